Source: an optimization exercise on an open RTL-to-GDS flow (aim: small area and a short achievable clock period). Production flows keep margins and buffers that such runs may drop. At most, simulation tests tie the RTL to the original design; equivalence was not proved. Order is by start time. A run may have started before the one above it ended, and the first run may already hold edits. The series may have gaps, and a smaller design here may also do less where the tests do not look. For runs 17, 27 and 41, only the layout was checked, not whether the RTL still works. Power figures rest on the tool's default switching activity, not on a simulated workload.

$ cat design.v
`timescale 1ns / 1ps
module CompareAndShift32Bit (
    input [7:0] exp_a,
    input [7:0] exp_b,
    input [23:0] man_a,
    input [23:0] man_b,
    output reg [23:0] al_man_a,
    output reg [23:0] al_man_b,
    output reg [7:0] shift
);
    always @(*) begin
        if (exp_a > exp_b) begin
            shift = exp_a - exp_b;
            al_man_a = man_a;
            al_man_b = man_b >> shift;
        end else begin
            shift = exp_b - exp_a;
            al_man_a = man_a >> shift;
            al_man_b = man_b;
        end
    end
endmodule
`timescale 1ns / 1ps
module Addition32Bit (
    input sign_a,
    input sign_b,
    input [23:0] a,b,
    output reg [24:0] res,
    output reg sign_res
    );
    always @(*) begin
        if (sign_a == sign_b) begin
            sign_res = sign_a;   
            res = a+b;
        end
        else if (a >= b) begin
            res = a - b;
            sign_res = sign_a;
        end
        else begin
            res = b - a;
            sign_res = sign_b;
        end
    end
endmodule	
`timescale 1ns / 1ps
module Normalization32Bit (
    input [24:0] res,
    input [7:0] exp_base,
    output reg [23:0] man_res,
    output reg [7:0] exp_res,
    output reg overflow
);
    reg [24:0] normalized_result;
    integer i;
    always @(*) begin
        normalized_result = res;
        exp_res = exp_base;
        if (normalized_result[24]) begin
            normalized_result = normalized_result >> 1;
            exp_res = exp_base + 1;
        end else begin
            for (i = 0; i < 24; i = i + 1) begin
                if (normalized_result[23] == 0 && exp_res > 0) begin
                    normalized_result = normalized_result << 1;
                    exp_res = exp_res - 1;
                end
            end
            if (normalized_result == 25'b0)
                exp_res = 8'b0;
        end
        man_res = normalized_result[23:0];
        overflow = (exp_res >= 8'b11111111);
    end
endmodule
`timescale 1ns / 1ps
module adder_32bit(
    input clk,
    input rst,
    input [31:0] i_a,
    input [31:0] i_b,
    input i_vld,
    output reg [31:0] o_res,
    output reg o_res_vld,
    output reg overflow
);
wire [7:0] shift;
wire [23:0] al_man_a, al_man_b;
wire sign_a, sign_b, sign_res;
wire [7:0] exp_a, exp_b, exp_res;
wire [23:0] man_a, man_b, man_res;
wire [24:0] res;
wire operation_overflow;
assign sign_a = i_a[31];
assign sign_b = i_b[31];
assign exp_a = i_a[30:23];
assign exp_b = i_b[30:23];
assign man_a = (exp_a == 8'b0) ? {1'b0, i_a[22:0]} : {1'b1, i_a[22:0]};  
assign man_b = (exp_b == 8'b0) ? {1'b0, i_b[22:0]} : {1'b1, i_b[22:0]};
wire is_nan_a = ((exp_a == 8'b11111111) && (man_a[22:0] != 0));  
wire is_nan_b = ((exp_b == 8'b11111111) && (man_b[22:0] != 0));
wire is_inf_a = ((exp_a == 8'b11111111) && (man_a[22:0] == 0));
wire is_inf_b = ((exp_b == 8'b11111111) && (man_b[22:0] == 0));
wire is_zero_a = ((i_a[30:0] == 0));  
wire is_zero_b = ((i_b[30:0] == 0));
CompareAndShift32Bit u_CompareAndShift32Bit (
    .exp_a(exp_a),           
    .exp_b(exp_b),           
    .man_a(man_a),           
    .man_b(man_b),           
    .al_man_a(al_man_a),     
    .al_man_b(al_man_b),     
    .shift(shift)            
);
Addition32Bit u_Addition32Bit (
    .sign_a(sign_a),         
    .sign_b(sign_b),         
    .a(al_man_a),            
    .b(al_man_b),            
    .res(res),               
    .sign_res(sign_res)      
);
Normalization32Bit u_Normalization32Bit (
    .res(res),                                   
    .exp_base((exp_a > exp_b) ? exp_a : exp_b),  
    .man_res(man_res),                           
    .exp_res(exp_res),                           
    .overflow(operation_overflow)                
);
always @(posedge clk or posedge rst) begin
    if (rst) begin
        o_res <= 32'b0;
        o_res_vld <= 1'b0;
        overflow <= 1'b0;
    end else if (i_vld) begin
        if (is_nan_a || is_nan_b || (is_inf_a && is_inf_b && (sign_a != sign_b))) begin
            o_res <= 32'h7FC00000;  
            overflow <= 1'b1;
        end 
        else if (is_inf_a || is_inf_b) begin
            o_res <= is_inf_a ? i_a : i_b;  
            overflow <= 1'b1;
        end 
        else if (is_zero_a && is_zero_b) begin
            o_res <= 32'b0;  
            overflow <= 1'b0;
        end 
        else begin
        o_res <= {sign_res, exp_res, man_res[22:0]};
        o_res_vld <= 1'b1;
        overflow <= operation_overflow;
        end
        o_res_vld <= 1'b1;
    end else begin
        o_res_vld <= 1'b0;
    end
end
endmodule
$ cat run.sh
#!/bin/bash
# synth_recipe.tcl (not shown) runs the flow's synth.tcl, then flattens the netlist and writes it again
# the make line also repeats each setting of config.mk as NAME=value (left out here)
make -C /OpenROAD-flow-scripts/flow DESIGN_CONFIG=/design/flow/config.mk WORK_HOME=/design/flow/orfs CLKGATE_MAP_FILE= SYNTH_SCRIPT=/design/flow/synth_recipe.tcl finish
$ cat config.mk
export PLATFORM = sky130hd
export DESIGN_NAME = adder_32bit
export DESIGN_NICKNAME = adder_32bit
export VERILOG_FILES = /design/flow/design.v
export SDC_FILE = /design/flow/constraint.sdc
export NUM_CORES = 4
export LEC_CHECK = 0
export CAP_MARGIN = 20
export CORE_MARGIN = 2
export CORE_UTILIZATION = 40
export SLEW_MARGIN = 20
$ cat constraint.sdc
create_clock -name core_clock -period 40.0 [get_ports {clk}]
set_input_delay 8.0000 -clock core_clock [delete_from_list [all_inputs] [get_ports {clk}]]
set_output_delay 8.0000 -clock core_clock [all_outputs]
set_load 0.01 [all_outputs]
==> results of run 1 <==
## logic make-up after synthesis
| group | synth area share |
|---|---|
| XOR/XNOR | 0.04350 |
| AND/OR/NAND/NOR | 0.2762 |
| buffers and inverters | 0.06295 |
| AO/OA/AOI/OAI | 0.3084 |
| adder cells (fa/ha/maj) | 0.06229 |
| multiplexers | 0.2120 |
| flip-flops | 0.03472 |
## per-layer routing
layer	vias to the layer above	share of wire	global-route usage	wire (um)
li1	13830	-	-	-
met1	13420	0.50	0.4355	46110
met2	1101	0.41	0.4128	38090
met3	119	0.072	0.02878	6750
met4	2	0.023	0.05816	2162
met5	-	0.00017	0	16
## power groups by stage
stage	registers, mW	logic, mW	clock network (mW)
finish	0.0672	2.56	0.0382
global placement	0.0664	2.42	0
CTS	0.0658	2.43	0.0388
floorplan	0.0652	1.79	0
detailed placement	0.0653	2.41	0
global route	0.0680	2.82	0.0403
## worst max-delay path by stage
stage	start	endpoint	slack (ps)	cells past startpoint
2_1_floorplan	i_a[23]	overflow$_DFFE_PP0P_	-4010	219
3_3_place_gp	i_b[23]	o_res[25]$_DFFE_PP0P_	160	164
3_5_place_dp	i_b[23]	o_res[25]$_DFFE_PP0P_	-480	164
4_1_cts	i_b[23]	o_res[25]$_DFFE_PP0P_	110	166
5_1_grt	i_a[25]	o_res[28]$_DFFE_PP0P_	-100	166
6_report	i_a[25]	o_res[22]$_DFFE_PP0P_	1660	160
## area by class of cell
| class | count | area share |
|---|---|---|
| multi-input combinational | 3206 | 0.8018 |
| timing repair buffer | 373 | 0.1076 |
| tap | 782 | 0.03352 |
| sequential | 34 | 0.02914 |
| inverter | 177 | 0.02302 |
| clock buffer | 6 | 0.004415 |
| clock inverter | 2 | 0.0004715 |
## cells in the mapped netlist (all sizes together) (15+ instances only)
cell / count
o22ai: 47
o21bai: 24
nand3: 108
nor3b: 16
o31ai: 38
xnor2: 92
o211ai: 33
mux2: 118
o21ai: 239
nand2: 423
a2111oi: 17
a31oi: 43
dfrtp: 34
nor4: 52
a21oi: 318
nor2b: 35
a22o: 36
mux2i: 361
o211a: 17
inv: 176
ha: 114
nand4: 48
o21a: 22
or2: 15
and2: 33
xor2: 25
nand2b: 31
buf: 72
or3: 27
nor2: 391
and3: 35
nor3: 98
clkbuf: 135
a211oi: 50
a21o: 41
## registers in the layout, indices dropped and copies added, names as in the netlist
register / flops
o_res: 32
overflow: 1
o_res_vld: 1
## critical path: cells and delay by family
family | cells | cell delay [ps]
AOI/OAI and AO/OA | 39 | 7950
buffers and inverters | 18 | 2240
and+or+nand+nor | 59 | 11320
muxes | 10 | 2780
adders and majority gates | 23 | 4250
xor gates and xnor gates | 11 | 1900
## what timing repair did
action / CTS / global route
setup endpoints to repair: 10 / 32
pin swaps: 1 / 41
hold buffers: 0 / 0
buffers inserted: 1 / 38
cloned: 0 / 2
resized for setup: 11 / 118
==> results.json, run 1 <==
{
  "dpl.hpwl_um": 75930,
  "finalSetupViolCount": 0,
  "hold_ws_ps": 519.6,
  "port_buffers": 100,
  "synth_nets": 3809,
  "status": "finished clean",
  "placed_area_um2": 28200,
  "synthArstFlopShare": 1.000,
  "core-area_um2": 60470,
  "path_common_cell": "ha_2",
  "start_util": 0.4053,
  "intPower_mw": 1.110,
  "cts_buffer_depth": 2,
  "post-place-cells": 4531,
  "grt_max_degree": 56,
  "fp.dieW_um": 251.5,
  "synth_top_area_frac": 0.1466,
  "cts-root-buf": "clkbuf_16",
  "totalPowerFinal_mw": 2.661,
  "irDropWorstVdd_mv": 0.05539,
  "holdPathStages": 1,
  "totalWireLength_um": 93130,
  "drive_gt1_frac": 0.1896,
  "grt_use_total": 0.2812,
  "fin_crit_sh": 0.9585,
  "p_per_area_nw_per_um2": 91.14,
  "drt_iter0_drc": 2812,
  "gp_congestion": 1.003,
  "first_global_vias": 26270,
  "p_sw_mw": 1.551,
  "reg2reg_depth": 2,
  "syn_inst": 3623,
  "drv_cap": 0,
  "syn_area_um2": 24510,
  "antenna_left": 0,
  "place_ws_ps": -478.6,
  "slew_headroom": 0.1504,
  "finClkSkew_ps": 0,
  "avgSynthCellArea_um2": 6.764,
  "worst_pin_slew_ps": 1274,
  "diodes": 0,
  "wl_per_cell_um": 20.33,
  "fin_area_um2": 29190,
  "clk_pin_slew_ps": 60,
  "swShare": 0.5830,
  "ys_seq_elements": 34,
  "criticalPathCategory": "input pin to register",
  "min_to": "o_res[28]$_DFFE_PP0P_",
  "pwr-share-seq": 0.025,
  "critPathMaxStageDelay_ps": 580,
  "nFillCells": 6179,
  "synthTopCellsByArea": "mux2i_1 (15%), nand2_1 (6.5%), a21oi_1 (6.3%), nor2_1 (5.9%), ha_1 (5.8%)",
  "synth_cell_type_count": 138,
  "via_per_inst": 6.216,
  "maxSlewViolCount": 0,
  "htreeDepth": 2,
  "multiInputGateArea_um2": 23410,
  "seqCellArea_um2": 850.8,
  "synthFlopType": "dfrtp_1",
  "cp_max_fo": 27,
  "yosysSeqAreaShare": 0.03472,
  "io_pins": 101,
  "fin_setup_tns_ps": 0,
  "comb_power_share": 0.960,
  "dr_total_vias": 28470,
  "fin_crit_ps": 38340,
  "die-area_um2": 63260,
  "hold_class": "register to register",
  "fin_util": 0.4828,
  "layout_commonest_cell": "nand2_1",
  "worstSkewPairLatency_ps": 280,
  "cp_slowest_cell": "or4_4",
  "critPathCaptureType": "register",
  "cts.sinks": 34,
  "antenna_found_initial": 1,
  "final_cell_mix": "nand2_1 (408), nor2_1 (371), mux2i_1 (356), a21oi_1 (293), buf_4 (264)",
  "cp.arrival_ps": 38560,
  "reg2reg_slack_ps": 39150,
  "final_cells": 4580,
  "clkPwrFrac": 0.014,
  "yosys.area.top_type": "mux2i_1",
  "min_from": "o_res[28]$_DFFE_PP0P_",
  "power_leakage_nw": 12.17,
  "synth-edff-count": 0,
  "drcViolationCount": 0,
  "r2r-start": "o_res[19]$_DFFE_PP0P_",
  "setup_ws_ps": 1660,
  "cts_made_buffers": 5,
  "hold_viol": 0,
  "reg2reg_to": "o_res[19]$_DFFE_PP0P_",
  "startpoint_type": "input pin",
  "required_ps": 40220,
  "die_h_um": 251.5,
  "syn2layout_area_growth_pct": 19.12,
  "yosysWarnings": 4,
  "grt_overflow": 0,
  "grt_pass1_wl_um": 146800,
  "layout.nets": 3983,
  "max_freq_mhz": 26.08,
  "cts_tree": "yes",
  "dr.pass1.iters": 6,
  "std_cell_rows": 90
}
==> run 2, diff against run 1 <==
==> design.v (replaced) <==
`timescale 1ns / 1ps
module CompareAndShift32Bit (
    input  [30:0] a,
    input  [30:0] b,
    output        a_ge_b,
    output [7:0]  exp_x,
    output [22:0] frac_x,
    output [23:0] man_x,
    output [23:0] al_man_y
);
    assign a_ge_b = (a >= b);
    wire [30:0] x = a_ge_b ? a : b;
    wire [30:0] y = a_ge_b ? b : a;
    assign exp_x  = x[30:23];
    assign frac_x = x[22:0];
    assign man_x  = {x[30:23] != 8'd0, x[22:0]};
    wire [7:0]  shift = x[30:23] - y[30:23];
    wire [23:0] man_y = {y[30:23] != 8'd0, y[22:0]};
    assign al_man_y = (shift[7:5] != 3'd0) ? 24'd0 : (man_y >> shift[4:0]);
endmodule
`timescale 1ns / 1ps
module Addition32Bit (
    input         sub,
    input  [23:0] x,
    input  [23:0] y,
    output [24:0] res
);
    assign res = sub ? {1'b0, x} - {1'b0, y} : {1'b0, x} + {1'b0, y};
endmodule
`timescale 1ns / 1ps
module Normalization32Bit (
    input  [24:0] res,
    input  [7:0]  exp_base,
    output [22:0] man_res,
    output [7:0]  exp_res,
    output        overflow
);
    wire [7:0] e = exp_base + 8'd1;
    wire       big = e[7:5] != 3'd0;
    wire [4:0] el = e[4:0];
    wire [24:0] r0 = res;
    wire k4 = (r0[24:9] == 16'd0) & (big | el[4]);
    wire [24:0] r1 = k4 ? {r0[8:0], 16'd0} : r0;
    wire eq4 = ~big & (el[4] == k4);
    wire k3 = (r1[24:17] == 8'd0) & (~eq4 | el[3]);
    wire [24:0] r2 = k3 ? {r1[16:0], 8'd0} : r1;
    wire eq3 = eq4 & (el[3] == k3);
    wire k2 = (r2[24:21] == 4'd0) & (~eq3 | el[2]);
    wire [24:0] r3 = k2 ? {r2[20:0], 4'd0} : r2;
    wire eq2 = eq3 & (el[2] == k2);
    wire k1 = (r3[24:23] == 2'd0) & (~eq2 | el[1]);
    wire [24:0] r4 = k1 ? {r3[22:0], 2'd0} : r3;
    wire eq1 = eq2 & (el[1] == k1);
    wire k0 = ~r4[24] & (~eq1 | el[0]);
    wire [24:0] r5 = k0 ? {r4[23:0], 1'b0} : r4;
    wire [4:0] k = {k4, k3, k2, k1, k0};
    assign exp_res = r5[24] ? e - {3'd0, k} : 8'd0;
    assign man_res = r5[23:1];
    assign overflow = (exp_base == 8'd254) & res[24];
endmodule
`timescale 1ns / 1ps
module adder_32bit(
    input clk,
    input rst,
    input [31:0] i_a,
    input [31:0] i_b,
    input i_vld,
    output reg [31:0] o_res,
    output reg o_res_vld,
    output reg overflow
);
wire sign_a = i_a[31];
wire sign_b = i_b[31];
wire        a_ge_b;
wire [7:0]  exp_x;
wire [22:0] frac_x;
wire [23:0] man_x, al_man_y;
wire [24:0] res;
wire [22:0] man_res;
wire [7:0]  exp_res;
wire        operation_overflow;
CompareAndShift32Bit u_CompareAndShift32Bit (
    .a(i_a[30:0]),
    .b(i_b[30:0]),
    .a_ge_b(a_ge_b),
    .exp_x(exp_x),
    .frac_x(frac_x),
    .man_x(man_x),
    .al_man_y(al_man_y)
);
Addition32Bit u_Addition32Bit (
    .sub(sign_a ^ sign_b),
    .x(man_x),
    .y(al_man_y),
    .res(res)
);
Normalization32Bit u_Normalization32Bit (
    .res(res),
    .exp_base(exp_x),
    .man_res(man_res),
    .exp_res(exp_res),
    .overflow(operation_overflow)
);
wire exp_a_max = &i_a[30:23];
wire exp_b_max = &i_b[30:23];
wire special   = exp_a_max | exp_b_max;
wire nan_res   = (|frac_x) | (exp_a_max & exp_b_max & (sign_a ^ sign_b));
wire x_zero    = (exp_x == 8'd0) & (frac_x == 23'd0);
wire sign_res  = a_ge_b ? (sign_a & ~x_zero) : sign_b;
wire [31:0] result;
assign result[31]    = sign_res & ~(special & nan_res);
assign result[30:23] = exp_res | {8{special}};
assign result[22]    = special ? nan_res : man_res[22];
assign result[21:0]  = man_res[21:0] & {22{~special}};
always @(posedge clk or posedge rst) begin
    if (rst) begin
        o_res <= 32'b0;
        o_res_vld <= 1'b0;
        overflow <= 1'b0;
    end else begin
        o_res <= result;
        overflow <= special | operation_overflow;
        o_res_vld <= i_vld;
    end
end
endmodule
==> run 2 against run 1 <==
  * Clock-buffer cell count grew 1
  * Synthesized cell count decreased by 65%
  * Total power decreased by 71%
  * Global-route usage decreased by 3.4 points
  * Via count fell by 66%
  * Flip-flop and latch count is the same
  * Synthesized area is 64% lower
  * Sequential power is 9.4% lower
  * Utilization decreased by 1.3 points
  * Largest cell class unchanged
  * Largest power group unchanged
  * Highest routed layer is now met4
==> results.json, run 2 <==
{
  "path_common_cell": "inv_1",
  "comb_power_share": 0.865,
  "status": "finished clean",
  "fin_setup_tns_ps": 0,
  "irDropWorstVdd_mv": 0.03749,
  "criticalPathCategory": "input pin to register",
  "p_sw_uw": 411.8,
  "power_leakage_nw": 4.274,
  "yosysSeqAreaShare": 0.09606,
  "cts-root-buf": "clkbuf_16",
  "first_global_vias": 9079,
  "critPathMaxStageDelay_ps": 790,
  "hold_class": "input pin to asynchronous set/reset pin",
  "cts_tree": "yes",
  "fp.dieW_um": 152.8,
  "diodes": 0,
  "required_ps": 40130,
  "synthFlopType": "dfrtp_1",
  "swShare": 0.5409,
  "dr.pass1.iters": 5,
  "reg_top3": "o_res: 32 flops, o_res_vld: 1 flops, overflow: 1 flops",
  "layout_commonest_cell": "nor2_1",
  "yosysWarnings": 1,
  "top_register": "o_res",
  "std_cell_rows": 54,
  "die_h_um": 152.8,
  "dpl.hpwl_um": 25000,
  "synth_commonest_cells": "nor2_1 (131), nand2_1 (130), a21oi_1 (103), o21ai_0 (90), mux2i_1 (82)",
  "synthArstFlopShare": 1.000,
  "clkPwrFrac": 0.055,
  "cp.arrival_ps": 27120,
  "clk_pin_slew_ps": 50,
  "pwr-share-seq": 0.080,
  "critPathCaptureType": "register",
  "core-area_um2": 21760,
  "p_per_area_nw_per_um2": 74.42,
  "fin_crit_sh": 0.6746,
  "antenna_found_initial": 0,
  "drcViolationCount": 0,
  "final_cells": 1609,
  "multiInputGateArea_um2": 7471,
  "nFillCells": 2273,
  "drive_gt1_frac": 0.06396,
  "hold_viol": 0,
  "ys_seq_elements": 34,
  "cts_made_buffers": 5,
  "cts_resized": 0,
  "grt_max_degree": 69,
  "postCtsHoldBufs": 0,
  "intPower_uw": 349.5,
  "final_cell_mix": "nor2_1 (131), nand2_1 (130), a21oi_1 (103), clkdlybuf4s50_1 (100), o21ai_0 (90)",
  "finalSetupViolCount": 0,
  "via_per_inst": 6.070,
  "syn2layout_area_growth_pct": 15.50,
  "drv_cap": 0,
  "cp_max_fo": 57,
  "die-area_um2": 23350,
  "synth_cell_type_count": 88,
  "synth-edff-count": 0,
  "rsz0062_at_grt": "false",
  "fin_crit_ps": 26980,
  "start_util": 0.4071,
  "antenna_left": 0,
  "io_pins": 101,
  "syn_inst": 1267,
  "port_buffers": 100,
  "syn_area_um2": 8857,
  "dr_total_vias": 9767,
  "yosys.area.top_type": "dfrtp_1",
  "totalWireLength_um": 30270,
  "gp_congestion": 0.9301,
  "wl_per_cell_um": 18.81,
  "yosysMostFrequentCell": "nor2_1",
  "synth_top_area_frac": 0.09606,
  "worst_pin_slew_ps": 1006,
  "cts.sinks": 34,
  "cts_buffer_depth": 2,
  "slew_headroom": 0.3207,
  "seqCellArea_um2": 850.8,
  "layout.nets": 1462,
  "grt_use_total": 0.2474,
  "max_freq_mhz": 37.06,
  "drt_iter0_drc": 673,
  "grt_pass1_wl_um": 48090,
  "avgSynthCellArea_um2": 6.991,
  "htreeDepth": 2,
  "maxSlewViolCount": 0,
  "post-place-cells": 1601,
  "grt_overflow": 0,
  "cts_setup_buffers": 0,
  "synthTopCellsByArea": "dfrtp_1 (9.6%), mux2i_1 (9.3%), ha_1 (9.2%), a21oi_1 (5.8%), nor2_1 (5.6%)",
  "cp_slowest_cell": "xnor2_2",
  "synth_nets": 1401,
  "startpoint_type": "input pin",
  "largest_reg_flops": 32
}
==> run 2: cell types whose count changed after synthesis, moves of 52 or more <==
cell      previous run  this run
nor2_1             386       131
mux2_2             101        12
a21oi_1            310       103
nand3_1            104        28
nand2_1            422       130
clkbuf_1           135        34
inv_1              169        74
o21ai_0            207        90
mux2i_1            359        82
xnor2_1             90        38
==> run 2: through the flow <==
stage | hold slack [ps] | setup WS, ps | area (um^2) | power [mW] | util
2_1_floorplan | 8031 | 16120 | 8857 | 0.5445 | -
3_3_place_gp | 8410 | 13260 | 10070 | 0.7077 | 0.4627
3_5_place_dp | 8417 | 12930 | 10070 | 0.7102 | 0.4627
4_1_cts | 8133 | 13190 | 10230 | 0.7566 | 0.4702
5_1_grt | 8163 | 11160 | 10230 | 0.8313 | 0.4702
6_report | 8117 | 13020 | 10230 | 0.7613 | 0.4702
==> run 2: kinds of logic after synthesis <==
group,after synthesis,share of synthesized area
XOR/XNOR,56,0.05622
AO/OA/AOI/OAI,403,0.3005
buffers and inverters,136,0.06159
AND/OR/NAND/NOR,466,0.2534
flip-flops,34,0.09606
multiplexers,105,0.1359
adder cells (fa/ha/maj),67,0.09634
==> run 2: layout make-up <==
cell class	instances	area share
timing repair buffer	115	0.1089
clock buffer	7	0.01296
multi-input combinational	1097	0.7303
clock inverter	1	0.002935
sequential	34	0.08317
inverter	75	0.02752
tap	280	0.03425
==> run 2: how the worst max path moves through the flow <==
stage,to,start,slack [ps]
2_1_floorplan,o_res[29]$_DFF_PP0_,i_b[28],16120
3_3_place_gp,o_res[29]$_DFF_PP0_,i_b[23],13260
3_5_place_dp,o_res[29]$_DFF_PP0_,i_b[23],12930
4_1_cts,o_res[29]$_DFF_PP0_,i_b[23],13190
5_1_grt,o_res[29]$_DFF_PP0_,i_b[23],11160
6_report,o_res[29]$_DFF_PP0_,i_b[23],13020
==> run 2: power groups by stage <==
| stage | logic, mW | clock network [mW] | registers [mW] |
|---|---|---|---|
| 6_report | 0.658 | 0.0420 | 0.0609 |
| 5_1_grt | 0.724 | 0.0450 | 0.0627 |
| 4_1_cts | 0.652 | 0.0431 | 0.0615 |
| 3_3_place_gp | 0.646 | 0 | 0.0618 |
| 3_5_place_dp | 0.648 | 0 | 0.0620 |
| 2_1_floorplan | 0.474 | 0 | 0.0702 |
==> run 2: layer usage <==
layer,routed length [um],vias to the layer above,share of wire,GRT usage
met5,0,-,0,0
met4,962,0,0.032,0.07892
met3,1408,53,0.047,0.01849
met2,14080,333,0.47,0.4151
met1,13810,4567,0.46,0.3381
li1,-,4814,-,-
==> run 2: critical path, delay by kind of cell <==
kind            cells  cell delay, ps
compound gates     22            5890
simple gates       21            4880
buf+inv            14            3630
fa+ha+maj           9            2900
xor+xnor            2             930
mux                 2             780
==> run 3, diff against run 2 <==
--- a/design.v
+++ b/design.v
@@ -9,13 +9,25 @@
     output [23:0] al_man_y
 );
-    assign a_ge_b = (a >= b);
-    wire [30:0] x = a_ge_b ? a : b;
-    wire [30:0] y = a_ge_b ? b : a;
-    assign exp_x  = x[30:23];
-    assign frac_x = x[22:0];
-    assign man_x  = {x[30:23] != 8'd0, x[22:0]};
-    wire [7:0]  shift = x[30:23] - y[30:23];
-    wire [23:0] man_y = {y[30:23] != 8'd0, y[22:0]};
-    assign al_man_y = (shift[7:5] != 3'd0) ? 24'd0 : (man_y >> shift[4:0]);
+    wire [7:0] ea = a[30:23];
+    wire [7:0] eb = b[30:23];
+    wire [8:0] dab = {1'b0, ea} - {1'b0, eb};
+    wire [8:0] dba = {1'b0, eb} - {1'b0, ea};
+    wire exp_gt = dba[8];
+    wire exp_eq = (ea == eb);
+    wire frac_ge = (a[22:0] >= b[22:0]);
+    assign a_ge_b = exp_gt | (exp_eq & frac_ge);
+    assign exp_x  = a_ge_b ? ea : eb;
+    assign frac_x = a_ge_b ? a[22:0] : b[22:0];
+    assign man_x  = {exp_x != 8'd0, frac_x};
+    wire [7:0]  shift = exp_gt ? dab[7:0] : dba[7:0];
+    wire [22:0] frac_y = a_ge_b ? b[22:0] : a[22:0];
+    wire        hid_y  = a_ge_b ? (eb != 8'd0) : (ea != 8'd0);
+    wire [23:0] man_y  = {hid_y, frac_y};
+    wire [23:0] s0 = shift[0] ? {1'b0, man_y[23:1]}  : man_y;
+    wire [23:0] s1 = shift[1] ? {2'b0, s0[23:2]}     : s0;
+    wire [23:0] s2 = shift[2] ? {4'b0, s1[23:4]}     : s1;
+    wire [23:0] s3 = shift[3] ? {8'b0, s2[23:8]}     : s2;
+    wire [23:0] s4 = shift[4] ? {16'b0, s3[23:16]}   : s3;
+    assign al_man_y = (shift[7:5] != 3'd0) ? 24'd0 : s4;
 endmodule
 `timescale 1ns / 1ps
@@ -26,5 +38,6 @@
     output [24:0] res
 );
-    assign res = sub ? {1'b0, x} - {1'b0, y} : {1'b0, x} + {1'b0, y};
+    wire [24:0] t = {1'b0, x} + {1'b0, y ^ {24{sub}}} + {24'd0, sub};
+    assign res = {t[24] & ~sub, t[23:0]};
 endmodule
 `timescale 1ns / 1ps
@@ -37,24 +50,31 @@
 );
     wire [7:0] e = exp_base + 8'd1;
-    wire       big = e[7:5] != 3'd0;
-    wire [4:0] el = e[4:0];
-    wire [24:0] r0 = res;
-    wire k4 = (r0[24:9] == 16'd0) & (big | el[4]);
-    wire [24:0] r1 = k4 ? {r0[8:0], 16'd0} : r0;
-    wire eq4 = ~big & (el[4] == k4);
-    wire k3 = (r1[24:17] == 8'd0) & (~eq4 | el[3]);
-    wire [24:0] r2 = k3 ? {r1[16:0], 8'd0} : r1;
-    wire eq3 = eq4 & (el[3] == k3);
-    wire k2 = (r2[24:21] == 4'd0) & (~eq3 | el[2]);
-    wire [24:0] r3 = k2 ? {r2[20:0], 4'd0} : r2;
-    wire eq2 = eq3 & (el[2] == k2);
-    wire k1 = (r3[24:23] == 2'd0) & (~eq2 | el[1]);
-    wire [24:0] r4 = k1 ? {r3[22:0], 2'd0} : r3;
-    wire eq1 = eq2 & (el[1] == k1);
-    wire k0 = ~r4[24] & (~eq1 | el[0]);
-    wire [24:0] r5 = k0 ? {r4[23:0], 1'b0} : r4;
-    wire [4:0] k = {k4, k3, k2, k1, k0};
-    assign exp_res = r5[24] ? e - {3'd0, k} : 8'd0;
-    assign man_res = r5[23:1];
+    wire [31:0] r = {res, 7'h7f};
+    wire z16 = (r[31:16] == 16'd0);
+    wire [15:0] q1 = z16 ? r[15:0] : r[31:16];
+    wire z8 = (q1[15:8] == 8'd0);
+    wire [7:0] q2 = z8 ? q1[7:0] : q1[15:8];
+    wire z4 = (q2[7:4] == 4'd0);
+    wire [3:0] q3 = z4 ? q2[3:0] : q2[7:4];
+    wire z2 = (q3[3:2] == 2'd0);
+    wire [1:0] q4 = z2 ? q3[1:0] : q3[3:2];
+    wire z1 = ~q4[1];
+    wire [4:0] lz = {z16, z8, z4, z2, z1};
+    wire big = e[7:5] != 3'd0;
+    wire [4:0] k;
+    wire [5:0] lt, gt;  
+    assign lt[5] = big;
+    assign gt[5] = 1'b0;
+    genvar i;
+    generate
+        for (i = 4; i >= 0; i = i - 1) begin : g_min
+            assign k[i] = gt[i+1] ? e[i] : (lt[i+1] ? lz[i] : (lz[i] & e[i]));
+            assign lt[i] = lt[i+1] | (~gt[i+1] & ~lz[i] & e[i]);
+            assign gt[i] = gt[i+1] | (~lt[i+1] & lz[i] & ~e[i]);
+        end
+    endgenerate
+    wire [24:0] n = res << k;
+    assign exp_res = n[24] ? e - {3'd0, k} : 8'd0;
+    assign man_res = n[23:1];
     assign overflow = (exp_base == 8'd254) & res[24];
 endmodule
--- a/config.mk
+++ b/config.mk
@@ -6,4 +6,5 @@
 export NUM_CORES = 4
 export LEC_CHECK = 0
+export ABC_AREA = 1
 export CAP_MARGIN = 20
 export CORE_MARGIN = 2
==> run 3 against run 2 <==
  * Die area fell by 9.1%
  * Clock power is 17% lower
  * Flip-flop and latch count did not move
  * Highest routed layer unchanged
  * Combinational power is 36% lower
  * Sequential share of layout area increased by 0.87 points
  * First-iteration DRC count increased by 5.6%
  * Still clean
  * Worst setup slack improved by 8100 ps
  * Clock-buffer cell count is 2 lower
  * Critical endpoint unchanged
  * Synthesized cell count increased by 8.8%
==> results.json, run 3 <==
{
  "cts_made_buffers": 5,
  "cts_setup_buffers": 0,
  "cts_buffer_depth": 2,
  "power_leakage_nw": 4.656,
  "p_per_area_nw_per_um2": 55.45,
  "nFillCells": 2182,
  "fin_crit_sh": 0.4728,
  "syn2layout_area_growth_pct": 15.32,
  "max_freq_mhz": 52.87,
  "start_util": 0.4098,
  "cp.arrival_ps": 19060,
  "diodes": 0,
  "final_cell_mix": "nand2_1 (377), nand3_1 (234), inv_1 (153), clkdlybuf4s50_1 (100), nor2_1 (88)",
  "yosysWarnings": 1,
  "place_ws_ps": 21000,
  "maxSlewViolCount": 0,
  "setup_ws_ps": 21090,
  "grt_max_degree": 90,
  "yosysSeqAreaShare": 0.1060,
  "gp_congestion": 0.9541,
  "grt_use_total": 0.2442,
  "clk_pin_slew_ps": 50,
  "startpoint_type": "input pin",
  "critPathMaxStageDelay_ps": 780,
  "fin_area_um2": 9259,
  "wl_per_cell_um": 15.62,
  "synth_top_area_frac": 0.1763,
  "critPathCaptureType": "register",
  "dr.pass1.iters": 5,
  "worst_pin_slew_ps": 927.1,
  "drv_cap": 0,
  "status": "finished clean",
  "irDropWorstVdd_mv": 0.02221,
  "layout_commonest_cell": "nand2_1",
  "path_common_cell": "nand2_1",
  "placed_area_um2": 9124,
  "totalWireLength_um": 26630,
  "yosys.area.top_type": "nand2_1",
  "yosysMostFrequentCell": "nand2_1",
  "grt_pass1_wl_um": 42830,
  "drive_gt1_frac": 0.04861,
  "hold_class": "input pin to asynchronous set/reset pin",
  "io_pins": 101,
  "postCtsHoldBufs": 0,
  "cp_max_fo": 89,
  "synth_nets": 1520,
  "largest_reg_flops": 32,
  "cts-root-buf": "clkbuf_16",
  "htreeDepth": 2,
  "dr_total_vias": 9184,
  "drcViolationCount": 0,
  "synth-edff-count": 0,
  "antenna_found_initial": 0,
  "cp_slowest_cell": "nand2_4",
  "finalSetupViolCount": 0,
  "fp.dieW_um": 145.7,
  "synth_cell_type_count": 53,
  "grt_overflow": 0,
  "synth_commonest_cells": "nand2_1 (377), nand3_1 (234), inv_1 (153), nor2_1 (88), o21ai_0 (75)",
  "core-area_um2": 19590,
  "die-area_um2": 21220,
  "layout.nets": 1581,
  "reg_top3": "o_res: 32 flops, o_res_vld: 1 flops, overflow: 1 flops",
  "ys_seq_elements": 34,
  "fin_crit_ps": 18910,
  "synthFlopType": "dfrtp_1",
  "rsz0062_at_grt": "false",
  "first_global_vias": 8392,
  "cts_resized": 0,
  "syn_inst": 1379,
  "fin_setup_tns_ps": 0,
  "required_ps": 40140,
  "drt_iter0_drc": 711,
  "dpl.hpwl_um": 22430,
  "via_per_inst": 5.387,
  "top_register": "o_res",
  "synthTopCellsByArea": "nand2_1 (18%), nand3_1 (15%), ha_1 (11%), dfrtp_1 (11%), inv_1 (7.2%)",
  "totalPowerFinal_uw": 513.4,
  "port_buffers": 100,
  "synthArstFlopShare": 1.000,
  "criticalPathCategory": "input pin to register",
  "cts.sinks": 34,
  "die_h_um": 145.7,
  "std_cell_rows": 51,
  "antenna_left": 0,
  "slew_headroom": 0.3818,
  "hold_viol": 0,
  "avgSynthCellArea_um2": 5.822,
  "cts_tree": "yes",
  "syn_area_um2": 8029
}
## run 3: cell type report
cell class	instances	area (um^2)	share of cell area
Inverter	167	626.9	0.06770
Clock buffer	5	125.1	0.01351
Clock inverter	2	10.01	0.001081
Multi-Input combinational cell	1129	6291	0.6795
Sequential cell	34	850.8	0.09189
Timing Repair Buffer	103	1023	0.1105
Tap cell	265	331.6	0.03581
## run 3: critical path: cells and delay by family
| kind | cells | cell delay (ps) |
|---|---|---|
| muxes | 1 | 250 |
| adders and majority gates | 4 | 1760 |
| AOI/OAI and AO/OA | 13 | 2450 |
| buffers and inverters | 7 | 1040 |
| and+or+nand+nor | 35 | 5180 |
| xor gates and xnor gates | 2 | 350 |
## run 3: per-layer routing
| layer | global-route usage | share of wire | vias to the layer above |
|---|---|---|---|
| li1 | - | - | 4700 |
| met1 | 0.3321 | 0.46 | 4133 |
| met2 | 0.4186 | 0.46 | 303 |
| met3 | 0.01003 | 0.046 | 48 |
| met4 | 0.07598 | 0.030 | 0 |
| met5 | 0 | 0 | - |
## run 3: final timing paths
path | start | endpoint | slack (ps) | cells after the start
max | i_a[23] | o_res[29]$_DFF_PP0_ | 21090 | 62
min | rst | overflow$_DFF_PP0_ | 8120 | 3
max in group asynchronous | rst | o_res[14]$_DFF_PP0_ | 31590 | 3
min in group core_clock | i_vld | o_res_vld$_DFF_PP0_ | 8180 | 1
## run 3: report_power, final
part	internal (mW)	switching, mW
Clock	0.0224	0.0124
Combinational	0.146	0.277
Sequential	0.0518	0.00367
## run 3: per-stage QoR
step                      hold WS (ps)  cells  utilization
after global placement            8414   1698       0.4657
after floorplan                   8031   1379            -
after CTS                         8145   1705       0.4726
after global routing              8184   1705       0.4726
final                             8125   1705       0.4726
after detailed placement          8433   1698       0.4657
## run 3: cells by family (layout without fill, tap and decap cells)
family,after synthesis,count (layout),share of synthesized area
multiplexers,3,3,0.004207
XOR/XNOR,60,60,0.06732
adder cells (fa/ha/maj),74,74,0.1191
AO/OA/AOI/OAI,207,207,0.1508
buffers and inverters,216,277,0.1105
flip-flops,34,34,0.1060
AND/OR/NAND/NOR,785,785,0.4421
==> run 4, diff against run 3 <==
==> flow/run.sh (new file) <==
#!/bin/bash
# Standard layout, with plain buf_1 cells as the port buffers and timing
# repair aimed at slack >= 24 ns.
set -euo pipefail
bash standard.sh BUFFER_PORTS_ARGS="-buffer_cell sky130_fd_sc_hd__buf_1" SETUP_SLACK_MARGIN=24 finish > make_finish.log 2>&1
==> standard.sh (new file) <==
#!/bin/bash
# synth_recipe.tcl (not shown) runs the flow's synth.tcl, then flattens the netlist and writes it again
# the make line also repeats each setting of config.mk as NAME=value (left out here)
make -C /OpenROAD-flow-scripts/flow DESIGN_CONFIG=/design/flow/config.mk WORK_HOME=/design/flow/orfs CLKGATE_MAP_FILE= SYNTH_SCRIPT=/design/flow/synth_recipe.tcl "${@:-finish}"
removed: run.sh
==> run 4 against run 3 <==
  * Critical endpoint unchanged
  * Combinational power up 18%
  * Clock-buffer cell count unchanged
  * Global-route usage up 1.8 points
  * Maximum frequency up 18%
  * Still clean
  * Die area unchanged
==> results.json, run 4 <==
{
  "status": "finished clean",
  "diodes": 0,
  "syn_area_um2": 8029,
  "drcViolationCount": 0,
  "gp_congestion": 0.9371,
  "synth_nets": 1520,
  "cp_slowest_cell": "fa_2",
  "dpl.hpwl_um": 21640,
  "fin_crit_sh": 0.4000,
  "yosysMostFrequentCell": "nand2_1",
  "cp_max_fo": 7,
  "cts-root-buf": "clkbuf_16",
  "place_ws_ps": 21630,
  "top_register": "o_res",
  "layout.nets": 1688,
  "worst_pin_slew_ps": 800.7,
  "wl_per_cell_um": 16.88,
  "layout_commonest_cell": "nand2_1",
  "maxSlewViolCount": 0,
  "dr.pass1.iters": 6,
  "use_met3": 0.03668,
  "port_buffers": 100,
  "required_ps": 40150,
  "largest_reg_flops": 32,
  "die-area_um2": 21220,
  "first_global_vias": 9000,
  "grt_use_total": 0.2618,
  "slew_headroom": 0.4629,
  "die_h_um": 145.7,
  "clk_pin_slew_ps": 50,
  "grt_max_degree": 45,
  "fin_setup_tns_ps": 0,
  "grt_pass1_wl_um": 45760,
  "synth_cell_type_count": 53,
  "max_freq_mhz": 62.49,
  "cp.arrival_ps": 16150,
  "hold_class": "input pin to asynchronous set/reset pin",
  "finalSetupViolCount": 0,
  "cts.sinks": 34,
  "totalWireLength_um": 30580,
  "avgSynthCellArea_um2": 5.822,
  "critPathTopFamily": "simple AND/OR/NAND/NOR gates",
  "cts_buffer_depth": 2,
  "antenna_found_initial": 0,
  "hold_viol": 0,
  "startpoint_type": "input pin",
  "setup_ws_ps": 24000,
  "use_met2": 0.4380,
  "cp.depth": 60,
  "fin_crit_ps": 16000,
  "synthArstFlopShare": 1.000,
  "drt_iter0_drc": 1129,
  "use_met1": 0.3422,
  "yosysSeqAreaShare": 0.1060,
  "yosys.area.top_type": "nand2_1",
  "io_pins": 101,
  "criticalPathCategory": "input pin to register",
  "synth_commonest_cells": "nand2_1 (377), nand3_1 (234), inv_1 (153), nor2_1 (88), o21ai_0 (75)",
  "nFillCells": 1947,
  "critPathCaptureType": "register",
  "fp.dieW_um": 145.7,
  "start_util": 0.4098,
  "drv_cap": 0,
  "reg_top3": "o_res: 32 flops, o_res_vld: 1 flops, overflow: 1 flops",
  "synthTopCellsByArea": "nand2_1 (18%), nand3_1 (15%), ha_1 (11%), dfrtp_1 (11%), inv_1 (7.2%)",
  "final_cell_mix": "nand2_1 (335), nand3_1 (221), inv_1 (124), buf_4 (84), nor2_1 (76)",
  "final_cells": 1812,
  "postCtsHoldBufs": 0,
  "antenna_left": 0,
  "drive_gt1_frac": 0.2515,
  "post-place-cells": 1699,
  "critPathMaxStageDelay_ps": 400,
  "irDropWorstVdd_mv": 0.02292,
  "synth_top_area_frac": 0.1763,
  "synth-edff-count": 0,
  "grt_busiest_layer": "met2",
  "htreeDepth": 2,
  "core-area_um2": 19590,
  "grt_overflow": 0,
  "ys_seq_elements": 34,
  "p_per_area_nw_per_um2": 54.73,
  "power_leakage_nw": 5.180,
  "cts_made_buffers": 5,
  "yosysWarnings": 1,
  "synthFlopType": "dfrtp_1",
  "std_cell_rows": 51,
  "syn_inst": 1379,
  "cts_tree": "yes",
  "totalPowerFinal_uw": 590.7,
  "dr_total_vias": 10180,
  "crit_buf_inv": 10,
  "via_per_inst": 5.620,
  "syn2layout_area_growth_pct": 34.44,
  "rsz0062_at_grt": "true"
}
==> run 4: cell counts after synthesis <==
Identical to the previous run, type by type.
==> run 4: metrics by stage <==
step | hold slack (ps) | instance area (um^2) | util
4_1_cts | 7536 | 9464 | 0.4831
6_report | 7542 | 10790 | 0.5510
5_1_grt | 7537 | 10790 | 0.5510
3_5_place_dp | 7821 | 8506 | 0.4342
2_1_floorplan | 8031 | 8029 | -
3_3_place_gp | 7819 | 8506 | 0.4342
==> run 4: final cells by class <==
class | instances | area, um^2 | share of cell area
multi-input cells | 1140 | 7468 | 0.6919
well taps | 265 | 331.6 | 0.03072
repair inverters | 3 | 22.52 | 0.002086
repair buffers | 196 | 1318 | 0.1221
inverters | 167 | 668.1 | 0.06190
clock inverters | 2 | 10.01 | 0.0009273
flip-flops and latches | 34 | 850.8 | 0.07882
clock buffers | 5 | 125.1 | 0.01159
==> run 4: power by group <==
group | switching (mW) | total (mW) | internal, mW | leakage [nW]
registers | 0.00349 | 0.0553 | 0.0518 | 0.408
clock network | 0.0121 | 0.0344 | 0.0223 | 0.0694
logic | 0.323 | 0.501 | 0.178 | 4.70
==> run 4: routing by layer <==
| metal | vias up | routed length (um) |
|---|---|---|
| li1 | 4934 | - |
| met1 | 4611 | 12890 |
| met2 | 539 | 14190 |
| met3 | 100 | 2419 |
| met4 | 0 | 1093 |
| met5 | - | 0 |
==> run 4: timing repair <==
item,CTS,global route
cloned,12,3
endpoints found under the setup margin,31,31
setup buffers,39,52
gates resized for setup,93,232
pin swaps,35,93
==> run 4: final timing paths <==
| kind | startpoint | to | slack, ps |
|---|---|---|---|
| max in group asynchronous | rst | o_res[20]$_DFF_PP0_ | 31910 |
| worst min-delay path | rst | o_res_vld$_DFF_PP0_ | 7540 |
| min in group core_clock | i_vld | o_res_vld$_DFF_PP0_ | 7840 |
| worst max-delay path | i_b[23] | o_res[29]$_DFF_PP0_ | 24000 |
==> run 4: logic make-up (layout without fill, tap and decap cells) <==
group | Yosys count | count (layout) | synth area share
and+or+nand+nor | 785 | 796 | 0.4421
buffers and inverters | 216 | 373 | 0.1105
AOI/OAI and AO/OA | 207 | 207 | 0.1508
adders and majority gates | 74 | 74 | 0.1191
xor gates and xnor gates | 60 | 60 | 0.06732
DFF | 34 | 34 | 0.1060
muxes | 3 | 3 | 0.004207
==> run 5, diff against run 4 <==
==> flow/run.sh (replaced) <==
#!/bin/bash
# Standard layout, with plain buf_1 cells as the port buffers.
set -euo pipefail
bash standard.sh BUFFER_PORTS_ARGS="-buffer_cell sky130_fd_sc_hd__buf_1" finish > make_finish.log 2>&1
==> run 5 against run 4 <==
  * Wire length fell by 16%
  * Hold slack better by 1.0 ps
  * Utilization decreased by 11 points
  * Worst setup slack got worse by 2300 ps
  * Global-route usage is 2.4 points lower
  * Largest cell class unchanged
==> results.json, run 5 <==
{
  "status": "finished clean",
  "critPathMaxStageDelay_ps": 770,
  "slew_headroom": 0.5012,
  "synthFlopType": "dfrtp_1",
  "dpl.hpwl_um": 21640,
  "muxShareOfSynthArea": 0.004208,
  "drcViolationCount": 0,
  "cts_tree": "yes",
  "drv_cap": 0,
  "post-place-cells": 1699,
  "first_global_vias": 8298,
  "cts_resized": 0,
  "diodes": 0,
  "yosysWarnings": 1,
  "ys_seq_elements": 34,
  "required_ps": 40140,
  "core-area_um2": 19590,
  "grt_use_total": 0.2374,
  "port_buffers": 100,
  "layout_commonest_cell": "nand2_1",
  "crit_end": "o_res[29]$_DFF_PP0_",
  "fin_area_um2": 8641,
  "rsz0062_at_grt": "false",
  "cp.arrival_ps": 18450,
  "maxSlewViolCount": 0,
  "yosys.area.top_type": "nand2_1",
  "final_cell_mix": "nand2_1 (377), nand3_1 (234), inv_1 (153), buf_1 (100), nor2_1 (88)",
  "grt_overflow": 0,
  "synthAdderAreaFrac": 0.1191,
  "wl_per_cell_um": 15.07,
  "start_util": 0.4098,
  "syn2layout_area_growth_pct": 7.620,
  "cts.sinks": 34,
  "totalWireLength_um": 25700,
  "antenna_left": 0,
  "fp.dieW_um": 145.7,
  "critPathCaptureType": "register",
  "grt_max_degree": 90,
  "fin_crit_ps": 18310,
  "dr_total_vias": 9156,
  "clk_pin_slew_ps": 50,
  "hold_class": "input pin to asynchronous set/reset pin",
  "hold_ws_ps": 7543,
  "top_register": "o_res",
  "grt_pass1_wl_um": 41790,
  "avgSynthCellArea_um2": 5.822,
  "final_cells": 1706,
  "die-area_um2": 21220,
  "nFillCells": 2181,
  "hold_viol": 0,
  "synth_top_area_frac": 0.1763,
  "startpoint_type": "input pin",
  "largest_reg_flops": 32,
  "finalSetupViolCount": 0,
  "reg_top3": "o_res: 32 flops, o_res_vld: 1 flops, overflow: 1 flops",
  "syn_area_um2": 8029,
  "crit_start": "i_a[23]",
  "cp_slowest_cell": "ha_1",
  "drive_gt1_frac": 0.04927,
  "fin_util": 0.4411,
  "cts_setup_buffers": 0,
  "cts_buffer_depth": 2,
  "synth_nets": 1520,
  "irDropWorstVdd_mv": 0.02234,
  "cp_max_fo": 89,
  "drt_iter0_drc": 862,
  "cts-root-buf": "clkbuf_16",
  "synth-compound-area-share": 0.1508,
  "fin_crit_sh": 0.4577,
  "via_per_inst": 5.367,
  "synth-edff-count": 0,
  "placed_area_um2": 8506,
  "synth_top_family_by_area": "simple AND/OR/NAND/NOR gates",
  "std_cell_rows": 51,
  "gp_congestion": 0.9371,
  "worst_pin_slew_ps": 740.4,
  "antenna_found_initial": 0,
  "synthSimpleGateAreaFrac": 0.4421,
  "syn_inst": 1379,
  "synthXorXnorAreaFrac": 0.06732,
  "criticalPathCategory": "input pin to register",
  "path_common_cell": "nand2_1",
  "io_pins": 101,
  "power_leakage_nw": 4.391,
  "synth_commonest_cells": "nand2_1 (377), nand3_1 (234), inv_1 (153), nor2_1 (88), o21ai_0 (75)",
  "cts_made_buffers": 5,
  "postCtsHoldBufs": 0,
  "multiInputGateArea_um2": 6291,
  "yosysMostFrequentCell": "nand2_1",
  "synthTopCellsByArea": "nand2_1 (18%), nand3_1 (15%), ha_1 (11%), dfrtp_1 (11%), inv_1 (7.2%)",
  "p_per_area_nw_per_um2": 56.51,
  "max_freq_mhz": 54.62,
  "layout.nets": 1582,
  "synthArstFlopShare": 1.000,
  "fin_setup_tns_ps": 0,
  "die_h_um": 145.7,
  "dr.pass1.iters": 6,
  "synth_cell_type_count": 53,
  "seqCellArea_um2": 850.8,
  "htreeDepth": 2,
  "yosysSeqAreaShare": 0.1060
}
[run 5: cell counts after synthesis]
No cell type changed its count.
[run 5: through the flow]
step	power (mW)	setup WS [ps]
detailed placement	0.4467	21630
floorplan	0.3529	24030
global placement	0.4465	22040
global route	0.5409	20420
CTS	0.4837	21890
finish	0.4883	21690
[run 5: layout make-up]
| cell class | instances | area share |
|---|---|---|
| sequential | 34 | 0.09847 |
| multi-input combinational | 1129 | 0.7281 |
| clock inverter | 2 | 0.001158 |
| clock buffer | 5 | 0.01448 |
| timing repair buffer | 104 | 0.04692 |
| inverter | 167 | 0.07255 |
| tap | 265 | 0.03837 |
[run 5: worst max-delay path: cells and delay by family]
family                     cells  cell delay, ps
muxes                          1             230
and+or+nand+nor               35            5060
adders and majority gates      4            1780
buffers and inverters          7             650
AOI/OAI and AO/OA             13            2330
xor gates and xnor gates       2             360
[run 5: kinds of logic after synthesis]
group           count (synthesis)
xor+xnor                       60
fa+ha+maj                      74
buf+inv                       216
mux                             3
simple gates                  785
flops                          34
compound gates                207
[run 5: routing by layer]
layer	vias to the layer above	GRT usage	wire length [um]
met3	54	0.02351	1422
met5	-	0	0
met4	0	0.07304	697
met2	319	0.4094	11860
met1	4084	0.3127	11720
li1	4699	-	-
[run 5: power breakdown]
group | total [mW] | internal, mW | switching (mW)
Sequential | 0.0553 | 0.0518 | 0.00348
Combinational | 0.399 | 0.123 | 0.276
Clock | 0.0344 | 0.0224 | 0.0121
Total | 0.488 | 0.197 | 0.291
[run 5: worst min path at each step]
stage | slack (ps) | from | endpoint
after global routing | 7540 | rst | o_res_vld$_DFF_PP0_
after detailed placement | 7820 | rst | o_res_vld$_DFF_PP0_
final | 7540 | rst | o_res_vld$_DFF_PP0_
after global placement | 7820 | rst | o_res_vld$_DFF_PP0_
after floorplan | 8030 | i_vld | o_res_vld$_DFF_PP0_
after CTS | 7540 | rst | o_res_vld$_DFF_PP0_
==> run 6, diff against run 5 <==
--- a/design.v
+++ b/design.v
@@ -3,4 +3,5 @@
     input  [30:0] a,
     input  [30:0] b,
+    input         sub,
     output        a_ge_b,
     output [7:0]  exp_x,
@@ -15,5 +16,18 @@
     wire exp_gt = dba[8];
     wire exp_eq = (ea == eb);
-    wire frac_ge = (a[22:0] >= b[22:0]);
+    reg [22:0] gt, eq;
+    integer s, i;
+    always @(*) begin
+        gt = a[22:0] & ~b[22:0];
+        eq = ~(a[22:0] ^ b[22:0]);
+        for (s = 1; s < 23; s = s * 2)
+            for (i = 2*s - 1; i < 23; i = i + 2*s) begin
+                gt[i] = gt[i] | (eq[i] & gt[i-s]);
+                eq[i] = eq[i] & eq[i-s];
+            end
+        gt[22] = gt[22] | (eq[22] & (gt[21] | (eq[21] & (gt[19] | (eq[19] & gt[15])))));
+        eq[22] = eq[22] & eq[21] & eq[19] & eq[15];
+    end
+    wire frac_ge = gt[22] | eq[22];
     assign a_ge_b = exp_gt | (exp_eq & frac_ge);
     assign exp_x  = a_ge_b ? ea : eb;
@@ -23,11 +37,12 @@
     wire [22:0] frac_y = a_ge_b ? b[22:0] : a[22:0];
     wire        hid_y  = a_ge_b ? (eb != 8'd0) : (ea != 8'd0);
-    wire [23:0] man_y  = {hid_y, frac_y};
-    wire [23:0] s0 = shift[0] ? {1'b0, man_y[23:1]}  : man_y;
-    wire [23:0] s1 = shift[1] ? {2'b0, s0[23:2]}     : s0;
-    wire [23:0] s2 = shift[2] ? {4'b0, s1[23:4]}     : s1;
-    wire [23:0] s3 = shift[3] ? {8'b0, s2[23:8]}     : s2;
-    wire [23:0] s4 = shift[4] ? {16'b0, s3[23:16]}   : s3;
-    assign al_man_y = (shift[7:5] != 3'd0) ? 24'd0 : s4;
+    wire [23:0] man_y  = {hid_y, frac_y} ^ {24{sub}};
+    wire [15:0] f = {16{sub}};
+    wire [23:0] s0 = shift[0] ? {f[0],    man_y[23:1]} : man_y;
+    wire [23:0] s1 = shift[1] ? {f[1:0],  s0[23:2]}    : s0;
+    wire [23:0] s2 = shift[2] ? {f[3:0],  s1[23:4]}    : s1;
+    wire [23:0] s3 = shift[3] ? {f[7:0],  s2[23:8]}    : s2;
+    wire [23:0] s4 = shift[4] ? {f[15:0], s3[23:16]}   : s3;
+    assign al_man_y = (shift[7:5] != 3'd0) ? {24{sub}} : s4;
 endmodule
 `timescale 1ns / 1ps
@@ -38,6 +53,24 @@
     output [24:0] res
 );
-    wire [24:0] t = {1'b0, x} + {1'b0, y ^ {24{sub}}} + {24'd0, sub};
-    assign res = {t[24] & ~sub, t[23:0]};
+    wire [23:0] p = x ^ y;
+    wire [23:0] g = x & y;
+    reg  [23:0] G, P;
+    integer s, i;
+    always @(*) begin
+        G = {g[23:1], g[0] | (p[0] & sub)};
+        P = p;
+        for (s = 1; s < 24; s = s * 2)
+            for (i = 2*s - 1; i < 24; i = i + 2*s) begin
+                G[i] = G[i] | (P[i] & G[i-s]);
+                P[i] = P[i] & P[i-s];
+            end
+        for (s = 8; s >= 1; s = s / 2)
+            for (i = 3*s - 1; i < 24; i = i + 2*s) begin
+                G[i] = G[i] | (P[i] & G[i-s]);
+                P[i] = P[i] & P[i-s];
+            end
+    end
+    assign res[23:0] = p ^ {G[22:0], sub};
+    assign res[24]   = G[23] & ~sub;
 endmodule
 `timescale 1ns / 1ps
@@ -86,7 +119,7 @@
     input [31:0] i_b,
     input i_vld,
-    output reg [31:0] o_res,
+    output [31:0] o_res,
     output reg o_res_vld,
-    output reg overflow
+    output overflow
 );
 wire sign_a = i_a[31];
@@ -97,10 +130,8 @@
 wire [23:0] man_x, al_man_y;
 wire [24:0] res;
-wire [22:0] man_res;
-wire [7:0]  exp_res;
-wire        operation_overflow;
 CompareAndShift32Bit u_CompareAndShift32Bit (
     .a(i_a[30:0]),
     .b(i_b[30:0]),
+    .sub(sign_a ^ sign_b),
     .a_ge_b(a_ge_b),
     .exp_x(exp_x),
@@ -115,11 +146,4 @@
     .res(res)
 );
-Normalization32Bit u_Normalization32Bit (
-    .res(res),
-    .exp_base(exp_x),
-    .man_res(man_res),
-    .exp_res(exp_res),
-    .overflow(operation_overflow)
-);
 wire exp_a_max = &i_a[30:23];
 wire exp_b_max = &i_b[30:23];
@@ -128,19 +152,38 @@
 wire x_zero    = (exp_x == 8'd0) & (frac_x == 23'd0);
 wire sign_res  = a_ge_b ? (sign_a & ~x_zero) : sign_b;
-wire [31:0] result;
-assign result[31]    = sign_res & ~(special & nan_res);
-assign result[30:23] = exp_res | {8{special}};
-assign result[22]    = special ? nan_res : man_res[22];
-assign result[21:0]  = man_res[21:0] & {22{~special}};
+reg [24:0] r_res;
+reg [7:0]  r_exp;
+reg        r_sign, r_special, r_nan;
 always @(posedge clk or posedge rst) begin
     if (rst) begin
-        o_res <= 32'b0;
+        r_res <= 25'b0;
+        r_exp <= 8'b0;
+        r_sign <= 1'b0;
+        r_special <= 1'b0;
+        r_nan <= 1'b0;
         o_res_vld <= 1'b0;
-        overflow <= 1'b0;
     end else begin
-        o_res <= result;
-        overflow <= special | operation_overflow;
+        r_res <= res;
+        r_exp <= exp_x;
+        r_sign <= sign_res & ~(special & nan_res);
+        r_special <= special;
+        r_nan <= special & nan_res;
         o_res_vld <= i_vld;
     end
 end
+wire [22:0] man_res;
+wire [7:0]  exp_res;
+wire        operation_overflow;
+Normalization32Bit u_Normalization32Bit (
+    .res(r_res),
+    .exp_base(r_exp),
+    .man_res(man_res),
+    .exp_res(exp_res),
+    .overflow(operation_overflow)
+);
+assign o_res[31]    = r_sign;
+assign o_res[30:23] = exp_res | {8{r_special}};
+assign o_res[22]    = r_special ? r_nan : man_res[22];
+assign o_res[21:0]  = man_res[21:0] & {22{~r_special}};
+assign overflow     = r_special | operation_overflow;
 endmodule
==> run 6 against run 5 <==
  * Still clean
  * Global-route usage increased by 0.75 points
  * Clock power is 41% higher
  * Wire length increased by 2.5%
  * Hold slack gained 230 ps
==> results.json, run 6 <==
{
  "rsz0062_at_grt": "false",
  "avgSynthCellArea_um2": 5.794,
  "dr_total_vias": 9142,
  "gp_congestion": 0.9229,
  "dpl.hpwl_um": 22020,
  "synthFlopType": "dfrtp_1",
  "irDropWorstVdd_mv": 0.02192,
  "critPathCaptureType": "register",
  "dr.pass1.iters": 5,
  "finalSetupViolCount": 0,
  "totalPowerFinal_uw": 531.0,
  "fp.dieW_um": 145.2,
  "crit_start": "i_a[28]",
  "layout_commonest_cell": "nand2_1",
  "syn2layout_area_growth_pct": 9.864,
  "die-area_um2": 21090,
  "max_freq_mhz": 63.11,
  "startpoint_type": "input pin",
  "maxSlewViolCount": 0,
  "syn_inst": 1377,
  "syn_area_um2": 7979,
  "top_register": "r_res",
  "port_buffers": 100,
  "grt_use_total": 0.2449,
  "via_per_inst": 5.337,
  "largest_reg_flops": 25,
  "cp_slowest_cell": "nand2_2",
  "synthArstFlopShare": 1.000,
  "std_cell_rows": 51,
  "yosysWarnings": 3,
  "p_per_area_nw_per_um2": 60.58,
  "drt_iter0_drc": 481,
  "grt_pass1_wl_um": 42630,
  "synth-edff-count": 0,
  "drcViolationCount": 0,
  "crit_end": "r_res[22]$_DFF_PP0_",
  "nFillCells": 2202,
  "grt_max_degree": 67,
  "wl_per_cell_um": 15.38,
  "fin_util": 0.4489,
  "yosysSeqAreaShare": 0.1160,
  "cts_resized": 0,
  "yosysMostFrequentCell": "nand2_1",
  "cts.sinks": 37,
  "drive_gt1_frac": 0.04420,
  "reg_top3": "r_res: 25 flops, r_exp: 8 flops",
  "cts_tree": "yes",
  "cp.arrival_ps": 16060,
  "fin_crit_sh": 0.3961,
  "synth_top_area_frac": 0.1962,
  "cts-root-buf": "clkbuf_16",
  "hold_class": "input pin to asynchronous set/reset pin",
  "hold_viol": 0,
  "criticalPathCategory": "input pin to register",
  "die_h_um": 145.2,
  "cts_made_buffers": 5,
  "grt_overflow": 0,
  "synthTopCellsByArea": "nand2_1 (20%), nand3_1 (18%), dfrtp_1 (12%), ha_1 (11%), inv_1 (7.5%)",
  "postCtsHoldBufs": 0,
  "cp_max_fo": 66,
  "fin_area_um2": 8766,
  "status": "finished clean",
  "fin_crit_ps": 15850,
  "slew_headroom": 0.4373,
  "place_ws_ps": 23930,
  "power_leakage_nw": 4.675,
  "final_cell_mix": "nand2_1 (416), nand3_1 (285), inv_1 (159), buf_1 (100), nor2_1 (70)",
  "critPathMaxStageDelay_ps": 580,
  "worst_pin_slew_ps": 835.2,
  "antenna_found_initial": 0,
  "core-area_um2": 19530,
  "cts_buffer_depth": 2,
  "diodes": 0,
  "path_common_cell": "nand2_1",
  "drv_cap": 0,
  "first_global_vias": 8449,
  "layout.nets": 1597,
  "clk_pin_slew_ps": 50,
  "start_util": 0.4086,
  "fin_setup_tns_ps": 0,
  "antenna_left": 0,
  "synth_cell_type_count": 50,
  "setup_ws_ps": 24150,
  "ys_seq_elements": 37,
  "htreeDepth": 2,
  "totalWireLength_um": 26350,
  "yosys.area.top_type": "nand2_1",
  "cts_setup_buffers": 0,
  "synth_nets": 1527,
  "io_pins": 101,
  "placed_area_um2": 8576,
  "synth_commonest_cells": "nand2_1 (417), nand3_1 (285), inv_1 (159), nor2_1 (70), ha_1 (67)",
  "required_ps": 40210
}
[run 6: cell types whose count changed after synthesis, moves of 12 or more]
cell / previous run / this run
o21ai_0: 75 / 55
xor2_1: 50 / 21
clkbuf_1: 21 / 33
a21oi_1: 61 / 47
nor2_1: 88 / 70
nand3_1: 234 / 285
nor3_1: 19 / 5
fa_1: 4 / 16
nand2_1: 377 / 417
[run 6: worst min-delay path by stage]
stage / startpoint / endpoint / slack (ps) / cells past startpoint
6_report: rst / o_res_vld$_DFF_PP0_ / 7770 / 3
5_1_grt: i_vld / o_res_vld$_DFF_PP0_ / 7820 / 1
4_1_cts: rst / o_res_vld$_DFF_PP0_ / 7790 / 3
3_5_place_dp: rst / o_res_vld$_DFF_PP0_ / 8080 / 3
3_3_place_gp: rst / o_res_vld$_DFF_PP0_ / 8080 / 3
2_1_floorplan: i_vld / o_res_vld$_DFF_PP0_ / 8030 / 0
[run 6: routing by layer]
layer / up-vias / share of wire / global-route usage / wire length (um)
li1: 4693 / - / - / -
met1: 4074 / 0.44 / 0.3105 / 11490
met2: 321 / 0.48 / 0.4367 / 12700
met3: 54 / 0.046 / 0.01415 / 1203
met4: 0 / 0.036 / 0.09216 / 952
met5: - / 0 / 0 / 0
[run 6: critical path, delay by kind of cell]
kind,cells,cell delay (ps)
and+or+nand+nor,22,2950
AOI/OAI and AO/OA,8,2080
adders and majority gates,4,1690
buffers and inverters,6,1280
[run 6: logic make-up (layout without fill, tap and decap cells)]
kind of cell / count (synthesis) / count (layout) / share of synthesized area
DFF: 37 / 37 / 0.1160
AOI/OAI and AO/OA: 169 / 169 / 0.1269
buffers and inverters: 221 / 292 / 0.1101
xor gates and xnor gates: 28 / 28 / 0.03074
and+or+nand+nor: 839 / 839 / 0.4711
adders and majority gates: 83 / 83 / 0.1452
[run 6: area by class of cell]
cell class / instances / area, um^2 / share of cell area
clock buffer: 5 / 125.1 / 0.01427
sequential: 37 / 925.9 / 0.1056
inverter: 166 / 623.1 / 0.07108
clock inverter: 3 / 65.06 / 0.007422
timing repair buffer: 118 / 510.5 / 0.05824
tap: 265 / 331.6 / 0.03782
multi-input combinational: 1119 / 6185 / 0.7055
[run 6: power breakdown]
group          internal (mW)  switching [mW]  total [mW]
logic                  0.138           0.276       0.415
registers             0.0522          0.0156      0.0677
clock network         0.0355          0.0131      0.0486
[run 6: metrics by stage]
stage	hold slack (ps)	instances
finish	7775	1713
global route	7825	1713
floorplan	8031	1377
global placement	8083	1705
CTS	7791	1713
detailed placement	8082	1705
==> run 7, diff against run 6 <==
==> flow/run.sh (replaced) <==
#!/bin/bash
# Standard layout, with plain buf_1 cells as the port buffers and timing
# repair aimed at setup slack >= 26 ns.
set -euo pipefail
bash standard.sh BUFFER_PORTS_ARGS="-buffer_cell sky130_fd_sc_hd__buf_1" SETUP_SLACK_MARGIN=26 finish > make_finish.log 2>&1
==> run 7 against run 6 <==
  * Still clean on timing, DRC and antenna
  * Clock-buffer cell count rose by 2
  * Maximum frequency up 15%
  * Hold slack better by 1.1 ps
==> results.json, run 7 <==
{
  "drive_gt1_frac": 0.1142,
  "intPower_uw": 233.6,
  "totalPowerFinal_uw": 551.8,
  "fin_crit_ps": 13750,
  "io_pins": 101,
  "yosysMostFrequentCell": "nand2_1",
  "synthXorXnorAreaFrac": 0.03074,
  "max_freq_mhz": 72.72,
  "dr_total_vias": 9497,
  "fin_setup_tns_ps": 0,
  "synth_top_family_by_area": "simple AND/OR/NAND/NOR gates",
  "clkPwrFrac": 0.072,
  "ys_seq_elements": 37,
  "synthFlopType": "dfrtp_1",
  "synth-edff-count": 0,
  "drt_iter0_drc": 600,
  "yosysSeqAreaShare": 0.1160,
  "drv_cap": 0,
  "via_per_inst": 5.414,
  "critPathMaxStageDelay_ps": 780,
  "dr.pass1.iters": 7,
  "cp_max_fo": 7,
  "cp.arrival_ps": 13970,
  "rsz0062_at_grt": "false",
  "largest_reg_flops": 25,
  "syn_area_um2": 7979,
  "layout.nets": 1638,
  "nFillCells": 2182,
  "clk_pin_slew_ps": 50,
  "criticalPathCategory": "input pin to register",
  "std_cell_rows": 51,
  "die-area_um2": 21090,
  "cts.sinks": 37,
  "gp_congestion": 0.9341,
  "start_util": 0.4086,
  "yosysWarnings": 3,
  "cts_made_buffers": 5,
  "synth_cell_type_count": 50,
  "synth-compound-area-share": 0.1269,
  "hold_viol": 0,
  "core-area_um2": 19530,
  "cts_tree": "yes",
  "wl_per_cell_um": 15.98,
  "first_global_vias": 8751,
  "hold_class": "input pin to asynchronous set/reset pin",
  "p_per_area_nw_per_um2": 58.33,
  "critPathCaptureType": "register",
  "diodes": 0,
  "antenna_left": 0,
  "grt_overflow": 0,
  "worst_pin_slew_ps": 1167,
  "synthArstFlopShare": 1.000,
  "top_register": "r_res",
  "synthAdderAreaFrac": 0.1452,
  "finalSetupViolCount": 0,
  "p_sw_uw": 318.3,
  "startpoint_type": "input pin",
  "synthSimpleGateAreaFrac": 0.4711,
  "antenna_found_initial": 0,
  "reg_top3": "r_res: 25 flops, r_exp: 8 flops",
  "status": "finished clean",
  "synthTopCellsByArea": "nand2_1 (20%), nand3_1 (18%), dfrtp_1 (12%), ha_1 (11%), inv_1 (7.5%)",
  "layout_commonest_cell": "nand2_1",
  "totalWireLength_um": 28030,
  "synth_commonest_cells": "nand2_1 (417), nand3_1 (285), inv_1 (159), nor2_1 (70), ha_1 (67)",
  "syn2layout_area_growth_pct": 18.57,
  "postCtsHoldBufs": 0,
  "required_ps": 40220,
  "grt_use_total": 0.2557,
  "syn_inst": 1377,
  "maxSlewViolCount": 0,
  "power_leakage_nw": 4.963,
  "drcViolationCount": 0,
  "dpl.hpwl_um": 21940,
  "die_h_um": 145.2,
  "muxShareOfSynthArea": 0,
  "cp_slowest_cell": "xor2_1",
  "pwr-share-seq": 0.123,
  "yosys.area.top_type": "nand2_1",
  "irDropWorstVdd_mv": 0.02390,
  "comb_power_share": 0.805,
  "final_cell_mix": "nand2_1 (404), nand3_1 (265), inv_1 (152), buf_1 (95), nor2_1 (68)",
  "grt_max_degree": 45,
  "grt_pass1_wl_um": 44280,
  "slew_headroom": 0.2209,
  "crit_end": "r_res[22]$_DFF_PP0_",
  "avgSynthCellArea_um2": 5.794,
  "port_buffers": 100,
  "path_common_cell": "inv_1",
  "cts_buffer_depth": 2,
  "fin_crit_sh": 0.3438,
  "crit_start": "i_a[28]",
  "cts-root-buf": "clkbuf_16",
  "fp.dieW_um": 145.2,
  "synth_top_area_frac": 0.1962,
  "synth_nets": 1527,
  "htreeDepth": 2,
  "swShare": 0.5767
}
[run 7: cell counts after synthesis]
No cell type changed its count.
[run 7: layer usage]
metal	wire, um	vias up	GRT usage
li1	-	4777	-
met5	0	-	0
met2	13450	324	0.4526
met3	1514	85	0.02138
met1	11650	4311	0.3158
met4	1415	0	0.1137
[run 7: cell type report]
| class | count | area [um^2] | area share |
|---|---|---|---|
| Sequential cell | 37 | 925.9 | 0.09787 |
| Clock buffer | 7 | 152.6 | 0.01614 |
| Timing Repair Buffer | 153 | 857.1 | 0.09060 |
| Clock inverter | 1 | 5.005 | 0.0005290 |
| Multi-Input combinational cell | 1122 | 6530 | 0.6903 |
| Timing Repair inverter | 3 | 20.02 | 0.002116 |
| Tap cell | 265 | 331.6 | 0.03505 |
| Inverter | 166 | 638.1 | 0.06745 |
[run 7: cells by family after synthesis]
logic type | Yosys count
compound gates | 169
xor+xnor | 28
fa+ha+maj | 83
buf+inv | 221
flops | 37
simple gates | 839
[run 7: worst min-delay path by stage]
stage               startpoint                   to  slack, ps  depth (start not counted)
finish                     rst   r_exp[6]$_DFF_PP0_       7780                          3
global route             i_vld  o_res_vld$_DFF_PP0_       7830                          1
CTS                        rst  o_res_vld$_DFF_PP0_       7800                          3
detailed placement         rst  o_res_vld$_DFF_PP0_       8090                          3
global placement           rst  o_res_vld$_DFF_PP0_       8080                          3
floorplan                i_vld  o_res_vld$_DFF_PP0_       8030                          0
[run 7: through the flow]
step	util	setup WS [ps]	hold WS, ps	instance area [um^2]	cells
final	0.4845	26250	7776	9460	1754
after global routing	0.4845	25890	7827	9460	1754
after CTS	0.4605	26050	7797	8992	1722
after detailed placement	0.4386	23790	8091	8564	1703
after global placement	0.4386	24010	8081	8564	1703
after floorplan	-	26080	8031	7984	1377
[run 7: critical path, delay by kind of cell]
family	cells	cell delay, ps
AND/OR/NAND/NOR	13	1170
adder cells (fa/ha/maj)	4	1530
XOR/XNOR	1	780
AO/OA/AOI/OAI	9	1700
buffers and inverters	6	760
[run 7: power by group through the flow]
stage | Sequential (mW) | Clock (mW) | Combinational [mW]
after floorplan | 0.0617 | 0 | 0.313
after global placement | 0.0681 | 0 | 0.409
after detailed placement | 0.0682 | 0 | 0.411
after CTS | 0.0675 | 0.0411 | 0.423
after global routing | 0.0694 | 0.0426 | 0.501
final | 0.0677 | 0.0397 | 0.444
[run 7: timing repair]
item | 4_1_cts | 5_1_grt
setup buffers | 6 | 29
endpoints found under the hold margin | 0 | 0
gates cloned | 5 | 3
endpoints found under the setup margin | 19 | 10
pin swaps | 5 | 26
gates resized for setup | 30 | 58
==> run 8, diff against run 7 <==
==> flow/run.sh (replaced) <==
#!/bin/bash
# Standard layout, with plain buf_1 cells as the port buffers and timing
# repair aimed at setup slack >= 24 ns.
set -euo pipefail
bash standard.sh BUFFER_PORTS_ARGS="-buffer_cell sky130_fd_sc_hd__buf_1" SETUP_SLACK_MARGIN=24 finish > make_finish.log 2>&1
==> run 8 against run 7 <==
  * Sequential share of layout area increased by 0.73 points
  * Global-route usage fell by 1.1 points
  * Sequential power about the same
  * Synthesized cell count unchanged
  * Synthesized area did not move
  * Non-clock buffer count decreased by 35
  * Die area unchanged
  * Via count decreased by 3.7%
  * Final cell count down 2.3%
  * Flip-flop and latch count did not move
  * Final area is 7.0% lower
  * Utilization is 3.4 points lower
  * Largest cell class unchanged
  * Largest power group unchanged
==> results.json, run 8 <==
{
  "cp_max_fo": 66,
  "cts.sinks": 37,
  "synthFlopType": "dfrtp_1",
  "fin_util": 0.4507,
  "path_common_cell": "nand2_1",
  "avgSynthCellArea_um2": 5.794,
  "start_util": 0.4086,
  "reg_top3": "r_res: 25 flops, r_exp: 8 flops",
  "final_cell_mix": "nand2_1 (415), nand3_1 (285), inv_1 (159), buf_1 (100), nor2_1 (70)",
  "drive_gt1_frac": 0.04627,
  "swShare": 0.5740,
  "cts_tree": "yes",
  "max_freq_mhz": 66.73,
  "yosysSeqAreaShare": 0.1160,
  "slew_headroom": 0.4106,
  "first_global_vias": 8449,
  "clkPwrFrac": 0.091,
  "top_register": "r_res",
  "ys_seq_elements": 37,
  "p_per_area_nw_per_um2": 60.44,
  "yosysWarnings": 3,
  "grt_max_degree": 67,
  "pwr-share-seq": 0.127,
  "syn_area_um2": 7979,
  "postCtsHoldBufs": 0,
  "synth_top_area_frac": 0.1962,
  "cts_setup_buffers": 0,
  "drt_iter0_drc": 529,
  "cp_slowest_cell": "fa_1",
  "fp.dieW_um": 145.2,
  "power_leakage_nw": 4.684,
  "synth_nets": 1527,
  "cts_buffer_depth": 2,
  "grt_use_total": 0.2449,
  "grt_overflow": 0,
  "hold_class": "input pin to asynchronous set/reset pin",
  "grt_pass1_wl_um": 42630,
  "synth_cell_type_count": 50,
  "fin_crit_sh": 0.3746,
  "cts-root-buf": "clkbuf_16",
  "syn_inst": 1377,
  "drv_cap": 0,
  "criticalPathCategory": "input pin to register",
  "gp_congestion": 0.9229,
  "layout.nets": 1597,
  "cp.arrival_ps": 15200,
  "diodes": 0,
  "antenna_found_initial": 0,
  "required_ps": 40210,
  "maxSlewViolCount": 0,
  "io_pins": 101,
  "wl_per_cell_um": 15.35,
  "critPathMaxStageDelay_ps": 470,
  "cts_resized": 0,
  "synth_commonest_cells": "nand2_1 (417), nand3_1 (285), inv_1 (159), nor2_1 (70), ha_1 (67)",
  "synthArstFlopShare": 1.000,
  "drcViolationCount": 0,
  "die-area_um2": 21090,
  "fin_setup_tns_ps": 0,
  "fin_crit_ps": 14990,
  "antenna_left": 0,
  "htreeDepth": 2,
  "port_buffers": 100,
  "dr.pass1.iters": 7,
  "cts_made_buffers": 5,
  "p_sw_uw": 305.3,
  "clk_pin_slew_ps": 50,
  "synthTopCellsByArea": "nand2_1 (20%), nand3_1 (18%), dfrtp_1 (12%), ha_1 (11%), inv_1 (7.5%)",
  "dr_total_vias": 9149,
  "irDropWorstVdd_mv": 0.02196,
  "intPower_uw": 226.6,
  "std_cell_rows": 51,
  "startpoint_type": "input pin",
  "dpl.hpwl_um": 22020,
  "via_per_inst": 5.341,
  "status": "finished clean",
  "yosysMostFrequentCell": "nand2_1",
  "placed_area_um2": 8576,
  "rsz0062_at_grt": "false",
  "totalWireLength_um": 26290,
  "die_h_um": 145.2,
  "layout_commonest_cell": "nand2_1",
  "fin_area_um2": 8801,
  "worst_pin_slew_ps": 874.8,
  "syn2layout_area_growth_pct": 10.30,
  "yosys.area.top_type": "nand2_1",
  "comb_power_share": 0.781,
  "largest_reg_flops": 25,
  "core-area_um2": 19530,
  "synth-edff-count": 0,
  "finalSetupViolCount": 0,
  "hold_viol": 0,
  "critPathCaptureType": "register"
}
[run 8: critical path, delay by kind of cell]
kind                     cells  cell delay, ps
AO/OA/AOI/OAI                5            1200
buffers and inverters        7            1080
AND/OR/NAND/NOR             33            3250
adder cells (fa/ha/maj)      4            1620
[run 8: cell families after synthesis]
family / count (synthesis) / synth area share
AND/OR/NAND/NOR: 839 / 0.4711
buffers and inverters: 221 / 0.1101
AO/OA/AOI/OAI: 169 / 0.1269
adder cells (fa/ha/maj): 83 / 0.1452
flip-flops: 37 / 0.1160
XOR/XNOR: 28 / 0.03074
[run 8: worst paths after layout]
path,from,end,slack (ps),depth (start not counted)
max,i_b[14],r_res[22]$_DFF_PP0_,25010,49
min,rst,o_res_vld$_DFF_PP0_,7770,3
max in group asynchronous,rst,r_res[4]$_DFF_PP0_,31920,3
min in group core_clock,i_vld,o_res_vld$_DFF_PP0_,7830,1
[run 8: cell type report]
class / count / area [um^2]
clock buffer: 5 / 125.1
clock inverter: 3 / 65.06
fill: 2199 / 10730
inverter: 166 / 623.1
multi-input combinational: 1119 / 6216
sequential: 37 / 925.9
tap: 265 / 331.6
timing repair buffer: 118 / 514.2
[run 8: power by group through the flow]
stage	registers, mW	clock network, mW	logic [mW]
after floorplan	0.0617	0	0.313
after global placement	0.0679	0	0.409
after detailed placement	0.0682	0	0.411
after CTS	0.0675	0.0495	0.413
after global routing	0.0696	0.0511	0.469
final	0.0678	0.0486	0.416
[run 8: through the flow]
step	power (mW)	setup slack [ps]	hold slack (ps)	instances
final	0.5319	25010	7775	1713
after global placement	0.4767	24110	8083	1705
after CTS	0.5297	24180	7791	1713
after floorplan	0.3744	25960	8031	1377
after detailed placement	0.4792	23930	8082	1705
after global routing	0.5893	24150	7825	1713
[run 8: per-layer routing]
layer	vias up	routed length, um	GRT usage
met3	52	1198	0.01415
met5	-	0	0
met2	323	12770	0.4367
li1	4694	-	-
met1	4080	11380	0.3105
met4	0	950	0.09216
==> run 9, diff against run 8 <==
==> flow/run.sh (replaced) <==
#!/bin/bash
# The standard ORFS layout with three changes:
#  - ABC maps with the script below (area mapping, no buffering; the
#    layout's repair steps size and buffer instead),
#  - plain buf_1 cells as the port buffers,
#  - timing repair aimed at setup slack >= 26 ns.
set -euo pipefail
rm -rf scripts_custom
cp -r "$FLOW_HOME/scripts" scripts_custom
printf '%s\n' strash '&get -n' '&dch' '&nf' '&put' topo 'stime -c' > scripts_custom/abc_area.script
bash standard.sh SCRIPTS_DIR="$PWD/scripts_custom" \
    BUFFER_PORTS_ARGS="-buffer_cell sky130_fd_sc_hd__buf_1" \
    SETUP_SLACK_MARGIN=26 finish > make_finish.log 2>&1
==> run 9 against run 8 <==
  * Hold slack got worse by 240 ps
  * Die area decreased by 13%
  * Final area increased by 3.5%
  * Non-clock buffer count increased by 48
  * Sequential power increased by 3.4%
  * Synthesized area decreased by 14%
  * Clock power decreased by 8.2%
  * Final cell count decreased by 23%
  * Worst setup slack improved by 950 ps
  * First-iteration DRC count increased by 11%
  * Utilization increased by 8.3 points
  * Via count decreased by 16%
  * Largest cell class unchanged
==> results.json, run 9 <==
{
  "wl_per_cell_um": 17.72,
  "yosysMostFrequentCell": "o21ai_0",
  "dr.pass1.iters": 6,
  "largest_reg_flops": 25,
  "maxSlewViolCount": 0,
  "drt_iter0_drc": 586,
  "max_freq_mhz": 71.25,
  "seqCellArea_um2": 925.9,
  "cts_buffer_depth": 2,
  "final_cell_mix": "buf_1 (88), a21oi_1 (86), o21ai_0 (85), nand2_1 (76), mux2i_1 (69)",
  "yosysSeqAreaShare": 0.1343,
  "syn_inst": 912,
  "grt_overflow": 0,
  "synth-compound-area-share": 0.2784,
  "avgSynthCellArea_um2": 7.561,
  "synth_cell_type_count": 51,
  "rsz0062_at_grt": "true",
  "drive_gt1_frac": 0.1940,
  "met2WireLength_um": 11330,
  "synthFlopType": "dfrtp_1",
  "hold_class": "input pin to asynchronous set/reset pin",
  "drcViolationCount": 0,
  "diodes": 0,
  "critPathMaxStageDelay_ps": 460,
  "antenna_found_initial": 0,
  "hold_viol": 0,
  "nFillCells": 1688,
  "fin_setup_tns_ps": 0,
  "irDropWorstVdd_mv": 0.05086,
  "io_pins": 101,
  "wl_met1_um": 9864,
  "std_cell_rows": 48,
  "start_util": 0.4043,
  "cts-root-buf": "clkbuf_16",
  "die_h_um": 135.3,
  "antenna_left": 0,
  "fin_util": 0.5339,
  "worst_pin_slew_ps": 975.9,
  "layout_commonest_cell": "buf_1",
  "dpl.hpwl_um": 17350,
  "wl_met3_um": 1035,
  "fp.dieW_um": 135.3,
  "power_leakage_nw": 3.593,
  "fin_crit_ps": 14030,
  "port_buffers": 100,
  "fin_crit_sh": 0.3509,
  "synthArstFlopShare": 1.000,
  "syn2layout_area_growth_pct": 32.06,
  "clk_pin_slew_ps": 50,
  "ys_seq_elements": 37,
  "drv_cap": 0,
  "first_global_vias": 7230,
  "cts_tree": "yes",
  "post-place-cells": 1242,
  "core-area_um2": 17060,
  "dr.max_layer_used": "met4",
  "grt_max_degree": 37,
  "cp.arrival_ps": 14250,
  "postCtsHoldBufs": 0,
  "gp_congestion": 0.9481,
  "htreeDepth": 2,
  "startpoint_type": "input pin",
  "cts.sinks": 37,
  "slew_headroom": 0.3453,
  "grt_pass1_wl_um": 36840,
  "required_ps": 40210,
  "synth-edff-count": 0,
  "dr_total_vias": 7709,
  "multiInputGateArea_um2": 6496,
  "grt_use_total": 0.2484,
  "p_per_area_nw_per_um2": 61.93,
  "synthAdderAreaFrac": 0.1680,
  "synthTopCellsByArea": "dfrtp_1 (13%), ha_1 (12%), mux2i_1 (11%), o21ai_0 (8.5%), a21oi_1 (6.6%)",
  "totalWireLength_um": 23360,
  "top_register": "r_res",
  "synthXorXnorAreaFrac": 0.07367,
  "reg_top3": "r_res: 25 flops, r_exp: 8 flops",
  "synth_top_area_frac": 0.1343,
  "layout.nets": 1242,
  "muxShareOfSynthArea": 0.1417,
  "cts_made_buffers": 5,
  "criticalPathCategory": "input pin to register",
  "yosys.area.top_type": "dfrtp_1",
  "synth_top_family_by_area": "compound AO/OA/AOI/OAI gates",
  "synth_commonest_cells": "o21ai_0 (117), a21oi_1 (91), nand2_1 (82), clkinv_1 (77), mux2i_1 (74)",
  "via_per_inst": 5.849,
  "cp_max_fo": 7,
  "finalSetupViolCount": 0,
  "synth_nets": 1062,
  "cp_slowest_cell": "fa_2",
  "yosysWarnings": 3,
  "die-area_um2": 18300,
  "critPathCaptureType": "register",
  "syn_area_um2": 6895,
  "status": "finished clean",
  "final_cells": 1318,
  "synthSimpleGateAreaFrac": 0.1610
}
==> run 9: layout make-up <==
cell class	instances	area share
tap	225	0.03092
timing repair buffer	166	0.1006
sequential	37	0.1017
inverter	77	0.03408
clock buffer	6	0.01525
clock inverter	2	0.004122
multi-input combinational	805	0.7134
==> run 9: through the flow <==
| step | hold slack (ps) | cell area (um^2) | setup slack [ps] | total power [mW] |
|---|---|---|---|---|
| after global placement | 7815 | 7746 | 24820 | 0.4651 |
| after global routing | 7536 | 9106 | 25640 | 0.6141 |
| after CTS | 7523 | 8793 | 25960 | 0.5436 |
| final | 7530 | 9106 | 25970 | 0.5640 |
| after detailed placement | 7818 | 7746 | 24700 | 0.4647 |
| after floorplan | 8021 | 7052 | 25910 | 0.3530 |
==> run 9: critical path, delay by kind of cell <==
family	cells	cell delay, ps
AO/OA/AOI/OAI	12	1970
XOR/XNOR	1	210
adder cells (fa/ha/maj)	4	1670
buffers and inverters	4	560
multiplexers	3	560
AND/OR/NAND/NOR	8	1270
==> run 9: worst max path at each step <==
stage	startpoint	end	cells after the start
floorplan	i_b[13]	r_res[22]$_DFF_PP0_	34
global placement	i_b[13]	r_res[22]$_DFF_PP0_	35
detailed placement	i_b[13]	r_res[22]$_DFF_PP0_	35
CTS	i_b[13]	r_res[22]$_DFF_PP0_	35
global route	i_a[23]	r_res[22]$_DFF_PP0_	35
finish	i_a[27]	r_res[22]$_DFF_PP0_	32
==> run 9: routing by layer <==
metal	track usage	vias to the layer above
li1	-	3769
met1	0.3107	3548
met2	0.4416	319
met3	0.01048	73
met4	0.1157	0
met5	0	-
==> run 9: power by group <==
part	switching, mW	internal [mW]	leakage [nW]	total [mW]
Clock	0.0136	0.0310	0.0831	0.0446
Sequential	0.0178	0.0523	0.440	0.0701
Combinational	0.267	0.182	3.07	0.449
Total	0.299	0.265	3.59	0.564
==> run 9: repair_timing <==
item / CTS / global route
pin swaps: 41 / 41
gates cloned: 7 / 1
endpoints found under the setup margin: 43 / 26
resized for setup: 132 / 41
buffers inserted: 43 / 17
==> run 9: logic make-up after synthesis <==
family / Yosys count
flip-flops: 37
AND/OR/NAND/NOR: 243
AO/OA/AOI/OAI: 321
buffers and inverters: 78
XOR/XNOR: 58
adder cells (fa/ha/maj): 83
multiplexers: 92
==> run 10, diff against run 9 <==
--- a/flow/run.sh
+++ b/flow/run.sh
@@ -8,5 +8,5 @@
 rm -rf scripts_custom
 cp -r "$FLOW_HOME/scripts" scripts_custom
-printf '%s\n' strash '&get -n' '&dch' '&nf' '&put' topo 'stime -c' > scripts_custom/abc_area.script
+printf '%s\n' strash dch 'map -a' topo 'stime -c' > scripts_custom/abc_area.script
 bash standard.sh SCRIPTS_DIR="$PWD/scripts_custom" \
     BUFFER_PORTS_ARGS="-buffer_cell sky130_fd_sc_hd__buf_1" \
==> run 10 against run 9 <==
  * Hold slack improved by 62 ps
  * Still clean
  * Global-route usage fell by 1.1 points
  * Synthesized cell count rose by 21%
  * Utilization rose by 0.46 points
  * Highest routed layer unchanged
  * Sequential share of layout area rose by 0.20 points
  * Final area fell by 1.9%
  * Critical endpoint unchanged
  * Maximum frequency fell by 0.52%
==> results.json, run 10 <==
{
  "crit_buf_inv": 6,
  "yosysMostFrequentCell": "nand2_1",
  "dpl.hpwl_um": 16570,
  "grt_pass1_wl_um": 35050,
  "synthArstFlopShare": 1.000,
  "critPathTopFamily": "compound AO/OA/AOI/OAI gates",
  "yosysWarnings": 3,
  "place_ws_ps": 24610,
  "synth-compound-area-share": 0.2642,
  "drcViolationCount": 0,
  "cp_max_fo": 7,
  "maxSlewViolCount": 0,
  "die_h_um": 134.2,
  "htreeDepth": 2,
  "synthAdderAreaFrac": 0.1708,
  "syn_area_um2": 6782,
  "postCtsHoldBufs": 0,
  "port_buffers": 100,
  "largest_reg_flops": 25,
  "cp_slowest_cell": "fa_2",
  "dr_total_vias": 7943,
  "cts.sinks": 37,
  "synthFlopType": "dfrtp_1",
  "antenna_found_initial": 0,
  "finalSetupViolCount": 0,
  "setup_ws_ps": 25890,
  "synthSimpleGateAreaFrac": 0.2550,
  "synth_nets": 1251,
  "wl_per_cell_um": 14.80,
  "layout_commonest_cell": "nand2_1",
  "max_freq_mhz": 70.88,
  "reg_top3": "r_res: 25 flops, r_exp: 8 flops",
  "synth_cell_type_count": 35,
  "clk_pin_slew_ps": 50,
  "irDropWorstVdd_mv": 0.04302,
  "p_per_area_nw_per_um2": 57.85,
  "post-place-cells": 1428,
  "dr.pass1.iters": 6,
  "fin_crit_sh": 0.3527,
  "synthXorXnorAreaFrac": 0.06716,
  "slew_headroom": 0.4113,
  "cts-root-buf": "clkbuf_16",
  "startpoint_type": "input pin",
  "core-area_um2": 16580,
  "synth_top_family_by_area": "compound AO/OA/AOI/OAI gates",
  "rsz0062_at_grt": "true",
  "io_pins": 101,
  "muxShareOfSynthArea": 0.01328,
  "std_cell_rows": 47,
  "hold_viol": 0,
  "worst_pin_slew_ps": 873.8,
  "critPathMaxStageDelay_ps": 450,
  "drt_iter0_drc": 537,
  "grt_max_degree": 56,
  "hold_class": "input pin to asynchronous set/reset pin",
  "grt_use_total": 0.2369,
  "yosysSeqAreaShare": 0.1365,
  "cp.depth": 47,
  "nFillCells": 1776,
  "power_leakage_nw": 3.658,
  "crit_start": "i_b[3]",
  "cts_tree": "yes",
  "avgSynthCellArea_um2": 6.159,
  "totalPowerFinal_uw": 516.6,
  "fin_setup_tns_ps": 0,
  "totalWireLength_um": 22080,
  "final_cells": 1492,
  "syn_inst": 1101,
  "first_global_vias": 7210,
  "start_util": 0.4089,
  "top_register": "r_res",
  "crit_end": "r_res[22]$_DFF_PP0_",
  "cts_made_buffers": 5,
  "synth_top_area_frac": 0.1365,
  "fin_util": 0.5385,
  "drive_gt1_frac": 0.1730,
  "antenna_left": 0,
  "final_cell_mix": "nand2_1 (236), clkinv_1 (137), o21ai_0 (130), nor2_1 (103), buf_1 (92)",
  "drv_cap": 0,
  "synthTopCellsByArea": "dfrtp_1 (14%), nand2_1 (14%), ha_1 (12%), o21ai_0 (12%), clkinv_1 (9.2%)",
  "status": "finished clean",
  "critPathCaptureType": "register",
  "syn2layout_area_growth_pct": 31.68,
  "fin_area_um2": 8930,
  "die-area_um2": 18010,
  "required_ps": 40220,
  "cp.arrival_ps": 14330,
  "gp_congestion": 0.9157,
  "synth_commonest_cells": "nand2_1 (246), clkinv_1 (166), o21ai_0 (158), nor2_1 (112), a21oi_1 (110)",
  "fin_crit_ps": 14110,
  "yosys.area.top_type": "dfrtp_1",
  "grt_overflow": 0,
  "criticalPathCategory": "input pin to register",
  "ys_seq_elements": 37,
  "diodes": 0,
  "cts_buffer_depth": 2,
  "fp.dieW_um": 134.2,
  "placed_area_um2": 7735,
  "hold_ws_ps": 7592,
  "via_per_inst": 5.324,
  "layout.nets": 1421,
  "synth-edff-count": 0
}
==> run 10: cell count changes in the layout (fill, tap and decap cells not counted), sizes merged, moves of 12 or more <==
| cell | before | now |
|---|---|---|
| xor2 | 13 | 41 |
| inv | 1 | 17 |
| nor2 | 68 | 112 |
| a211oi | 19 | 5 |
| mux2i | 74 | 9 |
| nand2 | 82 | 254 |
| buf | 165 | 149 |
| nor3 | 17 | 5 |
| mux2 | 15 | 0 |
| o21ai | 117 | 159 |
| clkinv | 76 | 149 |
| xnor2 | 45 | 12 |
| a21oi | 91 | 110 |
==> run 10: cell type report <==
class	count	area [um^2]	area share
Multi-Input combinational cell	907	6007	0.6727
Sequential cell	37	925.9	0.1037
Timing Repair Buffer	152	853.3	0.09556
Inverter	166	681.9	0.07636
Tap cell	220	275.3	0.03083
Clock buffer	6	138.9	0.01555
Clock inverter	2	37.54	0.004203
Timing Repair inverter	2	10.01	0.001121
==> run 10: what timing repair did <==
item | CTS | global route
resized for setup | 45 | 113
pin swaps | 18 | 48
cloned | 8 | 4
setup buffers | 17 | 27
setup endpoints to repair | 15 | 21
==> run 10: worst min path at each step <==
stage	from	end	slack, ps
4_1_cts	rst	r_sign$_DFF_PP0_	7590
2_1_floorplan	rst	o_res_vld$_DFF_PP0_	8020
6_report	rst	r_sign$_DFF_PP0_	7590
3_3_place_gp	rst	r_sign$_DFF_PP0_	7890
3_5_place_dp	rst	r_sign$_DFF_PP0_	7890
5_1_grt	rst	r_exp[4]$_DFF_PP0_	7620
==> run 10: where the power goes <==
part | internal [mW] | switching (mW) | total [mW]
Combinational | 0.149 | 0.257 | 0.406
Sequential | 0.0522 | 0.0138 | 0.0660
Clock | 0.0310 | 0.0133 | 0.0444
Total | 0.232 | 0.284 | 0.517
==> run 10: per-layer routing <==
layer	track usage	routed length, um
met1	0.3157	9862
met2	0.4141	10540
met3	0.006803	858
met4	0.08012	818
met5	0	0
==> run 10: kinds of logic after synthesis <==
kind of cell	count (synthesis)
AOI/OAI and AO/OA	329
xor gates and xnor gates	52
adders and majority gates	83
buffers and inverters	167
DFF	37
muxes	9
and+or+nand+nor	424
==> run 11, diff against run 10 <==
--- a/config.mk
+++ b/config.mk
@@ -9,4 +9,4 @@
 export CAP_MARGIN = 20
 export CORE_MARGIN = 2
-export CORE_UTILIZATION = 40
+export CORE_UTILIZATION = 65
 export SLEW_MARGIN = 20
==> run 11 against run 10 <==
  * Synthesized cell count is the same
  * Flip-flop and latch count did not move
  * First-iteration DRC count increased by 150%
  * Synthesized area unchanged
  * Global-route usage is 13 points higher
  * Die area shrank 37%
  * Sequential power barely moved
  * Wire length up 20%
==> results.json, run 11 <==
{
  "hold_ws_ps": 7572,
  "cp.arrival_ps": 14890,
  "totalWireLength_um": 26440,
  "worst_pin_slew_ps": 844.7,
  "dr_total_vias": 9037,
  "htreeDepth": 2,
  "slew_headroom": 0.4309,
  "cts-root-buf": "clkbuf_8",
  "critPathCaptureType": "register",
  "clk_pin_slew_ps": 70,
  "place_ws_ps": 24620,
  "syn_inst": 1101,
  "start_util": 0.6628,
  "fin_area_um2": 8708,
  "port_buffers": 100,
  "synth_top_area_frac": 0.1365,
  "core-area_um2": 10230,
  "startpoint_type": "input pin",
  "power_leakage_nw": 3.603,
  "grt_pass1_wl_um": 33840,
  "final_cells": 1404,
  "synthTopCellsByArea": "dfrtp_1 (14%), nand2_1 (14%), ha_1 (12%), o21ai_0 (12%), clkinv_1 (9.2%)",
  "largest_reg_flops": 25,
  "layout_commonest_cell": "nand2_1",
  "die_h_um": 106.1,
  "io_pins": 101,
  "cts_tree": "yes",
  "seqCellArea_um2": 925.9,
  "dpl.hpwl_um": 15830,
  "gp_congestion": 1.043,
  "top_register": "r_res",
  "drcViolationCount": 0,
  "ys_seq_elements": 37,
  "cp_slowest_cell": "fa_2",
  "std_cell_rows": 37,
  "path_common_cell": "nand2_1",
  "antenna_left": 0,
  "status": "finished clean",
  "finalSetupViolCount": 0,
  "criticalPathCategory": "input pin to register",
  "yosysSeqAreaShare": 0.1365,
  "maxSlewViolCount": 0,
  "totalPowerFinal_uw": 512.6,
  "fin_crit_ps": 14660,
  "fp.dieW_um": 106.1,
  "setup_ws_ps": 25340,
  "first_global_vias": 7381,
  "fin_crit_sh": 0.3664,
  "wl_per_cell_um": 18.83,
  "hold_viol": 0,
  "drive_gt1_frac": 0.1719,
  "reg_top3": "r_res: 25 flops, r_exp: 8 flops",
  "cts.sinks": 37,
  "drt_iter0_drc": 1319,
  "synth_cell_type_count": 35,
  "placed_area_um2": 7622,
  "fin_util": 0.8512,
  "via_per_inst": 6.437,
  "synthFlopType": "dfrtp_1",
  "post-place-cells": 1343,
  "cts_made_buffers": 5,
  "yosys.area.top_type": "dfrtp_1",
  "avgSynthCellArea_um2": 6.159,
  "multiInputGateArea_um2": 6020,
  "fin_setup_tns_ps": 0,
  "antenna_found_initial": 0,
  "crit_start": "i_b[6]",
  "drv_cap": 0,
  "rsz0062_at_grt": "true",
  "final_cell_mix": "nand2_1 (237), clkinv_1 (135), o21ai_0 (131), nor2_1 (100), a21oi_1 (92)",
  "syn2layout_area_growth_pct": 28.41,
  "diodes": 0,
  "postCtsHoldBufs": 0,
  "cp_max_fo": 7,
  "grt_max_degree": 56,
  "p_per_area_nw_per_um2": 58.87,
  "critPathMaxStageDelay_ps": 460,
  "required_ps": 40240,
  "cts_buffer_depth": 2,
  "synth_commonest_cells": "nand2_1 (246), clkinv_1 (166), o21ai_0 (158), nor2_1 (112), a21oi_1 (110)",
  "nFillCells": 624,
  "layout.nets": 1417,
  "hold_class": "input pin to asynchronous set/reset pin",
  "yosysMostFrequentCell": "nand2_1",
  "dr.pass1.iters": 8,
  "max_freq_mhz": 68.23,
  "grt_overflow": 0,
  "syn_area_um2": 6782,
  "irDropWorstVdd_mv": 0.04821,
  "yosysWarnings": 3,
  "synth_nets": 1251,
  "grt_use_total": 0.3689,
  "synth-edff-count": 0,
  "die-area_um2": 11270,
  "synthArstFlopShare": 1.000
}
==> run 11: kinds of logic after synthesis <==
logic type / count (synthesis) / share of synthesized area
buffers and inverters: 167 / 0.09299
xor gates and xnor gates: 52 / 0.06716
adders and majority gates: 83 / 0.1708
and+or+nand+nor: 424 / 0.2550
DFF: 37 / 0.1365
AOI/OAI and AO/OA: 329 / 0.2642
muxes: 9 / 0.01328
==> run 11: path summary, 6_finish.rpt <==
check                                       to  slack (ps)  cells past startpoint
min in group core_clock    o_res_vld$_DFF_PP0_        7830                      1
worst max-delay path       r_res[22]$_DFF_PP0_       25340                     45
worst min-delay path        r_exp[1]$_DFF_PP0_        7570                      2
max in group asynchronous   r_res[0]$_DFF_PP0_       31830                      3
==> run 11: power breakdown <==
part	internal, mW	total (mW)	switching, mW
Combinational	0.149	0.423	0.273
Clock	0.0120	0.0241	0.0121
Sequential	0.0521	0.0657	0.0135
==> run 11: worst max-delay path, delay by kind of cell <==
| family | cells | cell delay, ps |
|---|---|---|
| compound gates | 16 | 2980 |
| simple gates | 18 | 1910 |
| fa+ha+maj | 3 | 1020 |
| buf+inv | 7 | 850 |
| xor+xnor | 1 | 130 |
==> run 11: area by class of cell <==
class / count / area share
Tap cell: 136 / 0.01954
Timing Repair Buffer: 150 / 0.09397
Sequential cell: 37 / 0.1063
Clock inverter: 2 / 0.001149
Inverter: 166 / 0.07830
Timing Repair inverter: 2 / 0.001149
Clock buffer: 6 / 0.008333
Multi-Input combinational cell: 905 / 0.6912
==> run 11: layer usage <==
layer	routed length [um]	GRT usage
met3	2514	0.02452
met1	9423	0.4414
met5	0	0
met4	2318	0.1992
met2	12190	0.6580
==> run 11: repair_timing <==
action	CTS	global route
gates cloned	6	4
gates resized for setup	50	112
pin swaps	24	46
buffers inserted	16	27
setup endpoints to repair	15	20
==> run 12, diff against run 11 <==
--- a/flow/run.sh
+++ b/flow/run.sh
@@ -8,5 +8,5 @@
 rm -rf scripts_custom
 cp -r "$FLOW_HOME/scripts" scripts_custom
-printf '%s\n' strash dch 'map -a' topo 'stime -c' > scripts_custom/abc_area.script
+printf '%s\n' strash dch amap topo 'stime -c' > scripts_custom/abc_area.script
 bash standard.sh SCRIPTS_DIR="$PWD/scripts_custom" \
     BUFFER_PORTS_ARGS="-buffer_cell sky130_fd_sc_hd__buf_1" \
--- a/config.mk
+++ b/config.mk
@@ -9,4 +9,4 @@
 export CAP_MARGIN = 20
 export CORE_MARGIN = 2
-export CORE_UTILIZATION = 65
+export CORE_UTILIZATION = 40
 export SLEW_MARGIN = 20
==> run 12 against run 11 <==
  * Still clean
  * Combinational power rose by 7.8%
  * Synthesized cell count fell by 18%
  * Maximum frequency decreased by 8.6%
  * Critical path type unchanged
==> results.json, run 12 <==
{
  "status": "finished clean",
  "largest_reg_flops": 25,
  "totalWireLength_um": 24880,
  "core-area_um2": 15310,
  "fin_setup_tns_ps": 0,
  "drive_gt1_frac": 0.2572,
  "slew_headroom": 0.4154,
  "p_per_area_nw_per_um2": 60.98,
  "cts_buffer_depth": 2,
  "top_register": "r_res",
  "layout.nets": 1300,
  "std_cell_rows": 45,
  "maxSlewViolCount": 0,
  "hold_viol": 0,
  "cp.arrival_ps": 16250,
  "synth_top_area_frac": 0.1463,
  "drt_iter0_drc": 587,
  "synth_top_family_by_area": "compound AO/OA/AOI/OAI gates",
  "synth_cell_type_count": 44,
  "clk_pin_slew_ps": 50,
  "drv_cap": 0,
  "first_global_vias": 7393,
  "gp_congestion": 0.9980,
  "dr.pass1.iters": 8,
  "antenna_left": 0,
  "avgSynthCellArea_um2": 7.023,
  "cts-root-buf": "clkbuf_16",
  "drcViolationCount": 0,
  "place_ws_ps": 22770,
  "dr_total_vias": 8269,
  "muxShareOfSynthArea": 0,
  "dpl.hpwl_um": 16440,
  "yosysSeqAreaShare": 0.1463,
  "synthXorXnorAreaFrac": 0.002768,
  "syn_inst": 901,
  "fin_crit_ps": 16030,
  "synthAdderAreaFrac": 0.1831,
  "rsz0062_at_grt": "true",
  "synth_commonest_cells": "nor2_1 (127), clkinv_1 (118), o22ai_1 (93), a21oi_1 (78), o21ai_0 (71)",
  "worst_pin_slew_ps": 871.5,
  "finalSetupViolCount": 0,
  "grt_use_total": 0.2765,
  "io_pins": 101,
  "cp_slowest_cell": "fa_2",
  "power_leakage_nw": 3.675,
  "synth-edff-count": 0,
  "max_freq_mhz": 62.39,
  "yosysMostFrequentCell": "nor2_1",
  "port_buffers": 100,
  "irDropWorstVdd_mv": 0.02968,
  "critPathMaxStageDelay_ps": 430,
  "startpoint_type": "input pin",
  "grt_overflow": 0,
  "yosys.area.top_type": "dfrtp_1",
  "multiInputGateArea_um2": 5648,
  "grt_max_degree": 42,
  "final_cell_mix": "nor2_1 (116), clkinv_1 (102), buf_1 (91), buf_4 (80), o22a_1 (70)",
  "syn_area_um2": 6327,
  "path_common_cell": "buf_6",
  "synthTopCellsByArea": "dfrtp_1 (15%), ha_1 (13%), o22a_1 (9.7%), o22ai_1 (9.2%), nor2_1 (7.5%)",
  "syn2layout_area_growth_pct": 48.07,
  "die_h_um": 129.8,
  "diodes": 0,
  "required_ps": 40220,
  "setup_ws_ps": 23970,
  "yosysWarnings": 3,
  "wl_per_cell_um": 18.26,
  "grt_pass1_wl_um": 37250,
  "start_util": 0.4132,
  "cts_made_buffers": 5,
  "cp_max_fo": 2,
  "synthFlopType": "dfrtp_1",
  "layout_commonest_cell": "nor2_1",
  "antenna_found_initial": 0,
  "synth-compound-area-share": 0.4250,
  "seqCellArea_um2": 927.1,
  "die-area_um2": 16840,
  "nFillCells": 1424,
  "synthSimpleGateAreaFrac": 0.1716,
  "htreeDepth": 2,
  "via_per_inst": 6.071,
  "ys_seq_elements": 37,
  "reg_top3": "r_res: 25 flops, r_exp: 8 flops",
  "hold_class": "input pin to asynchronous set/reset pin",
  "cts_tree": "yes",
  "fp.dieW_um": 129.8,
  "fin_crit_sh": 0.4007,
  "criticalPathCategory": "input pin to register",
  "cts.sinks": 37,
  "synth_nets": 1051,
  "synthArstFlopShare": 1.000,
  "critPathCaptureType": "register"
}
-- run 12: path summary, 6_finish.rpt --
path | from | to | cells past startpoint
setup / recovery | i_b[3] | r_res[12]$_DFF_PP0_ | 67
hold / removal | rst | r_sign$_DFF_PP0_ | 3
max in group asynchronous | rst | r_res[24]$_DFF_PP0_ | 3
min in group core_clock | i_vld | o_res_vld$_DFF_PP0_ | 1
-- run 12: cell type report --
| type | count | share of cell area |
|---|---|---|
| clock buffers | 6 | 0.01482 |
| clock inverters | 2 | 0.004006 |
| inverters | 118 | 0.05569 |
| multi-input cells | 745 | 0.6028 |
| flip-flops and latches | 37 | 0.09896 |
| well taps | 211 | 0.02818 |
| repair buffers | 238 | 0.1886 |
| repair inverters | 5 | 0.006944 |
-- run 12: power by group --
part | switching (mW) | leakage [nW] | internal (mW)
logic | 0.255 | 3.16 | 0.201
registers | 0.0191 | 0.436 | 0.0515
clock network | 0.0139 | 0.0831 | 0.0310
-- run 12: per-layer routing --
layer,share of wire,global-route usage
met5,0,0
met4,0.044,0.1265
met3,0.055,0.01681
met2,0.49,0.4857
met1,0.41,0.3491
-- run 12: worst max-delay path: cells and delay by family --
family	cells	cell delay (ps)
buf+inv	43	4180
compound gates	15	2290
fa+ha+maj	3	1220
simple gates	6	510
-- run 12: repair_timing --
| item | in CTS | in global routing |
|---|---|---|
| endpoints found under the setup margin | 37 | 33 |
| pin swaps | 61 | 60 |
| hold buffers | 0 | 0 |
| resized for setup | 113 | 118 |
| gates cloned | 6 | 2 |
| setup buffers | 103 | 20 |
-- run 12: metrics by stage --
step | hold WS, ps | util | instance area, um^2 | cells | power (mW)
floorplan | 8021 | - | 6519 | 901 | 0.3276
finish | 7767 | 0.6118 | 9369 | 1362 | 0.5714
global route | 7820 | 0.6118 | 9369 | 1362 | 0.6163
CTS | 7785 | 0.5717 | 8756 | 1340 | 0.5277
detailed placement | 8082 | 0.4731 | 7246 | 1223 | 0.4235
global placement | 8083 | 0.4731 | 7246 | 1223 | 0.4259
-- run 12: logic make-up after synthesis --
| logic type | after synthesis |
|---|---|
| adders and majority gates | 83 |
| xor gates and xnor gates | 2 |
| AOI/OAI and AO/OA | 405 |
| buffers and inverters | 119 |
| DFF | 37 |
| and+or+nand+nor | 255 |
==> run 13, diff against run 12 <==
--- a/design.v
+++ b/design.v
@@ -12,27 +12,39 @@
     wire [7:0] ea = a[30:23];
     wire [7:0] eb = b[30:23];
-    wire [8:0] dab = {1'b0, ea} - {1'b0, eb};
-    wire [8:0] dba = {1'b0, eb} - {1'b0, ea};
-    wire exp_gt = dba[8];
-    wire exp_eq = (ea == eb);
-    reg [22:0] gt, eq;
+    wire [7:0] ep = ~(ea ^ eb);
+    wire [7:0] eg = ea & ~eb;
+    reg  [7:0] EG, EP;
+    integer l, j;
+    always @(*) begin
+        EG = eg;
+        EP = ep;
+        for (l = 0; l < 3; l = l + 1)
+            for (j = 0; j < 8; j = j + 1)
+                if (((j >> l) & 1) == 1) begin
+                    EG[j] = EG[j] | (EP[j] & EG[((j >> l) << l) - 1]);
+                    EP[j] = EP[j] & EP[((j >> l) << l) - 1];
+                end
+    end
+    wire exp_gt = EG[7];
+    wire exp_eq = EP[7];
+    reg [22:0] gg, tt;
     integer s, i;
     always @(*) begin
-        gt = a[22:0] & ~b[22:0];
-        eq = ~(a[22:0] ^ b[22:0]);
+        gg = a[22:0] & ~b[22:0];
+        tt = a[22:0] | ~b[22:0];
         for (s = 1; s < 23; s = s * 2)
             for (i = 2*s - 1; i < 23; i = i + 2*s) begin
-                gt[i] = gt[i] | (eq[i] & gt[i-s]);
-                eq[i] = eq[i] & eq[i-s];
+                gg[i] = gg[i] | (tt[i] & gg[i-s]);
+                tt[i] = tt[i] & tt[i-s];
             end
-        gt[22] = gt[22] | (eq[22] & (gt[21] | (eq[21] & (gt[19] | (eq[19] & gt[15])))));
-        eq[22] = eq[22] & eq[21] & eq[19] & eq[15];
-    end
-    wire frac_ge = gt[22] | eq[22];
+        gg[22] = gg[22] | (tt[22] & (gg[21] | (tt[21] & (gg[19] | (tt[19] & gg[15])))));
+        tt[22] = tt[22] & tt[21] & tt[19] & tt[15];
+    end
+    wire frac_ge = gg[22] | tt[22];
     assign a_ge_b = exp_gt | (exp_eq & frac_ge);
     assign exp_x  = a_ge_b ? ea : eb;
     assign frac_x = a_ge_b ? a[22:0] : b[22:0];
     assign man_x  = {exp_x != 8'd0, frac_x};
-    wire [7:0]  shift = exp_gt ? dab[7:0] : dba[7:0];
+    wire [7:0]  shift = ep ^ (exp_gt ? {EG[6:0] | EP[6:0], 1'b1} : ~{EG[6:0], 1'b0});
     wire [22:0] frac_y = a_ge_b ? b[22:0] : a[22:0];
     wire        hid_y  = a_ge_b ? (eb != 8'd0) : (ea != 8'd0);
@@ -154,5 +166,5 @@
 reg [24:0] r_res;
 reg [7:0]  r_exp;
-reg        r_sign, r_special, r_nan;
+reg        r_sign, r_nan;
 always @(posedge clk or posedge rst) begin
     if (rst) begin
@@ -160,5 +172,4 @@
         r_exp <= 8'b0;
         r_sign <= 1'b0;
-        r_special <= 1'b0;
         r_nan <= 1'b0;
         o_res_vld <= 1'b0;
@@ -167,9 +178,9 @@
         r_exp <= exp_x;
         r_sign <= sign_res & ~(special & nan_res);
-        r_special <= special;
         r_nan <= special & nan_res;
         o_res_vld <= i_vld;
     end
 end
+wire        r_special = &r_exp;
 wire [22:0] man_res;
 wire [7:0]  exp_res;
--- a/flow/run.sh
+++ b/flow/run.sh
@@ -8,5 +8,5 @@
 rm -rf scripts_custom
 cp -r "$FLOW_HOME/scripts" scripts_custom
-printf '%s\n' strash dch amap topo 'stime -c' > scripts_custom/abc_area.script
+printf '%s\n' 'strash' 'dch' 'map -a' 'topo' 'stime -c' > scripts_custom/abc_area.script
 bash standard.sh SCRIPTS_DIR="$PWD/scripts_custom" \
     BUFFER_PORTS_ARGS="-buffer_cell sky130_fd_sc_hd__buf_1" \
==> run 13 against run 12 <==
  * Still clean
  * Global-route usage shrank 3.5 points
  * Worst setup slack gained 1900 ps
  * Combinational power shrank about 10%
  * Utilization shrank 5.2 points
  * Final cell count grew 8.8%
  * First-iteration DRC count grew 3.2%
  * Total power shrank 9.0%
  * Non-clock buffer count shrank 51
  * Synthesized area grew 1.2%
  * Clock power shrank 7.1%
  * Hold slack lost 230 ps
  * Final area shrank 5.8%
  * Critical path type unchanged
  * Critical endpoint is now r_res[15]$_DFF_PP0_
==> results.json, run 13 <==
{
  "final_cells": 1482,
  "synthAdderAreaFrac": 0.1181,
  "grt_pass1_wl_um": 33260,
  "synthXorXnorAreaFrac": 0.07115,
  "setup_ws_ps": 25890,
  "crit_buf_inv": 11,
  "synth_top_family_by_area": "compound AO/OA/AOI/OAI gates",
  "synth-edff-count": 0,
  "place_ws_ps": 24360,
  "dpl.hpwl_um": 15790,
  "power_leakage_nw": 3.626,
  "yosysWarnings": 3,
  "critPathCaptureType": "register",
  "first_global_vias": 6991,
  "grt_overflow": 0,
  "synth_cell_type_count": 36,
  "required_ps": 40150,
  "syn_area_um2": 6401,
  "drt_iter0_drc": 606,
  "gp_congestion": 0.9201,
  "die-area_um2": 17030,
  "startpoint_type": "input pin",
  "dr.pass1.iters": 5,
  "clk_pin_slew_ps": 50,
  "syn_inst": 1069,
  "largest_reg_flops": 25,
  "criticalPathCategory": "input pin to register",
  "cts.sinks": 36,
  "muxShareOfSynthArea": 0.01251,
  "fin_setup_tns_ps": 0,
  "hold_ws_ps": 7533,
  "synth_top_area_frac": 0.1431,
  "max_freq_mhz": 70.87,
  "layout.nets": 1384,
  "slew_headroom": 0.4566,
  "htreeDepth": 2,
  "cts_tree": "yes",
  "clkPwrFrac": 0.080,
  "totalPowerFinal_uw": 519.7,
  "totalWireLength_um": 21350,
  "cp_max_fo": 14,
  "hold_class": "input pin to asynchronous set/reset pin",
  "status": "finished clean",
  "layout_commonest_cell": "nand2_1",
  "synthArstFlopShare": 1.000,
  "reg_top3": "r_res: 25 flops, r_exp: 8 flops",
  "port_buffers": 100,
  "synthSimpleGateAreaFrac": 0.2643,
  "antenna_found_initial": 0,
  "drv_cap": 0,
  "maxSlewViolCount": 0,
  "synth_nets": 1188,
  "critPathMaxStageDelay_ps": 400,
  "core-area_um2": 15770,
  "fin_util": 0.5597,
  "io_pins": 101,
  "std_cell_rows": 46,
  "finalSetupViolCount": 0,
  "yosysMostFrequentCell": "nand2_1",
  "placed_area_um2": 7340,
  "fin_crit_ps": 14110,
  "fin_crit_sh": 0.3527,
  "yosysSeqAreaShare": 0.1407,
  "ys_seq_elements": 36,
  "cts_buffer_depth": 2,
  "synth-compound-area-share": 0.2953,
  "irDropWorstVdd_mv": 0.03404,
  "post-place-cells": 1393,
  "drcViolationCount": 0,
  "final_cell_mix": "nand2_1 (211), o21ai_0 (149), clkinv_1 (134), nor2_1 (95), buf_1 (82)",
  "cp.arrival_ps": 14260,
  "fp.dieW_um": 130.5,
  "wl_per_cell_um": 14.41,
  "rsz0062_at_grt": "true",
  "drive_gt1_frac": 0.2117,
  "via_per_inst": 5.273,
  "antenna_left": 0,
  "die_h_um": 130.5,
  "grt_use_total": 0.2417,
  "yosys.area.top_type": "o21ai_0",
  "comb_power_share": 0.790,
  "p_per_area_nw_per_um2": 58.89,
  "swShare": 0.5409,
  "grt_max_degree": 56,
  "avgSynthCellArea_um2": 5.988,
  "pwr-share-seq": 0.130,
  "synthFlopType": "dfrtp_1",
  "worst_pin_slew_ps": 810.2,
  "postCtsHoldBufs": 0,
  "fin_area_um2": 8826,
  "intPower_uw": 238.6,
  "dr_total_vias": 7815,
  "nFillCells": 1636,
  "start_util": 0.4059,
  "cts_made_buffers": 5,
  "top_register": "r_res",
  "p_sw_uw": 281.1,
  "cp_slowest_cell": "fa_2",
  "synthTopCellsByArea": "o21ai_0 (14%), dfrtp_1 (14%), nand2_1 (13%), clkinv_1 (9.7%), a21oi_1 (7.5%)",
  "critPathTopFamily": "compound AO/OA/AOI/OAI gates",
  "path_common_cell": "buf_4",
  "cts-root-buf": "clkbuf_16",
  "synth_commonest_cells": "nand2_1 (221), o21ai_0 (183), clkinv_1 (165), nor2_1 (105), a21oi_1 (96)",
  "hold_viol": 0,
  "diodes": 0,
  "syn2layout_area_growth_pct": 37.88
}
run 13: cell types whose count changed in the layout (fill, tap and decap cells not counted), sizes merged, moves of 22 or more:
cell | previous run | this run
nand2 | 70 | 221
o21ai | 71 | 183
o22ai | 93 | 11
o22a | 70 | 1
buf | 234 | 174
xor2 | 0 | 38
clkinv | 114 | 144
nand3 | 7 | 37
ha | 67 | 38
nor2 | 127 | 105
run 13: final timing paths:
kind / startpoint / endpoint / slack [ps] / cells after the start
max in group asynchronous: rst / r_res[24]$_DFF_PP0_ / 31890 / 3
min in group core_clock: i_vld / o_res_vld$_DFF_PP0_ / 7840 / 1
worst max-delay path: i_a[15] / r_res[15]$_DFF_PP0_ / 25890 / 43
worst min-delay path: rst / o_res_vld$_DFF_PP0_ / 7530 / 2
run 13: routing by layer:
| layer | part of all wire | track usage | vias up |
|---|---|---|---|
| li1 | - | - | 4050 |
| met1 | 0.43 | 0.3000 | 3470 |
| met2 | 0.49 | 0.4354 | 243 |
| met5 | 0 | 0 | - |
| met3 | 0.038 | 0.01425 | 52 |
| met4 | 0.037 | 0.1020 | 0 |
run 13: cell families (layout without fill, tap and decap cells):
logic type               Yosys count  count (layout)
AO/OA/AOI/OAI                    346             346
XOR/XNOR                          52              53
flip-flops                        36              36
buffers and inverters            166             362
AND/OR/NAND/NOR                  409             409
adder cells (fa/ha/maj)           52              52
multiplexers                       8               8
run 13: timing repair:
item	4_1_cts	5_1_grt
cloned	6	3
pin swaps	39	49
endpoints found under the setup margin	16	21
gates resized for setup	72	103
setup buffers	43	29
run 13: layout make-up:
type,count,area [um^2],share of cell area
multi-input combinational,868,5549,0.6287
timing repair buffer,187,1252,0.1419
sequential,36,902.1,0.1022
inverter,165,678.2,0.07684
tap,216,270.3,0.03062
clock buffer,6,128.9,0.01460
clock inverter,2,35.03,0.003969
timing repair inverter,2,10.01,0.001134
run 13: power groups by stage:
stage	Sequential (mW)	Clock (mW)	Combinational, mW
finish	0.0676	0.0417	0.410
CTS	0.0655	0.0430	0.387
global route	0.0691	0.0447	0.464
global placement	0.0658	0	0.354
detailed placement	0.0661	0	0.355
floorplan	0.0600	0	0.260
==> run 14, diff against run 13 <==
==> flow/run.sh (replaced) <==
#!/bin/bash
# The standard ORFS layout with two changes:
#  - plain buf_1 cells as the port buffers,
#  - timing repair aimed at setup slack >= 26 ns.
set -euo pipefail
bash standard.sh BUFFER_PORTS_ARGS="-buffer_cell sky130_fd_sc_hd__buf_1" \
    SETUP_SLACK_MARGIN=26 finish > make_finish.log 2>&1
==> run 14 against run 13 <==
  * Largest cell class unchanged
  * Still clean on timing, DRC and antenna
  * Non-clock buffer count down 61
  * Synthesized area up 17%
  * Hold slack better by 240 ps
  * Worst setup slack better by 350 ps
  * Synthesized cell count up 26%
  * Die area up 17%
  * Sequential share of layout area up 0.28 points
  * Sequential power down 9.8%
  * Combinational power up 2%
  * Highest routed layer unchanged
  * Total power about the same
  * Critical endpoint is now r_res[21]$_DFF_PP0_
  * Global-route usage up 0.59 points
  * Clock-buffer cell count up 1
==> results.json, run 14 <==
{
  "status": "finished clean",
  "synth_nets": 1464,
  "cp_max_fo": 11,
  "synthTopCellsByArea": "nand3_1 (24%), nand2_1 (18%), dfrtp_1 (12%), inv_1 (8.7%), ha_1 (6.3%)",
  "hold_ws_ps": 7774,
  "layout.nets": 1549,
  "wl_per_cell_um": 15.34,
  "max_freq_mhz": 72.65,
  "drcViolationCount": 0,
  "yosysMostFrequentCell": "nand2_1",
  "syn2layout_area_growth_pct": 14.11,
  "syn_area_um2": 7518,
  "yosys.area.top_type": "nand3_1",
  "die_h_um": 141.1,
  "grt_pass1_wl_um": 40700,
  "hold_viol": 0,
  "dr.pass1.iters": 6,
  "std_cell_rows": 50,
  "cts_made_buffers": 5,
  "diodes": 0,
  "fin_area_um2": 8579,
  "grt_use_total": 0.2476,
  "postCtsHoldBufs": 0,
  "post-place-cells": 1633,
  "p_per_area_nw_per_um2": 60.60,
  "grt_overflow": 0,
  "via_per_inst": 5.454,
  "avgSynthCellArea_um2": 5.590,
  "final_cells": 1664,
  "fin_crit_ps": 13760,
  "criticalPathCategory": "input pin to register",
  "critPathMaxStageDelay_ps": 440,
  "rsz0062_at_grt": "false",
  "io_pins": 101,
  "setup_ws_ps": 26240,
  "synthArstFlopShare": 1.000,
  "power_leakage_nw": 4.471,
  "irDropWorstVdd_mv": 0.02199,
  "synth_top_area_frac": 0.2356,
  "worst_pin_slew_ps": 852.8,
  "yosysWarnings": 3,
  "synth-edff-count": 0,
  "yosysSeqAreaShare": 0.1198,
  "fp.dieW_um": 141.1,
  "drv_cap": 0,
  "dpl.hpwl_um": 20070,
  "clk_pin_slew_ps": 50,
  "crit_start": "i_b[23]",
  "fin_setup_tns_ps": 0,
  "start_util": 0.4046,
  "cts_buffer_depth": 2,
  "required_ps": 40150,
  "cts.sinks": 36,
  "placed_area_um2": 8006,
  "cts-root-buf": "clkbuf_16",
  "syn_inst": 1345,
  "die-area_um2": 19910,
  "critPathCaptureType": "register",
  "cp_slowest_cell": "clkinvlp_2",
  "largest_reg_flops": 25,
  "port_buffers": 100,
  "drt_iter0_drc": 818,
  "antenna_found_initial": 0,
  "drive_gt1_frac": 0.06853,
  "top_register": "r_res",
  "layout_commonest_cell": "nand2_1",
  "grt_max_degree": 81,
  "synth_cell_type_count": 47,
  "cts_tree": "yes",
  "core-area_um2": 18580,
  "maxSlewViolCount": 0,
  "antenna_left": 0,
  "dr_total_vias": 9075,
  "final_cell_mix": "nand2_1 (361), nand3_1 (353), inv_1 (170), buf_1 (97), nor2_1 (70)",
  "slew_headroom": 0.4255,
  "synthFlopType": "dfrtp_1",
  "gp_congestion": 1.024,
  "totalPowerFinal_uw": 519.9,
  "fin_util": 0.4618,
  "hold_class": "input pin to asynchronous set/reset pin",
  "first_global_vias": 8302,
  "finalSetupViolCount": 0,
  "fin_crit_sh": 0.3441,
  "reg_top3": "r_res: 25 flops, r_exp: 8 flops",
  "ys_seq_elements": 36,
  "place_ws_ps": 24390,
  "htreeDepth": 2,
  "path_common_cell": "nand3_1",
  "synth_commonest_cells": "nand2_1 (363), nand3_1 (354), inv_1 (174), nor2_1 (70), o21ai_0 (61)",
  "startpoint_type": "input pin",
  "totalWireLength_um": 25520,
  "cp.arrival_ps": 13910
}
run 14: logic make-up (layout without fill, tap and decap cells):
group / count (synthesis) / in the layout / share of synthesized area
adder cells (fa/ha/maj): 52 / 52 / 0.1005
flip-flops: 36 / 36 / 0.1198
multiplexers: 1 / 1 / 0.001331
buffers and inverters: 234 / 318 / 0.1243
AND/OR/NAND/NOR: 842 / 843 / 0.5041
XOR/XNOR: 29 / 29 / 0.03378
AO/OA/AOI/OAI: 151 / 151 / 0.1162
run 14: critical path: cells and delay by family:
kind | cells | cell delay [ps]
mux | 1 | 220
simple gates | 15 | 1800
fa+ha+maj | 3 | 1000
buf+inv | 7 | 1060
compound gates | 7 | 1420
xor+xnor | 2 | 410
run 14: worst max-delay path by stage:
stage                          end  depth (start not counted)
2_1_floorplan  r_res[22]$_DFF_PP0_                         36
5_1_grt        r_res[21]$_DFF_PP0_                         35
6_report       r_res[21]$_DFF_PP0_                         35
4_1_cts        r_res[21]$_DFF_PP0_                         41
3_5_place_dp   r_res[22]$_DFF_PP0_                         37
3_3_place_gp   r_res[22]$_DFF_PP0_                         37
run 14: what timing repair did:
item,4_1_cts,5_1_grt
pin swaps,1,6
hold endpoints to repair,0,0
resized for setup,21,20
setup endpoints to repair,17,8
cloned,3,5
buffers inserted,4,11
run 14: power breakdown:
| group | internal (mW) | leakage (nW) | switching (mW) | total [mW] |
|---|---|---|---|---|
| clock network | 0.0260 | 0.0760 | 0.0124 | 0.0385 |
| registers | 0.0511 | 0.421 | 0.00991 | 0.0610 |
| logic | 0.142 | 3.97 | 0.278 | 0.420 |
run 14: cell type report:
type	count	area (um^2)
Clock buffer	7	152.6
Fill cell	2014	10000
Timing Repair inverter	4	25.02
Multi-Input combinational cell	1076	5838
Sequential cell	36	900.9
Timing Repair Buffer	126	663.1
Inverter	181	706.9
Tap cell	234	292.8
run 14: routing by layer:
layer / track usage / routed length, um / part of all wire
met1: 0.3166 / 10870 / 0.43
met2: 0.4218 / 11890 / 0.47
met3: 0.02412 / 1646 / 0.065
met4: 0.1137 / 1120 / 0.044
met5: 0 / 0 / 0
==> run 15, diff against run 14 <==
==> flow/run.sh (replaced) <==
#!/bin/bash
# The standard ORFS layout with two changes:
#  - plain buf_1 cells as the port buffers,
#  - timing repair aimed at setup slack >= 27 ns.
set -euo pipefail
bash standard.sh BUFFER_PORTS_ARGS="-buffer_cell sky130_fd_sc_hd__buf_1" \
    SETUP_SLACK_MARGIN=27 finish > make_finish.log 2>&1
==> run 15 against run 14 <==
  * Final area increased by 17%
  * First-iteration DRC count increased by 22%
  * Clock-buffer cell count decreased by 1
  * Largest cell class unchanged
==> results.json, run 15 <==
{
  "pwr-share-seq": 0.107,
  "core-area_um2": 18580,
  "drt_iter0_drc": 997,
  "yosysWarnings": 3,
  "ys_seq_elements": 36,
  "maxSlewViolCount": 0,
  "cp_slowest_cell": "fa_1",
  "hold_viol": 0,
  "hold_class": "input pin to asynchronous set/reset pin",
  "grt_pass1_wl_um": 44940,
  "synth-edff-count": 0,
  "cp_max_fo": 8,
  "swShare": 0.5676,
  "status": "finished clean",
  "synth_nets": 1464,
  "synthTopCellsByArea": "nand3_1 (24%), nand2_1 (18%), dfrtp_1 (12%), inv_1 (8.7%), ha_1 (6.3%)",
  "layout.nets": 1631,
  "path_common_cell": "buf_4",
  "fin_setup_tns_ps": 0,
  "clkPwrFrac": 0.067,
  "antenna_found_initial": 0,
  "grt_use_total": 0.2761,
  "via_per_inst": 5.561,
  "synth_top_area_frac": 0.2356,
  "slew_headroom": 0.3221,
  "synth_cell_type_count": 47,
  "startpoint_type": "input pin",
  "power_leakage_nw": 5.052,
  "yosys.area.top_type": "nand3_1",
  "syn_inst": 1345,
  "antenna_left": 0,
  "drive_gt1_frac": 0.2115,
  "start_util": 0.4046,
  "fin_crit_sh": 0.3304,
  "dr_total_vias": 9715,
  "htreeDepth": 2,
  "fin_crit_ps": 13220,
  "intPower_uw": 250.8,
  "drcViolationCount": 0,
  "comb_power_share": 0.827,
  "synthFlopType": "dfrtp_1",
  "rsz0062_at_grt": "true",
  "cts_buffer_depth": 2,
  "cp.arrival_ps": 13370,
  "syn_area_um2": 7518,
  "cts_made_buffers": 5,
  "yosysMostFrequentCell": "nand2_1",
  "required_ps": 40160,
  "synthArstFlopShare": 1.000,
  "die-area_um2": 19910,
  "max_freq_mhz": 75.67,
  "clk_pin_slew_ps": 60,
  "worst_pin_slew_ps": 1016,
  "p_per_area_nw_per_um2": 58.00,
  "dpl.hpwl_um": 20580,
  "cts_tree": "yes",
  "fp.dieW_um": 141.1,
  "grt_overflow": 0,
  "largest_reg_flops": 25,
  "grt_max_degree": 41,
  "critPathCaptureType": "register",
  "top_register": "r_res",
  "criticalPathCategory": "input pin to register",
  "reg_top3": "r_res: 25 flops, r_exp: 8 flops",
  "die_h_um": 141.1,
  "diodes": 0,
  "syn2layout_area_growth_pct": 32.98,
  "wl_per_cell_um": 16.34,
  "avgSynthCellArea_um2": 5.590,
  "post-place-cells": 1633,
  "totalWireLength_um": 28540,
  "irDropWorstVdd_mv": 0.01767,
  "layout_commonest_cell": "nand2_1",
  "synth_commonest_cells": "nand2_1 (363), nand3_1 (354), inv_1 (174), nor2_1 (70), o21ai_0 (61)",
  "gp_congestion": 0.9935,
  "std_cell_rows": 50,
  "finalSetupViolCount": 0,
  "port_buffers": 100,
  "first_global_vias": 8987,
  "yosysSeqAreaShare": 0.1198,
  "drv_cap": 0,
  "io_pins": 101,
  "p_sw_uw": 329.1,
  "final_cell_mix": "nand2_1 (314), nand3_1 (306), inv_1 (161), buf_4 (91), buf_1 (90)",
  "critPathMaxStageDelay_ps": 440,
  "cts.sinks": 36,
  "dr.pass1.iters": 6,
  "final_cells": 1747,
  "cts-root-buf": "clkbuf_16"
}
[run 15: cell counts after synthesis]
Identical to the previous run, type by type.
[run 15: metal layers]
metal,global-route usage,routed length [um]
met4,0.1232,1547
met3,0.01393,1799
met2,0.4803,13680
met1,0.3543,11510
met5,0,0
[run 15: worst max-delay path, delay by kind of cell]
family | cells | cell delay, ps
buf+inv | 18 | 2110
simple gates | 15 | 1420
fa+ha+maj | 3 | 960
compound gates | 5 | 730
xor+xnor | 1 | 130
[run 15: per-stage QoR]
step	setup slack [ps]	utilization	power [mW]	instance area [um^2]	hold WS, ps
final	26790	0.5381	0.5799	9998	7543
after global routing	26590	0.5381	0.6411	9998	7551
after CTS	26890	0.4964	0.5442	9224	7542
after detailed placement	24940	0.4370	0.4683	8119	7839
after global placement	25160	0.4370	0.4652	8119	7838
after floorplan	27020	-	0.3707	7676	8031
[run 15: cells by family (layout without fill, tap and decap cells)]
group / count (synthesis) / count (layout) / synth area share
and+or+nand+nor: 842 / 842 / 0.5041
xor gates and xnor gates: 29 / 29 / 0.03378
muxes: 1 / 1 / 0.001331
buffers and inverters: 234 / 402 / 0.1243
DFF: 36 / 36 / 0.1198
adders and majority gates: 52 / 52 / 0.1005
AOI/OAI and AO/OA: 151 / 151 / 0.1162
[run 15: cell type report]
class,instances,area (um^2)
timing repair buffer,207,1425
clock inverter,2,15.01
timing repair inverter,6,40.04
clock buffer,6,138.9
sequential,36,902.1
inverter,181,719.4
tap,234,292.8
multi-input combinational,1075,6465
fill,1832,8582
[run 15: what timing repair did]
item / in CTS / in global routing
hold buffers: 0 / 0
pin swaps: 32 / 65
hold endpoints to repair: 0 / 0
setup buffers: 65 / 29
gates resized for setup: 75 / 134
setup endpoints to repair: 23 / 16
cloned: 8 / 4
[run 15: worst max-delay path by stage]
| stage | cells past startpoint | slack (ps) | end | start |
|---|---|---|---|---|
| floorplan | 36 | 27020 | r_res[21]$_DFF_PP0_ | i_b[24] |
| global placement | 37 | 25160 | r_res[22]$_DFF_PP0_ | i_a[23] |
| detailed placement | 36 | 24940 | r_res[21]$_DFF_PP0_ | i_a[23] |
| CTS | 40 | 26890 | r_res[22]$_DFF_PP0_ | i_b[24] |
| global route | 41 | 26590 | r_res[22]$_DFF_PP0_ | i_b[24] |
| finish | 42 | 26790 | r_res[23]$_DFF_PP0_ | i_a[24] |
[run 15: power by group through the flow]
stage,clock [mW],sequential [mW],combinational [mW]
floorplan,0,0.0583,0.312
global placement,0,0.0615,0.404
detailed placement,0,0.0623,0.406
CTS,0.0399,0.0615,0.443
global route,0.0414,0.0638,0.536
finish,0.0387,0.0618,0.479
==> run 16, diff against run 15 <==
==> flow/run.sh (replaced) <==
#!/bin/bash
# The standard ORFS layout with two changes:
#  - plain buf_1 cells as the port buffers,
#  - timing repair aimed at setup slack >= 28 ns.
set -euo pipefail
bash standard.sh BUFFER_PORTS_ARGS="-buffer_cell sky130_fd_sc_hd__buf_1" \
    SETUP_SLACK_MARGIN=28 finish > make_finish.log 2>&1
==> run 16 against run 15 <==
  * Via count grew 5.8%
  * Combinational power is 18% higher
  * Final cell count grew 3.9%
  * Die area stayed put
  * First-iteration DRC count down 9.6%
  * Total power rose by 14%
  * Still clean on timing, DRC and antenna
  * Synthesized area is the same
  * Highest routed layer unchanged
==> results.json, run 16 <==
{
  "fp.dieW_um": 141.1,
  "layout_commonest_cell": "nand2_1",
  "cts_made_buffers": 5,
  "drcViolationCount": 0,
  "wl_per_cell_um": 16.82,
  "fin_setup_tns_ps": 0,
  "antenna_found_initial": 0,
  "clk_pin_slew_ps": 50,
  "core-area_um2": 18580,
  "reg_top3": "r_res: 25 flops, r_exp: 8 flops",
  "hold_viol": 0,
  "antenna_left": 0,
  "synth_nets": 1464,
  "synth_top_area_frac": 0.2356,
  "layout.nets": 1701,
  "grt_max_degree": 40,
  "yosysSeqAreaShare": 0.1198,
  "port_buffers": 100,
  "cts_buffer_depth": 2,
  "hold_class": "input pin to asynchronous set/reset pin",
  "grt_overflow": 0,
  "power_leakage_nw": 5.670,
  "start_util": 0.4046,
  "drv_cap": 0,
  "fin_util": 0.6079,
  "syn_inst": 1345,
  "yosys.area.top_type": "nand3_1",
  "dr_total_vias": 10280,
  "critPathCaptureType": "register",
  "final_cell_mix": "nand2_1 (310), nand3_1 (253), inv_1 (161), buf_4 (134), nand3_2 (93)",
  "first_global_vias": 9401,
  "synth-edff-count": 0,
  "synth_cell_type_count": 47,
  "p_per_area_nw_per_um2": 58.58,
  "finalSetupViolCount": 0,
  "diodes": 0,
  "fin_crit_sh": 0.3275,
  "drt_iter0_drc": 901,
  "criticalPathCategory": "input pin to register",
  "cts_tree": "yes",
  "cp_max_fo": 5,
  "drive_gt1_frac": 0.3015,
  "cp_slowest_cell": "fa_1",
  "rsz0062_at_grt": "true",
  "gp_congestion": 0.9639,
  "synthArstFlopShare": 1.000,
  "maxSlewViolCount": 0,
  "synthTopCellsByArea": "nand3_1 (24%), nand2_1 (18%), dfrtp_1 (12%), inv_1 (8.7%), ha_1 (6.3%)",
  "critPathMaxStageDelay_ps": 410,
  "slew_headroom": 0.3027,
  "grt_use_total": 0.2823,
  "required_ps": 40210,
  "ys_seq_elements": 36,
  "die_h_um": 141.1,
  "largest_reg_flops": 25,
  "yosysWarnings": 3,
  "top_register": "r_res",
  "via_per_inst": 5.662,
  "status": "finished clean",
  "path_common_cell": "nand3_2",
  "cp.arrival_ps": 13310,
  "syn_area_um2": 7518,
  "dpl.hpwl_um": 20270,
  "cts.sinks": 36,
  "synthFlopType": "dfrtp_1",
  "startpoint_type": "input pin",
  "totalWireLength_um": 30540,
  "max_freq_mhz": 76.34,
  "syn2layout_area_growth_pct": 50.24,
  "nFillCells": 1691,
  "io_pins": 101,
  "die-area_um2": 19910,
  "synth_commonest_cells": "nand2_1 (363), nand3_1 (354), inv_1 (174), nor2_1 (70), o21ai_0 (61)",
  "std_cell_rows": 50,
  "htreeDepth": 2,
  "cts-root-buf": "clkbuf_16",
  "grt_pass1_wl_um": 46000,
  "avgSynthCellArea_um2": 5.590,
  "irDropWorstVdd_mv": 0.02545,
  "yosysMostFrequentCell": "nand2_1",
  "worst_pin_slew_ps": 1035,
  "fin_crit_ps": 13100,
  "dr.pass1.iters": 6
}
## run 16: cell counts after synthesis
No cell type changed its count.
## run 16: final timing paths
| check | endpoint | cells past startpoint | startpoint | slack, ps |
|---|---|---|---|---|
| hold / removal | r_sign$_DFF_PP0_ | 2 | rst | 7550 |
| min in group core_clock | o_res_vld$_DFF_PP0_ | 1 | i_vld | 7830 |
| max in group asynchronous | r_res[11]$_DFF_PP0_ | 3 | rst | 31830 |
| setup / recovery | r_res[22]$_DFF_PP0_ | 41 | i_b[24] | 26900 |
## run 16: power by group
part           switching, mW  internal, mW  leakage, nW
registers            0.00776        0.0513        0.418
logic                  0.343         0.220         5.18
clock network         0.0132        0.0261       0.0760
## run 16: per-stage QoR
step                setup WS, ps  instance area (um^2)  hold slack [ps]  cells  total power, mW
floorplan                  27140                  7726             8031   1345           0.3733
CTS                        27020                 10220             7544   1757           0.5797
global placement           25400                  8157             7836   1633           0.4672
detailed placement         25250                  8157             7835   1633           0.4696
finish                     26900                 11300             7550   1816           0.6617
global route               26600                 11300             7556   1816           0.7191
## run 16: routing by layer
layer  GRT usage  vias to the layer above  wire (um)
met1      0.3416                     4661      11820
met4      0.1663                        0       2179
met3     0.02582                      167       1825
li1            -                     4938          -
met2      0.4882                      517      14720
met5           0                        -          0
## run 16: layout make-up
class | instances | area (um^2) | area share
flip-flops and latches | 36 | 904.6 | 0.08008
clock buffers | 7 | 152.6 | 0.01351
repair buffers | 275 | 2161 | 0.1913
well taps | 234 | 292.8 | 0.02592
repair inverters | 4 | 31.28 | 0.002769
inverters | 181 | 744.5 | 0.06591
multi-input cells | 1079 | 7009 | 0.6205
## run 16: timing repair
item | in CTS | in global routing
pin swaps | 56 | 84
resized for setup | 195 | 149
hold buffers | 0 | 0
endpoints found under the setup margin | 46 | 54
gates cloned | 13 | 4
buffers inserted | 104 | 54
endpoints found under the hold margin | 0 | 0
## run 16: cells by family after synthesis
| group | Yosys count | synth area share |
|---|---|---|
| adder cells (fa/ha/maj) | 52 | 0.1005 |
| multiplexers | 1 | 0.001331 |
| flip-flops | 36 | 0.1198 |
| buffers and inverters | 234 | 0.1243 |
| AND/OR/NAND/NOR | 842 | 0.5041 |
| AO/OA/AOI/OAI | 151 | 0.1162 |
| XOR/XNOR | 29 | 0.03378 |
## run 16: worst max-delay path: cells and delay by family
family,cells,cell delay (ps)
adders and majority gates,4,1320
AOI/OAI and AO/OA,7,1320
buffers and inverters,9,820
and+or+nand+nor,21,1830
==> run 17, diff against run 16 <==
--- a/design.v
+++ b/design.v
@@ -89,10 +89,9 @@
 module Normalization32Bit (
     input  [24:0] res,
-    input  [7:0]  exp_base,
+    input  [7:0]  e,
     output [22:0] man_res,
     output [7:0]  exp_res,
     output        overflow
 );
-    wire [7:0] e = exp_base + 8'd1;
     wire [31:0] r = {res, 7'h7f};
     wire z16 = (r[31:16] == 16'd0);
@@ -122,5 +121,5 @@
     assign exp_res = n[24] ? e - {3'd0, k} : 8'd0;
     assign man_res = n[23:1];
-    assign overflow = (exp_base == 8'd254) & res[24];
+    assign overflow = (e == 8'd255) & res[24];
 endmodule
 `timescale 1ns / 1ps
@@ -165,6 +164,6 @@
 wire sign_res  = a_ge_b ? (sign_a & ~x_zero) : sign_b;
 reg [24:0] r_res;
-reg [7:0]  r_exp;
-reg        r_sign, r_nan;
+reg [7:0]  r_exp;   
+reg        r_sign, r_special, r_nan;
 always @(posedge clk or posedge rst) begin
     if (rst) begin
@@ -172,9 +171,11 @@
         r_exp <= 8'b0;
         r_sign <= 1'b0;
+        r_special <= 1'b0;
         r_nan <= 1'b0;
         o_res_vld <= 1'b0;
     end else begin
         r_res <= res;
-        r_exp <= exp_x;
+        r_exp <= exp_x + 8'd1;
+        r_special <= special;
         r_sign <= sign_res & ~(special & nan_res);
         r_nan <= special & nan_res;
@@ -182,5 +183,4 @@
     end
 end
-wire        r_special = &r_exp;
 wire [22:0] man_res;
 wire [7:0]  exp_res;
@@ -188,5 +188,5 @@
 Normalization32Bit u_Normalization32Bit (
     .res(r_res),
-    .exp_base(r_exp),
+    .e(r_exp),
     .man_res(man_res),
     .exp_res(exp_res),
==> flow/run.sh (replaced) <==
#!/bin/bash
# The standard ORFS layout with two changes:
#  - plain buf_1 cells as the port buffers,
#  - timing repair aimed at setup slack >= 26 ns.
set -euo pipefail
bash standard.sh BUFFER_PORTS_ARGS="-buffer_cell sky130_fd_sc_hd__buf_1" \
    SETUP_SLACK_MARGIN=26 finish > make_finish.log 2>&1
==> run 17 against run 16 <==
  * Clock-buffer cell count is 1 lower
  * Total power decreased by 15%
  * Clock power grew 15%
  * Maximum frequency is 3.5% lower
  * Combinational power fell by about 20%
  * Final cell count decreased by 3.7%
  * Die area increased by 2.9%
  * Non-clock buffer count is 132 lower
  * Via count shrank 6.8%
  * Sequential power rose by 9.5%
==> results.json, run 17 <==
{
  "status": "finished clean",
  "cp_max_fo": 6,
  "power_leakage_nw": 4.768,
  "synth_commonest_cells": "nand2_1 (401), nand3_1 (348), inv_1 (173), nor2_1 (70), o21ai_0 (63)",
  "path_common_cell": "nand3_1",
  "drcViolationCount": 0,
  "cts_tree": "yes",
  "cts_buffer_depth": 2,
  "die_h_um": 143.2,
  "die-area_um2": 20490,
  "core-area_um2": 18830,
  "irDropWorstVdd_mv": 0.02271,
  "final_cells": 1748,
  "grt_pass1_wl_um": 43780,
  "cts_made_buffers": 5,
  "totalWireLength_um": 27680,
  "dpl.hpwl_um": 20800,
  "comb_power_share": 0.804,
  "first_global_vias": 8524,
  "grt_overflow": 0,
  "antenna_left": 0,
  "fin_crit_sh": 0.3393,
  "grt_use_total": 0.2656,
  "max_freq_mhz": 73.69,
  "clk_pin_slew_ps": 50,
  "fin_area_um2": 9120,
  "place_ws_ps": 24010,
  "top_register": "r_res",
  "ys_seq_elements": 37,
  "fin_util": 0.4843,
  "setup_ws_ps": 26430,
  "totalPowerFinal_uw": 559.9,
  "finalSetupViolCount": 0,
  "yosys.area.top_type": "nand3_1",
  "final_cell_mix": "nand2_1 (394), nand3_1 (331), inv_1 (168), buf_1 (97), nor2_1 (69)",
  "synth-edff-count": 0,
  "port_buffers": 100,
  "placed_area_um2": 8275,
  "cp.arrival_ps": 13720,
  "syn_inst": 1388,
  "io_pins": 101,
  "dr.pass1.iters": 7,
  "swShare": 0.5737,
  "criticalPathCategory": "input pin to register",
  "yosysWarnings": 3,
  "fp.dieW_um": 143.2,
  "synth_cell_type_count": 47,
  "critPathCaptureType": "register",
  "syn_area_um2": 7746,
  "pwr-share-seq": 0.116,
  "grt_max_degree": 43,
  "intPower_uw": 238.7,
  "diodes": 0,
  "drt_iter0_drc": 891,
  "clkPwrFrac": 0.081,
  "gp_congestion": 1.002,
  "postCtsHoldBufs": 0,
  "hold_class": "input pin to asynchronous set/reset pin",
  "hold_ws_ps": 7527,
  "drive_gt1_frac": 0.1102,
  "hold_viol": 0,
  "synthTopCellsByArea": "nand3_1 (22%), nand2_1 (19%), dfrtp_1 (12%), inv_1 (8.4%), ha_1 (6.1%)",
  "reg_top3": "r_res: 25 flops, r_exp: 8 flops",
  "required_ps": 40150,
  "wl_per_cell_um": 15.84,
  "cts-root-buf": "clkbuf_16",
  "worst_pin_slew_ps": 893.3,
  "drv_cap": 0,
  "critPathMaxStageDelay_ps": 440,
  "htreeDepth": 2,
  "via_per_inst": 5.481,
  "layout_commonest_cell": "nand2_1",
  "synthArstFlopShare": 1.000,
  "synth_top_area_frac": 0.2248,
  "post-place-cells": 1700,
  "avgSynthCellArea_um2": 5.581,
  "rsz0062_at_grt": "false",
  "synthFlopType": "dfrtp_1",
  "p_sw_uw": 321.2,
  "syn2layout_area_growth_pct": 17.74,
  "yosysMostFrequentCell": "nand2_1",
  "start_util": 0.4114,
  "cts.sinks": 37,
  "fin_crit_ps": 13570,
  "cp_slowest_cell": "fa_1",
  "synth_nets": 1507,
  "slew_headroom": 0.3982,
  "yosysSeqAreaShare": 0.1195,
  "fin_setup_tns_ps": 0,
  "maxSlewViolCount": 0,
  "std_cell_rows": 50,
  "startpoint_type": "input pin",
  "antenna_found_initial": 0,
  "dr_total_vias": 9580,
  "layout.nets": 1606,
  "largest_reg_flops": 25,
  "p_per_area_nw_per_um2": 61.40
}
run 17: cell types whose count changed in the layout (fill, tap and decap cells not counted), sizes merged, moves of 4 or more:
cell / previous run / this run
inv: 175 / 179
buf: 267 / 137
o211ai: 14 / 3
nand2: 379 / 417
nand3: 358 / 363
clkinv: 4 / 0
run 17: worst max-delay path: cells and delay by family:
family	cells	cell delay, ps
xor+xnor	2	400
fa+ha+maj	4	1440
simple gates	17	1570
compound gates	7	1100
mux	1	220
buf+inv	8	980
run 17: area by class of cell:
cell class,count,area (um^2)
inverter,183,704.4
clock buffer,6,138.9
timing repair buffer,143,817.0
clock inverter,2,37.54
multi-input combinational,1114,6148
fill,2020,9711
sequential,37,925.9
timing repair inverter,3,22.52
tap,260,325.3
run 17: path summary, 6_finish.rpt:
| path | startpoint | endpoint | slack, ps | depth (start not counted) |
|---|---|---|---|---|
| max in group asynchronous | rst | r_res[2]$_DFF_PP0_ | 31890 | 3 |
| min in group core_clock | i_vld | o_res_vld$_DFF_PP0_ | 7820 | 1 |
| hold / removal | rst | o_res_vld$_DFF_PP0_ | 7530 | 2 |
| setup / recovery | i_b[23] | r_res[21]$_DFF_PP0_ | 26430 | 39 |
run 17: cells by family (layout without fill, tap and decap cells):
kind of cell | count (synthesis) | in the layout | synth area share
AND/OR/NAND/NOR | 888 | 890 | 0.5225
buffers and inverters | 239 | 337 | 0.1218
AO/OA/AOI/OAI | 140 | 140 | 0.1022
adder cells (fa/ha/maj) | 52 | 52 | 0.09756
flip-flops | 37 | 37 | 0.1195
XOR/XNOR | 31 | 31 | 0.03505
multiplexers | 1 | 1 | 0.001292
run 17: repair_timing:
action,4_1_cts,5_1_grt
gates cloned,6,3
setup endpoints to repair,17,10
resized for setup,29,44
buffers inserted,12,19
pin swaps,7,14
run 17: power by group through the flow:
stage               clock network (mW)  registers [mW]  logic [mW]
floorplan                            0          0.0607       0.321
global placement                     0          0.0648       0.417
detailed placement                   0          0.0652       0.420
CTS                             0.0462          0.0646       0.435
global route                    0.0480          0.0669       0.507
finish                          0.0451          0.0647       0.450
run 17: metal layers:
metal / track usage / wire length [um] / up-vias
met5: 0 / 0 / -
li1: - / - / 4759
met1: 0.3450 / 11510 / 4257
met2: 0.4520 / 12960 / 465
met3: 0.03085 / 2001 / 99
met4: 0.09849 / 1211 / 0
==> run 18, diff against run 17 <==
--- a/design.v
+++ b/design.v
@@ -89,9 +89,10 @@
 module Normalization32Bit (
     input  [24:0] res,
-    input  [7:0]  e,
+    input  [7:0]  exp_base,
     output [22:0] man_res,
     output [7:0]  exp_res,
     output        overflow
 );
+    wire [7:0] e = exp_base + 8'd1;
     wire [31:0] r = {res, 7'h7f};
     wire z16 = (r[31:16] == 16'd0);
@@ -121,5 +122,5 @@
     assign exp_res = n[24] ? e - {3'd0, k} : 8'd0;
     assign man_res = n[23:1];
-    assign overflow = (e == 8'd255) & res[24];
+    assign overflow = (exp_base == 8'd254) & res[24];
 endmodule
 `timescale 1ns / 1ps
@@ -164,6 +165,6 @@
 wire sign_res  = a_ge_b ? (sign_a & ~x_zero) : sign_b;
 reg [24:0] r_res;
-reg [7:0]  r_exp;   
-reg        r_sign, r_special, r_nan;
+reg [7:0]  r_exp;
+reg        r_sign, r_nan;
 always @(posedge clk or posedge rst) begin
     if (rst) begin
@@ -171,11 +172,9 @@
         r_exp <= 8'b0;
         r_sign <= 1'b0;
-        r_special <= 1'b0;
         r_nan <= 1'b0;
         o_res_vld <= 1'b0;
     end else begin
         r_res <= res;
-        r_exp <= exp_x + 8'd1;
-        r_special <= special;
+        r_exp <= exp_x;
         r_sign <= sign_res & ~(special & nan_res);
         r_nan <= special & nan_res;
@@ -183,4 +182,5 @@
     end
 end
+wire        r_special = &r_exp;
 wire [22:0] man_res;
 wire [7:0]  exp_res;
@@ -188,5 +188,5 @@
 Normalization32Bit u_Normalization32Bit (
     .res(r_res),
-    .e(r_exp),
+    .exp_base(r_exp),
     .man_res(man_res),
     .exp_res(exp_res),
--- a/config.mk
+++ b/config.mk
@@ -10,3 +10,4 @@
 export CORE_MARGIN = 2
 export CORE_UTILIZATION = 40
+export CTS_BUF_LIST = sky130_fd_sc_hd__clkbuf_4 sky130_fd_sc_hd__clkbuf_8
 export SLEW_MARGIN = 20
==> run 18 against run 17 <==
  * Global-route usage decreased by 1.9 points
  * Flip-flop and latch count decreased by 1
  * Final area decreased by 6.7%
  * Via count decreased by 5.5%
  * Total power decreased by 9.7%
  * Critical path depth decreased by 4
  * Final cell count decreased by 4.8%
  * Wire length decreased by 8.3%
==> results.json, run 18 <==
{
  "final_cell_mix": "nand2_1 (361), nand3_1 (353), inv_1 (170), buf_1 (97), nor2_1 (70)",
  "layout_commonest_cell": "nand2_1",
  "fin_setup_tns_ps": 0,
  "setup_ws_ps": 26290,
  "cts_tree": "yes",
  "dr_total_vias": 9052,
  "critPathCaptureType": "register",
  "crit_buf_inv": 7,
  "worst_pin_slew_ps": 857.4,
  "synth_commonest_cells": "nand2_1 (363), nand3_1 (354), inv_1 (174), nor2_1 (70), o21ai_0 (61)",
  "gp_congestion": 1.024,
  "criticalPathCategory": "input pin to register",
  "grt_overflow": 0,
  "synthArstFlopShare": 1.000,
  "yosysMostFrequentCell": "nand2_1",
  "die_h_um": 141.1,
  "antenna_found_initial": 0,
  "cts_buffer_depth": 2,
  "maxSlewViolCount": 0,
  "yosysWarnings": 3,
  "final_cells": 1664,
  "drv_cap": 0,
  "fp.dieW_um": 141.1,
  "nFillCells": 2034,
  "post-place-cells": 1633,
  "use_met1": 0.3162,
  "postCtsHoldBufs": 0,
  "synthFlopType": "dfrtp_1",
  "hold_class": "input pin to asynchronous set/reset pin",
  "finalSetupViolCount": 0,
  "totalWireLength_um": 25380,
  "cp.arrival_ps": 13870,
  "avgSynthCellArea_um2": 5.590,
  "fin_crit_ps": 13710,
  "use_met2": 0.4231,
  "diodes": 0,
  "syn2layout_area_growth_pct": 13.13,
  "path_common_cell": "nand3_1",
  "yosysSeqAreaShare": 0.1198,
  "antenna_left": 0,
  "layout.nets": 1549,
  "rsz0062_at_grt": "false",
  "top_register": "r_res",
  "drive_gt1_frac": 0.06853,
  "startpoint_type": "input pin",
  "synth-edff-count": 0,
  "dpl.hpwl_um": 20070,
  "power_leakage_nw": 4.441,
  "die-area_um2": 19910,
  "ys_seq_elements": 36,
  "grt_use_total": 0.2469,
  "port_buffers": 100,
  "slew_headroom": 0.4223,
  "synthTopCellsByArea": "nand3_1 (24%), nand2_1 (18%), dfrtp_1 (12%), inv_1 (8.7%), ha_1 (6.3%)",
  "hold_viol": 0,
  "drt_iter0_drc": 766,
  "irDropWorstVdd_mv": 0.01622,
  "max_freq_mhz": 72.92,
  "synth_cell_type_count": 47,
  "syn_area_um2": 7518,
  "synth_nets": 1464,
  "start_util": 0.4046,
  "totalPowerFinal_uw": 505.6,
  "cts-root-buf": "clkbuf_8",
  "io_pins": 101,
  "grt_max_degree": 81,
  "cts_made_buffers": 5,
  "synth_top_area_frac": 0.2356,
  "htreeDepth": 2,
  "dr.pass1.iters": 8,
  "critPathTopFamily": "simple AND/OR/NAND/NOR gates",
  "std_cell_rows": 50,
  "clk_pin_slew_ps": 60,
  "yosys.area.top_type": "nand3_1",
  "fin_crit_sh": 0.3428,
  "cp_slowest_cell": "fa_1",
  "p_per_area_nw_per_um2": 59.45,
  "status": "finished clean",
  "required_ps": 40160,
  "use_met3": 0.02480,
  "largest_reg_flops": 25,
  "core-area_um2": 18580,
  "via_per_inst": 5.440,
  "reg_top3": "r_res: 25 flops, r_exp: 8 flops",
  "critPathMaxStageDelay_ps": 440,
  "syn_inst": 1345,
  "place_ws_ps": 24390,
  "cp_max_fo": 11,
  "drcViolationCount": 0,
  "grt_pass1_wl_um": 40650,
  "first_global_vias": 8292,
  "grt_busiest_layer": "met2",
  "wl_per_cell_um": 15.25,
  "cts.sinks": 36
}
## run 18: repair_timing
| action | 4_1_cts | 5_1_grt |
|---|---|---|
| setup buffers | 4 | 11 |
| resized for setup | 21 | 18 |
| pin swaps | 1 | 6 |
| setup endpoints to repair | 17 | 8 |
| endpoints found under the hold margin | 0 | 0 |
| gates cloned | 3 | 5 |
## run 18: how the worst max path moves through the flow
stage | start | end | slack, ps | cells past startpoint
2_1_floorplan | i_b[24] | r_res[22]$_DFF_PP0_ | 26260 | 36
3_3_place_gp | i_a[23] | r_res[22]$_DFF_PP0_ | 24580 | 37
3_5_place_dp | i_a[23] | r_res[22]$_DFF_PP0_ | 24390 | 37
4_1_cts | i_b[24] | r_res[21]$_DFF_PP0_ | 26040 | 41
5_1_grt | i_b[23] | r_res[21]$_DFF_PP0_ | 25980 | 35
6_report | i_b[23] | r_res[21]$_DFF_PP0_ | 26290 | 35
## run 18: logic make-up (layout without fill, tap and decap cells)
family,count (synthesis),after routing,share of synthesized area
adders and majority gates,52,52,0.1005
muxes,1,1,0.001331
AOI/OAI and AO/OA,151,151,0.1162
buffers and inverters,234,318,0.1243
and+or+nand+nor,842,843,0.5041
xor gates and xnor gates,29,29,0.03378
DFF,36,36,0.1198
## run 18: per-stage QoR
step           area [um^2]  hold WS (ps)  utilization
6_report              8506          7765       0.4578
5_1_grt               8506          7819       0.4578
4_1_cts               8244          7775       0.4437
3_5_place_dp          8006          8084       0.4309
3_3_place_gp          8006          8084       0.4309
2_1_floorplan         7518          8031            -
## run 18: final cells by class
cell class	instances	area [um^2]	share of cell area
Tap cell	234	292.8	0.03442
Timing Repair Buffer	126	663.1	0.07796
Timing Repair inverter	4	25.02	0.002942
Sequential cell	36	900.9	0.1059
Clock buffer	7	96.34	0.01133
Multi-Input combinational cell	1076	5821	0.6843
Inverter	181	706.9	0.08311
## run 18: metal layers
layer | vias to the layer above | wire length (um)
li1 | 4621 | -
met1 | 3944 | 10790
met2 | 412 | 11860
met3 | 75 | 1655
met4 | 0 | 1081
met5 | - | 0
## run 18: power by group
| group | leakage [nW] | total, mW | switching (mW) | internal, mW |
|---|---|---|---|---|
| registers | 0.421 | 0.0608 | 0.00973 | 0.0510 |
| logic | 3.97 | 0.419 | 0.277 | 0.141 |
| clock network | 0.0503 | 0.0264 | 0.0111 | 0.0153 |
| total | 4.44 | 0.506 | 0.298 | 0.208 |
==> run 19, diff against run 18 <==
==> flow/run.sh (replaced) <==
#!/bin/bash
# The standard ORFS layout with two changes:
#  - plain buf_1 cells as the port buffers,
#  - timing repair aimed at setup slack >= 26.5 ns.
set -euo pipefail
bash standard.sh BUFFER_PORTS_ARGS="-buffer_cell sky130_fd_sc_hd__buf_1" \
    SETUP_SLACK_MARGIN=26.5 finish > make_finish.log 2>&1
==> run 19 against run 18 <==
  * Maximum frequency grew 3.3%
  * Hold slack improved by 2.4 ps
  * Critical path depth grew 5
  * Combinational power up 3%
  * Utilization up 1.6 points
  * Global-route usage up 0.68 points
  * Worst setup slack improved by 440 ps
  * Final cell count rose by 0.84%
  * Synthesized cell count unchanged
  * Largest power group unchanged
==> results.json, run 19 <==
{
  "status": "finished clean",
  "synth_cell_type_count": 47,
  "first_global_vias": 8208,
  "port_buffers": 100,
  "die-area_um2": 19910,
  "dpl.hpwl_um": 20010,
  "crit_buf_inv": 8,
  "required_ps": 40220,
  "syn_inst": 1345,
  "fin_crit_ps": 13270,
  "io_pins": 101,
  "cp_slowest_cell": "fa_1",
  "largest_reg_flops": 25,
  "hold_class": "input pin to asynchronous set/reset pin",
  "clk_pin_slew_ps": 60,
  "cts_buffer_depth": 2,
  "rsz0062_at_grt": "false",
  "grt_max_degree": 37,
  "irDropWorstVdd_mv": 0.01737,
  "cts_made_buffers": 5,
  "drv_cap": 0,
  "antenna_left": 0,
  "gp_congestion": 0.9542,
  "yosysWarnings": 3,
  "critPathMaxStageDelay_ps": 420,
  "via_per_inst": 5.499,
  "antenna_found_initial": 0,
  "fp.dieW_um": 141.1,
  "critPathTopFamily": "simple AND/OR/NAND/NOR gates",
  "final_cell_mix": "nand2_1 (355), nand3_1 (345), inv_1 (167), buf_1 (97), nor2_1 (68)",
  "reg_top3": "r_res: 25 flops, r_exp: 8 flops",
  "syn_area_um2": 7518,
  "cp.arrival_ps": 13490,
  "intPower_uw": 215.4,
  "criticalPathCategory": "input pin to register",
  "worst_pin_slew_ps": 1109,
  "fin_crit_sh": 0.3318,
  "wl_per_cell_um": 15.51,
  "synthTopCellsByArea": "nand3_1 (24%), nand2_1 (18%), dfrtp_1 (12%), inv_1 (8.7%), ha_1 (6.3%)",
  "finalSetupViolCount": 0,
  "nFillCells": 2048,
  "cts-root-buf": "clkbuf_8",
  "dr.pass1.iters": 6,
  "yosys.area.top_type": "nand3_1",
  "drt_iter0_drc": 798,
  "syn2layout_area_growth_pct": 17.21,
  "totalWireLength_um": 26030,
  "core-area_um2": 18580,
  "p_sw_uw": 304.9,
  "hold_viol": 0,
  "slew_headroom": 0.2598,
  "ys_seq_elements": 36,
  "fin_setup_tns_ps": 0,
  "startpoint_type": "input pin",
  "p_per_area_nw_per_um2": 59.04,
  "max_freq_mhz": 75.35,
  "swShare": 0.5860,
  "layout.nets": 1563,
  "synthArstFlopShare": 1.000,
  "yosysSeqAreaShare": 0.1198,
  "maxSlewViolCount": 0,
  "avgSynthCellArea_um2": 5.590,
  "layout_commonest_cell": "nand2_1",
  "std_cell_rows": 50,
  "cp_max_fo": 8,
  "grt_use_total": 0.2536,
  "diodes": 0,
  "start_util": 0.4046,
  "synth_commonest_cells": "nand2_1 (363), nand3_1 (354), inv_1 (174), nor2_1 (70), o21ai_0 (61)",
  "synth_top_area_frac": 0.2356,
  "grt_pass1_wl_um": 41300,
  "power_leakage_nw": 4.569,
  "comb_power_share": 0.832,
  "yosysMostFrequentCell": "nand2_1",
  "synthFlopType": "dfrtp_1",
  "fin_util": 0.4743,
  "critPathCaptureType": "register",
  "postCtsHoldBufs": 0,
  "drcViolationCount": 0,
  "htreeDepth": 2,
  "top_register": "r_res",
  "hold_ws_ps": 7768,
  "synth-edff-count": 0,
  "path_common_cell": "nand2_1",
  "drive_gt1_frac": 0.09695,
  "clkPwrFrac": 0.051,
  "cts.sinks": 36,
  "cts_tree": "yes",
  "die_h_um": 141.1,
  "grt_overflow": 0,
  "pwr-share-seq": 0.117,
  "cp.depth": 40,
  "dr_total_vias": 9228,
  "synth_nets": 1464
}
==> run 19: changes by cell type in the layout (fill, tap and decap cells not counted), sizes merged <==
cell | previous run | this run
bufbuf | 0 | 2
buf | 120 | 136
clkbuf | 13 | 9
clkinv | 4 | 3
inv | 173 | 175
clkinvlp | 8 | 7
==> run 19: power groups by stage <==
| stage | combinational, mW | clock (mW) | sequential, mW |
|---|---|---|---|
| final | 0.433 | 0.0265 | 0.0611 |
| after global placement | 0.398 | 0 | 0.0617 |
| after detailed placement | 0.400 | 0 | 0.0619 |
| after global routing | 0.487 | 0.0291 | 0.0633 |
| after CTS | 0.417 | 0.0275 | 0.0612 |
| after floorplan | 0.307 | 0 | 0.0583 |
==> run 19: kinds of logic after synthesis <==
logic type,count (synthesis),share of synthesized area
AO/OA/AOI/OAI,151,0.1162
XOR/XNOR,29,0.03378
adder cells (fa/ha/maj),52,0.1005
buffers and inverters,234,0.1243
flip-flops,36,0.1198
multiplexers,1,0.001331
AND/OR/NAND/NOR,842,0.5041
==> run 19: cell type report <==
cell class | count | area [um^2] | share of cell area
clock buffer | 7 | 96.34 | 0.01093
inverter | 181 | 706.9 | 0.08022
multi-input combinational | 1076 | 5979 | 0.6785
sequential | 36 | 900.9 | 0.1022
tap | 234 | 292.8 | 0.03322
timing repair buffer | 140 | 805.8 | 0.09144
timing repair inverter | 4 | 30.03 | 0.003408
==> run 19: worst paths after layout <==
kind | slack [ps] | endpoint | startpoint
setup / recovery | 26730 | r_res[22]$_DFF_PP0_ | i_b[24]
hold / removal | 7770 | r_sign$_DFF_PP0_ | rst
max in group asynchronous | 31920 | r_res[9]$_DFF_PP0_ | rst
min in group core_clock | 7810 | o_res_vld$_DFF_PP0_ | i_vld
==> run 19: per-stage QoR <==
stage          total power [mW]  std cells  setup WS (ps)  cell area [um^2]
2_1_floorplan            0.3653       1345          26500              7555
3_3_place_gp             0.4601       1633          24610              8025
3_5_place_dp             0.4616       1633          24450              8025
4_1_cts                  0.5055       1661          26510              8522
5_1_grt                  0.5799       1678          26430              8812
6_report                 0.5203       1678          26730              8812
==> run 19: metal layers <==
layer	global-route usage	up-vias	wire, um
met5	0	-	0
met4	0.1184	0	1244
met3	0.01868	84	1385
met2	0.4361	397	12410
met1	0.3238	4098	10990
li1	-	4649	-
==> run 19: repair_timing <==
item / 4_1_cts / 5_1_grt
pin swaps: 8 / 16
resized for setup: 39 / 43
cloned: 7 / 2
setup buffers: 14 / 15
endpoints found under the setup margin: 22 / 9
==> run 20, diff against run 19 <==
==> flow/run.sh (replaced) <==
#!/bin/bash
# The standard ORFS layout with three changes:
#  - ABC maps with the script below (area mapping, no buffering; the
#    layout's repair steps size and buffer instead),
#  - plain buf_1 cells as the port buffers,
#  - timing repair aimed at setup slack >= 26 ns.
set -euo pipefail
rm -rf scripts_custom
cp -r "$FLOW_HOME/scripts" scripts_custom
printf '%s\n' 'strash' 'dch' 'map -a' 'topo' 'stime -c' 'buffer -c' 'upsize -c' 'dnsize -c' > scripts_custom/abc_area.script
bash standard.sh SCRIPTS_DIR="$PWD/scripts_custom" \
    BUFFER_PORTS_ARGS="-buffer_cell sky130_fd_sc_hd__buf_1" \
    SETUP_SLACK_MARGIN=26 finish > make_finish.log 2>&1
==> run 20 against run 19 <==
  * Wire length is 16% lower
  * Hold slack worse by 7.0 ps
  * Sequential share of layout area is 0.38 points higher
  * Final area is 3.6% lower
  * Total power is 1.5% lower
  * Via count is 16% lower
  * Utilization is 3.8 points higher
  * Non-clock buffer count is 19 higher
  * Worst setup slack worse by 840 ps
  * Die area is 9.4% lower
  * Combinational power is 3% lower
==> results.json, run 20 <==
{
  "std_cell_rows": 47,
  "final_cell_mix": "nand2_1 (208), inv_1 (140), o21ai_0 (97), buf_1 (89), nor2_1 (86)",
  "finalSetupViolCount": 0,
  "pwr-share-seq": 0.127,
  "start_util": 0.4097,
  "cp_slowest_cell": "fa_1",
  "rsz0062_at_grt": "true",
  "maxSlewViolCount": 0,
  "dr.pass1.iters": 5,
  "fin_crit_sh": 0.3527,
  "avgSynthCellArea_um2": 6.093,
  "grt_overflow": 0,
  "core-area_um2": 16580,
  "gp_congestion": 0.9230,
  "fin_crit_ps": 14110,
  "synth_top_family_by_area": "compound AO/OA/AOI/OAI gates",
  "p_sw_uw": 291.5,
  "syn_area_um2": 6794,
  "hold_ws_ps": 7761,
  "synth_commonest_cells": "nand2_1 (218), inv_1 (150), o21ai_0 (128), nor2_1 (99), a21oi_1 (87)",
  "synth_nets": 1234,
  "largest_reg_flops": 25,
  "syn2layout_area_growth_pct": 25.01,
  "hold_class": "input pin to asynchronous set/reset pin",
  "cp.arrival_ps": 14270,
  "synthFlopType": "dfrtp_1",
  "yosys.area.top_type": "dfrtp_1",
  "io_pins": 101,
  "drv_cap": 0,
  "via_per_inst": 5.327,
  "die-area_um2": 18040,
  "p_per_area_nw_per_um2": 60.36,
  "slew_headroom": 0.4609,
  "cts-root-buf": "clkbuf_8",
  "layout_commonest_cell": "nand2_1",
  "ys_seq_elements": 36,
  "yosysSeqAreaShare": 0.1326,
  "top_register": "r_res",
  "yosysMostFrequentCell": "nand2_1",
  "htreeDepth": 2,
  "grt_max_degree": 56,
  "path_common_cell": "a21oi_1",
  "diodes": 0,
  "critPathMaxStageDelay_ps": 440,
  "dr_total_vias": 7767,
  "required_ps": 40170,
  "fin_setup_tns_ps": 0,
  "totalWireLength_um": 21940,
  "clk_pin_slew_ps": 70,
  "dpl.hpwl_um": 16320,
  "yosysWarnings": 3,
  "worst_pin_slew_ps": 807.8,
  "syn_inst": 1115,
  "wl_per_cell_um": 15.05,
  "drt_iter0_drc": 451,
  "intPower_uw": 221.1,
  "irDropWorstVdd_mv": 0.03960,
  "reg_top3": "r_res: 25 flops, r_exp: 8 flops",
  "hold_viol": 0,
  "synth_cell_type_count": 62,
  "die_h_um": 134.3,
  "drive_gt1_frac": 0.1882,
  "layout.nets": 1356,
  "max_freq_mhz": 70.89,
  "antenna_left": 0,
  "comb_power_share": 0.822,
  "port_buffers": 100,
  "cts_tree": "yes",
  "synthTopCellsByArea": "dfrtp_1 (13%), nand2_1 (12%), o21ai_0 (9.4%), inv_1 (8.3%), ha_1 (7.0%)",
  "startpoint_type": "input pin",
  "cts.sinks": 36,
  "synthAdderAreaFrac": 0.1112,
  "cts_buffer_depth": 2,
  "synthArstFlopShare": 1.000,
  "clkPwrFrac": 0.051,
  "critPathCaptureType": "register",
  "status": "finished clean",
  "grt_pass1_wl_um": 34240,
  "grt_use_total": 0.2324,
  "cp_max_fo": 27,
  "power_leakage_nw": 3.914,
  "synth-edff-count": 0,
  "fp.dieW_um": 134.3,
  "drcViolationCount": 0,
  "swShare": 0.5687,
  "first_global_vias": 7067,
  "cts_made_buffers": 5,
  "synth_top_area_frac": 0.1326,
  "criticalPathCategory": "input pin to register",
  "muxShareOfSynthArea": 0.01179,
  "synthXorXnorAreaFrac": 0.06703,
  "synth-compound-area-share": 0.2882,
  "synthSimpleGateAreaFrac": 0.2630,
  "antenna_found_initial": 0
}
[run 20: area by class of cell]
| cell class | count | area [um^2] |
|---|---|---|
| Clock inverter | 2 | 15.01 |
| Clock buffer | 6 | 82.58 |
| Sequential cell | 36 | 900.9 |
| Fill cell | 1780 | 8090 |
| Inverter | 165 | 631.9 |
| Timing Repair inverter | 2 | 12.51 |
| Tap cell | 220 | 275.3 |
| Timing Repair Buffer | 159 | 997.2 |
| Multi-Input combinational cell | 868 | 5578 |
[run 20: power by group through the flow]
stage | Combinational (mW) | Clock (mW) | Sequential (mW)
floorplan | 0.286 | 0 | 0.0596
global placement | 0.372 | 0 | 0.0653
detailed placement | 0.373 | 0 | 0.0651
CTS | 0.404 | 0.0269 | 0.0646
global route | 0.470 | 0.0287 | 0.0669
finish | 0.421 | 0.0261 | 0.0652
[run 20: worst max path at each step]
stage                       start                   to  depth (start not counted)
after global placement     i_b[7]  r_res[22]$_DFF_PP0_                         47
after CTS                  i_b[7]  r_res[22]$_DFF_PP0_                         47
after global routing       i_b[3]  r_res[22]$_DFF_PP0_                         47
final                      i_b[3]  r_res[23]$_DFF_PP0_                         47
after detailed placement   i_b[7]  r_res[22]$_DFF_PP0_                         47
after floorplan           i_b[15]  r_res[21]$_DFF_PP0_                         44
[run 20: layer usage]
metal  global-route usage  vias to the layer above  routed length (um)  part of all wire
li1                     -                     3972                   -                 -
met4              0.07485                        0                 569             0.026
met2               0.4283                      184               11180              0.51
met3              0.01209                       38                 614             0.028
met5                    0                        -                   0                 0
met1               0.2893                     3573                9584              0.44
[run 20: logic make-up (layout without fill, tap and decap cells)]
kind of cell	Yosys count	count (layout)
simple gates	409	410
compound gates	346	346
buf+inv	212	334
fa+ha+maj	52	52
xor+xnor	52	52
flops	36	36
mux	8	8
[run 20: repair_timing]
action | CTS | global route
pin swaps | 34 | 51
endpoints found under the setup margin | 13 | 17
gates cloned | 5 | 3
buffers inserted | 34 | 12
gates resized for setup | 76 | 92
hold buffers | 0 | 0
[run 20: critical path: cells and delay by family]
kind,cells,cell delay [ps]
buffers and inverters,4,470
AO/OA/AOI/OAI,23,3030
adder cells (fa/ha/maj),2,840
XOR/XNOR,2,370
AND/OR/NAND/NOR,16,1550
[run 20: through the flow]
stage | std cells | power (mW) | util | setup slack [ps] | instance area (um^2)
finish | 1458 | 0.5127 | 0.5121 | 25890 | 8493
global route | 1458 | 0.5654 | 0.5121 | 25620 | 8493
CTS | 1443 | 0.4953 | 0.4872 | 25670 | 8079
detailed placement | 1396 | 0.4379 | 0.4425 | 24440 | 7338
global placement | 1396 | 0.4373 | 0.4425 | 24670 | 7338
floorplan | 1115 | 0.3459 | - | 26000 | 6857
==> run 21, diff against run 20 <==
--- a/flow/run.sh
+++ b/flow/run.sh
@@ -8,5 +8,5 @@
 rm -rf scripts_custom
 cp -r "$FLOW_HOME/scripts" scripts_custom
-printf '%s\n' 'strash' 'dch' 'map -a' 'topo' 'stime -c' 'buffer -c' 'upsize -c' 'dnsize -c' > scripts_custom/abc_area.script
+printf '%s\n' 'strash' 'dch' 'map -D 3000' 'topo' 'stime -c' 'buffer -c' 'upsize -c' 'dnsize -c' > scripts_custom/abc_area.script
 bash standard.sh SCRIPTS_DIR="$PWD/scripts_custom" \
     BUFFER_PORTS_ARGS="-buffer_cell sky130_fd_sc_hd__buf_1" \
==> run 21 against run 20 <==
  * Highest routed layer unchanged
  * Via count grew 0.31%
  * Global-route usage shrank 0.27 points
  * Maximum frequency is essentially flat
  * Final cell count shrank 0.55%
  * Die area shrank 1.7%
  * Clock-buffer cell count grew 1
  * Synthesized area shrank 1.8%
  * Synthesized cell count shrank 1.7%
==> results.json, run 21 <==
{
  "status": "finished clean",
  "dr_total_vias": 7791,
  "dpl.hpwl_um": 16220,
  "synth-edff-count": 0,
  "cts_tree": "yes",
  "totalWireLength_um": 21760,
  "fin_crit_ps": 14110,
  "wl_per_cell_um": 15.01,
  "fin_area_um2": 8645,
  "pwr-share-seq": 0.124,
  "cp.arrival_ps": 14280,
  "cp.depth": 44,
  "finalSetupViolCount": 0,
  "crit_start": "i_b[13]",
  "fin_setup_tns_ps": 0,
  "swShare": 0.5660,
  "slew_headroom": 0.3934,
  "drcViolationCount": 0,
  "drv_cap": 0,
  "comb_power_share": 0.825,
  "core-area_um2": 16470,
  "max_freq_mhz": 70.85,
  "dr.pass1.iters": 5,
  "synth_commonest_cells": "nand2_1 (239), o21ai_0 (138), inv_1 (135), nor2_1 (100), a21oi_1 (74)",
  "cp_slowest_cell": "fa_2",
  "syn2layout_area_growth_pct": 29.53,
  "syn_inst": 1096,
  "grt_pass1_wl_um": 33800,
  "hold_class": "input pin to asynchronous set/reset pin",
  "grt_max_degree": 56,
  "rsz0062_at_grt": "true",
  "first_global_vias": 7037,
  "grt_use_total": 0.2297,
  "worst_pin_slew_ps": 909.9,
  "intPower_uw": 225.3,
  "crit_buf_inv": 6,
  "maxSlewViolCount": 0,
  "syn_area_um2": 6674,
  "std_cell_rows": 47,
  "clkPwrFrac": 0.051,
  "power_leakage_nw": 4.062,
  "cts.sinks": 36,
  "via_per_inst": 5.373,
  "synth_nets": 1215,
  "fp.dieW_um": 133.2,
  "avgSynthCellArea_um2": 6.089,
  "drt_iter0_drc": 515,
  "yosysSeqAreaShare": 0.1350,
  "antenna_left": 0,
  "port_buffers": 100,
  "cts_made_buffers": 5,
  "p_sw_uw": 293.9,
  "synthFlopType": "dfrtp_1",
  "synth_cell_type_count": 56,
  "clk_pin_slew_ps": 60,
  "fin_crit_sh": 0.3529,
  "reg_top3": "r_res: 25 flops, r_exp: 8 flops",
  "gp_congestion": 0.9248,
  "drive_gt1_frac": 0.1878,
  "top_register": "r_res",
  "layout.nets": 1349,
  "die-area_um2": 17730,
  "htreeDepth": 2,
  "startpoint_type": "input pin",
  "ys_seq_elements": 36,
  "synthArstFlopShare": 1.000,
  "cts-root-buf": "clkbuf_8",
  "criticalPathCategory": "input pin to register",
  "antenna_found_initial": 0,
  "p_per_area_nw_per_um2": 60.06,
  "irDropWorstVdd_mv": 0.03771,
  "synth_top_area_frac": 0.1350,
  "hold_ws_ps": 7760,
  "required_ps": 40170,
  "critPathMaxStageDelay_ps": 410,
  "yosysWarnings": 3,
  "crit_end": "r_res[21]$_DFF_PP0_",
  "cts_buffer_depth": 2,
  "critPathTopFamily": "compound AO/OA/AOI/OAI gates",
  "synthTopCellsByArea": "dfrtp_1 (13%), nand2_1 (13%), o21ai_0 (10%), inv_1 (7.6%), ha_1 (7.1%)",
  "io_pins": 101,
  "final_cell_mix": "nand2_1 (222), inv_1 (127), o21ai_0 (97), nor2_1 (94), buf_1 (86)",
  "diodes": 0,
  "grt_overflow": 0,
  "yosysMostFrequentCell": "nand2_1",
  "layout_commonest_cell": "nand2_1",
  "cp_max_fo": 7,
  "placed_area_um2": 7273,
  "largest_reg_flops": 25,
  "start_util": 0.4053,
  "yosys.area.top_type": "dfrtp_1",
  "critPathCaptureType": "register",
  "die_h_um": 133.2,
  "hold_viol": 0
}
==> run 21: cell types whose count changed after synthesis, sizes merged, moves of 3 or more <==
cell | before | now
o21a | 3 | 6
clkbuf | 29 | 36
nor2 | 105 | 101
inv | 159 | 140
clkinv | 6 | 2
buf | 18 | 11
nor3 | 10 | 14
a21oi | 96 | 74
mux2i | 8 | 21
nand2 | 221 | 240
o211ai | 8 | 4
o21ai | 183 | 179
==> run 21: repair_timing <==
item | CTS | global route
resized for setup | 58 | 129
gates cloned | 6 | 4
hold buffers | 0 | 0
endpoints found under the setup margin | 13 | 13
endpoints found under the hold margin | 0 | 0
buffers inserted | 30 | 27
pin swaps | 29 | 30
==> run 21: per-layer routing <==
layer | vias to the layer above | track usage | part of all wire
li1 | 3965 | - | -
met1 | 3526 | 0.2893 | 0.44
met2 | 236 | 0.4088 | 0.48
met3 | 64 | 0.01104 | 0.038
met4 | 0 | 0.1017 | 0.042
met5 | - | 0 | 0
==> run 21: through the flow <==
stage	setup slack [ps]	std cells	power, mW	utilization
2_1_floorplan	25900	1096	0.3466	-
3_3_place_gp	24550	1376	0.4391	0.4417
3_5_place_dp	24460	1376	0.4401	0.4417
4_1_cts	26000	1419	0.4917	0.4823
5_1_grt	25530	1450	0.5739	0.5250
6_report	25890	1450	0.5192	0.5250
==> run 21: cell type report <==
cell class | instances | area, um^2
inverter | 142 | 550.5
fill | 1705 | 7821
timing repair inverter | 1 | 7.507
multi-input combinational | 873 | 5649
sequential | 36 | 900.9
tap | 220 | 275.3
clock buffer | 7 | 96.34
timing repair buffer | 171 | 1165
==> run 21: cell families (layout without fill, tap and decap cells) <==
kind of cell	after synthesis	after routing	share of synthesized area
multiplexers	21	21	0.03150
flip-flops	36	36	0.1350
adder cells (fa/ha/maj)	52	52	0.1132
AND/OR/NAND/NOR	425	427	0.2702
AO/OA/AOI/OAI	321	321	0.2707
buffers and inverters	189	321	0.1112
XOR/XNOR	52	52	0.06824
==> run 21: how the worst min path moves through the flow <==
stage,from,end,cells past startpoint,slack [ps]
2_1_floorplan,i_vld,o_res_vld$_DFF_PP0_,0,8030
3_3_place_gp,rst,o_res_vld$_DFF_PP0_,3,8080
3_5_place_dp,rst,r_sign$_DFF_PP0_,3,8080
4_1_cts,rst,r_sign$_DFF_PP0_,3,7760
5_1_grt,rst,r_exp[4]$_DFF_PP0_,3,7800
6_report,rst,r_sign$_DFF_PP0_,3,7760
==> run 21: power groups by stage <==
stage	combinational [mW]	sequential [mW]	clock, mW
2_1_floorplan	0.287	0.0600	0
3_3_place_gp	0.375	0.0639	0
3_5_place_dp	0.376	0.0640	0
4_1_cts	0.401	0.0633	0.0275
5_1_grt	0.478	0.0665	0.0290
6_report	0.428	0.0645	0.0263
==> run 22, diff against run 21 <==
--- a/flow/run.sh
+++ b/flow/run.sh
@@ -8,5 +8,5 @@
 rm -rf scripts_custom
 cp -r "$FLOW_HOME/scripts" scripts_custom
-printf '%s\n' 'strash' 'dch' 'map -D 3000' 'topo' 'stime -c' 'buffer -c' 'upsize -c' 'dnsize -c' > scripts_custom/abc_area.script
+printf '%s\n' 'strash' 'dch' 'map -D 2500' 'topo' 'stime -c' 'buffer -c' 'upsize -c' 'dnsize -c' > scripts_custom/abc_area.script
 bash standard.sh SCRIPTS_DIR="$PWD/scripts_custom" \
     BUFFER_PORTS_ARGS="-buffer_cell sky130_fd_sc_hd__buf_1" \
==> run 22 against run 21 <==
  * Critical path type unchanged
  * Clock-buffer cell count stayed put
  * Utilization fell by 2.2 points
  * Sequential power grew 6.7%
  * Largest cell class unchanged
==> results.json, run 22 <==
{
  "status": "finished clean",
  "p_per_area_nw_per_um2": 59.31,
  "p_sw_uw": 289.1,
  "clkPwrFrac": 0.051,
  "worst_pin_slew_ps": 944.7,
  "die-area_um2": 18520,
  "fin_crit_sh": 0.3493,
  "htreeDepth": 2,
  "intPower_uw": 223.4,
  "dpl.hpwl_um": 17620,
  "criticalPathCategory": "input pin to register",
  "clk_pin_slew_ps": 60,
  "wl_met1_um": 10190,
  "postCtsHoldBufs": 0,
  "start_util": 0.4064,
  "grt_use_total": 0.2409,
  "syn2layout_area_growth_pct": 23.79,
  "fp.dieW_um": 136.1,
  "maxSlewViolCount": 0,
  "power_leakage_nw": 3.986,
  "synthArstFlopShare": 1.000,
  "die_h_um": 136.1,
  "gp_congestion": 0.9947,
  "dr_total_vias": 8170,
  "synth_nets": 1235,
  "syn_area_um2": 6980,
  "critPathMaxStageDelay_ps": 430,
  "layout_commonest_cell": "nand2_1",
  "required_ps": 40150,
  "cts-root-buf": "clkbuf_8",
  "ys_seq_elements": 36,
  "hold_viol": 0,
  "irDropWorstVdd_mv": 0.03988,
  "dr.max_layer_used": "met4",
  "yosys.area.top_type": "dfrtp_1",
  "met2WireLength_um": 11170,
  "startpoint_type": "input pin",
  "synth_commonest_cells": "nand2_1 (226), inv_1 (139), o21ai_0 (107), nand3_1 (77)",
  "wl_met3_um": 881,
  "totalPowerFinal_uw": 512.5,
  "synthFlopType": "dfrtp_1",
  "std_cell_rows": 48,
  "cp.arrival_ps": 14130,
  "grt_max_degree": 61,
  "post-place-cells": 1396,
  "cp_max_fo": 6,
  "wl_per_cell_um": 15.87,
  "place_ws_ps": 24250,
  "pwr-share-seq": 0.134,
  "setup_ws_ps": 26030,
  "synth-edff-count": 0,
  "max_freq_mhz": 71.56,
  "cts_buffer_depth": 2,
  "fin_setup_tns_ps": 0,
  "reg_top3": "r_res: 25 flops, r_exp: 8 flops",
  "cts_made_buffers": 5,
  "yosysSeqAreaShare": 0.1291,
  "syn_inst": 1116,
  "critPathCaptureType": "register",
  "avgSynthCellArea_um2": 6.255,
  "first_global_vias": 7401,
  "yosysMostFrequentCell": "nand2_1",
  "port_buffers": 100,
  "nFillCells": 1804,
  "cts_tree": "yes",
  "fin_crit_ps": 13970,
  "final_cell_mix": "nand2_1 (215), inv_1 (132), buf_1 (86), o21ai_0 (75), nand3_1 (69)",
  "drt_iter0_drc": 574,
  "slew_headroom": 0.3657,
  "final_cells": 1465,
  "hold_class": "input pin to asynchronous set/reset pin",
  "comb_power_share": 0.815,
  "cp_slowest_cell": "fa_2",
  "synth_top_area_frac": 0.1291,
  "synth_cell_type_count": 58,
  "core-area_um2": 17180,
  "yosysWarnings": 3,
  "cts.sinks": 36,
  "synthTopCellsByArea": "dfrtp_1 (13%), nand2_1 (12%), o21ai_0 (7.7%), inv_1 (7.5%), ha_1 (6.8%)",
  "path_common_cell": "buf_4",
  "drv_cap": 0,
  "largest_reg_flops": 25,
  "totalWireLength_um": 23250,
  "via_per_inst": 5.577,
  "top_register": "r_res",
  "antenna_left": 0,
  "diodes": 0,
  "drive_gt1_frac": 0.1710,
  "grt_pass1_wl_um": 36070,
  "rsz0062_at_grt": "true",
  "antenna_found_initial": 0,
  "finalSetupViolCount": 0,
  "io_pins": 101,
  "grt_overflow": 0,
  "swShare": 0.5641,
  "layout.nets": 1359,
  "drcViolationCount": 0,
  "dr.pass1.iters": 8
}
-- run 22: changes by cell type after synthesis, moves of 9 or more --
cell | before | now
o21ai_1 | 39 | 14
nand2_1 | 239 | 226
o21ai_0 | 138 | 107
nor3_1 | 14 | 5
nand3_1 | 33 | 77
o211ai_1 | 4 | 55
a31oi_1 | 11 | 26
mux2i_1 | 21 | 8
o21a_1 | 6 | 19
nor2_1 | 100 | 71
-- run 22: logic make-up (layout without fill, tap and decap cells) --
kind of cell	Yosys count	after routing	synth area share
and+or+nand+nor	424	425	0.2707
AOI/OAI and AO/OA	341	341	0.2965
buffers and inverters	200	323	0.1151
xor gates and xnor gates	55	55	0.06901
adders and majority gates	52	52	0.1083
DFF	36	36	0.1291
muxes	8	8	0.01147
-- run 22: area by class of cell --
class                      instances  area, um^2  area share
timing repair inverter             1       5.005   0.0005792
tap                              225       281.5     0.03258
clock buffer                       7       96.34     0.01115
multi-input combinational        881        5705      0.6603
sequential                        36       900.9      0.1043
inverter                         146       565.5     0.06545
timing repair buffer             169        1086      0.1257
-- run 22: stage by stage --
| stage | hold slack (ps) | area, um^2 | util |
|---|---|---|---|
| floorplan | 8031 | 7009 | - |
| CTS | 7781 | 8075 | 0.4701 |
| global placement | 8080 | 7487 | 0.4359 |
| detailed placement | 8085 | 7487 | 0.4359 |
| global route | 7813 | 8641 | 0.5031 |
| finish | 7773 | 8641 | 0.5031 |
-- run 22: timing repair --
item                                    in CTS  in global routing
endpoints found under the setup margin      16                 13
cloned                                       4                  3
resized for setup                           59                105
pin swaps                                   26                 45
buffers inserted                            30                 25
-- run 22: critical path: cells and delay by family --
family	cells	cell delay, ps
xor gates and xnor gates	2	310
adders and majority gates	3	1200
AOI/OAI and AO/OA	8	1340
buffers and inverters	18	2150
and+or+nand+nor	9	1090
-- run 22: power groups by stage --
| stage | clock network [mW] | logic (mW) | registers, mW |
|---|---|---|---|
| global route | 0.0292 | 0.467 | 0.0706 |
| CTS | 0.0272 | 0.394 | 0.0684 |
| finish | 0.0262 | 0.418 | 0.0688 |
| floorplan | 0 | 0.282 | 0.0624 |
| global placement | 0 | 0.366 | 0.0690 |
| detailed placement | 0 | 0.368 | 0.0691 |
-- run 22: worst max path at each step --
stage | start | to | depth (start not counted)
after CTS | i_a[15] | r_res[22]$_DFF_PP0_ | 41
after floorplan | i_b[24] | r_res[21]$_DFF_PP0_ | 41
final | i_a[15] | r_res[5]$_DFF_PP0_ | 40
after global placement | i_b[24] | r_res[22]$_DFF_PP0_ | 43
after global routing | i_b[6] | r_res[22]$_DFF_PP0_ | 41
after detailed placement | i_b[24] | r_res[22]$_DFF_PP0_ | 43
-- run 22: metal layers --
metal	vias up	global-route usage
met5	-	0
met4	0	0.1157
met3	66	0.01678
met2	292	0.4168
met1	3737	0.3037
li1	4075	-
==> run 23, diff against run 22 <==
==> flow/run.sh (replaced) <==
#!/bin/bash
# The standard ORFS layout with two changes:
#  - plain buf_1 cells as the port buffers,
#  - timing repair aimed at setup slack >= 26 ns.
set -euo pipefail
bash standard.sh BUFFER_PORTS_ARGS="-buffer_cell sky130_fd_sc_hd__buf_1" \
    SETUP_SLACK_MARGIN=26 finish > make_finish.log 2>&1
--- a/config.mk
+++ b/config.mk
@@ -9,5 +9,5 @@
 export CAP_MARGIN = 20
 export CORE_MARGIN = 2
-export CORE_UTILIZATION = 40
+export CORE_UTILIZATION = 50
 export CTS_BUF_LIST = sky130_fd_sc_hd__clkbuf_4 sky130_fd_sc_hd__clkbuf_8
 export SLEW_MARGIN = 20
==> run 23 against run 22 <==
  * Still clean on timing, DRC and antenna
  * Synthesized cell count rose by 21%
  * Die area fell by 13%
  * Final area fell by 1.3%
  * Non-clock buffer count fell by 39
  * Worst setup slack improved by 390 ps
  * Critical endpoint is now r_res[21]$_DFF_PP0_
==> results.json, run 23 <==
{
  "fin_crit_sh": 0.3395,
  "power_leakage_nw": 4.475,
  "synth_nets": 1464,
  "cts-root-buf": "clkbuf_8",
  "slew_headroom": 0.2832,
  "layout_commonest_cell": "nand2_1",
  "critPathCaptureType": "register",
  "first_global_vias": 8440,
  "reg_top3": "r_res: 25 flops, r_exp: 8 flops",
  "via_per_inst": 5.726,
  "io_pins": 101,
  "multiInputGateArea_um2": 5827,
  "cts_tree": "yes",
  "gp_congestion": 0.9457,
  "maxSlewViolCount": 0,
  "drt_iter0_drc": 913,
  "worst_pin_slew_ps": 1069,
  "std_cell_rows": 44,
  "cts_buffer_depth": 2,
  "fin_setup_tns_ps": 0,
  "wl_met3_um": 1628,
  "yosysSeqAreaShare": 0.1198,
  "drive_gt1_frac": 0.07043,
  "syn_inst": 1345,
  "fin_crit_ps": 13580,
  "wl_met1_um": 10180,
  "totalPowerFinal_uw": 527.0,
  "cp_slowest_cell": "fa_1",
  "grt_max_degree": 81,
  "yosysWarnings": 3,
  "fp.dieW_um": 126.6,
  "diodes": 0,
  "p_per_area_nw_per_um2": 61.77,
  "layout.nets": 1552,
  "fin_util": 0.5848,
  "synthFlopType": "dfrtp_1",
  "final_cell_mix": "nand2_1 (361), nand3_1 (353), inv_1 (169), buf_1 (99), nor2_1 (69)",
  "yosysMostFrequentCell": "nand2_1",
  "drcViolationCount": 0,
  "ys_seq_elements": 36,
  "grt_pass1_wl_um": 40770,
  "die-area_um2": 16030,
  "antenna_left": 0,
  "synth_commonest_cells": "nand2_1 (363), nand3_1 (354), inv_1 (174), nor2_1 (70), o21ai_0 (61)",
  "critPathMaxStageDelay_ps": 430,
  "seqCellArea_um2": 900.9,
  "irDropWorstVdd_mv": 0.02306,
  "avgSynthCellArea_um2": 5.590,
  "hold_viol": 0,
  "criticalPathCategory": "input pin to register",
  "finalSetupViolCount": 0,
  "hold_class": "input pin to asynchronous set/reset pin",
  "syn_area_um2": 7518,
  "synth-edff-count": 0,
  "cts.sinks": 36,
  "core-area_um2": 14590,
  "largest_reg_flops": 25,
  "wl_per_cell_um": 15.65,
  "setup_ws_ps": 26420,
  "totalWireLength_um": 25330,
  "grt_use_total": 0.3092,
  "max_freq_mhz": 73.64,
  "place_ws_ps": 24420,
  "die_h_um": 126.6,
  "synth_top_area_frac": 0.2356,
  "syn2layout_area_growth_pct": 13.48,
  "dr.max_layer_used": "met4",
  "met2WireLength_um": 12110,
  "start_util": 0.5154,
  "rsz0062_at_grt": "false",
  "synthTopCellsByArea": "nand3_1 (24%), nand2_1 (18%), dfrtp_1 (12%), inv_1 (8.7%), ha_1 (6.3%)",
  "dr_total_vias": 9264,
  "cts_made_buffers": 5,
  "antenna_found_initial": 0,
  "yosys.area.top_type": "nand3_1",
  "cp_max_fo": 14,
  "required_ps": 40160,
  "dpl.hpwl_um": 19950,
  "top_register": "r_res",
  "port_buffers": 100,
  "status": "finished clean",
  "grt_overflow": 0,
  "cp.arrival_ps": 13740,
  "synth_cell_type_count": 47,
  "htreeDepth": 2,
  "dr.pass1.iters": 7,
  "clk_pin_slew_ps": 70,
  "synthArstFlopShare": 1.000,
  "startpoint_type": "input pin",
  "nFillCells": 1595,
  "drv_cap": 0
}
-- run 23: cell types whose count changed in the layout (fill, tap and decap cells not counted), moves of 17 or more --
cell,before,now
nand3_1,69,353
nand2_1,215,361
o211ai_1,55,14
inv_1,132,169
a21oi_1,62,28
buf_4,56,24
o21ai_2,22,3
a31oi_1,21,3
o21ai_1,31,14
xor2_1,35,18
-- run 23: logic make-up after synthesis --
logic type / count (synthesis) / share of synthesized area
compound gates: 151 / 0.1162
xor+xnor: 29 / 0.03378
fa+ha+maj: 52 / 0.1005
buf+inv: 234 / 0.1243
flops: 36 / 0.1198
mux: 1 / 0.001331
simple gates: 842 / 0.5041
-- run 23: cell type report --
cell class              count  area share
clock buffers               5    0.008066
repair buffers            130     0.08007
clock inverters             3     0.01056
inverters                 181     0.08286
repair inverters            4    0.002933
multi-input cells        1075      0.6829
flip-flops and latches     36      0.1056
well taps                 184     0.02698
-- run 23: how the worst max path moves through the flow --
| stage | start | end | slack [ps] | depth (start not counted) |
|---|---|---|---|---|
| floorplan | i_b[24] | r_res[22]$_DFF_PP0_ | 26260 | 36 |
| global placement | i_a[23] | r_res[22]$_DFF_PP0_ | 24540 | 37 |
| detailed placement | i_a[23] | r_res[22]$_DFF_PP0_ | 24420 | 37 |
| CTS | i_b[24] | r_res[22]$_DFF_PP0_ | 26030 | 42 |
| global route | i_a[23] | r_res[21]$_DFF_PP0_ | 25950 | 36 |
| finish | i_b[24] | r_res[21]$_DFF_PP0_ | 26420 | 36 |
-- run 23: worst max-delay path: cells and delay by family --
kind,cells,cell delay (ps)
AND/OR/NAND/NOR,15,1530
adder cells (fa/ha/maj),4,1460
AO/OA/AOI/OAI,7,1240
buffers and inverters,7,880
XOR/XNOR,2,420
multiplexers,1,190
-- run 23: where the power goes --
group | total, mW | internal [mW] | leakage, nW | switching [mW]
clock network | 0.0434 | 0.0312 | 0.0784 | 0.0122
registers | 0.0611 | 0.0510 | 0.421 | 0.0101
logic | 0.423 | 0.143 | 3.98 | 0.279
total | 0.527 | 0.226 | 4.48 | 0.302
-- run 23: what timing repair did --
item,4_1_cts,5_1_grt
hold buffers,0,0
pin swaps,2,8
resized for setup,20,20
endpoints found under the hold margin,0,0
buffers inserted,4,13
gates cloned,3,4
setup endpoints to repair,17,9
-- run 23: through the flow --
| stage | instances | hold slack (ps) | area (um^2) |
|---|---|---|---|
| CTS | 1601 | 7548 | 8260 |
| global placement | 1586 | 7853 | 7966 |
| detailed placement | 1586 | 7863 | 7966 |
| floorplan | 1345 | 8031 | 7518 |
| global route | 1618 | 7555 | 8532 |
| finish | 1618 | 7558 | 8532 |
-- run 23: layer usage --
metal | track usage | vias to the layer above
met5 | 0 | -
met4 | 0.1687 | 0
met3 | 0.02278 | 87
met2 | 0.5376 | 411
met1 | 0.3800 | 4133
li1 | - | 4633
==> run 24, diff against run 23 <==
--- a/config.mk
+++ b/config.mk
@@ -9,5 +9,5 @@
 export CAP_MARGIN = 20
 export CORE_MARGIN = 2
-export CORE_UTILIZATION = 50
+export CORE_UTILIZATION = 30
 export CTS_BUF_LIST = sky130_fd_sc_hd__clkbuf_4 sky130_fd_sc_hd__clkbuf_8
 export SLEW_MARGIN = 20
==> run 24 against run 23 <==
  * Still clean
  * Flip-flop and latch count unchanged
  * Clock power shrank 29%
  * Sequential share of layout area shrank 0.35 points
  * Wire length increased by 5.1%
  * Combinational power up 2%
  * Clock-buffer cell count increased by 1
  * Critical endpoint unchanged
  * Largest cell class unchanged
  * Highest routed layer unchanged
==> results.json, run 24 <==
{
  "status": "finished clean",
  "htreeDepth": 2,
  "synthTopCellsByArea": "nand3_1 (24%), nand2_1 (18%), dfrtp_1 (12%), inv_1 (8.7%), ha_1 (6.3%)",
  "fin_crit_ps": 13710,
  "criticalPathCategory": "input pin to register",
  "ys_seq_elements": 36,
  "yosysSeqAreaShare": 0.1198,
  "syn2layout_area_growth_pct": 17.34,
  "die_h_um": 162.3,
  "grt_pass1_wl_um": 41720,
  "yosys.area.top_type": "nand3_1",
  "die-area_um2": 26340,
  "p_per_area_nw_per_um2": 59.16,
  "first_global_vias": 8285,
  "final_cell_mix": "nand2_1 (359), nand3_1 (351), inv_1 (170), buf_1 (97), nor2_1 (69)",
  "synth_cell_type_count": 47,
  "reg_top3": "r_res: 25 flops, r_exp: 8 flops",
  "dr_total_vias": 9302,
  "critPathCaptureType": "register",
  "port_buffers": 100,
  "synth_nets": 1464,
  "start_util": 0.3074,
  "dpl.hpwl_um": 20510,
  "yosysMostFrequentCell": "nand2_1",
  "nFillCells": 2784,
  "critPathMaxStageDelay_ps": 450,
  "wl_per_cell_um": 15.05,
  "irDropWorstVdd_mv": 0.04125,
  "cp_slowest_cell": "fa_1",
  "syn_area_um2": 7518,
  "hold_class": "input pin to asynchronous set/reset pin",
  "std_cell_rows": 57,
  "power_leakage_nw": 4.546,
  "cp.arrival_ps": 13870,
  "io_pins": 101,
  "final_cells": 1769,
  "maxSlewViolCount": 0,
  "cts_made_buffers": 5,
  "cts-root-buf": "clkbuf_8",
  "synth_top_area_frac": 0.2356,
  "rsz0062_at_grt": "false",
  "cts_buffer_depth": 2,
  "synth-edff-count": 0,
  "syn_inst": 1345,
  "drt_iter0_drc": 869,
  "layout_commonest_cell": "nand2_1",
  "fin_crit_sh": 0.3427,
  "layout.nets": 1563,
  "synthArstFlopShare": 1.000,
  "antenna_found_initial": 0,
  "worst_pin_slew_ps": 928.2,
  "totalWireLength_um": 26630,
  "postCtsHoldBufs": 0,
  "via_per_inst": 5.258,
  "grt_use_total": 0.1929,
  "cp_max_fo": 12,
  "dr.pass1.iters": 6,
  "startpoint_type": "input pin",
  "post-place-cells": 1724,
  "hold_viol": 0,
  "fin_setup_tns_ps": 0,
  "yosysWarnings": 3,
  "cp.depth": 36,
  "synthFlopType": "dfrtp_1",
  "slew_headroom": 0.3747,
  "largest_reg_flops": 25,
  "antenna_left": 0,
  "max_freq_mhz": 72.96,
  "clk_pin_slew_ps": 70,
  "avgSynthCellArea_um2": 5.590,
  "fp.dieW_um": 162.3,
  "top_register": "r_res",
  "grt_overflow": 0,
  "drcViolationCount": 0,
  "critPathTopFamily": "simple AND/OR/NAND/NOR gates",
  "diodes": 0,
  "synth_commonest_cells": "nand2_1 (363), nand3_1 (354), inv_1 (174), nor2_1 (70), o21ai_0 (61)",
  "crit_buf_inv": 7,
  "drv_cap": 0,
  "cts.sinks": 36,
  "grt_max_degree": 37,
  "core-area_um2": 24460,
  "drive_gt1_frac": 0.08512,
  "required_ps": 40160,
  "gp_congestion": 0.9230,
  "cts_tree": "yes",
  "finalSetupViolCount": 0
}
[run 24: cell counts after synthesis]
No cell type changed its count.
[run 24: timing repair]
item | 4_1_cts | 5_1_grt
setup endpoints to repair | 17 | 10
pin swaps | 2 | 8
cloned | 4 | 5
setup buffers | 6 | 21
gates resized for setup | 20 | 35
[run 24: cells by family (layout without fill, tap and decap cells)]
group | count (synthesis) | in the layout | share of synthesized area
DFF | 36 | 36 | 0.1198
AOI/OAI and AO/OA | 151 | 151 | 0.1162
muxes | 1 | 1 | 0.001331
adders and majority gates | 52 | 52 | 0.1005
buffers and inverters | 234 | 332 | 0.1243
and+or+nand+nor | 842 | 844 | 0.5041
xor gates and xnor gates | 29 | 29 | 0.03378
[run 24: stage by stage]
| stage | util | setup WS (ps) | total power [mW] | hold slack, ps | instance area, um^2 |
|---|---|---|---|---|---|
| 2_1_floorplan | - | 26260 | 0.3635 | 8031 | 7518 |
| 3_3_place_gp | 0.3322 | 24470 | 0.4606 | 7817 | 8127 |
| 3_5_place_dp | 0.3322 | 24320 | 0.4637 | 7824 | 8127 |
| 4_1_cts | 0.3444 | 26000 | 0.5048 | 7509 | 8424 |
| 5_1_grt | 0.3606 | 25910 | 0.5827 | 7520 | 8822 |
| 6_report | 0.3606 | 26290 | 0.5220 | 7516 | 8822 |
[run 24: report_power, final]
part / internal (mW) / switching, mW / leakage, nW / total (mW)
combinational: 0.146 / 0.284 / 4.07 / 0.430
sequential: 0.0510 / 0.0101 / 0.421 / 0.0612
clock: 0.0191 / 0.0117 / 0.0586 / 0.0309
total: 0.216 / 0.306 / 4.55 / 0.522
[run 24: layout make-up]
type,count,area [um^2],share of cell area
well taps,324,405.4,0.04595
repair inverters,4,25.02,0.002836
clock buffers,6,76.32,0.008651
flip-flops and latches,36,900.9,0.1021
clock inverters,2,35.03,0.003971
repair buffers,139,779.5,0.08836
inverters,181,701.9,0.07956
multi-input cells,1077,5898,0.6686
[run 24: worst paths after layout]
kind / startpoint / endpoint / slack (ps)
max in group asynchronous: rst / r_res[1]$_DFF_PP0_ / 31900
worst max-delay path: i_b[24] / r_res[21]$_DFF_PP0_ / 26290
worst min-delay path: rst / o_res_vld$_DFF_PP0_ / 7520
min in group core_clock: i_vld / o_res_vld$_DFF_PP0_ / 7810
[run 24: per-layer routing]
metal	wire length [um]	track usage	vias to the layer above
li1	-	-	4658
met1	12150	0.2670	4207
met2	11980	0.3164	372
met3	1625	0.01404	65
met4	870	0.06838	0
met5	0	0	-
==> run 25, diff against run 24 <==
--- a/design.v
+++ b/design.v
@@ -3,5 +3,4 @@
     input  [30:0] a,
     input  [30:0] b,
-    input         sub,
     output        a_ge_b,
     output [7:0]  exp_x,
@@ -49,12 +48,11 @@
     wire [22:0] frac_y = a_ge_b ? b[22:0] : a[22:0];
     wire        hid_y  = a_ge_b ? (eb != 8'd0) : (ea != 8'd0);
-    wire [23:0] man_y  = {hid_y, frac_y} ^ {24{sub}};
-    wire [15:0] f = {16{sub}};
-    wire [23:0] s0 = shift[0] ? {f[0],    man_y[23:1]} : man_y;
-    wire [23:0] s1 = shift[1] ? {f[1:0],  s0[23:2]}    : s0;
-    wire [23:0] s2 = shift[2] ? {f[3:0],  s1[23:4]}    : s1;
-    wire [23:0] s3 = shift[3] ? {f[7:0],  s2[23:8]}    : s2;
-    wire [23:0] s4 = shift[4] ? {f[15:0], s3[23:16]}   : s3;
-    assign al_man_y = (shift[7:5] != 3'd0) ? {24{sub}} : s4;
+    wire [23:0] man_y  = {hid_y, frac_y};
+    wire [23:0] s0 = shift[0] ? {1'b0,  man_y[23:1]} : man_y;
+    wire [23:0] s1 = shift[1] ? {2'b0,  s0[23:2]}    : s0;
+    wire [23:0] s2 = shift[2] ? {4'b0,  s1[23:4]}    : s1;
+    wire [23:0] s3 = shift[3] ? {8'b0,  s2[23:8]}    : s2;
+    wire [23:0] s4 = shift[4] ? {16'b0, s3[23:16]}   : s3;
+    assign al_man_y = (shift[7:5] != 3'd0) ? 24'd0 : s4;
 endmodule
 `timescale 1ns / 1ps
@@ -65,6 +63,7 @@
     output [24:0] res
 );
-    wire [23:0] p = x ^ y;
-    wire [23:0] g = x & y;
+    wire [23:0] xs = x ^ {24{sub}};
+    wire [23:0] p  = xs ^ y;
+    wire [23:0] g  = (x & {24{~sub}} & y) | (x & {24{sub}} & ~y);
     reg  [23:0] G, P;
     integer s, i;
@@ -145,5 +144,4 @@
     .a(i_a[30:0]),
     .b(i_b[30:0]),
-    .sub(sign_a ^ sign_b),
     .a_ge_b(a_ge_b),
     .exp_x(exp_x),
--- a/config.mk
+++ b/config.mk
@@ -9,5 +9,5 @@
 export CAP_MARGIN = 20
 export CORE_MARGIN = 2
-export CORE_UTILIZATION = 30
+export CORE_UTILIZATION = 40
 export CTS_BUF_LIST = sky130_fd_sc_hd__clkbuf_4 sky130_fd_sc_hd__clkbuf_8
 export SLEW_MARGIN = 20
==> run 25 against run 24 <==
  * Total power fell by 8.3%
  * Combinational power fell by 9.3%
  * Critical path depth rose by 1
  * Worst setup slack improved by 690 ps
  * First-iteration DRC count fell by 28%
  * Critical path type unchanged
  * Largest power group unchanged
==> results.json, run 25 <==
{
  "status": "finished clean",
  "die-area_um2": 21520,
  "syn2layout_area_growth_pct": 7.327,
  "synthArstFlopShare": 1.000,
  "grt_use_total": 0.2324,
  "layout_commonest_cell": "nand2_1",
  "use_met2": 0.3998,
  "drcViolationCount": 0,
  "synthFlopType": "dfrtp_1",
  "dr_total_vias": 9090,
  "fp.dieW_um": 146.7,
  "via_per_inst": 5.236,
  "cp.arrival_ps": 13170,
  "hold_ws_ps": 7549,
  "critPathTopFamily": "simple AND/OR/NAND/NOR gates",
  "syn_area_um2": 8145,
  "grt_pass1_wl_um": 41350,
  "gp_congestion": 0.9501,
  "clk_pin_slew_ps": 60,
  "avgSynthCellArea_um2": 5.814,
  "swShare": 0.5915,
  "startpoint_type": "input pin",
  "maxSlewViolCount": 0,
  "final_cell_mix": "nand2_1 (424), nand3_1 (220), inv_1 (145), buf_1 (100), o21ai_0 (79)",
  "cts_buffer_depth": 2,
  "nFillCells": 2265,
  "antenna_left": 0,
  "setup_ws_ps": 26990,
  "antenna_found_initial": 0,
  "cts_made_buffers": 5,
  "slew_headroom": 0.3598,
  "fin_crit_sh": 0.3253,
  "grt_max_degree": 82,
  "ys_seq_elements": 36,
  "yosysMostFrequentCell": "nand2_1",
  "power_leakage_nw": 4.488,
  "post-place-cells": 1729,
  "drive_gt1_frac": 0.07981,
  "grt_busiest_layer": "met2",
  "yosys.area.top_type": "nand2_1",
  "start_util": 0.4052,
  "grt_overflow": 0,
  "irDropWorstVdd_mv": 0.01999,
  "synth_cell_type_count": 55,
  "p_per_area_nw_per_um2": 54.73,
  "rsz0062_at_grt": "false",
  "finalSetupViolCount": 0,
  "dr.pass1.iters": 7,
  "wl_per_cell_um": 14.38,
  "use_met1": 0.3153,
  "yosysSeqAreaShare": 0.1106,
  "max_freq_mhz": 76.85,
  "cts_tree": "yes",
  "io_pins": 101,
  "intPower_uw": 195.4,
  "placed_area_um2": 8643,
  "synthTopCellsByArea": "nand2_1 (20%), nand3_1 (14%), ha_1 (11%), dfrtp_1 (11%), inv_1 (6.7%)",
  "first_global_vias": 8214,
  "critPathMaxStageDelay_ps": 690,
  "cp_slowest_cell": "ha_2",
  "fin_crit_ps": 13010,
  "comb_power_share": 0.814,
  "core-area_um2": 20100,
  "htreeDepth": 2,
  "drt_iter0_drc": 628,
  "largest_reg_flops": 25,
  "fin_setup_tns_ps": 0,
  "worst_pin_slew_ps": 956.8,
  "layout.nets": 1608,
  "syn_inst": 1401,
  "die_h_um": 146.7,
  "clkPwrFrac": 0.055,
  "synth_nets": 1543,
  "required_ps": 40160,
  "yosysWarnings": 3,
  "place_ws_ps": 26420,
  "drv_cap": 0,
  "pwr-share-seq": 0.131,
  "synth-edff-count": 0,
  "dpl.hpwl_um": 20850,
  "cts-root-buf": "clkbuf_8",
  "hold_class": "input pin to asynchronous set/reset pin",
  "cp_max_fo": 81,
  "hold_viol": 0,
  "use_met3": 0.01056,
  "top_register": "r_res",
  "criticalPathCategory": "input pin to register",
  "final_cells": 1736,
  "fin_area_um2": 8742,
  "crit_buf_inv": 6,
  "cts.sinks": 36,
  "totalWireLength_um": 24960,
  "reg_top3": "r_res: 25 flops, r_exp: 8 flops",
  "synth_top_area_frac": 0.1954,
  "critPathCaptureType": "register",
  "std_cell_rows": 52,
  "p_sw_uw": 283.0,
  "synth_commonest_cells": "nand2_1 (424), nand3_1 (220), inv_1 (145), o21ai_0 (79), ha_1 (74)",
  "port_buffers": 100,
  "diodes": 0,
  "path_common_cell": "nand2_1"
}
## run 25: layer usage
metal | part of all wire | wire (um) | vias to the layer above
met1 | 0.45 | 11340 | 4042
met3 | 0.048 | 1191 | 49
li1 | - | - | 4713
met5 | 0 | 0 | -
met4 | 0.025 | 617 | 0
met2 | 0.47 | 11810 | 286
## run 25: final timing paths
kind | start | to | slack, ps | cells after the start
worst max-delay path | i_a[23] | r_res[23]$_DFF_PP0_ | 26990 | 37
worst min-delay path | rst | r_exp[4]$_DFF_PP0_ | 7550 | 2
max in group asynchronous | rst | r_res[4]$_DFF_PP0_ | 31860 | 3
min in group core_clock | i_vld | o_res_vld$_DFF_PP0_ | 7820 | 1
## run 25: layout make-up
cell class              count  area (um^2)  share of cell area
flip-flops and latches     36        900.9              0.1030
inverters                 173        654.4             0.07485
clock buffers               7        96.34             0.01102
repair buffers            110        450.4             0.05152
multi-input cells        1140         6302              0.7209
well taps                 270        337.8             0.03864
## run 25: metrics by stage
stage	utilization	total power, mW
after floorplan	-	0.3549
after global placement	0.4299	0.4467
after detailed placement	0.4299	0.4496
after CTS	0.4347	0.4778
after global routing	0.4348	0.5370
final	0.4348	0.4784
## run 25: repair_timing
item | 4_1_cts | 5_1_grt
buffers inserted | 0 | 0
resized for setup | 0 | 1
hold buffers | 0 | 0
setup endpoints to repair | 0 | 4
## run 25: kinds of logic after synthesis
kind of cell | after synthesis | synth area share
compound gates | 194 | 0.1389
xor+xnor | 47 | 0.05791
fa+ha+maj | 75 | 0.1161
buf+inv | 225 | 0.1178
flops | 36 | 0.1106
mux | 8 | 0.01014
simple gates | 816 | 0.4485
## run 25: power groups by stage
| stage | sequential [mW] | combinational (mW) | clock, mW |
|---|---|---|---|
| 4_1_cts | 0.0626 | 0.388 | 0.0275 |
| 6_report | 0.0626 | 0.390 | 0.0263 |
| 2_1_floorplan | 0.0575 | 0.297 | 0 |
| 3_3_place_gp | 0.0630 | 0.384 | 0 |
| 3_5_place_dp | 0.0633 | 0.386 | 0 |
| 5_1_grt | 0.0638 | 0.445 | 0.0285 |
==> run 26, diff against run 25 <==
==> flow/run.sh (replaced) <==
#!/bin/bash
# The standard ORFS layout with two changes:
#  - plain buf_1 cells as the port buffers,
#  - timing repair aimed at setup slack >= 28 ns.
set -euo pipefail
bash standard.sh BUFFER_PORTS_ARGS="-buffer_cell sky130_fd_sc_hd__buf_1" \
    SETUP_SLACK_MARGIN=28 finish > make_finish.log 2>&1
==> run 26 against run 25 <==
  * Sequential power about the same
  * Synthesized area unchanged
  * Utilization increased by 12 points
  * Non-clock buffer count increased by 115
  * Maximum frequency increased by 6.9%
  * Flip-flop and latch count unchanged
==> results.json, run 26 <==
{
  "hold_ws_ps": 7768,
  "startpoint_type": "register",
  "criticalPathCategory": "register to output port",
  "io_pins": 101,
  "clk_pin_slew_ps": 70,
  "synth_top_area_frac": 0.1954,
  "drt_iter0_drc": 750,
  "antenna_found_initial": 0,
  "dpl.hpwl_um": 20390,
  "cp_slowest_cell": "dfrtp_1",
  "totalWireLength_um": 29620,
  "cts-root-buf": "clkbuf_8",
  "critPathCaptureType": "output port",
  "yosysWarnings": 3,
  "synth-edff-count": 0,
  "yosysMostFrequentCell": "nand2_1",
  "worst_pin_slew_ps": 986.9,
  "max_freq_mhz": 82.16,
  "via_per_inst": 5.413,
  "finalSetupViolCount": 0,
  "fp.dieW_um": 146.7,
  "required_ps": 32000,
  "avgSynthCellArea_um2": 5.814,
  "cts.sinks": 36,
  "synth_commonest_cells": "nand2_1 (424), nand3_1 (220), inv_1 (145), o21ai_0 (79), ha_1 (74)",
  "cp_max_fo": 11,
  "drcViolationCount": 0,
  "irDropWorstVdd_mv": 0.02680,
  "postCtsHoldBufs": 0,
  "drive_gt1_frac": 0.3028,
  "fin_setup_tns_ps": 0,
  "largest_reg_flops": 25,
  "cts_made_buffers": 5,
  "yosys.area.top_type": "nand2_1",
  "critPathMaxStageDelay_ps": 410,
  "start_util": 0.4052,
  "maxSlewViolCount": 0,
  "top_register": "r_res",
  "die-area_um2": 21520,
  "grt_overflow": 0,
  "fin_crit_ps": 12170,
  "fin_crit_sh": 0.3043,
  "synthTopCellsByArea": "nand2_1 (20%), nand3_1 (14%), ha_1 (11%), dfrtp_1 (11%), inv_1 (6.7%)",
  "grt_use_total": 0.2550,
  "antenna_left": 0,
  "cp.arrival_ps": 4170,
  "p_per_area_nw_per_um2": 57.94,
  "dr.pass1.iters": 6,
  "synth_nets": 1543,
  "hold_class": "input pin to asynchronous set/reset pin",
  "htreeDepth": 2,
  "synth_cell_type_count": 55,
  "slew_headroom": 0.3413,
  "final_cell_mix": "nand2_1 (370), nand3_1 (177), inv_1 (126), buf_4 (102), buf_1 (60)",
  "synthFlopType": "dfrtp_1",
  "first_global_vias": 9009,
  "synthArstFlopShare": 1.000,
  "syn_inst": 1401,
  "reg_top3": "r_res: 25 flops, r_exp: 8 flops",
  "dr_total_vias": 10080,
  "std_cell_rows": 52,
  "wl_per_cell_um": 15.91,
  "gp_congestion": 0.9602,
  "totalPowerFinal_uw": 647.4,
  "ys_seq_elements": 36,
  "path_common_cell": "nand2_1",
  "syn2layout_area_growth_pct": 37.19,
  "rsz0062_at_grt": "true",
  "hold_viol": 0,
  "power_leakage_nw": 5.511,
  "drv_cap": 0,
  "layout_commonest_cell": "nand2_1",
  "die_h_um": 146.7,
  "cts_buffer_depth": 2,
  "cts_tree": "yes",
  "status": "finished clean",
  "grt_pass1_wl_um": 45420,
  "yosysSeqAreaShare": 0.1106,
  "layout.nets": 1734,
  "core-area_um2": 20100,
  "port_buffers": 100,
  "syn_area_um2": 8145,
  "diodes": 0,
  "grt_max_degree": 41
}
==> run 26: cell counts after synthesis <==
No cell type changed its count.
==> run 26: worst max-delay path: cells and delay by family (launching register included) <==
family | cells | cell delay (ps)
AO/OA/AOI/OAI | 3 | 490
buffers and inverters | 9 | 1100
flip-flops | 1 | 410
AND/OR/NAND/NOR | 17 | 1880
==> run 26: where the power goes <==
group | internal, mW | switching, mW
Clock | 0.0153 | 0.0114
Combinational | 0.226 | 0.332
Sequential | 0.0506 | 0.0119
==> run 26: timing repair <==
item | CTS | global route
pin swaps | 49 | 99
cloned | 12 | 7
gates resized for setup | 145 | 228
setup endpoints to repair | 54 | 49
setup buffers | 62 | 47
==> run 26: logic make-up (layout without fill, tap and decap cells) <==
logic type / after synthesis / in the layout / share of synthesized area
adders and majority gates: 75 / 75 / 0.1161
buffers and inverters: 225 / 408 / 0.1178
DFF: 36 / 36 / 0.1106
xor gates and xnor gates: 47 / 47 / 0.05791
muxes: 8 / 8 / 0.01014
AOI/OAI and AO/OA: 194 / 194 / 0.1389
and+or+nand+nor: 816 / 824 / 0.4485
==> run 26: layer usage <==
layer | GRT usage | part of all wire | up-vias
li1 | - | - | 4994
met1 | 0.3287 | 0.41 | 4572
met2 | 0.4324 | 0.49 | 409
met3 | 0.02019 | 0.055 | 104
met4 | 0.1228 | 0.047 | 0
met5 | 0 | 0 | -
==> run 26: final timing paths <==
kind                                startpoint             endpoint  slack (ps)  cells after the start
hold / removal                             rst  o_res_vld$_DFF_PP0_        7770                      3
setup / recovery           r_res[16]$_DFF_PP0_            o_res[22]       27830                     29
min in group core_clock                  i_vld  o_res_vld$_DFF_PP0_        7810                      1
max in group asynchronous                  rst  r_res[10]$_DFF_PP0_       31890                      3
==> run 26: per-stage QoR <==
| stage | instances | utilization | setup WS (ps) | cell area, um^2 |
|---|---|---|---|---|
| 6_report | 1862 | 0.5558 | 27830 | 11170 |
| 5_1_grt | 1862 | 0.5558 | 27550 | 11170 |
| 4_1_cts | 1808 | 0.4953 | 27940 | 9957 |
| 3_5_place_dp | 1727 | 0.4298 | 26400 | 8641 |
| 3_3_place_gp | 1727 | 0.4298 | 26580 | 8641 |
| 2_1_floorplan | 1401 | - | 28000 | 8158 |
==> run 26: cell type report <==
cell class | instances | area (um^2)
multi-input cells | 1148 | 7491
clock buffers | 7 | 96.34
inverters | 173 | 718.2
repair inverters | 3 | 17.52
flip-flops and latches | 36 | 903.4
well taps | 270 | 337.8
fillers | 1977 | 8930
repair buffers | 225 | 1610
==> run 27, diff against run 26 <==
--- a/design.v
+++ b/design.v
@@ -88,10 +88,9 @@
 module Normalization32Bit (
     input  [24:0] res,
-    input  [7:0]  exp_base,
+    input  [7:0]  e,
     output [22:0] man_res,
     output [7:0]  exp_res,
     output        overflow
 );
-    wire [7:0] e = exp_base + 8'd1;
     wire [31:0] r = {res, 7'h7f};
     wire z16 = (r[31:16] == 16'd0);
@@ -119,7 +118,8 @@
     endgenerate
     wire [24:0] n = res << k;
-    assign exp_res = n[24] ? e - {3'd0, k} : 8'd0;
+    wire [8:0] ed = {1'b0, e} - {4'd0, lz};
+    assign exp_res = (ed[8] | (res == 25'd0)) ? 8'd0 : ed[7:0];
     assign man_res = n[23:1];
-    assign overflow = (exp_base == 8'd254) & res[24];
+    assign overflow = (e == 8'd255) & res[24];
 endmodule
 `timescale 1ns / 1ps
@@ -163,6 +163,6 @@
 wire sign_res  = a_ge_b ? (sign_a & ~x_zero) : sign_b;
 reg [24:0] r_res;
-reg [7:0]  r_exp;
-reg        r_sign, r_nan;
+reg [7:0]  r_exp;   
+reg        r_sign, r_special, r_nan;
 always @(posedge clk or posedge rst) begin
     if (rst) begin
@@ -170,9 +170,11 @@
         r_exp <= 8'b0;
         r_sign <= 1'b0;
+        r_special <= 1'b0;
         r_nan <= 1'b0;
         o_res_vld <= 1'b0;
     end else begin
         r_res <= res;
-        r_exp <= exp_x;
+        r_exp <= exp_x + 8'd1;
+        r_special <= special;
         r_sign <= sign_res & ~(special & nan_res);
         r_nan <= special & nan_res;
@@ -180,5 +182,4 @@
     end
 end
-wire        r_special = &r_exp;
 wire [22:0] man_res;
 wire [7:0]  exp_res;
@@ -186,5 +187,5 @@
 Normalization32Bit u_Normalization32Bit (
     .res(r_res),
-    .exp_base(r_exp),
+    .e(r_exp),
     .man_res(man_res),
     .exp_res(exp_res),
==> flow/run.sh (replaced) <==
#!/bin/bash
# The standard ORFS layout with two changes:
#  - plain buf_1 cells as the port buffers,
#  - timing repair aimed at setup slack >= 27 ns.
set -euo pipefail
bash standard.sh BUFFER_PORTS_ARGS="-buffer_cell sky130_fd_sc_hd__buf_1" \
    SETUP_SLACK_MARGIN=27 finish > make_finish.log 2>&1
==> run 27 against run 26 <==
  * Still clean on timing, DRC and antenna
  * Die area rose by 1.0%
  * Worst setup slack lost 480 ps
  * Clock-buffer cell count unchanged
==> results.json, run 27 <==
{
  "status": "finished clean",
  "dpl.hpwl_um": 20910,
  "diodes": 0,
  "std_cell_rows": 52,
  "syn_area_um2": 8233,
  "path_common_cell": "nand2_1",
  "swShare": 0.5994,
  "placed_area_um2": 8737,
  "core-area_um2": 20230,
  "fin_crit_sh": 0.3164,
  "irDropWorstVdd_mv": 0.01558,
  "gp_congestion": 0.9031,
  "antenna_found_initial": 0,
  "via_per_inst": 5.301,
  "slew_headroom": 0.4303,
  "cp_max_fo": 28,
  "yosysMostFrequentCell": "nand2_1",
  "cts_buffer_depth": 2,
  "first_global_vias": 8149,
  "setup_ws_ps": 27340,
  "critPathMaxStageDelay_ps": 510,
  "synth_commonest_cells": "nand2_1 (375), nand3_1 (262), inv_1 (153), ha_1 (79), nor2_1 (79)",
  "wl_per_cell_um": 14.46,
  "intPower_uw": 200.4,
  "startpoint_type": "input pin",
  "htreeDepth": 2,
  "ys_seq_elements": 37,
  "place_ws_ps": 26410,
  "finalSetupViolCount": 0,
  "fp.dieW_um": 147.5,
  "layout_commonest_cell": "nand2_1",
  "antenna_left": 0,
  "crit_buf_inv": 7,
  "cts.sinks": 37,
  "die_h_um": 147.5,
  "port_buffers": 100,
  "drive_gt1_frac": 0.08147,
  "yosys.area.top_type": "nand2_1",
  "dr_total_vias": 9239,
  "cp_slowest_cell": "nor2_2",
  "postCtsHoldBufs": 0,
  "syn_inst": 1399,
  "grt_use_total": 0.2233,
  "max_freq_mhz": 79.02,
  "cts_tree": "yes",
  "clk_pin_slew_ps": 60,
  "multiInputGateArea_um2": 6434,
  "required_ps": 40160,
  "drcViolationCount": 0,
  "start_util": 0.4069,
  "grt_pass1_wl_um": 40330,
  "drv_cap": 0,
  "clkPwrFrac": 0.050,
  "cts-root-buf": "clkbuf_8",
  "reg_top3": "r_res: 25 flops, r_exp: 8 flops",
  "hold_class": "input pin to asynchronous set/reset pin",
  "die-area_um2": 21750,
  "maxSlewViolCount": 0,
  "pwr-share-seq": 0.131,
  "synthFlopType": "dfrtp_1",
  "p_per_area_nw_per_um2": 55.83,
  "grt_overflow": 0,
  "synthArstFlopShare": 1.000,
  "critPathCaptureType": "register",
  "top_register": "r_res",
  "nFillCells": 2238,
  "drt_iter0_drc": 477,
  "yosysWarnings": 3,
  "worst_pin_slew_ps": 848.8,
  "syn2layout_area_growth_pct": 8.830,
  "layout.nets": 1620,
  "cts_made_buffers": 5,
  "synthTopCellsByArea": "nand2_1 (17%), nand3_1 (16%), ha_1 (12%), dfrtp_1 (11%), inv_1 (7.0%)",
  "hold_viol": 0,
  "synth_top_area_frac": 0.1710,
  "grt_max_degree": 82,
  "fin_crit_ps": 12660,
  "fin_setup_tns_ps": 0,
  "cp.arrival_ps": 12820,
  "totalPowerFinal_uw": 500.2,
  "criticalPathCategory": "input pin to register",
  "seqCellArea_um2": 925.9,
  "totalWireLength_um": 25210,
  "synth-edff-count": 0,
  "yosysSeqAreaShare": 0.1125,
  "power_leakage_nw": 4.593,
  "synth_cell_type_count": 57,
  "fin_area_um2": 8960,
  "dr.pass1.iters": 5,
  "synth_nets": 1546,
  "final_cell_mix": "nand2_1 (373), nand3_1 (262), inv_1 (153), buf_1 (100)",
  "p_sw_uw": 299.8,
  "io_pins": 101,
  "avgSynthCellArea_um2": 5.885,
  "critPathTopFamily": "simple AND/OR/NAND/NOR gates",
  "largest_reg_flops": 25,
  "comb_power_share": 0.819,
  "rsz0062_at_grt": "true"
}
[run 27: cell types whose count changed after synthesis, moves of 10 or more]
cell	change
nand2_1	-49
nand3_1	+42
nor2_1	+10
o211ai_1	+12
o21ai_0	-14
or2_1	-10
[run 27: cell type report]
type	instances	area share
sequential	37	0.1033
tap	270	0.03770
timing repair buffer	114	0.05362
multi-input combinational	1134	0.7181
clock buffer	7	0.01005
inverter	181	0.07722
[run 27: power groups by stage]
stage	combinational, mW	sequential [mW]	clock (mW)
detailed placement	0.400	0.0658	0
global route	0.458	0.0667	0.0278
floorplan	0.301	0.0608	0
global placement	0.398	0.0654	0
finish	0.410	0.0653	0.0252
CTS	0.402	0.0651	0.0263
[run 27: path summary, 6_finish.rpt]
kind	start	end	slack [ps]	cells past startpoint
max	i_b[28]	r_res[23]$_DFF_PP0_	27340	33
min	rst	o_res_vld$_DFF_PP0_	7520	2
max in group asynchronous	rst	r_res[10]$_DFF_PP0_	31890	3
min in group core_clock	i_vld	o_res_vld$_DFF_PP0_	7810	1
[run 27: metrics by stage]
stage          std cells    util  hold WS [ps]
3_5_place_dp        1729  0.4318          7820
6_report            1743  0.4428          7522
3_3_place_gp        1729  0.4318          7819
4_1_cts             1736  0.4365          7507
5_1_grt             1743  0.4428          7529
2_1_floorplan       1399       -          8031
[run 27: cell families after synthesis]
group	Yosys count	share of synthesized area
and+or+nand+nor	814	0.4512
buffers and inverters	229	0.1167
AOI/OAI and AO/OA	186	0.1339
adders and majority gates	80	0.1225
xor gates and xnor gates	46	0.05441
DFF	37	0.1125
muxes	7	0.008815
[run 27: per-layer routing]
layer | vias up | global-route usage | routed length (um)
met3 | 39 | 0.01327 | 971
met2 | 239 | 0.3890 | 11840
met4 | 0 | 0.07067 | 657
li1 | 4799 | - | -
met1 | 4162 | 0.2966 | 11740
met5 | - | 0 | 0
[run 27: repair_timing]
| item | in CTS | in global routing |
|---|---|---|
| cloned | 0 | 1 |
| pin swaps | 0 | 4 |
| setup endpoints to repair | 13 | 51 |
| buffers inserted | 0 | 6 |
| resized for setup | 2 | 15 |
==> run 28, diff against run 27 <==
--- a/design.v
+++ b/design.v
@@ -88,9 +88,10 @@
 module Normalization32Bit (
     input  [24:0] res,
-    input  [7:0]  e,
+    input  [7:0]  exp_base,
     output [22:0] man_res,
     output [7:0]  exp_res,
     output        overflow
 );
+    wire [7:0] e = exp_base + 8'd1;
     wire [31:0] r = {res, 7'h7f};
     wire z16 = (r[31:16] == 16'd0);
@@ -118,8 +119,7 @@
     endgenerate
     wire [24:0] n = res << k;
-    wire [8:0] ed = {1'b0, e} - {4'd0, lz};
-    assign exp_res = (ed[8] | (res == 25'd0)) ? 8'd0 : ed[7:0];
+    assign exp_res = n[24] ? e - {3'd0, k} : 8'd0;
     assign man_res = n[23:1];
-    assign overflow = (e == 8'd255) & res[24];
+    assign overflow = (exp_base == 8'd254) & res[24];
 endmodule
 `timescale 1ns / 1ps
@@ -163,6 +163,6 @@
 wire sign_res  = a_ge_b ? (sign_a & ~x_zero) : sign_b;
 reg [24:0] r_res;
-reg [7:0]  r_exp;   
-reg        r_sign, r_special, r_nan;
+reg [7:0]  r_exp;
+reg        r_sign, r_nan;
 always @(posedge clk or posedge rst) begin
     if (rst) begin
@@ -170,11 +170,9 @@
         r_exp <= 8'b0;
         r_sign <= 1'b0;
-        r_special <= 1'b0;
         r_nan <= 1'b0;
         o_res_vld <= 1'b0;
     end else begin
         r_res <= res;
-        r_exp <= exp_x + 8'd1;
-        r_special <= special;
+        r_exp <= exp_x;
         r_sign <= sign_res & ~(special & nan_res);
         r_nan <= special & nan_res;
@@ -182,4 +180,5 @@
     end
 end
+wire        r_special = &r_exp;
 wire [22:0] man_res;
 wire [7:0]  exp_res;
@@ -187,5 +186,5 @@
 Normalization32Bit u_Normalization32Bit (
     .res(r_res),
-    .e(r_exp),
+    .exp_base(r_exp),
     .man_res(man_res),
     .exp_res(exp_res),
==> run 28 against run 27 <==
  * Die area is 1.0% lower
  * Final cell count rose by 0.11%
  * Sequential power down 4.0%
  * Via count fell by 0.92%
  * Combinational power is 3% lower
  * Worst setup slack improved by 78 ps
  * Highest routed layer unchanged
==> results.json, run 28 <==
{
  "muxShareOfSynthArea": 0.01014,
  "totalWireLength_um": 25520,
  "synth_cell_type_count": 55,
  "synthArstFlopShare": 1.000,
  "power_leakage_nw": 4.546,
  "dpl.hpwl_um": 20850,
  "yosysMostFrequentCell": "nand2_1",
  "drv_cap": 0,
  "status": "finished clean",
  "path_common_cell": "nand2_1",
  "hold_ws_ps": 7550,
  "required_ps": 40160,
  "htreeDepth": 2,
  "cts-root-buf": "clkbuf_8",
  "dr_total_vias": 9154,
  "yosysWarnings": 3,
  "syn2layout_area_growth_pct": 9.723,
  "fin_setup_tns_ps": 0,
  "synthTopCellsByArea": "nand2_1 (20%), nand3_1 (14%), ha_1 (11%), dfrtp_1 (11%), inv_1 (6.7%)",
  "cts.sinks": 36,
  "wl_per_cell_um": 14.62,
  "cts_made_buffers": 5,
  "yosys.area.top_type": "nand2_1",
  "clkPwrFrac": 0.054,
  "port_buffers": 100,
  "die-area_um2": 21520,
  "worst_pin_slew_ps": 955.7,
  "cp_slowest_cell": "inv_2",
  "cp.arrival_ps": 12740,
  "synthXorXnorAreaFrac": 0.05791,
  "die_h_um": 146.7,
  "via_per_inst": 5.246,
  "yosysSeqAreaShare": 0.1106,
  "syn_inst": 1401,
  "diodes": 0,
  "syn_area_um2": 8145,
  "synth-compound-area-share": 0.1389,
  "layout.nets": 1617,
  "ys_seq_elements": 36,
  "fin_crit_ps": 12580,
  "drcViolationCount": 0,
  "cts_tree": "yes",
  "place_ws_ps": 26420,
  "clk_pin_slew_ps": 60,
  "antenna_left": 0,
  "synth_nets": 1543,
  "rsz0062_at_grt": "false",
  "critPathCaptureType": "register",
  "gp_congestion": 0.9501,
  "synth-edff-count": 0,
  "pwr-share-seq": 0.129,
  "synth_top_area_frac": 0.1954,
  "nFillCells": 2247,
  "irDropWorstVdd_mv": 0.02027,
  "hold_viol": 0,
  "synthSimpleGateAreaFrac": 0.4485,
  "synth_top_family_by_area": "simple AND/OR/NAND/NOR gates",
  "swShare": 0.5899,
  "setup_ws_ps": 27420,
  "drive_gt1_frac": 0.09695,
  "fin_util": 0.4445,
  "start_util": 0.4052,
  "final_cell_mix": "nand2_1 (423), nand3_1 (219), inv_1 (144), buf_1 (100), o21ai_0 (77)",
  "largest_reg_flops": 25,
  "p_per_area_nw_per_um2": 54.56,
  "avgSynthCellArea_um2": 5.814,
  "antenna_found_initial": 0,
  "layout_commonest_cell": "nand2_1",
  "drt_iter0_drc": 732,
  "cts_buffer_depth": 2,
  "p_sw_uw": 287.6,
  "slew_headroom": 0.3605,
  "synthAdderAreaFrac": 0.1161,
  "maxSlewViolCount": 0,
  "multiInputGateArea_um2": 6424,
  "grt_overflow": 0,
  "max_freq_mhz": 79.51,
  "synthFlopType": "dfrtp_1",
  "top_register": "r_res",
  "critPathMaxStageDelay_ps": 410,
  "synth_commonest_cells": "nand2_1 (424), nand3_1 (220), inv_1 (145), o21ai_0 (79), ha_1 (74)",
  "seqCellArea_um2": 902.1,
  "std_cell_rows": 52,
  "cp_max_fo": 29,
  "intPower_uw": 200.0,
  "grt_use_total": 0.2324,
  "grt_max_degree": 82,
  "criticalPathCategory": "input pin to register",
  "first_global_vias": 8216,
  "startpoint_type": "input pin",
  "io_pins": 101,
  "hold_class": "input pin to asynchronous set/reset pin",
  "fp.dieW_um": 146.7,
  "grt_pass1_wl_um": 41350,
  "comb_power_share": 0.817,
  "dr.pass1.iters": 6,
  "reg_top3": "r_res: 25 flops, r_exp: 8 flops",
  "fin_crit_sh": 0.3144,
  "finalSetupViolCount": 0,
  "core-area_um2": 20100
}
run 28: changes by cell type after synthesis, sizes merged, moves of 7 or more:
| cell | change |
|---|---|
| inv | -10 |
| nand3 | -51 |
| o21ai | +18 |
| a21oi | +8 |
| o211ai | -12 |
| or2 | +7 |
| nand2 | +51 |
run 28: power by group through the flow:
stage / clock (mW) / combinational (mW) / sequential, mW
after floorplan: 0 / 0.297 / 0.0575
after global placement: 0 / 0.384 / 0.0630
after detailed placement: 0 / 0.386 / 0.0633
after CTS: 0.0275 / 0.388 / 0.0626
after global routing: 0.0285 / 0.454 / 0.0640
final: 0.0263 / 0.399 / 0.0627
run 28: cell families after synthesis:
group / Yosys count
multiplexers: 8
AND/OR/NAND/NOR: 816
AO/OA/AOI/OAI: 194
XOR/XNOR: 47
buffers and inverters: 225
flip-flops: 36
adder cells (fa/ha/maj): 75
run 28: cell type report:
cell class,instances,area share
clock buffer,7,0.01078
inverter,173,0.07462
multi-input combinational,1143,0.7187
sequential,36,0.1009
tap,270,0.03780
timing repair buffer,116,0.05712
run 28: path summary, 6_finish.rpt:
check / startpoint / depth (start not counted) / end / slack (ps)
max: i_b[24] / 35 / r_res[23]$_DFF_PP0_ / 27420
min: rst / 2 / r_exp[4]$_DFF_PP0_ / 7550
max in group asynchronous: rst / 3 / r_exp[0]$_DFF_PP0_ / 31850
min in group core_clock: i_vld / 1 / o_res_vld$_DFF_PP0_ / 7820
run 28: metal layers:
layer	up-vias	wire length, um	track usage
li1	4739	-	-
met1	4064	11520	0.3153
met2	304	12100	0.3998
met3	47	1276	0.01056
met4	0	620	0.07233
met5	-	0	0
run 28: timing repair:
| action | CTS | global route |
|---|---|---|
| cloned | 0 | 3 |
| pin swaps | 0 | 7 |
| buffers inserted | 0 | 6 |
| setup endpoints to repair | 11 | 24 |
| gates resized for setup | 1 | 34 |
| hold buffers | 0 | 0 |
run 28: critical path, delay by kind of cell:
kind | cells | cell delay (ps)
AO/OA/AOI/OAI | 9 | 1520
buffers and inverters | 8 | 1190
AND/OR/NAND/NOR | 13 | 1000
adder cells (fa/ha/maj) | 3 | 730
XOR/XNOR | 2 | 280
run 28: stage by stage:
| step | power [mW] | area [um^2] | cells |
|---|---|---|---|
| final | 0.4877 | 8937 | 1745 |
| after global placement | 0.4467 | 8643 | 1729 |
| after detailed placement | 0.4496 | 8643 | 1729 |
| after CTS | 0.4778 | 8742 | 1736 |
| after global routing | 0.5462 | 8937 | 1745 |
| after floorplan | 0.3549 | 8145 | 1401 |
==> run 29, diff against run 28 <==
--- a/config.mk
+++ b/config.mk
@@ -10,4 +10,4 @@
 export CORE_MARGIN = 2
 export CORE_UTILIZATION = 40
-export CTS_BUF_LIST = sky130_fd_sc_hd__clkbuf_4 sky130_fd_sc_hd__clkbuf_8
+export CTS_BUF_LIST = sky130_fd_sc_hd__clkbuf_2 sky130_fd_sc_hd__clkbuf_4
 export SLEW_MARGIN = 20
==> run 29 against run 28 <==
  * Clock-buffer cell count shrank 2
  * Hold slack lost 68 ps
  * Synthesized area is the same
  * Final area shrank 0.49%
  * Utilization shrank 0.22 points
  * Non-clock buffer count grew 5
  * Critical path depth shrank 8
  * Maximum frequency is essentially flat
  * Sequential power is essentially flat
  * Total power shrank 2.0%
  * Critical path type is now register to output port
  * Highest routed layer unchanged
==> results.json, run 29 <==
{
  "worst_pin_slew_ps": 966.2,
  "synth_nets": 1543,
  "cts_tree": "yes",
  "yosysSeqAreaShare": 0.1106,
  "drive_gt1_frac": 0.09675,
  "status": "finished clean",
  "fin_crit_ps": 12580,
  "die-area_um2": 21520,
  "synthFlopType": "dfrtp_1",
  "cts_buffer_depth": 2,
  "ys_seq_elements": 36,
  "critPathCaptureType": "output port",
  "yosys.area.top_type": "nand2_1",
  "synth_cell_type_count": 55,
  "gp_congestion": 0.9501,
  "io_pins": 101,
  "irDropWorstVdd_mv": 0.02078,
  "drcViolationCount": 0,
  "synthTopCellsByArea": "nand2_1 (20%), nand3_1 (14%), ha_1 (11%), dfrtp_1 (11%), inv_1 (6.7%)",
  "grt_use_total": 0.2324,
  "via_per_inst": 5.230,
  "antenna_left": 0,
  "first_global_vias": 8202,
  "post-place-cells": 1729,
  "yosysMostFrequentCell": "nand2_1",
  "slew_headroom": 0.3535,
  "required_ps": 32000,
  "syn2layout_area_growth_pct": 9.186,
  "reg_top3": "r_res: 25 flops, r_exp: 8 flops",
  "dpl.hpwl_um": 20850,
  "drv_cap": 0,
  "cts-root-buf": "clkbuf_4",
  "grt_overflow": 0,
  "cp.arrival_ps": 4580,
  "cts_made_buffers": 5,
  "start_util": 0.4052,
  "hold_viol": 0,
  "cts.sinks": 36,
  "dr_total_vias": 9147,
  "totalWireLength_um": 25380,
  "layout.nets": 1620,
  "port_buffers": 100,
  "cp_max_fo": 23,
  "antenna_found_initial": 1,
  "hold_class": "input pin to asynchronous set/reset pin",
  "synth-edff-count": 0,
  "std_cell_rows": 52,
  "top_register": "r_res",
  "synthArstFlopShare": 1.000,
  "fin_crit_sh": 0.3145,
  "grt_pass1_wl_um": 41380,
  "wl_per_cell_um": 14.51,
  "path_common_cell": "nand2_1",
  "fin_util": 0.4424,
  "synth_commonest_cells": "nand2_1 (424), nand3_1 (220), inv_1 (145), o21ai_0 (79), ha_1 (74)",
  "syn_area_um2": 8145,
  "die_h_um": 146.7,
  "drt_iter0_drc": 751,
  "power_leakage_nw": 4.534,
  "final_cells": 1749,
  "synth_top_area_frac": 0.1954,
  "largest_reg_flops": 25,
  "fin_setup_tns_ps": 0,
  "maxSlewViolCount": 0,
  "dr.pass1.iters": 5,
  "critPathMaxStageDelay_ps": 500,
  "startpoint_type": "register",
  "core-area_um2": 20100,
  "grt_max_degree": 82,
  "max_freq_mhz": 79.49,
  "rsz0062_at_grt": "true",
  "criticalPathCategory": "register to output port",
  "yosysWarnings": 3,
  "syn_inst": 1401,
  "layout_commonest_cell": "nand2_1",
  "fp.dieW_um": 146.7,
  "cp_slowest_cell": "inv_1",
  "totalPowerFinal_uw": 478.0,
  "p_per_area_nw_per_um2": 53.75,
  "htreeDepth": 2,
  "clk_pin_slew_ps": 90,
  "final_cell_mix": "nand2_1 (423), nand3_1 (219), inv_1 (144), buf_1 (100), o21ai_0 (77)",
  "postCtsHoldBufs": 0,
  "avgSynthCellArea_um2": 5.814,
  "finalSetupViolCount": 0
}
-- run 29: cell counts after synthesis --
Identical to the previous run, type by type.
-- run 29: where the power goes --
group	internal (mW)	switching, mW	total [mW]	leakage, nW
Clock	0.00612	0.0105	0.0166	0.0261
Combinational	0.134	0.265	0.399	4.09
Sequential	0.0504	0.0120	0.0624	0.422
Total	0.191	0.287	0.478	4.53
-- run 29: cell families after synthesis --
family / count (synthesis) / share of synthesized area
compound gates: 194 / 0.1389
xor+xnor: 47 / 0.05791
fa+ha+maj: 75 / 0.1161
buf+inv: 225 / 0.1178
flops: 36 / 0.1106
mux: 8 / 0.01014
simple gates: 816 / 0.4485
-- run 29: critical path, delay by kind of cell (launching register included) --
family	cells	cell delay [ps]
simple gates	15	1650
buf+inv	6	1200
compound gates	4	500
flops	1	400
fa+ha+maj	1	390
xor+xnor	1	130
-- run 29: final timing paths --
check	start	end	slack (ps)	cells after the start
max in group asynchronous	rst	r_res[4]$_DFF_PP0_	31920	3
setup / recovery	r_res[24]$_DFF_PP0_	o_res[30]	27420	27
hold / removal	rst	r_exp[4]$_DFF_PP0_	7480	2
min in group core_clock	i_vld	o_res_vld$_DFF_PP0_	7750	1
-- run 29: layer usage --
metal  part of all wire  wire length [um]  GRT usage
met5                  0                 0          0
met1               0.46             11620     0.3160
met3              0.042              1060   0.009006
met4              0.024               605    0.06553
met2               0.48             12090     0.4031
-- run 29: through the flow --
| stage | worst slack [ps] | hold WS, ps | area, um^2 |
|---|---|---|---|
| 2_1_floorplan | 28000 | 8031 | 8145 |
| 3_3_place_gp | 26540 | 7835 | 8643 |
| 3_5_place_dp | 26420 | 7845 | 8643 |
| 4_1_cts | 27100 | 7463 | 8691 |
| 5_1_grt | 26970 | 7476 | 8894 |
| 6_report | 27420 | 7482 | 8894 |
-- run 29: cell type report --
type,instances,area [um^2]
Clock inverter,2,7.507
Timing Repair Buffer,121,544.3
Multi-Input combinational cell,1141,6395
Inverter,173,666.9
Fill cell,2262,11210
Sequential cell,36,902.1
Antenna cell,1,2.502
Clock buffer,5,37.54
Tap cell,270,337.8
-- run 29: timing repair --
item	in CTS	in global routing
pin swaps	0	7
buffers inserted	0	11
gates resized for setup	1	31
setup endpoints to repair	6	25
cloned	0	1
==> run 30, diff against run 29 <==
==> flow/run.sh (replaced) <==
#!/bin/bash
# The standard ORFS layout with these changes:
#  - plain buf_1 cells as the port buffers,
#  - timing repair aimed at setup slack >= MARGIN ns,
#  - after the repair at global route, cells are downsized where the setup
#    slack stays >= MARGIN ns (recover_power, with the margin applied as
#    setup clock uncertainty only while it runs).
set -euo pipefail
MARGIN=27
rm -rf scripts_custom
cp -r "$FLOW_HOME/scripts" scripts_custom
python3 - scripts_custom/util.tcl <<'PY'
import sys
p = sys.argv[1]
s = open(p).read()
old = "  log_cmd repair_timing {*}$additional_args\n  report_tns\n  report_wns\n  report_power\n}"
assert old in s
new = ("  set_clock_uncertainty $::env(SETUP_SLACK_MARGIN) -setup [all_clocks]\n"
       "  log_cmd repair_timing {*}$additional_args\n"
       "  set_clock_uncertainty 0 -setup [all_clocks]\n"
       "  report_tns\n  report_wns\n  report_power\n}")
open(p, "w").write(s.replace(old, new))
PY
bash standard.sh SCRIPTS_DIR="$PWD/scripts_custom" \
    BUFFER_PORTS_ARGS="-buffer_cell sky130_fd_sc_hd__buf_1" \
    SETUP_SLACK_MARGIN=$MARGIN RECOVER_POWER=100 finish > make_finish.log 2>&1
==> run 30 against run 29 <==
  * Critical path type unchanged
  * Wire length barely moved
  * Now fails the layout checks on capacitance limit, slew limit
  * Flip-flop and latch count did not move
  * Clock power barely moved
  * Die area did not move
  * Maximum frequency barely moved
  * Via count barely moved
==> results.json, run 30 <==
{
  "fin_crit_ps": 12580,
  "syn2layout_area_growth_pct": 9.094,
  "synthArstFlopShare": 1.000,
  "std_cell_rows": 52,
  "drive_gt1_frac": 0.09540,
  "grt_max_degree": 82,
  "fin_crit_sh": 0.3146,
  "port_buffers": 100,
  "dr_total_vias": 9146,
  "dpl.hpwl_um": 20850,
  "grt_overflow": 0,
  "avgSynthCellArea_um2": 5.814,
  "drcViolationCount": 0,
  "start_util": 0.4052,
  "drt_iter0_drc": 750,
  "cts_made_buffers": 5,
  "antenna_found_initial": 1,
  "cts.sinks": 36,
  "criticalPathCategory": "register to output port",
  "die_h_um": 146.7,
  "so.violations": "capacitance limit, slew limit",
  "gp_congestion": 0.9501,
  "pwr-share-seq": 0.131,
  "reg_top3": "r_res: 25 flops, r_exp: 8 flops",
  "synthFlopType": "dfrtp_1",
  "synth_top_area_frac": 0.1954,
  "top_register": "r_res",
  "place_ws_ps": 26420,
  "syn_inst": 1401,
  "cts_buffer_depth": 2,
  "slew_headroom": -0.09801,
  "setup_ws_ps": 27420,
  "first_global_vias": 8202,
  "final_cells": 1749,
  "seqCellArea_um2": 902.1,
  "finalSetupViolCount": 0,
  "worst_pin_slew_ps": 1647,
  "synth_commonest_cells": "nand2_1 (424), nand3_1 (220), inv_1 (145), o21ai_0 (79), ha_1 (74)",
  "intPower_uw": 190.7,
  "power_leakage_nw": 4.527,
  "status": "finished with violations",
  "yosysSeqAreaShare": 0.1106,
  "core-area_um2": 20100,
  "syn_area_um2": 8145,
  "yosys.area.top_type": "nand2_1",
  "grt_use_total": 0.2324,
  "fp.dieW_um": 146.7,
  "hold_ws_ps": 7481,
  "via_per_inst": 5.229,
  "nFillCells": 2262,
  "crit_start": "r_res[24]$_DFF_PP0_",
  "totalPowerFinal_uw": 477.8,
  "largest_reg_flops": 25,
  "htreeDepth": 2,
  "final_cell_mix": "nand2_1 (423), nand3_1 (219), inv_1 (144), buf_1 (100), o21ai_0 (77)",
  "irDropWorstVdd_mv": 0.02078,
  "synth-edff-count": 0,
  "startpoint_type": "register",
  "dr.pass1.iters": 5,
  "critPathCaptureType": "output port",
  "clk_pin_slew_ps": 90,
  "layout.nets": 1620,
  "p_sw_uw": 287.1,
  "wl_per_cell_um": 14.51,
  "post-place-cells": 1729,
  "synth_cell_type_count": 55,
  "yosysMostFrequentCell": "nand2_1",
  "cts_tree": "yes",
  "clkPwrFrac": 0.035,
  "synth_nets": 1543,
  "multiInputGateArea_um2": 6395,
  "postCtsHoldBufs": 0,
  "drv_cap": 1,
  "hold_class": "input pin to asynchronous set/reset pin",
  "maxSlewViolCount": 35,
  "cts-root-buf": "clkbuf_4",
  "totalWireLength_um": 25380,
  "hold_viol": 0,
  "rsz0062_at_grt": "true",
  "grt_pass1_wl_um": 41380,
  "cp.arrival_ps": 4580,
  "yosysWarnings": 3,
  "swShare": 0.6009,
  "cp_max_fo": 23,
  "synthTopCellsByArea": "nand2_1 (20%), nand3_1 (14%), ha_1 (11%), dfrtp_1 (11%), inv_1 (6.7%)",
  "die-area_um2": 21520,
  "p_per_area_nw_per_um2": 53.77,
  "fin_setup_tns_ps": 0,
  "antenna_left": 0,
  "io_pins": 101,
  "layout_commonest_cell": "nand2_1",
  "required_ps": 32000,
  "max_freq_mhz": 79.47,
  "comb_power_share": 0.835,
  "crit_end": "o_res[30]",
  "ys_seq_elements": 36
}
run 30: stage by stage:
stage	utilization	cell area (um^2)
floorplan	-	8145
global placement	0.4299	8643
detailed placement	0.4299	8643
CTS	0.4323	8691
global route	0.4420	8886
finish	0.4420	8886
run 30: per-layer routing:
metal	track usage	part of all wire	vias up	wire, um
met3	0.009006	0.042	42	1057
met4	0.06553	0.024	0	605
met1	0.3160	0.46	4102	11620
met2	0.4031	0.48	262	12090
met5	0	0	-	0
li1	-	-	4740	-
run 30: cells by family after synthesis:
group	after synthesis	synth area share
compound gates	194	0.1389
xor+xnor	47	0.05791
fa+ha+maj	75	0.1161
buf+inv	225	0.1178
flops	36	0.1106
mux	8	0.01014
simple gates	816	0.4485
run 30: worst min-delay path by stage:
| stage | to | slack, ps | cells past startpoint |
|---|---|---|---|
| after detailed placement | r_exp[4]$_DFF_PP0_ | 7840 | 2 |
| final | r_exp[4]$_DFF_PP0_ | 7480 | 2 |
| after floorplan | o_res_vld$_DFF_PP0_ | 8030 | 0 |
| after global routing | r_exp[4]$_DFF_PP0_ | 7470 | 2 |
| after CTS | r_exp[4]$_DFF_PP0_ | 7460 | 2 |
| after global placement | r_exp[4]$_DFF_PP0_ | 7840 | 2 |
run 30: layout make-up:
cell class                 instances  share of cell area
multi-input combinational       1141              0.7197
sequential                        36              0.1015
inverter                         173             0.07505
timing repair buffer             121             0.06041
tap                              270             0.03802
clock buffer                       5            0.004224
clock inverter                     2           0.0008448
antenna                            1           0.0002816
run 30: repair_timing:
action                     in CTS  in global routing
pin swaps                       0                  7
resized for setup               1                 31
gates cloned                    0                  1
setup endpoints to repair       6                 25
buffers inserted                0                 11
run 30: critical path: stages (launching register included):
cell	delay [ps]
dfrtp_1	400
inv_2	70
nand4_1	150
nor2_2	70
nand2_4	130
inv_4	70
nand2_1	60
nand2_1	80
nor4_2	300
nand2_2	190
buf_4	190
nand2_1	100
o21ai_2	80
nor2_2	140
a21oi_1	70
buf_4	220
inv_1	500
ha_1	390
a21oi_1	160
nand2_1	90
nand2_1	70
nand2_1	50
a21oi_1	200
nand2_1	100
xor2_1	130
nand2_1	60
nand2_1	60
buf_1	150
run 30: power groups by stage:
stage / clock network [mW] / registers [mW] / logic [mW]
after floorplan: 0 / 0.0575 / 0.297
after global placement: 0 / 0.0630 / 0.384
after detailed placement: 0 / 0.0633 / 0.386
after CTS: 0.0175 / 0.0624 / 0.388
after global routing: 0.0184 / 0.0637 / 0.453
final: 0.0166 / 0.0624 / 0.399
==> run 31, diff against run 30 <==
==> flow/run.sh (replaced) <==
#!/bin/bash
# The standard ORFS layout with three changes:
#  - plain buf_1 cells as the port buffers,
#  - timing repair aimed at setup slack >= 27 ns,
#  - no gate cloning during timing repair.
set -euo pipefail
bash standard.sh BUFFER_PORTS_ARGS="-buffer_cell sky130_fd_sc_hd__buf_1" \
    SETUP_SLACK_MARGIN=27 SKIP_GATE_CLONING=1 finish > make_finish.log 2>&1
==> run 31 against run 30 <==
  * The run now finishes clean
  * Worst setup slack worse by 17 ps
  * Synthesized area unchanged
  * Clock-buffer cell count unchanged
  * Largest cell class unchanged
==> results.json, run 31 <==
{
  "criticalPathCategory": "register to output port",
  "synth_top_family_by_area": "simple AND/OR/NAND/NOR gates",
  "power_leakage_nw": 4.537,
  "finalSetupViolCount": 0,
  "comb_power_share": 0.835,
  "postCtsHoldBufs": 0,
  "ys_seq_elements": 36,
  "cts.sinks": 36,
  "synth_commonest_cells": "nand2_1 (424), nand3_1 (220), inv_1 (145), o21ai_0 (79), ha_1 (74)",
  "final_cell_mix": "nand2_1 (423), nand3_1 (219), inv_1 (144), buf_1 (100), o21ai_0 (77)",
  "cts_buffer_depth": 2,
  "syn_area_um2": 8145,
  "hold_class": "input pin to asynchronous set/reset pin",
  "required_ps": 32000,
  "placed_area_um2": 8643,
  "startpoint_type": "register",
  "fp.dieW_um": 146.7,
  "worst_pin_slew_ps": 968.0,
  "fin_crit_ps": 12600,
  "totalWireLength_um": 25360,
  "port_buffers": 100,
  "dpl.hpwl_um": 20850,
  "synthXorXnorAreaFrac": 0.05791,
  "top_register": "r_res",
  "drv_cap": 0,
  "reg_top3": "r_res: 25 flops, r_exp: 8 flops",
  "swShare": 0.6000,
  "synth-compound-area-share": 0.1389,
  "via_per_inst": 5.237,
  "dr_total_vias": 9160,
  "gp_congestion": 0.9501,
  "grt_pass1_wl_um": 41380,
  "layout_commonest_cell": "nand2_1",
  "fin_setup_tns_ps": 0,
  "synthTopCellsByArea": "nand2_1 (20%), nand3_1 (14%), ha_1 (11%), dfrtp_1 (11%), inv_1 (6.7%)",
  "synthAdderAreaFrac": 0.1161,
  "drive_gt1_frac": 0.09675,
  "fin_area_um2": 8902,
  "rsz0062_at_grt": "true",
  "antenna_left": 0,
  "antenna_found_initial": 1,
  "grt_max_degree": 82,
  "cts_made_buffers": 5,
  "syn_inst": 1401,
  "largest_reg_flops": 25,
  "cp.arrival_ps": 4600,
  "synthFlopType": "dfrtp_1",
  "first_global_vias": 8202,
  "yosysMostFrequentCell": "nand2_1",
  "grt_use_total": 0.2324,
  "synth-edff-count": 0,
  "p_sw_uw": 286.9,
  "synth_cell_type_count": 55,
  "std_cell_rows": 52,
  "intPower_uw": 191.3,
  "cp_max_fo": 23,
  "synth_top_area_frac": 0.1954,
  "layout.nets": 1620,
  "yosysSeqAreaShare": 0.1106,
  "p_per_area_nw_per_um2": 53.71,
  "synthSimpleGateAreaFrac": 0.4485,
  "dr.pass1.iters": 5,
  "syn2layout_area_growth_pct": 9.293,
  "muxShareOfSynthArea": 0.01014,
  "die_h_um": 146.7,
  "cts-root-buf": "clkbuf_4",
  "cts_tree": "yes",
  "yosys.area.top_type": "nand2_1",
  "clk_pin_slew_ps": 90,
  "yosysWarnings": 3,
  "drcViolationCount": 0,
  "clkPwrFrac": 0.035,
  "wl_per_cell_um": 14.50,
  "start_util": 0.4052,
  "hold_viol": 0,
  "die-area_um2": 21520,
  "avgSynthCellArea_um2": 5.814,
  "maxSlewViolCount": 0,
  "irDropWorstVdd_mv": 0.02078,
  "grt_overflow": 0,
  "synthArstFlopShare": 1.000,
  "core-area_um2": 20100,
  "synth_nets": 1543,
  "drt_iter0_drc": 730,
  "slew_headroom": 0.3523,
  "status": "finished clean",
  "io_pins": 101,
  "pwr-share-seq": 0.131,
  "htreeDepth": 2,
  "critPathCaptureType": "output port",
  "fin_crit_sh": 0.3150,
  "max_freq_mhz": 79.37
}
==> run 31: cell type report <==
class	count	area (um^2)
Antenna cell	1	2.502
Clock buffer	5	37.54
Clock inverter	2	7.507
Fill cell	2257	11200
Inverter	173	666.9
Multi-Input combinational cell	1140	6384
Sequential cell	36	902.1
Tap cell	270	337.8
Timing Repair Buffer	122	564.3
==> run 31: through the flow <==
step | hold slack, ps | setup slack (ps) | std cells | util | power (mW)
floorplan | 8031 | 28000 | 1401 | - | 0.3549
global placement | 7835 | 26540 | 1729 | 0.4299 | 0.4467
detailed placement | 7845 | 26420 | 1729 | 0.4299 | 0.4496
CTS | 7463 | 27100 | 1736 | 0.4323 | 0.4677
global route | 7476 | 26970 | 1749 | 0.4428 | 0.5361
finish | 7483 | 27400 | 1749 | 0.4428 | 0.4781
==> run 31: worst paths after layout <==
kind	slack [ps]	end	startpoint	cells past startpoint
min in group core_clock	7750	o_res_vld$_DFF_PP0_	i_vld	1
max in group asynchronous	31920	r_res[4]$_DFF_PP0_	rst	3
worst max-delay path	27400	o_res[30]	r_res[24]$_DFF_PP0_	27
worst min-delay path	7480	r_exp[4]$_DFF_PP0_	rst	2
==> run 31: cells by family (layout without fill, tap and decap cells) <==
group           Yosys count  count (layout)
flops                    36              36
mux                       8               8
compound gates          194             194
simple gates            816             816
fa+ha+maj                75              75
buf+inv                 225             302
xor+xnor                 47              47
other cells               0               1
==> run 31: metal layers <==
metal  vias up  wire (um)  track usage
li1       4739          -            -
met1      4092      11520       0.3160
met2       289      12130       0.4031
met3        40       1128     0.009006
met4         0        586      0.06553
met5         -          0            0
==> run 31: worst max-delay path, cell delays in order (launching register included) <==
cell and delay, ps:
dfrtp_1 400, inv_2 70, nand4_1 150, nor2_2 70
nand2_4 130, inv_4 70, nand2_1 60, nand2_1 80
nor4_2 320, nand2_2 190, buf_4 190, nand2_1 100
o21ai_2 80, nor2_2 140, a21oi_1 70, buf_4 220
inv_1 500, ha_1 390, a21oi_1 160, nand2_1 90
nand2_1 70, nand2_1 50, a21oi_1 190, nand2_1 100
xor2_1 130, nand2_1 60, nand2_1 60, buf_1 150
==> run 31: power by group through the flow <==
stage	registers (mW)	logic [mW]	clock network, mW
floorplan	0.0575	0.297	0
global placement	0.0630	0.384	0
detailed placement	0.0633	0.386	0
CTS	0.0624	0.388	0.0175
global route	0.0637	0.454	0.0184
finish	0.0624	0.399	0.0166
==> run 31: repair_timing <==
item / in CTS / in global routing
endpoints found under the setup margin: 6 / 25
buffers inserted: 0 / 12
pin swaps: 0 / 7
gates resized for setup: 1 / 31
==> run 32, diff against run 31 <==
==> flow/run.sh (replaced) <==
#!/bin/bash
# The standard ORFS layout with two changes:
#  - plain buf_1 cells as the port buffers,
#  - timing repair aimed at setup slack >= 27 ns.
set -euo pipefail
bash standard.sh BUFFER_PORTS_ARGS="-buffer_cell sky130_fd_sc_hd__buf_1" \
    SETUP_SLACK_MARGIN=27 finish > make_finish.log 2>&1
--- a/config.mk
+++ b/config.mk
@@ -11,3 +11,4 @@
 export CORE_UTILIZATION = 40
 export CTS_BUF_LIST = sky130_fd_sc_hd__clkbuf_2 sky130_fd_sc_hd__clkbuf_4
+export PLACE_DENSITY = 0.75
 export SLEW_MARGIN = 20
==> run 32 against run 31 <==
  * Clock power grew 3%
  * Combinational power is essentially flat
  * Sequential power decreased by 1%
  * Largest cell class unchanged
  * Critical endpoint is now o_res[29]
  * Wire length is 7.2% lower
  * Hold slack better by 210 ps
  * Worst setup slack better by 5.4 ps
  * Still clean on timing, DRC and antenna
  * Flip-flop and latch count did not move
  * Utilization is 0.42 points lower
  * Largest power group unchanged
  * Final cell count decreased by 0.40%
  * Die area unchanged
  * Global-route usage is 1.9 points lower
  * Clock-buffer cell count stayed put
==> results.json, run 32 <==
{
  "synthFlopType": "dfrtp_1",
  "syn_area_um2": 8145,
  "synth-edff-count": 0,
  "reg_top3": "r_res: 25 flops, r_exp: 8 flops",
  "first_global_vias": 8098,
  "drive_gt1_frac": 0.09177,
  "wl_per_cell_um": 13.51,
  "synth_cell_type_count": 55,
  "critPathCaptureType": "output port",
  "top_register": "r_res",
  "slew_headroom": 0.4198,
  "drt_iter0_drc": 723,
  "grt_max_degree": 82,
  "hold_class": "input pin to asynchronous set/reset pin",
  "synthArstFlopShare": 1.000,
  "io_pins": 101,
  "yosysSeqAreaShare": 0.1106,
  "antenna_found_initial": 1,
  "antenna_left": 0,
  "critPathMaxStageDelay_ps": 460,
  "placed_area_um2": 8628,
  "cp.arrival_ps": 4590,
  "hold_ws_ps": 7688,
  "grt_overflow": 0,
  "via_per_inst": 5.201,
  "criticalPathCategory": "register to output port",
  "port_buffers": 100,
  "hold_viol": 0,
  "fin_crit_sh": 0.3149,
  "rsz0062_at_grt": "false",
  "synth_top_area_frac": 0.1954,
  "finalSetupViolCount": 0,
  "drcViolationCount": 0,
  "gp_congestion": 1.005,
  "syn_inst": 1401,
  "startpoint_type": "register",
  "totalPowerFinal_uw": 474.7,
  "power_leakage_nw": 4.490,
  "std_cell_rows": 52,
  "ys_seq_elements": 36,
  "layout.nets": 1613,
  "synth_commonest_cells": "nand2_1 (424), nand3_1 (220), inv_1 (145), o21ai_0 (79), ha_1 (74)",
  "syn2layout_area_growth_pct": 8.264,
  "synth_nets": 1543,
  "htreeDepth": 2,
  "dpl.hpwl_um": 19210,
  "worst_pin_slew_ps": 869.4,
  "drv_cap": 0,
  "grt_pass1_wl_um": 38740,
  "yosys.area.top_type": "nand2_1",
  "cp_slowest_cell": "fa_1",
  "final_cell_mix": "nand2_1 (423), nand3_1 (219), inv_1 (144), buf_1 (100), o21ai_0 (77)",
  "totalWireLength_um": 23530,
  "cts_made_buffers": 5,
  "irDropWorstVdd_mv": 0.02344,
  "cp_max_fo": 47,
  "avgSynthCellArea_um2": 5.814,
  "postCtsHoldBufs": 0,
  "path_common_cell": "nand2_1",
  "yosysWarnings": 3,
  "start_util": 0.4052,
  "die_h_um": 146.7,
  "p_per_area_nw_per_um2": 53.83,
  "largest_reg_flops": 25,
  "grt_use_total": 0.2131,
  "fin_area_um2": 8818,
  "max_freq_mhz": 79.40,
  "maxSlewViolCount": 0,
  "dr.pass1.iters": 7,
  "crit_end": "o_res[29]",
  "cts-root-buf": "clkbuf_4",
  "synthTopCellsByArea": "nand2_1 (20%), nand3_1 (14%), ha_1 (11%), dfrtp_1 (11%), inv_1 (6.7%)",
  "fin_crit_ps": 12590,
  "fp.dieW_um": 146.7,
  "cts.sinks": 36,
  "layout_commonest_cell": "nand2_1",
  "clk_pin_slew_ps": 100,
  "dr_total_vias": 9060,
  "fin_setup_tns_ps": 0,
  "required_ps": 32000,
  "status": "finished clean",
  "cts_buffer_depth": 2,
  "core-area_um2": 20100,
  "crit_start": "r_res[15]$_DFF_PP0_",
  "die-area_um2": 21520,
  "cts_tree": "yes",
  "yosysMostFrequentCell": "nand2_1"
}
==> run 32: cell count changes in the layout (fill, tap and decap cells not counted), sizes merged <==
cell,previous run,this run
clkinvlp,0,3
nand2,445,446
buf,122,113
inv,169,168
clkinv,6,5
==> run 32: worst min-delay path by stage <==
stage | startpoint | end | slack [ps] | cells past startpoint
after floorplan | i_vld | o_res_vld$_DFF_PP0_ | 8030 | 0
after global placement | rst | o_res_vld$_DFF_PP0_ | 8080 | 3
after detailed placement | rst | o_res_vld$_DFF_PP0_ | 8080 | 3
after CTS | rst | o_res_vld$_DFF_PP0_ | 7690 | 3
after global routing | rst | o_res_vld$_DFF_PP0_ | 7740 | 3
final | rst | o_res_vld$_DFF_PP0_ | 7690 | 3
==> run 32: cell type report <==
type | instances | area [um^2]
Antenna cell | 1 | 2.502
Clock buffer | 5 | 37.54
Clock inverter | 2 | 12.51
Fill cell | 2197 | 11290
Inverter | 173 | 668.1
Multi-Input combinational cell | 1141 | 6371
Sequential cell | 36 | 903.4
Tap cell | 270 | 337.8
Timing Repair Buffer | 113 | 480.5
Timing Repair inverter | 1 | 5.005
==> run 32: metrics by stage <==
step           worst slack (ps)  cells    util
3_5_place_dp              26550   1727  0.4292
3_3_place_gp              26670   1727  0.4292
6_report                  27410   1742  0.4386
2_1_floorplan             28000   1401       -
4_1_cts                   27100   1734  0.4318
5_1_grt                   27000   1742  0.4386
==> run 32: per-layer routing <==
layer | wire length, um | vias to the layer above | GRT usage
met5 | 0 | - | 0
met4 | 522 | 0 | 0.06359
met3 | 1463 | 38 | 0.01056
met2 | 10770 | 337 | 0.3580
met1 | 10770 | 3954 | 0.2967
li1 | - | 4731 | -
==> run 32: critical path: cells and delay by family (launching register included) <==
family / cells / cell delay [ps]
xor+xnor: 1 / 150
simple gates: 16 / 1440
flops: 1 / 410
buf+inv: 7 / 910
fa+ha+maj: 2 / 590
compound gates: 4 / 730
==> run 32: what timing repair did <==
action	in CTS	in global routing
gates cloned	0	2
endpoints found under the setup margin	1	25
setup buffers	0	5
gates resized for setup	1	25
pin swaps	0	4
endpoints found under the hold margin	0	0
==> run 32: cells by family after synthesis <==
logic type | Yosys count | share of synthesized area
simple gates | 816 | 0.4485
buf+inv | 225 | 0.1178
compound gates | 194 | 0.1389
fa+ha+maj | 75 | 0.1161
xor+xnor | 47 | 0.05791
flops | 36 | 0.1106
mux | 8 | 0.01014
==> run 32: where the power goes <==
group,switching [mW],internal (mW)
clock network,0.0107,0.00639
logic,0.263,0.133
registers,0.0112,0.0505
total,0.285,0.190
==> run 33, diff against run 32 <==
--- a/config.mk
+++ b/config.mk
@@ -11,4 +11,4 @@
 export CORE_UTILIZATION = 40
 export CTS_BUF_LIST = sky130_fd_sc_hd__clkbuf_2 sky130_fd_sc_hd__clkbuf_4
-export PLACE_DENSITY = 0.75
+export PLACE_DENSITY = 0.85
 export SLEW_MARGIN = 20
==> run 33 against run 32 <==
  * Hold slack gained 16 ps
  * Synthesized cell count is the same
  * Critical path type is now input pin to register
  * Non-clock buffer count grew 2
  * Clock power grew 37%
  * Maximum frequency shrank 1.0%
  * Highest routed layer unchanged
  * Total power grew 2.2%
  * Wire length grew 2.5%
  * Final area grew 1.4%
==> results.json, run 33 <==
{
  "std_cell_rows": 52,
  "p_per_area_nw_per_um2": 54.27,
  "p_sw_uw": 287.0,
  "postCtsHoldBufs": 0,
  "cts.sinks": 36,
  "cp.arrival_ps": 12930,
  "die_h_um": 146.7,
  "cts_made_buffers": 5,
  "setup_ws_ps": 27280,
  "dr.pass1.iters": 5,
  "fin_crit_ps": 12720,
  "swShare": 0.5914,
  "irDropWorstVdd_mv": 0.02891,
  "intPower_uw": 198.3,
  "synth_commonest_cells": "nand2_1 (424), nand3_1 (220), inv_1 (145), o21ai_0 (79), ha_1 (74)",
  "io_pins": 101,
  "drcViolationCount": 0,
  "layout_commonest_cell": "nand2_1",
  "yosys.area.top_type": "nand2_1",
  "syn2layout_area_growth_pct": 9.785,
  "reg_top3": "r_res: 25 flops, r_exp: 8 flops",
  "avgSynthCellArea_um2": 5.814,
  "critPathMaxStageDelay_ps": 520,
  "pwr-share-seq": 0.128,
  "grt_max_degree": 82,
  "synthArstFlopShare": 1.000,
  "grt_use_total": 0.2144,
  "yosysMostFrequentCell": "nand2_1",
  "syn_area_um2": 8145,
  "top_register": "r_res",
  "antenna_left": 0,
  "synth_nets": 1543,
  "fp.dieW_um": 146.7,
  "via_per_inst": 5.331,
  "cts-root-buf": "clkbuf_4",
  "grt_pass1_wl_um": 39090,
  "fin_util": 0.4448,
  "comb_power_share": 0.824,
  "finalSetupViolCount": 0,
  "power_leakage_nw": 4.540,
  "htreeDepth": 2,
  "die-area_um2": 21520,
  "fin_crit_sh": 0.3181,
  "synth_top_area_frac": 0.1954,
  "start_util": 0.4052,
  "multiInputGateArea_um2": 6426,
  "final_cell_mix": "nand2_1 (424), nand3_1 (219), inv_1 (144), buf_1 (100), o21ai_0 (77)",
  "hold_viol": 0,
  "critPathCaptureType": "register",
  "gp_congestion": 1.003,
  "startpoint_type": "input pin",
  "drive_gt1_frac": 0.09282,
  "synthTopCellsByArea": "nand2_1 (20%), nand3_1 (14%), ha_1 (11%), dfrtp_1 (11%), inv_1 (6.7%)",
  "largest_reg_flops": 25,
  "cp_slowest_cell": "nor2_2",
  "dpl.hpwl_um": 19350,
  "cp_max_fo": 29,
  "criticalPathCategory": "input pin to register",
  "grt_overflow": 0,
  "antenna_found_initial": 1,
  "max_freq_mhz": 78.59,
  "drv_cap": 0,
  "rsz0062_at_grt": "true",
  "core-area_um2": 20100,
  "fin_setup_tns_ps": 0,
  "synth_cell_type_count": 55,
  "totalWireLength_um": 24120,
  "place_ws_ps": 26440,
  "cts_buffer_depth": 2,
  "drt_iter0_drc": 706,
  "required_ps": 40210,
  "yosysWarnings": 3,
  "clk_pin_slew_ps": 100,
  "cts_tree": "yes",
  "first_global_vias": 8263,
  "status": "finished clean",
  "worst_pin_slew_ps": 877.2,
  "totalPowerFinal_uw": 485.3,
  "clkPwrFrac": 0.048,
  "wl_per_cell_um": 13.80,
  "maxSlewViolCount": 0,
  "yosysSeqAreaShare": 0.1106,
  "synth-edff-count": 0,
  "synthFlopType": "dfrtp_1",
  "seqCellArea_um2": 902.1,
  "hold_ws_ps": 7704,
  "ys_seq_elements": 36,
  "syn_inst": 1401,
  "port_buffers": 100,
  "slew_headroom": 0.4090,
  "layout.nets": 1617,
  "nFillCells": 2126,
  "dr_total_vias": 9314,
  "hold_class": "input pin to asynchronous set/reset pin"
}
-- run 33: cell counts after synthesis --
Identical to the previous run, type by type.
-- run 33: critical path: cells and delay by family --
kind            cells  cell delay [ps]
compound gates      9             1570
xor+xnor            3              470
fa+ha+maj           2              550
buf+inv             6              890
simple gates       10             1450
-- run 33: metrics by stage --
stage | instances | instance area [um^2]
4_1_cts | 1733 | 8702
3_5_place_dp | 1725 | 8613
2_1_floorplan | 1401 | 8145
3_3_place_gp | 1725 | 8613
6_report | 1747 | 8942
5_1_grt | 1747 | 8942
-- run 33: worst max-delay path by stage --
stage | start | to | slack, ps | cells after the start
floorplan | i_b[24] | r_res[23]$_DFF_PP0_ | 28000 | 35
CTS | i_a[23] | r_res[23]$_DFF_PP0_ | 27110 | 37
global placement | i_b[24] | r_res[23]$_DFF_PP0_ | 26620 | 34
global route | i_b[25] | r_res[23]$_DFF_PP0_ | 26940 | 37
finish | i_b[24] | r_res[23]$_DFF_PP0_ | 27280 | 30
detailed placement | i_a[23] | r_res[23]$_DFF_PP0_ | 26440 | 31
-- run 33: repair_timing --
| item | in CTS | in global routing |
|---|---|---|
| cloned | 0 | 4 |
| gates resized for setup | 2 | 27 |
| setup buffers | 0 | 9 |
| endpoints found under the setup margin | 5 | 20 |
| pin swaps | 0 | 6 |
-- run 33: power groups by stage --
stage               Sequential [mW]  Clock, mW  Combinational, mW
floorplan                    0.0575          0              0.297
global placement             0.0624          0              0.376
detailed placement           0.0625          0              0.383
CTS                          0.0616     0.0240              0.385
global route                 0.0630     0.0258              0.453
finish                       0.0619     0.0234              0.400
-- run 33: logic make-up (layout without fill, tap and decap cells) --
family	after synthesis	in the layout	synth area share
buf+inv	225	297	0.1178
mux	8	8	0.01014
xor+xnor	47	48	0.05791
flops	36	36	0.1106
simple gates	816	818	0.4485
other cells	0	1	0
compound gates	194	194	0.1389
fa+ha+maj	75	75	0.1161
-- run 33: metal layers --
metal | up-vias | share of wire | GRT usage
met2 | 365 | 0.46 | 0.3535
met1 | 4137 | 0.45 | 0.2966
li1 | 4756 | - | -
met5 | - | 0 | 0
met3 | 56 | 0.065 | 0.01304
met4 | 0 | 0.031 | 0.07864
-- run 33: final cells by class --
cell class                 instances  share of cell area
timing repair buffer             115             0.05905
timing repair inverter             1           0.0005597
sequential                        36              0.1009
clock buffer                       5            0.004198
antenna                            1           0.0002798
multi-input combinational       1143              0.7186
clock inverter                     3            0.004198
tap                              270             0.03778
inverter                         173             0.07444
==> run 34, diff against run 33 <==
--- a/config.mk
+++ b/config.mk
@@ -6,9 +6,9 @@
 export NUM_CORES = 4
 export LEC_CHECK = 0
-export ABC_AREA = 1
+export ABC_AREA = 0
 export CAP_MARGIN = 20
 export CORE_MARGIN = 2
 export CORE_UTILIZATION = 40
 export CTS_BUF_LIST = sky130_fd_sc_hd__clkbuf_2 sky130_fd_sc_hd__clkbuf_4
-export PLACE_DENSITY = 0.85
+export PLACE_DENSITY = 0.75
 export SLEW_MARGIN = 20
==> run 34 against run 33 <==
  * Total power grew 21%
  * Critical path depth shrank 2
  * Still clean
  * Critical endpoint is now r_res[21]$_DFF_PP0_
  * Global-route usage grew 6.3 points
  * Combinational power grew 25%
  * Clock power shrank 29%
  * Maximum frequency shrank 1.4%
  * Via count grew 19%
  * Hold slack lost 9.1 ps
  * Non-clock buffer count grew 100
==> results.json, run 34 <==
{
  "drv_cap": 0,
  "port_buffers": 100,
  "p_sw_uw": 316.7,
  "diodes": 0,
  "setup_ws_ps": 27090,
  "fin_crit_sh": 0.3227,
  "post-place-cells": 1607,
  "place_ws_ps": 25380,
  "cp_max_fo": 6,
  "yosysWarnings": 3,
  "die_h_um": 156.3,
  "swShare": 0.5402,
  "fp.dieW_um": 156.3,
  "p_per_area_nw_per_um2": 48.70,
  "critPathCaptureType": "register",
  "yosys.area.top_type": "mux2i_1",
  "totalWireLength_um": 36900,
  "ys_seq_elements": 36,
  "start_util": 0.4086,
  "layout_commonest_cell": "nand2_1",
  "required_ps": 40220,
  "antenna_left": 0,
  "pwr-share-seq": 0.120,
  "layout.nets": 1572,
  "clk_pin_slew_ps": 100,
  "power_leakage_nw": 5.043,
  "drt_iter0_drc": 1223,
  "drcViolationCount": 0,
  "hold_viol": 0,
  "startpoint_type": "input pin",
  "rsz0062_at_grt": "true",
  "synth_nets": 1410,
  "fin_crit_ps": 12910,
  "cts.sinks": 36,
  "cts-root-buf": "clkbuf_4",
  "htreeDepth": 2,
  "io_pins": 101,
  "criticalPathCategory": "input pin to register",
  "clkPwrFrac": 0.029,
  "max_freq_mhz": 77.46,
  "grt_overflow": 0,
  "yosysSeqAreaShare": 0.09709,
  "final_cell_mix": "nand2_1 (195), nor2_1 (98), mux2i_1 (97), buf_4 (86), buf_1 (71)",
  "hold_class": "input pin to asynchronous set/reset pin",
  "dr.pass1.iters": 6,
  "maxSlewViolCount": 0,
  "synth_commonest_cells": "nand2_1 (198), nor2_1 (106), mux2i_1 (102), ha_1 (74), a21oi_1 (73)",
  "worst_pin_slew_ps": 980.4,
  "dpl.hpwl_um": 25990,
  "synth_cell_type_count": 100,
  "first_global_vias": 9902,
  "yosysMostFrequentCell": "nand2_1",
  "cts_buffer_depth": 2,
  "status": "finished clean",
  "cp.arrival_ps": 13130,
  "synth_top_area_frac": 0.1100,
  "comb_power_share": 0.852,
  "fin_setup_tns_ps": 0,
  "syn_inst": 1268,
  "reg_top3": "r_res: 25 flops, r_exp: 8 flops",
  "grt_max_degree": 38,
  "postCtsHoldBufs": 0,
  "die-area_um2": 24430,
  "cts_tree": "yes",
  "final_cells": 1715,
  "intPower_uw": 269.5,
  "placed_area_um2": 9856,
  "antenna_found_initial": 1,
  "synth-edff-count": 0,
  "largest_reg_flops": 25,
  "std_cell_rows": 55,
  "grt_use_total": 0.2773,
  "drive_gt1_frac": 0.2448,
  "finalSetupViolCount": 0,
  "synthArstFlopShare": 1.000,
  "fin_area_um2": 12040,
  "wl_per_cell_um": 21.51,
  "avgSynthCellArea_um2": 7.318,
  "cts_made_buffers": 5,
  "gp_congestion": 0.9894,
  "syn2layout_area_growth_pct": 29.72,
  "synthFlopType": "dfrtp_1",
  "top_register": "r_res",
  "core-area_um2": 22710,
  "grt_pass1_wl_um": 53990,
  "slew_headroom": 0.3395,
  "via_per_inst": 6.475,
  "irDropWorstVdd_mv": 0.03938,
  "synthTopCellsByArea": "mux2i_1 (11%), ha_1 (10%), dfrtp_1 (9.7%), nand2_1 (8.0%), nor2_1 (4.3%)",
  "dr_total_vias": 11110,
  "syn_area_um2": 9279
}
run 34: cell types whose count changed after synthesis, moves of 20 or more:
cell and change:
nand2_1 -226, nand3_1 -192, inv_1 -96, mux2i_1 +96, a211oi_1 +42, nor2_1 +37, a21oi_1 +34, nand2b_1 +32
o21ai_0 -31, xnor2_1 +25, a22oi_1 +24, inv_2 -20
run 34: worst paths after layout:
path                         start  depth (start not counted)                  end  slack, ps
max in group asynchronous      rst                          3  r_res[13]$_DFF_PP0_      31970
min in group core_clock      i_vld                          1  o_res_vld$_DFF_PP0_       7750
worst max-delay path       i_a[23]                         28  r_res[21]$_DFF_PP0_      27090
worst min-delay path           rst                          3  o_res_vld$_DFF_PP0_       7700
run 34: stage by stage:
| step | power [mW] | util | hold slack [ps] |
|---|---|---|---|
| 3_3_place_gp | 0.4649 | 0.4340 | 8079 |
| 4_1_cts | 0.5317 | 0.4794 | 7694 |
| 3_5_place_dp | 0.4717 | 0.4340 | 8085 |
| 5_1_grt | 0.6255 | 0.5300 | 7730 |
| 6_report | 0.5862 | 0.5300 | 7695 |
| 2_1_floorplan | 0.3634 | - | 8031 |
run 34: repair_timing:
action / CTS / global route
gates cloned: 10 / 5
setup endpoints to repair: 33 / 22
buffers inserted: 28 / 58
pin swaps: 25 / 72
gates resized for setup: 106 / 155
endpoints found under the hold margin: 0 / 0
run 34: worst max-delay path, stage by stage:
cell      delay [ps]
buf_2            140
inv_1             90
ha_4             230
buf_12           130
buf_4            170
nor3_1           280
o31a_1           230
a32oi_2          120
xnor2_1          640
nor3_1           240
nand2_1          150
nor3_1            70
a21oi_1          230
o211ai_1         240
xnor2_1          220
ha_2             200
nor2_1            40
mux2_4           270
o211ai_1         190
and4b_1          240
o21ai_2           70
a21oi_2          200
a21o_4           170
a21oi_2           50
o21ai_1          170
ha_2             190
nand2b_4         120
xnor2_2           50
run 34: layer usage:
metal,routed length (um),up-vias,global-route usage
met5,0,-,0
met4,2414,0,0.1267
met3,3343,177,0.04182
met2,17070,665,0.4816
met1,14070,5222,0.3375
li1,-,5041,-
run 34: cell type report:
class,instances,area (um^2)
well taps,285,356.6
multi-input cells,1121,8808
inverters,51,215.2
clock inverters,2,7.507
flip-flops and latches,36,905.9
clock buffers,5,37.54
repair buffers,215,1705
fillers,2090,10670
run 34: logic make-up (layout without fill, tap and decap cells):
family / count (synthesis) / count (layout) / synth area share
XOR/XNOR: 52 / 52 / 0.05151
AO/OA/AOI/OAI: 345 / 347 / 0.2681
multiplexers: 133 / 133 / 0.1592
flip-flops: 36 / 36 / 0.09709
AND/OR/NAND/NOR: 508 / 509 / 0.2624
adder cells (fa/ha/maj): 80 / 80 / 0.1076
buffers and inverters: 114 / 273 / 0.05407
run 34: power by group through the flow:
| stage | Sequential [mW] | Clock, mW | Combinational (mW) |
|---|---|---|---|
| 2_1_floorplan | 0.0613 | 0 | 0.302 |
| 6_report | 0.0702 | 0.0167 | 0.499 |
| 3_3_place_gp | 0.0681 | 0 | 0.397 |
| 3_5_place_dp | 0.0685 | 0 | 0.403 |
| 4_1_cts | 0.0690 | 0.0177 | 0.445 |
| 5_1_grt | 0.0710 | 0.0192 | 0.535 |
==> run 35, diff against run 34 <==
==> flow/run.sh (replaced) <==
#!/bin/bash
# The standard ORFS layout with these changes:
#  - ABC's area script without its upsize step (the layout's timing repair
#    sizes the critical paths instead),
#  - plain buf_1 cells as the port buffers,
#  - timing repair aimed at setup slack >= 27 ns.
set -euo pipefail
rm -rf scripts_custom
cp -r "$FLOW_HOME/scripts" scripts_custom
printf '%s\n' strash dch 'map -B 0.9' topo 'stime -c' 'buffer -c' 'dnsize -c' > scripts_custom/abc_area.script
bash standard.sh SCRIPTS_DIR="$PWD/scripts_custom" \
    BUFFER_PORTS_ARGS="-buffer_cell sky130_fd_sc_hd__buf_1" \
    SETUP_SLACK_MARGIN=27 finish > make_finish.log 2>&1
--- a/config.mk
+++ b/config.mk
@@ -6,5 +6,5 @@
 export NUM_CORES = 4
 export LEC_CHECK = 0
-export ABC_AREA = 0
+export ABC_AREA = 1
 export CAP_MARGIN = 20
 export CORE_MARGIN = 2
==> run 35 against run 34 <==
  * Still clean on timing, DRC and antenna
  * Maximum frequency rose by 3.0%
  * Die area fell by 16%
  * Clock power hardly changed
  * Highest routed layer unchanged
==> results.json, run 35 <==
{
  "status": "finished clean",
  "totalWireLength_um": 23150,
  "maxSlewViolCount": 0,
  "hold_viol": 0,
  "critPathTopFamily": "compound AO/OA/AOI/OAI gates",
  "layout.nets": 1635,
  "fin_crit_sh": 0.3133,
  "dr_total_vias": 9180,
  "postCtsHoldBufs": 0,
  "required_ps": 40210,
  "hold_ws_ps": 7466,
  "fin_crit_ps": 12530,
  "synth_cell_type_count": 39,
  "grt_pass1_wl_um": 36750,
  "cts.sinks": 36,
  "io_pins": 101,
  "finalSetupViolCount": 0,
  "die-area_um2": 20460,
  "hold_class": "input pin to asynchronous set/reset pin",
  "htreeDepth": 2,
  "grt_max_degree": 82,
  "cts_tree": "yes",
  "yosysSeqAreaShare": 0.1165,
  "std_cell_rows": 50,
  "critPathCaptureType": "register",
  "yosysMostFrequentCell": "nand2_1",
  "drv_cap": 0,
  "port_buffers": 100,
  "core-area_um2": 18830,
  "cts_made_buffers": 5,
  "synthArstFlopShare": 1.000,
  "largest_reg_flops": 25,
  "irDropWorstVdd_mv": 0.02249,
  "startpoint_type": "input pin",
  "cts-root-buf": "clkbuf_4",
  "max_freq_mhz": 79.80,
  "wl_per_cell_um": 13.20,
  "yosys.area.top_type": "nand2_1",
  "critPathMaxStageDelay_ps": 330,
  "syn_inst": 1401,
  "final_cell_mix": "nand2_1 (442), nand3_1 (225), inv_1 (162), o21ai_0 (104), buf_1 (99)",
  "fin_setup_tns_ps": 0,
  "p_per_area_nw_per_um2": 53.42,
  "avgSynthCellArea_um2": 5.518,
  "crit_buf_inv": 8,
  "synthFlopType": "dfrtp_1",
  "start_util": 0.4106,
  "drcViolationCount": 0,
  "antenna_found_initial": 1,
  "synth-edff-count": 0,
  "grt_use_total": 0.2157,
  "crit_start": "i_b[28]",
  "dpl.hpwl_um": 18390,
  "gp_congestion": 0.9633,
  "criticalPathCategory": "input pin to register",
  "syn2layout_area_growth_pct": 13.64,
  "grt_overflow": 0,
  "first_global_vias": 7888,
  "via_per_inst": 5.234,
  "synth_commonest_cells": "nand2_1 (445), nand3_1 (226), inv_1 (168), o21ai_0 (111), nor2_1 (80)",
  "antenna_left": 0,
  "reg_top3": "r_res: 25 flops, r_exp: 8 flops",
  "cp_slowest_cell": "ha_1",
  "synthTopCellsByArea": "nand2_1 (22%), nand3_1 (15%), ha_1 (12%), dfrtp_1 (12%), inv_1 (8.2%)",
  "totalPowerFinal_uw": 469.4,
  "dr.pass1.iters": 6,
  "die_h_um": 143.0,
  "rsz0062_at_grt": "false",
  "path_common_cell": "nand2_1",
  "worst_pin_slew_ps": 872.5,
  "power_leakage_nw": 4.519,
  "fp.dieW_um": 143.0,
  "cp_max_fo": 31,
  "top_register": "r_res",
  "drt_iter0_drc": 758,
  "yosysWarnings": 3,
  "cp.arrival_ps": 12740,
  "layout_commonest_cell": "nand2_1",
  "drive_gt1_frac": 0.06363,
  "ys_seq_elements": 36,
  "synth_nets": 1543,
  "synth_top_area_frac": 0.2161,
  "slew_headroom": 0.4162,
  "clk_pin_slew_ps": 100,
  "syn_area_um2": 7731,
  "cts_buffer_depth": 2
}
[run 35: cell types whose count changed in the layout (fill, tap and decap cells not counted), moves of 59 or more]
cell	previous run	this run
buf_4	86	26
nand3_1	27	225
o21ai_0	45	104
mux2i_1	97	6
inv_1	40	162
nand2_1	195	442
[run 35: metal layers]
layer / vias to the layer above / track usage / part of all wire / wire [um]
met5: - / 0 / 0 / 0
met4: 0 / 0.07348 / 0.030 / 689
met3: 50 / 0.006707 / 0.052 / 1194
met2: 328 / 0.3687 / 0.47 / 10830
met1: 4026 / 0.2926 / 0.45 / 10440
li1: 4776 / - / - / -
[run 35: logic make-up after synthesis]
kind of cell | count (synthesis) | synth area share
fa+ha+maj | 75 | 0.1224
compound gates | 194 | 0.1342
flops | 36 | 0.1165
mux | 8 | 0.01068
simple gates | 816 | 0.4525
buf+inv | 225 | 0.1105
xor+xnor | 47 | 0.05324
[run 35: worst paths after layout]
check                                       to  slack, ps  depth (start not counted)
hold / removal             o_res_vld$_DFF_PP0_       7470                          2
setup / recovery           r_res[23]$_DFF_PP0_      27470                         35
max in group asynchronous   r_exp[0]$_DFF_PP0_      31950                          3
min in group core_clock    o_res_vld$_DFF_PP0_       7760                          1
[run 35: stage by stage]
stage / area [um^2] / setup slack [ps] / util / std cells
after global routing: 8786 / 26980 / 0.4666 / 1754
final: 8786 / 27470 / 0.4666 / 1754
after global placement: 8319 / 26030 / 0.4418 / 1719
after CTS: 8409 / 26980 / 0.4466 / 1729
after floorplan: 7731 / 27580 / - / 1401
after detailed placement: 8319 / 25860 / 0.4418 / 1719
[run 35: timing repair]
action                                 in CTS  in global routing
endpoints found under the hold margin       0                  0
resized for setup                           8                 50
setup endpoints to repair                  23                 37
cloned                                      1                  6
pin swaps                                   0                  8
buffers inserted                            2                 18
[run 35: where the power goes]
part | total, mW | switching (mW) | leakage, nW | internal (mW)
Clock | 0.0169 | 0.0105 | 0.0271 | 0.00639
Combinational | 0.392 | 0.258 | 4.07 | 0.135
Sequential | 0.0602 | 0.00987 | 0.422 | 0.0504
Total | 0.469 | 0.278 | 4.52 | 0.191
[run 35: cell type report]
type,instances,area (um^2)
fillers,2035,10040
multi-input cells,1141,6131
flip-flops and latches,36,902.1
repair buffers,132,683.2
inverters,173,671.9
well taps,260,325.3
clock buffers,5,37.54
repair inverters,4,20.02
clock inverters,2,12.51
diodes,1,2.502
==> run 36, diff against run 35 <==
--- a/flow/run.sh
+++ b/flow/run.sh
@@ -4,5 +4,5 @@
 #    sizes the critical paths instead),
 #  - plain buf_1 cells as the port buffers,
-#  - timing repair aimed at setup slack >= 27 ns.
+#  - timing repair aimed at setup slack >= 27.3 ns.
 set -euo pipefail
 rm -rf scripts_custom
@@ -11,3 +11,3 @@
 bash standard.sh SCRIPTS_DIR="$PWD/scripts_custom" \
     BUFFER_PORTS_ARGS="-buffer_cell sky130_fd_sc_hd__buf_1" \
-    SETUP_SLACK_MARGIN=27 finish > make_finish.log 2>&1
+    SETUP_SLACK_MARGIN=27.3 finish > make_finish.log 2>&1
==> run 36 against run 35 <==
  * Still clean on timing, DRC and antenna
  * Wire length is 6.0% higher
  * Sequential power about the same
  * Clock power hardly changed
  * Critical path depth increased by 1
  * Worst setup slack gained 140 ps
  * Critical endpoint unchanged
  * Largest power group unchanged
  * Highest routed layer unchanged
==> results.json, run 36 <==
{
  "status": "finished clean",
  "cts.sinks": 36,
  "synth_top_area_frac": 0.2161,
  "yosysSeqAreaShare": 0.1165,
  "die_h_um": 143.0,
  "layout.nets": 1655,
  "std_cell_rows": 50,
  "syn_area_um2": 7731,
  "first_global_vias": 8012,
  "cp.arrival_ps": 12610,
  "finalSetupViolCount": 0,
  "reg_top3": "r_res: 25 flops, r_exp: 8 flops",
  "wl_per_cell_um": 13.84,
  "htreeDepth": 2,
  "grt_max_degree": 82,
  "syn_inst": 1401,
  "worst_pin_slew_ps": 819.5,
  "irDropWorstVdd_mv": 0.02070,
  "fin_setup_tns_ps": 0,
  "drcViolationCount": 0,
  "max_freq_mhz": 80.66,
  "use_met2": 0.3770,
  "grt_busiest_layer": "met2",
  "totalWireLength_um": 24550,
  "p_per_area_nw_per_um2": 53.94,
  "layout_commonest_cell": "nand2_1",
  "rsz0062_at_grt": "true",
  "clk_pin_slew_ps": 100,
  "hold_viol": 0,
  "drive_gt1_frac": 0.1005,
  "path_common_cell": "nand2_1",
  "cp_slowest_cell": "mux2i_2",
  "cts_buffer_depth": 2,
  "use_met3": 0.008384,
  "multiInputGateArea_um2": 6334,
  "power_leakage_nw": 4.680,
  "port_buffers": 100,
  "syn2layout_area_growth_pct": 20.02,
  "yosysWarnings": 3,
  "synth_cell_type_count": 39,
  "totalPowerFinal_uw": 500.5,
  "use_met1": 0.2941,
  "hold_class": "input pin to asynchronous set/reset pin",
  "ys_seq_elements": 36,
  "final_cell_mix": "nand2_1 (433), nand3_1 (221), inv_1 (162), o21ai_0 (101), buf_1 (99)",
  "synthTopCellsByArea": "nand2_1 (22%), nand3_1 (15%), ha_1 (12%), dfrtp_1 (12%), inv_1 (8.2%)",
  "seqCellArea_um2": 902.1,
  "nFillCells": 1994,
  "required_ps": 40210,
  "cts_made_buffers": 5,
  "grt_use_total": 0.2191,
  "fp.dieW_um": 143.0,
  "die-area_um2": 20460,
  "gp_congestion": 0.9633,
  "slew_headroom": 0.4531,
  "cts-root-buf": "clkbuf_4",
  "avgSynthCellArea_um2": 5.518,
  "antenna_found_initial": 1,
  "synthArstFlopShare": 1.000,
  "drt_iter0_drc": 636,
  "fin_crit_sh": 0.3099,
  "cp_max_fo": 9,
  "cts_tree": "yes",
  "grt_pass1_wl_um": 37360,
  "criticalPathCategory": "input pin to register",
  "place_ws_ps": 25860,
  "synth_nets": 1543,
  "startpoint_type": "input pin",
  "critPathMaxStageDelay_ps": 330,
  "maxSlewViolCount": 0,
  "final_cells": 1774,
  "fin_crit_ps": 12400,
  "yosys.area.top_type": "nand2_1",
  "start_util": 0.4106,
  "antenna_left": 0,
  "synth_commonest_cells": "nand2_1 (445), nand3_1 (226), inv_1 (168), o21ai_0 (111), nor2_1 (80)",
  "largest_reg_flops": 25,
  "dr_total_vias": 9458,
  "io_pins": 101,
  "dpl.hpwl_um": 18390,
  "core-area_um2": 18830,
  "synthFlopType": "dfrtp_1",
  "via_per_inst": 5.331,
  "synth-edff-count": 0,
  "post-place-cells": 1719,
  "grt_overflow": 0,
  "setup_ws_ps": 27600,
  "critPathCaptureType": "register",
  "dr.pass1.iters": 6,
  "drv_cap": 0,
  "yosysMostFrequentCell": "nand2_1",
  "top_register": "r_res"
}
-- run 36: metrics by stage --
stage	cell area, um^2	hold slack (ps)	utilization
after floorplan	7731	8031	-
after global placement	8319	7818	0.4418
after detailed placement	8319	7819	0.4418
after CTS	8526	7438	0.4528
after global routing	9279	7456	0.4928
final	9279	7466	0.4928
-- run 36: final cells by class --
class,count,share of cell area
Clock buffer,5,0.004045
Timing Repair inverter,6,0.003506
Clock inverter,2,0.001348
Multi-Input combinational cell,1141,0.6826
Tap cell,260,0.03506
Sequential cell,36,0.09722
Antenna cell,1,0.0002697
Inverter,173,0.07349
Timing Repair Buffer,150,0.1025
-- run 36: cells by family (layout without fill, tap and decap cells) --
group                      count (synthesis)  count (layout)  share of synthesized area
muxes                                      8               8                    0.01068
AOI/OAI and AO/OA                        194             195                     0.1342
xor gates and xnor gates                  47              47                    0.05324
buffers and inverters                    225             336                     0.1105
DFF                                       36              36                     0.1165
adders and majority gates                 75              75                     0.1224
and+or+nand+nor                          816             816                     0.4525
other                                      0               1                          0
-- run 36: worst paths after layout --
kind | start | to | slack (ps)
min in group core_clock | i_vld | o_res_vld$_DFF_PP0_ | 7760
hold / removal | rst | o_res_vld$_DFF_PP0_ | 7470
max in group asynchronous | rst | r_exp[0]$_DFF_PP0_ | 31950
setup / recovery | i_b[24] | r_res[23]$_DFF_PP0_ | 27600
-- run 36: worst max-delay path, delay by kind of cell --
kind | cells | cell delay [ps]
AND/OR/NAND/NOR | 16 | 1360
adder cells (fa/ha/maj) | 3 | 660
XOR/XNOR | 3 | 460
AO/OA/AOI/OAI | 5 | 690
buffers and inverters | 8 | 1090
multiplexers | 1 | 330
-- run 36: per-layer routing --
layer / vias to the layer above / wire length [um]
li1: 4813 / -
met1: 4158 / 10530
met4: 0 / 923
met2: 414 / 11520
met3: 73 / 1570
met5: - / 0
-- run 36: timing repair --
item                       CTS  global route
hold buffers                 0             0
cloned                       3            12
gates resized for setup     19            93
setup endpoints to repair   42            42
pin swaps                    3            25
buffers inserted            10            22
-- run 36: where the power goes --
part	internal, mW	switching (mW)
clock network	0.00639	0.0105
logic	0.152	0.271
registers	0.0504	0.00956
==> run 37, diff against run 36 <==
--- a/flow/run.sh
+++ b/flow/run.sh
@@ -4,5 +4,5 @@
 #    sizes the critical paths instead),
 #  - plain buf_1 cells as the port buffers,
-#  - timing repair aimed at setup slack >= 27.3 ns.
+#  - timing repair aimed at setup slack >= 27 ns.
 set -euo pipefail
 rm -rf scripts_custom
@@ -11,3 +11,3 @@
 bash standard.sh SCRIPTS_DIR="$PWD/scripts_custom" \
     BUFFER_PORTS_ARGS="-buffer_cell sky130_fd_sc_hd__buf_1" \
-    SETUP_SLACK_MARGIN=27.3 finish > make_finish.log 2>&1
+    SETUP_SLACK_MARGIN=27 finish > make_finish.log 2>&1
--- a/config.mk
+++ b/config.mk
@@ -11,4 +11,4 @@
 export CORE_UTILIZATION = 40
 export CTS_BUF_LIST = sky130_fd_sc_hd__clkbuf_2 sky130_fd_sc_hd__clkbuf_4
-export PLACE_DENSITY = 0.75
+export PLACE_DENSITY = 0.65
 export SLEW_MARGIN = 20
==> run 37 against run 36 <==
  * Synthesized area unchanged
  * Critical endpoint unchanged
  * Highest routed layer unchanged
  * Sequential share of layout area up 0.45 points
  * Critical path depth down 5
  * Maximum frequency down 2.1%
  * First-iteration DRC count down 8.3%
  * Total power down 3.0%
  * Utilization down 2.1 points
==> results.json, run 37 <==
{
  "layout.nets": 1644,
  "p_per_area_nw_per_um2": 54.65,
  "fin_crit_sh": 0.3166,
  "slew_headroom": 0.3821,
  "critPathCaptureType": "register",
  "grt_pass1_wl_um": 38360,
  "hold_ws_ps": 7456,
  "synthTopCellsByArea": "nand2_1 (22%), nand3_1 (15%), ha_1 (12%), dfrtp_1 (12%), inv_1 (8.2%)",
  "fin_crit_ps": 12660,
  "cts_made_buffers": 5,
  "hold_class": "input pin to asynchronous set/reset pin",
  "dpl.hpwl_um": 18670,
  "cp.arrival_ps": 12890,
  "port_buffers": 100,
  "max_freq_mhz": 78.97,
  "grt_max_degree": 82,
  "drv_cap": 0,
  "fp.dieW_um": 143.0,
  "hold_viol": 0,
  "reg_top3": "r_res: 25 flops, r_exp: 8 flops",
  "postCtsHoldBufs": 0,
  "top_register": "r_res",
  "io_pins": 101,
  "syn2layout_area_growth_pct": 14.89,
  "drt_iter0_drc": 583,
  "wl_met1_um": 10880,
  "fin_util": 0.4717,
  "dr_total_vias": 9315,
  "antenna_found_initial": 1,
  "nFillCells": 2020,
  "cp_max_fo": 31,
  "critPathMaxStageDelay_ps": 530,
  "place_ws_ps": 25730,
  "clk_pin_slew_ps": 100,
  "final_cell_mix": "nand2_1 (439), nand3_1 (225), inv_1 (162), o21ai_0 (104), buf_1 (99)",
  "dr.max_layer_used": "met4",
  "first_global_vias": 8012,
  "yosysWarnings": 3,
  "drive_gt1_frac": 0.07186,
  "totalPowerFinal_uw": 485.5,
  "ys_seq_elements": 36,
  "yosysSeqAreaShare": 0.1165,
  "path_common_cell": "nand2_1",
  "htreeDepth": 2,
  "yosysMostFrequentCell": "nand2_1",
  "core-area_um2": 18830,
  "synth_top_area_frac": 0.2161,
  "power_leakage_nw": 4.554,
  "synth-edff-count": 0,
  "cts_tree": "yes",
  "gp_congestion": 1.015,
  "criticalPathCategory": "input pin to register",
  "grt_use_total": 0.2270,
  "syn_inst": 1401,
  "wl_met3_um": 1532,
  "start_util": 0.4106,
  "avgSynthCellArea_um2": 5.518,
  "synth_cell_type_count": 39,
  "layout_commonest_cell": "nand2_1",
  "cts_buffer_depth": 2,
  "std_cell_rows": 50,
  "setup_ws_ps": 27340,
  "met2WireLength_um": 10990,
  "finalSetupViolCount": 0,
  "rsz0062_at_grt": "true",
  "wl_per_cell_um": 13.73,
  "startpoint_type": "input pin",
  "synth_commonest_cells": "nand2_1 (445), nand3_1 (226), inv_1 (168), o21ai_0 (111), nor2_1 (80)",
  "syn_area_um2": 7731,
  "synthArstFlopShare": 1.000,
  "largest_reg_flops": 25,
  "die-area_um2": 20460,
  "yosys.area.top_type": "nand2_1",
  "cts.sinks": 36,
  "antenna_left": 0,
  "required_ps": 40220,
  "drcViolationCount": 0,
  "synthFlopType": "dfrtp_1",
  "die_h_um": 143.0,
  "synth_nets": 1543,
  "fin_setup_tns_ps": 0,
  "dr.pass1.iters": 6,
  "via_per_inst": 5.281,
  "worst_pin_slew_ps": 917.2,
  "cp_slowest_cell": "clkinvlp_2",
  "cts-root-buf": "clkbuf_4",
  "irDropWorstVdd_mv": 0.01874,
  "totalWireLength_um": 24230,
  "status": "finished clean",
  "maxSlewViolCount": 0,
  "grt_overflow": 0
}
[run 37: cells by family (layout without fill, tap and decap cells)]
group           count (synthesis)  count (layout)  share of synthesized area
xor+xnor                       47              47                    0.05324
flops                          36              36                     0.1165
mux                             8               8                    0.01068
buf+inv                       225             326                     0.1105
fa+ha+maj                      75              75                     0.1224
other cells                     0               1                          0
simple gates                  816             817                     0.4525
compound gates                194             194                     0.1342
[run 37: per-layer routing]
layer	global-route usage	vias up
li1	-	4802
met1	0.3049	4067
met2	0.3828	381
met3	0.01677	65
met4	0.08129	0
met5	0	-
[run 37: worst max-delay path by stage]
stage | cells after the start | endpoint | start
after floorplan | 35 | r_res[23]$_DFF_PP0_ | i_b[24]
after global placement | 38 | r_res[23]$_DFF_PP0_ | i_b[24]
after detailed placement | 38 | r_res[23]$_DFF_PP0_ | i_b[24]
after CTS | 38 | r_res[23]$_DFF_PP0_ | i_b[24]
after global routing | 35 | r_res[23]$_DFF_PP0_ | i_b[24]
final | 31 | r_res[23]$_DFF_PP0_ | i_b[24]
[run 37: where the power goes]
group / internal, mW / switching, mW
sequential: 0.0504 / 0.00950
clock: 0.0138 / 0.0109
combinational: 0.138 / 0.263
[run 37: worst max-delay path, delay by kind of cell]
family / cells / cell delay (ps)
xor gates and xnor gates: 2 / 350
AOI/OAI and AO/OA: 5 / 840
adders and majority gates: 2 / 570
muxes: 1 / 300
buffers and inverters: 5 / 990
and+or+nand+nor: 16 / 1840
[run 37: repair_timing]
item,4_1_cts,5_1_grt
pin swaps,0,11
resized for setup,11,49
endpoints found under the setup margin,52,37
gates cloned,2,8
buffers inserted,6,21
[run 37: cell type report]
type	count	area [um^2]	share of cell area
Timing Repair inverter	7	35.03	0.003944
Clock buffer	6	45.04	0.005071
Inverter	173	673.1	0.07579
Antenna cell	1	2.502	0.0002817
Clock inverter	2	35.03	0.003944
Tap cell	260	325.3	0.03662
Multi-Input combinational cell	1141	6145	0.6918
Timing Repair Buffer	138	718.2	0.08086
Sequential cell	36	903.4	0.1017
[run 37: stage by stage]
| stage | cell area (um^2) | instances |
|---|---|---|
| 3_5_place_dp | 8312 | 1718 |
| 5_1_grt | 8882 | 1764 |
| 6_report | 8882 | 1764 |
| 3_3_place_gp | 8312 | 1718 |
| 2_1_floorplan | 7731 | 1401 |
| 4_1_cts | 8478 | 1734 |
==> run 38, diff against run 37 <==
--- a/flow/run.sh
+++ b/flow/run.sh
@@ -8,5 +8,5 @@
 rm -rf scripts_custom
 cp -r "$FLOW_HOME/scripts" scripts_custom
-printf '%s\n' strash dch 'map -B 0.9' topo 'stime -c' 'buffer -c' 'dnsize -c' > scripts_custom/abc_area.script
+printf '%s\n' strash '&get -n' '&dch' '&put' 'map -B 0.9' topo 'stime -c' 'buffer -c' 'dnsize -c' > scripts_custom/abc_area.script
 bash standard.sh SCRIPTS_DIR="$PWD/scripts_custom" \
     BUFFER_PORTS_ARGS="-buffer_cell sky130_fd_sc_hd__buf_1" \
--- a/config.mk
+++ b/config.mk
@@ -11,4 +11,4 @@
 export CORE_UTILIZATION = 40
 export CTS_BUF_LIST = sky130_fd_sc_hd__clkbuf_2 sky130_fd_sc_hd__clkbuf_4
-export PLACE_DENSITY = 0.65
+export PLACE_DENSITY = 0.75
 export SLEW_MARGIN = 20
==> run 38 against run 37 <==
  * Hold slack better by 250 ps
  * First-iteration DRC count up 27%
  * Global-route usage down 0.19 points
  * Synthesized area up 1.0%
  * Sequential power up 4.0%
  * Synthesized cell count up 1.6%
  * Critical path type unchanged
  * Combinational power about the same
  * Utilization down 1.7 points
  * Via count up 0.48%
  * Maximum frequency up 0.13%
  * Still clean on timing, DRC and antenna
==> results.json, run 38 <==
{
  "synthFlopType": "dfrtp_1",
  "drv_cap": 0,
  "antenna_found_initial": 1,
  "layout.nets": 1649,
  "startpoint_type": "input pin",
  "clk_pin_slew_ps": 100,
  "place_ws_ps": 25980,
  "nFillCells": 2151,
  "cts_buffer_depth": 2,
  "io_pins": 101,
  "path_common_cell": "nand2_1",
  "dr_total_vias": 9360,
  "grt_max_degree": 80,
  "syn_inst": 1424,
  "grt_pass1_wl_um": 38520,
  "status": "finished clean",
  "fin_crit_sh": 0.3162,
  "antenna_left": 0,
  "syn2layout_area_growth_pct": 12.59,
  "final_cell_mix": "nand2_1 (457), nand3_1 (253), inv_1 (163), buf_1 (99), o21ai_0 (91)",
  "gp_congestion": 0.9664,
  "cts_made_buffers": 5,
  "p_sw_uw": 289.7,
  "setup_ws_ps": 27350,
  "port_buffers": 100,
  "drt_iter0_drc": 739,
  "grt_use_total": 0.2251,
  "yosysMostFrequentCell": "nand2_1",
  "totalPowerFinal_uw": 481.8,
  "fin_crit_ps": 12650,
  "htreeDepth": 2,
  "max_freq_mhz": 79.07,
  "finalSetupViolCount": 0,
  "layout_commonest_cell": "nand2_1",
  "maxSlewViolCount": 0,
  "crit_start": "i_b[28]",
  "ys_seq_elements": 36,
  "grt_overflow": 0,
  "fin_util": 0.4548,
  "comb_power_share": 0.832,
  "first_global_vias": 8062,
  "hold_class": "input pin to asynchronous set/reset pin",
  "core-area_um2": 19330,
  "criticalPathCategory": "input pin to register",
  "worst_pin_slew_ps": 865.7,
  "hold_viol": 0,
  "wl_per_cell_um": 13.61,
  "syn_area_um2": 7810,
  "drcViolationCount": 0,
  "rsz0062_at_grt": "false",
  "critPathMaxStageDelay_ps": 330,
  "seqCellArea_um2": 900.9,
  "synth_nets": 1566,
  "yosysWarnings": 3,
  "largest_reg_flops": 25,
  "cts-root-buf": "clkbuf_4",
  "required_ps": 40220,
  "synth_commonest_cells": "nand2_1 (460), nand3_1 (254), inv_1 (168), o21ai_0 (97), nor2_1 (79)",
  "reg_top3": "r_res: 25 flops, r_exp: 8 flops",
  "irDropWorstVdd_mv": 0.01944,
  "top_register": "r_res",
  "dpl.hpwl_um": 19020,
  "crit_end": "r_res[23]$_DFF_PP0_",
  "postCtsHoldBufs": 0,
  "dr.pass1.iters": 5,
  "synth-compound-area-share": 0.1253,
  "synthXorXnorAreaFrac": 0.05383,
  "p_per_area_nw_per_um2": 54.79,
  "synthTopCellsByArea": "nand2_1 (22%), nand3_1 (16%), ha_1 (12%), dfrtp_1 (12%), inv_1 (8.1%)",
  "cts.sinks": 36,
  "hold_ws_ps": 7708,
  "power_leakage_nw": 4.601,
  "multiInputGateArea_um2": 6213,
  "yosys.area.top_type": "nand2_1",
  "intPower_uw": 192.1,
  "fin_setup_tns_ps": 0,
  "yosysSeqAreaShare": 0.1153,
  "totalWireLength_um": 24140,
  "die_h_um": 143.7,
  "via_per_inst": 5.276,
  "std_cell_rows": 51,
  "swShare": 0.6013,
  "synthSimpleGateAreaFrac": 0.4648,
  "pwr-share-seq": 0.129,
  "cp_slowest_cell": "ha_1",
  "cp_max_fo": 23,
  "cp.arrival_ps": 12860,
  "critPathCaptureType": "register",
  "fp.dieW_um": 143.7,
  "synth_cell_type_count": 38,
  "muxShareOfSynthArea": 0.009292,
  "slew_headroom": 0.4222,
  "synthAdderAreaFrac": 0.1211,
  "synthArstFlopShare": 1.000,
  "clkPwrFrac": 0.038,
  "drive_gt1_frac": 0.04775,
  "die-area_um2": 20660,
  "synth-edff-count": 0,
  "synth_top_area_frac": 0.2211,
  "synth_top_family_by_area": "simple AND/OR/NAND/NOR gates",
  "cts_tree": "yes",
  "avgSynthCellArea_um2": 5.485,
  "start_util": 0.4039
}
==> run 38: changes by cell type in the layout (fill, tap and decap cells not counted), moves of 3 or more <==
cell,before,now
o21ai_2,0,3
buf_4,32,19
or2_2,12,1
o21ai_0,104,91
clkinvlp_2,7,3
o22ai_1,7,2
o21bai_1,4,1
a21oi_1,50,57
nand3_1,225,253
o21ai_1,7,3
nand2_1,439,457
o211ai_1,3,8
==> run 38: routing by layer <==
layer	wire (um)	track usage
met5	0	0
met4	547	0.06398
met3	1488	0.01166
met2	11140	0.3870
met1	10970	0.3056
==> run 38: kinds of logic after synthesis <==
| kind of cell | after synthesis |
|---|---|
| adder cells (fa/ha/maj) | 75 |
| AND/OR/NAND/NOR | 849 |
| AO/OA/AOI/OAI | 182 |
| flip-flops | 36 |
| buffers and inverters | 227 |
| XOR/XNOR | 48 |
| multiplexers | 7 |
==> run 38: how the worst min path moves through the flow <==
| stage | to | startpoint | cells past startpoint |
|---|---|---|---|
| 6_report | o_res_vld$_DFF_PP0_ | rst | 3 |
| 5_1_grt | r_exp[6]$_DFF_PP0_ | rst | 3 |
| 4_1_cts | o_res_vld$_DFF_PP0_ | rst | 3 |
| 3_5_place_dp | r_sign$_DFF_PP0_ | rst | 3 |
| 3_3_place_gp | r_sign$_DFF_PP0_ | rst | 3 |
| 2_1_floorplan | o_res_vld$_DFF_PP0_ | i_vld | 0 |
==> run 38: cell type report <==
type,instances,area share
timing repair buffer,124,0.06801
inverter,173,0.07598
multi-input combinational,1163,0.7066
timing repair inverter,4,0.002561
tap,265,0.03771
clock inverter,1,0.0004269
antenna,1,0.0002846
clock buffer,7,0.005976
sequential,36,0.1024
==> run 38: timing repair <==
action / CTS / global route
gates cloned: 2 / 5
endpoints found under the hold margin: 0 / 0
buffers inserted: 4 / 9
pin swaps: 1 / 4
endpoints found under the setup margin: 27 / 43
resized for setup: 10 / 36
==> run 38: critical path, delay by kind of cell <==
| family | cells | cell delay (ps) |
|---|---|---|
| AO/OA/AOI/OAI | 8 | 1350 |
| XOR/XNOR | 2 | 290 |
| adder cells (fa/ha/maj) | 3 | 710 |
| buffers and inverters | 8 | 1140 |
| AND/OR/NAND/NOR | 15 | 1340 |
==> run 38: power groups by stage <==
stage / combinational [mW] / sequential [mW] / clock, mW
2_1_floorplan: 0.285 / 0.0580 / 0
3_3_place_gp: 0.375 / 0.0633 / 0
3_5_place_dp: 0.379 / 0.0631 / 0
4_1_cts: 0.384 / 0.0623 / 0.0197
5_1_grt: 0.456 / 0.0638 / 0.0218
6_report: 0.401 / 0.0623 / 0.0185
==> run 38: stage by stage <==
stage | instances | cell area (um^2)
finish | 1774 | 8793
global route | 1774 | 8793
CTS | 1759 | 8539
detailed placement | 1745 | 8401
global placement | 1745 | 8401
floorplan | 1424 | 7810
==> run 39, diff against run 38 <==
==> flow/run.sh (replaced) <==
#!/bin/bash
# The standard ORFS layout with these changes:
#  - ABC's area script without its buffer and upsize steps (the layout's timing repair
#    sizes the critical paths instead),
#  - plain buf_1 cells as the port buffers,
#  - timing repair aimed at setup slack >= 27 ns.
set -euo pipefail
rm -rf scripts_custom
cp -r "$FLOW_HOME/scripts" scripts_custom
printf '%s\n' strash dch 'map -B 0.9' topo 'stime -c' 'dnsize -c' > scripts_custom/abc_area.script
bash standard.sh SCRIPTS_DIR="$PWD/scripts_custom" \
    BUFFER_PORTS_ARGS="-buffer_cell sky130_fd_sc_hd__buf_1" \
    SETUP_SLACK_MARGIN=27 finish > make_finish.log 2>&1
==> run 39 against run 38 <==
  * Non-clock buffer count up 12
  * Global-route usage up 0.70 points
  * Worst setup slack worse by 23 ps
  * Sequential power shrank 1%
  * Synthesized cell count shrank 5.2%
  * Combinational power grew 2%
  * Clock power decreased by 14%
  * Hold slack worse by 210 ps
  * Via count up 0.49%
  * Utilization grew 2.7 points
  * Critical path type unchanged
==> results.json, run 39 <==
{
  "syn_inst": 1350,
  "die_h_um": 141.2,
  "port_buffers": 100,
  "grt_pass1_wl_um": 38600,
  "status": "finished clean",
  "fin_setup_tns_ps": 0,
  "cp.arrival_ps": 12870,
  "grt_use_total": 0.2322,
  "cts_buffer_depth": 2,
  "ys_seq_elements": 36,
  "slew_headroom": 0.4016,
  "synth_commonest_cells": "nand2_1 (445), nand3_1 (226), clkinv_1 (173), o21ai_0 (112), nor2_1 (80)",
  "antenna_left": 0,
  "layout_commonest_cell": "nand2_1",
  "drive_gt1_frac": 0.07949,
  "fin_crit_sh": 0.3167,
  "layout.nets": 1639,
  "use_met3": 0.01766,
  "postCtsHoldBufs": 0,
  "critPathCaptureType": "register",
  "criticalPathCategory": "input pin to register",
  "critPathMaxStageDelay_ps": 400,
  "grt_busiest_layer": "met2",
  "syn_area_um2": 7533,
  "htreeDepth": 2,
  "synth_cell_type_count": 33,
  "die-area_um2": 19950,
  "path_common_cell": "nand2_1",
  "top_register": "r_res",
  "post-place-cells": 1690,
  "yosysWarnings": 3,
  "power_leakage_nw": 4.047,
  "avgSynthCellArea_um2": 5.580,
  "hold_class": "input pin to asynchronous set/reset pin",
  "cp_max_fo": 8,
  "drv_cap": 0,
  "via_per_inst": 5.431,
  "grt_max_degree": 48,
  "synthFlopType": "dfrtp_1",
  "dpl.hpwl_um": 18760,
  "dr.pass1.iters": 5,
  "use_met1": 0.3091,
  "largest_reg_flops": 25,
  "final_cells": 1732,
  "worst_pin_slew_ps": 894.3,
  "synth-edff-count": 0,
  "p_per_area_nw_per_um2": 54.22,
  "max_freq_mhz": 78.93,
  "io_pins": 101,
  "cts_made_buffers": 5,
  "cts.sinks": 36,
  "grt_overflow": 0,
  "fp.dieW_um": 141.2,
  "synth_nets": 1492,
  "core-area_um2": 18580,
  "clk_pin_slew_ps": 90,
  "crit_start": "i_b[24]",
  "reg_top3": "r_res: 25 flops, r_exp: 8 flops",
  "fin_util": 0.4816,
  "first_global_vias": 8121,
  "required_ps": 40200,
  "yosysMostFrequentCell": "nand2_1",
  "drt_iter0_drc": 742,
  "wl_per_cell_um": 14.13,
  "use_met2": 0.3922,
  "irDropWorstVdd_mv": 0.01903,
  "synthTopCellsByArea": "nand2_1 (22%), nand3_1 (15%), ha_1 (12%), dfrtp_1 (12%), clkinv_1 (8.6%)",
  "startpoint_type": "input pin",
  "yosysSeqAreaShare": 0.1196,
  "nFillCells": 1968,
  "placed_area_um2": 8297,
  "maxSlewViolCount": 0,
  "cts-root-buf": "clkbuf_4",
  "yosys.area.top_type": "nand2_1",
  "synth_top_area_frac": 0.2217,
  "syn2layout_area_growth_pct": 18.78,
  "final_cell_mix": "nand2_1 (440), nand3_1 (224), clkinv_1 (164), o21ai_0 (103), buf_1 (99)",
  "dr_total_vias": 9406,
  "finalSetupViolCount": 0,
  "rsz0062_at_grt": "false",
  "fin_crit_ps": 12670,
  "cts_tree": "yes",
  "antenna_found_initial": 1,
  "start_util": 0.4055,
  "totalWireLength_um": 24470,
  "std_cell_rows": 50,
  "fin_area_um2": 8949,
  "synthArstFlopShare": 1.000,
  "gp_congestion": 1.026,
  "cp_slowest_cell": "ha_4",
  "drcViolationCount": 0,
  "hold_viol": 0
}
run 39: final cells by class:
type / count / area, um^2 / share of cell area
clock buffers: 5 / 37.54 / 0.004195
diodes: 1 / 2.502 / 0.0002796
multi-input cells: 1144 / 6322 / 0.7065
well taps: 234 / 292.8 / 0.03272
inverters: 173 / 686.9 / 0.07676
flip-flops and latches: 36 / 903.4 / 0.1010
clock inverters: 2 / 7.507 / 0.0008389
repair inverters: 1 / 5.005 / 0.0005593
repair buffers: 136 / 690.7 / 0.07718
run 39: kinds of logic (layout without fill, tap and decap cells):
kind of cell | after synthesis | after routing | share of synthesized area
buffers and inverters | 174 | 317 | 0.08719
adders and majority gates | 75 | 75 | 0.1256
muxes | 8 | 8 | 0.01096
DFF | 36 | 36 | 0.1196
and+or+nand+nor | 816 | 819 | 0.4644
other | 0 | 1 | 0
xor gates and xnor gates | 47 | 48 | 0.05464
AOI/OAI and AO/OA | 194 | 194 | 0.1377
run 39: routing by layer:
metal / vias up / part of all wire / wire (um)
li1: 4814 / - / -
met1: 4158 / 0.44 / 10660
met2: 368 / 0.46 / 11350
met3: 66 / 0.064 / 1569
met4: 0 / 0.036 / 885
met5: - / 0 / 0
run 39: stage by stage:
stage,power [mW],hold WS [ps],worst slack (ps)
after global routing,0.5418,7486,26940
after global placement,0.4320,7849,25900
after detailed placement,0.4361,7851,25760
final,0.4852,7501,27330
after floorplan,0.3315,8013,27060
after CTS,0.4596,7476,26930
run 39: final timing paths:
check | slack (ps) | end
worst max-delay path | 27330 | r_res[23]$_DFF_PP0_
worst min-delay path | 7500 | o_res_vld$_DFF_PP0_
max in group asynchronous | 31920 | r_exp[0]$_DFF_PP0_
min in group core_clock | 7770 | o_res_vld$_DFF_PP0_
run 39: worst max-delay path, delay by kind of cell:
family          cells  cell delay (ps)
xor+xnor            2              420
mux                 1              350
compound gates      8             1440
simple gates       14             1160
fa+ha+maj           3              790
buf+inv             6              650
run 39: power by group:
part	internal (mW)	switching [mW]
combinational	0.141	0.267
sequential	0.0504	0.0111
clock	0.00612	0.00983
total	0.197	0.288
run 39: repair_timing:
action,4_1_cts,5_1_grt
gates resized for setup,20,60
pin swaps,4,15
setup buffers,9,19
cloned,2,4
endpoints found under the setup margin,43,47
==> run 40, diff against run 39 <==
==> flow/run.sh (replaced) <==
#!/bin/bash
# The standard ORFS layout with these changes:
#  - ABC's area script without its upsize step (the layout's timing repair
#    sizes the critical paths instead),
#  - plain buf_1 cells as the port buffers,
#  - timing repair aimed at setup slack >= 26.7 ns.
set -euo pipefail
rm -rf scripts_custom
cp -r "$FLOW_HOME/scripts" scripts_custom
printf '%s\n' strash dch 'map -B 0.9' topo 'stime -c' 'buffer -c' 'dnsize -c' > scripts_custom/abc_area.script
bash standard.sh SCRIPTS_DIR="$PWD/scripts_custom" \
    BUFFER_PORTS_ARGS="-buffer_cell sky130_fd_sc_hd__buf_1" \
    SETUP_SLACK_MARGIN=26.7 finish > make_finish.log 2>&1
==> run 40 against run 39 <==
  * Critical endpoint is now o_res[29]
  * Non-clock buffer count shrank 13
  * Wire length shrank 7.4%
  * Sequential power decreased by 2%
  * Die area is 2.6% higher
  * Largest cell class unchanged
  * Still clean on timing, DRC and antenna
  * Highest routed layer unchanged
==> results.json, run 40 <==
{
  "status": "finished clean",
  "fin_crit_sh": 0.3229,
  "start_util": 0.4106,
  "wl_met1_um": 10280,
  "synthArstFlopShare": 1.000,
  "dpl.hpwl_um": 18390,
  "synth-edff-count": 0,
  "top_register": "r_res",
  "clk_pin_slew_ps": 100,
  "yosysSeqAreaShare": 0.1165,
  "avgSynthCellArea_um2": 5.518,
  "layout_commonest_cell": "nand2_1",
  "syn2layout_area_growth_pct": 11.20,
  "synth_nets": 1543,
  "critPathMaxStageDelay_ps": 450,
  "core-area_um2": 18830,
  "crit_buf_inv": 8,
  "postCtsHoldBufs": 0,
  "synth_top_area_frac": 0.2161,
  "dr.max_layer_used": "met4",
  "htreeDepth": 2,
  "syn_inst": 1401,
  "placed_area_um2": 8319,
  "layout.nets": 1623,
  "rsz0062_at_grt": "false",
  "dr.pass1.iters": 5,
  "grt_max_degree": 82,
  "synth_commonest_cells": "nand2_1 (445), nand3_1 (226), inv_1 (168), o21ai_0 (111), nor2_1 (80)",
  "via_per_inst": 5.211,
  "grt_use_total": 0.2143,
  "slew_headroom": 0.4142,
  "hold_ws_ps": 7466,
  "max_freq_mhz": 77.43,
  "yosysWarnings": 3,
  "critPathTopFamily": "simple AND/OR/NAND/NOR gates",
  "syn_area_um2": 7731,
  "path_common_cell": "nand2_1",
  "cts.sinks": 36,
  "required_ps": 32000,
  "dr_total_vias": 9077,
  "cts-root-buf": "clkbuf_4",
  "place_ws_ps": 25860,
  "drcViolationCount": 0,
  "final_cell_mix": "nand2_1 (443), nand3_1 (225), inv_1 (165), o21ai_0 (109), buf_1 (100)",
  "synth_cell_type_count": 39,
  "fin_crit_ps": 12910,
  "synthTopCellsByArea": "nand2_1 (22%), nand3_1 (15%), ha_1 (12%), dfrtp_1 (12%), inv_1 (8.2%)",
  "totalPowerFinal_uw": 459.1,
  "crit_start": "r_res[16]$_DFF_PP0_",
  "finalSetupViolCount": 0,
  "wl_per_cell_um": 13.00,
  "cp_slowest_cell": "fa_1",
  "startpoint_type": "register",
  "cts_buffer_depth": 2,
  "totalWireLength_um": 22650,
  "port_buffers": 100,
  "post-place-cells": 1719,
  "fin_setup_tns_ps": 0,
  "gp_congestion": 0.9633,
  "antenna_left": 0,
  "critPathCaptureType": "output port",
  "fp.dieW_um": 143.0,
  "fin_area_um2": 8597,
  "io_pins": 101,
  "yosys.area.top_type": "nand2_1",
  "drive_gt1_frac": 0.04659,
  "reg_top3": "r_res: 25 flops, r_exp: 8 flops",
  "hold_viol": 0,
  "cts_made_buffers": 5,
  "wl_met3_um": 1208,
  "irDropWorstVdd_mv": 0.02014,
  "final_cells": 1742,
  "hold_class": "input pin to asynchronous set/reset pin",
  "antenna_found_initial": 1,
  "p_per_area_nw_per_um2": 53.40,
  "maxSlewViolCount": 0,
  "grt_overflow": 0,
  "std_cell_rows": 50,
  "worst_pin_slew_ps": 875.5,
  "grt_pass1_wl_um": 36510,
  "met2WireLength_um": 10380,
  "cts_tree": "yes",
  "fin_util": 0.4565,
  "die_h_um": 143.0,
  "die-area_um2": 20460,
  "criticalPathCategory": "register to output port",
  "cp_max_fo": 47,
  "power_leakage_nw": 4.453,
  "setup_ws_ps": 27090,
  "synthFlopType": "dfrtp_1",
  "drv_cap": 0,
  "ys_seq_elements": 36,
  "drt_iter0_drc": 590,
  "largest_reg_flops": 25,
  "cp.arrival_ps": 4910,
  "first_global_vias": 7822,
  "yosysMostFrequentCell": "nand2_1"
}
==> run 40: changes by cell type in the layout (fill, tap and decap cells not counted), sizes merged <==
cell | previous run | this run
buf | 133 | 122
clkbuf | 8 | 6
nand2 | 448 | 445
clkinv | 164 | 4
clkinvlp | 3 | 6
inv | 9 | 167
xor2 | 30 | 29
==> run 40: per-layer routing <==
| metal | vias up | GRT usage |
|---|---|---|
| met5 | - | 0 |
| met3 | 55 | 0.006707 |
| met4 | 0 | 0.07191 |
| met1 | 3979 | 0.2912 |
| li1 | 4750 | - |
| met2 | 293 | 0.3662 |
==> run 40: report_power, final <==
part / leakage, nW / switching, mW / internal, mW / total, mW
Sequential: 0.422 / 0.00990 / 0.0504 / 0.0603
Combinational: 4.00 / 0.253 / 0.129 / 0.382
Clock: 0.0271 / 0.0105 / 0.00639 / 0.0168
==> run 40: worst max path at each step <==
stage	endpoint	slack, ps	cells after the start
after floorplan	r_res[23]$_DFF_PP0_	27580	35
after CTS	o_res[29]	26710	30
after global placement	r_res[23]$_DFF_PP0_	26030	38
after detailed placement	r_res[23]$_DFF_PP0_	25860	38
final	o_res[29]	27090	32
after global routing	o_res[29]	26530	32
==> run 40: logic make-up after synthesis <==
| kind of cell | count (synthesis) | share of synthesized area |
|---|---|---|
| buffers and inverters | 225 | 0.1105 |
| adders and majority gates | 75 | 0.1224 |
| AOI/OAI and AO/OA | 194 | 0.1342 |
| muxes | 8 | 0.01068 |
| DFF | 36 | 0.1165 |
| xor gates and xnor gates | 47 | 0.05324 |
| and+or+nand+nor | 816 | 0.4525 |
==> run 40: timing repair <==
action,CTS,global route
cloned,0,3
setup endpoints to repair,17,42
buffers inserted,0,12
resized for setup,3,27
pin swaps,0,4
==> run 40: area by class of cell <==
type                       instances  area (um^2)
antenna                            1        2.502
clock buffer                       5        37.54
clock inverter                     2        12.51
fill                            2060        10230
inverter                         173        663.1
multi-input combinational       1140         6062
sequential                        36        902.1
tap                              260        325.3
timing repair buffer             123        581.8
timing repair inverter             2        10.01
==> run 41, diff against run 40 <==
--- a/design.v
+++ b/design.v
@@ -88,10 +88,9 @@
 module Normalization32Bit (
     input  [24:0] res,
-    input  [7:0]  exp_base,
+    input  [7:0]  e,
     output [22:0] man_res,
     output [7:0]  exp_res,
     output        overflow
 );
-    wire [7:0] e = exp_base + 8'd1;
     wire [31:0] r = {res, 7'h7f};
     wire z16 = (r[31:16] == 16'd0);
@@ -119,7 +118,8 @@
     endgenerate
     wire [24:0] n = res << k;
-    assign exp_res = n[24] ? e - {3'd0, k} : 8'd0;
+    wire [8:0] ed = {1'b0, e} - {4'd0, lz};
+    assign exp_res = (ed[8] | (res == 25'd0)) ? 8'd0 : ed[7:0];
     assign man_res = n[23:1];
-    assign overflow = (exp_base == 8'd254) & res[24];
+    assign overflow = (e == 8'd255) & res[24];
 endmodule
 `timescale 1ns / 1ps
@@ -163,6 +163,6 @@
 wire sign_res  = a_ge_b ? (sign_a & ~x_zero) : sign_b;
 reg [24:0] r_res;
-reg [7:0]  r_exp;
-reg        r_sign, r_nan;
+reg [7:0]  r_exp;   
+reg        r_sign, r_special, r_nan;
 always @(posedge clk or posedge rst) begin
     if (rst) begin
@@ -170,9 +170,11 @@
         r_exp <= 8'b0;
         r_sign <= 1'b0;
+        r_special <= 1'b0;
         r_nan <= 1'b0;
         o_res_vld <= 1'b0;
     end else begin
         r_res <= res;
-        r_exp <= exp_x;
+        r_exp <= exp_x + 8'd1;
+        r_special <= special;
         r_sign <= sign_res & ~(special & nan_res);
         r_nan <= special & nan_res;
@@ -180,5 +182,4 @@
     end
 end
-wire        r_special = &r_exp;
 wire [22:0] man_res;
 wire [7:0]  exp_res;
@@ -186,5 +187,5 @@
 Normalization32Bit u_Normalization32Bit (
     .res(r_res),
-    .exp_base(r_exp),
+    .e(r_exp),
     .man_res(man_res),
     .exp_res(exp_res),
--- a/flow/run.sh
+++ b/flow/run.sh
@@ -4,5 +4,5 @@
 #    sizes the critical paths instead),
 #  - plain buf_1 cells as the port buffers,
-#  - timing repair aimed at setup slack >= 26.7 ns.
+#  - timing repair aimed at setup slack >= 27 ns.
 set -euo pipefail
 rm -rf scripts_custom
@@ -11,3 +11,3 @@
 bash standard.sh SCRIPTS_DIR="$PWD/scripts_custom" \
     BUFFER_PORTS_ARGS="-buffer_cell sky130_fd_sc_hd__buf_1" \
-    SETUP_SLACK_MARGIN=26.7 finish > make_finish.log 2>&1
+    SETUP_SLACK_MARGIN=27 finish > make_finish.log 2>&1
==> run 41 against run 40 <==
  * Flip-flop and latch count rose by 1
  * Wire length rose by 9.3%
  * Maximum frequency rose by 1.6%
  * Utilization rose by 1.4 points
  * Via count rose by 6.8%
  * Total power rose by 9.9%
  * Non-clock buffer count rose by 17
  * Critical endpoint is now o_res[21]
  * Largest cell class unchanged
==> results.json, run 41 <==
{
  "fin_crit_sh": 0.3178,
  "max_freq_mhz": 78.67,
  "port_buffers": 100,
  "synthArstFlopShare": 1.000,
  "synth_top_area_frac": 0.1875,
  "final_cell_mix": "nand2_1 (386), nand3_1 (274), inv_1 (163), buf_1 (97), o21ai_0 (80)",
  "core-area_um2": 19400,
  "yosysWarnings": 3,
  "cp_max_fo": 18,
  "synthFlopType": "dfrtp_1",
  "die-area_um2": 20810,
  "synth-edff-count": 0,
  "drv_cap": 0,
  "critPathMaxStageDelay_ps": 410,
  "startpoint_type": "register",
  "dr_total_vias": 9691,
  "drive_gt1_frac": 0.07176,
  "antenna_found_initial": 0,
  "synth_commonest_cells": "nand2_1 (393), nand3_1 (277), inv_1 (174), o21ai_0 (91), nor2_1 (83)",
  "totalWireLength_um": 24760,
  "dr.pass1.iters": 5,
  "cts-root-buf": "clkbuf_4",
  "layout.nets": 1651,
  "fin_setup_tns_ps": 0,
  "critPathCaptureType": "output port",
  "top_register": "r_res",
  "drt_iter0_drc": 914,
  "avgSynthCellArea_um2": 5.625,
  "irDropWorstVdd_mv": 0.02094,
  "required_ps": 32000,
  "diodes": 0,
  "layout_commonest_cell": "nand2_1",
  "cts_tree": "yes",
  "ys_seq_elements": 37,
  "start_util": 0.4056,
  "antenna_left": 0,
  "synth_nets": 1546,
  "die_h_um": 144.3,
  "synthTopCellsByArea": "nand2_1 (19%), nand3_1 (18%), ha_1 (13%), dfrtp_1 (12%), inv_1 (8.3%)",
  "reg_top3": "r_res: 25 flops, r_exp: 8 flops",
  "rsz0062_at_grt": "false",
  "cp.arrival_ps": 4710,
  "crit_start": "r_res[14]$_DFF_PP0_",
  "grt_use_total": 0.2277,
  "crit_end": "o_res[21]",
  "status": "finished clean",
  "cts_made_buffers": 5,
  "placed_area_um2": 8489,
  "hold_class": "input pin to asynchronous set/reset pin",
  "yosys.area.top_type": "nand2_1",
  "grt_pass1_wl_um": 39210,
  "htreeDepth": 2,
  "crit_buf_inv": 9,
  "io_pins": 101,
  "syn2layout_area_growth_pct": 15.95,
  "dpl.hpwl_um": 18980,
  "wl_per_cell_um": 13.99,
  "hold_viol": 0,
  "fp.dieW_um": 144.3,
  "yosysMostFrequentCell": "nand2_1",
  "first_global_vias": 8418,
  "worst_pin_slew_ps": 968.5,
  "slew_headroom": 0.3475,
  "grt_max_degree": 64,
  "grt_overflow": 0,
  "cts.sinks": 37,
  "largest_reg_flops": 25,
  "clk_pin_slew_ps": 100,
  "cp.depth": 33,
  "syn_inst": 1399,
  "fin_crit_ps": 12710,
  "p_per_area_nw_per_um2": 55.28,
  "drcViolationCount": 0,
  "fin_area_um2": 9124,
  "maxSlewViolCount": 0,
  "critPathTopFamily": "simple AND/OR/NAND/NOR gates",
  "finalSetupViolCount": 0,
  "cp_slowest_cell": "dfrtp_1",
  "syn_area_um2": 7869,
  "criticalPathCategory": "register to output port",
  "path_common_cell": "nand2_1",
  "via_per_inst": 5.475,
  "cts_buffer_depth": 2,
  "yosysSeqAreaShare": 0.1177,
  "synth_cell_type_count": 42,
  "power_leakage_nw": 4.696,
  "gp_congestion": 1.006,
  "std_cell_rows": 51
}
## run 41: cell types whose count changed after synthesis, moves of 4 or more
cell | before | now
a21oi_1 | 53 | 45
ha_1 | 74 | 79
inv_1 | 168 | 174
nand2_1 | 445 | 393
nand3_1 | 226 | 277
o211ai_1 | 3 | 15
o21ai_0 | 111 | 91
or2_2 | 12 | 5
xnor2_1 | 18 | 22
xor2_1 | 29 | 24
## run 41: power breakdown
part,switching (mW),total [mW],internal (mW)
combinational,0.274,0.423,0.149
sequential,0.0112,0.0632,0.0520
clock,0.0107,0.0181,0.00736
total,0.296,0.504,0.209
## run 41: cells by family after synthesis
| group | share of synthesized area |
|---|---|
| and+or+nand+nor | 0.4505 |
| buffers and inverters | 0.1107 |
| AOI/OAI and AO/OA | 0.1326 |
| adders and majority gates | 0.1282 |
| xor gates and xnor gates | 0.05120 |
| DFF | 0.1177 |
| muxes | 0.009223 |
## run 41: how the worst min path moves through the flow
stage                      from                   to  depth (start not counted)
after floorplan           i_vld  o_res_vld$_DFF_PP0_                          0
after global placement      rst  o_res_vld$_DFF_PP0_                          2
after detailed placement    rst  o_res_vld$_DFF_PP0_                          2
after CTS                   rst  o_res_vld$_DFF_PP0_                          2
after global routing        rst  o_res_vld$_DFF_PP0_                          2
final                       rst  o_res_vld$_DFF_PP0_                          2
## run 41: cell type report
type / instances / area, um^2
inverters: 181 / 703.2
repair buffers: 140 / 834.6
clock buffers: 6 / 45.04
fillers: 2061 / 10270
repair inverters: 3 / 20.02
well taps: 265 / 331.6
flip-flops and latches: 37 / 925.9
clock inverters: 2 / 10.01
multi-input cells: 1136 / 6254
## run 41: metal layers
metal  share of wire  up-vias  track usage  routed length (um)
met5               0        -            0                   0
met2            0.47      423       0.3857               11610
met1            0.43     4330       0.3001               10770
met4           0.033        0      0.08431                 811
li1                -     4868            -                   -
met3           0.064       70      0.02318                1574
## run 41: repair_timing
item                                    4_1_cts  5_1_grt
endpoints found under the setup margin       31       48
pin swaps                                     0       18
hold endpoints to repair                      0        0
setup buffers                                 3       21
gates cloned                                  2        8
hold buffers                                  0        0
gates resized for setup                      12       69
## run 41: per-stage QoR
step                power, mW  setup WS (ps)  std cells    util  hold slack, ps
floorplan              0.3415          27540       1399       -            8031
CTS                    0.4661          27000       1741  0.4437            7431
detailed placement     0.4406          26480       1728  0.4376            7818
global placement       0.4362          26530       1728  0.4376            7816
finish                 0.5043          27290       1770  0.4703            7461
global route           0.5620          26970       1770  0.4703            7468

-- separate check: timing with driven ports --
How much do the figures lean on ideal ports? The routed layouts below were timed once more, with nothing changed but the port constraints.
Step 1 sets driving cells, clkbuf_16 on the clock port and buf_2 on the other inputs (assumed; they add their load-dependent delay and slew).
Step 2 moves the port delays by t, midway between the first and last clock arrival at a register: inputs arrive t later, outputs are due t later. That takes back most of the time a late clock gives input paths.
Three values: ideal ports, drivers, drivers and shift; two values: the first two.
run | t (ns) | slack for setup (ns) | hold WS [ns]
run 1 | 0.320 | 1.660 / 1.678 / 1.358 | 0.520 / 0.520 / 0.520
run 2 | 0.312 | 13.016 / 13.033 / 12.721 | 8.117 / 8.102 / 8.414
run 3 | 0.300 | 21.087 / 21.097 / 20.796 | 8.125 / 8.115 / 8.416
run 4 | 0.301 | 23.999 / 23.982 / 23.681 | 7.542 / 7.529 / 7.830
run 5 | 0.300 | 21.692 / 21.696 / 21.396 | 7.543 / 7.530 / 7.830
run 6 | 0.305 | 24.154 / 24.160 / 23.855 | 7.775 / 7.764 / 8.069
run 7 | 0.310 | 26.249 / 26.259 / 25.949 | 7.776 / 7.761 / 8.071
run 8 | 0.305 | 25.014 / 25.019 / 24.714 | 7.775 / 7.763 / 8.068
run 9 | 0.304 | 25.965 / 25.967 / 25.663 | 7.530 / 7.517 / 7.821
run 10 | 0.306 | 25.892 / 25.886 / 25.580 | 7.592 / 7.579 / 7.885
run 11 | 0.312 | 25.343 / 25.349 / 25.037 | 7.572 / 7.568 / 7.880
run 12 | 0.309 | 23.971 / 23.984 / 23.674 | 7.767 / 7.753 / 8.063
run 13 | 0.303 | 25.890 / 25.860 / 25.557 | 7.533 / 7.522 / 7.825
run 14 | 0.309 | 26.236 / 26.248 / 25.939 | 7.774 / 7.756 / 8.066
run 15 | 0.309 | 26.785 / 26.777 / 26.468 | 7.543 / 7.530 / 7.839
run 16 | 0.306 | 26.901 / 26.884 / 26.578 | 7.550 / 7.537 / 7.843
run 17 | 0.309 | 26.429 / 26.432 / 26.122 | 7.527 / 7.517 / 7.827
run 18 | 0.309 | 26.287 / 26.292 / 25.983 | 7.765 / 7.755 / 8.064
run 19 | 0.308 | 26.729 / 26.730 / 26.422 | 7.768 / 7.759 / 8.067
run 20 | 0.318 | 25.893 / 25.905 / 25.587 | 7.761 / 7.747 / 8.065
run 21 | 0.305 | 25.886 / 25.862 / 25.556 | 7.760 / 7.752 / 8.057
run 22 | 0.302 | 26.026 / 26.003 / 25.701 | 7.773 / 7.762 / 8.064
run 23 | 0.313 | 26.420 / 26.431 / 26.118 | 7.558 / 7.544 / 7.857
run 24 | 0.309 | 26.294 / 26.298 / 25.989 | 7.516 / 7.508 / 7.817
run 25 | 0.308 | 26.988 / 26.999 / 26.690 | 7.549 / 7.546 / 7.854
run 26 | 0.313 | 27.829 / 27.795 / 27.683 | 7.768 / 7.756 / 8.069
run 27 | 0.306 | 27.345 / 27.323 / 27.040 | 7.522 / 7.515 / 7.822
run 28 | 0.309 | 27.422 / 27.429 / 27.120 | 7.550 / 7.547 / 7.856
run 29 | 0.366 | 27.420 / 27.385 / 27.091 | 7.482 / 7.477 / 7.844
run 30 | 0.366 | 27.417 / 27.383 / 27.092 | 7.481 / 7.476 / 7.842
run 31 | 0.366 | 27.400 / 27.366 / 27.098 | 7.483 / 7.477 / 7.843
run 32 | 0.367 | 27.406 / 27.371 / 27.159 | 7.688 / 7.673 / 8.040
run 33 | 0.356 | 27.276 / 27.287 / 26.930 | 7.704 / 7.695 / 8.052
run 34 | 0.362 | 27.090 / 27.100 / 26.738 | 7.695 / 7.691 / 8.053
run 35 | 0.349 | 27.468 / 27.463 / 27.123 | 7.466 / 7.462 / 7.811
run 36 | 0.349 | 27.603 / 27.597 / 27.257 | 7.466 / 7.462 / 7.811
run 37 | 0.359 | 27.337 / 27.339 / 26.980 | 7.456 / 7.449 / 7.808
run 38 | 0.358 | 27.354 / 27.361 / 27.002 | 7.708 / 7.695 / 8.053
run 39 | 0.346 | 27.331 / 27.307 / 26.989 | 7.501 / 7.492 / 7.839
run 40 | 0.349 | 27.086 / 27.060 / 26.926 | 7.466 / 7.462 / 7.811
run 41 | 0.353 | 27.289 / 27.263 / 27.101 | 7.461 / 7.457 / 7.810
The setup slack of run 37, which loses most, moves by +0.002 ns with the drivers and by -0.357 ns with both steps.
